This design comes from an exercise in tuning for small area, a short achievable clock period and few clock cycles on the open sky130 flow, not from production work.
RTL that was checked went through simulation tests only; none was proved equivalent to the original.
Runs are listed by start time; runs that overlapped did not see each other's results, and the first one shown may already differ from the original design.
Some runs may be left out. An edit can pass the tests and still lose a function that they never use.
Function not checked in runs 1, 10, 11, 20, 21 and 39 to 41: the RTL went through the layout flow alone.
In runs 10 to 43 the design's own scripts or RTL, not TritonCTS, make the clock network.
The clock input has no modelled driver; a real chip could not lean on it and would need a root buffer or a full tree.

**design.v**
```verilog
module S_Axi_Lite #(
    parameter integer P_S_AXI_DATA_WIDTH	= 32,
    parameter integer P_S_AXI_ADDR_WIDTH	= 4
)
(       input wire  S_AXI_ACLK,
		input wire  S_AXI_ARESETN,
		input wire [P_S_AXI_ADDR_WIDTH-1 : 0] S_AXI_AWADDR,
		input wire [2 : 0] S_AXI_AWPROT,
		input wire  S_AXI_AWVALID,
		output wire  S_AXI_AWREADY,
		input wire [P_S_AXI_DATA_WIDTH-1 : 0] S_AXI_WDATA,
		input wire [(P_S_AXI_DATA_WIDTH/8)-1 : 0] S_AXI_WSTRB,
		input wire  S_AXI_WVALID,
		output wire  S_AXI_WREADY,
		output wire [1 : 0] S_AXI_BRESP,
		output wire  S_AXI_BVALID,
		input wire  S_AXI_BREADY,
		input wire [P_S_AXI_ADDR_WIDTH-1 : 0] S_AXI_ARADDR,
		input wire [2 : 0] S_AXI_ARPROT,
		input wire  S_AXI_ARVALID,
		output wire  S_AXI_ARREADY,
		output wire [P_S_AXI_DATA_WIDTH-1 : 0] S_AXI_RDATA,
		output wire [1 : 0] S_AXI_RRESP,
		output wire  S_AXI_RVALID,
		input wire  S_AXI_RREADY
);
reg [P_S_AXI_DATA_WIDTH-1:0] r_axi_awaddr;
reg                          r_axi_wready;
reg [1:0]                    r_axi_bresp;
reg                          r_axi_bvalid;
reg [P_S_AXI_ADDR_WIDTH-1:0] r_axi_araddr;
reg                          r_axi_arready;
reg [P_S_AXI_DATA_WIDTH-1:0] r_axi_rdata;
reg [1:0]                    r_axi_rresp;
reg                          r_axi_rvalid;
reg                          r_axi_awready;
assign S_AXI_WREADY = r_axi_wready;
assign S_AXI_BRESP = r_axi_bresp;
assign S_AXI_BVALID = r_axi_bvalid;
assign S_AXI_ARREADY = r_axi_arready;
assign S_AXI_RDATA = r_axi_rdata;
assign S_AXI_RRESP = r_axi_rresp;
assign S_AXI_RVALID = r_axi_rvalid;
assign S_AXI_AWREADY = r_axi_awready;
wire axi_reg_wren = r_axi_wready && S_AXI_WVALID ;
wire axi_reg_rden = r_axi_arready && S_AXI_ARVALID && ~r_axi_rvalid;
reg							 r_aw_valid;
reg							 r_aw_full;
reg [P_S_AXI_DATA_WIDTH-1:0] r_axi_reg0;
reg [P_S_AXI_DATA_WIDTH-1:0] r_axi_reg1;
reg [P_S_AXI_DATA_WIDTH-1:0] r_axi_reg2;
reg [P_S_AXI_DATA_WIDTH-1:0] r_axi_reg3;
always @(posedge S_AXI_ACLK) begin
    if(~S_AXI_ARESETN)
        r_axi_awready <= 1'b0;   
    else begin
        if(~r_axi_awready && S_AXI_AWVALID && ~r_aw_full)
            r_axi_awready <= 1'b1;
        else if(S_AXI_BREADY && r_axi_bvalid) 
            r_axi_awready <= 1'b0;
        else
            r_axi_awready <= 1'b0; 
    end
end
always @(posedge S_AXI_ACLK) begin
    if(~S_AXI_ARESETN)
        r_axi_awaddr <= {P_S_AXI_ADDR_WIDTH{1'b0}};
    else begin
        if(r_axi_awready && S_AXI_AWVALID )
            r_axi_awaddr <= S_AXI_AWADDR;
        else
            r_axi_awaddr <= r_axi_awaddr;
    end
end
always @(posedge S_AXI_ACLK) begin
    if(~S_AXI_ARESETN)
        r_aw_full <= 1'b0;
    else begin
        if(r_axi_awready && S_AXI_AWVALID)
            r_aw_full <= 1'b1;
        else if(r_axi_bvalid && S_AXI_BREADY)
            r_aw_full <= 1'b0;
        else
            r_aw_full <= r_aw_full;
    end
end
always @(posedge S_AXI_ACLK) begin
    if(~S_AXI_ARESETN)
        r_axi_wready <= 1'b0;
    else begin
       if(~r_axi_wready  && S_AXI_WVALID && r_aw_full && ~r_axi_bvalid)
            r_axi_wready <= 1'b1;
        else
            r_axi_wready <= 1'b0;
    end
end
always @(posedge S_AXI_ACLK) begin
    if(~S_AXI_ARESETN)
        r_axi_bvalid <= 1'b0;
    else begin
        if( ~r_axi_bvalid && r_axi_wready && S_AXI_WVALID)
            r_axi_bvalid <= 1'b1;
        else if (r_axi_bvalid && S_AXI_BREADY)
            r_axi_bvalid <= 1'b0;
        else
            r_axi_bvalid <= r_axi_bvalid;
    end
end
always @(posedge S_AXI_ACLK) begin
	if(~S_AXI_ARESETN)
		r_axi_bresp <= 2'b00;
	else begin
		if(r_axi_awready && ~r_axi_bvalid && r_axi_wready && S_AXI_WVALID)
			r_axi_bresp <= 2'b00;
		else
			r_axi_bresp <= 2'b00;
	end
end
always @(posedge S_AXI_ACLK) begin
	if(~S_AXI_ARESETN)
	 	r_axi_arready <= 1'b0;
	else begin
		if(~r_axi_arready && S_AXI_ARVALID && ~r_axi_rvalid)
			r_axi_arready <= 1'b1;
		else
			r_axi_arready <= 1'b0;
	end
end
always @(posedge S_AXI_ACLK) begin
	if(~S_AXI_ARESETN)
		r_axi_araddr <= {P_S_AXI_ADDR_WIDTH{1'b0}};
	else begin
		if(~r_axi_arready && S_AXI_ARVALID)
			r_axi_araddr <= S_AXI_ARADDR;
		else
			r_axi_araddr <= r_axi_araddr;
	end
end
always @(posedge S_AXI_ACLK) begin
	if(~S_AXI_ARESETN)
		r_axi_rvalid <= 1'b0;
	else begin
		if(~r_axi_rvalid && r_axi_arready && S_AXI_ARVALID)
			r_axi_rvalid <= 1'b1;
		else if(r_axi_rvalid && S_AXI_RREADY)
			r_axi_rvalid <= 1'b0;
		else
			r_axi_rvalid <= r_axi_rvalid;
	end
end
always @(posedge S_AXI_ACLK) begin
	if(~S_AXI_ARESETN)
		r_axi_rresp <= 2'b00;
	else begin
		if(~r_axi_rvalid && r_axi_arready )
			r_axi_rresp <= 2'b00;
		else
			r_axi_rresp <= 2'b00;
	end
end
always @(posedge S_AXI_ACLK) begin
	if(~S_AXI_ARESETN) begin
		r_axi_reg0 <= {P_S_AXI_DATA_WIDTH{1'b0}};
		r_axi_reg1 <= {P_S_AXI_DATA_WIDTH{1'b0}};
		r_axi_reg2 <= {P_S_AXI_DATA_WIDTH{1'b0}};
		r_axi_reg3 <= {P_S_AXI_DATA_WIDTH{1'b0}};
	end
	else begin
		if(axi_reg_wren) begin
			case(r_axi_awaddr[1:0]) 
				2'b00: r_axi_reg0 <= S_AXI_WDATA;
				2'b01: r_axi_reg1 <= S_AXI_WDATA;
				2'b10: r_axi_reg2 <= S_AXI_WDATA;
				2'b11: r_axi_reg3 <= S_AXI_WDATA;
				default: begin
					r_axi_reg0 <= r_axi_reg0;
					r_axi_reg1 <= r_axi_reg1;
					r_axi_reg2 <= r_axi_reg2;
					r_axi_reg3 <= r_axi_reg3;
				end
			endcase
		end
		else begin
			r_axi_reg0 <= r_axi_reg0;
			r_axi_reg1 <= r_axi_reg1;
			r_axi_reg2 <= r_axi_reg2;
			r_axi_reg3 <= r_axi_reg3;
		end
	end
end
always @(posedge S_AXI_ACLK) begin
	if(~S_AXI_ARESETN)
		r_axi_rdata <= {P_S_AXI_DATA_WIDTH{1'b0}};
	else begin
		if(axi_reg_rden)
			case(r_axi_araddr[1:0])
			2'b00: r_axi_rdata <= r_axi_reg0;
			2'b01: r_axi_rdata <= r_axi_reg1;
			2'b10: r_axi_rdata <= r_axi_reg2;
			2'b11: r_axi_rdata <= r_axi_reg3;
			default: r_axi_rdata <= {P_S_AXI_DATA_WIDTH{1'b0}};
			endcase
		else
			r_axi_rdata <= r_axi_rdata;
	end
end
endmodule
```
**run.sh**
```bash
#!/bin/bash
# synth_recipe.tcl (not shown) runs the flow's synth.tcl, then flattens the netlist and writes it again
# the make line also repeats each setting of config.mk as NAME=value (left out here)
make -C /OpenROAD-flow-scripts/flow DESIGN_CONFIG=/design/flow/config.mk WORK_HOME=/design/flow/orfs CLKGATE_MAP_FILE= SYNTH_SCRIPT=/design/flow/synth_recipe.tcl finish
```
**config.mk**
```make
export PLATFORM = sky130hd
export DESIGN_NAME = S_Axi_Lite
export DESIGN_NICKNAME = S_Axi_Lite
export VERILOG_FILES = /design/flow/design.v
export SDC_FILE = /design/flow/constraint.sdc
export NUM_CORES = 4
export LEC_CHECK = 0
export CAP_MARGIN = 20
export CORE_MARGIN = 2
export CORE_UTILIZATION = 40
export SLEW_MARGIN = 20
```
**constraint.sdc**
```tcl
create_clock -name core_clock -period 4.0 [get_ports {S_AXI_ACLK}]
set_input_delay 0.8000 -clock core_clock [delete_from_list [all_inputs] [get_ports {S_AXI_ACLK}]]
set_output_delay 0.8000 -clock core_clock [all_outputs]
set_load 0.01 [all_outputs]
```
==> reports/results.txt, run 1 <==
Final period util = 60.6%
Main synth FF type = dfxtp_1
relative slew slack = 33.4%
critical path's top delay family = simple AND/OR/NAND/NOR gates
Synth area leaders = dfxtp_1 (49%), nand2_1 (14%), mux4_2 (9.4%), a21boi_0 (7.1%), a21boi_1 (7.1%)
postcts setup bufs = 0
Initial Util = 40.5%
syn_area_per_cell = 9.62 um^2
synth unique cells = 27
sequential cell area = 3410 um^2
IO Pins = 98
Die W = 136 um
status = timing/DRC/antenna clean
worst-path maximum fanout = 32
vias in the first global route = 5,266
commonest cells in the synthesized netlist = nand2_1 (263), dfxtp_1 (170), a21boi_0 (66), a21boi_1 (66), a22o_1 (32)
share of the synthesized area in the top cell type = 49.1%
gr ovfl total = 0
row cnt = 48
via count = 5,325
mux contribution to synthesized area = 11.0%
share of layout cells above drive strength 1 = 10.2%
Pre-antenna DRT Iters = 5
post-synthesis compound-gate area fraction = 18.3%
largest net degree at the start of global routing = 139
Tot GR Track Use = 19.7%
hpwl dp = 10,400 um
total CTS buffers = 17
stages on the worst setup path = 4
initial antenna violation count = 1
core area = 17,100 um^2
RSZ-0062 raised after global routing = false
adder-cell area share of the yosys netlist = 0%
# nets final = 827
Worst-Margin Slew = 999 ps
Max stage delay cell, worst path = and4bb_2
post-cts resize count = 0
cells after synthesis = 721
register area share after synthesis = 49.1%
CTS tree = yes
# setup viols final = 0
fillers = 1,591
number of maximum-capacitance violations = 0
Final ANT Viol Nets = 0
Crit. End Element = register
hold path depth = 2
CP arrival = 2760 ps
Area Overhead vs Synth = 21.6%
Post-CTS Hold Fix Bufs = 0
FF-to-FF path depth = 3
Root Driver = clkbuf_16
xor-xnor portion of the synthesized cell area = 0%
asr flop ratio synth = 0%
Clock Latency Late Sink = 430 ps
CTS max path bufs = 2
first-pass GRT wire length = 27,600 um
wire per inst = 17.3 um
H-tree Lvls = 4
area of the multi-input gates = 3210 um^2
mapped cell area = 6930 um^2
Max Clock Skew = 7.09 ps
Hold Path Class = reg2reg
die area = 18,400 um^2
Die H = 136 um
Final Hold Viols = 0
vias per cell = 5.28
register bit total from synthesis = 170
Final min period = 2420 ps
Final GP Congestion = 0.686
CP Data Required Time = 4340 ps
EDFF count, synth = 0
TNS Setup = 0 ps
fmax = 413 MHz
Critical path buffers and inverters = 1
1st-iter DRT viols = 298
CP peak stage delay = 930 ps
top-count cell post-synth = nand2_1
Yosys top cell by area = dfxtp_1
# clock sinks = 170
Post-Synth Simple-Gate Area = 16.7%
crit path kind = in2reg
critical path startpoint category = primary input
Clock transition at path regs = 60 ps
WL final = 17,500 um
critical-path cell list = clkdlybuf4s50_1 -> and4bb_2 -> nand2_1 -> a21boi_0
Yosys warnings = 1
port bufs = 79
main combinational cell family by area after synthesis = compound AO/OA/AOI/OAI gates
Final Max Slew Viols = 0
DRC errors left = 0
[final cells by class]
type	count	share of cell area, %
antenna	1	0.0297
timing repair buffer	93	10.6
sequential	170	40.4
clock inverter	10	1.63
tap	225	3.34
multi-input combinational	488	38.1
clock buffer	22	5.86
[path summary, 6_finish.rpt]
kind	from	to	slack, ps
setup / recovery	S_AXI_WVALID	r_axi_reg0[14]	1580
hold / removal	r_axi_reg3[8]	r_axi_reg3[8]	450
setup reg to reg	r_axi_araddr[0]	r_axi_rdata[18]	1770
hold reg to reg	r_axi_reg3[8]	r_axi_reg3[8]	450
[placed cells by master (no fill, tap or decap), types with 4 or more instances in the layout]
cell type	count
nand2_1	263
dfxtp_1	168
clkdlybuf4s50_1	78
a21boi_0	66
a21boi_1	66
a22o_1	32
mux4_2	29
clkbuf_16	17
buf_4	14
clkbuf_8	5
conb_1	4
[registers in the layout, summed over array words and instances, names as in the netlist]
| name | count |
|---|---|
| r_aw_full | 1 |
| r_axi_reg0 | 32 |
| r_axi_reg3 | 32 |
| r_axi_awready | 1 |
| r_axi_reg1 | 32 |
| r_axi_araddr | 2 |
| r_axi_rvalid | 1 |
| r_axi_wready | 1 |
| r_axi_reg2 | 32 |
| r_axi_arready | 1 |
| r_axi_rdata | 32 |
| r_axi_bvalid | 1 |
| r_axi_awaddr | 2 |
[cell families (layout without fill, tap and decap cells)]
| kind of cell | after synthesis | in the layout |
|---|---|---|
| flip-flops | 170 | 170 |
| other | 1 | 5 |
| AND/OR/NAND/NOR | 285 | 285 |
| multiplexers | 35 | 35 |
| AO/OA/AOI/OAI | 164 | 164 |
| buffers and inverters | 66 | 125 |
[worst register-to-register path, delay by kind of cell, from the launching register on]
family,cells,cell delay [ps]
DFF,1,990
muxes,1,550
buffers and inverters,1,400
AOI/OAI and AO/OA,1,190
[metal layers]
| metal | GRT usage [%] | wire [um] | vias up |
|---|---|---|---|
| li1 | - | - | 2547 |
| met1 | 24.6 | 7450 | 2584 |
| met4 | 5.67 | 203 | 0 |
| met2 | 34.0 | 8800 | 176 |
| met5 | 0 | 0 | - |
| met3 | 4.71 | 1010 | 18 |
[per-stage QoR]
step	hold slack [ps]	worst slack, ps	cell area, um^2	utilization [%]	cells
2_1_floorplan	419	2320	6940	-	724
3_3_place_gp	436	1210	7790	45.5	976
5_1_grt	470	1460	8430	49.2	1008
3_5_place_dp	445	1180	7790	45.5	976
4_1_cts	454	1610	8420	49.2	1008
6_report	451	1580	8430	49.2	1009
Power of run 1 is not shown: the default activity estimate is doubtful for this run.
==> run 2, diff against run 1 <==
==> design.v (replaced) <==
module S_Axi_Lite #(
    parameter integer P_S_AXI_DATA_WIDTH = 32,
    parameter integer P_S_AXI_ADDR_WIDTH = 4
)
(
    input  wire                                S_AXI_ACLK,
    input  wire                                S_AXI_ARESETN,
    input  wire [P_S_AXI_ADDR_WIDTH-1 : 0]     S_AXI_AWADDR,
    input  wire [2 : 0]                        S_AXI_AWPROT,
    input  wire                                S_AXI_AWVALID,
    output wire                                S_AXI_AWREADY,
    input  wire [P_S_AXI_DATA_WIDTH-1 : 0]     S_AXI_WDATA,
    input  wire [(P_S_AXI_DATA_WIDTH/8)-1 : 0] S_AXI_WSTRB,
    input  wire                                S_AXI_WVALID,
    output wire                                S_AXI_WREADY,
    output wire [1 : 0]                        S_AXI_BRESP,
    output wire                                S_AXI_BVALID,
    input  wire                                S_AXI_BREADY,
    input  wire [P_S_AXI_ADDR_WIDTH-1 : 0]     S_AXI_ARADDR,
    input  wire [2 : 0]                        S_AXI_ARPROT,
    input  wire                                S_AXI_ARVALID,
    output wire                                S_AXI_ARREADY,
    output wire [P_S_AXI_DATA_WIDTH-1 : 0]     S_AXI_RDATA,
    output wire [1 : 0]                        S_AXI_RRESP,
    output wire                                S_AXI_RVALID,
    input  wire                                S_AXI_RREADY
);
localparam integer DW = P_S_AXI_DATA_WIDTH;
reg       wq_v0, wq_v1;
reg [1:0] wq_a0, wq_a1;
reg [1:0] bcnt;
reg       r_awready, r_wready, r_bvalid;
wire aw_hs = S_AXI_AWVALID & r_awready;
wire w_hs  = S_AXI_WVALID  & r_wready;
wire b_hs  = r_bvalid      & S_AXI_BREADY;
wire       wq_v0_n = wq_v1 | aw_hs | (wq_v0 & ~w_hs);
wire       wq_v1_n = ~w_hs & (wq_v1 | (aw_hs & wq_v0));
wire [1:0] bcnt_n  = bcnt + {1'b0, w_hs} - {1'b0, b_hs};
always @(posedge S_AXI_ACLK) begin
    if (~S_AXI_ARESETN) begin
        wq_v0     <= 1'b0;
        wq_v1     <= 1'b0;
        bcnt      <= 2'd0;
        r_awready <= 1'b1;
        r_wready  <= 1'b0;
        r_bvalid  <= 1'b0;
    end else begin
        wq_v0     <= wq_v0_n;
        wq_v1     <= wq_v1_n;
        bcnt      <= bcnt_n;
        r_awready <= ~wq_v1_n;
        r_wready  <= wq_v0_n & ~bcnt_n[1];
        r_bvalid  <= |bcnt_n;
    end
end
always @(posedge S_AXI_ACLK) begin
    if (r_awready)
        wq_a1 <= S_AXI_AWADDR[1:0];
    if (~wq_v0 | w_hs)
        wq_a0 <= wq_v1 ? wq_a1 : S_AXI_AWADDR[1:0];
end
reg [DW-1:0] r_reg0, r_reg1, r_reg2, r_reg3;
reg [3:0]    rv;
wire [3:0] we = {4{w_hs}} & {wq_a0 == 2'd3, wq_a0 == 2'd2, wq_a0 == 2'd1, wq_a0 == 2'd0};
always @(posedge S_AXI_ACLK) begin
    if (~S_AXI_ARESETN)
        rv <= 4'd0;
    else
        rv <= rv | we;
end
always @(posedge S_AXI_ACLK) begin
    if (we[0]) r_reg0 <= S_AXI_WDATA;
    if (we[1]) r_reg1 <= S_AXI_WDATA;
    if (we[2]) r_reg2 <= S_AXI_WDATA;
    if (we[3]) r_reg3 <= S_AXI_WDATA;
end
reg       rq_v0, rq_v1;
reg [1:0] rq_a0, rq_a1;
reg       r_arready, r_rvalid;
reg [DW-1:0] r_rdata;
wire ar_hs = S_AXI_ARVALID & r_arready;
wire r_adv = ~r_rvalid | S_AXI_RREADY;    
wire r_mv  = rq_v0 & r_adv;
wire rq_v0_n = rq_v1 | ar_hs | (rq_v0 & ~r_mv);
wire rq_v1_n = ~r_mv & (rq_v1 | (ar_hs & rq_v0));
always @(posedge S_AXI_ACLK) begin
    if (~S_AXI_ARESETN) begin
        rq_v0     <= 1'b0;
        rq_v1     <= 1'b0;
        r_arready <= 1'b1;
        r_rvalid  <= 1'b0;
    end else begin
        rq_v0     <= rq_v0_n;
        rq_v1     <= rq_v1_n;
        r_arready <= ~rq_v1_n;
        r_rvalid  <= r_mv | ~r_adv;
    end
end
always @(posedge S_AXI_ACLK) begin
    if (r_arready)
        rq_a1 <= S_AXI_ARADDR[1:0];
    if (~rq_v0 | r_mv)
        rq_a0 <= rq_v1 ? rq_a1 : S_AXI_ARADDR[1:0];
end
wire [3:0] rsel = rv & {rq_a0 == 2'd3, rq_a0 == 2'd2, rq_a0 == 2'd1, rq_a0 == 2'd0};
always @(posedge S_AXI_ACLK) begin
    if (r_adv)
        r_rdata <= ({DW{rsel[0]}} & r_reg0) | ({DW{rsel[1]}} & r_reg1) |
                   ({DW{rsel[2]}} & r_reg2) | ({DW{rsel[3]}} & r_reg3);
end
assign S_AXI_AWREADY = r_awready;
assign S_AXI_WREADY  = r_wready;
assign S_AXI_BVALID  = r_bvalid;
assign S_AXI_BRESP   = 2'b00;
assign S_AXI_ARREADY = r_arready;
assign S_AXI_RVALID  = r_rvalid;
assign S_AXI_RDATA   = r_rdata;
assign S_AXI_RRESP   = 2'b00;
endmodule
==> reports/results.txt, run 2 <==
Root Driver = clkbuf_16
Worst Setup SP = rq_a0[0]
CP arrival = 2530 ps (-230 ps)
Clock Latency Late Sink = 430 ps (about the same)
post-cts resize count = 0 (unchanged)
Area Overhead vs Synth = 23.6%
most common cell after layout, fill and taps aside = edfxtp_1
top-count cell post-synth = edfxtp_1
synth unique cells = 33 (+22%)
TNS Setup = 0 ps (unchanged)
CP peak stage delay = 1000 ps (+70 ps)
initial antenna violation count = 0 (-1)
largest net degree at the start of global routing = 48 (-65%)
vias in the first global route = 3,725 (-29%)
Final Hold Viols = 0 (unchanged)
relative slew slack = 24.5% (-8.9 points)
# clock sinks = 183 (+7.6%)
hpwl dp = 7330 um (-29%)
register area share after synthesis = 80.7% (+32 points)
total CTS buffers = 17 (unchanged)
Initial Util = 40.3% (-0.16 points)
port bufs = 79 (unchanged)
Yosys warnings = 1 (unchanged)
most frequent cells in the layout = edfxtp_1 (168), clkdlybuf4s50_1 (79), nand3_1 (24)
postcts setup bufs = 0 (unchanged)
Worst-Margin Slew = 1130 ps (+133 ps)
mapped cell area = 6620 um^2 (-4.5%)
min-delay src = rv[3]
wire per inst = 19.1 um (+11%)
IO Pins = 98 (unchanged)
number of maximum-capacitance violations = 0 (unchanged)
vias per cell = 5.19 (-1.7%)
Core Util, Final = 49.9% (+0.62 points)
Final ANT Viol Nets = 0 (unchanged)
CTS tree = yes
diodes inserted = 0 (-1)
cells after synthesis = 376 (-48%)
# nets final = 519 (-37%)
via count = 3,589 (-33%)
critical path startpoint category = register
asr flop ratio synth = 0% (unchanged)
RSZ-0062 raised after global routing = false
Final min period = 2240 ps (-179 ps)
share of layout cells above drive strength 1 = 9.53% (-0.68 points)
worst-path maximum fanout = 47 (+47%)
# setup viols final = 0 (unchanged)
Hold Path Class = reg2reg
commonest cells in the synthesized netlist = edfxtp_1 (168), nand3_1 (24), a21oi_1 (22), a221o_1 (22), a22oi_1 (20)
Post-CTS Hold Fix Bufs = 0 (unchanged)
core area = 16,400 um^2 (-4.1%)
Max stage delay cell, worst path = and3_1
Die W = 133 um (-2.2%)
worst r2r src = rq_a0[0]
critical-path cell list = buf_4 -> and3_1 -> a221o_1
Final GP Congestion = 0.722 (+5.3%)
register bit total from synthesis = 183 (+7.6%)
Synth area leaders = edfxtp_1 (76%), dfxtp_1 (4.5%), a221o_1 (3.3%), a22oi_1 (2.3%), nand3b_1 (2.0%)
CTS max path bufs = 2 (unchanged)
final hold slack = 496 ps (+44.6 ps)
gr ovfl total = 0 (unchanged)
status = timing/DRC/antenna clean
Final Max Slew Viols = 0 (unchanged)
crit path kind = reg2reg
CP Data Required Time = 4290 ps (-50 ps)
syn_area_per_cell = 17.6 um^2 (+83%)
Main synth FF type = edfxtp_1
Clock transition at path regs = 60 ps (about the same)
1st-iter DRT viols = 319 (+7.0%)
row cnt = 47 (-2.1%)
fmax = 446 MHz (+8.0%)
WL final = 13,200 um (-24%)
share of the synthesized area in the top cell type = 76.2% (+27 points)
Crit. End Element = register
Pre-antenna DRT Iters = 4 (-1)
Max Clock Skew = 13.6 ps (+6.46 ps)
H-tree Lvls = 4 (unchanged)
DRC errors left = 0 (unchanged)
first-pass GRT wire length = 20,500 um (-26%)
Tot GR Track Use = 15.7% (-4.0 points)
Yosys top cell by area = edfxtp_1
EDFF count, synth = 168 (+168)
Die H = 133 um (-2.2%)
Final period util = 56.1% (-4.5 points)
die area = 17,600 um^2 (-4.4%)
[run 2: path summary, 6_finish.rpt]
check	to	slack, ps	depth (start not counted)
setup / recovery	r_rdata[27]	1760	3
hold reg to reg	rv[3]	500	2
setup reg to reg	r_rdata[27]	1760	3
hold / removal	rv[3]	500	2
[run 2: per-layer routing]
| metal | vias to the layer above | share of wire [%] | GRT usage [%] |
|---|---|---|---|
| met4 | 0 | 1.7 | 5.91 |
| met3 | 20 | 7.8 | 4.90 |
| met5 | - | 0 | 0 |
| met2 | 134 | 48 | 24.4 |
| met1 | 1767 | 42 | 20.9 |
| li1 | 1668 | - | - |
[run 2: final cells by class]
type	instances	area, um^2
Fill cell	1337	8230
Sequential cell	183	5350
Multi-Input combinational cell	166	1140
Timing Repair Buffer	87	851
Clock buffer	21	440
Tap cell	220	275
Clock inverter	10	106
Inverter	5	18.8
[run 2: logic make-up after synthesis]
family	count (synthesis)	share of synthesized area (%)
AO/OA/AOI/OAI	85	9.22
XOR/XNOR	2	0.265
adder cells (fa/ha/maj)	2	0.378
buffers and inverters	30	2.51
flip-flops	183	80.7
multiplexers	4	0.680
other	1	0.0566
AND/OR/NAND/NOR	69	6.14
[run 2: through the flow]
step                worst slack [ps]  area [um^2]  std cells
global route                    1610         8180        692
floorplan                        126         6630        379
finish                          1760         8180        692
detailed placement              1330         7630        661
global placement                1370         7630        661
CTS                             1460         8170        692
[run 2: critical path: cells and delay by family (launching register included)]
family / cells / cell delay (ps)
buffers and inverters: 1 / 420
and+or+nand+nor: 1 / 1000
DFF: 1 / 350
AOI/OAI and AO/OA: 1 / 330
Testbench counts for the RTL of run 2, summed over its fixed seeds: cycles 784.
Power of run 2 is not shown: the default activity estimate is doubtful for this run.
==> run 3, diff against run 2 <==
--- a/config.mk
+++ b/config.mk
@@ -8,4 +8,5 @@
 export CAP_MARGIN = 20
 export CORE_MARGIN = 2
 export CORE_UTILIZATION = 40
+export SETUP_SLACK_MARGIN = 2.5
 export SLEW_MARGIN = 20
==> reports/results.txt, run 3 <==
register bit total from synthesis = 183 (unchanged)
hpwl dp = 7330 um (about the same)
Die H = 133 um (unchanged)
Max Used Layer = met4
TNS Setup = 0 ps (unchanged)
Finished Layout Cells = 721 (+4.2%)
status = timing/DRC/antenna clean
Clock Latency Late Sink = 430 ps (about the same)
FF-to-FF path depth = 8 (+5)
cells after synthesis = 376 (unchanged)
initial antenna violation count = 0 (unchanged)
RSZ-0062 raised after global routing = true
fmax = 555 MHz (+25%)
hold path depth = 2 (unchanged)
Area Overhead vs Synth = 30.8%
Inst Count DP = 661 (unchanged)
Clock transition at path regs = 60 ps (about the same)
share of the synthesized area in the top cell type = 76.2% (unchanged)
asr flop ratio synth = 0% (unchanged)
Yosys top cell by area = edfxtp_1
IO Pins = 98 (unchanged)
synth unique cells = 33 (unchanged)
Main synth FF type = edfxtp_1
Crit. End Element = output pin
# setup viols final = 0 (unchanged)
Die W = 133 um (unchanged)
metal2 WL = 6570 um (+2.9%)
Hold Path Class = reg2reg
Final Hold Viols = 0 (unchanged)
mapped cell area = 6620 um^2 (unchanged)
CP peak stage delay = 420 ps (-580 ps)
CTS tree = yes
most frequent cells in the layout = edfxtp_1 (168), clkdlybuf4s50_1 (38), buf_2 (31)
diodes inserted = 0 (unchanged)
gr ovfl total = 0 (unchanged)
# nets final = 547 (+5.4%)
min-delay src = rq_v0
worst r2r src = r_wready
total CTS buffers = 17 (unchanged)
Tot GR Track Use = 15.7% (about the same)
CP Data Required Time = 3200 ps (-1090 ps)
CTS max path bufs = 2 (unchanged)
WL met3 = 908 um (-13%)
core area = 16,400 um^2 (unchanged)
first-pass GRT wire length = 20,400 um (-0.41%)
share of layout cells above drive strength 1 = 28.7% (+19 points)
die area = 17,600 um^2 (unchanged)
Post-CTS Hold Fix Bufs = 0 (unchanged)
reg-to-reg endpoint = r_bvalid
critical path startpoint category = register
Final GP Congestion = 0.719 (-0.47%)
Pre-antenna DRT Iters = 4 (unchanged)
CP arrival = 1000 ps (-1530 ps)
reg-to-reg slack, setup = 2410 ps (+650 ps)
critical-path cell list = buf_2
fillers = 1,286 (-3.8%)
final hold slack = 519 ps (+23.5 ps)
Max stage delay cell, worst path = edfxtp_1
WL final = 13,700 um (+3.5%)
Worst Setup SP = r_rdata[11]
Final period util = 45.1% (-11 points)
EDFF count, synth = 168 (unchanged)
Final Max Slew Viols = 0 (unchanged)
vias in the first global route = 3,701 (-0.64%)
Hold Path Sink = r_rvalid
critical path's top delay family = flip-flops
vias per cell = 5.17 (-0.33%)
largest net degree at the start of global routing = 34 (-29%)
worst-path maximum fanout = 1 (-98%)
# clock sinks = 183 (unchanged)
wire per inst = 19.0 um (-0.62%)
Yosys warnings = 1 (unchanged)
top-count cell post-synth = edfxtp_1
1st-iter DRT viols = 281 (-12%)
commonest cells in the synthesized netlist = edfxtp_1 (168), nand3_1 (24), a21oi_1 (22), a221o_1 (22), a22oi_1 (20)
port bufs = 79 (unchanged)
Final ANT Viol Nets = 0 (unchanged)
row cnt = 47 (unchanged)
number of maximum-capacitance violations = 0 (unchanged)
via count = 3,727 (+3.8%)
M1 WL = 6100 um (+9.1%)
Max Clock Skew = 11.8 ps (-1.72 ps)
Synth area leaders = edfxtp_1 (76%), dfxtp_1 (4.5%), a221o_1 (3.3%), a22oi_1 (2.3%), nand3b_1 (2.0%)
Root Driver = clkbuf_16
syn_area_per_cell = 17.6 um^2 (unchanged)
H-tree Lvls = 4 (unchanged)
Critical path buffers and inverters = 1 (unchanged)
DRC errors left = 0 (unchanged)
Final min period = 1800 ps (-442 ps)
Initial Util = 40.3% (unchanged)
most common cell after layout, fill and taps aside = edfxtp_1
register area share after synthesis = 80.7% (unchanged)
crit path kind = reg2out
[run 3: cell counts after synthesis]
No cell type changed its count.
[run 3: how the worst max path moves through the flow]
stage	to	depth (start not counted)	slack (ps)
final	S_AXI_RDATA[11]	1	2200
after global routing	S_AXI_RDATA[11]	1	2160
after CTS	S_AXI_RDATA[11]	1	2180
after detailed placement	r_reg3[23]	2	1260
after global placement	r_reg3[22]	2	1270
after floorplan	r_reg1[0]	2	1790
[run 3: layout make-up]
| class | instances | area, um^2 | share of cell area, % |
|---|---|---|---|
| clock buffer | 23 | 533 | 6.15 |
| multi-input combinational | 167 | 1320 | 15.2 |
| timing repair inverter | 1 | 7.51 | 0.0867 |
| sequential | 183 | 5360 | 61.9 |
| inverter | 5 | 26.3 | 0.303 |
| tap | 220 | 275 | 3.18 |
| timing repair buffer | 113 | 1060 | 12.2 |
| clock inverter | 9 | 81.3 | 0.939 |
[run 3: logic make-up (layout without fill, tap and decap cells)]
| family | count (synthesis) | in the layout | share of synthesized area [%] |
|---|---|---|---|
| multiplexers | 4 | 4 | 0.680 |
| buffers and inverters | 30 | 151 | 2.51 |
| XOR/XNOR | 2 | 2 | 0.265 |
| other | 1 | 4 | 0.0566 |
| AND/OR/NAND/NOR | 69 | 70 | 6.14 |
| flip-flops | 183 | 183 | 80.7 |
| adder cells (fa/ha/maj) | 2 | 2 | 0.378 |
| AO/OA/AOI/OAI | 85 | 85 | 9.22 |
[run 3: layer usage]
metal  vias to the layer above  GRT usage [%]
met4                         0           5.73
met5                         -              0
met1                      1870           20.4
met2                       117           24.4
li1                       1728              -
met3                        12           5.75
[run 3: metrics by stage]
step	worst slack (ps)	utilization, %	cell area (um^2)
after floorplan	1790	-	6710
after global placement	1270	46.8	7680
after detailed placement	1260	46.9	7690
after CTS	2180	51.5	8450
after global routing	2160	52.8	8660
final	2200	52.8	8660
[run 3: tightest hold or removal path, stage by stage, from the launching register on]
cell     delay [ps]
dfxtp_1         330
nor2_1          110
nor2_1           40
[run 3: what timing repair did]
item,CTS,global route
endpoints found under the hold margin,0,0
setup buffers,17,7
setup endpoints to repair,241,163
gates cloned,3,1
gates resized for setup,196,38
pin swaps,7,16
Power of run 3 is not shown: the default activity estimate is doubtful for this run.
==> run 4, diff against run 3 <==
--- a/config.mk
+++ b/config.mk
@@ -7,6 +7,7 @@
 export LEC_CHECK = 0
 export CAP_MARGIN = 20
 export CORE_MARGIN = 2
-export CORE_UTILIZATION = 40
+export CORE_UTILIZATION = 70
+export CTS_BUF_LIST = sky130_fd_sc_hd__clkbuf_4 sky130_fd_sc_hd__clkbuf_8
 export SETUP_SLACK_MARGIN = 2.5
 export SLEW_MARGIN = 20
==> reports/results.txt, run 4 <==
largest net degree at the start of global routing = 34 (unchanged)
Yosys top cell by area = edfxtp_1
CP peak stage delay = 450 ps (+30 ps)
mapped cell area = 6620 um^2 (unchanged)
register bit total from synthesis = 183 (unchanged)
critical path's top delay family = flip-flops
crit path kind = reg2out
Area Overhead vs Synth = 33.8%
fmax = 530 MHz (-4.5%)
final hold slack = 558 ps (+39.0 ps)
initial antenna violation count = 0 (unchanged)
Final ANT Viol Nets = 0 (unchanged)
Clock transition at path regs = 110 ps (+50 ps)
RSZ-0062 raised after global routing = true
Die H = 101 um (-24%)
WL final = 23,200 um (+69%)
Final min period = 1890 ps (+85.3 ps)
wire per inst = 35.8 um (+88%)
asr flop ratio synth = 0% (unchanged)
register area share after synthesis = 80.7% (unchanged)
Final GP Congestion = 0.747 (+3.9%)
# setup viols final = 0 (unchanged)
DRC errors left = 0 (unchanged)
most frequent cells in the layout = edfxtp_1 (168), clkdlybuf4s50_1 (38), buf_2 (31)
critical-path cell list = buf_2
CTS tree = yes
Crit. End Element = output pin
1st-iter DRT viols = 799 (+180%)
Yosys warnings = 1 (unchanged)
first-pass GRT wire length = 26,700 um (+31%)
total CTS buffers = 17 (unchanged)
# nets final = 582 (+6.4%)
Critical path buffers and inverters = 1 (unchanged)
Final period util = 47.2% (+2.1 points)
hpwl dp = 7440 um (+1.5%)
share of the synthesized area in the top cell type = 76.2% (unchanged)
number of maximum-capacitance violations = 0 (unchanged)
Max Clock Skew = 12.3 ps (+0.448 ps)
cells after synthesis = 376 (unchanged)
# clock sinks = 183 (unchanged)
Initial Util = 72.0% (+32 points)
Pre-antenna DRT Iters = 5 (+1)
Die W = 101 um (-24%)
Core Util, Final = 96.3% (+43 points)
synth unique cells = 33 (unchanged)
CP arrival = 1090 ps (+90 ps)
via count = 4,972 (+33%)
die area = 10,300 um^2 (-42%)
commonest cells in the synthesized netlist = edfxtp_1 (168), nand3_1 (24), a21oi_1 (22), a221o_1 (22), a22oi_1 (20)
Hold Path Class = reg2reg
area of placed instances = 7550 um^2 (-1.9%)
Root Driver = clkbuf_8
row cnt = 35 (-26%)
CTS max path bufs = 2 (unchanged)
vias in the first global route = 4,478 (+21%)
EDFF count, synth = 168 (unchanged)
core area = 9200 um^2 (-44%)
fin area = 8850 um^2 (+2.2%)
CP Data Required Time = 3200 ps (about the same)
Final Hold Viols = 0 (unchanged)
Clock Latency Late Sink = 470 ps (+40 ps)
vias per cell = 7.68 (+49%)
Main synth FF type = edfxtp_1
worst-path maximum fanout = 1 (unchanged)
most common cell after layout, fill and taps aside = edfxtp_1
syn_area_per_cell = 17.6 um^2 (unchanged)
top-count cell post-synth = edfxtp_1
status = timing/DRC/antenna clean
TNS Setup = 0 ps (unchanged)
critical path startpoint category = register
port bufs = 79 (unchanged)
Final Max Slew Viols = 0 (unchanged)
H-tree Lvls = 4 (unchanged)
Max stage delay cell, worst path = edfxtp_1
IO Pins = 98 (unchanged)
Synth area leaders = edfxtp_1 (76%), dfxtp_1 (4.5%), a221o_1 (3.3%), a22oi_1 (2.3%), nand3b_1 (2.0%)
share of layout cells above drive strength 1 = 36.9% (+8.2 points)
diodes inserted = 0 (unchanged)
gr ovfl total = 0 (unchanged)
Tot GR Track Use = 36.9% (+21 points)
==> run 4: cell counts after synthesis <==
No cell type changed its count.
==> run 4: what timing repair did <==
action                                  in CTS  in global routing
gates resized for setup                    228                 48
cloned                                       9                  4
pin swaps                                   27                 10
hold buffers                                 0                  0
setup buffers                               32                 18
endpoints found under the setup margin     239                172
==> run 4: final timing paths <==
path / start / endpoint / slack, ps / cells past startpoint
min: r_reg3[21] / r_rdata[21] / 560 / 1
max reg2reg: rq_a0[0] / r_rdata[11] / 2310 / 7
min reg2reg: r_reg3[21] / r_rdata[21] / 560 / 1
max: r_rdata[26] / S_AXI_RDATA[26] / 2110 / 1
==> run 4: per-stage QoR <==
| stage | setup WS (ps) | std cells |
|---|---|---|
| after global placement | 1240 | 552 |
| after floorplan | 1790 | 379 |
| after CTS | 2170 | 625 |
| after global routing | 2060 | 647 |
| after detailed placement | 1240 | 552 |
| final | 2110 | 647 |
==> run 4: final cells by class <==
cell class	instances	area, um^2
timing repair buffer	145	1530
tap	111	139
timing repair inverter	1	7.51
multi-input combinational	170	1420
inverter	5	26.3
clock inverter	14	141
sequential	183	5360
fill	168	342
clock buffer	18	241
==> run 4: cells by family (layout without fill, tap and decap cells) <==
logic type	count (synthesis)	in the layout	share of synthesized area, %
compound gates	85	85	9.22
buf+inv	30	183	2.51
other cells	1	4	0.0566
xor+xnor	2	2	0.265
flops	183	183	80.7
fa+ha+maj	2	2	0.378
simple gates	69	73	6.14
mux	4	4	0.680
==> run 4: routing by layer <==
| metal | vias up | track usage, % | routed length [um] |
|---|---|---|---|
| met5 | - | 0 | 0 |
| met1 | 2316 | 46.4 | 6680 |
| li1 | 1804 | - | - |
| met2 | 679 | 62.8 | 11300 |
| met3 | 173 | 8.01 | 3490 |
| met4 | 0 | 16.1 | 1710 |
Power of run 4 is not shown: the default activity estimate is doubtful for this run.
==> run 5, diff against run 4 <==
--- a/design.v
+++ b/design.v
@@ -26,31 +26,31 @@
     input  wire                                S_AXI_RREADY
 );
 localparam integer DW = P_S_AXI_DATA_WIDTH;
-reg       wq_v0, wq_v1;
+reg       wq_v0;
 reg [1:0] wq_a0, wq_a1;
-reg [1:0] bcnt;
-reg       r_awready, r_wready, r_bvalid;
+reg       r_bvalid, b2;
+reg       r_awready, r_wready;
+wire wq_v1 = ~r_awready;
 wire aw_hs = S_AXI_AWVALID & r_awready;
 wire w_hs  = S_AXI_WVALID  & r_wready;
 wire b_hs  = r_bvalid      & S_AXI_BREADY;
-wire       wq_v0_n = wq_v1 | aw_hs | (wq_v0 & ~w_hs);
-wire       wq_v1_n = ~w_hs & (wq_v1 | (aw_hs & wq_v0));
-wire [1:0] bcnt_n  = bcnt + {1'b0, w_hs} - {1'b0, b_hs};
+wire wq_v0_n = wq_v1 | aw_hs | (wq_v0 & ~w_hs);
+wire wq_v1_n = ~w_hs & (wq_v1 | (aw_hs & wq_v0));
+wire b1_n    = b2 | w_hs | (r_bvalid & ~b_hs);
+wire b2_n    = ~b_hs & (b2 | (r_bvalid & w_hs));
 always @(posedge S_AXI_ACLK) begin
     if (~S_AXI_ARESETN) begin
         wq_v0     <= 1'b0;
-        wq_v1     <= 1'b0;
-        bcnt      <= 2'd0;
         r_awready <= 1'b1;
         r_wready  <= 1'b0;
         r_bvalid  <= 1'b0;
+        b2        <= 1'b0;
     end else begin
         wq_v0     <= wq_v0_n;
-        wq_v1     <= wq_v1_n;
-        bcnt      <= bcnt_n;
         r_awready <= ~wq_v1_n;
-        r_wready  <= wq_v0_n & ~bcnt_n[1];
-        r_bvalid  <= |bcnt_n;
+        r_wready  <= wq_v0_n & ~b2_n;
+        r_bvalid  <= b1_n;
+        b2        <= b2_n;
     end
 end
 always @(posedge S_AXI_ACLK) begin
@@ -74,10 +74,11 @@
     if (we[2]) r_reg2 <= S_AXI_WDATA;
     if (we[3]) r_reg3 <= S_AXI_WDATA;
 end
-reg       rq_v0, rq_v1;
+reg       rq_v0;
 reg [1:0] rq_a0, rq_a1;
 reg       r_arready, r_rvalid;
 reg [DW-1:0] r_rdata;
+wire rq_v1 = ~r_arready;
 wire ar_hs = S_AXI_ARVALID & r_arready;
 wire r_adv = ~r_rvalid | S_AXI_RREADY;    
 wire r_mv  = rq_v0 & r_adv;
@@ -86,12 +87,10 @@
 always @(posedge S_AXI_ACLK) begin
     if (~S_AXI_ARESETN) begin
         rq_v0     <= 1'b0;
-        rq_v1     <= 1'b0;
         r_arready <= 1'b1;
         r_rvalid  <= 1'b0;
     end else begin
         rq_v0     <= rq_v0_n;
-        rq_v1     <= rq_v1_n;
         r_arready <= ~rq_v1_n;
         r_rvalid  <= r_mv | ~r_adv;
     end
--- a/config.mk
+++ b/config.mk
@@ -7,7 +7,8 @@
 export LEC_CHECK = 0
 export CAP_MARGIN = 20
 export CORE_MARGIN = 2
-export CORE_UTILIZATION = 70
+export CORE_UTILIZATION = 55
 export CTS_BUF_LIST = sky130_fd_sc_hd__clkbuf_4 sky130_fd_sc_hd__clkbuf_8
-export SETUP_SLACK_MARGIN = 2.5
+export CTS_CLUSTER_SIZE = 30
+export SETUP_SLACK_MARGIN = 2.2
 export SLEW_MARGIN = 20
==> reports/results.txt, run 5 <==
Final Max Slew Viols = 0 (unchanged)
Hold Path Class = reg2reg
EDFF count, synth = 164 (-2.4%)
number of maximum-capacitance violations = 0 (unchanged)
Max Clock Skew = 6.84 ps (-5.44 ps)
syn_area_per_cell = 16.9 um^2 (-3.8%)
initial antenna violation count = 0 (unchanged)
most common cell after layout, fill and taps aside = edfxtp_1
# setup viols final = 0 (unchanged)
CP peak stage delay = 420 ps (-30 ps)
DRC errors left = 0 (unchanged)
critical path startpoint category = register
Pre-antenna DRT Iters = 4 (-1)
vias in the first global route = 3,680 (-18%)
fmax = 547 MHz (+3.3%)
first-pass GRT wire length = 19,500 um (-27%)
Clock Latency Late Sink = 450 ps (-20 ps)
Die H = 112 um (+11%)
hpwl dp = 6810 um (-8.5%)
gr ovfl total = 0 (unchanged)
Initial Util = 56.5% (-15 points)
Final Hold Viols = 0 (unchanged)
share of the synthesized area in the top cell type = 76.4% (+0.15 points)
Clock transition at path regs = 80 ps (-30 ps)
Final GP Congestion = 0.705 (-5.7%)
asr flop ratio synth = 0% (unchanged)
share of layout cells above drive strength 1 = 22.3% (-15 points)
critical-path cell list = buf_2
crit path kind = reg2out
largest net degree at the start of global routing = 34 (unchanged)
# nets final = 533 (-8.4%)
H-tree Lvls = 4 (unchanged)
synth unique cells = 30 (-9.1%)
via count = 3,565 (-28%)
CP arrival = 1030 ps (-60 ps)
Area Overhead vs Synth = 21.2%
register area share after synthesis = 81.3% (+0.58 points)
row cnt = 39 (+11%)
port bufs = 79 (unchanged)
status = timing/DRC/antenna clean
Root Driver = clkbuf_8
Tot GR Track Use = 20.8% (-16 points)
TNS Setup = 0 ps (unchanged)
1st-iter DRT viols = 273 (-66%)
Synth area leaders = edfxtp_1 (76%), a221o_1 (5.0%), dfxtp_1 (5.0%), nand2_1 (4.1%), o22ai_1 (3.0%)
Crit. End Element = output pin
Yosys top cell by area = edfxtp_1
wire per inst = 19.8 um (-45%)
Final min period = 1830 ps (-60.3 ps)
critical path's top delay family = flip-flops
Final ANT Viol Nets = 0 (unchanged)
vias per cell = 5.64 (-27%)
die area = 12,600 um^2 (+23%)
IO Pins = 98 (unchanged)
cells after synthesis = 381 (+1.3%)
Main synth FF type = edfxtp_1
CP Data Required Time = 3200 ps (about the same)
mapped cell area = 6450 um^2 (-2.6%)
Max stage delay cell, worst path = edfxtp_1
commonest cells in the synthesized netlist = edfxtp_1 (164), nand2_1 (71), a221o_1 (32)
Die W = 112 um (+11%)
Post-CTS Hold Fix Bufs = 0 (unchanged)
core area = 11,400 um^2 (+24%)
CTS max path bufs = 2 (unchanged)
top-count cell post-synth = edfxtp_1
Yosys warnings = 1 (unchanged)
# clock sinks = 180 (-1.6%)
Final period util = 45.7% (-1.5 points)
CTS tree = yes
total CTS buffers = 17 (unchanged)
WL final = 12,500 um (-46%)
register bit total from synthesis = 180 (-1.6%)
Critical path buffers and inverters = 1 (unchanged)
diodes inserted = 0 (unchanged)
RSZ-0062 raised after global routing = true
worst-path maximum fanout = 1 (unchanged)
most frequent cells in the layout = edfxtp_1 (164), nand2_1 (70), clkdlybuf4s50_1 (41)
-- run 5: cell count changes after synthesis, sizes merged, moves of 3 or more --
cell,change
a21oi,-19
a221o,+10
a22oi,-20
and2,-3
clkbuf,+4
edfxtp,-4
nand2,+63
nand3,-23
nand3b,-18
o21ai,-9
o22ai,+27
-- run 5: worst paths after layout --
path / to / slack (ps) / cells after the start / from
hold / removal: rq_a1[0] / 470 / 1 / rq_a1[0]
setup / recovery: S_AXI_RDATA[26] / 2170 / 1 / r_rdata[26]
hold reg to reg: rq_a1[0] / 470 / 1 / rq_a1[0]
setup reg to reg: r_rdata[1] / 2290 / 3 / rq_a0[1]
-- run 5: what timing repair did --
| action | CTS | global route |
|---|---|---|
| pin swaps | 1 | 3 |
| setup buffers | 4 | 5 |
| setup endpoints to repair | 224 | 52 |
| hold endpoints to repair | 0 | 0 |
| gates resized for setup | 171 | 4 |
| gates cloned | 1 | 1 |
-- run 5: layout make-up --
class | instances | area (um^2)
inverter | 6 | 27.5
clock inverter | 12 | 160
clock buffer | 20 | 263
tap | 143 | 179
multi-input combinational | 172 | 1110
timing repair buffer | 99 | 818
sequential | 180 | 5260
fill | 808 | 3600
-- run 5: kinds of logic after synthesis --
family | after synthesis | share of synthesized area [%]
buf+inv | 33 | 3.03
other cells | 1 | 0.0581
flops | 180 | 81.3
compound gates | 76 | 9.33
simple gates | 87 | 5.57
mux | 4 | 0.698
-- run 5: metal layers --
layer	part of all wire, %	wire (um)	track usage [%]
met3	6.8	846	4.70
met2	51	6370	35.8
met5	0	0	0
met1	40	5040	25.8
met4	1.9	235	8.54
-- run 5: through the flow --
stage               utilization [%]  cells  worst slack [ps]  area [um^2]  hold WS, ps
floorplan                         -    384              1790         6510          429
global placement               64.7    589              1310         7390          441
detailed placement             64.7    589              1290         7390          451
CTS                            68.0    626              2100         7760          470
global route                   68.4    632              2120         7820          502
finish                         68.4    632              2170         7820          467
Testbench counts for the RTL of run 5, summed over its fixed seeds: cycles 784.
Power of run 5 is not shown: the default activity estimate is doubtful for this run.
==> run 6, diff against run 5 <==
==> flow/run.sh (new file) <==
#!/bin/bash
# Own layout flow: the standard ORFS flow (standard.sh, standard synthesis
# unchanged) with minimum-size port buffers and a clock tree without dummy loads.
set -euo pipefail
W=$PWD
export BUFFER_PORTS_ARGS="-buffer_cell sky130_fd_sc_hd__buf_1"
export CTS_ARGS="-sink_clustering_enable -repair_clock_nets -dont_use_dummy_load -buf_list sky130_fd_sc_hd__clkbuf_8"
bash standard.sh > "$W/standard.log" 2>&1
==> standard.sh (new file) <==
#!/bin/bash
# synth_recipe.tcl (not shown) runs the flow's synth.tcl, then flattens the netlist and writes it again
# the make line also repeats each setting of config.mk as NAME=value (left out here)
make -C /OpenROAD-flow-scripts/flow DESIGN_CONFIG=/design/flow/config.mk WORK_HOME=/design/flow/orfs CLKGATE_MAP_FILE= SYNTH_SCRIPT=/design/flow/synth_recipe.tcl "${@:-finish}"
--- a/config.mk
+++ b/config.mk
@@ -7,8 +7,6 @@
 export LEC_CHECK = 0
 export CAP_MARGIN = 20
 export CORE_MARGIN = 2
-export CORE_UTILIZATION = 55
-export CTS_BUF_LIST = sky130_fd_sc_hd__clkbuf_4 sky130_fd_sc_hd__clkbuf_8
-export CTS_CLUSTER_SIZE = 30
+export CORE_UTILIZATION = 40
 export SETUP_SLACK_MARGIN = 2.2
 export SLEW_MARGIN = 20
removed: run.sh
==> reports/results.txt, run 6 <==
Max stage delay cell, worst path = edfxtp_1
crit path kind = reg2out
reg-to-reg slack, setup = 2240 ps (-50 ps)
most common cell after layout, fill and taps aside = edfxtp_1
row cnt = 46 (+18%)
Final period util = 45.0% (-0.73 points)
CP peak stage delay = 410 ps (about the same)
share of the synthesized area in the top cell type = 76.4% (unchanged)
fmax = 556 MHz (+1.6%)
Final min period = 1800 ps (-29.1 ps)
cells after synthesis = 381 (unchanged)
fin area = 7290 um^2 (-6.8%)
stages on the worst setup path = 1 (unchanged)
# setup viols final = 0 (unchanged)
register bit total from synthesis = 180 (unchanged)
Initial Util = 40.8% (-16 points)
Yosys top cell by area = edfxtp_1
CTS tree = yes
Worst-Margin Slew = 948 ps
Worst Setup SP = r_rdata[31]
most frequent cells in the layout = edfxtp_1 (164), nand2_1 (70), buf_1 (60)
routing usage on met2 = 25.0% (-11 points)
TNS Setup = 0 ps (unchanged)
reg-to-reg endpoint = r_rdata[15]
FF-to-FF path depth = 2 (-1)
Worst Setup EP = S_AXI_RDATA[31]
first-pass GRT wire length = 19,300 um (-1.1%)
worst-path maximum fanout = 1 (unchanged)
asr flop ratio synth = 0% (unchanged)
mapped cell area = 6450 um^2 (unchanged)
wire per inst = 18.7 um (-5.3%)
busiest layer in global routing = met2
total CTS buffers = 17 (unchanged)
register area share after synthesis = 81.3% (unchanged)
Critical path buffers and inverters = 1 (unchanged)
gr ovfl total = 0 (unchanged)
vias per cell = 5.06 (-10%)
Die H = 131 um (+17%)
area of placed instances = 6980 um^2 (-5.6%)
WL final = 12,700 um (+1.7%)
Root Driver = clkbuf_8
Yosys warnings = 1 (unchanged)
met3 Use GR = 4.11% (-0.59 points)
core area = 15,800 um^2 (+39%)
final hold slack = 463 ps (-4.38 ps)
critical path's top delay family = flip-flops
commonest cells in the synthesized netlist = edfxtp_1 (164), nand2_1 (71), a221o_1 (32)
fillers = 1,390 (+72%)
# clock sinks = 180 (unchanged)
Clock transition at path regs = 80 ps (about the same)
Final GP Congestion = 0.690 (-2.1%)
Final Hold Viols = 0 (unchanged)
CP Data Required Time = 3200 ps (about the same)
diodes inserted = 0 (unchanged)
critical path startpoint category = register
Crit. End Element = output pin
largest net degree at the start of global routing = 34 (unchanged)
worst r2r src = rq_a0[0]
share of layout cells above drive strength 1 = 13.4% (-8.9 points)
Max Clock Skew = 15.3 ps (+8.44 ps)
Clock Latency Late Sink = 440 ps (about the same)
Synth area leaders = edfxtp_1 (76%), a221o_1 (5.0%), dfxtp_1 (5.0%), nand2_1 (4.1%), o22ai_1 (3.0%)
H-tree Lvls = 4 (unchanged)
RSZ-0062 raised after global routing = true
min-delay src = rq_a1[1]
dpl ws = 1490 ps (+196 ps)
synth unique cells = 30 (unchanged)
via count = 3,433 (-3.7%)
EDFF count, synth = 164 (unchanged)
syn_area_per_cell = 16.9 um^2 (unchanged)
met1 usage in global routing = 21.0% (-4.9 points)
Main synth FF type = edfxtp_1
critical-path cell list = clkbuf_2
# nets final = 522 (-2.1%)
top-count cell post-synth = edfxtp_1
initial antenna violation count = 0 (unchanged)
DRC errors left = 0 (unchanged)
hpwl dp = 6980 um (+2.5%)
port bufs = 79 (unchanged)
1st-iter DRT viols = 332 (+22%)
CP arrival = 1000 ps (-30 ps)
Pre-antenna DRT Iters = 4 (unchanged)
Final WS setup = 2200 ps (+29.1 ps)
Hold Path Class = reg2reg
die area = 17,200 um^2 (+36%)
CTS max path bufs = 2 (unchanged)
Final Max Slew Viols = 0 (unchanged)
Area Overhead vs Synth = 13.0%
Tot GR Track Use = 15.7% (-5.2 points)
vias in the first global route = 3,433 (-6.7%)
relative slew slack = 36.7%
Die W = 131 um (+17%)
IO Pins = 98 (unchanged)
Final ANT Viol Nets = 0 (unchanged)
status = timing/DRC/antenna clean
number of maximum-capacitance violations = 0 (unchanged)
-- run 6: metal layers --
layer | vias up | wire length, um
li1 | 1629 | -
met1 | 1693 | 5670
met2 | 97 | 6140
met3 | 14 | 743
met4 | 0 | 157
met5 | - | 0
-- run 6: cell type report --
class / count / area [um^2] / area share [%]
multi-input combinational: 172 / 1110 / 15.2
sequential: 180 / 5260 / 72.1
tap: 216 / 270 / 3.71
clock buffer: 17 / 234 / 3.21
timing repair buffer: 88 / 395 / 5.43
inverter: 6 / 22.5 / 0.309
-- run 6: logic make-up after synthesis --
| family | share of synthesized area (%) |
|---|---|
| mux | 0.698 |
| buf+inv | 3.03 |
| simple gates | 5.57 |
| other cells | 0.0581 |
| compound gates | 9.33 |
| flops | 81.3 |
-- run 6: how the worst min path moves through the flow --
stage / endpoint / slack (ps) / cells after the start
after floorplan: rq_a1[0] / 430 / 1
after global placement: rv[3] / 440 / 1
after detailed placement: rq_a1[1] / 450 / 1
after CTS: rq_a1[1] / 460 / 1
after global routing: rq_a1[1] / 490 / 1
final: rq_a1[1] / 460 / 1
-- run 6: repair_timing --
item	in CTS	in global routing
pin swaps	1	1
setup endpoints to repair	69	76
cloned	1	0
gates resized for setup	14	19
hold buffers	0	0
setup buffers	0	1
-- run 6: metrics by stage --
step | utilization, % | instances
final | 46.0 | 679
after global routing | 46.0 | 679
after CTS | 45.8 | 678
after detailed placement | 44.1 | 660
after global placement | 44.1 | 660
after floorplan | - | 384
Power of run 6 is not shown: the default activity estimate is doubtful for this run.
==> run 7, diff against run 6 <==
==> run.sh (new file) <==
#!/bin/bash
# synth_recipe.tcl (not shown) runs the flow's synth.tcl, then flattens the netlist and writes it again
# the make line also repeats each setting of config.mk as NAME=value (left out here)
make -C /OpenROAD-flow-scripts/flow DESIGN_CONFIG=/design/flow/config.mk WORK_HOME=/design/flow/orfs CLKGATE_MAP_FILE= SYNTH_SCRIPT=/design/flow/synth_recipe.tcl finish
--- a/config.mk
+++ b/config.mk
@@ -8,5 +8,6 @@
 export CAP_MARGIN = 20
 export CORE_MARGIN = 2
 export CORE_UTILIZATION = 40
+export CTS_BUF_LIST = sky130_fd_sc_hd__clkbuf_8
 export SETUP_SLACK_MARGIN = 2.2
 export SLEW_MARGIN = 20
removed: flow/run.sh
removed: standard.sh
==> reports/results.txt, run 7 <==
share of the synthesized area in the top cell type = 76.4% (unchanged)
cells after synthesis = 381 (unchanged)
Synth area leaders = edfxtp_1 (76%), a221o_1 (5.0%), dfxtp_1 (5.0%), nand2_1 (4.1%), o22ai_1 (3.0%)
register area share after synthesis = 81.3% (unchanged)
Inst Count DP = 661 (+0.15%)
share of layout cells above drive strength 1 = 19.8% (+6.4 points)
Die W = 131 um (unchanged)
Final period util = 45.9% (+0.92 points)
critical path startpoint category = register
RSZ-0062 raised after global routing = true
Root Driver = clkbuf_8
port bufs = 79 (unchanged)
Max stage delay cell, worst path = edfxtp_1
Max Clock Skew = 11.5 ps (-3.75 ps)
reg-to-reg slack, setup = 2320 ps (+80 ps)
first-pass GRT wire length = 19,100 um (-1.0%)
Die H = 131 um (unchanged)
most frequent cells in the layout = edfxtp_1 (164), nand2_1 (70), clkdlybuf4s50_1 (41)
critical path's top delay family = flip-flops
Initial Util = 40.8% (unchanged)
fin area = 7820 um^2 (+7.3%)
WL final = 12,700 um (-0.19%)
H-tree Lvls = 4 (unchanged)
Final min period = 1840 ps (+36.7 ps)
vias per cell = 5.10 (+0.81%)
critical-path cell list = buf_2
area of placed instances = 7480 um^2 (+7.2%)
TNS Setup = 0 ps (unchanged)
Yosys warnings = 1 (unchanged)
# setup viols final = 0 (unchanged)
wire per inst = 18.1 um (-3.2%)
diodes inserted = 0 (unchanged)
DRC errors left = 0 (unchanged)
largest net degree at the start of global routing = 34 (unchanged)
hpwl dp = 6920 um (-0.90%)
synth unique cells = 30 (unchanged)
Main synth FF type = edfxtp_1
commonest cells in the synthesized netlist = edfxtp_1 (164), nand2_1 (71), a221o_1 (32)
Hold Path Class = reg2reg
syn_area_per_cell = 16.9 um^2 (unchanged)
CP arrival = 1040 ps (+40 ps)
asr flop ratio synth = 0% (unchanged)
vias in the first global route = 3,544 (+3.2%)
Final Max Slew Viols = 0 (unchanged)
Final Hold Viols = 0 (unchanged)
Clock Latency Late Sink = 450 ps (about the same)
row cnt = 46 (unchanged)
Final GP Congestion = 0.698 (+1.1%)
CP Data Required Time = 3200 ps (about the same)
relative slew slack = 63.8% (+27 points)
crit path kind = reg2out
CTS max path bufs = 2 (unchanged)
Yosys top cell by area = edfxtp_1
# nets final = 528 (+1.1%)
gr ovfl total = 0 (unchanged)
CTS tree = yes
IO Pins = 98 (unchanged)
register bit total from synthesis = 180 (unchanged)
Pre-antenna DRT Iters = 4 (unchanged)
initial antenna violation count = 0 (unchanged)
Crit. End Element = output pin
fmax = 545 MHz (-2.0%)
status = timing/DRC/antenna clean
Post-CTS Hold Fix Bufs = 0 (unchanged)
number of maximum-capacitance violations = 0 (unchanged)
via count = 3,568 (+3.9%)
Finished Layout Cells = 700 (+3.1%)
Clock transition at path regs = 80 ps (about the same)
# clock sinks = 180 (unchanged)
Area Overhead vs Synth = 21.2%
Core Util, Final = 49.4% (+3.4 points)
EDFF count, synth = 164 (unchanged)
mapped cell area = 6450 um^2 (unchanged)
top-count cell post-synth = edfxtp_1
total CTS buffers = 17 (unchanged)
Final ANT Viol Nets = 0 (unchanged)
Worst-Margin Slew = 543 ps (-405 ps)
Tot GR Track Use = 15.5% (-0.20 points)
1st-iter DRT viols = 264 (-20%)
die area = 17,200 um^2 (unchanged)
most common cell after layout, fill and taps aside = edfxtp_1
core area = 15,800 um^2 (unchanged)
worst-path maximum fanout = 1 (unchanged)
CP peak stage delay = 420 ps (about the same)
Critical path buffers and inverters = 1 (unchanged)
==> run 7: cell counts after synthesis <==
No cell type changed its count.
==> run 7: per-stage QoR <==
step / worst slack, ps / hold slack [ps]
global route: 2100 / 494
CTS: 2150 / 472
global placement: 1450 / 443
detailed placement: 1440 / 452
finish: 2160 / 467
floorplan: 1790 / 429
==> run 7: logic make-up after synthesis <==
group | share of synthesized area [%]
buffers and inverters | 3.03
flip-flops | 81.3
other | 0.0581
AO/OA/AOI/OAI | 9.33
AND/OR/NAND/NOR | 5.57
multiplexers | 0.698
==> run 7: worst paths after layout <==
path | from | endpoint | depth (start not counted)
setup / recovery | r_rdata[14] | S_AXI_RDATA[14] | 1
hold / removal | rq_a1[1] | rq_a1[1] | 1
hold reg to reg | rq_a1[1] | rq_a1[1] | 1
setup reg to reg | rq_a0[0] | r_rdata[0] | 5
==> run 7: timing repair <==
action / 4_1_cts / 5_1_grt
endpoints found under the setup margin: 233 / 48
setup buffers: 4 / 1
cloned: 1 / 1
gates resized for setup: 168 / 4
endpoints found under the hold margin: 0 / 0
==> run 7: final cells by class <==
type	instances	area (um^2)
Tap cell	216	270
Inverter	6	27.5
Clock inverter	15	149
Sequential cell	180	5260
Clock buffer	17	234
Fill cell	1356	8010
Timing Repair Buffer	94	769
Multi-Input combinational cell	172	1110
==> run 7: layer usage <==
layer | up-vias | part of all wire (%) | GRT usage (%)
met2 | 112 | 49 | 24.6
met3 | 19 | 5.7 | 4.52
met5 | - | 0 | 0
li1 | 1655 | - | -
met1 | 1782 | 44 | 20.0
met4 | 0 | 1.6 | 6.57
Power of run 7 is not shown: the default activity estimate is doubtful for this run.
==> run 8, diff against run 7 <==
--- a/design.v
+++ b/design.v
@@ -102,10 +102,12 @@
         rq_a0 <= rq_v1 ? rq_a1 : S_AXI_ARADDR[1:0];
 end
 wire [3:0] rsel = rv & {rq_a0 == 2'd3, rq_a0 == 2'd2, rq_a0 == 2'd1, rq_a0 == 2'd0};
+wire [3:0] rld  = rsel & {4{r_adv}};
+wire       rhld = ~r_adv;
 always @(posedge S_AXI_ACLK) begin
-    if (r_adv)
-        r_rdata <= ({DW{rsel[0]}} & r_reg0) | ({DW{rsel[1]}} & r_reg1) |
-                   ({DW{rsel[2]}} & r_reg2) | ({DW{rsel[3]}} & r_reg3);
+    r_rdata <= ({DW{rld[0]}} & r_reg0) | ({DW{rld[1]}} & r_reg1) |
+               ({DW{rld[2]}} & r_reg2) | ({DW{rld[3]}} & r_reg3) |
+               ({DW{rhld}}   & r_rdata);
 end
 assign S_AXI_AWREADY = r_awready;
 assign S_AXI_WREADY  = r_wready;
==> flow/run.sh (new file) <==
#!/bin/bash
# Own layout flow: the standard synthesis (standard.sh synth, unchanged),
# then the gates between the registers re-mapped for area (remap.sh; registers
# untouched, equivalence checked), then the standard layout steps with
# minimum-size port buffers and a clock tree of clkbuf_8 without dummy loads.
set -euo pipefail
W=$PWD
F=$W/flow
R=$W/orfs/results/sky130hd/S_Axi_Lite/base
mkdir -p "$W/remap"
bash standard.sh synth > "$W/synth.log" 2>&1
cp "$R/1_2_yosys.v" "$W/remap/std_synth.v"
bash "$F/remap.sh" "$W/remap/std_synth.v" "$W/remap/remapped.v" "$W/remap" > "$W/remap.log" 2>&1
cp "$W/remap/remapped.v" "$R/1_2_yosys.v"
rm -f "$R/1_synth.odb" "$R/1_synth.sdc"
export BUFFER_PORTS_ARGS="-buffer_cell sky130_fd_sc_hd__buf_1"
export CTS_ARGS="-sink_clustering_enable -repair_clock_nets -dont_use_dummy_load -root_buf sky130_fd_sc_hd__clkbuf_16 -buf_list sky130_fd_sc_hd__clkbuf_8"
bash standard.sh > "$W/layout.log" 2>&1
==> flow/amap.abc (new file) <==
strash
dch
amap
topo
==> flow/map_a.abc (new file) <==
strash
dch
map -a
topo
==> flow/remap.sh (new file) <==
#!/bin/bash
set -uo pipefail
STD=$1; OUT=$2; D=$3
F=$(cd "$(dirname "$0")" && pwd)
LIB=$FLOW_HOME/platforms/sky130hd/lib/sky130_fd_sc_hd__tt_025C_1v80.lib
DU=$(grep -o 'sky130_fd_sc_hd__lpflow_[a-z0-9_]*\|sky130_fd_sc_hd__probe[a-z0-9_]*' "$LIB" | sort -u | sed 's/^/-dont_use /' | tr '\n' ' ')
best=""; best_area=""
cp "$STD" "$OUT"
for sc in map_a amap; do
  cat > "$D/remap_$sc.ys" <<EOY
read_liberty -ignore_miss_func $LIB
blackbox =sky130_fd_sc_hd__*df* =sky130_fd_sc_hd__*dl* =sky130_fd_sc_hd__*sdf*
read_verilog $STD
hierarchy -top S_Axi_Lite
flatten
opt_clean
abc -liberty $LIB $DU -script $F/$sc.abc
opt_clean -purge
rename -hide w:*.*
opt_clean -purge
hilomap -singleton -hicell sky130_fd_sc_hd__conb_1 HI -locell sky130_fd_sc_hd__conb_1 LO
opt_clean -purge
tee -o $D/remap_$sc.stat stat -liberty $LIB
write_verilog -noattr -nohex -nodec $D/remap_$sc.v
EOY
  yosys -l "$D/remap_$sc.log" -s "$D/remap_$sc.ys" > /dev/null 2>&1 || continue
  cat > "$D/equiv_$sc.ys" <<EOY
read_liberty -ignore_miss_func $LIB
read_verilog $STD
rename S_Axi_Lite gold
read_verilog $D/remap_$sc.v
rename S_Axi_Lite gate
hierarchy -check
flatten gold gate
rename -hide w:_*
opt_clean
equiv_make gold gate equiv
hierarchy -top equiv
equiv_simple -seq 2
equiv_induct
equiv_status -assert
EOY
  yosys -l "$D/equiv_$sc.log" -s "$D/equiv_$sc.ys" > /dev/null 2>&1 || { echo "remap $sc: not proven equivalent, skipped"; continue; }
  # every register instance of the standard netlist must still be there
  a=$(grep -o '^ *sky130_fd_sc_hd__e\?df[a-z0-9_]* [^ ]*' "$STD" | sort | md5sum)
  b=$(grep -o '^ *sky130_fd_sc_hd__e\?df[a-z0-9_]* [^ ]*' "$D/remap_$sc.v" | sort | md5sum)
  [[ "$a" == "$b" ]] || { echo "remap $sc: registers differ, skipped"; continue; }
  area=$(grep -o "Chip area for module '\\\\S_Axi_Lite': [0-9.]*" "$D/remap_$sc.stat" | awk '{print $NF}')
  echo "remap $sc: area $area"
  if [[ -z "$best" ]] || awk "BEGIN{exit !($area < $best_area)}"; then best=$sc; best_area=$area; fi
done
if [[ -n "$best" ]]; then cp "$D/remap_$best.v" "$OUT"; echo "using remap $best"; else echo "using the standard netlist"; fi
==> standard.sh (new file) <==
#!/bin/bash
# synth_recipe.tcl (not shown) runs the flow's synth.tcl, then flattens the netlist and writes it again
# the make line also repeats each setting of config.mk as NAME=value (left out here)
make -C /OpenROAD-flow-scripts/flow DESIGN_CONFIG=/design/flow/config.mk WORK_HOME=/design/flow/orfs CLKGATE_MAP_FILE= SYNTH_SCRIPT=/design/flow/synth_recipe.tcl "${@:-finish}"
--- a/config.mk
+++ b/config.mk
@@ -7,7 +7,6 @@
 export LEC_CHECK = 0
 export CAP_MARGIN = 20
 export CORE_MARGIN = 2
-export CORE_UTILIZATION = 40
-export CTS_BUF_LIST = sky130_fd_sc_hd__clkbuf_8
-export SETUP_SLACK_MARGIN = 2.2
+export CORE_UTILIZATION = 60
+export SETUP_SLACK_MARGIN = 2.45
 export SLEW_MARGIN = 20
removed: run.sh
==> reports/results.txt, run 8 <==
Inst Count DP = 577 (-13%)
number of maximum-capacitance violations = 0 (unchanged)
crit path kind = reg2out
IO Pins = 98 (unchanged)
fmax = 613 MHz (+13%)
dpl ws = 1430 ps (-11.2 ps)
CTS max path bufs = 2 (unchanged)
hpwl dp = 6620 um (-4.3%)
status = timing/DRC/antenna clean
Critical path buffers and inverters = 1 (unchanged)
diodes inserted = 0 (unchanged)
RSZ-0062 raised after global routing = true
gr ovfl total = 0 (unchanged)
Tot GR Track Use = 25.1% (+9.6 points)
Final WS setup = 2370 ps (+205 ps)
worst-path maximum fanout = 2 (+1)
reg-to-reg slack, setup = 2410 ps (+90 ps)
# nets final = 574 (+8.7%)
# setup viols final = 0 (unchanged)
WL final = 13,800 um (+8.5%)
Final period util = 40.8% (-5.1 points)
H-tree Lvls = 4 (unchanged)
Final Hold Viols = 0 (unchanged)
Area Overhead vs Synth = 31.6%
# clock sinks = 180 (unchanged)
Clock Latency Late Sink = 360 ps (-90 ps)
die area = 10,900 um^2 (-37%)
Final ANT Viol Nets = 0 (unchanged)
Max Clock Skew = 18.2 ps (+6.69 ps)
via count = 3,887 (+8.9%)
hold path depth = 2 (+1)
Crit. End Element = output pin
DRC errors left = 0 (unchanged)
CP Data Required Time = 3200 ps (about the same)
Clock transition at path regs = 80 ps (about the same)
mapped cell area = 6030 um^2 (-6.6%)
vias in the first global route = 3,788 (+6.9%)
Final GP Congestion = 0.718 (+2.9%)
Hold Path Sink = r_rdata[16]
initial antenna violation count = 0 (unchanged)
wire per inst = 21.2 um (+17%)
Max stage delay cell, worst path = dfxtp_4
Final min period = 1630 ps (-205 ps)
first-pass GRT wire length = 20,300 um (+6.0%)
most common cell after layout, fill and taps aside = edfxtp_1
min-delay src = r_reg2[16]
CP peak stage delay = 350 ps (-70 ps)
most frequent cells in the layout = edfxtp_1 (132), buf_6 (44), buf_4 (41)
critical path startpoint category = register
cells after synthesis = 354 (-7.1%)
Die W = 104 um (-20%)
core area = 9770 um^2 (-38%)
fillers = 482 (-64%)
Worst-Margin Slew = 626 ps (+83.8 ps)
worst r2r src = r_rvalid
syn_area_per_cell = 17.0 um^2 (+0.55%)
Pre-antenna DRT Iters = 5 (+1)
reg-to-reg endpoint = r_rdata[3]
Finished Layout Cells = 648 (-7.4%)
Final Max Slew Viols = 0 (unchanged)
TNS Setup = 0 ps (unchanged)
largest net degree at the start of global routing = 45 (+32%)
Hold Path Class = reg2reg
port bufs = 79 (unchanged)
1st-iter DRT viols = 384 (+45%)
CP arrival = 830 ps (-210 ps)
CTS tree = yes
FF-to-FF path depth = 7 (+2)
Root Driver = clkbuf_16
vias per cell = 6.00 (+18%)
relative slew slack = 58.1% (-5.7 points)
critical path's top delay family = flip-flops
Die H = 104 um (-20%)
share of layout cells above drive strength 1 = 35.3% (+16 points)
critical-path cell list = buf_6
total CTS buffers = 17 (unchanged)
Initial Util = 61.6% (+21 points)
row cnt = 36 (-22%)
Yosys warnings = 1 (unchanged)
==> run 8: layer usage <==
layer	share of wire, %	global-route usage, %	vias to the layer above
met5	0	0	-
met4	0.77	7.24	0
met3	8.5	6.14	10
met2	51	41.4	193
met1	39	33.5	1918
li1	-	-	1766
==> run 8: layout make-up <==
class                   instances  area [um^2]  area share (%)
flip-flops and latches        180         4980            62.8
multi-input cells             168         1270            16.1
repair buffers                137         1190            15.0
clock buffers                  17          245            3.09
well taps                     133          166            2.10
inverters                      11         53.8           0.679
repair inverters                2         22.5           0.284
==> run 8: worst max-delay path by stage <==
| stage | start | to | slack [ps] | cells past startpoint |
|---|---|---|---|---|
| after floorplan | S_AXI_RREADY | r_rdata[0] | 1450 | 4 |
| after global placement | S_AXI_RREADY | r_rdata[15] | 1440 | 6 |
| after detailed placement | S_AXI_RREADY | r_rdata[15] | 1430 | 6 |
| after CTS | r_wready | S_AXI_WREADY | 2360 | 1 |
| after global routing | rq_a0[1] | r_rdata[23] | 2330 | 6 |
| final | r_wready | S_AXI_WREADY | 2370 | 1 |
==> run 8: repair_timing <==
| action | 4_1_cts | 5_1_grt |
|---|---|---|
| pin swaps | 9 | 3 |
| setup buffers | 32 | 16 |
| gates resized for setup | 147 | 31 |
| hold buffers | 0 | 0 |
| cloned | 5 | 1 |
| setup endpoints to repair | 203 | 105 |
==> run 8: worst reg2reg max path, stage by stage, from the launching register on <==
cell and delay (ps):
dfxtp_4 360, buf_4 140, nor2b_4 250, buf_6 150, nor2_4 50, bufbuf_16 270
a22oi_2 170, o21ai_1 80
==> run 8: metrics by stage <==
step | area (um^2) | util [%] | hold WS, ps
finish | 7930 | 81.1 | 466
global route | 7930 | 81.1 | 498
CTS | 7680 | 78.5 | 461
detailed placement | 6670 | 68.3 | 444
global placement | 6670 | 68.3 | 432
floorplan | 6120 | - | 427
Testbench counts for the RTL of run 8, summed over its fixed seeds: cycles 784.
Power of run 8 is not shown: the default activity estimate is doubtful for this run.
==> run 9, diff against run 8 <==
--- a/flow/run.sh
+++ b/flow/run.sh
@@ -14,5 +14,5 @@
 cp "$W/remap/remapped.v" "$R/1_2_yosys.v"
 rm -f "$R/1_synth.odb" "$R/1_synth.sdc"
 export BUFFER_PORTS_ARGS="-buffer_cell sky130_fd_sc_hd__buf_1"
-export CTS_ARGS="-sink_clustering_enable -repair_clock_nets -dont_use_dummy_load -root_buf sky130_fd_sc_hd__clkbuf_16 -buf_list sky130_fd_sc_hd__clkbuf_8"
+export CTS_ARGS="-sink_clustering_enable -repair_clock_nets -dont_use_dummy_load -sink_clustering_size 30 -buf_list sky130_fd_sc_hd__clkbuf_8"
 bash standard.sh > "$W/layout.log" 2>&1
--- a/config.mk
+++ b/config.mk
@@ -8,5 +8,5 @@
 export CAP_MARGIN = 20
 export CORE_MARGIN = 2
 export CORE_UTILIZATION = 60
-export SETUP_SLACK_MARGIN = 2.45
+export SETUP_SLACK_MARGIN = 2.2
 export SLEW_MARGIN = 20
==> reports/results.txt, run 9 <==
status = timing/DRC/antenna clean
Final period util = 44.1% (+3.4 points)
Die H = 104 um (unchanged)
share of layout cells above drive strength 1 = 12.9% (-22 points)
Crit. End Element = output pin
core area = 9770 um^2 (unchanged)
diodes inserted = 0 (unchanged)
Tot GR Track Use = 23.3% (-1.7 points)
CP arrival = 960 ps (+130 ps)
RSZ-0062 raised after global routing = false
vias per cell = 5.95 (-0.75%)
Pre-antenna DRT Iters = 5 (unchanged)
WL final = 11,900 um (-14%)
Worst-Margin Slew = 565 ps (-61.6 ps)
mapped cell area = 6030 um^2 (unchanged)
largest net degree at the start of global routing = 45 (unchanged)
syn_area_per_cell = 17.0 um^2 (unchanged)
relative slew slack = 62.3% (+4.2 points)
IO Pins = 98 (unchanged)
Inst Count DP = 577 (unchanged)
final hold slack = 457 ps (-8.82 ps)
Yosys warnings = 1 (unchanged)
total CTS buffers = 17 (unchanged)
1st-iter DRT viols = 227 (-41%)
fmax = 567 MHz (-7.6%)
Hold Path Class = reg2reg
worst r2r src = rq_a0[0]
Final GP Congestion = 0.718 (unchanged)
Final Hold Viols = 0 (unchanged)
Hold Path Sink = r_rdata[7]
cells after synthesis = 354 (unchanged)
vias in the first global route = 3,577 (-5.6%)
Max stage delay cell, worst path = dfxtp_2
# nets final = 531 (-7.5%)
TNS Setup = 0 ps (unchanged)
fillers = 645 (+34%)
min-delay src = r_reg2[7]
CP peak stage delay = 390 ps (+40 ps)
DRC errors left = 0 (unchanged)
worst-path maximum fanout = 3 (+1)
# setup viols final = 0 (unchanged)
H-tree Lvls = 4 (unchanged)
via count = 3,602 (-7.3%)
most frequent cells in the layout = edfxtp_1 (132), buf_1 (70), dfxtp_1 (44)
hold path depth = 2 (unchanged)
reg-to-reg slack, setup = 2340 ps (-70 ps)
Worst Setup SP = r_rvalid
number of maximum-capacitance violations = 0 (unchanged)
critical-path cell list = clkbuf_2
hpwl dp = 6620 um (unchanged)
Clock Latency Late Sink = 430 ps (+70 ps)
Max Clock Skew = 18.8 ps (+0.571 ps)
Final ANT Viol Nets = 0 (unchanged)
CP Data Required Time = 3200 ps (about the same)
critical path's top delay family = flip-flops
FF-to-FF path depth = 5 (-2)
reg-to-reg endpoint = r_rdata[4]
first-pass GRT wire length = 18,800 um (-7.3%)
Area Overhead vs Synth = 16.8%
# clock sinks = 180 (unchanged)
die area = 10,900 um^2 (unchanged)
CTS max path bufs = 2 (unchanged)
Finished Layout Cells = 605 (-6.6%)
Clock transition at path regs = 70 ps (about the same)
port bufs = 79 (unchanged)
Critical path buffers and inverters = 1 (unchanged)
Final min period = 1760 ps (+134 ps)
Final Max Slew Viols = 0 (unchanged)
crit path kind = reg2out
initial antenna violation count = 0 (unchanged)
Core Util, Final = 72.0% (-9.1 points)
gr ovfl total = 0 (unchanged)
critical path startpoint category = register
Initial Util = 61.6% (unchanged)
Die W = 104 um (unchanged)
wire per inst = 19.6 um (-7.5%)
row cnt = 36 (unchanged)
most common cell after layout, fill and taps aside = edfxtp_1
CTS tree = yes
Root Driver = clkbuf_8
## run 9: changes by cell type in the layout (fill, tap and decap cells not counted), sizes merged
cell	change
clkinv	-1
clkbuf	+6
bufbuf	-1
buf	-46
inv	-1
## run 9: worst max path at each step
stage,endpoint,depth (start not counted)
finish,S_AXI_RVALID,1
global route,S_AXI_RVALID,1
CTS,S_AXI_RVALID,1
detailed placement,r_rdata[15],6
global placement,r_rdata[15],6
floorplan,r_rdata[0],4
## run 9: timing repair
action / 4_1_cts / 5_1_grt
gates resized for setup: 7 / 14
setup endpoints to repair: 135 / 32
gates cloned: 2 / 0
pin swaps: 5 / 0
setup buffers: 9 / 0
hold buffers: 0 / 0
## run 9: area by class of cell
cell class	instances	area, um^2	share of cell area [%]
multi-input combinational	168	1180	16.7
inverter	11	48.8	0.693
sequential	180	4930	70.1
tap	133	166	2.36
timing repair buffer	96	480	6.83
clock buffer	17	234	3.32
## run 9: layer usage
layer | track usage (%) | share of wire, %
met1 | 31.8 | 42
met2 | 37.3 | 49
met3 | 6.27 | 8.2
met4 | 7.14 | 1.1
met5 | 0 | 0
## run 9: through the flow
stage | cell area [um^2] | setup WS, ps
after floorplan | 6120 | 1450
after global placement | 6670 | 1440
after detailed placement | 6670 | 1430
after CTS | 7010 | 2140
after global routing | 7040 | 2200
final | 7040 | 2240
Power of run 9 is not shown: the default activity estimate is doubtful for this run.
==> run 10, diff against run 9 <==
--- a/design.v
+++ b/design.v
@@ -27,7 +27,8 @@
 );
 localparam integer DW = P_S_AXI_DATA_WIDTH;
 reg       wq_v0;
-reg [1:0] wq_a0, wq_a1;
+reg [3:0] wq_h0;
+reg [1:0] wq_a1;
 reg       r_bvalid, b2;
 reg       r_awready, r_wready;
 wire wq_v1 = ~r_awready;
@@ -57,11 +58,11 @@
     if (r_awready)
         wq_a1 <= S_AXI_AWADDR[1:0];
     if (~wq_v0 | w_hs)
-        wq_a0 <= wq_v1 ? wq_a1 : S_AXI_AWADDR[1:0];
+        wq_h0 <= 4'b0001 << (wq_v1 ? wq_a1 : S_AXI_AWADDR[1:0]);
 end
 reg [DW-1:0] r_reg0, r_reg1, r_reg2, r_reg3;
 reg [3:0]    rv;
-wire [3:0] we = {4{w_hs}} & {wq_a0 == 2'd3, wq_a0 == 2'd2, wq_a0 == 2'd1, wq_a0 == 2'd0};
+wire [3:0] we = {4{w_hs}} & wq_h0;
 always @(posedge S_AXI_ACLK) begin
     if (~S_AXI_ARESETN)
         rv <= 4'd0;
==> flow/run.sh (replaced) <==
#!/bin/bash
# Own layout flow: the standard synthesis (standard.sh synth, unchanged),
# then the gates between the registers re-mapped for area (remap.sh; registers
# untouched, equivalence checked), then the standard layout steps with
# minimum-size port buffers and a two-level clock tree: the clock port drives
# four clkbuf_16, which drive eight clkbuf_16, each feeding one placement
# cluster of registers (mytree.tcl).
set -euo pipefail
W=$PWD
F=$W/flow
R=$W/orfs/results/sky130hd/S_Axi_Lite/base
mkdir -p "$W/remap"
bash standard.sh synth > "$W/synth.log" 2>&1
cp "$R/1_2_yosys.v" "$W/remap/std_synth.v"
bash "$F/remap.sh" "$W/remap/std_synth.v" "$W/remap/remapped.v" "$W/remap" > "$W/remap.log" 2>&1
cp "$W/remap/remapped.v" "$R/1_2_yosys.v"
rm -f "$R/1_synth.odb" "$R/1_synth.sdc"
export BUFFER_PORTS_ARGS="-buffer_cell sky130_fd_sc_hd__buf_1"
export PRE_CTS_TCL="$F/pre_cts.tcl"
bash standard.sh > "$W/layout.log" 2>&1
==> flow/mytree.tcl (new file) <==
# Clock tree built directly: the clock port drives NROOT clock buffers; each
# of them drives some of the NLEAF leaf buffers; each leaf buffer drives the
# clock pins of one cluster of registers (k-means on placement). Every
# register is two buffers from the port, so the tree is balanced.

# k-means on points {id x y}; returns the cluster index of each point and the
# centres. Deterministic start: points spread along the x order.
proc my_kmeans {pts k} {
  set n [llength $pts]
  set sorted [lsort -real -index 1 $pts]
  set cents {}
  for {set j 0} {$j < $k} {incr j} {
    set p [lindex $sorted [expr {int(($j + 0.5) * $n / $k)}]]
    lappend cents [list [lindex $p 1] [lindex $p 2]]
  }
  for {set iter 0} {$iter < 100} {incr iter} {
    set assign {}
    foreach p $pts {
      set best 0; set bd 1e30
      for {set j 0} {$j < $k} {incr j} {
        set c [lindex $cents $j]
        set d [expr {hypot([lindex $p 1]-[lindex $c 0], [lindex $p 2]-[lindex $c 1])}]
        if {$d < $bd} { set bd $d; set best $j }
      }
      lappend assign $best
    }
    set newc {}
    for {set j 0} {$j < $k} {incr j} {
      set sx 0.0; set sy 0.0; set m 0
      foreach p $pts a $assign {
        if {$a == $j} { set sx [expr {$sx+[lindex $p 1]}]; set sy [expr {$sy+[lindex $p 2]}]; incr m }
      }
      if {$m > 0} { lappend newc [list [expr {$sx/$m}] [expr {$sy/$m}]] } else { lappend newc [lindex $cents $j] }
    }
    if {$newc eq $cents} { break }
    set cents $newc
  }
  return [list $assign $cents]
}

proc my_make_buf {blk master name in_net xy} {
  set inst [odb::dbInst_create $blk $master $name]
  set net [odb::dbNet_create $blk "${name}_net"]
  $net setSigType CLOCK
  [$inst findITerm X] connect $net
  [$inst findITerm A] connect $in_net
  $inst setLocation [expr {int([lindex $xy 0])}] [expr {int([lindex $xy 1])}]
  $inst setPlacementStatus PLACED
  return $net
}

proc my_clock_tree {nroot nleaf rootcell leafcell} {
  set blk [ord::get_db_block]
  set clk_net [$blk findNet S_AXI_ACLK]
  set sinks {}
  foreach it [$clk_net getITerms] {
    set bb [[$it getInst] getBBox]
    lappend sinks [list $it [expr {([$bb xMin]+[$bb xMax])/2.0}] [expr {([$bb yMin]+[$bb yMax])/2.0}]]
  }
  lassign [my_kmeans $sinks $nleaf] sink_assign leaf_cents
  set leaves {}
  for {set j 0} {$j < $nleaf} {incr j} { lappend leaves [list $j {*}[lindex $leaf_cents $j]] }
  lassign [my_kmeans $leaves $nroot] leaf_assign root_cents
  # a root buffer sits between the port and its leaves' centre
  set rmaster [[ord::get_db] findMaster $rootcell]
  set lmaster [[ord::get_db] findMaster $leafcell]
  set root_nets {}
  for {set r 0} {$r < $nroot} {incr r} {
    lappend root_nets [my_make_buf $blk $rmaster "clkbuf_root_$r" $clk_net [lindex $root_cents $r]]
  }
  set leaf_nets {}
  for {set j 0} {$j < $nleaf} {incr j} {
    lappend leaf_nets [my_make_buf $blk $lmaster "clkbuf_leaf_$j" [lindex $root_nets [lindex $leaf_assign $j]] [lindex $leaf_cents $j]]
  }
  foreach s $sinks a $sink_assign {
    set it [lindex $s 0]
    $it disconnect
    $it connect [lindex $leaf_nets $a]
  }
  set_propagated_clock [all_clocks]
  puts "my_clock_tree: [llength $sinks] sinks, $nroot root and $nleaf leaf buffers"
}
==> flow/pre_cts.tcl (new file) <==
# Sourced by ORFS's cts.tcl before clock tree synthesis (PRE_CTS_TCL).
# Builds the clock tree here (mytree.tcl) and turns the step's own
# clock_tree_synthesis call into a no-op; the rest of the CTS step
# (legalization, timing repair) runs as usual.
source [file join [file dirname [info script]] mytree.tcl]
my_clock_tree 4 8 sky130_fd_sc_hd__clkbuf_16 sky130_fd_sc_hd__clkbuf_16
proc clock_tree_synthesis {args} {
  puts "clock tree built by flow/mytree.tcl; clock_tree_synthesis skipped"
}
--- a/config.mk
+++ b/config.mk
@@ -8,5 +8,5 @@
 export CAP_MARGIN = 20
 export CORE_MARGIN = 2
 export CORE_UTILIZATION = 60
-export SETUP_SLACK_MARGIN = 2.2
+export SETUP_SLACK_MARGIN = 2.5
 export SLEW_MARGIN = 20
==> reports/results.txt, run 10 <==
largest net degree at the start of global routing = 34 (-24%)
fin area = 8460 um^2 (+20%)
wire per inst = 22.2 um (+13%)
vias per cell = 6.16 (+3.5%)
CP Data Required Time = 4150 ps (+950 ps)
Post-CTS Hold Fix Bufs = 0 (unchanged)
DRC errors left = 0 (unchanged)
number of maximum-capacitance violations = 0 (unchanged)
area of placed instances = 6890 um^2 (+3.2%)
gr ovfl total = 0 (unchanged)
fmax = 577 MHz (+1.8%)
first-pass GRT wire length = 22,700 um (+21%)
Final Max Slew Viols = 0 (unchanged)
CP peak stage delay = 290 ps (-100 ps)
reg-to-reg slack, setup = 2390 ps (+50 ps)
critical path's top delay family = simple AND/OR/NAND/NOR gates
Final period util = 43.3% (-0.77 points)
Hold Path Class = reg2reg
Die W = 106 um (+1.7%)
core area = 10,200 um^2 (+4.7%)
critical-path cell list = buf_8 -> nor2_4 -> buf_12 -> nor2_4 -> and3_4 -> a221oi_4 -> nand3_1
mapped cell area = 6240 um^2 (+3.6%)
Clock Latency Late Sink = 300 ps (-130 ps)
Pre-antenna DRT Iters = 5 (unchanged)
die area = 11,200 um^2 (+3.5%)
Max Clock Skew = 33.6 ps (+14.8 ps)
row cnt = 37 (+2.8%)
syn_area_per_cell = 15.1 um^2 (-11%)
Crit. End Element = register
IO Pins = 98 (unchanged)
status = timing/DRC/antenna clean
via count = 4,392 (+22%)
reg-to-reg endpoint = r_rdata[28]
Die H = 106 um (+1.7%)
critical path startpoint category = primary input
most frequent cells in the layout = edfxtp_1 (134), nand3_1 (80), buf_4 (49)
Tot GR Track Use = 26.6% (+3.3 points)
vias in the first global route = 4,370 (+22%)
Max stage delay cell, worst path = a221oi_4
TNS Setup = 0 ps (unchanged)
# setup viols final = 0 (unchanged)
Yosys warnings = 1 (unchanged)
port bufs = 79 (unchanged)
dpl ws = 1190 ps (-237 ps)
hpwl dp = 6940 um (+4.9%)
Critical path buffers and inverters = 2 (+1)
most common cell after layout, fill and taps aside = edfxtp_1
1st-iter DRT viols = 354 (+56%)
worst-path maximum fanout = 6 (+3)
crit-path most repeated cell = nor2_4
Worst Setup SP = S_AXI_RREADY
initial antenna violation count = 0 (unchanged)
Final ANT Viol Nets = 0 (unchanged)
Clock transition at path regs = 100 ps (+30 ps)
WL final = 15,800 um (+33%)
worst r2r src = rq_a0[0]
cells after synthesis = 413 (+17%)
diodes inserted = 0 (unchanged)
share of layout cells above drive strength 1 = 40.0% (+27 points)
Final min period = 1730 ps (-31.0 ps)
stages on the worst setup path = 7 (+6)
# nets final = 636 (+20%)
fillers = 529 (-18%)
min-delay src = r_reg1[21]
Worst Setup EP = r_rdata[28]
crit path kind = in2reg
Final GP Congestion = 0.754 (+5.0%)
FF-to-FF path depth = 6 (+1)
Area Overhead vs Synth = 35.5%
Initial Util = 61.0% (-0.64 points)
Final WS setup = 2270 ps (+31.0 ps)
Final Hold Viols = 0 (unchanged)
RSZ-0062 raised after global routing = true
CP arrival = 1880 ps (+920 ps)
[run 10: metrics by stage]
step	hold WS (ps)	utilization, %	cells
2_1_floorplan	425	-	416
3_5_place_dp	458	67.3	635
4_1_cts	471	80.2	700
6_report	467	82.7	713
3_3_place_gp	447	67.3	635
5_1_grt	491	82.7	713
[run 10: how the worst min path moves through the flow]
| stage | slack (ps) | cells after the start | end |
|---|---|---|---|
| final | 470 | 2 | r_rdata[21] |
| after floorplan | 430 | 2 | rv[0] |
| after global placement | 450 | 2 | r_rdata[0] |
| after CTS | 470 | 2 | r_rdata[22] |
| after global routing | 490 | 2 | r_rdata[10] |
| after detailed placement | 460 | 2 | r_rdata[27] |
[run 10: worst register-to-register path: stages (launching register included)]
cell	delay (ps)
edfxtp_1	460
clkinv_1	130
nor3_2	50
buf_6	180
and3_2	290
a221oi_4	240
nand3_1	110
[run 10: repair_timing]
item                       4_1_cts  5_1_grt
setup endpoints to repair       73       69
resized for setup              158       34
cloned                           8        1
pin swaps                       28       22
setup buffers                   45       12
[run 10: layout make-up]
cell class | count | area [um^2] | share of cell area, %
sequential | 182 | 5040 | 59.6
multi-input combinational | 217 | 1570 | 18.5
timing repair buffer | 140 | 1150 | 13.6
buffer | 12 | 300 | 3.55
tap | 136 | 170 | 2.01
inverter | 22 | 169 | 2.00
timing repair inverter | 4 | 63.8 | 0.754
[run 10: per-layer routing]
metal	share of wire, %	vias to the layer above	track usage (%)
met2	51	249	47.9
met4	4.1	0	8.55
met1	37	2147	34.4
met3	7.8	50	2.51
met5	0	-	0
li1	-	1946	-
Power of run 10 is not shown: the default activity estimate is doubtful for this run.
==> run 11, diff against run 10 <==
--- a/config.mk
+++ b/config.mk
@@ -8,5 +8,5 @@
 export CAP_MARGIN = 20
 export CORE_MARGIN = 2
 export CORE_UTILIZATION = 60
-export SETUP_SLACK_MARGIN = 2.5
+export SETUP_SLACK_MARGIN = 2.35
 export SLEW_MARGIN = 20
==> reports/results.txt, run 11 <==
Crit. End Element = register
IO Pins = 98 (unchanged)
gr ovfl total = 0 (unchanged)
initial antenna violation count = 0 (unchanged)
Max Clock Skew = 46.9 ps (+13.3 ps)
most frequent cells in the layout = edfxtp_1 (134), nand3_1 (82), buf_1 (69)
critical path's top delay family = simple AND/OR/NAND/NOR gates
Worst-Margin Slew = 586 ps
hpwl dp = 7040 um (+1.4%)
Final Hold Viols = 0 (unchanged)
status = timing/DRC/antenna clean
Pre-antenna DRT Iters = 4 (-1)
fillers = 687 (+30%)
Die W = 106 um (unchanged)
CP peak stage delay = 240 ps (-50 ps)
Yosys warnings = 1 (unchanged)
DRC errors left = 0 (unchanged)
dpl ws = 1220 ps (+31.5 ps)
Initial Util = 61.0% (unchanged)
WL final = 13,600 um (-14%)
Final WS setup = 2360 ps (+89.3 ps)
port bufs = 79 (unchanged)
via count = 4,022 (-8.4%)
crit path kind = in2reg
CP Data Required Time = 4170 ps (+20 ps)
share of layout cells above drive strength 1 = 17.5% (-22 points)
relative slew slack = 60.9%
Final GP Congestion = 0.713 (-5.5%)
diodes inserted = 0 (unchanged)
Final ANT Viol Nets = 0 (unchanged)
1st-iter DRT viols = 267 (-25%)
Die H = 106 um (unchanged)
mapped cell area = 6240 um^2 (unchanged)
Final Max Slew Viols = 0 (unchanged)
most common cell after layout, fill and taps aside = edfxtp_1
vias per cell = 5.99 (-2.8%)
number of maximum-capacitance violations = 0 (unchanged)
CP arrival = 1810 ps (-70 ps)
worst-path maximum fanout = 6 (unchanged)
Max stage delay cell, worst path = a221oi_2
core area = 10,200 um^2 (unchanged)
row cnt = 37 (unchanged)
critical path startpoint category = primary input
Critical path buffers and inverters = 2 (unchanged)
Tot GR Track Use = 23.5% (-3.1 points)
cells after synthesis = 413 (unchanged)
fmax = 608 MHz (+5.4%)
Final min period = 1640 ps (-89.3 ps)
Clock transition at path regs = 90 ps (about the same)
die area = 11,200 um^2 (unchanged)
Final period util = 41.1% (-2.2 points)
critical-path cell list = buf_8 -> nor2_4 -> buf_6 -> nor2_4 -> and3_4 -> a221oi_2 -> nand3_1
largest net degree at the start of global routing = 34 (unchanged)
# nets final = 595 (-6.4%)
Area Overhead vs Synth = 21.2%
first-pass GRT wire length = 20,300 um (-11%)
syn_area_per_cell = 15.1 um^2 (unchanged)
Clock Latency Late Sink = 310 ps (about the same)
crit-path most repeated cell = nor2_4
vias in the first global route = 3,907 (-11%)
wire per inst = 20.2 um (-9.1%)
# setup viols final = 0 (unchanged)
Hold Path Class = reg2reg
RSZ-0062 raised after global routing = true
TNS Setup = 0 ps (unchanged)
-- run 11: area by class of cell --
class	count	area (um^2)	share of cell area, %
flip-flops and latches	182	5000	66.1
multi-input cells	217	1350	17.8
repair buffers	102	553	7.31
plain buffers	12	300	3.97
inverters	22	183	2.42
well taps	136	170	2.25
repair inverters	1	16.3	0.215
-- run 11: worst register-to-register path, stage by stage, from the launching register on --
cell and delay (ps):
edfxtp_1 500, nor2_4 400, buf_4 360, nand3_1 130, nand4_1 100
-- run 11: path summary, 6_finish.rpt --
check,start,end,slack [ps],depth (start not counted)
worst max register to register,rq_a0[0],r_rdata[9],2430,4
worst min-delay path,r_reg1[1],r_rdata[1],470,2
worst max-delay path,S_AXI_RREADY,r_rdata[19],2360,7
worst min register to register,r_reg1[1],r_rdata[1],470,2
-- run 11: repair_timing --
action                                  CTS  global route
gates cloned                              5             1
hold endpoints to repair                  0             0
pin swaps                                 6             4
hold buffers                              0             0
endpoints found under the setup margin   79           156
gates resized for setup                  26            23
buffers inserted                         10             8
-- run 11: per-stage QoR --
step | cell area (um^2) | util, % | cells | hold WS, ps
after detailed placement | 6840 | 66.8 | 636 | 458
after CTS | 7410 | 72.5 | 663 | 473
after global routing | 7560 | 73.9 | 672 | 490
after global placement | 6830 | 66.8 | 636 | 448
final | 7560 | 73.9 | 672 | 467
after floorplan | 6320 | - | 416 | 425
-- run 11: layer usage --
layer	share of wire [%]	vias up	wire, um	track usage (%)
met4	1.8	0	246	5.92
met3	6.0	26	816	2.45
met1	41	1995	5550	31.3
met5	0	-	0	0
met2	51	146	6950	42.0
li1	-	1855	-	-
Power of run 11 is not shown: the default activity estimate is doubtful for this run.
==> run 12, diff against run 11 <==
--- a/design.v
+++ b/design.v
@@ -27,8 +27,7 @@
 );
 localparam integer DW = P_S_AXI_DATA_WIDTH;
 reg       wq_v0;
-reg [3:0] wq_h0;
-reg [1:0] wq_a1;
+reg [1:0] wq_a0, wq_a1;
 reg       r_bvalid, b2;
 reg       r_awready, r_wready;
 wire wq_v1 = ~r_awready;
@@ -58,11 +57,11 @@
     if (r_awready)
         wq_a1 <= S_AXI_AWADDR[1:0];
     if (~wq_v0 | w_hs)
-        wq_h0 <= 4'b0001 << (wq_v1 ? wq_a1 : S_AXI_AWADDR[1:0]);
+        wq_a0 <= wq_v1 ? wq_a1 : S_AXI_AWADDR[1:0];
 end
 reg [DW-1:0] r_reg0, r_reg1, r_reg2, r_reg3;
 reg [3:0]    rv;
-wire [3:0] we = {4{w_hs}} & wq_h0;
+wire [3:0] we = {4{w_hs}} & {wq_a0 == 2'd3, wq_a0 == 2'd2, wq_a0 == 2'd1, wq_a0 == 2'd0};
 always @(posedge S_AXI_ACLK) begin
     if (~S_AXI_ARESETN)
         rv <= 4'd0;
==> flow/remap.sh (replaced) <==
#!/bin/bash
set -uo pipefail
STD=$1; OUT=$2; D=$3
F=$(cd "$(dirname "$0")" && pwd)
LIB=$FLOW_HOME/platforms/sky130hd/lib/sky130_fd_sc_hd__tt_025C_1v80.lib
DU=$(grep -o 'sky130_fd_sc_hd__lpflow_[a-z0-9_]*\|sky130_fd_sc_hd__probe[a-z0-9_]*' "$LIB" | sort -u | sed 's/^/-dont_use /' | tr '\n' ' ')
best=""; best_area=""
cp "$STD" "$OUT"
n=0
while IFS= read -r line; do
  [[ -z "$line" ]] && continue
  n=$((n+1)); sc=s$n
  echo "$line" | tr ';' '\n' | sed 's/^ *//' > "$D/$sc.abc"; echo topo >> "$D/$sc.abc"
  cat > "$D/remap_$sc.ys" <<EOY
read_liberty -ignore_miss_func $LIB
blackbox =sky130_fd_sc_hd__*df* =sky130_fd_sc_hd__*dl* =sky130_fd_sc_hd__*sdf*
read_verilog $STD
hierarchy -top S_Axi_Lite
flatten
opt_clean
abc -liberty $LIB $DU -script $D/$sc.abc
opt_clean -purge
rename -hide w:*.*
opt_clean -purge
hilomap -singleton -hicell sky130_fd_sc_hd__conb_1 HI -locell sky130_fd_sc_hd__conb_1 LO
opt_clean -purge
tee -o $D/remap_$sc.stat stat -liberty $LIB
write_verilog -noattr -nohex -nodec $D/remap_$sc.v
EOY
  yosys -l "$D/remap_$sc.log" -s "$D/remap_$sc.ys" < /dev/null > /dev/null 2>&1 || continue
  cat > "$D/equiv_$sc.ys" <<EOY
read_liberty -ignore_miss_func $LIB
read_verilog $STD
rename S_Axi_Lite gold
read_verilog $D/remap_$sc.v
rename S_Axi_Lite gate
hierarchy -check
cd gold
rename -hide w:* i:* %d o:* %d
rename -hide c:* t:sky130_fd_sc_hd__*df* %d
cd gate
rename -hide w:* i:* %d o:* %d
rename -hide c:* t:sky130_fd_sc_hd__*df* %d
cd
flatten gold gate
opt_clean
equiv_make gold gate equiv
hierarchy -top equiv
equiv_simple -seq 2
equiv_induct
equiv_status -assert
EOY
  yosys -l "$D/equiv_$sc.log" -s "$D/equiv_$sc.ys" < /dev/null > /dev/null 2>&1 || { echo "remap $sc: not proven equivalent, skipped"; continue; }
  # every register instance of the standard netlist must still be there
  a=$(grep -o '^ *sky130_fd_sc_hd__e\?df[a-z0-9_]* [^ ]*' "$STD" | sort | md5sum)
  b=$(grep -o '^ *sky130_fd_sc_hd__e\?df[a-z0-9_]* [^ ]*' "$D/remap_$sc.v" | sort | md5sum)
  [[ "$a" == "$b" ]] || { echo "remap $sc: registers differ, skipped"; continue; }
  area=$(grep -o "Chip area for module '\\\\S_Axi_Lite': [0-9.]*" "$D/remap_$sc.stat" | awk '{print $NF}')
  echo "remap $sc: area $area"
  if [[ -z "$best" ]] || awk "BEGIN{exit !($area < $best_area)}"; then best=$sc; best_area=$area; fi
done < "$F/scripts.abc"
if [[ -n "$best" ]]; then cp "$D/remap_$best.v" "$OUT"; echo "using remap $best"; else echo "using the standard netlist"; fi
==> flow/scripts.abc (new file) <==
strash; dch; map -a
strash; dch; amap
strash; dc2; dch; map -a
strash; balance; rewrite; refactor; balance; rewrite -z; rewrite -z; balance; dch; map -a
strash; dch -f; map -a
strash; dch; map -a; strash; dch; amap
strash; dc2; dc2; dch -f; amap
strash; dch -f; amap
strash; dc2; dch -f; map -a
strash; balance; rewrite; refactor; balance; rewrite -z; rewrite -z; balance; dch -f; amap
strash; dc2; dch; amap
strash; dch; amap; strash; dch -f; map -a
removed: flow/amap.abc
removed: flow/map_a.abc
==> reports/results.txt, run 12 <==
gr ovfl total = 0 (unchanged)
dpl ws = 1440 ps (+218 ps)
Initial Util = 61.0% (about the same)
Die H = 103 um (-2.6%)
Clock Latency Late Sink = 310 ps (about the same)
first-pass GRT wire length = 17,700 um (-13%)
reg-to-reg slack, setup = 2410 ps (-20 ps)
Area Overhead vs Synth = 22.1%
hold path depth = 2 (unchanged)
Pre-antenna DRT Iters = 6 (+2)
largest net degree at the start of global routing = 41 (+21%)
CP Data Required Time = 4150 ps (-20 ps)
cells after synthesis = 331 (-20%)
worst-path maximum fanout = 7 (+1)
Inst Count DP = 553 (-13%)
core area = 9680 um^2 (-5.3%)
port bufs = 79 (unchanged)
Final min period = 1670 ps (+25.4 ps)
worst r2r src = rq_a0[0]
Final period util = 41.7% (+0.64 points)
number of maximum-capacitance violations = 0 (unchanged)
most common cell after layout, fill and taps aside = edfxtp_1
critical path startpoint category = primary input
Clock transition at path regs = 110 ps (+20 ps)
TNS Setup = 0 ps (unchanged)
Post-CTS Hold Fix Bufs = 0 (unchanged)
wire per inst = 20.4 um (+1.1%)
Final GP Congestion = 0.711 (-0.27%)
FF-to-FF path depth = 6 (+2)
initial antenna violation count = 0 (unchanged)
WL final = 12,000 um (-11%)
syn_area_per_cell = 17.9 um^2 (+18%)
relative slew slack = 55.0% (-5.9 points)
# nets final = 515 (-13%)
reg-to-reg endpoint = r_rdata[15]
row cnt = 36 (-2.7%)
vias in the first global route = 3,337 (-15%)
DRC errors left = 0 (unchanged)
Finished Layout Cells = 589 (-12%)
IO Pins = 98 (unchanged)
vias per cell = 5.93 (-0.91%)
1st-iter DRT viols = 313 (+17%)
status = timing/DRC/antenna clean
Max Clock Skew = 37.3 ps (-9.67 ps)
Crit. End Element = register
diodes inserted = 0 (unchanged)
Tot GR Track Use = 22.2% (-1.3 points)
crit path kind = in2reg
fmax = 599 MHz (-1.5%)
Final Max Slew Viols = 0 (unchanged)
most frequent cells in the layout = edfxtp_1 (132), buf_1 (69), dfxtp_1 (43)
fillers = 605 (-12%)
Core Util, Final = 74.5% (+0.58 points)
Worst-Margin Slew = 672 ps (+86.1 ps)
Die W = 103 um (-2.6%)
Hold Path Class = reg2reg
Final WS setup = 2330 ps (-25.4 ps)
min-delay src = r_reg2[21]
mapped cell area = 5910 um^2 (-5.3%)
via count = 3,493 (-13%)
Final ANT Viol Nets = 0 (unchanged)
die area = 10,700 um^2 (-5.1%)
Yosys warnings = 1 (unchanged)
hpwl dp = 6310 um (-10%)
RSZ-0062 raised after global routing = true
CP arrival = 1820 ps (about the same)
Hold Path Sink = r_rdata[21]
Final Hold Viols = 0 (unchanged)
share of layout cells above drive strength 1 = 15.6% (-2.0 points)
# setup viols final = 0 (unchanged)
## run 12: stage by stage
stage | hold WS, ps | instance area [um^2]
floorplan | 432 | 6010
global placement | 442 | 6560
detailed placement | 452 | 6560
CTS | 455 | 7170
global route | 487 | 7220
finish | 461 | 7220
## run 12: critical path: stages
cell and delay [ps]:
buf_8 100, nor2b_4 240, nor2_4 120, buf_12 150, a222oi_1 300, o21ai_1 90
## run 12: how the worst max path moves through the flow
stage / start / to / slack (ps) / cells after the start
final: S_AXI_RREADY / r_rdata[24] / 2330 / 6
after global routing: S_AXI_RREADY / r_rdata[22] / 2230 / 6
after CTS: S_AXI_RREADY / r_rdata[8] / 2290 / 6
after detailed placement: S_AXI_WVALID / r_reg3[7] / 1440 / 4
after global placement: S_AXI_WVALID / r_reg3[7] / 1480 / 4
after floorplan: S_AXI_RREADY / r_rdata[11] / 1630 / 4
## run 12: area by class of cell
cell class,instances,area [um^2],share of cell area [%]
multi-input combinational,147,1110,15.4
timing repair buffer,105,657,9.10
buffer,12,300,4.16
inverter,12,45.0,0.624
sequential,180,4930,68.4
tap,133,166,2.31
## run 12: timing repair
| action | in CTS | in global routing |
|---|---|---|
| buffers inserted | 17 | 1 |
| setup endpoints to repair | 166 | 42 |
| gates resized for setup | 46 | 22 |
| gates cloned | 6 | 0 |
| pin swaps | 24 | 7 |
## run 12: per-layer routing
layer / wire length [um] / GRT usage, %
met5: 0 / 0
met4: 223 / 4.35
met3: 926 / 3.43
met2: 6220 / 39.8
met1: 4650 / 29.4
Testbench counts for the RTL of run 12, summed over its fixed seeds: cycles 784.
Power of run 12 is not shown: the default activity estimate is doubtful for this run.
==> run 13, diff against run 12 <==
--- a/design.v
+++ b/design.v
@@ -27,7 +27,8 @@
 );
 localparam integer DW = P_S_AXI_DATA_WIDTH;
 reg       wq_v0;
-reg [1:0] wq_a0, wq_a1;
+reg [3:0] wq_h0;
+reg [1:0] wq_a1;
 reg       r_bvalid, b2;
 reg       r_awready, r_wready;
 wire wq_v1 = ~r_awready;
@@ -38,6 +39,7 @@
 wire wq_v1_n = ~w_hs & (wq_v1 | (aw_hs & wq_v0));
 wire b1_n    = b2 | w_hs | (r_bvalid & ~b_hs);
 wire b2_n    = ~b_hs & (b2 | (r_bvalid & w_hs));
+wire wq_ld   = ~wq_v0 | w_hs;              
 always @(posedge S_AXI_ACLK) begin
     if (~S_AXI_ARESETN) begin
         wq_v0     <= 1'b0;
@@ -56,12 +58,12 @@
 always @(posedge S_AXI_ACLK) begin
     if (r_awready)
         wq_a1 <= S_AXI_AWADDR[1:0];
-    if (~wq_v0 | w_hs)
-        wq_a0 <= wq_v1 ? wq_a1 : S_AXI_AWADDR[1:0];
+    wq_h0 <= ({4{wq_ld}} & (4'b0001 << (wq_v1 ? wq_a1 : S_AXI_AWADDR[1:0]))) |
+             ({4{~wq_ld}} & wq_h0);
 end
 reg [DW-1:0] r_reg0, r_reg1, r_reg2, r_reg3;
 reg [3:0]    rv;
-wire [3:0] we = {4{w_hs}} & {wq_a0 == 2'd3, wq_a0 == 2'd2, wq_a0 == 2'd1, wq_a0 == 2'd0};
+wire [3:0] we = {4{w_hs}} & wq_h0;
 always @(posedge S_AXI_ACLK) begin
     if (~S_AXI_ARESETN)
         rv <= 4'd0;
@@ -75,7 +77,8 @@
     if (we[3]) r_reg3 <= S_AXI_WDATA;
 end
 reg       rq_v0;
-reg [1:0] rq_a0, rq_a1;
+reg [3:0] rq_h0;                           
+reg [1:0] rq_a1;
 reg       r_arready, r_rvalid;
 reg [DW-1:0] r_rdata;
 wire rq_v1 = ~r_arready;
@@ -84,6 +87,7 @@
 wire r_mv  = rq_v0 & r_adv;
 wire rq_v0_n = rq_v1 | ar_hs | (rq_v0 & ~r_mv);
 wire rq_v1_n = ~r_mv & (rq_v1 | (ar_hs & rq_v0));
+wire rq_ld   = ~rq_v0 | r_mv;              
 always @(posedge S_AXI_ACLK) begin
     if (~S_AXI_ARESETN) begin
         rq_v0     <= 1'b0;
@@ -98,10 +102,10 @@
 always @(posedge S_AXI_ACLK) begin
     if (r_arready)
         rq_a1 <= S_AXI_ARADDR[1:0];
-    if (~rq_v0 | r_mv)
-        rq_a0 <= rq_v1 ? rq_a1 : S_AXI_ARADDR[1:0];
+    rq_h0 <= ({4{rq_ld}} & (4'b0001 << (rq_v1 ? rq_a1 : S_AXI_ARADDR[1:0]))) |
+             ({4{~rq_ld}} & rq_h0);
 end
-wire [3:0] rsel = rv & {rq_a0 == 2'd3, rq_a0 == 2'd2, rq_a0 == 2'd1, rq_a0 == 2'd0};
+wire [3:0] rsel = rv & rq_h0;
 wire [3:0] rld  = rsel & {4{r_adv}};
 wire       rhld = ~r_adv;
 always @(posedge S_AXI_ACLK) begin
==> reports/results.txt, run 13 <==
CP arrival = 810 ps (-1010 ps)
wire per inst = 19.8 um (-2.9%)
CP peak stage delay = 360 ps (+60 ps)
mapped cell area = 6080 um^2 (+2.9%)
fillers = 688 (+14%)
RSZ-0062 raised after global routing = false
Final Max Slew Viols = 0 (unchanged)
port bufs = 79 (unchanged)
CP Data Required Time = 3200 ps (-950 ps)
worst-path maximum fanout = 2 (-5)
# setup viols final = 0 (unchanged)
Die H = 105 um (+1.4%)
die area = 11,000 um^2 (+2.8%)
row cnt = 36 (unchanged)
critical-path cell list = buf_1
Max stage delay cell, worst path = dfxtp_1
Core Util, Final = 72.3% (-2.2 points)
hpwl dp = 6650 um (+5.5%)
Final period util = 40.3% (-1.5 points)
Initial Util = 62.0% (+0.92 points)
Pre-antenna DRT Iters = 5 (-1)
cells after synthesis = 371 (+12%)
critical path's top delay family = flip-flops
Critical path buffers and inverters = 1 (-1)
Clock transition at path regs = 120 ps (about the same)
crit path kind = reg2out
TNS Setup = 0 ps (unchanged)
diodes inserted = 0 (unchanged)
1st-iter DRT viols = 350 (+12%)
Final min period = 1610 ps (-58.8 ps)
most common cell after layout, fill and taps aside = edfxtp_1
core area = 9820 um^2 (+1.4%)
IO Pins = 98 (unchanged)
vias per cell = 5.93 (about the same)
# nets final = 541 (+5.0%)
sequential cell area = 5050 um^2 (+2.3%)
largest net degree at the start of global routing = 36 (-12%)
gr ovfl total = 0 (unchanged)
Crit. End Element = output pin
DRC errors left = 0 (unchanged)
Clock Latency Late Sink = 290 ps (-20 ps)
critical path startpoint category = register
fmax = 621 MHz (+3.7%)
initial antenna violation count = 0 (unchanged)
syn_area_per_cell = 16.4 um^2 (-8.2%)
number of maximum-capacitance violations = 0 (unchanged)
Final ANT Viol Nets = 0 (unchanged)
first-pass GRT wire length = 19,300 um (+8.9%)
WL final = 12,200 um (+1.4%)
Max Clock Skew = 29.5 ps (-7.79 ps)
area of the multi-input gates = 1070 um^2 (-3.6%)
vias in the first global route = 3,628 (+8.7%)
Tot GR Track Use = 22.3% (+0.087 points)
Final Hold Viols = 0 (unchanged)
Area Overhead vs Synth = 16.7%
status = timing/DRC/antenna clean
share of layout cells above drive strength 1 = 9.13% (-6.4 points)
Die W = 105 um (+1.4%)
via count = 3,645 (+4.4%)
most frequent cells in the layout = edfxtp_1 (136), buf_1 (74), a21oi_1 (66)
Final GP Congestion = 0.688 (-3.2%)
Yosys warnings = 1 (unchanged)
Hold Path Class = reg2reg
[run 13: cell types whose count changed in the layout (fill, tap and decap cells not counted), sizes merged, moves of 3 or more]
| cell | change |
|---|---|
| a21oi | +62 |
| nor2 | +32 |
| a22oi | -31 |
| o21ai | -31 |
| buf | -9 |
| and2 | +5 |
| edfxtp | +4 |
| nor3 | -4 |
| o22a | -4 |
| o22ai | +3 |
[run 13: timing repair]
item / in CTS / in global routing
gates resized for setup: 9 / 10
hold buffers: 0 / 0
cloned: 1 / 0
setup endpoints to repair: 134 / 35
setup buffers: 7 / 0
[run 13: stage by stage]
step	instance area [um^2]	std cells	hold WS, ps	worst slack (ps)
floorplan	6150	374	433	2130
global placement	6690	595	440	1570
detailed placement	6690	595	449	1570
CTS	7080	615	467	2350
global route	7100	615	513	2360
finish	7100	615	463	2390
[run 13: layer usage]
metal / vias to the layer above / track usage, % / wire length, um
met5: - / 0 / 0
met4: 0 / 3.52 / 172
met3: 12 / 2.37 / 849
met2: 136 / 40.1 / 6180
met1: 1812 / 30.5 / 5000
li1: 1685 / - / -
[run 13: layout make-up]
type	count	share of cell area, %
Buffer	12	4.23
Inverter	12	0.705
Multi-Input combinational cell	179	15.1
Sequential cell	184	71.1
Tap cell	133	2.34
Timing Repair Buffer	95	6.50
[run 13: worst paths after layout]
path	to	cells after the start	startpoint	slack [ps]
worst max-delay path	S_AXI_RDATA[13]	1	r_rdata[13]	2390
worst max register to register	r_rdata[0]	4	register	2460
worst min-delay path	rv[0]	2	rv[0]	460
worst min register to register	rv[0]	2	rv[0]	460
Testbench counts for the RTL of run 13, summed over its fixed seeds: cycles 784.
Power of run 13 is not shown: the default activity estimate is doubtful for this run.
==> run 14, diff against run 13 <==
--- a/flow/run.sh
+++ b/flow/run.sh
@@ -3,7 +3,7 @@
 # then the gates between the registers re-mapped for area (remap.sh; registers
 # untouched, equivalence checked), then the standard layout steps with
 # minimum-size port buffers and a two-level clock tree: the clock port drives
-# four clkbuf_16, which drive eight clkbuf_16, each feeding one placement
+# four clkbuf_16, which drive ten clkbuf_16, each feeding one placement
 # cluster of registers (mytree.tcl).
 set -euo pipefail
 W=$PWD
==> flow/pre_cts.tcl (replaced) <==
# Sourced by ORFS's cts.tcl before clock tree synthesis (PRE_CTS_TCL).
# Builds the clock tree here (mytree.tcl) and turns the step's own
# clock_tree_synthesis call into a no-op; the rest of the CTS step
# (legalization, timing repair) runs as usual.
source [file join [file dirname [info script]] mytree.tcl]
my_clock_tree 4 10 sky130_fd_sc_hd__clkbuf_16 sky130_fd_sc_hd__clkbuf_16
proc clock_tree_synthesis {args} {
  puts "clock tree built by flow/mytree.tcl; clock_tree_synthesis skipped"
}
--- a/config.mk
+++ b/config.mk
@@ -8,5 +8,5 @@
 export CAP_MARGIN = 20
 export CORE_MARGIN = 2
 export CORE_UTILIZATION = 60
-export SETUP_SLACK_MARGIN = 2.35
+export SETUP_SLACK_MARGIN = 2.45
 export SLEW_MARGIN = 20
==> reports/results.txt, run 14 <==
via count = 3,700 (+1.5%)
Yosys warnings = 1 (unchanged)
row cnt = 36 (unchanged)
Max Clock Skew = 35.1 ps (+5.63 ps)
Max stage delay cell, worst path = nor2b_4
Crit. End Element = register
Pre-antenna DRT Iters = 6 (+1)
routing usage on met2 = 36.1% (-4.0 points)
WL final = 12,800 um (+4.9%)
Final min period = 1550 ps (-59.0 ps)
hpwl dp = 6530 um (-1.8%)
syn_area_per_cell = 16.4 um^2 (unchanged)
# nets final = 554 (+2.4%)
CP peak stage delay = 230 ps (-130 ps)
IO Pins = 98 (unchanged)
mapped cell area = 6080 um^2 (unchanged)
share of layout cells above drive strength 1 = 24.8% (+16 points)
met1 usage in global routing = 33.9% (+3.5 points)
Final period util = 38.8% (-1.5 points)
TNS Setup = 0 ps (unchanged)
vias in the first global route = 3,575 (-1.5%)
critical-path cell list = buf_2 -> nand2_8 -> nor2b_4 -> buf_6
DRC errors left = 0 (unchanged)
worst-path maximum fanout = 11 (+9)
die area = 11,000 um^2 (unchanged)
reg-to-reg endpoint = r_rdata[4]
Final Max Slew Viols = 0 (unchanged)
met3 Use GR = 2.93% (+0.56 points)
port bufs = 79 (unchanged)
RSZ-0062 raised after global routing = true
wire per inst = 20.4 um (+2.7%)
Critical path buffers and inverters = 2 (+1)
Hold Path Sink = r_bvalid
critical path startpoint category = primary input
busiest layer in global routing = met2
min-delay src = b2
Hold Path Class = reg2reg
number of maximum-capacitance violations = 0 (unchanged)
# setup viols final = 0 (unchanged)
initial antenna violation count = 0 (unchanged)
Post-CTS Hold Fix Bufs = 0 (unchanged)
status = timing/DRC/antenna clean
reg-to-reg slack, setup = 2640 ps (+180 ps)
area of the multi-input gates = 1130 um^2 (+5.4%)
Initial Util = 62.0% (unchanged)
Area Overhead vs Synth = 23.6%
gr ovfl total = 0 (unchanged)
core area = 9820 um^2 (unchanged)
fillers = 612 (-11%)
cells after synthesis = 371 (unchanged)
Die W = 105 um (unchanged)
crit path kind = in2reg
vias per cell = 5.89 (-0.59%)
critical path's top delay family = simple AND/OR/NAND/NOR gates
Final ANT Viol Nets = 0 (unchanged)
most common cell after layout, fill and taps aside = edfxtp_1
Clock transition at path regs = 60 ps (-60 ps)
fmax = 644 MHz (+3.8%)
CP Data Required Time = 3970 ps (+770 ps)
first-pass GRT wire length = 19,100 um (-0.89%)
largest net degree at the start of global routing = 34 (-5.6%)
Die H = 105 um (unchanged)
hold path depth = 2 (unchanged)
Final Hold Viols = 0 (unchanged)
FF-to-FF path depth = 3 (-1)
1st-iter DRT viols = 439 (+25%)
Tot GR Track Use = 22.3% (about the same)
most frequent cells in the layout = edfxtp_1 (136), a21oi_1 (66), nor2_1 (51)
Clock Latency Late Sink = 290 ps (about the same)
Final GP Congestion = 0.705 (+2.5%)
diodes inserted = 0 (unchanged)
CP arrival = 1520 ps (+710 ps)
sequential cell area = 5090 um^2 (+0.74%)
## run 14: timing repair
action	CTS	global route
pin swaps	1	0
resized for setup	77	35
endpoints found under the setup margin	206	64
setup buffers	17	2
gates cloned	4	0
## run 14: worst min-delay path, delay by kind of cell (launching register included)
family | cells | cell delay, ps
compound gates | 1 | 60
buf+inv | 1 | 50
flops | 1 | 310
## run 14: area by class of cell
type,instances,share of cell area (%)
tap,133,2.21
sequential,184,67.6
inverter,12,0.766
buffer,14,4.66
timing repair buffer,103,9.67
multi-input combinational,182,15.0
## run 14: layer usage
| layer | vias to the layer above | wire (um) |
|---|---|---|
| met1 | 1812 | 5410 |
| met5 | - | 0 |
| met3 | 13 | 1090 |
| met4 | 0 | 176 |
| li1 | 1716 | - |
| met2 | 159 | 6110 |
## run 14: stage by stage
step	setup slack (ps)	instance area (um^2)	util (%)	hold slack, ps	cells
after floorplan	2130	6150	-	433	374
after global placement	1540	6660	67.8	444	591
after detailed placement	1510	6660	67.8	455	591
after CTS	2440	7350	74.9	471	626
after global routing	2430	7520	76.6	479	628
final	2450	7520	76.6	469	628
## run 14: worst max path at each step
stage                       startpoint          end  cells past startpoint
after floorplan           S_AXI_RREADY  r_rdata[18]                      4
after global placement    S_AXI_WVALID   r_reg1[22]                      4
after detailed placement  S_AXI_WVALID   r_reg1[22]                      4
after CTS                 S_AXI_WVALID   r_reg3[27]                      4
after global routing      S_AXI_WVALID   r_reg1[12]                      4
final                     S_AXI_WVALID   r_reg1[12]                      4
Power of run 14 is not shown: the default activity estimate is doubtful for this run.
==> run 15, diff against run 14 <==
--- a/flow/run.sh
+++ b/flow/run.sh
@@ -3,7 +3,7 @@
 # then the gates between the registers re-mapped for area (remap.sh; registers
 # untouched, equivalence checked), then the standard layout steps with
 # minimum-size port buffers and a two-level clock tree: the clock port drives
-# four clkbuf_16, which drive ten clkbuf_16, each feeding one placement
+# four clkbuf_16, which drive eight clkbuf_16, each feeding one placement
 # cluster of registers (mytree.tcl).
 set -euo pipefail
 W=$PWD
==> flow/pre_cts.tcl (replaced) <==
# Sourced by ORFS's cts.tcl before clock tree synthesis (PRE_CTS_TCL).
# Builds the clock tree here (mytree.tcl) and turns the step's own
# clock_tree_synthesis call into a no-op; the rest of the CTS step
# (legalization, timing repair) runs as usual.
source [file join [file dirname [info script]] mytree.tcl]
my_clock_tree 4 8 sky130_fd_sc_hd__clkbuf_16 sky130_fd_sc_hd__clkbuf_16
proc clock_tree_synthesis {args} {
  puts "clock tree built by flow/mytree.tcl; clock_tree_synthesis skipped"
}
--- a/config.mk
+++ b/config.mk
@@ -7,6 +7,6 @@
 export LEC_CHECK = 0
 export CAP_MARGIN = 20
 export CORE_MARGIN = 2
-export CORE_UTILIZATION = 60
-export SETUP_SLACK_MARGIN = 2.45
+export CORE_UTILIZATION = 70
+export SETUP_SLACK_MARGIN = 2.35
 export SLEW_MARGIN = 20
==> reports/results.txt, run 15 <==
status = timing/DRC/antenna clean
number of maximum-capacitance violations = 0 (unchanged)
sequential cell area = 5050 um^2 (-0.64%)
share of layout cells above drive strength 1 = 12.4% (-12 points)
Clock Latency Late Sink = 300 ps (about the same)
port bufs = 79 (unchanged)
initial antenna violation count = 0 (unchanged)
most common cell after layout, fill and taps aside = edfxtp_1
wire per inst = 21.9 um (+7.7%)
critical path startpoint category = register
# setup viols final = 0 (unchanged)
CP peak stage delay = 380 ps (+150 ps)
1st-iter DRT viols = 369 (-16%)
Final Max Slew Viols = 0 (unchanged)
Final ANT Viol Nets = 0 (unchanged)
DRC errors left = 0 (unchanged)
Post-CTS Hold Fix Bufs = 0 (unchanged)
dpl ws = 1580 ps (+68.8 ps)
syn_area_per_cell = 16.4 um^2 (unchanged)
via count = 3,807 (+2.9%)
first-pass GRT wire length = 20,000 um (+4.8%)
# nets final = 551 (-0.54%)
vias per cell = 6.35 (+7.7%)
CP Data Required Time = 4140 ps (+170 ps)
cells after synthesis = 371 (unchanged)
RSZ-0062 raised after global routing = true
diodes inserted = 0 (unchanged)
TNS Setup = 0 ps (unchanged)
final hold slack = 486 ps (+17.4 ps)
Area Overhead vs Synth = 18.4%
reg-to-reg slack, setup = 2370 ps (-270 ps)
gr ovfl total = 0 (unchanged)
Tot GR Track Use = 27.2% (+4.9 points)
worst-path maximum fanout = 25 (+14)
Core Util, Final = 83.8% (+7.3 points)
largest net degree at the start of global routing = 34 (unchanged)
Final WS setup = 2370 ps (-79.0 ps)
Final Hold Viols = 0 (unchanged)
Max Clock Skew = 33.2 ps (-1.89 ps)
core area = 8590 um^2 (-12%)
Max stage delay cell, worst path = edfxtp_1
die area = 9450 um^2 (-14%)
Yosys warnings = 1 (unchanged)
mapped cell area = 6080 um^2 (unchanged)
min-delay src = rv[3]
Hold Path Class = reg2reg
crit path kind = reg2reg
Final period util = 40.8% (+2.0 points)
IO Pins = 98 (unchanged)
Die W = 97.2 um (-7.1%)
hpwl dp = 6330 um (-3.1%)
Final GP Congestion = 0.694 (-1.6%)
fmax = 613 MHz (-4.8%)
fillers = 449 (-27%)
critical-path cell list = and2_1 -> buf_6 -> a222oi_1 -> a21oi_1
Pre-antenna DRT Iters = 8 (+2)
WL final = 13,200 um (+2.9%)
area of the multi-input gates = 1110 um^2 (-1.4%)
CP arrival = 1770 ps (+250 ps)
vias in the first global route = 3,878 (+8.5%)
row cnt = 34 (-5.6%)
Initial Util = 70.8% (+8.8 points)
Die H = 97.2 um (-7.1%)
most frequent cells in the layout = edfxtp_1 (136), buf_1 (71), a21oi_1 (66)
Crit. End Element = register
Clock transition at path regs = 90 ps (+30 ps)
Final min period = 1630 ps (+79.0 ps)
## run 15: area by class of cell
cell class / count / area share [%]
Multi-Input combinational cell: 182 / 15.5
Inverter: 12 / 0.695
Sequential cell: 184 / 70.2
Timing Repair Buffer: 102 / 7.63
Buffer: 12 / 4.17
Tap cell: 108 / 1.88
## run 15: final timing paths
check / end / cells past startpoint
min reg2reg: rv[3] / 2
max reg2reg: r_rdata[4] / 4
min: rv[3] / 2
max: r_rdata[4] / 4
## run 15: worst max-delay path: cells and delay by family, from the launching register on
| kind | cells | cell delay [ps] |
|---|---|---|
| buf+inv | 1 | 250 |
| flops | 1 | 380 |
| compound gates | 2 | 530 |
| simple gates | 1 | 310 |
## run 15: metrics by stage
step                      instances  cell area [um^2]
after global routing            600              7200
final                           600              7200
after CTS                       600              7180
after detailed placement        566              6620
after floorplan                 374              6150
after global placement          566              6620
## run 15: timing repair
| item | in CTS | in global routing |
|---|---|---|
| cloned | 4 | 0 |
| pin swaps | 0 | 1 |
| resized for setup | 7 | 14 |
| setup endpoints to repair | 135 | 19 |
| buffers inserted | 18 | 0 |
## run 15: layer usage
layer | GRT usage [%] | vias up | wire length [um]
li1 | - | 1698 | -
met2 | 49.0 | 232 | 6760
met1 | 34.6 | 1849 | 4680
met3 | 3.17 | 28 | 1290
met4 | 9.83 | 0 | 424
met5 | 0 | - | 0
Power of run 15 is not shown: the default activity estimate is doubtful for this run.
==> run 16, diff against run 15 <==
--- a/flow/run.sh
+++ b/flow/run.sh
@@ -3,7 +3,7 @@
 # then the gates between the registers re-mapped for area (remap.sh; registers
 # untouched, equivalence checked), then the standard layout steps with
 # minimum-size port buffers and a two-level clock tree: the clock port drives
-# four clkbuf_16, which drive eight clkbuf_16, each feeding one placement
+# four buf_16, which drive twelve buf_12, each feeding one placement
 # cluster of registers (mytree.tcl).
 set -euo pipefail
 W=$PWD
==> flow/pre_cts.tcl (replaced) <==
# Sourced by ORFS's cts.tcl before clock tree synthesis (PRE_CTS_TCL).
# Builds the clock tree here (mytree.tcl) and turns the step's own
# clock_tree_synthesis call into a no-op; the rest of the CTS step
# (legalization, timing repair) runs as usual.
source [file join [file dirname [info script]] mytree.tcl]
my_clock_tree 4 12 sky130_fd_sc_hd__buf_16 sky130_fd_sc_hd__buf_12
proc clock_tree_synthesis {args} {
  puts "clock tree built by flow/mytree.tcl; clock_tree_synthesis skipped"
}
--- a/config.mk
+++ b/config.mk
@@ -7,6 +7,6 @@
 export LEC_CHECK = 0
 export CAP_MARGIN = 20
 export CORE_MARGIN = 2
-export CORE_UTILIZATION = 70
-export SETUP_SLACK_MARGIN = 2.35
+export CORE_UTILIZATION = 60
+export SETUP_SLACK_MARGIN = 2.4
 export SLEW_MARGIN = 20
==> reports/results.txt, run 16 <==
crit path kind = in2reg
critical path startpoint category = primary input
WL final = 12,800 um (-2.8%)
vias in the first global route = 3,592 (-7.4%)
via count = 3,726 (-2.1%)
Hold Path Class = reg2reg
Tot GR Track Use = 22.5% (-4.7 points)
status = timing/DRC/antenna clean
syn_area_per_cell = 16.4 um^2 (unchanged)
TNS Setup = 0 ps (unchanged)
# setup viols final = 0 (unchanged)
DRC errors left = 0 (unchanged)
number of maximum-capacitance violations = 0 (unchanged)
Core Util, Final = 75.2% (-8.6 points)
Final period util = 40.0% (-0.77 points)
cells after synthesis = 371 (unchanged)
most common cell after layout, fill and taps aside = edfxtp_1
share of layout cells above drive strength 1 = 11.7% (-0.68 points)
Die W = 105 um (+7.7%)
Final min period = 1600 ps (-30.8 ps)
vias per cell = 5.93 (-6.5%)
Initial Util = 62.0% (-8.8 points)
Final Max Slew Viols = 0 (unchanged)
IO Pins = 98 (unchanged)
first-pass GRT wire length = 19,400 um (-3.1%)
row cnt = 36 (+5.9%)
Final WS setup = 2400 ps (+30.8 ps)
hpwl dp = 6730 um (+6.4%)
Max Clock Skew = 30.8 ps (-2.40 ps)
# nets final = 554 (+0.54%)
wire per inst = 20.4 um (-7.2%)
CP arrival = 1500 ps (-270 ps)
Final Hold Viols = 0 (unchanged)
diodes inserted = 0 (unchanged)
port bufs = 79 (unchanged)
Crit. End Element = register
Post-CTS Hold Fix Bufs = 0 (unchanged)
1st-iter DRT viols = 501 (+36%)
Clock Latency Late Sink = 240 ps (-60 ps)
most frequent cells in the layout = edfxtp_1 (136), buf_1 (77), a21oi_1 (66)
mapped cell area = 6080 um^2 (unchanged)
worst-path maximum fanout = 15 (-40%)
gr ovfl total = 0 (unchanged)
CP Data Required Time = 3900 ps (-240 ps)
Final ANT Viol Nets = 0 (unchanged)
Area Overhead vs Synth = 21.3%
largest net degree at the start of global routing = 34 (unchanged)
Clock transition at path regs = 70 ps (-20 ps)
fmax = 625 MHz (+1.9%)
die area = 11,000 um^2 (+16%)
Pre-antenna DRT Iters = 7 (-1)
initial antenna violation count = 0 (unchanged)
core area = 9820 um^2 (+14%)
Yosys warnings = 1 (unchanged)
RSZ-0062 raised after global routing = true
final hold slack = 469 ps (-16.8 ps)
dpl ws = 1550 ps (-24.0 ps)
Final GP Congestion = 0.733 (+5.6%)
Die H = 105 um (+7.7%)
-- run 16: cell count changes in the layout (fill, tap and decap cells not counted), moves of 4 or more --
cell,change
clkbuf_16,-10
clkbuf_2,-6
buf_16,+4
buf_1,+6
dfxtp_2,-4
dfxtp_1,+4
buf_4,-9
buf_12,+15
-- run 16: layout make-up --
cell class | instances | area [um^2]
fill | 638 | 2440
buffer | 16 | 350
multi-input combinational | 180 | 1090
sequential | 184 | 5050
tap | 133 | 166
inverter | 12 | 71.3
timing repair buffer | 103 | 652
-- run 16: worst max-delay path: stages --
cell and delay, ps:
buf_2 130, nand2_8 110, nor2b_4 220, buf_6 230
-- run 16: final timing paths --
| path | start | end | slack [ps] | depth (start not counted) |
|---|---|---|---|---|
| worst min register to register | rv[0] | rv[0] | 470 | 2 |
| worst max-delay path | S_AXI_WVALID | r_reg1[5] | 2400 | 4 |
| worst max register to register | register | r_rdata[5] | 2480 | 4 |
| worst min-delay path | rv[0] | rv[0] | 470 | 2 |
-- run 16: routing by layer --
layer / up-vias / share of wire, % / wire length [um] / global-route usage [%]
met4: 0 / 1.9 / 243 / 3.24
met2: 172 / 48 / 6130 / 36.5
met3: 19 / 8.2 / 1050 / 2.99
li1: 1718 / - / - / -
met1: 1817 / 42 / 5360 / 34.1
met5: - / 0 / 0 / 0
-- run 16: per-stage QoR --
| stage | instance area, um^2 | std cells |
|---|---|---|
| 6_report | 7380 | 628 |
| 3_5_place_dp | 6680 | 594 |
| 5_1_grt | 7380 | 628 |
| 2_1_floorplan | 6150 | 374 |
| 4_1_cts | 7230 | 621 |
| 3_3_place_gp | 6680 | 594 |
-- run 16: timing repair --
| action | in CTS | in global routing |
|---|---|---|
| setup buffers | 9 | 5 |
| pin swaps | 0 | 2 |
| setup endpoints to repair | 167 | 54 |
| gates resized for setup | 19 | 14 |
| gates cloned | 2 | 2 |
Power of run 16 is not shown: the default activity estimate is doubtful for this run.
==> run 17, diff against run 16 <==
--- a/config.mk
+++ b/config.mk
@@ -8,5 +8,5 @@
 export CAP_MARGIN = 20
 export CORE_MARGIN = 2
 export CORE_UTILIZATION = 60
-export SETUP_SLACK_MARGIN = 2.4
+export SETUP_SLACK_MARGIN = 2.35
 export SLEW_MARGIN = 20
==> reports/results.txt, run 17 <==
hold path depth = 2 (unchanged)
first-pass GRT wire length = 19,400 um (about the same)
Die H = 105 um (unchanged)
metal2 WL = 6350 um (+3.7%)
Max Clock Skew = 63.3 ps (+32.5 ps)
via count = 3,640 (-2.3%)
Crit. End Element = output pin
reg-to-reg slack, setup = 2450 ps (-30 ps)
Final GP Congestion = 0.688 (-6.1%)
fmax = 616 MHz (-1.4%)
gr ovfl total = 0 (unchanged)
RSZ-0062 raised after global routing = false
cells after synthesis = 371 (unchanged)
reg-to-reg endpoint = r_rdata[9]
Critical path buffers and inverters = 1 (-1)
CP peak stage delay = 430 ps (+200 ps)
CP arrival = 820 ps (-680 ps)
initial antenna violation count = 0 (unchanged)
critical path startpoint category = register
Max stage delay cell, worst path = dfxtp_1
IO Pins = 98 (unchanged)
Clock Latency Late Sink = 270 ps (+30 ps)
min-delay src = rv[1]
sequential cell area = 5050 um^2 (about the same)
M1 WL = 4810 um (-10%)
Initial Util = 62.0% (unchanged)
Final Max Slew Viols = 0 (unchanged)
row cnt = 36 (unchanged)
TNS Setup = 0 ps (unchanged)
syn_area_per_cell = 16.4 um^2 (unchanged)
vias per cell = 5.88 (-0.89%)
crit path kind = reg2out
Die W = 105 um (unchanged)
Final min period = 1620 ps (+23.5 ps)
wire per inst = 19.7 um (-3.1%)
critical-path cell list = buf_1
vias in the first global route = 3,708 (+3.2%)
Tot GR Track Use = 22.4% (-0.082 points)
DRC errors left = 0 (unchanged)
WL met3 = 868 um (-17%)
diodes inserted = 0 (unchanged)
port bufs = 79 (unchanged)
most common cell after layout, fill and taps aside = edfxtp_1
# nets final = 545 (-1.6%)
worst-path maximum fanout = 2 (-13)
Max Used Layer = met4
largest net degree at the start of global routing = 35 (+2.9%)
Clock transition at path regs = 50 ps (-20 ps)
Pre-antenna DRT Iters = 6 (-1)
CP Data Required Time = 3200 ps (-700 ps)
Final ANT Viol Nets = 0 (unchanged)
Yosys warnings = 1 (unchanged)
Hold Path Class = reg2reg
most frequent cells in the layout = edfxtp_1 (136), buf_1 (78), a21oi_1 (66)
die area = 11,000 um^2 (unchanged)
Final Hold Viols = 0 (unchanged)
status = timing/DRC/antenna clean
Post-CTS Hold Fix Bufs = 0 (unchanged)
1st-iter DRT viols = 295 (-41%)
area of the multi-input gates = 1070 um^2 (-1.8%)
Hold Path Sink = rv[1]
share of layout cells above drive strength 1 = 8.85% (-2.9 points)
number of maximum-capacitance violations = 0 (unchanged)
Final period util = 40.6% (+0.59 points)
FF-to-FF path depth = 4 (unchanged)
critical path's top delay family = flip-flops
hpwl dp = 6650 um (-1.2%)
core area = 9820 um^2 (unchanged)
fillers = 681 (+6.7%)
mapped cell area = 6080 um^2 (unchanged)
# setup viols final = 0 (unchanged)
Area Overhead vs Synth = 18.0%
WL final = 12,200 um (-4.5%)
## run 17: cell types whose count changed in the layout (fill, tap and decap cells not counted), sizes merged
cell	before	now
buf	116	111
clkbuf	3	0
nor2b	7	6
## run 17: cell type report
class | instances | share of cell area, %
Buffer | 16 | 4.88
Inverter | 12 | 0.697
Multi-Input combinational cell | 179 | 15.0
Sequential cell | 184 | 70.3
Tap cell | 133 | 2.32
Timing Repair Buffer | 95 | 6.83
## run 17: per-layer routing
| layer | vias up | global-route usage, % |
|---|---|---|
| met3 | 17 | 4.30 |
| met2 | 134 | 39.7 |
| met1 | 1793 | 29.4 |
| met4 | 0 | 4.29 |
| li1 | 1696 | - |
| met5 | - | 0 |
## run 17: worst max-delay path by stage
| stage | startpoint | end | slack (ps) | cells after the start |
|---|---|---|---|---|
| finish | r_wready | S_AXI_WREADY | 2380 | 1 |
| global route | r_wready | S_AXI_WREADY | 2350 | 1 |
| CTS | S_AXI_RREADY | register | 2350 | 4 |
| global placement | S_AXI_WVALID | r_reg0[8] | 1570 | 4 |
| detailed placement | S_AXI_WVALID | r_reg0[8] | 1570 | 4 |
| floorplan | S_AXI_RREADY | r_rdata[18] | 2130 | 4 |
## run 17: timing repair
item | CTS | global route
gates cloned | 1 | 0
setup endpoints to repair | 136 | 6
endpoints found under the hold margin | 0 | 0
resized for setup | 20 | 2
pin swaps | 0 | 0
buffers inserted | 7 | 0
## run 17: per-stage QoR
stage	cells	util, %	hold WS [ps]	setup WS, ps	cell area, um^2
after floorplan	374	-	433	2130	6150
after global placement	595	68.1	440	1570	6690
after detailed placement	595	68.1	449	1570	6690
after CTS	619	73.0	461	2350	7170
after global routing	619	73.1	509	2350	7180
final	619	73.1	456	2380	7180
Power of run 17 is not shown: the default activity estimate is doubtful for this run.
==> run 18, diff against run 17 <==
--- a/flow/run.sh
+++ b/flow/run.sh
@@ -3,7 +3,7 @@
 # then the gates between the registers re-mapped for area (remap.sh; registers
 # untouched, equivalence checked), then the standard layout steps with
 # minimum-size port buffers and a two-level clock tree: the clock port drives
-# four buf_16, which drive twelve buf_12, each feeding one placement
+# four clkbuf_16, which drive eight clkbuf_16, each feeding one placement
 # cluster of registers (mytree.tcl).
 set -euo pipefail
 W=$PWD
--- a/flow/pre_cts.tcl
+++ b/flow/pre_cts.tcl
@@ -3,7 +3,7 @@
 # clock_tree_synthesis call into a no-op; the rest of the CTS step
 # (legalization, timing repair) runs as usual.
 source [file join [file dirname [info script]] mytree.tcl]
-my_clock_tree 4 12 sky130_fd_sc_hd__buf_16 sky130_fd_sc_hd__buf_12
+my_clock_tree 4 8 sky130_fd_sc_hd__clkbuf_16 sky130_fd_sc_hd__clkbuf_16
 proc clock_tree_synthesis {args} {
   puts "clock tree built by flow/mytree.tcl; clock_tree_synthesis skipped"
 }
--- a/config.mk
+++ b/config.mk
@@ -8,5 +8,5 @@
 export CAP_MARGIN = 20
 export CORE_MARGIN = 2
 export CORE_UTILIZATION = 60
-export SETUP_SLACK_MARGIN = 2.35
+export SETUP_SLACK_MARGIN = 2.3
 export SLEW_MARGIN = 20
==> reports/results.txt, run 18 <==
final hold slack = 468 ps (+12.2 ps)
Final Hold Viols = 0 (unchanged)
TNS Setup = 0 ps (unchanged)
syn_area_per_cell = 16.4 um^2 (unchanged)
Die W = 105 um (unchanged)
Yosys warnings = 1 (unchanged)
sequential cell area = 5050 um^2 (about the same)
cells after synthesis = 371 (unchanged)
port bufs = 79 (unchanged)
Finished Layout Cells = 615 (-0.65%)
Post-CTS Hold Fix Bufs = 0 (unchanged)
DRC errors left = 0 (unchanged)
Die H = 105 um (unchanged)
Clock Latency Late Sink = 290 ps (+20 ps)
fmax = 601 MHz (-2.5%)
die area = 11,000 um^2 (unchanged)
gr ovfl total = 0 (unchanged)
wire per inst = 20.1 um (+1.9%)
Core Util, Final = 72.4% (-0.71 points)
relative slew slack = 62.6%
via count = 3,640 (unchanged)
first-pass GRT wire length = 19,300 um (-0.54%)
row cnt = 36 (unchanged)
status = timing/DRC/antenna clean
Area Overhead vs Synth = 16.8%
Tot GR Track Use = 22.6% (+0.17 points)
largest net degree at the start of global routing = 34 (-2.9%)
Final period util = 41.6% (+1.0 points)
crit path kind = in2reg
Initial Util = 62.0% (unchanged)
critical path startpoint category = primary input
WL final = 12,400 um (+1.2%)
mapped cell area = 6080 um^2 (unchanged)
Max Clock Skew = 42.1 ps (-21.2 ps)
# setup viols final = 0 (unchanged)
# nets final = 541 (-0.73%)
critical-path cell list = buf_1 -> nand2_8 -> nor2b_4 -> buf_4
vias in the first global route = 3,568 (-3.8%)
number of maximum-capacitance violations = 0 (unchanged)
initial antenna violation count = 0 (unchanged)
share of layout cells above drive strength 1 = 8.30% (-0.55 points)
diodes inserted = 0 (unchanged)
Hold Path Class = reg2reg
Final Max Slew Viols = 0 (unchanged)
vias per cell = 5.92 (+0.65%)
1st-iter DRT viols = 297 (+0.68%)
hpwl dp = 6710 um (+0.87%)
core area = 9820 um^2 (unchanged)
Final min period = 1660 ps (+41.3 ps)
IO Pins = 98 (unchanged)
RSZ-0062 raised after global routing = false
Pre-antenna DRT Iters = 6 (unchanged)
Clock transition at path regs = 100 ps (+50 ps)
CP peak stage delay = 280 ps (-150 ps)
fillers = 697 (+2.3%)
Final GP Congestion = 0.712 (+3.4%)
area of the multi-input gates = 1100 um^2 (+2.7%)
Max stage delay cell, worst path = buf_4
most common cell after layout, fill and taps aside = edfxtp_1
Inst Count DP = 595 (unchanged)
Crit. End Element = register
CP Data Required Time = 3990 ps (+790 ps)
Final ANT Viol Nets = 0 (unchanged)
CP arrival = 1660 ps (+840 ps)
Worst-Margin Slew = 561 ps
worst-path maximum fanout = 13 (+11)
most frequent cells in the layout = edfxtp_1 (136), buf_1 (79), a21oi_1 (66)
## run 18: path summary, 6_finish.rpt
check	start	endpoint	slack, ps	depth (start not counted)
worst max register to register	register	r_rdata[9]	2390	4
worst min register to register	b2	r_bvalid	470	2
worst min-delay path	b2	r_bvalid	470	2
worst max-delay path	S_AXI_WVALID	r_reg0[20]	2340	4
## run 18: worst max-delay path, delay by kind of cell
family	cells	cell delay [ps]
and+or+nand+nor	2	380
buffers and inverters	2	460
## run 18: metal layers
metal / wire length, um / GRT usage, % / share of wire [%] / vias up
met4: 211 / 3.71 / 1.7 / 0
met5: 0 / 0 / 0 / -
met3: 841 / 2.87 / 6.8 / 19
met1: 5360 / 33.7 / 43 / 1796
li1: - / - / - / 1689
met2: 5940 / 37.2 / 48 / 136
## run 18: final cells by class
cell class / instances / area share [%]
timing repair buffer: 93 / 6.09
sequential: 184 / 71.0
multi-input combinational: 181 / 15.5
inverter: 12 / 0.810
tap: 133 / 2.34
buffer: 12 / 4.22
## run 18: timing repair
action / CTS / global route
gates resized for setup: 8 / 5
cloned: 3 / 0
setup buffers: 5 / 0
setup endpoints to repair: 150 / 43
## run 18: per-stage QoR
step                cell area [um^2]  worst slack (ps)
finish                          7110              2340
floorplan                       6150              2130
detailed placement              6690              1560
CTS                             7090              2290
global route                    7110              2300
global placement                6690              1560
Power of run 18 is not shown: the default activity estimate is doubtful for this run.
==> run 19, diff against run 18 <==
--- a/config.mk
+++ b/config.mk
@@ -7,6 +7,6 @@
 export LEC_CHECK = 0
 export CAP_MARGIN = 20
 export CORE_MARGIN = 2
-export CORE_UTILIZATION = 60
-export SETUP_SLACK_MARGIN = 2.3
+export CORE_UTILIZATION = 50
+export SETUP_SLACK_MARGIN = 2.35
 export SLEW_MARGIN = 20
==> reports/results.txt, run 19 <==
CP Data Required Time = 3200 ps (-790 ps)
vias per cell = 5.79 (-2.1%)
die area = 13,100 um^2 (+19%)
fmax = 615 MHz (+2.5%)
1st-iter DRT viols = 381 (+28%)
Yosys warnings = 1 (unchanged)
Critical path buffers and inverters = 1 (-1)
# setup viols final = 0 (unchanged)
initial antenna violation count = 0 (unchanged)
DRC errors left = 0 (unchanged)
Final min period = 1620 ps (-40.1 ps)
met1 usage in global routing = 26.4% (-7.3 points)
share of layout cells above drive strength 1 = 10.8% (+2.5 points)
syn_area_per_cell = 16.4 um^2 (unchanged)
Die H = 114 um (+9.2%)
RSZ-0062 raised after global routing = false
Hold Path Class = reg2reg
CP arrival = 820 ps (-840 ps)
Max Clock Skew = 51.3 ps (+9.16 ps)
reg-to-reg slack, setup = 2460 ps (+70 ps)
row cnt = 40 (+11%)
Post-CTS Hold Fix Bufs = 0 (unchanged)
first-pass GRT wire length = 19,300 um (+0.22%)
Crit. End Element = output pin
number of maximum-capacitance violations = 0 (unchanged)
busiest layer in global routing = met2
# nets final = 539 (-0.37%)
Max stage delay cell, worst path = dfxtp_1
largest net degree at the start of global routing = 36 (+5.9%)
Area Overhead vs Synth = 17.3%
critical path's top delay family = flip-flops
Clock Latency Late Sink = 300 ps (about the same)
Clock transition at path regs = 100 ps (about the same)
WL final = 12,500 um (+1.5%)
hpwl dp = 6550 um (-2.4%)
met3 Use GR = 2.38% (-0.49 points)
crit path kind = reg2out
Worst-Margin Slew = 810 ps (+249 ps)
most frequent cells in the layout = edfxtp_1 (136), buf_1 (71), a21oi_1 (66)
critical-path cell list = buf_1
critical path startpoint category = register
Final ANT Viol Nets = 0 (unchanged)
most common cell after layout, fill and taps aside = edfxtp_1
routing usage on met2 = 33.7% (-3.5 points)
cells after synthesis = 371 (unchanged)
Pre-antenna DRT Iters = 5 (-1)
core area = 12,000 um^2 (+22%)
CP peak stage delay = 360 ps (+80 ps)
worst-path maximum fanout = 2 (-11)
diodes inserted = 0 (unchanged)
IO Pins = 98 (unchanged)
relative slew slack = 46.0% (-17 points)
Die W = 114 um (+9.2%)
mapped cell area = 6080 um^2 (unchanged)
Initial Util = 50.9% (-11 points)
Final Hold Viols = 0 (unchanged)
via count = 3,632 (-0.22%)
wire per inst = 20.0 um (-0.48%)
TNS Setup = 0 ps (unchanged)
status = timing/DRC/antenna clean
gr ovfl total = 0 (unchanged)
Final period util = 40.6% (-1.0 points)
vias in the first global route = 3,593 (+0.70%)
Final Max Slew Viols = 0 (unchanged)
Tot GR Track Use = 19.1% (-3.5 points)
Final GP Congestion = 0.670 (-5.8%)
port bufs = 79 (unchanged)
## run 19: worst reg2reg max path, stage by stage, from the launching register on
cell      delay (ps)
dfxtp_1          330
and2_2           680
a222oi_1         260
a21oi_1          170
## run 19: path summary, 6_finish.rpt
path / startpoint / end / cells after the start
worst max register to register: rv[3] / r_rdata[7] / 3
worst max-delay path: r_rdata[23] / S_AXI_RDATA[23] / 1
worst min register to register: b2 / r_bvalid / 2
worst min-delay path: b2 / r_bvalid / 2
## run 19: layer usage
metal / share of wire [%] / up-vias
met5: 0 / -
met4: 1.3 / 0
met3: 6.4 / 14
met2: 50 / 129
met1: 42 / 1813
li1: - / 1676
## run 19: what timing repair did
action | 4_1_cts | 5_1_grt
endpoints found under the setup margin | 172 | 43
cloned | 2 | 0
gates resized for setup | 10 | 16
setup buffers | 8 | 0
## run 19: area by class of cell
| type | count | area, um^2 |
|---|---|---|
| Buffer | 12 | 300 |
| Timing Repair Buffer | 92 | 445 |
| Inverter | 12 | 57.6 |
| Multi-Input combinational cell | 180 | 1100 |
| Sequential cell | 184 | 5050 |
| Tap cell | 147 | 184 |
| Fill cell | 946 | 4820 |
## run 19: metrics by stage
| step | util (%) | instance area (um^2) | std cells | setup slack [ps] | hold WS (ps) |
|---|---|---|---|---|---|
| after floorplan | - | 6150 | 374 | 2130 | 433 |
| after global placement | 55.8 | 6680 | 605 | 1490 | 442 |
| after detailed placement | 55.8 | 6680 | 605 | 1500 | 460 |
| after CTS | 59.4 | 7110 | 627 | 2350 | 480 |
| after global routing | 59.7 | 7140 | 627 | 2350 | 505 |
| final | 59.7 | 7140 | 627 | 2380 | 465 |
Power of run 19 is not shown: the default activity estimate is doubtful for this run.
==> run 20, diff against run 19 <==
--- a/design.v
+++ b/design.v
@@ -31,6 +31,7 @@
 reg [1:0] wq_a1;
 reg       r_bvalid, b2;
 reg       r_awready, r_wready;
+reg [3:0] wsel;                            
 wire wq_v1 = ~r_awready;
 wire aw_hs = S_AXI_AWVALID & r_awready;
 wire w_hs  = S_AXI_WVALID  & r_wready;
@@ -40,17 +41,21 @@
 wire b1_n    = b2 | w_hs | (r_bvalid & ~b_hs);
 wire b2_n    = ~b_hs & (b2 | (r_bvalid & w_hs));
 wire wq_ld   = ~wq_v0 | w_hs;              
+wire [3:0] wq_h0_n = wq_ld ? (4'b0001 << (wq_v1 ? wq_a1 : S_AXI_AWADDR[1:0])) : wq_h0;
+wire       wready_n = wq_v0_n & ~b2_n;
 always @(posedge S_AXI_ACLK) begin
     if (~S_AXI_ARESETN) begin
         wq_v0     <= 1'b0;
         r_awready <= 1'b1;
         r_wready  <= 1'b0;
+        wsel      <= 4'd0;
         r_bvalid  <= 1'b0;
         b2        <= 1'b0;
     end else begin
         wq_v0     <= wq_v0_n;
         r_awready <= ~wq_v1_n;
-        r_wready  <= wq_v0_n & ~b2_n;
+        r_wready  <= wready_n;
+        wsel      <= {4{wready_n}} & wq_h0_n;
         r_bvalid  <= b1_n;
         b2        <= b2_n;
     end
@@ -58,18 +63,14 @@
 always @(posedge S_AXI_ACLK) begin
     if (r_awready)
         wq_a1 <= S_AXI_AWADDR[1:0];
-    wq_h0 <= ({4{wq_ld}} & (4'b0001 << (wq_v1 ? wq_a1 : S_AXI_AWADDR[1:0]))) |
-             ({4{~wq_ld}} & wq_h0);
+    wq_h0 <= wq_h0_n;
 end
 reg [DW-1:0] r_reg0, r_reg1, r_reg2, r_reg3;
 reg [3:0]    rv;
-wire [3:0] we = {4{w_hs}} & wq_h0;
-always @(posedge S_AXI_ACLK) begin
-    if (~S_AXI_ARESETN)
-        rv <= 4'd0;
-    else
-        rv <= rv | we;
-end
+wire [3:0] we = {4{S_AXI_WVALID}} & wsel;
+wire [3:0] rv_n = {4{S_AXI_ARESETN}} & (rv | we);
+always @(posedge S_AXI_ACLK)
+    rv <= rv_n;
 always @(posedge S_AXI_ACLK) begin
     if (we[0]) r_reg0 <= S_AXI_WDATA;
     if (we[1]) r_reg1 <= S_AXI_WDATA;
@@ -77,7 +78,7 @@
     if (we[3]) r_reg3 <= S_AXI_WDATA;
 end
 reg       rq_v0;
-reg [3:0] rq_h0;                           
+reg [3:0] rq_h0;
 reg [1:0] rq_a1;
 reg       r_arready, r_rvalid;
 reg [DW-1:0] r_rdata;
@@ -102,10 +103,10 @@
 always @(posedge S_AXI_ACLK) begin
     if (r_arready)
         rq_a1 <= S_AXI_ARADDR[1:0];
-    rq_h0 <= ({4{rq_ld}} & (4'b0001 << (rq_v1 ? rq_a1 : S_AXI_ARADDR[1:0]))) |
+    rq_h0 <= ({4{rq_ld}} & (4'b0001 << (rq_v1 ? rq_a1 : S_AXI_ARADDR[1:0])) & rv_n) |
              ({4{~rq_ld}} & rq_h0);
 end
-wire [3:0] rsel = rv & rq_h0;
+wire [3:0] rsel = rq_h0;
 wire [3:0] rld  = rsel & {4{r_adv}};
 wire       rhld = ~r_adv;
 always @(posedge S_AXI_ACLK) begin
--- a/config.mk
+++ b/config.mk
@@ -7,6 +7,6 @@
 export LEC_CHECK = 0
 export CAP_MARGIN = 20
 export CORE_MARGIN = 2
-export CORE_UTILIZATION = 50
+export CORE_UTILIZATION = 60
 export SETUP_SLACK_MARGIN = 2.35
 export SLEW_MARGIN = 20
==> reports/results.txt, run 20 <==
sequential cell area = 5050 um^2 (about the same)
most frequent cells in the layout = edfxtp_1 (128), buf_1 (71), dfxtp_1 (55)
# nets final = 569 (+5.6%)
Pre-antenna DRT Iters = 6 (+1)
Clock transition at path regs = 90 ps (about the same)
Area Overhead vs Synth = 18.5%
critical path's top delay family = flip-flops
TNS Setup = 0 ps (unchanged)
core area = 10,100 um^2 (-15%)
Die H = 105 um (-7.8%)
gr ovfl total = 0 (unchanged)
largest net degree at the start of global routing = 48 (+33%)
Core Util, Final = 72.1% (+12 points)
vias per cell = 5.86 (+1.2%)
reg-to-reg slack, setup = 2470 ps (about the same)
hold path depth = 2 (unchanged)
port bufs = 79 (unchanged)
Max stage delay cell, worst path = dfxtp_1
RSZ-0062 raised after global routing = true
FF-to-FF path depth = 3 (unchanged)
WL final = 12,500 um (about the same)
worst r2r src = rq_h0[0]
Clock Latency Late Sink = 290 ps (about the same)
wire per inst = 19.4 um (-3.0%)
DRC errors left = 0 (unchanged)
CP arrival = 820 ps (about the same)
Worst Setup SP = r_rdata[1]
fmax = 615 MHz (about the same)
fin area = 7310 um^2 (+2.5%)
mapped cell area = 6170 um^2 (+1.4%)
1st-iter DRT viols = 366 (-3.9%)
critical-path cell list = buf_1
die area = 11,100 um^2 (-15%)
share of layout cells above drive strength 1 = 12.9% (+2.1 points)
syn_area_per_cell = 15.8 um^2 (-3.8%)
area of the multi-input gates = 1180 um^2 (+7.3%)
Final Hold Viols = 0 (unchanged)
number of maximum-capacitance violations = 0 (unchanged)
Tot GR Track Use = 22.2% (+3.1 points)
Final ANT Viol Nets = 0 (unchanged)
Final GP Congestion = 0.748 (+12%)
Die W = 105 um (-7.8%)
Hold Path Sink = rv[0]
worst-path maximum fanout = 2 (unchanged)
relative slew slack = 58.2% (+12 points)
most common cell after layout, fill and taps aside = edfxtp_1
CP peak stage delay = 360 ps (about the same)
first-pass GRT wire length = 19,300 um (-0.25%)
area of placed instances = 6830 um^2 (+2.2%)
Worst-Margin Slew = 624 ps (-186 ps)
diodes inserted = 0 (unchanged)
fillers = 707 (-25%)
# setup viols final = 0 (unchanged)
Hold Path Class = reg2reg
Max Clock Skew = 38.4 ps (-12.8 ps)
reg-to-reg endpoint = r_rdata[31]
IO Pins = 98 (unchanged)
hpwl dp = 7010 um (+7.0%)
Critical path buffers and inverters = 1 (unchanged)
initial antenna violation count = 0 (unchanged)
vias in the first global route = 3,624 (+0.86%)
CP Data Required Time = 3200 ps (about the same)
row cnt = 37 (-7.5%)
Final min period = 1620 ps (+0.170 ps)
Initial Util = 60.9% (+10 points)
Final period util = 40.6% (about the same)
via count = 3,787 (+4.3%)
Crit. End Element = output pin
final hold slack = 460 ps (-4.98 ps)
Yosys warnings = 1 (unchanged)
Final Max Slew Viols = 0 (unchanged)
cells after synthesis = 391 (+5.4%)
crit path kind = reg2out
status = timing/DRC/antenna clean
min-delay src = rv[0]
critical path startpoint category = register
run 20: how the worst max path moves through the flow:
| stage | endpoint | slack [ps] | cells past startpoint |
|---|---|---|---|
| 6_report | S_AXI_RDATA[1] | 2380 | 1 |
| 5_1_grt | wsel[1] | 2330 | 7 |
| 4_1_cts | S_AXI_RVALID | 2330 | 1 |
| 3_5_place_dp | r_reg1[26] | 1390 | 4 |
| 3_3_place_gp | r_reg3[11] | 1430 | 4 |
| 2_1_floorplan | rq_h0[3] | 2180 | 4 |
run 20: layout make-up:
class | count | area share [%]
buffer | 12 | 4.11
inverter | 23 | 1.71
timing repair buffer | 100 | 6.71
multi-input combinational | 187 | 16.1
sequential | 188 | 69.1
tap | 136 | 2.33
run 20: what timing repair did:
action	CTS	global route
resized for setup	14	11
setup buffers	10	0
endpoints found under the setup margin	183	13
pin swaps	0	0
gates cloned	4	0
hold buffers	0	0
run 20: routing by layer:
layer / global-route usage (%) / vias to the layer above / routed length, um
met5: 0 / - / 0
met4: 3.24 / 0 / 215
met3: 2.04 / 17 / 843
met2: 39.9 / 138 / 6280
met1: 30.5 / 1869 / 5180
li1: - / 1763 / -
run 20: metrics by stage:
| step | std cells | setup slack, ps |
|---|---|---|
| finish | 646 | 2380 |
| global route | 646 | 2330 |
| CTS | 646 | 2330 |
| detailed placement | 620 | 1390 |
| global placement | 620 | 1430 |
| floorplan | 394 | 2180 |
run 20: worst min-delay path, cell delays in order, from the launching register on:
cell and delay (ps):
dfxtp_1 330, o21ai_2 70, clkinv_1 40
Power of run 20 is not shown: the default activity estimate is doubtful for this run.
==> run 21, diff against run 20 <==
--- a/config.mk
+++ b/config.mk
@@ -8,5 +8,5 @@
 export CAP_MARGIN = 20
 export CORE_MARGIN = 2
 export CORE_UTILIZATION = 60
-export SETUP_SLACK_MARGIN = 2.35
+export SETUP_SLACK_MARGIN = 2.45
 export SLEW_MARGIN = 20
==> reports/results.txt, run 21 <==
hold path depth = 2 (unchanged)
gr ovfl total = 0 (unchanged)
core area = 10,100 um^2 (unchanged)
Worst Setup SP = r_rdata[0]
fmax = 643 MHz (+4.4%)
Final Max Slew Viols = 0 (unchanged)
Area Overhead vs Synth = 26.7%
stages on the worst setup path = 1 (unchanged)
worst r2r src = r_awready
Max stage delay cell, worst path = dfxtp_2
critical-path cell list = buf_6
Critical path buffers and inverters = 1 (unchanged)
wire per inst = 20.6 um (+6.1%)
hpwl dp = 6980 um (-0.40%)
TNS Setup = 0 ps (unchanged)
Pre-antenna DRT Iters = 8 (+2)
number of maximum-capacitance violations = 0 (unchanged)
initial antenna violation count = 0 (unchanged)
CP arrival = 760 ps (-60 ps)
DRC errors left = 0 (unchanged)
1st-iter DRT viols = 375 (+2.5%)
WL final = 13,500 um (+8.1%)
min-delay src = rv[3]
Final period util = 38.9% (-1.7 points)
crit path kind = reg2out
# nets final = 581 (+2.1%)
area of the multi-input gates = 1210 um^2 (+3.2%)
Final ANT Viol Nets = 0 (unchanged)
CP Data Required Time = 3200 ps (about the same)
row cnt = 37 (unchanged)
Yosys warnings = 1 (unchanged)
critical path startpoint category = register
die area = 11,100 um^2 (unchanged)
share of layout cells above drive strength 1 = 28.5% (+16 points)
Hold Path Class = reg2reg
syn_area_per_cell = 15.8 um^2 (unchanged)
Tot GR Track Use = 23.5% (+1.2 points)
diodes inserted = 0 (unchanged)
Worst-Margin Slew = 597 ps (-26.8 ps)
Post-CTS Hold Fix Bufs = 0 (unchanged)
via count = 3,871 (+2.2%)
first-pass GRT wire length = 20,300 um (+5.3%)
relative slew slack = 60.2% (+2.0 points)
port bufs = 79 (unchanged)
Final GP Congestion = 0.729 (-2.5%)
mapped cell area = 6170 um^2 (unchanged)
most common cell after layout, fill and taps aside = edfxtp_1
vias in the first global route = 3,839 (+5.9%)
Initial Util = 60.9% (unchanged)
# setup viols final = 0 (unchanged)
FF-to-FF path depth = 8 (+5)
sequential cell area = 5090 um^2 (+0.79%)
Clock transition at path regs = 90 ps (about the same)
Clock Latency Late Sink = 300 ps (about the same)
Max Clock Skew = 40.4 ps (+1.95 ps)
Final Hold Viols = 0 (unchanged)
worst-path maximum fanout = 2 (unchanged)
largest net degree at the start of global routing = 48 (unchanged)
cells after synthesis = 391 (unchanged)
most frequent cells in the layout = edfxtp_1 (128), nor2_1 (45), buf_1 (39)
fillers = 626 (-11%)
critical path's top delay family = flip-flops
RSZ-0062 raised after global routing = true
CP peak stage delay = 340 ps (-20 ps)
vias per cell = 5.88 (+0.35%)
Die H = 105 um (unchanged)
Crit. End Element = output pin
Final min period = 1560 ps (-69.0 ps)
status = timing/DRC/antenna clean
IO Pins = 98 (unchanged)
Die W = 105 um (unchanged)
-- run 21: tightest hold or removal path: cells and delay by family, from the launching register on --
kind                   cells  cell delay [ps]
buffers and inverters      1               40
DFF                        1              340
AOI/OAI and AO/OA          1               60
-- run 21: path summary, 6_finish.rpt --
path                     to  slack [ps]
max          S_AXI_RDATA[0]        2440
min                   rv[3]         450
max reg2reg        wq_h0[3]        2500
min reg2reg           rv[3]         450
-- run 21: through the flow --
stage	cells	setup WS (ps)	hold slack (ps)	cell area (um^2)	util [%]
after floorplan	394	2180	413	6300	-
after global placement	617	1350	425	6830	67.4
after detailed placement	617	1350	434	6830	67.4
after CTS	650	2430	458	7570	74.7
after global routing	658	2380	481	7820	77.1
final	658	2440	451	7820	77.1
-- run 21: layer usage --
metal / global-route usage, % / vias to the layer above / part of all wire, %
li1: - / 1782 / -
met1: 32.6 / 1927 / 41
met2: 40.7 / 147 / 50
met3: 2.72 / 15 / 6.9
met4: 4.48 / 0 / 1.5
met5: 0 / - / 0
-- run 21: area by class of cell --
class	count	share of cell area (%)
Tap cell	136	2.18
Inverter	23	1.63
Multi-Input combinational cell	186	15.5
Sequential cell	188	65.1
Timing Repair Buffer	113	11.7
Buffer	12	3.84
-- run 21: timing repair --
| action | CTS | global route |
|---|---|---|
| pin swaps | 5 | 1 |
| buffers inserted | 17 | 5 |
| endpoints found under the hold margin | 0 | 0 |
| gates resized for setup | 101 | 34 |
| gates cloned | 4 | 3 |
| setup endpoints to repair | 215 | 92 |
Power of run 21 is not shown: the default activity estimate is doubtful for this run.
==> run 22, diff against run 21 <==
--- a/design.v
+++ b/design.v
@@ -31,7 +31,6 @@
 reg [1:0] wq_a1;
 reg       r_bvalid, b2;
 reg       r_awready, r_wready;
-reg [3:0] wsel;                            
 wire wq_v1 = ~r_awready;
 wire aw_hs = S_AXI_AWVALID & r_awready;
 wire w_hs  = S_AXI_WVALID  & r_wready;
@@ -41,21 +40,17 @@
 wire b1_n    = b2 | w_hs | (r_bvalid & ~b_hs);
 wire b2_n    = ~b_hs & (b2 | (r_bvalid & w_hs));
 wire wq_ld   = ~wq_v0 | w_hs;              
-wire [3:0] wq_h0_n = wq_ld ? (4'b0001 << (wq_v1 ? wq_a1 : S_AXI_AWADDR[1:0])) : wq_h0;
-wire       wready_n = wq_v0_n & ~b2_n;
 always @(posedge S_AXI_ACLK) begin
     if (~S_AXI_ARESETN) begin
         wq_v0     <= 1'b0;
         r_awready <= 1'b1;
         r_wready  <= 1'b0;
-        wsel      <= 4'd0;
         r_bvalid  <= 1'b0;
         b2        <= 1'b0;
     end else begin
         wq_v0     <= wq_v0_n;
         r_awready <= ~wq_v1_n;
-        r_wready  <= wready_n;
-        wsel      <= {4{wready_n}} & wq_h0_n;
+        r_wready  <= wq_v0_n & ~b2_n;
         r_bvalid  <= b1_n;
         b2        <= b2_n;
     end
@@ -63,14 +58,18 @@
 always @(posedge S_AXI_ACLK) begin
     if (r_awready)
         wq_a1 <= S_AXI_AWADDR[1:0];
-    wq_h0 <= wq_h0_n;
+    wq_h0 <= ({4{wq_ld}} & (4'b0001 << (wq_v1 ? wq_a1 : S_AXI_AWADDR[1:0]))) |
+             ({4{~wq_ld}} & wq_h0);
 end
 reg [DW-1:0] r_reg0, r_reg1, r_reg2, r_reg3;
 reg [3:0]    rv;
-wire [3:0] we = {4{S_AXI_WVALID}} & wsel;
-wire [3:0] rv_n = {4{S_AXI_ARESETN}} & (rv | we);
-always @(posedge S_AXI_ACLK)
-    rv <= rv_n;
+wire [3:0] we = {4{w_hs}} & wq_h0;
+always @(posedge S_AXI_ACLK) begin
+    if (~S_AXI_ARESETN)
+        rv <= 4'd0;
+    else
+        rv <= rv | we;
+end
 always @(posedge S_AXI_ACLK) begin
     if (we[0]) r_reg0 <= S_AXI_WDATA;
     if (we[1]) r_reg1 <= S_AXI_WDATA;
@@ -78,7 +77,7 @@
     if (we[3]) r_reg3 <= S_AXI_WDATA;
 end
 reg       rq_v0;
-reg [3:0] rq_h0;
+reg [3:0] rq_h0;                           
 reg [1:0] rq_a1;
 reg       r_arready, r_rvalid;
 reg [DW-1:0] r_rdata;
@@ -103,10 +102,10 @@
 always @(posedge S_AXI_ACLK) begin
     if (r_arready)
         rq_a1 <= S_AXI_ARADDR[1:0];
-    rq_h0 <= ({4{rq_ld}} & (4'b0001 << (rq_v1 ? rq_a1 : S_AXI_ARADDR[1:0])) & rv_n) |
+    rq_h0 <= ({4{rq_ld}} & (4'b0001 << (rq_v1 ? rq_a1 : S_AXI_ARADDR[1:0]))) |
              ({4{~rq_ld}} & rq_h0);
 end
-wire [3:0] rsel = rq_h0;
+wire [3:0] rsel = rv & rq_h0;
 wire [3:0] rld  = rsel & {4{r_adv}};
 wire       rhld = ~r_adv;
 always @(posedge S_AXI_ACLK) begin
--- a/config.mk
+++ b/config.mk
@@ -10,3 +10,4 @@
 export CORE_UTILIZATION = 60
 export SETUP_SLACK_MARGIN = 2.45
 export SLEW_MARGIN = 20
+export TNS_END_PERCENT = 5
==> reports/results.txt, run 22 <==
Final WS setup = 2280 ps (-168 ps)
row cnt = 36 (-2.7%)
hpwl dp = 6820 um (-2.2%)
wire per inst = 20.3 um (-1.4%)
Final GP Congestion = 0.712 (-2.3%)
Initial Util = 62.0% (+1.1 points)
Post-CTS Hold Fix Bufs = 0 (unchanged)
syn_area_per_cell = 16.4 um^2 (+3.9%)
core area = 9820 um^2 (-3.1%)
CP Data Required Time = 4200 ps (+1000 ps)
share of layout cells above drive strength 1 = 9.92% (-19 points)
Final ANT Viol Nets = 0 (unchanged)
largest net degree at the start of global routing = 34 (-29%)
vias in the first global route = 3,640 (-5.2%)
crit path kind = in2reg
Max Clock Skew = 18.6 ps (-21.8 ps)
mapped cell area = 6080 um^2 (-1.4%)
Finished Layout Cells = 627 (-4.7%)
1st-iter DRT viols = 458 (+22%)
Clock transition at path regs = 90 ps (about the same)
diodes inserted = 0 (unchanged)
initial antenna violation count = 0 (unchanged)
dpl ws = 1600 ps (+252 ps)
WL final = 12,700 um (-6.0%)
Final min period = 1720 ps (+168 ps)
gr ovfl total = 0 (unchanged)
Final period util = 43.1% (+4.2 points)
number of maximum-capacitance violations = 0 (unchanged)
die area = 11,000 um^2 (-1.3%)
IO Pins = 98 (unchanged)
first-pass GRT wire length = 19,500 um (-4.0%)
Clock Latency Late Sink = 280 ps (-20 ps)
# nets final = 553 (-4.8%)
worst-path maximum fanout = 18 (+16)
port bufs = 79 (unchanged)
critical path startpoint category = primary input
Final Max Slew Viols = 0 (unchanged)
Die W = 105 um (-0.67%)
most frequent cells in the layout = edfxtp_1 (136), buf_1 (78), a21oi_1 (66)
Area Overhead vs Synth = 18.1%
via count = 3,724 (-3.8%)
Inst Count DP = 595 (-3.6%)
Pre-antenna DRT Iters = 7 (-1)
Worst-Margin Slew = 545 ps (-52.1 ps)
Final Hold Viols = 0 (unchanged)
Crit. End Element = register
fmax = 580 MHz (-9.7%)
most common cell after layout, fill and taps aside = edfxtp_1
CP arrival = 1930 ps (+1170 ps)
Yosys warnings = 1 (unchanged)
vias per cell = 5.94 (+0.96%)
# setup viols final = 0 (unchanged)
cells after synthesis = 371 (-5.1%)
Tot GR Track Use = 22.6% (-0.83 points)
TNS Setup = 0 ps (unchanged)
DRC errors left = 0 (unchanged)
Hold Path Class = reg2reg
Die H = 105 um (-0.67%)
status = timing/DRC/antenna clean
RSZ-0062 raised after global routing = true
final hold slack = 475 ps (+23.5 ps)
relative slew slack = 63.7% (+3.5 points)
run 22: final timing paths:
check / from / to / slack [ps] / depth (start not counted)
worst max register to register: rv[3] / r_rdata[14] / 2350 / 4
worst min-delay path: b2 / r_bvalid / 470 / 2
worst max-delay path: S_AXI_RREADY / rq_v0 / 2280 / 5
worst min register to register: b2 / r_bvalid / 470 / 2
run 22: layer usage:
metal / track usage, % / vias to the layer above / wire [um]
met5: 0 / - / 0
met3: 2.31 / 16 / 895
met2: 38.6 / 151 / 6400
met4: 3.90 / 0 / 158
met1: 32.7 / 1841 / 5260
li1: - / 1716 / -
run 22: area by class of cell:
class | count | area, um^2
Timing Repair Buffer | 104 | 523
Buffer | 12 | 300
Multi-Input combinational cell | 182 | 1100
Tap cell | 133 | 166
Inverter | 12 | 50.0
Fill cell | 687 | 2640
Sequential cell | 184 | 5040
run 22: repair_timing:
action | CTS | global route
pin swaps | 0 | 1
setup buffers | 8 | 8
endpoints found under the setup margin | 207 | 179
gates cloned | 3 | 1
gates resized for setup | 1 | 6
run 22: critical path, stage by stage:
cell and delay [ps]:
buf_1 100, nor2b_4 260, buf_4 340, nand2_1 220
a31oi_1 210
run 22: per-stage QoR:
step           util [%]  instance area, um^2
2_1_floorplan         -                 6150
3_3_place_gp       68.0                 6680
3_5_place_dp       68.0                 6680
4_1_cts            72.1                 7080
5_1_grt            73.2                 7180
6_report           73.2                 7180
Testbench counts for the RTL of run 22, summed over its fixed seeds: cycles 784.
Power of run 22 is not shown: the default activity estimate is doubtful for this run.
==> run 23, diff against run 22 <==
--- a/config.mk
+++ b/config.mk
@@ -8,6 +8,6 @@
 export CAP_MARGIN = 20
 export CORE_MARGIN = 2
 export CORE_UTILIZATION = 60
-export SETUP_SLACK_MARGIN = 2.45
+export SETUP_SLACK_MARGIN = 2.35
 export SLEW_MARGIN = 20
-export TNS_END_PERCENT = 5
+export TNS_END_PERCENT = 20
==> reports/results.txt, run 23 <==
status = timing/DRC/antenna clean
relative slew slack = 55.5% (-8.1 points)
metal2 WL = 5910 um (-7.6%)
Hold Path Sink = rv[3]
Yosys warnings = 1 (unchanged)
largest net degree at the start of global routing = 34 (unchanged)
RSZ-0062 raised after global routing = true
Inst Count DP = 597 (+0.34%)
Die W = 105 um (unchanged)
crit path kind = in2reg
Final Hold Viols = 0 (unchanged)
vias in the first global route = 3,676 (+0.99%)
fillers = 661 (-3.8%)
WL met3 = 1040 um (+16%)
reg-to-reg slack, setup = 2410 ps (+60 ps)
die area = 11,000 um^2 (unchanged)
wire per inst = 19.6 um (-3.3%)
Die H = 105 um (unchanged)
IO Pins = 98 (unchanged)
share of layout cells above drive strength 1 = 9.35% (-0.57 points)
# nets final = 551 (-0.36%)
fmax = 561 MHz (-3.3%)
via count = 3,678 (-1.2%)
DRC errors left = 0 (unchanged)
Final GP Congestion = 0.686 (-3.7%)
FF-to-FF path depth = 4 (unchanged)
CP arrival = 1710 ps (-220 ps)
most frequent cells in the layout = edfxtp_1 (136), buf_1 (79), a21oi_1 (66)
diodes inserted = 0 (unchanged)
final hold slack = 463 ps (-11.6 ps)
min-delay src = rv[3]
# setup viols final = 0 (unchanged)
initial antenna violation count = 0 (unchanged)
critical path startpoint category = primary input
fin area = 7140 um^2 (-0.54%)
core area = 9820 um^2 (unchanged)
Worst Setup SP = S_AXI_WVALID
Hold Path Class = reg2reg
gr ovfl total = 0 (unchanged)
first-pass GRT wire length = 19,100 um (-2.0%)
Pre-antenna DRT Iters = 5 (-2)
Max Used Layer = met4
TNS Setup = 0 ps (unchanged)
number of maximum-capacitance violations = 0 (unchanged)
cells after synthesis = 371 (unchanged)
Final Max Slew Viols = 0 (unchanged)
row cnt = 36 (unchanged)
1st-iter DRT viols = 440 (-3.9%)
syn_area_per_cell = 16.4 um^2 (unchanged)
Worst-Margin Slew = 664 ps (+119 ps)
mapped cell area = 6080 um^2 (unchanged)
Final ANT Viol Nets = 0 (unchanged)
area of placed instances = 6700 um^2 (+0.36%)
M1 WL = 5100 um (-3.1%)
Post-CTS Hold Fix Bufs = 0 (unchanged)
Final period util = 44.6% (+1.5 points)
port bufs = 79 (unchanged)
hold path depth = 2 (unchanged)
Tot GR Track Use = 22.1% (-0.52 points)
Crit. End Element = register
Max Clock Skew = 24.9 ps (+6.29 ps)
Finished Layout Cells = 625 (-0.32%)
vias per cell = 5.88 (-0.92%)
most common cell after layout, fill and taps aside = edfxtp_1
hpwl dp = 6980 um (+2.2%)
Initial Util = 62.0% (unchanged)
worst-path maximum fanout = 11 (-7)
Clock transition at path regs = 90 ps (about the same)
WL final = 12,300 um (-3.6%)
Clock Latency Late Sink = 290 ps (about the same)
Area Overhead vs Synth = 17.4%
reg-to-reg endpoint = r_rdata[7]
Final min period = 1780 ps (+58.3 ps)
CP Data Required Time = 3930 ps (-270 ps)
[run 23: layout make-up]
type                       instances  area [um^2]  area share [%]
buffer                            12          300            4.20
inverter                          12         52.6           0.736
multi-input combinational        180         1080            15.1
sequential                       184         5040            70.6
tap                              133          166            2.33
timing repair buffer             104          503            7.04
[run 23: worst max path at each step]
stage | cells after the start | to | slack, ps
floorplan | 4 | r_rdata[18] | 2130
global placement | 4 | r_reg1[30] | 1550
detailed placement | 4 | r_reg1[26] | 1560
CTS | 4 | r_reg2[18] | 2030
global route | 3 | r_reg3[28] | 2160
finish | 3 | r_reg3[3] | 2220
[run 23: layer usage]
layer,up-vias,GRT usage (%)
met5,-,0
met4,0,4.00
met3,19,2.31
met2,167,37.0
met1,1786,32.5
li1,1706,-
[run 23: worst max-delay path, stage by stage]
cell and delay (ps):
buf_1 190, nand2_8 140, nor2b_2 570
[run 23: stage by stage]
stage / worst slack (ps) / utilization, %
3_3_place_gp: 1550 / 68.2
5_1_grt: 2160 / 72.8
3_5_place_dp: 1560 / 68.2
6_report: 2220 / 72.8
2_1_floorplan: 2130 / -
4_1_cts: 2030 / 72.0
[run 23: timing repair]
action,CTS,global route
setup endpoints to repair,157,119
gates cloned,2,0
buffers inserted,6,8
resized for setup,3,3
Power of run 23 is not shown: the default activity estimate is doubtful for this run.
==> run 24, diff against run 23 <==
--- a/config.mk
+++ b/config.mk
@@ -8,6 +8,5 @@
 export CAP_MARGIN = 20
 export CORE_MARGIN = 2
 export CORE_UTILIZATION = 60
-export SETUP_SLACK_MARGIN = 2.35
+export SETUP_SLACK_MARGIN = 2.4
 export SLEW_MARGIN = 20
-export TNS_END_PERCENT = 20
==> reports/results.txt, run 24 <==
CP peak stage delay = 350 ps (-220 ps)
IO Pins = 98 (unchanged)
fillers = 658 (-0.45%)
share of layout cells above drive strength 1 = 18.3% (+9.0 points)
initial antenna violation count = 0 (unchanged)
critical path's top delay family = flip-flops
# nets final = 545 (-1.1%)
Yosys warnings = 1 (unchanged)
wire per inst = 20.2 um (+3.2%)
Hold Path Class = reg2reg
Clock transition at path regs = 80 ps (about the same)
CP arrival = 780 ps (-930 ps)
mapped cell area = 6080 um^2 (unchanged)
WL final = 12,500 um (+2.2%)
number of maximum-capacitance violations = 0 (unchanged)
Final Hold Viols = 0 (unchanged)
Post-CTS Hold Fix Bufs = 0 (unchanged)
# setup viols final = 0 (unchanged)
Final min period = 1580 ps (-205 ps)
diodes inserted = 0 (unchanged)
Final GP Congestion = 0.733 (+6.9%)
Crit. End Element = output pin
stages on the worst setup path = 1 (-2)
Pre-antenna DRT Iters = 7 (+2)
Final Max Slew Viols = 0 (unchanged)
first-pass GRT wire length = 19,400 um (+1.8%)
1st-iter DRT viols = 398 (-9.5%)
Max Clock Skew = 35.7 ps (+10.8 ps)
Final ANT Viol Nets = 0 (unchanged)
worst-path maximum fanout = 2 (-9)
hpwl dp = 6730 um (-3.5%)
row cnt = 36 (unchanged)
area of the multi-input gates = 1090 um^2 (+1.5%)
most frequent cells in the layout = edfxtp_1 (136), a21oi_1 (66), nor2_1 (51)
FF-to-FF path depth = 4 (unchanged)
critical path startpoint category = register
status = timing/DRC/antenna clean
RSZ-0062 raised after global routing = true
Clock Latency Late Sink = 300 ps (about the same)
hold path depth = 2 (unchanged)
sequential cell area = 5070 um^2 (+0.45%)
Initial Util = 62.0% (unchanged)
largest net degree at the start of global routing = 34 (unchanged)
Die W = 105 um (unchanged)
vias in the first global route = 3,519 (-4.3%)
cells after synthesis = 371 (unchanged)
Tot GR Track Use = 22.5% (+0.40 points)
via count = 3,672 (-0.16%)
syn_area_per_cell = 16.4 um^2 (unchanged)
TNS Setup = 0 ps (unchanged)
fmax = 634 MHz (+13%)
most common cell after layout, fill and taps aside = edfxtp_1
core area = 9820 um^2 (unchanged)
crit path kind = reg2out
gr ovfl total = 0 (unchanged)
Max stage delay cell, worst path = dfxtp_1
Critical path buffers and inverters = 1 (unchanged)
die area = 11,000 um^2 (unchanged)
DRC errors left = 0 (unchanged)
CP Data Required Time = 3200 ps (-730 ps)
Die H = 105 um (unchanged)
vias per cell = 5.93 (+0.80%)
Area Overhead vs Synth = 19.5%
critical-path cell list = buf_2
Final period util = 39.4% (-5.1 points)
port bufs = 79 (unchanged)
## run 24: final timing paths
check	startpoint	to	slack, ps
min	b2	r_bvalid	470
min reg2reg	b2	r_bvalid	470
max reg2reg	register	r_rdata[9]	2450
max	r_rdata[1]	S_AXI_RDATA[1]	2420
## run 24: timing repair
action | in CTS | in global routing
cloned | 2 | 0
resized for setup | 33 | 37
setup buffers | 11 | 0
pin swaps | 0 | 3
setup endpoints to repair | 181 | 64
## run 24: per-stage QoR
stage	std cells	hold WS (ps)	area [um^2]	util [%]	worst slack, ps
after floorplan	374	433	6150	-	2130
after global placement	594	441	6680	68.0	1530
after detailed placement	594	456	6680	68.0	1550
after CTS	619	474	7210	73.4	2380
after global routing	619	491	7270	74.0	2370
final	619	471	7270	74.0	2420
## run 24: layer usage
layer	track usage (%)	part of all wire, %
met1	33.3	42
met2	37.5	49
met3	2.56	7.2
met4	3.43	1.6
met5	0	0
## run 24: final cells by class
class                           instances  share of cell area [%]
Multi-Input combinational cell        180                    15.0
Timing Repair Buffer                   98                    8.05
Inverter                               12                   0.792
Buffer                                 12                    4.13
Tap cell                              133                    2.29
Sequential cell                       184                    69.7
Power of run 24 is not shown: the default activity estimate is doubtful for this run.
==> run 25, diff against run 24 <==
--- a/config.mk
+++ b/config.mk
@@ -7,6 +7,6 @@
 export LEC_CHECK = 0
 export CAP_MARGIN = 20
 export CORE_MARGIN = 2
-export CORE_UTILIZATION = 60
-export SETUP_SLACK_MARGIN = 2.4
+export CORE_UTILIZATION = 55
+export SETUP_SLACK_MARGIN = 2.35
 export SLEW_MARGIN = 20
==> reports/results.txt, run 25 <==
status = timing/DRC/antenna clean
most common cell after layout, fill and taps aside = edfxtp_1
syn_area_per_cell = 16.4 um^2 (unchanged)
row cnt = 38 (+5.6%)
Crit. End Element = register
worst-path maximum fanout = 16 (+14)
reg-to-reg slack, setup = 2530 ps (+80 ps)
Die W = 109 um (+4.3%)
CP peak stage delay = 260 ps (-90 ps)
reg-to-reg endpoint = r_rdata[31]
port bufs = 79 (unchanged)
fmax = 617 MHz (-2.7%)
Initial Util = 56.1% (-5.8 points)
Clock transition at path regs = 90 ps (about the same)
vias per cell = 5.73 (-3.5%)
Max stage delay cell, worst path = nor2b_4
Final GP Congestion = 0.688 (-6.2%)
hold path depth = 2 (unchanged)
via count = 3,561 (-3.0%)
Tot GR Track Use = 19.7% (-2.9 points)
largest net degree at the start of global routing = 35 (+2.9%)
Final ANT Viol Nets = 0 (unchanged)
hpwl dp = 6340 um (-5.9%)
Hold Path Class = reg2reg
1st-iter DRT viols = 347 (-13%)
# nets final = 541 (-0.73%)
core area = 10,800 um^2 (+10%)
RSZ-0062 raised after global routing = false
Final Max Slew Viols = 0 (unchanged)
critical path's top delay family = buffers and inverters
CP arrival = 1590 ps (+810 ps)
first-pass GRT wire length = 17,800 um (-8.2%)
critical path startpoint category = primary input
Final min period = 1620 ps (+44.2 ps)
Max Clock Skew = 42.2 ps (+6.52 ps)
initial antenna violation count = 0 (unchanged)
IO Pins = 98 (unchanged)
Yosys warnings = 1 (unchanged)
cells after synthesis = 371 (unchanged)
DRC errors left = 0 (unchanged)
vias in the first global route = 3,432 (-2.5%)
Area Overhead vs Synth = 17.0%
wire per inst = 19.3 um (-4.7%)
Clock Latency Late Sink = 300 ps (about the same)
FF-to-FF path depth = 4 (unchanged)
TNS Setup = 0 ps (unchanged)
Final period util = 40.5% (+1.1 points)
CP Data Required Time = 3970 ps (+770 ps)
critical-path cell list = buf_1 -> nand2_8 -> nor2b_4 -> buf_12
Pre-antenna DRT Iters = 5 (-2)
# setup viols final = 0 (unchanged)
Die H = 109 um (+4.3%)
diodes inserted = 0 (unchanged)
Hold Path Sink = r_bvalid
Final Hold Viols = 0 (unchanged)
Critical path buffers and inverters = 2 (+1)
number of maximum-capacitance violations = 0 (unchanged)
min-delay src = b2
most frequent cells in the layout = edfxtp_1 (136), buf_1 (71), a21oi_1 (66)
gr ovfl total = 0 (unchanged)
WL final = 12,000 um (-4.3%)
die area = 11,900 um^2 (+8.7%)
crit path kind = in2reg
mapped cell area = 6080 um^2 (unchanged)
share of layout cells above drive strength 1 = 9.75% (-8.6 points)
run 25: area by class of cell:
| cell class | instances | area, um^2 |
|---|---|---|
| Buffer | 12 | 300 |
| Fill cell | 821 | 3720 |
| Inverter | 12 | 50.0 |
| Multi-Input combinational cell | 178 | 1060 |
| Sequential cell | 184 | 5050 |
| Tap cell | 140 | 175 |
| Timing Repair Buffer | 96 | 483 |
run 25: worst min-delay path, delay by kind of cell, from the launching register on:
kind	cells	cell delay [ps]
flip-flops	1	320
AO/OA/AOI/OAI	1	60
buffers and inverters	1	50
run 25: worst max-delay path by stage:
stage	start	endpoint	slack, ps	depth (start not counted)
after floorplan	S_AXI_RREADY	r_rdata[18]	2130	4
after global placement	S_AXI_WVALID	r_reg0[2]	1660	4
after detailed placement	S_AXI_WVALID	r_reg0[2]	1660	4
after CTS	r_rdata[16]	S_AXI_RDATA[16]	2360	1
after global routing	S_AXI_WVALID	r_reg2[17]	2340	4
final	S_AXI_WVALID	r_reg2[12]	2380	4
run 25: routing by layer:
metal | track usage (%) | share of wire [%] | vias up
met4 | 2.98 | 1.2 | 0
met5 | 0 | 0 | -
li1 | - | - | 1692
met3 | 2.99 | 7.9 | 10
met2 | 34.7 | 50 | 126
met1 | 26.5 | 41 | 1733
run 25: stage by stage:
stage	cells	hold slack, ps	instance area, um^2	utilization (%)	setup WS, ps
6_report	622	470	7120	65.7	2380
4_1_cts	619	472	7060	65.1	2360
5_1_grt	622	493	7120	65.7	2340
3_3_place_gp	603	441	6700	61.8	1660
3_5_place_dp	603	454	6700	61.8	1660
2_1_floorplan	374	433	6150	-	2130
run 25: timing repair:
item / in CTS / in global routing
endpoints found under the setup margin: 106 / 23
gates cloned: 0 / 1
hold buffers: 0 / 0
gates resized for setup: 7 / 14
setup buffers: 4 / 2
Power of run 25 is not shown: the default activity estimate is doubtful for this run.
==> run 26, diff against run 25 <==
--- a/flow/run.sh
+++ b/flow/run.sh
@@ -2,9 +2,9 @@
 # Own layout flow: the standard synthesis (standard.sh synth, unchanged),
 # then the gates between the registers re-mapped for area (remap.sh; registers
 # untouched, equivalence checked), then the standard layout steps with
-# minimum-size port buffers and a two-level clock tree: the clock port drives
-# four clkbuf_16, which drive eight clkbuf_16, each feeding one placement
-# cluster of registers (mytree.tcl).
+# minimum-size port buffers and a balanced two-level clock tree: the clock
+# port drives four buf_16, each driving four buf_8, each feeding an equal
+# share of the registers, split by recursive bisection (mytree.tcl).
 set -euo pipefail
 W=$PWD
 F=$W/flow
==> flow/mytree.tcl (replaced) <==
# Clock tree built directly, balanced by recursive bisection: the registers
# are split in halves of equal count (across the longer side of their
# bounding box) until there are NLEAF groups; each group gets a leaf buffer
# at its centre. The clock port drives NROOT root buffers; root r drives the
# NLEAF/NROOT leaves that come from the same part of the bisection. Every
# register is two buffers from the port and every buffer drives the same
# number of loads (within one), so the tree is balanced.

proc my_bisect {pts n} {
  # pts: list of {item x y}; returns n groups of nearly equal size
  if {$n <= 1} { return [list $pts] }
  set xs [lmap p $pts {lindex $p 1}]
  set ys [lmap p $pts {lindex $p 2}]
  set w [expr {[tcl::mathfunc::max {*}$xs] - [tcl::mathfunc::min {*}$xs]}]
  set h [expr {[tcl::mathfunc::max {*}$ys] - [tcl::mathfunc::min {*}$ys]}]
  set idx [expr {$w >= $h ? 1 : 2}]
  set sorted [lsort -real -index $idx $pts]
  set half [expr {$n / 2}]
  set cut [expr {int(round([llength $pts] * double($half) / $n))}]
  return [concat [my_bisect [lrange $sorted 0 [expr {$cut - 1}]] $half] \
                 [my_bisect [lrange $sorted $cut end] [expr {$n - $half}]]]
}

proc my_centre {pts} {
  set sx 0.0; set sy 0.0
  foreach p $pts { set sx [expr {$sx + [lindex $p 1]}]; set sy [expr {$sy + [lindex $p 2]}] }
  set m [llength $pts]
  return [list [expr {$sx / $m}] [expr {$sy / $m}]]
}

proc my_make_buf {blk master name in_net xy} {
  set inst [odb::dbInst_create $blk $master $name]
  set net [odb::dbNet_create $blk "${name}_net"]
  $net setSigType CLOCK
  [$inst findITerm X] connect $net
  [$inst findITerm A] connect $in_net
  $inst setLocation [expr {int([lindex $xy 0])}] [expr {int([lindex $xy 1])}]
  $inst setPlacementStatus PLACED
  return $net
}

proc my_clock_tree {nroot nleaf rootcell leafcell} {
  set blk [ord::get_db_block]
  set clk_net [$blk findNet S_AXI_ACLK]
  set sinks {}
  foreach it [$clk_net getITerms] {
    set bb [[$it getInst] getBBox]
    lappend sinks [list $it [expr {([$bb xMin]+[$bb xMax])/2.0}] [expr {([$bb yMin]+[$bb yMax])/2.0}]]
  }
  set rmaster [[ord::get_db] findMaster $rootcell]
  set lmaster [[ord::get_db] findMaster $leafcell]
  set per [expr {$nleaf / $nroot}]
  set r 0; set l 0
  foreach rgroup [my_bisect $sinks $nroot] {
    set lgroups [my_bisect $rgroup $per]
    set lcentres [lmap g $lgroups {my_centre $g}]
    set rnet [my_make_buf $blk $rmaster "clkbuf_root_$r" $clk_net [my_centre [lmap c $lcentres {list x {*}$c}]]]
    foreach g $lgroups c $lcentres {
      set lnet [my_make_buf $blk $lmaster "clkbuf_leaf_$l" $rnet $c]
      foreach s $g {
        set it [lindex $s 0]
        $it disconnect
        $it connect $lnet
      }
      incr l
    }
    incr r
  }
  set_propagated_clock [all_clocks]
  puts "my_clock_tree: [llength $sinks] sinks, $nroot root and $nleaf leaf buffers"
}
==> flow/pre_cts.tcl (replaced) <==
# Sourced by ORFS's cts.tcl before clock tree synthesis (PRE_CTS_TCL).
# Builds the clock tree here (mytree.tcl) and turns the step's own
# clock_tree_synthesis call into a no-op; the rest of the CTS step
# (legalization, timing repair) runs as usual.
source [file join [file dirname [info script]] mytree.tcl]
my_clock_tree 4 16 sky130_fd_sc_hd__buf_16 sky130_fd_sc_hd__buf_8
proc clock_tree_synthesis {args} {
  puts "clock tree built by flow/mytree.tcl; clock_tree_synthesis skipped"
}
--- a/config.mk
+++ b/config.mk
@@ -7,6 +7,6 @@
 export LEC_CHECK = 0
 export CAP_MARGIN = 20
 export CORE_MARGIN = 2
-export CORE_UTILIZATION = 55
+export CORE_UTILIZATION = 60
 export SETUP_SLACK_MARGIN = 2.35
 export SLEW_MARGIN = 20
==> reports/results.txt, run 26 <==
area of placed instances = 6690 um^2 (-0.24%)
critical-path cell list = buf_1
status = timing/DRC/antenna clean
Final Max Slew Viols = 0 (unchanged)
worst-path maximum fanout = 5 (-11)
Post-CTS Hold Fix Bufs = 0 (unchanged)
critical path's top delay family = flip-flops
share of layout cells above drive strength 1 = 9.20% (-0.55 points)
CP arrival = 790 ps (-800 ps)
fin area = 7170 um^2 (+0.65%)
most common cell after layout, fill and taps aside = edfxtp_1
Critical path buffers and inverters = 1 (-1)
Yosys warnings = 1 (unchanged)
Max Clock Skew = 19.6 ps (-22.6 ps)
mapped cell area = 6080 um^2 (unchanged)
Tot GR Track Use = 22.8% (+3.1 points)
Final Hold Viols = 0 (unchanged)
Final ANT Viol Nets = 0 (unchanged)
Initial Util = 62.0% (+5.8 points)
Clock Latency Late Sink = 240 ps (-60 ps)
Worst Setup SP = r_arready
gr ovfl total = 0 (unchanged)
Finished Layout Cells = 622 (unchanged)
Inst Count DP = 595 (-1.3%)
syn_area_per_cell = 16.4 um^2 (unchanged)
first-pass GRT wire length = 19,700 um (+11%)
critical path startpoint category = register
Die H = 105 um (-4.1%)
1st-iter DRT viols = 363 (+4.6%)
CP peak stage delay = 400 ps (+140 ps)
Max stage delay cell, worst path = dfxtp_1
Final GP Congestion = 0.688 (about the same)
DRC errors left = 0 (unchanged)
IO Pins = 98 (unchanged)
port bufs = 79 (unchanged)
Die W = 105 um (-4.1%)
wire per inst = 19.8 um (+3.0%)
die area = 11,000 um^2 (-8.0%)
Clock transition at path regs = 60 ps (-30 ps)
vias per cell = 5.83 (+1.9%)
cells after synthesis = 371 (unchanged)
Hold Path Class = reg2reg
most frequent cells in the layout = edfxtp_1 (136), buf_1 (78), a21oi_1 (66)
vias in the first global route = 3,738 (+8.9%)
fillers = 701 (-15%)
CP Data Required Time = 3200 ps (-770 ps)
# setup viols final = 0 (unchanged)
diodes inserted = 0 (unchanged)
via count = 3,629 (+1.9%)
Area Overhead vs Synth = 17.8%
RSZ-0062 raised after global routing = false
# nets final = 548 (+1.3%)
Final min period = 1590 ps (-27.8 ps)
WL final = 12,300 um (+3.0%)
Crit. End Element = output pin
row cnt = 36 (-5.3%)
number of maximum-capacitance violations = 0 (unchanged)
largest net degree at the start of global routing = 35 (unchanged)
TNS Setup = 0 ps (unchanged)
fmax = 627 MHz (+1.7%)
Final period util = 39.8% (-0.70 points)
Pre-antenna DRT Iters = 5 (unchanged)
hpwl dp = 6650 um (+5.0%)
core area = 9820 um^2 (-9.4%)
crit path kind = reg2out
initial antenna violation count = 0 (unchanged)
min-delay src = rv[0]
-- run 26: cell types whose count changed in the layout (fill, tap and decap cells not counted), sizes merged --
| cell | change |
|---|---|
| nor2b | +1 |
| clkbuf | -20 |
| buf | +26 |
-- run 26: metal layers --
layer / vias up / share of wire (%) / track usage (%)
met2: 146 / 50 / 39.4
met4: 0 / 1.9 / 4.57
met5: - / 0 / 0
met1: 1765 / 41 / 31.1
met3: 18 / 7.0 / 3.74
li1: 1700 / - / -
-- run 26: path summary, 6_finish.rpt --
path                                      end  slack, ps  cells after the start
worst max-delay path            S_AXI_ARREADY       2410                      1
worst min-delay path                    rv[0]        460                      2
worst max register to register     r_rdata[1]       2510                      4
worst min register to register          rv[0]        460                      2
-- run 26: worst min-delay path: cells and delay by family (launching register included) --
family	cells	cell delay [ps]
flops	1	320
simple gates	2	100
-- run 26: area by class of cell --
cell class	instances	area, um^2	area share (%)
Sequential cell	184	5050	70.4
Multi-Input combinational cell	179	1070	15.0
Buffer	20	350	4.89
Inverter	12	50.0	0.698
Timing Repair Buffer	94	479	6.69
Tap cell	133	166	2.32
-- run 26: timing repair --
action	4_1_cts	5_1_grt
buffers inserted	6	0
setup endpoints to repair	133	92
gates resized for setup	14	6
cloned	1	0
-- run 26: metrics by stage --
stage	setup slack, ps	utilization [%]	hold slack [ps]
2_1_floorplan	2130	-	433
3_3_place_gp	1570	68.1	440
3_5_place_dp	1570	68.1	449
4_1_cts	2330	72.7	465
5_1_grt	2360	73.0	509
6_report	2410	73.0	460
Power of run 26 is not shown: the default activity estimate is doubtful for this run.
==> run 27, diff against run 26 <==
--- a/flow/run.sh
+++ b/flow/run.sh
@@ -3,7 +3,7 @@
 # then the gates between the registers re-mapped for area (remap.sh; registers
 # untouched, equivalence checked), then the standard layout steps with
 # minimum-size port buffers and a balanced two-level clock tree: the clock
-# port drives four buf_16, each driving four buf_8, each feeding an equal
+# port drives four buf_16, each driving two buf_12, each feeding an equal
 # share of the registers, split by recursive bisection (mytree.tcl).
 set -euo pipefail
 W=$PWD
--- a/flow/pre_cts.tcl
+++ b/flow/pre_cts.tcl
@@ -3,7 +3,7 @@
 # clock_tree_synthesis call into a no-op; the rest of the CTS step
 # (legalization, timing repair) runs as usual.
 source [file join [file dirname [info script]] mytree.tcl]
-my_clock_tree 4 16 sky130_fd_sc_hd__buf_16 sky130_fd_sc_hd__buf_8
+my_clock_tree 4 8 sky130_fd_sc_hd__buf_16 sky130_fd_sc_hd__buf_12
 proc clock_tree_synthesis {args} {
   puts "clock tree built by flow/mytree.tcl; clock_tree_synthesis skipped"
 }
--- a/config.mk
+++ b/config.mk
@@ -8,5 +8,5 @@
 export CAP_MARGIN = 20
 export CORE_MARGIN = 2
 export CORE_UTILIZATION = 60
-export SETUP_SLACK_MARGIN = 2.35
+export SETUP_SLACK_MARGIN = 2.45
 export SLEW_MARGIN = 20
==> reports/results.txt, run 27 <==
status = timing/DRC/antenna clean
fmax = 647 MHz (+3.2%)
CP Data Required Time = 3940 ps (+740 ps)
mapped cell area = 6080 um^2 (unchanged)
cells after synthesis = 371 (unchanged)
TNS Setup = 0 ps (unchanged)
via count = 3,734 (+2.9%)
vias in the first global route = 3,627 (-3.0%)
gr ovfl total = 0 (unchanged)
Final min period = 1550 ps (-48.8 ps)
Pre-antenna DRT Iters = 6 (+1)
Post-CTS Hold Fix Bufs = 0 (unchanged)
hpwl dp = 6530 um (-1.8%)
critical path startpoint category = primary input
initial antenna violation count = 0 (unchanged)
# setup viols final = 0 (unchanged)
Tot GR Track Use = 21.8% (-1.0 points)
critical path's top delay family = buffers and inverters
Max Clock Skew = 8.12 ps (-11.5 ps)
critical-path cell list = buf_6 -> nand2_8 -> buf_4 -> nor2b_4 -> buf_8
Clock Latency Late Sink = 230 ps (about the same)
CP peak stage delay = 180 ps (-220 ps)
wire per inst = 19.7 um (-0.69%)
Hold Path Class = reg2reg
Final period util = 38.6% (-1.2 points)
syn_area_per_cell = 16.4 um^2 (unchanged)
Crit. End Element = register
first-pass GRT wire length = 18,900 um (-4.3%)
vias per cell = 5.91 (+1.3%)
WL final = 12,500 um (+0.91%)
worst-path maximum fanout = 11 (+6)
Final Max Slew Viols = 0 (unchanged)
crit path kind = in2reg
Die H = 105 um (unchanged)
DRC errors left = 0 (unchanged)
# nets final = 558 (+1.8%)
Final GP Congestion = 0.705 (+2.5%)
Die W = 105 um (unchanged)
core area = 9820 um^2 (unchanged)
CP arrival = 1490 ps (+700 ps)
Final Hold Viols = 0 (unchanged)
most frequent cells in the layout = edfxtp_1 (136), a21oi_1 (65), nor2_1 (51), buf_1 (51), dfxtp_1 (37)
Yosys warnings = 1 (unchanged)
Max stage delay cell, worst path = buf_8
port bufs = 79 (unchanged)
diodes inserted = 0 (unchanged)
most common cell after layout, fill and taps aside = edfxtp_1
RSZ-0062 raised after global routing = true
row cnt = 36 (unchanged)
Initial Util = 62.0% (unchanged)
Area Overhead vs Synth = 20.9%
Final ANT Viol Nets = 0 (unchanged)
1st-iter DRT viols = 434 (+20%)
Critical path buffers and inverters = 3 (+2)
IO Pins = 98 (unchanged)
die area = 11,000 um^2 (unchanged)
number of maximum-capacitance violations = 0 (unchanged)
share of layout cells above drive strength 1 = 19.8% (+11 points)
largest net degree at the start of global routing = 34 (-2.9%)
Clock transition at path regs = 90 ps (+30 ps)
==> run 27: cell count changes in the layout (fill, tap and decap cells not counted), sizes merged <==
cell / previous run / this run
clkbuf: 1 / 15
buf: 113 / 106
nor2b: 6 / 9
==> run 27: what timing repair did <==
item                       4_1_cts  5_1_grt
resized for setup               33       36
cloned                           5        0
buffers inserted                20        4
setup endpoints to repair      182       92
==> run 27: final cells by class <==
| cell class | count | area [um^2] |
|---|---|---|
| sequential | 184 | 5060 |
| fill | 645 | 2470 |
| multi-input combinational | 182 | 1140 |
| timing repair buffer | 109 | 658 |
| buffer | 12 | 270 |
| tap | 133 | 166 |
| inverter | 12 | 57.6 |
==> run 27: layer usage <==
metal  track usage, %  part of all wire, %  vias up  wire length, um
met2             35.3                   47      150             5910
met3             2.43                  7.8        6              974
met1             33.4                   44     1858             5500
met5                0                    0        -                0
li1                 -                    -     1720                -
met4             2.95                 0.59        0               74
==> run 27: tightest hold or removal path, delay by kind of cell (launching register included) <==
family,cells,cell delay [ps]
DFF,1,340
and+or+nand+nor,2,120
==> run 27: path summary, 6_finish.rpt <==
kind	start	end	slack (ps)	cells after the start
hold reg to reg	rv[0]	rv[0]	480	2
setup reg to reg	r_wready	r_reg0[6]	2630	5
setup / recovery	S_AXI_WVALID	r_reg0[6]	2450	5
hold / removal	rv[0]	rv[0]	480	2
==> run 27: through the flow <==
step / setup WS (ps) / area (um^2) / utilization [%] / hold slack (ps) / std cells
2_1_floorplan: 2130 / 6150 / - / 433 / 374
3_3_place_gp: 1540 / 6660 / 67.8 / 444 / 591
3_5_place_dp: 1510 / 6660 / 67.8 / 455 / 591
4_1_cts: 2440 / 7260 / 73.9 / 475 / 628
5_1_grt: 2440 / 7350 / 74.9 / 504 / 632
6_report: 2450 / 7350 / 74.9 / 481 / 632
Power of run 27 is not shown: the default activity estimate is doubtful for this run.
==> run 28, diff against run 27 <==
--- a/config.mk
+++ b/config.mk
@@ -8,5 +8,5 @@
 export CAP_MARGIN = 20
 export CORE_MARGIN = 2
 export CORE_UTILIZATION = 60
-export SETUP_SLACK_MARGIN = 2.45
+export SETUP_SLACK_MARGIN = 2.4
 export SLEW_MARGIN = 20
==> reports/results.txt, run 28 <==
reg-to-reg endpoint = r_rdata[13]
number of maximum-capacitance violations = 0 (unchanged)
Area Overhead vs Synth = 18.5%
worst-path maximum fanout = 16 (+5)
cells after synthesis = 371 (unchanged)
Worst Setup EP = r_reg3[6]
Critical path buffers and inverters = 2 (-1)
hpwl dp = 6730 um (+3.1%)
hold path depth = 2 (unchanged)
# setup viols final = 0 (unchanged)
final hold slack = 469 ps (-12.3 ps)
fin area = 7210 um^2 (-1.9%)
initial antenna violation count = 0 (unchanged)
Final ANT Viol Nets = 0 (unchanged)
Hold Path Class = reg2reg
CP peak stage delay = 250 ps (+70 ps)
Die W = 105 um (unchanged)
CP Data Required Time = 3940 ps (about the same)
1st-iter DRT viols = 360 (-17%)
mapped cell area = 6080 um^2 (unchanged)
largest net degree at the start of global routing = 34 (unchanged)
syn_area_per_cell = 16.4 um^2 (unchanged)
reg-to-reg slack, setup = 2500 ps (-130 ps)
core area = 9820 um^2 (unchanged)
wire per inst = 19.9 um (+1.1%)
Final Hold Viols = 0 (unchanged)
Yosys warnings = 1 (unchanged)
FF-to-FF path depth = 4 (-1)
vias in the first global route = 3,579 (-1.3%)
fmax = 628 MHz (-2.9%)
stages on the worst setup path = 4 (-1)
first-pass GRT wire length = 18,900 um (+0.19%)
# nets final = 545 (-2.3%)
IO Pins = 98 (unchanged)
WL final = 12,300 um (-0.99%)
port bufs = 79 (unchanged)
die area = 11,000 um^2 (unchanged)
most common cell after layout, fill and taps aside = edfxtp_1
critical-path cell list = buf_2 -> nand2_8 -> nor2b_4 -> buf_8
Final GP Congestion = 0.733 (+3.9%)
status = timing/DRC/antenna clean
Clock Latency Late Sink = 230 ps (about the same)
Pre-antenna DRT Iters = 8 (+2)
area of placed instances = 6680 um^2 (+0.26%)
Finished Layout Cells = 619 (-2.1%)
share of layout cells above drive strength 1 = 10.5% (-9.3 points)
Clock transition at path regs = 80 ps (about the same)
most frequent cells in the layout = edfxtp_1 (136), buf_1 (74), a21oi_1 (66)
critical path's top delay family = simple AND/OR/NAND/NOR gates
Final period util = 39.8% (+1.2 points)
Max stage delay cell, worst path = nor2b_4
via count = 3,637 (-2.6%)
Die H = 105 um (unchanged)
Initial Util = 62.0% (unchanged)
TNS Setup = 0 ps (unchanged)
DRC errors left = 0 (unchanged)
row cnt = 36 (unchanged)
critical path startpoint category = primary input
Final min period = 1590 ps (+46.7 ps)
Inst Count DP = 594 (+0.51%)
diodes inserted = 0 (unchanged)
gr ovfl total = 0 (unchanged)
CP arrival = 1530 ps (+40 ps)
Final Max Slew Viols = 0 (unchanged)
vias per cell = 5.88 (-0.55%)
Worst Setup SP = S_AXI_WVALID
Max Clock Skew = 8.00 ps (-0.122 ps)
Tot GR Track Use = 21.9% (+0.075 points)
Post-CTS Hold Fix Bufs = 0 (unchanged)
crit path kind = in2reg
Crit. End Element = register
fillers = 662 (+2.6%)
RSZ-0062 raised after global routing = false
## run 28: worst min-delay path, cell delays in order, from the launching register on
cell	delay (ps)
dfxtp_1	330
nor2_1	40
nor2_1	70
## run 28: metal layers
layer	share of wire [%]	GRT usage (%)
met5	0	0
met4	1.3	3.52
met3	9.0	2.56
met2	48	36.2
met1	42	32.5
## run 28: layout make-up
class	instances	area [um^2]	share of cell area [%]
sequential	184	5050	70.0
multi-input combinational	180	1090	15.1
timing repair buffer	98	563	7.81
buffer	12	270	3.75
tap	133	166	2.31
inverter	12	71.3	0.989
## run 28: timing repair
action,CTS,global route
endpoints found under the setup margin,167,60
endpoints found under the hold margin,0,0
gates resized for setup,18,11
cloned,2,1
buffers inserted,8,2
## run 28: worst min-delay path by stage
| stage | startpoint | to | slack, ps |
|---|---|---|---|
| after global routing | rv[0] | rv[0] | 500 |
| final | rv[0] | rv[0] | 470 |
| after floorplan | rv[0] | rv[0] | 430 |
| after global placement | rv[1] | rv[1] | 440 |
| after detailed placement | rv[0] | rv[0] | 460 |
| after CTS | b2 | r_bvalid | 470 |
## run 28: through the flow
stage / worst slack [ps] / utilization, %
after floorplan: 2130 / -
after global placement: 1530 / 68.0
after detailed placement: 1550 / 68.0
after CTS: 2400 / 72.7
after global routing: 2400 / 73.4
final: 2410 / 73.4
Power of run 28 is not shown: the default activity estimate is doubtful for this run.
==> run 29, diff against run 28 <==
--- a/config.mk
+++ b/config.mk
@@ -8,5 +8,5 @@
 export CAP_MARGIN = 20
 export CORE_MARGIN = 2
 export CORE_UTILIZATION = 60
-export SETUP_SLACK_MARGIN = 2.4
+export SETUP_SLACK_MARGIN = 2.35
 export SLEW_MARGIN = 20
==> reports/results.txt, run 29 <==
status = timing/DRC/antenna clean
IO Pins = 98 (unchanged)
crit path kind = reg2out
Final Max Slew Viols = 0 (unchanged)
worst-path maximum fanout = 4 (-12)
sequential cell area = 5050 um^2 (about the same)
critical path startpoint category = register
Die H = 105 um (unchanged)
largest net degree at the start of global routing = 35 (+2.9%)
Area Overhead vs Synth = 16.7%
hold path depth = 2 (unchanged)
Tot GR Track Use = 21.9% (+0.079 points)
# setup viols final = 0 (unchanged)
row cnt = 36 (unchanged)
CP arrival = 790 ps (-740 ps)
Final min period = 1590 ps (-6.26 ps)
Final Hold Viols = 0 (unchanged)
Core Util, Final = 72.3% (-1.2 points)
Crit. End Element = output pin
Pre-antenna DRT Iters = 5 (-3)
met3 Use GR = 2.12% (-0.44 points)
Post-CTS Hold Fix Bufs = 0 (unchanged)
diodes inserted = 0 (unchanged)
Yosys warnings = 1 (unchanged)
hpwl dp = 6650 um (-1.2%)
vias per cell = 5.88 (about the same)
Hold Path Class = reg2reg
dpl ws = 1570 ps (+16.2 ps)
critical-path cell list = buf_1
fmax = 631 MHz (+0.39%)
port bufs = 79 (unchanged)
fillers = 690 (+4.2%)
cells after synthesis = 371 (unchanged)
Initial Util = 62.0% (unchanged)
Final GP Congestion = 0.688 (-6.1%)
area of the multi-input gates = 1070 um^2 (-1.7%)
Clock Latency Late Sink = 240 ps (about the same)
gr ovfl total = 0 (unchanged)
Die W = 105 um (unchanged)
wire per inst = 19.7 um (-1.1%)
mapped cell area = 6080 um^2 (unchanged)
Critical path buffers and inverters = 1 (-1)
Inst Count DP = 595 (+0.17%)
via count = 3,615 (-0.60%)
initial antenna violation count = 0 (unchanged)
stages on the worst setup path = 1 (-3)
DRC errors left = 0 (unchanged)
number of maximum-capacitance violations = 0 (unchanged)
Clock transition at path regs = 90 ps (about the same)
Final WS setup = 2410 ps (+6.26 ps)
core area = 9820 um^2 (unchanged)
die area = 11,000 um^2 (unchanged)
vias in the first global route = 3,629 (+1.4%)
1st-iter DRT viols = 312 (-13%)
Max Clock Skew = 11.4 ps (+3.36 ps)
most frequent cells in the layout = edfxtp_1 (136), buf_1 (78), a21oi_1 (66)
# nets final = 541 (-0.73%)
critical path's top delay family = flip-flops
share of layout cells above drive strength 1 = 8.09% (-2.4 points)
busiest layer in global routing = met2
first-pass GRT wire length = 19,000 um (+0.66%)
WL final = 12,100 um (-1.7%)
TNS Setup = 0 ps (unchanged)
Finished Layout Cells = 615 (-0.65%)
syn_area_per_cell = 16.4 um^2 (unchanged)
Final period util = 39.6% (-0.16 points)
met1 usage in global routing = 30.0% (-2.4 points)
CP Data Required Time = 3200 ps (-740 ps)
RSZ-0062 raised after global routing = false
routing usage on met2 = 39.6% (+3.5 points)
CP peak stage delay = 380 ps (+130 ps)
Max stage delay cell, worst path = dfxtp_1
FF-to-FF path depth = 4 (unchanged)
most common cell after layout, fill and taps aside = edfxtp_1
Final ANT Viol Nets = 0 (unchanged)
-- run 29: cell types whose count changed in the layout (fill, tap and decap cells not counted), moves of 2 or more --
cell | before | now
and2_1 | 1 | 4
and2_2 | 2 | 0
buf_1 | 74 | 78
buf_4 | 5 | 8
buf_6 | 6 | 2
clkbuf_2 | 4 | 1
-- run 29: layout make-up --
cell class,count,share of cell area (%)
tap,133,2.34
buffer,12,3.81
multi-input combinational,179,15.1
inverter,12,0.705
timing repair buffer,95,6.91
sequential,184,71.1
-- run 29: path summary, 6_finish.rpt --
| kind | from | to | slack [ps] |
|---|---|---|---|
| hold reg to reg | rv[0] | rv[0] | 470 |
| setup / recovery | r_awready | S_AXI_AWREADY | 2410 |
| hold / removal | rv[0] | rv[0] | 470 |
| setup reg to reg | register | r_rdata[1] | 2500 |
-- run 29: per-layer routing --
layer | vias up | wire length (um)
met5 | - | 0
met4 | 0 | 137
met3 | 11 | 735
met2 | 128 | 6230
met1 | 1789 | 5020
li1 | 1687 | -
-- run 29: timing repair --
action | in CTS | in global routing
gates cloned | 1 | 0
endpoints found under the setup margin | 133 | 71
resized for setup | 13 | 9
setup buffers | 7 | 0
-- run 29: through the flow --
step / hold WS, ps / cell area, um^2
after floorplan: 433 / 6150
after global placement: 440 / 6690
after detailed placement: 449 / 6690
after CTS: 469 / 7070
after global routing: 512 / 7100
final: 466 / 7100
Power of run 29 is not shown: the default activity estimate is doubtful for this run.
==> run 30, diff against run 29 <==
--- a/flow/scripts.abc
+++ b/flow/scripts.abc
@@ -10,3 +10,6 @@
 strash; balance; rewrite; refactor; balance; rewrite -z; rewrite -z; balance; dch -f; amap
 strash; dc2; dch; amap
 strash; dch; amap; strash; dch -f; map -a
+strash; collapse; sop; fx; strash; dch; amap
+strash; collapse; sop; fx; strash; balance; dch; amap
+strash; collapse; sop; fx; strash; dch -f; amap
==> reports/results.txt, run 30 <==
RSZ-0062 raised after global routing = true
1st-iter DRT viols = 466 (+49%)
metal2 WL = 6510 um (+4.4%)
fillers = 645 (-6.5%)
Final min period = 1780 ps (+198 ps)
Final Max Slew Viols = 0 (unchanged)
Hold Path Class = reg2reg
row cnt = 36 (unchanged)
CP Data Required Time = 4120 ps (+920 ps)
mapped cell area = 6050 um^2 (-0.60%)
sequential cell area = 5050 um^2 (about the same)
Crit. End Element = register
CP arrival = 1900 ps (+1110 ps)
Die W = 104 um (-0.29%)
most common cell after layout, fill and taps aside = edfxtp_1
diodes inserted = 0 (unchanged)
worst-path maximum fanout = 9 (+5)
vias in the first global route = 3,522 (-2.9%)
Area Overhead vs Synth = 18.2%
die area = 10,900 um^2 (-0.57%)
wire per inst = 21.6 um (+9.7%)
Final GP Congestion = 0.789 (+15%)
Final Hold Viols = 0 (unchanged)
M1 WL = 5230 um (+4.1%)
IO Pins = 98 (unchanged)
most frequent cells in the layout = edfxtp_1 (136), buf_1 (78), dfxtp_1 (45)
hpwl dp = 6410 um (-3.6%)
syn_area_per_cell = 17.3 um^2 (+5.7%)
first-pass GRT wire length = 18,100 um (-5.0%)
final hold slack = 452 ps (-14.5 ps)
gr ovfl total = 0 (unchanged)
Die H = 104 um (-0.29%)
share of layout cells above drive strength 1 = 11.1% (+3.0 points)
initial antenna violation count = 0 (unchanged)
cells after synthesis = 349 (-5.9%)
via count = 3,704 (+2.5%)
Final ANT Viol Nets = 0 (unchanged)
port bufs = 79 (unchanged)
Clock Latency Late Sink = 240 ps (about the same)
number of maximum-capacitance violations = 0 (unchanged)
WL final = 13,000 um (+7.2%)
vias per cell = 6.16 (+4.8%)
# nets final = 527 (-2.6%)
fmax = 561 MHz (-11%)
crit path kind = in2reg
TNS Setup = 0 ps (unchanged)
# setup viols final = 0 (unchanged)
Yosys warnings = 1 (unchanged)
Initial Util = 61.9% (-0.086 points)
status = timing/DRC/antenna clean
Pre-antenna DRT Iters = 5 (unchanged)
area of the multi-input gates = 1140 um^2 (+6.3%)
Max Clock Skew = 13.8 ps (+2.46 ps)
core area = 9770 um^2 (-0.46%)
largest net degree at the start of global routing = 35 (unchanged)
critical path startpoint category = primary input
Max Used Layer = met4
WL met3 = 1090 um (+48%)
DRC errors left = 0 (unchanged)
Clock transition at path regs = 90 ps (about the same)
Post-CTS Hold Fix Bufs = 0 (unchanged)
Tot GR Track Use = 20.9% (-1.0 points)
Final period util = 44.6% (+4.9 points)
==> run 30: what timing repair did <==
item / 4_1_cts / 5_1_grt
setup buffers: 9 / 4
gates resized for setup: 7 / 9
pin swaps: 0 / 17
cloned: 3 / 5
endpoints found under the setup margin: 171 / 41
==> run 30: cell type report <==
cell class / instances / area share [%]
Timing Repair Buffer: 96 / 6.78
Tap cell: 133 / 2.33
Sequential cell: 184 / 70.6
Inverter: 9 / 0.508
Multi-Input combinational cell: 167 / 16.0
Buffer: 12 / 3.78
==> run 30: critical path: stages <==
cell and delay (ps):
buf_1 100, nor2b_4 140, inv_4 80, and3_4 200
buf_6 160, a222oi_1 350, nand2_1 70
==> run 30: per-layer routing <==
layer	track usage, %	up-vias
li1	-	1673
met1	29.2	1848
met2	36.6	166
met3	2.07	17
met4	3.67	0
met5	0	-
==> run 30: stage by stage <==
stage	instances	setup slack, ps	utilization, %	cell area, um^2
6_report	601	2220	73.1	7150
3_3_place_gp	568	1550	67.8	6630
4_1_cts	592	2190	72.0	7040
2_1_floorplan	352	1810	-	6130
3_5_place_dp	568	1520	67.8	6630
5_1_grt	601	2190	73.1	7150
==> run 30: path summary, 6_finish.rpt <==
check	depth (start not counted)	start	endpoint	slack (ps)
setup / recovery	7	S_AXI_RREADY	r_rdata[22]	2220
hold / removal	2	r_reg0[9]	r_rdata[9]	450
setup reg to reg	6	r_rvalid	r_rdata[22]	2510
hold reg to reg	2	r_reg0[9]	r_rdata[9]	450
Power of run 30 is not shown: the default activity estimate is doubtful for this run.
==> run 31, diff against run 30 <==
==> flow/scripts.abc (replaced) <==
strash; dch; map -a
==> reports/results.txt, run 31 <==
Final Max Slew Viols = 0 (unchanged)
Die H = 105 um (+0.90%)
critical path startpoint category = register
Area Overhead vs Synth = 16.0%
core area = 9860 um^2 (+0.92%)
vias in the first global route = 3,617 (+2.7%)
initial antenna violation count = 0 (unchanged)
Pre-antenna DRT Iters = 5 (unchanged)
most common cell after layout, fill and taps aside = edfxtp_1
Critical path buffers and inverters = 1 (-2)
port bufs = 79 (unchanged)
Final period util = 39.6% (-4.9 points)
fillers = 654 (+1.4%)
fmax = 631 MHz (+12%)
IO Pins = 98 (unchanged)
relative slew slack = 59.5%
Final Hold Viols = 0 (unchanged)
busiest layer in global routing = met2
worst-path maximum fanout = 7 (-2)
largest net degree at the start of global routing = 66 (+89%)
diodes inserted = 0 (unchanged)
share of layout cells above drive strength 1 = 7.94% (-3.2 points)
CP peak stage delay = 390 ps (+40 ps)
Yosys warnings = 1 (unchanged)
critical path's top delay family = flip-flops
# nets final = 550 (+4.4%)
Final WS setup = 2410 ps (+197 ps)
routing usage on met2 = 38.3% (+1.7 points)
Clock Latency Late Sink = 240 ps (about the same)
sequential cell area = 5050 um^2 (about the same)
Max Clock Skew = 11.4 ps (-2.43 ps)
WL final = 12,400 um (-4.6%)
CP Data Required Time = 3200 ps (-920 ps)
CP arrival = 790 ps (-1110 ps)
row cnt = 36 (unchanged)
Clock transition at path regs = 90 ps (about the same)
Die W = 105 um (+0.90%)
Core Util, Final = 72.5% (-0.66 points)
Hold Path Class = reg2reg
die area = 11,100 um^2 (+1.8%)
mapped cell area = 6160 um^2 (+1.9%)
Final GP Congestion = 0.675 (-14%)
first-pass GRT wire length = 18,700 um (+3.7%)
# setup viols final = 0 (unchanged)
gr ovfl total = 0 (unchanged)
TNS Setup = 0 ps (unchanged)
Tot GR Track Use = 21.9% (+0.97 points)
1st-iter DRT viols = 266 (-43%)
Max stage delay cell, worst path = dfxtp_2
Worst-Margin Slew = 606 ps
vias per cell = 5.91 (-4.1%)
wire per inst = 19.9 um (-8.1%)
crit path kind = reg2out
met3 Use GR = 2.66% (+0.59 points)
RSZ-0062 raised after global routing = false
DRC errors left = 0 (unchanged)
number of maximum-capacitance violations = 0 (unchanged)
Final min period = 1590 ps (-197 ps)
Initial Util = 62.5% (+0.59 points)
area of the multi-input gates = 1110 um^2 (-3.0%)
hpwl dp = 6080 um (-5.2%)
Final ANT Viol Nets = 0 (unchanged)
most frequent cells in the layout = edfxtp_1 (136), buf_1 (79), a22oi_1 (64)
status = timing/DRC/antenna clean
dpl ws = 1970 ps (+442 ps)
syn_area_per_cell = 15.9 um^2 (-8.4%)
met1 usage in global routing = 29.8% (+0.64 points)
cells after synthesis = 388 (+11%)
critical-path cell list = buf_1
Crit. End Element = output pin
via count = 3,687 (-0.46%)
## run 31: worst paths after layout
| check | from | endpoint | slack [ps] | cells past startpoint |
|---|---|---|---|---|
| max | r_arready | S_AXI_ARREADY | 2410 | 1 |
| min | r_rdata[8] | r_rdata[8] | 490 | 2 |
| max reg2reg | rv[0] | r_rdata[29] | 2480 | 4 |
| min reg2reg | r_rdata[8] | r_rdata[8] | 490 | 2 |
## run 31: layout make-up
type | count | share of cell area, %
Multi-Input combinational cell | 182 | 15.5
Timing Repair Buffer | 84 | 5.20
Inverter | 29 | 2.59
Buffer | 12 | 3.78
Tap cell | 133 | 2.33
Sequential cell | 184 | 70.6
## run 31: through the flow
step                area (um^2)  hold slack (ps)  std cells
floorplan                  6210              437        391
global placement           6690              465        603
detailed placement         6690              476        603
CTS                        7050              488        619
global route               7150              512        624
finish                     7150              487        624
## run 31: layer usage
layer / share of wire [%] / up-vias
met5: 0 / -
met4: 1.8 / 0
met3: 4.6 / 15
met2: 50 / 107
met1: 44 / 1846
li1: - / 1719
## run 31: timing repair
item                                    CTS  global route
resized for setup                        10             7
cloned                                    4             0
buffers inserted                          0             5
hold buffers                              0             0
endpoints found under the setup margin  161           146
pin swaps                                 4             3
Power of run 31 is not shown: the default activity estimate is doubtful for this run.
==> run 32, diff against run 31 <==
==> flow/scripts.abc (replaced) <==
strash; dch -f; map -a
==> reports/results.txt, run 32 <==
status = timing/DRC/antenna clean
RSZ-0062 raised after global routing = false
number of maximum-capacitance violations = 0 (unchanged)
Final Max Slew Viols = 0 (unchanged)
postcts setup bufs = 0 (unchanged)
vias in the first global route = 3,635 (+0.50%)
hpwl dp = 6280 um (+3.4%)
most common cell after layout, fill and taps aside = edfxtp_1
final hold slack = 486 ps (-0.875 ps)
Initial Util = 62.4% (about the same)
area of the multi-input gates = 1050 um^2 (-5.5%)
Crit. End Element = output pin
row cnt = 36 (unchanged)
IO Pins = 98 (unchanged)
port bufs = 79 (unchanged)
CP arrival = 790 ps (about the same)
Die W = 105 um (about the same)
worst-path maximum fanout = 4 (-3)
Clock Latency Late Sink = 230 ps (about the same)
fmax = 628 MHz (-0.41%)
1st-iter DRT viols = 201 (-24%)
most frequent cells in the layout = edfxtp_1 (136), buf_1 (79), a22oi_1 (64)
syn_area_per_cell = 15.8 um^2 (-0.34%)
TNS Setup = 0 ps (unchanged)
die area = 11,100 um^2 (about the same)
Final period util = 39.8% (+0.16 points)
Clock transition at path regs = 80 ps (about the same)
gr ovfl total = 0 (unchanged)
Critical path buffers and inverters = 1 (unchanged)
Yosys warnings = 1 (unchanged)
Max stage delay cell, worst path = dfxtp_1
vias per cell = 5.70 (-3.4%)
cells after synthesis = 389 (+0.26%)
Max Clock Skew = 11.5 ps (+0.138 ps)
via count = 3,537 (-4.1%)
wire per inst = 18.1 um (-9.0%)
reg-to-reg slack, setup = 2470 ps (about the same)
critical-path cell list = buf_1
fillers = 681 (+4.1%)
share of layout cells above drive strength 1 = 6.78% (-1.2 points)
Area Overhead vs Synth = 14.2%
CP Data Required Time = 3200 ps (about the same)
Pre-antenna DRT Iters = 5 (unchanged)
WL final = 11,200 um (-9.5%)
initial antenna violation count = 0 (unchanged)
# setup viols final = 0 (unchanged)
critical path's top delay family = flip-flops
Final min period = 1590 ps (+6.59 ps)
sequential cell area = 5050 um^2 (unchanged)
Final GP Congestion = 0.727 (+7.7%)
Die H = 105 um (about the same)
Hold Path Class = reg2reg
crit path kind = reg2out
largest net degree at the start of global routing = 65 (-1.5%)
Final Hold Viols = 0 (unchanged)
critical path startpoint category = register
core area = 9860 um^2 (unchanged)
CP peak stage delay = 380 ps (about the same)
Tot GR Track Use = 20.3% (-1.6 points)
mapped cell area = 6160 um^2 (about the same)
diodes inserted = 0 (unchanged)
DRC errors left = 0 (unchanged)
# nets final = 546 (-0.73%)
Final ANT Viol Nets = 0 (unchanged)
first-pass GRT wire length = 18,000 um (-3.9%)
-- run 32: timing repair --
| item | 4_1_cts | 5_1_grt |
|---|---|---|
| resized for setup | 8 | 8 |
| endpoints found under the setup margin | 165 | 152 |
| gates cloned | 0 | 0 |
| hold buffers | 0 | 0 |
-- run 32: through the flow --
stage	util, %	std cells	instance area (um^2)	worst slack [ps]
2_1_floorplan	-	392	6200	2360
3_3_place_gp	67.8	608	6690	2030
3_5_place_dp	67.8	608	6690	2000
4_1_cts	71.0	620	7000	2320
5_1_grt	71.3	620	7030	2350
6_report	71.3	620	7030	2410
-- run 32: final cells by class --
type | instances | area share [%]
multi-input cells | 184 | 14.9
flip-flops and latches | 184 | 71.8
repair buffers | 83 | 4.65
well taps | 133 | 2.37
inverters | 24 | 2.46
plain buffers | 12 | 3.84
-- run 32: routing by layer --
| metal | global-route usage, % | share of wire, % | vias to the layer above |
|---|---|---|---|
| met3 | 2.04 | 4.6 | 13 |
| met5 | 0 | 0 | - |
| met1 | 28.4 | 43 | 1737 |
| met2 | 35.3 | 51 | 91 |
| met4 | 3.62 | 1.7 | 0 |
| li1 | - | - | 1696 |
-- run 32: final timing paths --
check / start / to / cells after the start
setup / recovery: r_bvalid / S_AXI_BVALID / 1
hold / removal: rv[3] / rv[3] / 2
setup reg to reg: register / r_rdata[5] / 5
hold reg to reg: rv[3] / rv[3] / 2
Power of run 32 is not shown: the default activity estimate is doubtful for this run.
==> run 33, diff against run 32 <==
--- a/config.mk
+++ b/config.mk
@@ -8,5 +8,5 @@
 export CAP_MARGIN = 20
 export CORE_MARGIN = 2
 export CORE_UTILIZATION = 60
-export SETUP_SLACK_MARGIN = 2.35
+export SETUP_SLACK_MARGIN = 2.4
 export SLEW_MARGIN = 20
==> reports/results.txt, run 33 <==
critical path startpoint category = register
TNS Setup = 0 ps (unchanged)
# setup viols final = 0 (unchanged)
Finished Layout Cells = 624 (+0.65%)
cells after synthesis = 389 (unchanged)
CP arrival = 780 ps (about the same)
Final Hold Viols = 0 (unchanged)
final hold slack = 487 ps (+0.440 ps)
via count = 3,603 (+1.9%)
share of layout cells above drive strength 1 = 8.76% (+2.0 points)
Final period util = 39.4% (-0.42 points)
mapped cell area = 6160 um^2 (unchanged)
Die W = 105 um (unchanged)
# nets final = 550 (+0.73%)
number of maximum-capacitance violations = 0 (unchanged)
worst-path maximum fanout = 2 (-2)
status = timing/DRC/antenna clean
largest net degree at the start of global routing = 65 (unchanged)
WL final = 11,500 um (+2.8%)
crit path kind = reg2out
Max Used Layer = met4
syn_area_per_cell = 15.8 um^2 (unchanged)
wire per inst = 18.5 um (+2.1%)
Max stage delay cell, worst path = dfxtp_1
Final Max Slew Viols = 0 (unchanged)
Area Overhead vs Synth = 15.4%
Critical path buffers and inverters = 1 (unchanged)
critical-path cell list = buf_1
vias per cell = 5.77 (+1.2%)
Die H = 105 um (unchanged)
Final GP Congestion = 0.727 (unchanged)
FF-to-FF path depth = 5 (unchanged)
Pre-antenna DRT Iters = 4 (-1)
Final min period = 1580 ps (-16.7 ps)
most common cell after layout, fill and taps aside = edfxtp_1
min-delay src = r_rdata[2]
Crit. End Element = output pin
Tot GR Track Use = 20.7% (+0.46 points)
Clock transition at path regs = 90 ps (about the same)
die area = 11,100 um^2 (unchanged)
critical path's top delay family = flip-flops
CP Data Required Time = 3200 ps (about the same)
fmax = 635 MHz (+1.1%)
fillers = 668 (-1.9%)
IO Pins = 98 (unchanged)
hpwl dp = 6280 um (unchanged)
Initial Util = 62.4% (unchanged)
Final ANT Viol Nets = 0 (unchanged)
reg-to-reg endpoint = r_rdata[5]
metal2 WL = 5770 um (+1.4%)
Max Clock Skew = 9.18 ps (-2.34 ps)
most frequent cells in the layout = edfxtp_1 (136), buf_1 (75), a22oi_1 (64)
sequential cell area = 5050 um^2 (+0.12%)
area of the multi-input gates = 1070 um^2 (+2.2%)
1st-iter DRT viols = 195 (-3.0%)
Yosys warnings = 1 (unchanged)
vias in the first global route = 3,606 (-0.80%)
port bufs = 79 (unchanged)
row cnt = 36 (unchanged)
Hold Path Class = reg2reg
diodes inserted = 0 (unchanged)
reg-to-reg slack, setup = 2570 ps (+100 ps)
Hold Path Sink = r_rdata[2]
Inst Count DP = 608 (unchanged)
WL met3 = 599 um (+15%)
M1 WL = 4930 um (+2.3%)
gr ovfl total = 0 (unchanged)
core area = 9860 um^2 (unchanged)
Clock Latency Late Sink = 230 ps (about the same)
RSZ-0062 raised after global routing = false
first-pass GRT wire length = 18,300 um (+1.7%)
initial antenna violation count = 0 (unchanged)
Post-CTS Hold Fix Bufs = 0 (unchanged)
postcts setup bufs = 0 (unchanged)
DRC errors left = 0 (unchanged)
hold path depth = 2 (unchanged)
CP peak stage delay = 340 ps (-40 ps)
-- run 33: layer usage --
metal | GRT usage [%] | up-vias
met5 | 0 | -
met4 | 3.81 | 0
met3 | 1.73 | 17
met2 | 35.8 | 114
met1 | 29.6 | 1768
li1 | - | 1704
-- run 33: stage by stage --
step / setup WS, ps / cell area (um^2) / util [%]
2_1_floorplan: 2360 / 6200 / -
3_3_place_gp: 2030 / 6690 / 67.8
3_5_place_dp: 2000 / 6690 / 67.8
4_1_cts: 2400 / 7070 / 71.7
5_1_grt: 2400 / 7100 / 72.0
6_report: 2420 / 7100 / 72.0
-- run 33: timing repair --
item / CTS / global route
cloned: 4 / 0
gates resized for setup: 21 / 10
setup endpoints to repair: 166 / 101
-- run 33: worst register-to-register path, cell delays in order, from the launching register on --
cell	delay, ps
edfxtp_1	360
nand2_1	80
clkinv_1	180
buf_4	320
a22oi_1	250
a31oi_1	120
-- run 33: final cells by class --
| cell class | count | area share (%) |
|---|---|---|
| timing repair inverter | 4 | 0.493 |
| buffer | 12 | 3.80 |
| timing repair buffer | 83 | 4.67 |
| sequential | 184 | 71.1 |
| tap | 133 | 2.34 |
| inverter | 24 | 2.50 |
| multi-input combinational | 184 | 15.0 |
-- run 33: how the worst max path moves through the flow --
stage                       startpoint         endpoint  cells past startpoint
after floorplan           S_AXI_WVALID        r_reg0[0]                      4
after global placement    S_AXI_WVALID       r_reg1[22]                      5
after detailed placement  S_AXI_WVALID       r_reg0[14]                      5
after CTS                 S_AXI_RREADY      r_rdata[19]                      5
after global routing       r_rdata[28]  S_AXI_RDATA[28]                      1
final                      r_rdata[28]  S_AXI_RDATA[28]                      1
Power of run 33 is not shown: the default activity estimate is doubtful for this run.
==> run 34, diff against run 33 <==
--- a/config.mk
+++ b/config.mk
@@ -8,5 +8,5 @@
 export CAP_MARGIN = 20
 export CORE_MARGIN = 2
 export CORE_UTILIZATION = 60
-export SETUP_SLACK_MARGIN = 2.4
+export SETUP_SLACK_MARGIN = 2.55
 export SLEW_MARGIN = 20
==> reports/results.txt, run 34 <==
status = timing/DRC/antenna clean
# nets final = 575 (+4.5%)
core area = 9860 um^2 (unchanged)
number of maximum-capacitance violations = 0 (unchanged)
cells after synthesis = 389 (unchanged)
largest net degree at the start of global routing = 34 (-48%)
CP peak stage delay = 360 ps (+20 ps)
Final Hold Viols = 0 (unchanged)
vias per cell = 5.83 (+0.90%)
Pre-antenna DRT Iters = 5 (+1)
TNS Setup = 0 ps (unchanged)
Clock transition at path regs = 90 ps (about the same)
1st-iter DRT viols = 235 (+21%)
die area = 11,100 um^2 (unchanged)
CP Data Required Time = 3200 ps (about the same)
area of the multi-input gates = 1140 um^2 (+6.6%)
fillers = 566 (-15%)
port bufs = 79 (unchanged)
crit path kind = reg2out
# setup viols final = 0 (unchanged)
Clock Latency Late Sink = 230 ps (about the same)
share of layout cells above drive strength 1 = 27.3% (+19 points)
fmax = 666 MHz (+5.0%)
critical path startpoint category = register
WL final = 13,300 um (+15%)
Yosys warnings = 1 (unchanged)
Die H = 105 um (unchanged)
most common cell after layout, fill and taps aside = edfxtp_1
Initial Util = 62.4% (unchanged)
syn_area_per_cell = 15.8 um^2 (unchanged)
DRC errors left = 0 (unchanged)
CP arrival = 700 ps (-80 ps)
Hold Path Class = reg2reg
final hold slack = 489 ps (+2.49 ps)
vias in the first global route = 3,819 (+5.9%)
Die W = 105 um (unchanged)
Final min period = 1500 ps (-75.4 ps)
Max stage delay cell, worst path = dfxtp_4
Max Clock Skew = 3.89 ps (-5.29 ps)
via count = 3,781 (+4.9%)
diodes inserted = 0 (unchanged)
gr ovfl total = 0 (unchanged)
hpwl dp = 6400 um (+1.8%)
Critical path buffers and inverters = 1 (unchanged)
mapped cell area = 6160 um^2 (unchanged)
Crit. End Element = output pin
Core Util, Final = 79.3% (+7.3 points)
first-pass GRT wire length = 19,400 um (+5.8%)
worst-path maximum fanout = 2 (unchanged)
sequential cell area = 5100 um^2 (+0.84%)
critical path's top delay family = flip-flops
IO Pins = 98 (unchanged)
Final GP Congestion = 0.687 (-5.5%)
Post-CTS Hold Fix Bufs = 0 (unchanged)
Final Max Slew Viols = 0 (unchanged)
Area Overhead vs Synth = 27.1%
RSZ-0062 raised after global routing = true
Final period util = 37.5% (-1.9 points)
Tot GR Track Use = 22.4% (+1.6 points)
Final ANT Viol Nets = 0 (unchanged)
most frequent cells in the layout = edfxtp_1 (136), a22oi_1 (64), nor2_1 (49)
initial antenna violation count = 0 (unchanged)
wire per inst = 20.5 um (+11%)
row cnt = 36 (unchanged)
critical-path cell list = buf_6
-- run 34: metrics by stage --
stage / setup WS, ps / area, um^2 / std cells
global route: 2480 / 7820 / 649
CTS: 2500 / 7560 / 631
finish: 2500 / 7820 / 649
floorplan: 2550 / 6290 / 392
detailed placement: 2180 / 6780 / 608
global placement: 2260 / 6780 / 608
-- run 34: path summary, 6_finish.rpt --
check | startpoint | end | cells past startpoint | slack (ps)
setup reg to reg | register | r_rdata[0] | 5 | 2620
hold reg to reg | rv[2] | rv[2] | 2 | 490
hold / removal | rv[2] | rv[2] | 2 | 490
setup / recovery | r_arready | S_AXI_ARREADY | 1 | 2500
-- run 34: final cells by class --
cell class	count	share of cell area (%)
Multi-Input combinational cell	184	14.6
Timing Repair inverter	8	1.36
Sequential cell	184	65.1
Tap cell	133	2.13
Buffer	12	3.45
Inverter	24	3.02
Timing Repair Buffer	104	10.3
-- run 34: worst reg2reg max path: stages, from the launching register on --
cell	delay, ps
edfxtp_1	380
nand2_1	130
clkinv_4	150
buf_4	260
a22oi_1	210
a31oi_1	130
-- run 34: routing by layer --
layer,share of wire [%],GRT usage (%)
met1,40,29.1
met2,52,41.6
met3,6.1,2.54
met4,2.2,2.86
met5,0,0
-- run 34: timing repair --
action	CTS	global route
buffers inserted	9	12
setup endpoints to repair	108	179
endpoints found under the hold margin	0	0
resized for setup	122	26
pin swaps	1	3
gates cloned	2	6
Power of run 34 is not shown: the default activity estimate is doubtful for this run.
==> run 35, diff against run 34 <==
--- a/config.mk
+++ b/config.mk
@@ -8,5 +8,5 @@
 export CAP_MARGIN = 20
 export CORE_MARGIN = 2
 export CORE_UTILIZATION = 60
-export SETUP_SLACK_MARGIN = 2.55
+export SETUP_SLACK_MARGIN = 2.5
 export SLEW_MARGIN = 20
==> reports/results.txt, run 35 <==
mapped cell area = 6160 um^2 (unchanged)
cells after synthesis = 389 (unchanged)
row cnt = 36 (unchanged)
CP arrival = 710 ps (about the same)
crit path kind = reg2out
1st-iter DRT viols = 227 (-3.4%)
WL final = 12,200 um (-8.1%)
RSZ-0062 raised after global routing = true
vias per cell = 5.76 (-1.1%)
Yosys warnings = 1 (unchanged)
Final Max Slew Viols = 0 (unchanged)
critical path's top delay family = flip-flops
DRC errors left = 0 (unchanged)
share of layout cells above drive strength 1 = 23.6% (-3.7 points)
# nets final = 558 (-3.0%)
Finished Layout Cells = 632 (-2.6%)
Final ANT Viol Nets = 0 (unchanged)
CP Data Required Time = 3200 ps (about the same)
initial antenna violation count = 0 (unchanged)
Die H = 105 um (unchanged)
Max stage delay cell, worst path = dfxtp_4
Clock Latency Late Sink = 230 ps (about the same)
Final min period = 1510 ps (+13.9 ps)
gr ovfl total = 0 (unchanged)
diodes inserted = 0 (unchanged)
die area = 11,100 um^2 (unchanged)
Core Util, Final = 76.3% (-3.0 points)
most common cell after layout, fill and taps aside = edfxtp_1
first-pass GRT wire length = 18,700 um (-3.5%)
port bufs = 79 (unchanged)
Final Hold Viols = 0 (unchanged)
Clock transition at path regs = 90 ps (about the same)
TNS Setup = 0 ps (unchanged)
IO Pins = 98 (unchanged)
# setup viols final = 0 (unchanged)
most frequent cells in the layout = edfxtp_1 (136), a22oi_1 (64), nor2_1 (51)
Die W = 105 um (unchanged)
number of maximum-capacitance violations = 0 (unchanged)
critical path startpoint category = register
hpwl dp = 6530 um (+2.1%)
Critical path buffers and inverters = 1 (unchanged)
wire per inst = 19.3 um (-5.7%)
largest net degree at the start of global routing = 34 (unchanged)
Final WS setup = 2490 ps (-13.9 ps)
Crit. End Element = output pin
Tot GR Track Use = 21.3% (-1.0 points)
CP peak stage delay = 360 ps (about the same)
status = timing/DRC/antenna clean
Pre-antenna DRT Iters = 4 (-1)
fmax = 660 MHz (-0.92%)
critical-path cell list = clkbuf_2
Inst Count DP = 608 (unchanged)
Max Clock Skew = 6.85 ps (+2.96 ps)
Final period util = 37.9% (+0.35 points)
dpl ws = 2230 ps (+48.2 ps)
Area Overhead vs Synth = 22.2%
Hold Path Class = reg2reg
vias in the first global route = 3,629 (-5.0%)
Initial Util = 62.4% (unchanged)
Final GP Congestion = 0.719 (+4.7%)
syn_area_per_cell = 15.8 um^2 (unchanged)
via count = 3,642 (-3.7%)
worst-path maximum fanout = 4 (+2)
core area = 9860 um^2 (unchanged)
==> run 35: through the flow <==
stage	instance area [um^2]	hold WS [ps]
2_1_floorplan	6280	440
3_3_place_gp	6770	450
3_5_place_dp	6770	460
4_1_cts	7250	481
5_1_grt	7520	512
6_report	7520	477
==> run 35: layout make-up <==
class / instances / area [um^2]
Buffer: 12 / 270
Multi-Input combinational cell: 184 / 1070
Tap cell: 133 / 166
Inverter: 24 / 219
Fill cell: 584 / 2340
Timing Repair Buffer: 94 / 682
Timing Repair inverter: 1 / 16.3
Sequential cell: 184 / 5100
==> run 35: path summary, 6_finish.rpt <==
| kind | from | endpoint | slack, ps | cells after the start |
|---|---|---|---|---|
| max | r_arready | S_AXI_ARREADY | 2490 | 1 |
| min | rv[2] | rv[2] | 480 | 2 |
| max reg2reg | register | r_rdata[23] | 2590 | 5 |
| min reg2reg | rv[2] | rv[2] | 480 | 2 |
==> run 35: metal layers <==
| metal | part of all wire, % | track usage, % |
|---|---|---|
| met5 | 0 | 0 |
| met4 | 0.79 | 2.38 |
| met3 | 4.8 | 2.04 |
| met2 | 52 | 38.9 |
| met1 | 42 | 29.0 |
==> run 35: timing repair <==
item,4_1_cts,5_1_grt
endpoints found under the setup margin,62,120
hold buffers,0,0
buffers inserted,4,7
cloned,1,0
gates resized for setup,76,43
pin swaps,1,0
Power of run 35 is not shown: the default activity estimate is doubtful for this run.
==> run 36, diff against run 35 <==
--- a/config.mk
+++ b/config.mk
@@ -8,5 +8,5 @@
 export CAP_MARGIN = 20
 export CORE_MARGIN = 2
 export CORE_UTILIZATION = 60
-export SETUP_SLACK_MARGIN = 2.5
+export SETUP_SLACK_MARGIN = 2.45
 export SLEW_MARGIN = 20
==> reports/results.txt, run 36 <==
status = timing/DRC/antenna clean
initial antenna violation count = 0 (unchanged)
# nets final = 555 (-0.54%)
worst-path maximum fanout = 2 (-2)
port bufs = 79 (unchanged)
CP Data Required Time = 3200 ps (about the same)
number of maximum-capacitance violations = 0 (unchanged)
Die W = 105 um (unchanged)
# setup viols final = 0 (unchanged)
Final Hold Viols = 0 (unchanged)
Clock transition at path regs = 90 ps (about the same)
vias per cell = 5.77 (+0.20%)
reg-to-reg endpoint = r_rdata[3]
Tot GR Track Use = 19.6% (-1.7 points)
crit path kind = reg2out
Final Max Slew Viols = 0 (unchanged)
critical-path cell list = clkbuf_2
min-delay src = r_arready
most common cell after layout, fill and taps aside = edfxtp_1
wire per inst = 19.3 um (-0.46%)
CP arrival = 730 ps (+20 ps)
Clock Latency Late Sink = 230 ps (about the same)
RSZ-0062 raised after global routing = true
IO Pins = 98 (unchanged)
share of layout cells above drive strength 1 = 16.9% (-6.7 points)
first-pass GRT wire length = 17,300 um (-7.5%)
M1 WL = 5100 um (-0.87%)
DRC errors left = 0 (unchanged)
vias in the first global route = 3,410 (-6.0%)
WL met3 = 710 um (+22%)
CP peak stage delay = 360 ps (about the same)
Area Overhead vs Synth = 17.2%
gr ovfl total = 0 (unchanged)
Die H = 105 um (unchanged)
fillers = 650 (+11%)
stages on the worst setup path = 1 (unchanged)
hold path depth = 1 (-1)
die area = 11,100 um^2 (unchanged)
core area = 9860 um^2 (unchanged)
FF-to-FF path depth = 5 (unchanged)
Final period util = 38.1% (+0.28 points)
cells after synthesis = 389 (unchanged)
Critical path buffers and inverters = 1 (unchanged)
Final GP Congestion = 0.710 (-1.3%)
Max stage delay cell, worst path = dfxtp_1
critical path startpoint category = register
mapped cell area = 6160 um^2 (unchanged)
diodes inserted = 0 (unchanged)
Final ANT Viol Nets = 0 (unchanged)
Initial Util = 62.4% (unchanged)
critical path's top delay family = flip-flops
1st-iter DRT viols = 275 (+21%)
WL final = 12,100 um (-0.93%)
Hold Path Class = reg2reg
most frequent cells in the layout = edfxtp_1 (136), a22oi_1 (64), nor2_1 (51)
hpwl dp = 6230 um (-4.6%)
Final min period = 1530 ps (+11.2 ps)
Post-CTS Hold Fix Bufs = 0 (unchanged)
via count = 3,632 (-0.27%)
row cnt = 36 (unchanged)
metal2 WL = 6150 um (-3.9%)
Max Clock Skew = 7.91 ps (+1.06 ps)
Hold Path Sink = rq_v0
Yosys warnings = 1 (unchanged)
TNS Setup = 0 ps (unchanged)
Pre-antenna DRT Iters = 5 (+1)
fmax = 656 MHz (-0.73%)
largest net degree at the start of global routing = 65 (+91%)
Max Used Layer = met4
Crit. End Element = output pin
reg-to-reg slack, setup = 2600 ps (about the same)
syn_area_per_cell = 15.8 um^2 (unchanged)
==> run 36: final cells by class <==
class / count / area, um^2 / area share (%)
Sequential cell: 184 / 5060 / 70.2
Multi-Input combinational cell: 184 / 1070 / 14.8
Timing Repair Buffer: 87 / 418 / 5.79
Buffer: 12 / 270 / 3.75
Tap cell: 133 / 166 / 2.31
Inverter: 24 / 160 / 2.22
Timing Repair inverter: 5 / 63.8 / 0.884
==> run 36: worst max path at each step <==
stage | end | from
floorplan | r_reg0[0] | S_AXI_WVALID
global placement | r_rdata[22] | S_AXI_RREADY
detailed placement | r_rdata[7] | S_AXI_RREADY
CTS | rv[3] | S_AXI_WVALID
global route | r_wready | S_AXI_WVALID
finish | S_AXI_RDATA[16] | r_rdata[16]
==> run 36: metrics by stage <==
| stage | hold slack (ps) | instances | utilization (%) | worst slack, ps | instance area, um^2 |
|---|---|---|---|---|---|
| 2_1_floorplan | 440 | 392 | - | 2440 | 6240 |
| 3_3_place_gp | 452 | 608 | 68.3 | 2140 | 6740 |
| 3_5_place_dp | 468 | 608 | 68.3 | 2090 | 6740 |
| 4_1_cts | 486 | 620 | 71.4 | 2430 | 7040 |
| 5_1_grt | 494 | 629 | 73.1 | 2410 | 7210 |
| 6_report | 484 | 629 | 73.1 | 2470 | 7210 |
==> run 36: timing repair <==
| action | 4_1_cts | 5_1_grt |
|---|---|---|
| buffers inserted | 0 | 4 |
| pin swaps | 0 | 1 |
| gates cloned | 0 | 5 |
| resized for setup | 23 | 40 |
| endpoints found under the setup margin | 145 | 166 |
==> run 36: per-layer routing <==
layer  vias up  GRT usage [%]
li1       1716              -
met1      1781           28.3
met2       125           34.1
met3        10           1.42
met4         0           2.67
met5         -              0
Power of run 36 is not shown: the default activity estimate is doubtful for this run.
==> run 37, diff against run 36 <==
==> flow/scripts.abc (replaced) <==
strash; balance; rewrite; refactor; balance; rewrite -z; rewrite -z; balance; dch; map -a
==> reports/results.txt, run 37 <==
DRC errors left = 0 (unchanged)
1st-iter DRT viols = 283 (+2.9%)
TNS Setup = 0 ps (unchanged)
Die H = 105 um (unchanged)
gr ovfl total = 0 (unchanged)
Final WS setup = 2460 ps (-10.3 ps)
Clock Latency Late Sink = 240 ps (about the same)
IO Pins = 98 (unchanged)
RSZ-0062 raised after global routing = true
Hold Path Class = reg2reg
Final min period = 1540 ps (+10.3 ps)
first-pass GRT wire length = 17,500 um (+1.2%)
area of the multi-input gates = 1050 um^2 (-2.2%)
Final Max Slew Viols = 0 (unchanged)
vias in the first global route = 3,562 (+4.5%)
Final period util = 38.4% (+0.26 points)
most common cell after layout, fill and taps aside = edfxtp_1
Clock transition at path regs = 90 ps (about the same)
CP Data Required Time = 3960 ps (+760 ps)
Final GP Congestion = 0.721 (+1.6%)
Yosys warnings = 1 (unchanged)
wire per inst = 19.0 um (-1.2%)
number of maximum-capacitance violations = 0 (unchanged)
Final ANT Viol Nets = 0 (unchanged)
via count = 3,597 (-0.96%)
Worst-Margin Slew = 533 ps
diodes inserted = 0 (unchanged)
dpl ws = 2100 ps (+17.3 ps)
mapped cell area = 6160 um^2 (unchanged)
cells after synthesis = 389 (unchanged)
largest net degree at the start of global routing = 66 (+1.5%)
sequential cell area = 5060 um^2 (unchanged)
Crit. End Element = register
Pre-antenna DRT Iters = 4 (-1)
vias per cell = 5.73 (-0.81%)
CP arrival = 1500 ps (+770 ps)
Tot GR Track Use = 19.7% (+0.090 points)
status = timing/DRC/antenna clean
Die W = 105 um (unchanged)
fmax = 651 MHz (-0.67%)
syn_area_per_cell = 15.8 um^2 (unchanged)
relative slew slack = 64.1%
share of layout cells above drive strength 1 = 16.6% (-0.37 points)
port bufs = 79 (unchanged)
Area Overhead vs Synth = 16.1%
crit path kind = in2reg
WL final = 11,900 um (-1.4%)
initial antenna violation count = 0 (unchanged)
Max Clock Skew = 12.5 ps (+4.56 ps)
hpwl dp = 6240 um (+0.19%)
# nets final = 554 (-0.18%)
worst-path maximum fanout = 17 (+15)
Final Hold Viols = 0 (unchanged)
most frequent cells in the layout = edfxtp_1 (136), a22oi_1 (64), nor2_1 (50)
fillers = 657 (+1.1%)
row cnt = 36 (unchanged)
die area = 11,100 um^2 (unchanged)
critical path startpoint category = primary input
Initial Util = 62.4% (unchanged)
# setup viols final = 0 (unchanged)
core area = 9860 um^2 (unchanged)
[run 37: path summary, 6_finish.rpt]
check                                  start  slack [ps]  depth (start not counted)     endpoint
worst max-delay path            S_AXI_WVALID        2460                          5    r_reg3[5]
worst min-delay path                   rv[0]         480                          2        rv[0]
worst max register to register      register        2550                          5  r_rdata[21]
worst min register to register         rv[0]         480                          2        rv[0]
[run 37: final cells by class]
cell class	instances	area share (%)
multi-input cells	183	14.6
flip-flops and latches	184	70.8
repair buffers	88	5.78
well taps	133	2.33
inverters	25	2.26
repair inverters	3	0.368
plain buffers	12	3.78
[run 37: timing repair]
item                                    in CTS  in global routing
cloned                                       0                  3
hold buffers                                 0                  0
buffers inserted                             0                  5
endpoints found under the setup margin      45                118
pin swaps                                    0                  1
resized for setup                           20                 32
[run 37: critical path, stage by stage]
cell and delay (ps):
buf_1 70, nand2_1 110, clkinv_2 130, nand2_2 220, clkinv_8 160
[run 37: through the flow]
step                      cell area, um^2  instances  utilization [%]  hold slack [ps]
after floorplan                      6240        392                -              440
after global placement               6740        608             68.3              451
after detailed placement             6740        608             68.3              464
after CTS                            7040        620             71.4              483
after global routing                 7150        628             72.5              503
final                                7150        628             72.5              481
[run 37: layer usage]
metal	GRT usage [%]	vias to the layer above	part of all wire, %
li1	-	1710	-
met1	26.5	1736	41
met2	35.4	134	50
met3	1.73	17	7.2
met4	4.00	0	1.8
met5	0	-	0
Power of run 37 is not shown: the default activity estimate is doubtful for this run.
==> run 38, diff against run 37 <==
--- a/design.v
+++ b/design.v
@@ -27,8 +27,7 @@
 );
 localparam integer DW = P_S_AXI_DATA_WIDTH;
 reg       wq_v0;
-reg [3:0] wq_h0;
-reg [1:0] wq_a1;
+reg [1:0] wq_a0, wq_a1;
 reg       r_bvalid, b2;
 reg       r_awready, r_wready;
 wire wq_v1 = ~r_awready;
@@ -39,7 +38,6 @@
 wire wq_v1_n = ~w_hs & (wq_v1 | (aw_hs & wq_v0));
 wire b1_n    = b2 | w_hs | (r_bvalid & ~b_hs);
 wire b2_n    = ~b_hs & (b2 | (r_bvalid & w_hs));
-wire wq_ld   = ~wq_v0 | w_hs;              
 always @(posedge S_AXI_ACLK) begin
     if (~S_AXI_ARESETN) begin
         wq_v0     <= 1'b0;
@@ -58,12 +56,12 @@
 always @(posedge S_AXI_ACLK) begin
     if (r_awready)
         wq_a1 <= S_AXI_AWADDR[1:0];
-    wq_h0 <= ({4{wq_ld}} & (4'b0001 << (wq_v1 ? wq_a1 : S_AXI_AWADDR[1:0]))) |
-             ({4{~wq_ld}} & wq_h0);
+    if (~wq_v0 | w_hs)
+        wq_a0 <= wq_v1 ? wq_a1 : S_AXI_AWADDR[1:0];
 end
 reg [DW-1:0] r_reg0, r_reg1, r_reg2, r_reg3;
 reg [3:0]    rv;
-wire [3:0] we = {4{w_hs}} & wq_h0;
+wire [3:0] we = {4{w_hs}} & {wq_a0 == 2'd3, wq_a0 == 2'd2, wq_a0 == 2'd1, wq_a0 == 2'd0};
 always @(posedge S_AXI_ACLK) begin
     if (~S_AXI_ARESETN)
         rv <= 4'd0;
@@ -77,8 +75,7 @@
     if (we[3]) r_reg3 <= S_AXI_WDATA;
 end
 reg       rq_v0;
-reg [3:0] rq_h0;                           
-reg [1:0] rq_a1;
+reg [1:0] rq_a0, rq_a1;
 reg       r_arready, r_rvalid;
 reg [DW-1:0] r_rdata;
 wire rq_v1 = ~r_arready;
@@ -87,7 +84,6 @@
 wire r_mv  = rq_v0 & r_adv;
 wire rq_v0_n = rq_v1 | ar_hs | (rq_v0 & ~r_mv);
 wire rq_v1_n = ~r_mv & (rq_v1 | (ar_hs & rq_v0));
-wire rq_ld   = ~rq_v0 | r_mv;              
 always @(posedge S_AXI_ACLK) begin
     if (~S_AXI_ARESETN) begin
         rq_v0     <= 1'b0;
@@ -102,10 +98,10 @@
 always @(posedge S_AXI_ACLK) begin
     if (r_arready)
         rq_a1 <= S_AXI_ARADDR[1:0];
-    rq_h0 <= ({4{rq_ld}} & (4'b0001 << (rq_v1 ? rq_a1 : S_AXI_ARADDR[1:0]))) |
-             ({4{~rq_ld}} & rq_h0);
+    if (~rq_v0 | r_mv)
+        rq_a0 <= rq_v1 ? rq_a1 : S_AXI_ARADDR[1:0];
 end
-wire [3:0] rsel = rv & rq_h0;
+wire [3:0] rsel = rv & {rq_a0 == 2'd3, rq_a0 == 2'd2, rq_a0 == 2'd1, rq_a0 == 2'd0};
 wire [3:0] rld  = rsel & {4{r_adv}};
 wire       rhld = ~r_adv;
 always @(posedge S_AXI_ACLK) begin
==> flow/scripts.abc (replaced) <==
strash; dch -f; map -a
==> reports/results.txt, run 38 <==
status = timing/DRC/antenna clean
Final min period = 1670 ps (+130 ps)
fillers = 463 (-30%)
DRC errors left = 0 (unchanged)
Final period util = 41.6% (+3.2 points)
syn_area_per_cell = 16.2 um^2 (+2.6%)
die area = 10,900 um^2 (-1.6%)
Area Overhead vs Synth = 37.2%
IO Pins = 98 (unchanged)
most common cell after layout, fill and taps aside = edfxtp_1
CP peak stage delay = 180 ps (-40 ps)
via count = 4,125 (+15%)
Critical path buffers and inverters = 4 (+1)
area of the multi-input gates = 1370 um^2 (+31%)
CP Data Required Time = 4140 ps (+180 ps)
wire per inst = 24.2 um (+27%)
fmax = 600 MHz (-7.8%)
Clock Latency Late Sink = 240 ps (about the same)
cells after synthesis = 373 (-4.1%)
share of layout cells above drive strength 1 = 35.0% (+18 points)
Final Hold Viols = 0 (unchanged)
core area = 9770 um^2 (-0.91%)
hpwl dp = 6360 um (+1.9%)
mapped cell area = 6060 um^2 (-1.6%)
Crit. End Element = register
row cnt = 36 (unchanged)
Clock transition at path regs = 90 ps (about the same)
Tot GR Track Use = 27.2% (+7.5 points)
area of placed instances = 6670 um^2 (-1.0%)
M1 WL = 5890 um (+20%)
critical-path cell list = buf_8 -> nor2_4 -> buf_6 -> buf_12 -> buf_16 -> a22oi_2 -> o21ai_1
gr ovfl total = 0 (unchanged)
# nets final = 593 (+7.0%)
WL final = 16,200 um (+35%)
Max Clock Skew = 11.2 ps (-1.29 ps)
WL met3 = 1450 um (+69%)
RSZ-0062 raised after global routing = true
# setup viols final = 0 (unchanged)
final hold slack = 481 ps (+0.698 ps)
Max stage delay cell, worst path = nor2_4
first-pass GRT wire length = 22,600 um (+29%)
Die W = 104 um (-0.78%)
Core Util, Final = 85.0% (+13 points)
Final Max Slew Viols = 0 (unchanged)
Yosys warnings = 1 (unchanged)
sequential cell area = 4960 um^2 (-2.1%)
diodes inserted = 0 (unchanged)
Max Used Layer = met4
CP arrival = 1810 ps (+310 ps)
fin area = 8310 um^2 (+16%)
Final GP Congestion = 0.712 (-1.2%)
Post-CTS Hold Fix Bufs = 0 (unchanged)
Pre-antenna DRT Iters = 4 (unchanged)
largest net degree at the start of global routing = 27 (-59%)
crit path kind = in2reg
port bufs = 79 (unchanged)
metal2 WL = 8410 um (+41%)
number of maximum-capacitance violations = 0 (unchanged)
TNS Setup = 0 ps (unchanged)
initial antenna violation count = 0 (unchanged)
most frequent cells in the layout = edfxtp_1 (132), buf_1 (44), nand2_1 (31)
Die H = 104 um (-0.78%)
critical path's top delay family = buffers and inverters
Hold Path Class = reg2reg
worst-path maximum fanout = 7 (-10)
critical path startpoint category = primary input
1st-iter DRT viols = 381 (+35%)
Final ANT Viol Nets = 0 (unchanged)
Initial Util = 62.0% (-0.45 points)
vias in the first global route = 4,019 (+13%)
vias per cell = 6.18 (+8.0%)
run 38: area by class of cell:
cell class / instances / area share [%]
Buffer: 12 / 3.25
Inverter: 13 / 0.798
Multi-Input combinational cell: 184 / 16.5
Sequential cell: 180 / 59.7
Tap cell: 133 / 2.00
Timing Repair Buffer: 142 / 17.1
Timing Repair inverter: 3 / 0.587
run 38: worst min-delay path: cells and delay by family (launching register included):
kind	cells	cell delay, ps
compound gates	1	70
flops	1	330
simple gates	1	50
run 38: layer usage:
layer / GRT usage [%] / up-vias
met5: 0 / -
met4: 7.24 / 0
met3: 3.51 / 36
met2: 48.4 / 249
met1: 35.6 / 2036
li1: - / 1804
run 38: worst paths after layout:
kind,from,endpoint,slack [ps],cells after the start
min reg2reg,r_rdata[14],r_rdata[14],480,2
max reg2reg,rq_a0[0],r_rdata[9],2450,7
min,r_rdata[14],r_rdata[14],480,2
max,S_AXI_RREADY,r_rdata[27],2330,7
run 38: per-stage QoR:
step           cells  setup slack [ps]
6_report         667              2330
5_1_grt          667              2290
4_1_cts          651              2370
3_5_place_dp     595              1590
3_3_place_gp     595              1610
2_1_floorplan    376              1710
run 38: what timing repair did:
action	4_1_cts	5_1_grt
endpoints found under the setup margin	179	168
pin swaps	17	23
buffers inserted	29	8
resized for setup	98	78
cloned	15	8
Testbench counts for the RTL of run 38, summed over its fixed seeds: cycles 784.
Power of run 38 is not shown: the default activity estimate is doubtful for this run.
==> run 39, diff against run 38 <==
==> design.v: back to that of run 20 <==
==> reports/results.txt, run 39 <==
Hold Path Sink = wq_h0[1]
WL final = 12,400 um (-23%)
hpwl dp = 6630 um (+4.2%)
vias in the first global route = 3,636 (-9.5%)
FF-to-FF path depth = 3 (-4)
initial antenna violation count = 0 (unchanged)
Final Hold Viols = 0 (unchanged)
Max stage delay cell, worst path = dfxtp_1
# setup viols final = 0 (unchanged)
DRC errors left = 0 (unchanged)
Pre-antenna DRT Iters = 5 (+1)
Die H = 106 um (+1.4%)
number of maximum-capacitance violations = 0 (unchanged)
via count = 3,798 (-7.9%)
row cnt = 37 (+2.8%)
crit path kind = reg2out
most frequent cells in the layout = edfxtp_1 (128), a22oi_1 (64), buf_1 (45)
Die W = 106 um (+1.4%)
Final GP Congestion = 0.717 (+0.73%)
Max Clock Skew = 11.4 ps (+0.191 ps)
reg-to-reg slack, setup = 2590 ps (+140 ps)
critical-path cell list = buf_2
critical path's top delay family = flip-flops
Critical path buffers and inverters = 1 (-3)
Final ANT Viol Nets = 0 (unchanged)
Worst-Margin Slew = 822 ps
Hold Path Class = reg2reg
min-delay src = wq_h0[1]
share of layout cells above drive strength 1 = 22.5% (-13 points)
mapped cell area = 6230 um^2 (+2.9%)
Clock transition at path regs = 90 ps (about the same)
wire per inst = 18.8 um (-22%)
gr ovfl total = 0 (unchanged)
largest net degree at the start of global routing = 34 (+26%)
status = timing/DRC/antenna clean
most common cell after layout, fill and taps aside = edfxtp_1
vias per cell = 5.79 (-6.4%)
Final Max Slew Viols = 0 (unchanged)
first-pass GRT wire length = 19,100 um (-15%)
Tot GR Track Use = 21.9% (-5.3 points)
1st-iter DRT viols = 249 (-35%)
Yosys warnings = 1 (unchanged)
die area = 11,200 um^2 (+2.8%)
cells after synthesis = 403 (+8.0%)
syn_area_per_cell = 15.5 um^2 (-4.8%)
reg-to-reg endpoint = r_rdata[6]
Area Overhead vs Synth = 20.1%
# nets final = 579 (-2.4%)
core area = 10,200 um^2 (+4.2%)
CP peak stage delay = 350 ps (+170 ps)
Clock Latency Late Sink = 230 ps (about the same)
worst r2r src = rq_h0[1]
port bufs = 79 (unchanged)
fmax = 658 MHz (+9.6%)
CP arrival = 720 ps (-1090 ps)
hold path depth = 2 (unchanged)
critical path startpoint category = register
Final period util = 38.0% (-3.7 points)
worst-path maximum fanout = 2 (-5)
TNS Setup = 0 ps (unchanged)
diodes inserted = 0 (unchanged)
Crit. End Element = output pin
relative slew slack = 45.2%
Final min period = 1520 ps (-147 ps)
Initial Util = 61.2% (-0.78 points)
RSZ-0062 raised after global routing = true
IO Pins = 98 (unchanged)
CP Data Required Time = 3200 ps (-940 ps)
## run 39: through the flow
| stage | std cells | util, % | worst slack [ps] | hold WS, ps | instance area [um^2] |
|---|---|---|---|---|---|
| finish | 656 | 73.5 | 2480 | 465 | 7480 |
| floorplan | 406 | - | 2090 | 414 | 6330 |
| CTS | 655 | 72.5 | 2440 | 462 | 7380 |
| detailed placement | 627 | 67.2 | 1460 | 441 | 6850 |
| global placement | 627 | 67.2 | 1500 | 429 | 6850 |
| global route | 656 | 73.5 | 2440 | 491 | 7480 |
## run 39: worst max path at each step
stage	startpoint	endpoint	depth (start not counted)
floorplan	S_AXI_WVALID	rq_h0[2]	4
global placement	S_AXI_WVALID	r_reg2[27]	4
detailed placement	S_AXI_WVALID	r_reg2[10]	4
CTS	S_AXI_WVALID	wsel[3]	6
global route	S_AXI_RREADY	rq_h0[3]	7
finish	r_rdata[6]	S_AXI_RDATA[6]	1
## run 39: area by class of cell
type / instances / area, um^2
inverter: 25 / 164
timing repair inverter: 3 / 28.8
tap: 136 / 170
multi-input combinational: 193 / 1200
fill: 674 / 2700
sequential: 188 / 5080
buffer: 12 / 270
timing repair buffer: 99 / 574
## run 39: layer usage
layer	wire length (um)	share of wire [%]	track usage (%)	vias up
met5	0	0	0	-
met4	170	1.4	3.95	0
met3	646	5.2	1.72	16
met2	6230	50	37.8	115
met1	5320	43	31.7	1883
li1	-	-	-	1784
## run 39: repair_timing
| action | 4_1_cts | 5_1_grt |
|---|---|---|
| setup endpoints to repair | 160 | 69 |
| pin swaps | 5 | 2 |
| buffers inserted | 13 | 1 |
| gates resized for setup | 36 | 54 |
| hold buffers | 0 | 0 |
| cloned | 3 | 0 |
Power of run 39 is not shown: the default activity estimate is doubtful for this run.
==> run 40, diff against run 39 <==
--- a/design.v
+++ b/design.v
@@ -31,7 +31,6 @@
 reg [1:0] wq_a1;
 reg       r_bvalid, b2;
 reg       r_awready, r_wready;
-reg [3:0] wsel;                            
 wire wq_v1 = ~r_awready;
 wire aw_hs = S_AXI_AWVALID & r_awready;
 wire w_hs  = S_AXI_WVALID  & r_wready;
@@ -41,21 +40,17 @@
 wire b1_n    = b2 | w_hs | (r_bvalid & ~b_hs);
 wire b2_n    = ~b_hs & (b2 | (r_bvalid & w_hs));
 wire wq_ld   = ~wq_v0 | w_hs;              
-wire [3:0] wq_h0_n = wq_ld ? (4'b0001 << (wq_v1 ? wq_a1 : S_AXI_AWADDR[1:0])) : wq_h0;
-wire       wready_n = wq_v0_n & ~b2_n;
 always @(posedge S_AXI_ACLK) begin
     if (~S_AXI_ARESETN) begin
         wq_v0     <= 1'b0;
         r_awready <= 1'b1;
         r_wready  <= 1'b0;
-        wsel      <= 4'd0;
         r_bvalid  <= 1'b0;
         b2        <= 1'b0;
     end else begin
         wq_v0     <= wq_v0_n;
         r_awready <= ~wq_v1_n;
-        r_wready  <= wready_n;
-        wsel      <= {4{wready_n}} & wq_h0_n;
+        r_wready  <= wq_v0_n & ~b2_n;
         r_bvalid  <= b1_n;
         b2        <= b2_n;
     end
@@ -63,11 +58,12 @@
 always @(posedge S_AXI_ACLK) begin
     if (r_awready)
         wq_a1 <= S_AXI_AWADDR[1:0];
-    wq_h0 <= wq_h0_n;
+    wq_h0 <= ({4{wq_ld}} & (4'b0001 << (wq_v1 ? wq_a1 : S_AXI_AWADDR[1:0]))) |
+             ({4{~wq_ld}} & wq_h0);
 end
 reg [DW-1:0] r_reg0, r_reg1, r_reg2, r_reg3;
 reg [3:0]    rv;
-wire [3:0] we = {4{S_AXI_WVALID}} & wsel;
+wire [3:0] we = {4{w_hs}} & wq_h0;
 wire [3:0] rv_n = {4{S_AXI_ARESETN}} & (rv | we);
 always @(posedge S_AXI_ACLK)
     rv <= rv_n;
--- a/config.mk
+++ b/config.mk
@@ -8,5 +8,5 @@
 export CAP_MARGIN = 20
 export CORE_MARGIN = 2
 export CORE_UTILIZATION = 60
-export SETUP_SLACK_MARGIN = 2.45
+export SETUP_SLACK_MARGIN = 2.5
 export SLEW_MARGIN = 20
==> reports/results.txt, run 40 <==
Post-CTS Hold Fix Bufs = 0 (unchanged)
Pre-antenna DRT Iters = 4 (-1)
diodes inserted = 0 (unchanged)
CP peak stage delay = 210 ps (-140 ps)
fin area = 7810 um^2 (+4.4%)
1st-iter DRT viols = 218 (-12%)
critical path startpoint category = primary input
# nets final = 575 (-0.69%)
number of maximum-capacitance violations = 0 (unchanged)
cells after synthesis = 384 (-4.7%)
Final Max Slew Viols = 0 (unchanged)
Final GP Congestion = 0.772 (+7.6%)
Die W = 105 um (-0.79%)
relative slew slack = 46.1% (+0.83 points)
crit path kind = in2reg
Crit. End Element = register
reg-to-reg slack, setup = 2580 ps (about the same)
share of layout cells above drive strength 1 = 29.7% (+7.2 points)
gr ovfl total = 0 (unchanged)
die area = 11,000 um^2 (-1.6%)
most common cell after layout, fill and taps aside = edfxtp_1
CP Data Required Time = 4130 ps (+930 ps)
Worst-Margin Slew = 809 ps (-12.4 ps)
TNS Setup = 0 ps (unchanged)
syn_area_per_cell = 16.0 um^2 (+3.2%)
status = timing/DRC/antenna clean
Final Hold Viols = 0 (unchanged)
Hold Path Class = reg2reg
hold path depth = 2 (unchanged)
Max Clock Skew = 12.7 ps (+1.32 ps)
core area = 9860 um^2 (-3.1%)
Max stage delay cell, worst path = a32o_1
# setup viols final = 0 (unchanged)
Initial Util = 62.1% (+0.95 points)
Clock transition at path regs = 90 ps (about the same)
largest net degree at the start of global routing = 34 (unchanged)
FF-to-FF path depth = 2 (-1)
initial antenna violation count = 0 (unchanged)
CP arrival = 1670 ps (+950 ps)
reg-to-reg endpoint = r_rdata[22]
crit-path most repeated cell = nand2_8
hpwl dp = 6140 um (-7.3%)
RSZ-0062 raised after global routing = true
fmax = 648 MHz (-1.6%)
mapped cell area = 6130 um^2 (-1.6%)
Tot GR Track Use = 23.5% (+1.5 points)
Final min period = 1540 ps (+25.3 ps)
IO Pins = 98 (unchanged)
area of placed instances = 6770 um^2 (-1.2%)
Hold Path Sink = r_bvalid
DRC errors left = 0 (unchanged)
wire per inst = 20.1 um (+6.9%)
row cnt = 36 (-2.7%)
most frequent cells in the layout = edfxtp_1 (132), a22oi_1 (64), nor2_1 (40), buf_1 (40), buf_6 (37)
Die H = 105 um (-0.79%)
worst r2r src = rq_h0[1]
Area Overhead vs Synth = 27.5%
Worst Setup SP = S_AXI_WVALID
min-delay src = b2
vias in the first global route = 3,842 (+5.7%)
Final ANT Viol Nets = 0 (unchanged)
Core Util, Final = 79.2% (+5.7 points)
port bufs = 79 (unchanged)
Clock Latency Late Sink = 230 ps (about the same)
Yosys warnings = 1 (unchanged)
via count = 3,774 (-0.63%)
vias per cell = 5.82 (+0.44%)
critical-path cell list = buf_8 -> nand2_8 -> clkinv_8 -> nand2_8 -> clkinv_16 -> o21ai_4 -> clkinv_2 -> a32o_1
first-pass GRT wire length = 19,900 um (+4.4%)
WL final = 13,100 um (+5.8%)
worst-path maximum fanout = 5 (+3)
Final period util = 38.6% (+0.63 points)
fillers = 591 (-12%)
==> run 40: cell type report <==
class	count	area, um^2	area share [%]
sequential	184	5060	64.8
inverter	24	210	2.69
buffer	12	270	3.46
tap	133	166	2.13
timing repair inverter	9	111	1.43
multi-input combinational	179	1180	15.1
timing repair buffer	108	812	10.4
==> run 40: routing by layer <==
metal | vias to the layer above | global-route usage (%) | share of wire, %
li1 | 1766 | - | -
met1 | 1864 | 31.8 | 40
met2 | 125 | 40.4 | 52
met3 | 19 | 2.62 | 5.9
met4 | 0 | 7.14 | 2.0
met5 | - | 0 | 0
==> run 40: worst max path at each step <==
stage,end,cells past startpoint
3_5_place_dp,rq_h0[2],8
3_3_place_gp,rq_h0[2],8
6_report,rq_h0[1],8
4_1_cts,rq_h0[2],8
2_1_floorplan,rq_h0[1],5
5_1_grt,rq_h0[2],8
==> run 40: worst max-delay path: cells and delay by family <==
kind | cells | cell delay (ps)
AO/OA/AOI/OAI | 2 | 330
buffers and inverters | 4 | 330
AND/OR/NAND/NOR | 2 | 210
==> run 40: repair_timing <==
action                                  4_1_cts  5_1_grt
buffers inserted                             20        7
gates cloned                                  6        3
gates resized for setup                      96       48
endpoints found under the setup margin      102      141
pin swaps                                     9        1
==> run 40: stage by stage <==
stage	hold slack, ps	setup WS [ps]	cells
finish	476	2460	649
global route	485	2410	649
CTS	457	2470	639
detailed placement	448	1940	601
global placement	426	1960	601
floorplan	416	2260	387
Power of run 40 is not shown: the default activity estimate is doubtful for this run.
==> run 41, diff against run 40 <==
--- a/config.mk
+++ b/config.mk
@@ -8,5 +8,5 @@
 export CAP_MARGIN = 20
 export CORE_MARGIN = 2
 export CORE_UTILIZATION = 60
-export SETUP_SLACK_MARGIN = 2.5
+export SETUP_SLACK_MARGIN = 2.45
 export SLEW_MARGIN = 20
==> reports/results.txt, run 41 <==
status = timing/DRC/antenna clean
Inst Count DP = 603 (+0.33%)
dpl ws = 1940 ps (+2.09 ps)
# nets final = 567 (-1.4%)
Final Hold Viols = 0 (unchanged)
largest net degree at the start of global routing = 34 (unchanged)
hpwl dp = 6110 um (-0.42%)
first-pass GRT wire length = 19,500 um (-2.5%)
critical-path cell list = buf_8 -> nand2_8 -> clkinv_8 -> nand2_8 -> clkinv_16 -> o21ai_4 -> clkinv_2 -> a32o_1
FF-to-FF path depth = 5 (+3)
worst r2r src = r_arready
CP arrival = 1670 ps (about the same)
critical path startpoint category = primary input
Die H = 105 um (unchanged)
CP Data Required Time = 4130 ps (about the same)
min-delay src = b2
diodes inserted = 0 (unchanged)
crit-path most repeated cell = nand2_8
TNS Setup = 0 ps (unchanged)
Final ANT Viol Nets = 0 (unchanged)
gr ovfl total = 0 (unchanged)
Hold Path Class = reg2reg
core area = 9860 um^2 (unchanged)
fin area = 7470 um^2 (-4.4%)
# setup viols final = 0 (unchanged)
most common cell after layout, fill and taps aside = edfxtp_1
Final GP Congestion = 0.809 (+4.8%)
WL final = 12,800 um (-2.3%)
vias per cell = 5.89 (+1.2%)
Worst Setup SP = S_AXI_WVALID
row cnt = 36 (unchanged)
most frequent cells in the layout = edfxtp_1 (132), a22oi_1 (64), buf_1 (49)
Initial Util = 62.1% (unchanged)
Die W = 105 um (unchanged)
Final WS setup = 2460 ps (+0.660 ps)
Crit. End Element = register
via count = 3,773 (-0.026%)
fmax = 648 MHz (about the same)
syn_area_per_cell = 16.0 um^2 (unchanged)
Yosys warnings = 1 (unchanged)
initial antenna violation count = 0 (unchanged)
IO Pins = 98 (unchanged)
Max Clock Skew = 8.18 ps (-4.52 ps)
CP peak stage delay = 210 ps (about the same)
cells after synthesis = 384 (unchanged)
DRC errors left = 0 (unchanged)
number of maximum-capacitance violations = 0 (unchanged)
Clock Latency Late Sink = 230 ps (about the same)
Area Overhead vs Synth = 21.9%
mapped cell area = 6130 um^2 (unchanged)
Max stage delay cell, worst path = a32o_1
vias in the first global route = 3,648 (-5.0%)
share of layout cells above drive strength 1 = 20.9% (-8.8 points)
port bufs = 79 (unchanged)
RSZ-0062 raised after global routing = true
hold path depth = 2 (unchanged)
area of placed instances = 6780 um^2 (+0.18%)
crit path kind = in2reg
Tot GR Track Use = 22.9% (-0.63 points)
die area = 11,000 um^2 (unchanged)
Final period util = 38.6% (about the same)
worst-path maximum fanout = 5 (unchanged)
Finished Layout Cells = 641 (-1.2%)
Final Max Slew Viols = 0 (unchanged)
Pre-antenna DRT Iters = 6 (+2)
Clock transition at path regs = 90 ps (about the same)
Final min period = 1540 ps (-0.660 ps)
1st-iter DRT viols = 175 (-20%)
wire per inst = 19.9 um (-1.1%)
## run 41: final timing paths
check                           endpoint  slack (ps)
worst max-delay path            rq_h0[2]        2460
worst min-delay path            r_bvalid         450
worst max register to register  rq_h0[1]        2600
worst min register to register  r_bvalid         450
## run 41: cell type report
type / count / area (um^2)
flip-flops and latches: 184 / 5030
repair buffers: 102 / 542
well taps: 133 / 166
plain buffers: 12 / 270
multi-input cells: 179 / 1160
repair inverters: 7 / 93.8
fillers: 623 / 2390
inverters: 24 / 210
## run 41: repair_timing
action / CTS / global route
cloned: 6 / 1
setup endpoints to repair: 20 / 97
resized for setup: 36 / 29
endpoints found under the hold margin: 0 / 0
hold buffers: 0 / 0
setup buffers: 16 / 3
pin swaps: 8 / 6
## run 41: per-stage QoR
step	util (%)	hold slack [ps]
4_1_cts	74.9	454
6_report	75.7	446
5_1_grt	75.7	477
3_5_place_dp	68.7	439
2_1_floorplan	-	416
3_3_place_gp	68.7	425
## run 41: metal layers
metal | global-route usage (%) | up-vias | wire length, um
met3 | 2.93 | 20 | 676
met1 | 30.8 | 1902 | 5240
li1 | - | 1745 | -
met4 | 5.14 | 0 | 206
met5 | 0 | - | 0
met2 | 40.1 | 106 | 6660
## run 41: critical path: cells and delay by family
family | cells | cell delay, ps
AND/OR/NAND/NOR | 2 | 190
AO/OA/AOI/OAI | 2 | 360
buffers and inverters | 4 | 330
Power of run 41 is not shown: the default activity estimate is doubtful for this run.
==> run 42, diff against run 41 <==
--- a/design.v
+++ b/design.v
@@ -64,9 +64,12 @@
 reg [DW-1:0] r_reg0, r_reg1, r_reg2, r_reg3;
 reg [3:0]    rv;
 wire [3:0] we = {4{w_hs}} & wq_h0;
-wire [3:0] rv_n = {4{S_AXI_ARESETN}} & (rv | we);
-always @(posedge S_AXI_ACLK)
-    rv <= rv_n;
+always @(posedge S_AXI_ACLK) begin
+    if (~S_AXI_ARESETN)
+        rv <= 4'd0;
+    else
+        rv <= rv | we;
+end
 always @(posedge S_AXI_ACLK) begin
     if (we[0]) r_reg0 <= S_AXI_WDATA;
     if (we[1]) r_reg1 <= S_AXI_WDATA;
@@ -74,7 +77,7 @@
     if (we[3]) r_reg3 <= S_AXI_WDATA;
 end
 reg       rq_v0;
-reg [3:0] rq_h0;
+reg [3:0] rq_h0;                           
 reg [1:0] rq_a1;
 reg       r_arready, r_rvalid;
 reg [DW-1:0] r_rdata;
@@ -99,10 +102,10 @@
 always @(posedge S_AXI_ACLK) begin
     if (r_arready)
         rq_a1 <= S_AXI_ARADDR[1:0];
-    rq_h0 <= ({4{rq_ld}} & (4'b0001 << (rq_v1 ? rq_a1 : S_AXI_ARADDR[1:0])) & rv_n) |
+    rq_h0 <= ({4{rq_ld}} & (4'b0001 << (rq_v1 ? rq_a1 : S_AXI_ARADDR[1:0]))) |
              ({4{~rq_ld}} & rq_h0);
 end
-wire [3:0] rsel = rq_h0;
+wire [3:0] rsel = rv & rq_h0;
 wire [3:0] rld  = rsel & {4{r_adv}};
 wire       rhld = ~r_adv;
 always @(posedge S_AXI_ACLK) begin
--- a/config.mk
+++ b/config.mk
@@ -7,6 +7,6 @@
 export LEC_CHECK = 0
 export CAP_MARGIN = 20
 export CORE_MARGIN = 2
-export CORE_UTILIZATION = 60
+export CORE_UTILIZATION = 55
 export SETUP_SLACK_MARGIN = 2.45
 export SLEW_MARGIN = 20
==> reports/results.txt, run 42 <==
CP arrival = 730 ps (-940 ps)
share of layout cells above drive strength 1 = 18.6% (-2.3 points)
wire per inst = 19.1 um (-4.2%)
Critical path buffers and inverters = 1 (-3)
Initial Util = 56.6% (-5.6 points)
Final min period = 1530 ps (-18.0 ps)
min-delay src = rv[2]
critical-path cell list = buf_2
Area Overhead vs Synth = 17.3%
DRC errors left = 0 (unchanged)
dpl ws = 1800 ps (-136 ps)
mapped cell area = 6160 um^2 (+0.45%)
initial antenna violation count = 0 (unchanged)
Final Max Slew Viols = 0 (unchanged)
FF-to-FF path depth = 5 (unchanged)
fmax = 655 MHz (+1.2%)
Final GP Congestion = 0.672 (-17%)
Clock Latency Late Sink = 230 ps (about the same)
core area = 10,900 um^2 (+10%)
via count = 3,570 (-5.4%)
1st-iter DRT viols = 192 (+9.7%)
Final WS setup = 2470 ps (+18.0 ps)
hold path depth = 2 (unchanged)
vias per cell = 5.62 (-4.5%)
RSZ-0062 raised after global routing = true
most common cell after layout, fill and taps aside = edfxtp_1
first-pass GRT wire length = 17,300 um (-11%)
cells after synthesis = 389 (+1.3%)
reg-to-reg slack, setup = 2580 ps (-20 ps)
# nets final = 554 (-2.3%)
Die H = 110 um (+4.5%)
area of placed instances = 6740 um^2 (-0.50%)
Final Hold Viols = 0 (unchanged)
diodes inserted = 0 (unchanged)
Max stage delay cell, worst path = dfxtp_4
Tot GR Track Use = 18.6% (-4.2 points)
final hold slack = 479 ps (+32.7 ps)
Max Clock Skew = 10.7 ps (+2.47 ps)
critical path's top delay family = flip-flops
worst-path maximum fanout = 4 (-1)
fin area = 7220 um^2 (-3.3%)
IO Pins = 98 (unchanged)
gr ovfl total = 0 (unchanged)
Pre-antenna DRT Iters = 4 (-2)
WL final = 12,100 um (-5.1%)
vias in the first global route = 3,444 (-5.6%)
crit path kind = reg2out
hpwl dp = 6290 um (+2.9%)
Final ANT Viol Nets = 0 (unchanged)
Yosys warnings = 1 (unchanged)
status = timing/DRC/antenna clean
CP Data Required Time = 3200 ps (-930 ps)
largest net degree at the start of global routing = 65 (+91%)
Hold Path Class = reg2reg
most frequent cells in the layout = edfxtp_1 (136), a22oi_1 (64), nor2_1 (51)
critical path startpoint category = register
row cnt = 38 (+5.6%)
syn_area_per_cell = 15.8 um^2 (-0.84%)
TNS Setup = 0 ps (unchanged)
Crit. End Element = output pin
# setup viols final = 0 (unchanged)
CP peak stage delay = 360 ps (+150 ps)
Hold Path Sink = rv[2]
Final period util = 38.1% (-0.45 points)
port bufs = 79 (unchanged)
Die W = 110 um (+4.5%)
Post-CTS Hold Fix Bufs = 0 (unchanged)
number of maximum-capacitance violations = 0 (unchanged)
reg-to-reg endpoint = r_rdata[24]
die area = 12,100 um^2 (+9.2%)
Clock transition at path regs = 90 ps (about the same)
-- run 42: timing repair --
item                                    4_1_cts  5_1_grt
gates resized for setup                      21       50
buffers inserted                              1        2
cloned                                        0        5
endpoints found under the setup margin      174      168
pin swaps                                     0        1
-- run 42: layout make-up --
type	count	area, um^2
Multi-Input combinational cell	184	1070
Timing Repair inverter	5	58.8
Inverter	24	163
Fill cell	820	3670
Tap cell	140	175
Buffer	12	270
Timing Repair Buffer	86	410
Sequential cell	184	5070
-- run 42: worst max-delay path by stage --
stage	end	slack (ps)	cells past startpoint	start
floorplan	r_reg0[0]	2440	4	S_AXI_WVALID
global placement	r_rdata[9]	1850	5	register
detailed placement	r_rdata[7]	1800	5	register
CTS	r_reg1[23]	2420	5	S_AXI_WVALID
global route	r_wready	2400	7	S_AXI_WVALID
finish	S_AXI_AWREADY	2470	1	r_awready
-- run 42: metal layers --
metal | vias up | global-route usage, % | share of wire [%]
li1 | 1717 | - | -
met1 | 1743 | 25.2 | 43
met2 | 96 | 33.5 | 51
met3 | 14 | 2.19 | 5.7
met4 | 0 | 2.44 | 1.1
met5 | - | 0 | 0
-- run 42: worst register-to-register path, cell delays in order, from the launching register on --
cell	delay, ps
edfxtp_1	360
nand2_1	90
clkinv_2	180
buf_4	290
a22oi_1	250
a31oi_1	120
-- run 42: per-stage QoR --
stage | util (%) | std cells
after global routing | 66.3 | 635
after CTS | 64.8 | 628
after detailed placement | 61.9 | 615
final | 66.3 | 635
after global placement | 61.9 | 615
after floorplan | - | 392
Testbench counts for the RTL of run 42, summed over its fixed seeds: cycles 784.
Power of run 42 is not shown: the default activity estimate is doubtful for this run.
==> run 43, diff against run 42 <==
--- a/config.mk
+++ b/config.mk
@@ -7,6 +7,6 @@
 export LEC_CHECK = 0
 export CAP_MARGIN = 20
 export CORE_MARGIN = 2
-export CORE_UTILIZATION = 55
+export CORE_UTILIZATION = 65
 export SETUP_SLACK_MARGIN = 2.45
 export SLEW_MARGIN = 20
==> reports/results.txt, run 43 <==
crit path kind = reg2out
Final ANT Viol Nets = 0 (unchanged)
reg-to-reg endpoint = r_rdata[9]
vias in the first global route = 3,520 (+2.2%)
most frequent cells in the layout = edfxtp_1 (136), a22oi_1 (64), nor2_1 (51)
worst-path maximum fanout = 2 (-2)
reg-to-reg slack, setup = 2580 ps (about the same)
syn_area_per_cell = 15.8 um^2 (unchanged)
met3 Use GR = 2.14% (-0.054 points)
CP Data Required Time = 3200 ps (about the same)
critical path startpoint category = register
Worst Setup SP = r_wready
Worst Setup EP = S_AXI_WREADY
Max stage delay cell, worst path = dfxtp_1
Final period util = 38.3% (+0.16 points)
Final min period = 1530 ps (+6.55 ps)
busiest layer in global routing = met2
Final Hold Viols = 0 (unchanged)
Initial Util = 67.0% (+10 points)
number of maximum-capacitance violations = 0 (unchanged)
status = timing/DRC/antenna clean
fillers = 556 (-32%)
1st-iter DRT viols = 198 (+3.1%)
routing usage on met2 = 40.0% (+6.5 points)
stages on the worst setup path = 1 (unchanged)
Die H = 101 um (-7.7%)
diodes inserted = 0 (unchanged)
die area = 10,300 um^2 (-15%)
via count = 3,630 (+1.7%)
# nets final = 556 (+0.36%)
CP arrival = 730 ps (about the same)
# setup viols final = 0 (unchanged)
most common cell after layout, fill and taps aside = edfxtp_1
Clock transition at path regs = 90 ps (about the same)
mapped cell area = 6160 um^2 (unchanged)
core area = 9200 um^2 (-16%)
Die W = 101 um (-7.7%)
IO Pins = 98 (unchanged)
Max Clock Skew = 9.57 ps (-1.08 ps)
WL final = 11,900 um (-1.9%)
Crit. End Element = output pin
Final GP Congestion = 0.691 (+2.8%)
port bufs = 79 (unchanged)
TNS Setup = 0 ps (unchanged)
row cnt = 35 (-7.9%)
fmax = 653 MHz (-0.43%)
Critical path buffers and inverters = 1 (unchanged)
Hold Path Class = reg2reg
DRC errors left = 0 (unchanged)
vias per cell = 5.97 (+6.2%)
Final Max Slew Viols = 0 (unchanged)
cells after synthesis = 389 (unchanged)
Area Overhead vs Synth = 16.7%
met1 usage in global routing = 27.5% (+2.3 points)
gr ovfl total = 0 (unchanged)
share of layout cells above drive strength 1 = 17.7% (-0.88 points)
dpl ws = 2100 ps (+293 ps)
Final WS setup = 2470 ps (-6.55 ps)
critical path's top delay family = flip-flops
first-pass GRT wire length = 17,100 um (-0.84%)
Yosys warnings = 1 (unchanged)
Clock Latency Late Sink = 230 ps (about the same)
RSZ-0062 raised after global routing = true
critical-path cell list = buf_1
FF-to-FF path depth = 5 (unchanged)
wire per inst = 19.6 um (+2.5%)
hpwl dp = 6250 um (-0.69%)
Pre-antenna DRT Iters = 4 (unchanged)
largest net degree at the start of global routing = 65 (unchanged)
Tot GR Track Use = 21.5% (+2.8 points)
initial antenna violation count = 0 (unchanged)
CP peak stage delay = 350 ps (about the same)
[run 43: metrics by stage]
step	cells	utilization (%)	instance area, um^2	hold slack (ps)
after floorplan	392	-	6240	440
after global placement	586	72.9	6710	451
after detailed placement	586	72.9	6710	465
after CTS	598	76.2	7010	487
after global routing	608	78.1	7190	511
final	608	78.1	7190	482
[run 43: layer usage]
metal	part of all wire, %	wire [um]	up-vias
met2	53	6300	116
met1	40	4780	1777
met3	5.2	614	16
li1	-	-	1721
met5	0	0	-
met4	1.7	204	0
[run 43: worst min path at each step]
stage	startpoint	slack [ps]	to	depth (start not counted)
6_report	rv[2]	480	rv[2]	2
3_5_place_dp	rv[2]	470	rv[2]	2
4_1_cts	rv[2]	490	rv[2]	2
5_1_grt	r_rdata[19]	510	r_rdata[19]	2
3_3_place_gp	rv[1]	450	rv[1]	2
2_1_floorplan	rv[0]	440	rv[0]	2
[run 43: what timing repair did]
item,4_1_cts,5_1_grt
setup endpoints to repair,168,190
buffers inserted,0,6
gates resized for setup,18,44
pin swaps,0,1
cloned,0,4
hold buffers,0,0
[run 43: layout make-up]
class | instances | area [um^2] | share of cell area [%]
timing repair buffer | 89 | 443 | 6.16
inverter | 24 | 166 | 2.32
sequential | 184 | 5060 | 70.5
multi-input combinational | 184 | 1070 | 14.9
buffer | 12 | 270 | 3.76
timing repair inverter | 4 | 35.0 | 0.487
tap | 111 | 139 | 1.93
Power of run 43 is not shown: the default activity estimate is doubtful for this run.

-- afterwards: timing with drivers on the ports --
Ports are ideal in the flow. The routed layouts listed here were re-timed in OpenROAD.
Step 1, drivers: a clkbuf_16 drives S_AXI_ACLK and a buf_2 each remaining input, both assumed.
Step 2, shift: input delay + t, output delay - t, t = (earliest + latest rising clock arrival at the registers) / 2. This alone moves slack from input paths to output paths.
a / b / c = ideal ports / drivers / drivers and shift; a / b = the first two.
| run | t (ns) | setup slack, ns | worst data-port slew with drivers (ns) |
|---|---|---|---|
| run 1 | 0.467 | 1.577 / 1.594 / 1.127 | 0.07 |
| run 2 | 0.460 | 1.755 / 1.755 / 1.336 | 0.06 |
| run 3 | 0.462 | 2.197 / 2.159 / 1.931 | 0.05 |
| run 4 | 0.497 | 2.112 / 2.079 / 1.829 | 0.13 |
| run 5 | 0.483 | 2.172 / 2.138 / 1.812 | 0.05 |
| run 6 | 0.468 | 2.201 / 2.165 / 1.817 | 0.06 |
| run 7 | 0.480 | 2.164 / 2.129 / 1.817 | 0.05 |
| run 8 | 0.395 | 2.370 / 2.331 / 2.017 | 0.05 |
| run 9 | 0.457 | 2.236 / 2.200 / 1.864 | 0.05 |
| run 10 | 0.364 | 2.266 / 2.314 / 1.950 | 0.06 |
| run 11 | 0.367 | 2.356 / 2.293 / 2.031 | 0.06 |
| run 12 | 0.368 | 2.330 / 2.298 / 2.005 | 0.06 |
| run 13 | 0.367 | 2.389 / 2.302 / 2.099 | 0.05 |
| run 14 | 0.360 | 2.448 / 2.372 / 2.150 | 0.05 |
| run 15 | 0.367 | 2.369 / 2.290 / 2.121 | 0.07 |
| run 16 | 0.334 | 2.400 / 2.311 / 2.153 | 0.05 |
| run 17 | 0.342 | 2.376 / 2.275 / 2.152 | 0.05 |
| run 18 | 0.362 | 2.335 / 2.258 / 2.034 | 0.05 |
| run 19 | 0.357 | 2.375 / 2.296 / 2.103 | 0.06 |
| run 20 | 0.358 | 2.375 / 2.293 / 2.135 | 0.06 |
| run 21 | 0.363 | 2.444 / 2.364 / 2.117 | 0.06 |
| run 22 | 0.356 | 2.276 / 2.254 / 1.971 | 0.05 |
| run 23 | 0.360 | 2.218 / 2.220 / 1.920 | 0.05 |
| run 24 | 0.361 | 2.423 / 2.342 / 2.125 | 0.05 |
| run 25 | 0.361 | 2.378 / 2.298 / 2.079 | 0.06 |
| run 26 | 0.333 | 2.406 / 2.302 / 2.172 | 0.05 |
| run 27 | 0.335 | 2.455 / 2.353 / 2.186 | 0.05 |
| run 28 | 0.332 | 2.408 / 2.325 / 2.160 | 0.05 |
| run 29 | 0.334 | 2.415 / 2.310 / 2.181 | 0.05 |
| run 30 | 0.337 | 2.217 / 2.301 / 1.965 | 0.05 |
| run 31 | 0.335 | 2.414 / 2.311 / 2.219 | 0.05 |
| run 32 | 0.336 | 2.407 / 2.301 / 2.237 | 0.06 |
| run 33 | 0.336 | 2.424 / 2.317 / 2.252 | 0.06 |
| run 34 | 0.332 | 2.500 / 2.394 / 2.266 | 0.06 |
| run 35 | 0.334 | 2.486 / 2.379 / 2.270 | 0.05 |
| run 36 | 0.336 | 2.475 / 2.367 / 2.244 | 0.05 |
| run 37 | 0.339 | 2.464 / 2.360 / 2.212 | 0.05 |
| run 38 | 0.338 | 2.334 / 2.311 / 2.055 | 0.06 |
| run 39 | 0.336 | 2.481 / 2.372 / 2.224 | 0.05 |
| run 40 | 0.333 | 2.456 / 2.391 / 2.190 | 0.05 |
| run 41 | 0.334 | 2.456 / 2.370 / 2.192 | 0.05 |
| run 42 | 0.339 | 2.474 / 2.363 / 2.253 | 0.05 |
| run 43 | 0.338 | 2.468 / 2.359 / 2.241 | 0.05 |
After both steps every run listed still meets setup and hold. The setup slack of run 1, which loses most, moves by +0.017 ns with the drivers and by -0.450 ns with both steps.
